Background: an optimization exercise with open tools, aiming at small area, a short achievable clock period and few clock cycles. Do not read the settings as production practice. At most, simulation tests tie the RTL to the original design; equivalence was not proved. Order is by start time. A run may have started before the one above it ended, and the first run may already hold edits. Some runs may be left out. An edit can pass the tests and still lose a function that they never use. Function not checked in runs 10, 14, 17, 19, 24 and 26: the RTL went through the layout flow alone.

[config.mk]
export PLATFORM = sky130hd
export DESIGN_NAME = ieee754multiplier
export DESIGN_NICKNAME = ieee754multiplier
export VERILOG_FILES = /design/flow/design.v
export SDC_FILE = /design/flow/constraint.sdc
export NUM_CORES = 4
export LEC_CHECK = 0
export CAP_MARGIN = 20
export CORE_MARGIN = 2
export CORE_UTILIZATION = 50
export SLEW_MARGIN = 20
[constraint.sdc]
create_clock -name core_clock -period 9.0 [get_ports {clk}]
set_input_delay 1.8000 -clock core_clock [delete_from_list [all_inputs] [get_ports {clk}]]
set_output_delay 1.8000 -clock core_clock [all_outputs]
set_load 0.01 [all_outputs]
[design.v]
module ieee754multiplier (
    input logic clk, rst_n,
    input logic [31:0] a_i,
    input logic [31:0] b_i,
    input logic start_i,
    output logic done_o,
    output logic nan_o,
    output logic inifinit_o,
    output logic overflow_o,
    output logic underflow_o,
    output logic [31:0] product_o
);
typedef enum logic[1:0] {
    INITIAL_STATE = 2'b00,
    MULTIPLY_STEP = 2'b01,
    RESULT_VERIFICATION_STEP = 2'b10,
    DONE = 2'b11
} MULTIPLIER_FSM_STATE;
MULTIPLIER_FSM_STATE current_state;
logic [31:0] a_r, b_r;  
logic signal_a, signal_b;
logic [7:0] exponent_a, exponent_b;
logic [23:0] mantissa_a, mantissa_b;  
logic [47:0] mantissa_temp;
logic [9:0] exponent_temp;
logic [31:0] product_r;      
logic [1:0]  exponent_hi_r;  
always_comb begin : MULTIPLIER_COMB_BLOCK
    signal_a = a_r[31];  
    signal_b = b_r[31];  
    exponent_a = a_r[30:23];  
    exponent_b = b_r[30:23];  
    mantissa_a[23] = 1;
    mantissa_a[22:0] = a_r[22:0];   
    mantissa_b[23] = 1;
    mantissa_b[22:0] = b_r[22:0];   
    if (mantissa_a[22-:23] == 0 || mantissa_b[22-:23] == 0) begin  
        mantissa_temp = 0;  
        exponent_temp = 0;  
    end else begin
        mantissa_temp = mantissa_a * mantissa_b;  
        exponent_temp = exponent_a + exponent_b - 127;  
        if (mantissa_temp[47] == 1) begin  
            mantissa_temp = mantissa_temp >> 1;  
            exponent_temp = exponent_temp + 1;  
        end
    end
end
always_ff @(posedge clk, negedge rst_n) begin : MULTIPLIER_FF_BLOCK
    if(!rst_n) begin
        current_state <= INITIAL_STATE;
        a_r <= 32'b0;
        b_r <= 32'b0;
        product_r <= 32'b0;
        exponent_hi_r <= 2'b0;
        done_o <= 1'b0;
        nan_o <= 1'b0;
        inifinit_o <= 1'b0;
        overflow_o <= 1'b0;
        underflow_o <= 1'b0;
        product_o <= 32'b0;
    end else begin
        case (current_state)
            INITIAL_STATE, DONE: begin
                done_o <= 1'b0;
                if (start_i) begin
                    a_r <= a_i;
                    b_r <= b_i;
                    current_state <= MULTIPLY_STEP;
                end else begin
                    current_state <= INITIAL_STATE;
                end
            end
            MULTIPLY_STEP: begin
                product_r[31] <= signal_a ^ signal_b;  
                product_r[30:23] <= exponent_temp[7:0];  
                product_r[22:0] <= mantissa_temp[45:23];  
                exponent_hi_r <= exponent_temp[9:8];
                current_state <= RESULT_VERIFICATION_STEP;
            end
            RESULT_VERIFICATION_STEP: begin
                nan_o <= 1'b0;
                inifinit_o <= 1'b0;
                overflow_o <= 1'b0;
                underflow_o <= 1'b0;
                product_o <= product_r;
                if (product_r[30:23] == 8'hFF && product_r[22:0] != 23'b00) begin
                    nan_o <= 1'b1;
                    product_o <= 32'b00;
                end else if (product_r[30:23] == 8'b11111111 && product_r[22:0] == 23'b0) begin
                    inifinit_o <= 1'b1;
                end else if (exponent_hi_r[0] == 1'b1 || exponent_hi_r[1] == 1'b1) begin
                    overflow_o <= 1'b1;
                    product_o <= 32'h7FFFFFFF;
                end else if (product_r[30:23] == 8'b00000000) begin
                    underflow_o <= 1'b1;
                    product_o <= 32'b00;
                end
                done_o <= 1'b1;
                current_state <= DONE;
            end
        endcase
    end
end
endmodule
[run.sh]
#!/bin/bash
# synth_recipe.tcl (not shown) runs the flow's synth.tcl, then flattens the netlist and writes it again
# the make line also repeats each setting of config.mk as NAME=value (left out here)
make -C /OpenROAD-flow-scripts/flow DESIGN_CONFIG=/design/flow/config.mk WORK_HOME=/design/flow/orfs CLKGATE_MAP_FILE= SYNTH_SCRIPT=/design/flow/synth_recipe.tcl finish
==> results of run 1 <==
## cell usage after synthesis (all sizes together) (11+ instances only)
master,number
fa,482
and2,238
nor2,93
xor2,16
o2bb2ai,45
a21oi,60
nand4,14
o21ai,33
mux2,66
nor2b,11
xnor2,22
ha,187
a21o,11
mux2i,13
nor3,14
inv,610
nand2,307
clkbuf,117
nor4,20
dfrtp,137
## cells by family after synthesis
family	count (synthesis)	synth area share, %
buffers and inverters	739	11.3
and+or+nand+nor	731	14.6
adders and majority gates	669	48.5
DFF	137	13.9
muxes	79	3.54
AOI/OAI and AO/OA	228	6.66
xor gates and xnor gates	39	1.47
## layout make-up
type | count | area (um^2) | area share [%]
Sequential cell | 137 | 3430 | 12.6
Tap cell | 664 | 831 | 3.06
Inverter | 613 | 2300 | 8.49
Clock buffer | 17 | 425 | 1.57
Multi-Input combinational cell | 1746 | 18500 | 68.2
Timing Repair Buffer | 157 | 1440 | 5.32
Clock inverter | 15 | 181 | 0.669
## per-stage QoR
step	utilization [%]	worst slack [ns]
2_1_floorplan	-	1.75
3_3_place_gp	54.2	1.01
3_5_place_dp	54.2	0.867
4_1_cts	55.5	0.835
5_1_grt	55.5	0.376
6_report	55.5	0.781
## flip-flops by register name, indices dropped and copies added (netlist names)
signal and count:
a_r 32, b_r 32, product_o 32, product_r 32, current_state 2, exponent_hi_r 2, done_o 1, inifinit_o 1
nan_o 1, overflow_o 1, underflow_o 1
## critical path: cells and delay by family (launching register included)
family | cells | cell delay (ns)
adders and majority gates | 8 | 3.95
muxes | 1 | 0.25
DFF | 1 | 0.76
and+or+nand+nor | 4 | 0.95
AOI/OAI and AO/OA | 4 | 1.06
buffers and inverters | 7 | 1.11
## routing by layer
| layer | wire length (um) | vias to the layer above | GRT usage [%] |
|---|---|---|---|
| met5 | 0 | - | 0 |
| met4 | 2350 | 0 | 9.66 |
| met3 | 3520 | 132 | 3.60 |
| met2 | 34700 | 540 | 50.3 |
| met1 | 27600 | 9426 | 36.2 |
| li1 | - | 8036 | - |
## path summary, 6_finish.rpt
kind / slack [ns] / depth (start not counted) / endpoint
setup / recovery: 0.78 / 24 / product_r[6]$_DFFE_PN0N_
hold / removal: 0.49 / 1 / nan_o$_DFFE_PN0P_
setup reg to reg: 0.78 / 24 / product_r[6]$_DFFE_PN0N_
hold reg to reg: 0.49 / 1 / nan_o$_DFFE_PN0P_
max in group asynchronous: 6.49 / 2 / b_r[10]$_DFFE_PN0P_
min in group asynchronous: 1.32 / 1 / product_o[26]$_DFFE_PN0P_
==> results.yml, run 1 <==
finish:
  final_common_cell: "inv_1"
  fin_area_um2: 27100
  final_nets: 3408
  diodes: 0
  final_cell_mix: "610 x inv_1, 482 x fa_1, 306 x nand2_1, 238 x and2_1, 187 x ha_1"
  area_growth_pct: 9.72
  final_cells: 3349
  layout-drive-gt1-share_pct: 6.29
  fillCellCount: 4486
yosys:
  synth_cell_type_count: 75
  synth_area_leaders: "fa_1 39%, dfrtp_1 14%, ha_1 9.5%"
  synth_nets: 3358
  async_flop_share_pct: 100
  synth_area_um2: 24700
  synth_top_area_cell: "fa_1"
  synth_top_area_share_pct: 39.1
  yosysWarnings: 1
  synth_flop_cell: "dfrtp_1"
  ys_seq_area_share_pct: 13.9
  synth_cells: 2622
  ys_seq_elements: 137
  syn_area_per_cell_um2: 9.42
  synth_edf_count: 0
setup_path:
  worstSetupPathType: "flop to flop"
  crit_fanout: 19
  r2r-start: "b_r[0]$_DFFE_PN0P_"
  cp_common_cell: "fa_1"
  endpoint_kind: "flop"
  max_stage_delay_ns: 0.76
  critical_path_arrival_ns: 8.56
  critical_path.slowest_cell: "dfrtp_1"
  path_cells: "inv_1, nor2_1, fa_1, fa_1, inv_1, fa_1, fa_1, inv_1, fa_1, fa_1, inv_1, fa_1, inv_1, ha_1, a21oi_1, a21boi_0, nor3_1, nor3_2, buf_4, a211o_1, and2_1, buf_4, mux2i_1, o2bb2ai_1"
  cp.required_ns: 9.34
  startpoint_type: "flop"
  startpoint: "b_r[0]$_DFFE_PN0P_"
routing:
  routed_via_density: 5.41
  antenna_left: 0
  drc: 0
  vias: 18134
  first_iter_violations: 1021
  dr.pass1.iters: 6
  avgRoutedWirePerCell_um: 20.4
  wl_um: 68200
grt:
  track_usage_pct: 28.5
  grt_pass1_wl_um: 110000
  gr-total-overflow: 0
  grt_pass1_vias: 19974
  grt_max_degree: 82
  antenna_found_initial: 1
timing:
  period_share_pct: 91.3
  grt_setup_unrepaired: "false"
  hold_ws_ns: 0.489
  max-slew-margin-rel_pct: 27.6
  fmax_mhz: 122
  finalClockSkew_ns: 0.0262
  final-setup-viol-count: 0
  finalHoldViolCount: 0
  maxSlewViolCount: 0
  setup-tns-final_ns: 0
  worst_slew_pin_slew_ns: 1.09
  post-route-min-period_ns: 8.22
min_path:
  hold_class: "flop to flop"
  worstHoldStart: "nan_o$_DFFE_PN0P_"
clocking:
  root_buffer: "clkbuf_16"
  clock_path_buffers: 2
  clk_pin_slew_ns: 0.07
  postCtsHoldBufs: 0
  cts_resized: 0
  htreeDepth: 4
  insertion_delay_ns: 0.47
  clock-sinks: 137
  cts_buffers: 17
  postCtsSetupBuffers: 0
  cts_tree: "built"
floorplan:
  ioPinCount: 104
  die_x_um: 226
  rows: 81
  fp.coreArea_um2: 48800
  die_h_um: 226
  die_area_um2: 51200
  initial_core_util_pct: 50.6
run:
  max-cap-violations: 0
placed_design:
  placed_area_um2: 26500
  place_inst: 3317
  numPortBuffers: 103
  hpwl_um: 55700
  gp_congestion: 0.965
run_status:
  outcome: "timing/DRC/antenna clean"
Testbench counts, summed over its fixed seeds: cycles 9,608.
Power of run 1 is left out: the tool's default activity adds up to more than one toggle a clock period on the data nets, which glitch-free logic cannot reach.
==> run 2, diff against run 1 <==
==> design.v (replaced) <==
module ieee754multiplier (
    input logic clk, rst_n,
    input logic [31:0] a_i,
    input logic [31:0] b_i,
    input logic start_i,
    output logic done_o,
    output logic nan_o,
    output logic inifinit_o,
    output logic overflow_o,
    output logic underflow_o,
    output logic [31:0] product_o
);
logic        zero;
logic [47:0] m;
logic        norm;        
logic [22:0] frac;
logic        frac_nz;
logic [9:0]  e0, e1, e;
logic        sign;
logic        nan_d, inf_d, ovf_d, unf_d;
logic [31:0] prod_d;
always_comb begin
    sign    = a_i[31] ^ b_i[31];
    zero    = (a_i[22:0] == 23'd0) || (b_i[22:0] == 23'd0);
    m       = {1'b1, a_i[22:0]} * {1'b1, b_i[22:0]};
    norm    = m[47];
    frac    = norm ? m[46:24] : m[45:23];
    frac_nz = norm ? (m[46:24] != 23'd0) : (m[45:23] != 23'd0);
    e0      = {2'b00, a_i[30:23]} + {2'b00, b_i[30:23]} - 10'd127;
    e1      = {2'b00, a_i[30:23]} + {2'b00, b_i[30:23]} - 10'd126;
    e       = norm ? e1 : e0;
    nan_d  = 1'b0;
    inf_d  = 1'b0;
    ovf_d  = 1'b0;
    unf_d  = 1'b0;
    prod_d = {sign, e[7:0], frac};
    if (zero) begin
        unf_d  = 1'b1;
        prod_d = 32'd0;
    end else if (e[7:0] == 8'hFF && frac_nz) begin
        nan_d  = 1'b1;
        prod_d = 32'd0;
    end else if (e[7:0] == 8'hFF) begin
        inf_d  = 1'b1;
    end else if (e[9:8] != 2'b00) begin
        ovf_d  = 1'b1;
        prod_d = 32'h7FFFFFFF;
    end else if (e[7:0] == 8'h00) begin
        unf_d  = 1'b1;
        prod_d = 32'd0;
    end
end
always_ff @(posedge clk, negedge rst_n) begin
    if (!rst_n) done_o <= 1'b0;
    else        done_o <= start_i;
end
always_ff @(posedge clk) begin
    nan_o       <= nan_d;
    inifinit_o  <= inf_d;
    overflow_o  <= ovf_d;
    underflow_o <= unf_d;
    product_o   <= prod_d;
end
endmodule
==> run 2 against run 1 <==
Sequential share of layout area is 10 points lower. Synthesized cell count is 6.6% lower. Routed wire length is 1.9% higher. Global-route usage rose by 4.1 points. Hold slack improved by 1.2 ns. Final area increased by 6.0%. Core utilization is 13 points higher. Flip-flop and latch count down 100. Non-clock buffer count grew 466. Critical path depth is 5 higher. Die area down 14%. Now fails the layout checks on negative setup slack.
==> results.yml, run 2 <==
placed_design:
  numPortBuffers: 103
  place_inst: 3351
  gp_congestion: 0.909
  hpwl_um: 54800
clocking:
  cts_buffers: 5
  htreeDepth: 2
  clk_pin_slew_ns: 0.06
  cts_tree: "built"
  root_buffer: "clkbuf_16"
  clock_path_buffers: 2
  clock-sinks: 37
timing:
  max-slew-margin-rel_pct: 45.7
  finalHoldViolCount: 0
  fin_ws_ns: -0.205
  final-setup-viol-count: 34
  worst_slew_pin_slew_ns: 0.815
  maxSlewViolCount: 0
  fmax_mhz: 109
  post-route-min-period_ns: 9.21
  grt_setup_unrepaired: "true"
  period_share_pct: 102
routing:
  first_iter_violations: 1083
  routed_via_density: 5.31
  dr.pass1.iters: 5
  drc: 0
  avgRoutedWirePerCell_um: 19.8
  wl_um: 69500
  vias: 18626
  antenna_left: 0
floorplan:
  initial_core_util_pct: 50.6
  fp.coreArea_um2: 41900
  die_x_um: 210
  die_h_um: 210
  die_area_um2: 44000
  rows: 75
  ioPinCount: 104
yosys:
  synth_cell_type_count: 75
  synth.most_common_cell: "inv_1"
  ys_seq_area_share_pct: 3.52
  ys_seq_elements: 37
  synth_top_area_share_pct: 45.6
  synth_area_leaders: "fa_1 46%, inv_1 11%, ha_1 11%"
  muxShareOfSynthArea_pct: 1.13
  async_flop_share_pct: 2.70
  synth_cells: 2450
  syn_area_per_cell_um2: 8.64
  synth_top_area_cell: "fa_1"
  synth-simple-area-share_pct: 17.3
  synth-compound-area-share_pct: 7.17
  synth_fa_ha_area_share_pct: 56.1
  synthXorXnorAreaFrac_pct: 1.74
  synth_nets: 3178
  synth_area_um2: 21200
  synth_edf_count: 0
  yosysWarnings: 1
  synth_flop_cell: "dfxtp_1"
  netlist_top_cells_count: "602 x inv_1, 482 x fa_1, 328 x nand2_1"
  synth_top_family_by_area: "adder cells"
grt:
  gr-total-overflow: 0
  grt_max_degree: 36
  grt_pass1_wl_um: 110000
  antenna_found_initial: 0
  track_usage_pct: 32.6
  grt_pass1_vias: 20161
finish:
  final_common_cell: "inv_1"
  top_register: "product_o"
  layout-drive-gt1-share_pct: 30.4
  area_growth_pct: 35.6
  postLayoutCoreUtil_pct: 68.6
  diodes: 0
  final_cell_mix: "541 x inv_1, 430 x fa_1, 397 x buf_4, 306 x nand2_1, 210 x and2_1"
  final_nets: 3693
  largest_register_ffs: 32
  final_cells: 3505
setup_path:
  critical_path.slowest_cell: "fa_2"
  crit_fanout: 6
  worstSetupPathType: "primary input to flop"
  cp.required_ns: 9.17
  endpoint_kind: "flop"
  max_stage_delay_ns: 0.61
  startpoint_type: "primary input"
  critical_path_arrival_ns: 9.38
min_path:
  hold_class: "primary input to async pin"
run_status:
  violations: "negative setup slack"
  outcome: "complete, but fails checks"
run:
  max-cap-violations: 0
## run 2: timing repair
action / CTS / global route
hold buffers: 0 / 0
pin swaps: 155 / 150
setup endpoints to repair: 36 / 36
gates resized for setup: 414 / 248
gates cloned: 20 / 4
setup buffers: 101 / 34
## run 2: cell families (layout without fill, tap and decap cells)
| family | after synthesis | after routing |
|---|---|---|
| simple gates | 744 | 744 |
| mux | 23 | 23 |
| compound gates | 224 | 224 |
| buf+inv | 719 | 1235 |
| fa+ha+maj | 661 | 661 |
| xor+xnor | 42 | 42 |
| flops | 37 | 37 |
## run 2: worst max-delay path by stage
stage               startpoint                        to  slack (ns)  depth (start not counted)
floorplan              a_i[12]   product_o[4]$_SDFF_PP0_      0.0008                         30
global placement        a_i[7]   product_o[3]$_SDFF_PP0_       -1.07                         30
detailed placement      a_i[7]  product_o[25]$_SDFF_PP0_       -1.06                         30
CTS                     b_i[5]   product_o[1]$_SDFF_PP0_       -0.19                         32
global route            a_i[4]  product_o[31]$_SDFF_PP0_       -0.42                         28
finish                  a_i[4]   product_o[8]$_SDFF_PP0_       -0.21                         29
## run 2: through the flow
stage	setup WS [ns]	TNS [ns]	hold slack [ns]	area (um^2)
2_1_floorplan	0.000806	0	1.50	21200
3_3_place_gp	-1.07	-37.18	1.95	25600
3_5_place_dp	-1.06	-36.78	1.95	25600
4_1_cts	-0.194	-5.91	1.64	28000
5_1_grt	-0.416	-13.66	1.65	28700
6_report	-0.205	-6.01	1.65	28700
## run 2: layer usage
layer | wire length, um | share of wire (%) | GRT usage (%) | vias to the layer above
met5 | 0 | 0 | 0 | -
met4 | 3450 | 5.0 | 13.3 | 0
met3 | 5580 | 8.0 | 6.96 | 179
met2 | 33100 | 48 | 53.9 | 700
met1 | 27300 | 39 | 41.8 | 9394
li1 | - | - | - | 8353
## run 2: final cells by class
class	instances	area, um^2
Clock inverter	3	21.3
Multi-Input combinational cell	1694	18800
Timing Repair Buffer	623	6030
Sequential cell	37	746
Tap cell	539	674
Inverter	604	2300
Clock buffer	5	125
Fill cell	3292	13100
## run 2: critical path, delay by kind of cell
kind / cells / cell delay, ns
buffers and inverters: 11 / 1.36
adders and majority gates: 8 / 4.00
AOI/OAI and AO/OA: 6 / 1.28
and+or+nand+nor: 3 / 0.73
xor gates and xnor gates: 1 / 0.16
Testbench counts for the RTL of run 2, summed over its fixed seeds: cycles 3,208.
Power of run 2 is left out for the same reason.
==> run 3, diff against run 2 <==
==> design.v (replaced) <==
module ieee754multiplier (
    input logic clk, rst_n,
    input logic [31:0] a_i,
    input logic [31:0] b_i,
    input logic start_i,
    output logic done_o,
    output logic nan_o,
    output logic inifinit_o,
    output logic overflow_o,
    output logic underflow_o,
    output logic [31:0] product_o
);
logic [47:0] m;
logic        zero, norm, sign;
logic [9:0]  e0, e1;
logic        eff0, eff1, ehi0, ehi1, ez0, ez1;
logic        eff, ehi, ez;
logic [22:0] frac;
logic        frac_nz;
logic        nan_d, inf_d, ovf_d, unf_d, kill;
logic [7:0]  exp_d;
logic [22:0] frac_d;
logic        sign_d;
fpmul_sigmul u_sigmul (.ma(a_i[22:0]), .mb(b_i[22:0]), .m(m));
assign sign = a_i[31] ^ b_i[31];
assign zero = (a_i[22:0] == 23'd0) || (b_i[22:0] == 23'd0);
assign e0   = {2'b00, a_i[30:23]} + {2'b00, b_i[30:23]} - 10'd127;
assign e1   = {2'b00, a_i[30:23]} + {2'b00, b_i[30:23]} - 10'd126;
assign eff0 = (e0[7:0] == 8'hFF);
assign eff1 = (e1[7:0] == 8'hFF);
assign ehi0 = (e0[9:8] != 2'b00);
assign ehi1 = (e1[9:8] != 2'b00);
assign ez0  = (e0[7:0] == 8'h00);
assign ez1  = (e1[7:0] == 8'h00);
assign norm    = m[47];
assign eff     = norm ? eff1 : eff0;
assign ehi     = norm ? ehi1 : ehi0;
assign ez      = norm ? ez1  : ez0;
assign frac    = norm ? m[46:24] : m[45:23];
assign frac_nz = (m[45:24] != 22'd0) | (norm ? m[46] : m[23]);
assign nan_d = !zero &  eff &  frac_nz;
assign inf_d = !zero &  eff & !frac_nz;
assign ovf_d = !zero & !eff &  ehi;
assign unf_d =  zero | (!eff & !ehi & ez);
assign kill   = zero | eff | (!ehi & ez);
assign frac_d = ovf_d ? 23'h7FFFFF : (kill ? 23'd0 : frac);
assign exp_d  = (zero || nan_d || (!eff && !ehi && ez)) ? 8'h00 :
                ((eff || ehi) ? 8'hFF : (norm ? e1[7:0] : e0[7:0]));
assign sign_d = sign & !zero & ((eff & !frac_nz) | (!eff & !ehi & !ez));
always_ff @(posedge clk, negedge rst_n) begin
    if (!rst_n) done_o <= 1'b0;
    else        done_o <= start_i;
end
always_ff @(posedge clk) begin
    nan_o       <= nan_d;
    inifinit_o  <= inf_d;
    overflow_o  <= ovf_d;
    underflow_o <= unf_d;
    product_o   <= {sign_d, exp_d, frac_d};
end
endmodule
module fpmul_sigmul (
    input  logic [22:0] ma,
    input  logic [22:0] mb,
    output logic [47:0] m
);
logic neg0;
logic one0;
logic two0;
logic pp1;
logic pp2;
logic pp3;
logic pp4;
logic pp5;
logic pp6;
logic pp7;
logic pp8;
logic pp9;
logic pp10;
logic pp11;
logic pp12;
logic pp13;
logic pp14;
logic pp15;
logic pp16;
logic pp17;
logic pp18;
logic pp19;
logic pp20;
logic pp21;
logic pp22;
logic pp23;
logic pp24;
logic pp25;
logic ns26;
logic neg1;
logic one1;
logic two1;
logic pp27;
logic pp28;
logic pp29;
logic pp30;
logic pp31;
logic pp32;
logic pp33;
logic pp34;
logic pp35;
logic pp36;
logic pp37;
logic pp38;
logic pp39;
logic pp40;
logic pp41;
logic pp42;
logic pp43;
logic pp44;
logic pp45;
logic pp46;
logic pp47;
logic pp48;
logic pp49;
logic pp50;
logic pp51;
logic ns52;
logic neg2;
logic one2;
logic two2;
logic pp53;
logic pp54;
logic pp55;
logic pp56;
logic pp57;
logic pp58;
logic pp59;
logic pp60;
logic pp61;
logic pp62;
logic pp63;
logic pp64;
logic pp65;
logic pp66;
logic pp67;
logic pp68;
logic pp69;
logic pp70;
logic pp71;
logic pp72;
logic pp73;
logic pp74;
logic pp75;
logic pp76;
logic pp77;
logic ns78;
logic neg3;
logic one3;
logic two3;
logic pp79;
logic pp80;
logic pp81;
logic pp82;
logic pp83;
logic pp84;
logic pp85;
logic pp86;
logic pp87;
logic pp88;
logic pp89;
logic pp90;
logic pp91;
logic pp92;
logic pp93;
logic pp94;
logic pp95;
logic pp96;
logic pp97;
logic pp98;
logic pp99;
logic pp100;
logic pp101;
logic pp102;
logic pp103;
logic ns104;
logic neg4;
logic one4;
logic two4;
logic pp105;
logic pp106;
logic pp107;
logic pp108;
logic pp109;
logic pp110;
logic pp111;
logic pp112;
logic pp113;
logic pp114;
logic pp115;
logic pp116;
logic pp117;
logic pp118;
logic pp119;
logic pp120;
logic pp121;
logic pp122;
logic pp123;
logic pp124;
logic pp125;
logic pp126;
logic pp127;
logic pp128;
logic pp129;
logic ns130;
logic neg5;
logic one5;
logic two5;
logic pp131;
logic pp132;
logic pp133;
logic pp134;
logic pp135;
logic pp136;
logic pp137;
logic pp138;
logic pp139;
logic pp140;
logic pp141;
logic pp142;
logic pp143;
logic pp144;
logic pp145;
logic pp146;
logic pp147;
logic pp148;
logic pp149;
logic pp150;
logic pp151;
logic pp152;
logic pp153;
logic pp154;
logic pp155;
logic ns156;
logic neg6;
logic one6;
logic two6;
logic pp157;
logic pp158;
logic pp159;
logic pp160;
logic pp161;
logic pp162;
logic pp163;
logic pp164;
logic pp165;
logic pp166;
logic pp167;
logic pp168;
logic pp169;
logic pp170;
logic pp171;
logic pp172;
logic pp173;
logic pp174;
logic pp175;
logic pp176;
logic pp177;
logic pp178;
logic pp179;
logic pp180;
logic pp181;
logic ns182;
logic neg7;
logic one7;
logic two7;
logic pp183;
logic pp184;
logic pp185;
logic pp186;
logic pp187;
logic pp188;
logic pp189;
logic pp190;
logic pp191;
logic pp192;
logic pp193;
logic pp194;
logic pp195;
logic pp196;
logic pp197;
logic pp198;
logic pp199;
logic pp200;
logic pp201;
logic pp202;
logic pp203;
logic pp204;
logic pp205;
logic pp206;
logic pp207;
logic ns208;
logic neg8;
logic one8;
logic two8;
logic pp209;
logic pp210;
logic pp211;
logic pp212;
logic pp213;
logic pp214;
logic pp215;
logic pp216;
logic pp217;
logic pp218;
logic pp219;
logic pp220;
logic pp221;
logic pp222;
logic pp223;
logic pp224;
logic pp225;
logic pp226;
logic pp227;
logic pp228;
logic pp229;
logic pp230;
logic pp231;
logic pp232;
logic pp233;
logic ns234;
logic neg9;
logic one9;
logic two9;
logic pp235;
logic pp236;
logic pp237;
logic pp238;
logic pp239;
logic pp240;
logic pp241;
logic pp242;
logic pp243;
logic pp244;
logic pp245;
logic pp246;
logic pp247;
logic pp248;
logic pp249;
logic pp250;
logic pp251;
logic pp252;
logic pp253;
logic pp254;
logic pp255;
logic pp256;
logic pp257;
logic pp258;
logic pp259;
logic ns260;
logic neg10;
logic one10;
logic two10;
logic pp261;
logic pp262;
logic pp263;
logic pp264;
logic pp265;
logic pp266;
logic pp267;
logic pp268;
logic pp269;
logic pp270;
logic pp271;
logic pp272;
logic pp273;
logic pp274;
logic pp275;
logic pp276;
logic pp277;
logic pp278;
logic pp279;
logic pp280;
logic pp281;
logic pp282;
logic pp283;
logic pp284;
logic pp285;
logic ns286;
logic neg11;
logic one11;
logic two11;
logic pp287;
logic pp288;
logic pp289;
logic pp290;
logic pp291;
logic pp292;
logic pp293;
logic pp294;
logic pp295;
logic pp296;
logic pp297;
logic pp298;
logic pp299;
logic pp300;
logic pp301;
logic pp302;
logic pp303;
logic pp304;
logic pp305;
logic pp306;
logic pp307;
logic pp308;
logic pp309;
logic pp310;
logic pp311;
logic s312;
logic c313;
logic s314;
logic c315;
logic s316;
logic c317;
logic s318;
logic c319;
logic s320;
logic c321;
logic s322;
logic c323;
logic s324;
logic c325;
logic s326;
logic c327;
logic s328;
logic c329;
logic s330;
logic c331;
logic s332;
logic c333;
logic s334;
logic c335;
logic s336;
logic c337;
logic s338;
logic c339;
logic s340;
logic c341;
logic s342;
logic c343;
logic s344;
logic c345;
logic s346;
logic c347;
logic s348;
logic c349;
logic s350;
logic c351;
logic s352;
logic c353;
logic s354;
logic c355;
logic s356;
logic c357;
logic s358;
logic c359;
logic s360;
logic c361;
logic s362;
logic c363;
logic s364;
logic c365;
logic s366;
logic c367;
logic s368;
logic c369;
logic s370;
logic c371;
logic s372;
logic c373;
logic s374;
logic c375;
logic s376;
logic c377;
logic s378;
logic c379;
logic s380;
logic c381;
logic s382;
logic c383;
logic s384;
logic c385;
logic s386;
logic c387;
logic s388;
logic c389;
logic s390;
logic c391;
logic s392;
logic c393;
logic s394;
logic c395;
logic s396;
logic c397;
logic s398;
logic c399;
logic s400;
logic c401;
logic s402;
logic c403;
logic s404;
logic c405;
logic s406;
logic c407;
logic s408;
logic c409;
logic s410;
logic c411;
logic s412;
logic c413;
logic s414;
logic c415;
logic s416;
logic c417;
logic s418;
logic c419;
logic s420;
logic c421;
logic s422;
logic c423;
logic s424;
logic c425;
logic s426;
logic c427;
logic s428;
logic c429;
logic s430;
logic c431;
logic s432;
logic c433;
logic s434;
logic c435;
logic s436;
logic c437;
logic s438;
logic c439;
logic s440;
logic c441;
logic s442;
logic c443;
logic s444;
logic c445;
logic s446;
logic c447;
logic s448;
logic c449;
logic s450;
logic c451;
logic s452;
logic c453;
logic s454;
logic c455;
logic s456;
logic c457;
logic s458;
logic c459;
logic s460;
logic c461;
logic s462;
logic c463;
logic s464;
logic c465;
logic s466;
logic c467;
logic s468;
logic c469;
logic s470;
logic c471;
logic s472;
logic c473;
logic s474;
logic c475;
logic s476;
logic c477;
logic s478;
logic c479;
logic s480;
logic c481;
logic s482;
logic c483;
logic s484;
logic c485;
logic s486;
logic c487;
logic s488;
logic c489;
logic s490;
logic c491;
logic s492;
logic c493;
logic s494;
logic c495;
logic s496;
logic c497;
logic s498;
logic c499;
logic s500;
logic c501;
logic s502;
logic c503;
logic s504;
logic c505;
logic s506;
logic c507;
logic s508;
logic c509;
logic s510;
logic c511;
logic s512;
logic c513;
logic s514;
logic c515;
logic s516;
logic c517;
logic s518;
logic c519;
logic s520;
logic c521;
logic s522;
logic c523;
logic s524;
logic c525;
logic s526;
logic c527;
logic s528;
logic c529;
logic s530;
logic c531;
logic ci532;
logic s533;
logic c534;
logic s535;
logic c536;
logic s537;
logic c538;
logic s539;
logic c540;
logic s541;
logic c542;
logic s543;
logic c544;
logic s545;
logic c546;
logic s547;
logic c548;
logic s549;
logic c550;
logic s551;
logic c552;
logic s553;
logic c554;
logic s555;
logic c556;
logic s557;
logic c558;
logic s559;
logic c560;
logic s561;
logic c562;
logic s563;
logic c564;
logic s565;
logic c566;
logic s567;
logic c568;
logic s569;
logic c570;
logic s571;
logic c572;
logic s573;
logic c574;
logic s575;
logic c576;
logic s577;
logic c578;
logic s579;
logic c580;
logic s581;
logic c582;
logic s583;
logic c584;
logic s585;
logic c586;
logic s587;
logic c588;
logic s589;
logic c590;
logic s591;
logic c592;
logic s593;
logic c594;
logic s595;
logic c596;
logic ci597;
logic s598;
logic c599;
logic s600;
logic c601;
logic s602;
logic c603;
logic s604;
logic c605;
logic s606;
logic c607;
logic s608;
logic c609;
logic s610;
logic c611;
logic s612;
logic c613;
logic s614;
logic c615;
logic s616;
logic c617;
logic s618;
logic c619;
logic ci620;
logic s621;
logic c622;
logic s623;
logic c624;
logic s625;
logic c626;
logic s627;
logic c628;
logic s629;
logic c630;
logic s631;
logic c632;
logic s633;
logic c634;
logic s635;
logic c636;
logic s637;
logic c638;
logic s639;
logic c640;
logic s641;
logic c642;
logic s643;
logic c644;
logic s645;
logic c646;
logic s647;
logic c648;
logic s649;
logic c650;
logic s651;
logic c652;
logic s653;
logic c654;
logic s655;
logic c656;
logic s657;
logic c658;
logic s659;
logic c660;
logic s661;
logic c662;
logic s663;
logic c664;
logic ci665;
logic s666;
logic c667;
logic s668;
logic c669;
logic s670;
logic c671;
logic s672;
logic c673;
logic s674;
logic c675;
logic s676;
logic c677;
logic s678;
logic c679;
logic s680;
logic c681;
logic s682;
logic c683;
logic s684;
logic c685;
logic s686;
logic c687;
logic s688;
logic c689;
logic s690;
logic c691;
logic s692;
logic c693;
logic s694;
logic c695;
logic s696;
logic c697;
logic s698;
logic c699;
logic s700;
logic c701;
logic s702;
logic c703;
logic s704;
logic c705;
logic ci706;
logic s707;
logic c708;
logic s709;
logic c710;
logic s711;
logic c712;
logic s713;
logic c714;
logic s715;
logic c716;
logic s717;
logic c718;
logic s719;
logic c720;
logic s721;
logic c722;
logic s723;
logic c724;
logic s725;
logic c726;
logic s727;
logic c728;
logic s729;
logic c730;
logic s731;
logic c732;
logic s733;
logic c734;
logic s735;
logic c736;
logic s737;
logic c738;
logic s739;
logic c740;
logic s741;
logic c742;
logic ci743;
logic s744;
logic c745;
logic s746;
logic c747;
logic s748;
logic c749;
logic s750;
logic c751;
logic s752;
logic c753;
logic s754;
logic c755;
logic s756;
logic c757;
logic s758;
logic c759;
logic s760;
logic c761;
logic s762;
logic c763;
logic s764;
logic c765;
logic s766;
logic c767;
logic s768;
logic c769;
logic s770;
logic c771;
logic s772;
logic c773;
logic s774;
logic c775;
logic ci776;
logic s777;
logic c778;
logic s779;
logic c780;
logic s781;
logic c782;
logic s783;
logic c784;
logic s785;
logic c786;
logic s787;
logic c788;
logic s789;
logic c790;
logic s791;
logic c792;
logic s793;
logic c794;
logic s795;
logic c796;
logic s797;
logic c798;
logic s799;
logic c800;
logic s801;
logic c802;
logic s803;
logic c804;
logic ci805;
logic s806;
logic c807;
logic s808;
logic c809;
logic s810;
logic c811;
logic s812;
logic c813;
logic s814;
logic c815;
logic s816;
logic c817;
logic s818;
logic c819;
logic s820;
logic c821;
logic s822;
logic c823;
logic s824;
logic c825;
logic s826;
logic c827;
logic s828;
logic c829;
logic ci830;
logic s831;
logic c832;
logic s833;
logic c834;
logic s835;
logic c836;
logic s837;
logic c838;
logic s839;
logic c840;
logic s841;
logic c842;
logic s843;
logic c844;
logic s845;
logic c846;
logic s847;
logic c848;
logic s849;
logic c850;
logic ci851;
logic s852;
logic c853;
logic s854;
logic c855;
logic s856;
logic c857;
logic s858;
logic c859;
logic s860;
logic c861;
logic s862;
logic c863;
logic s864;
logic c865;
logic s866;
logic c867;
logic ci868;
logic s869;
logic c870;
logic s871;
logic c872;
logic s873;
logic c874;
logic s875;
logic c876;
logic s877;
logic c878;
logic s879;
logic c880;
logic ci881;
logic s882;
logic c883;
logic s884;
logic c885;
logic s886;
logic c887;
logic s888;
logic c889;
logic ci890;
logic s891;
logic c892;
logic ci893;
logic [47:0] rx, ry;
assign neg0 = mb[1];
assign one0 = mb[0] ^ 0;
assign two0 = (mb[1] & ~mb[0] & ~0) | (~mb[1] & mb[0] & 0);
assign pp1 = ((one0 & ma[0])) ^ neg0;
assign pp2 = ((one0 & ma[1]) | (two0 & ma[0])) ^ neg0;
assign pp3 = ((one0 & ma[2]) | (two0 & ma[1])) ^ neg0;
assign pp4 = ((one0 & ma[3]) | (two0 & ma[2])) ^ neg0;
assign pp5 = ((one0 & ma[4]) | (two0 & ma[3])) ^ neg0;
assign pp6 = ((one0 & ma[5]) | (two0 & ma[4])) ^ neg0;
assign pp7 = ((one0 & ma[6]) | (two0 & ma[5])) ^ neg0;
assign pp8 = ((one0 & ma[7]) | (two0 & ma[6])) ^ neg0;
assign pp9 = ((one0 & ma[8]) | (two0 & ma[7])) ^ neg0;
assign pp10 = ((one0 & ma[9]) | (two0 & ma[8])) ^ neg0;
assign pp11 = ((one0 & ma[10]) | (two0 & ma[9])) ^ neg0;
assign pp12 = ((one0 & ma[11]) | (two0 & ma[10])) ^ neg0;
assign pp13 = ((one0 & ma[12]) | (two0 & ma[11])) ^ neg0;
assign pp14 = ((one0 & ma[13]) | (two0 & ma[12])) ^ neg0;
assign pp15 = ((one0 & ma[14]) | (two0 & ma[13])) ^ neg0;
assign pp16 = ((one0 & ma[15]) | (two0 & ma[14])) ^ neg0;
assign pp17 = ((one0 & ma[16]) | (two0 & ma[15])) ^ neg0;
assign pp18 = ((one0 & ma[17]) | (two0 & ma[16])) ^ neg0;
assign pp19 = ((one0 & ma[18]) | (two0 & ma[17])) ^ neg0;
assign pp20 = ((one0 & ma[19]) | (two0 & ma[18])) ^ neg0;
assign pp21 = ((one0 & ma[20]) | (two0 & ma[19])) ^ neg0;
assign pp22 = ((one0 & ma[21]) | (two0 & ma[20])) ^ neg0;
assign pp23 = ((one0 & ma[22]) | (two0 & ma[21])) ^ neg0;
assign pp24 = (one0 | (two0 & ma[22])) ^ neg0;
assign pp25 = (two0) ^ neg0;
assign ns26 = ~neg0;
assign neg1 = mb[3];
assign one1 = mb[2] ^ mb[1];
assign two1 = (mb[3] & ~mb[2] & ~mb[1]) | (~mb[3] & mb[2] & mb[1]);
assign pp27 = ((one1 & ma[0])) ^ neg1;
assign pp28 = ((one1 & ma[1]) | (two1 & ma[0])) ^ neg1;
assign pp29 = ((one1 & ma[2]) | (two1 & ma[1])) ^ neg1;
assign pp30 = ((one1 & ma[3]) | (two1 & ma[2])) ^ neg1;
assign pp31 = ((one1 & ma[4]) | (two1 & ma[3])) ^ neg1;
assign pp32 = ((one1 & ma[5]) | (two1 & ma[4])) ^ neg1;
assign pp33 = ((one1 & ma[6]) | (two1 & ma[5])) ^ neg1;
assign pp34 = ((one1 & ma[7]) | (two1 & ma[6])) ^ neg1;
assign pp35 = ((one1 & ma[8]) | (two1 & ma[7])) ^ neg1;
assign pp36 = ((one1 & ma[9]) | (two1 & ma[8])) ^ neg1;
assign pp37 = ((one1 & ma[10]) | (two1 & ma[9])) ^ neg1;
assign pp38 = ((one1 & ma[11]) | (two1 & ma[10])) ^ neg1;
assign pp39 = ((one1 & ma[12]) | (two1 & ma[11])) ^ neg1;
assign pp40 = ((one1 & ma[13]) | (two1 & ma[12])) ^ neg1;
assign pp41 = ((one1 & ma[14]) | (two1 & ma[13])) ^ neg1;
assign pp42 = ((one1 & ma[15]) | (two1 & ma[14])) ^ neg1;
assign pp43 = ((one1 & ma[16]) | (two1 & ma[15])) ^ neg1;
assign pp44 = ((one1 & ma[17]) | (two1 & ma[16])) ^ neg1;
assign pp45 = ((one1 & ma[18]) | (two1 & ma[17])) ^ neg1;
assign pp46 = ((one1 & ma[19]) | (two1 & ma[18])) ^ neg1;
assign pp47 = ((one1 & ma[20]) | (two1 & ma[19])) ^ neg1;
assign pp48 = ((one1 & ma[21]) | (two1 & ma[20])) ^ neg1;
assign pp49 = ((one1 & ma[22]) | (two1 & ma[21])) ^ neg1;
assign pp50 = (one1 | (two1 & ma[22])) ^ neg1;
assign pp51 = (two1) ^ neg1;
assign ns52 = ~neg1;
assign neg2 = mb[5];
assign one2 = mb[4] ^ mb[3];
assign two2 = (mb[5] & ~mb[4] & ~mb[3]) | (~mb[5] & mb[4] & mb[3]);
assign pp53 = ((one2 & ma[0])) ^ neg2;
assign pp54 = ((one2 & ma[1]) | (two2 & ma[0])) ^ neg2;
assign pp55 = ((one2 & ma[2]) | (two2 & ma[1])) ^ neg2;
assign pp56 = ((one2 & ma[3]) | (two2 & ma[2])) ^ neg2;
assign pp57 = ((one2 & ma[4]) | (two2 & ma[3])) ^ neg2;
assign pp58 = ((one2 & ma[5]) | (two2 & ma[4])) ^ neg2;
assign pp59 = ((one2 & ma[6]) | (two2 & ma[5])) ^ neg2;
assign pp60 = ((one2 & ma[7]) | (two2 & ma[6])) ^ neg2;
assign pp61 = ((one2 & ma[8]) | (two2 & ma[7])) ^ neg2;
assign pp62 = ((one2 & ma[9]) | (two2 & ma[8])) ^ neg2;
assign pp63 = ((one2 & ma[10]) | (two2 & ma[9])) ^ neg2;
assign pp64 = ((one2 & ma[11]) | (two2 & ma[10])) ^ neg2;
assign pp65 = ((one2 & ma[12]) | (two2 & ma[11])) ^ neg2;
assign pp66 = ((one2 & ma[13]) | (two2 & ma[12])) ^ neg2;
assign pp67 = ((one2 & ma[14]) | (two2 & ma[13])) ^ neg2;
assign pp68 = ((one2 & ma[15]) | (two2 & ma[14])) ^ neg2;
assign pp69 = ((one2 & ma[16]) | (two2 & ma[15])) ^ neg2;
assign pp70 = ((one2 & ma[17]) | (two2 & ma[16])) ^ neg2;
assign pp71 = ((one2 & ma[18]) | (two2 & ma[17])) ^ neg2;
assign pp72 = ((one2 & ma[19]) | (two2 & ma[18])) ^ neg2;
assign pp73 = ((one2 & ma[20]) | (two2 & ma[19])) ^ neg2;
assign pp74 = ((one2 & ma[21]) | (two2 & ma[20])) ^ neg2;
assign pp75 = ((one2 & ma[22]) | (two2 & ma[21])) ^ neg2;
assign pp76 = (one2 | (two2 & ma[22])) ^ neg2;
assign pp77 = (two2) ^ neg2;
assign ns78 = ~neg2;
assign neg3 = mb[7];
assign one3 = mb[6] ^ mb[5];
assign two3 = (mb[7] & ~mb[6] & ~mb[5]) | (~mb[7] & mb[6] & mb[5]);
assign pp79 = ((one3 & ma[0])) ^ neg3;
assign pp80 = ((one3 & ma[1]) | (two3 & ma[0])) ^ neg3;
assign pp81 = ((one3 & ma[2]) | (two3 & ma[1])) ^ neg3;
assign pp82 = ((one3 & ma[3]) | (two3 & ma[2])) ^ neg3;
assign pp83 = ((one3 & ma[4]) | (two3 & ma[3])) ^ neg3;
assign pp84 = ((one3 & ma[5]) | (two3 & ma[4])) ^ neg3;
assign pp85 = ((one3 & ma[6]) | (two3 & ma[5])) ^ neg3;
assign pp86 = ((one3 & ma[7]) | (two3 & ma[6])) ^ neg3;
assign pp87 = ((one3 & ma[8]) | (two3 & ma[7])) ^ neg3;
assign pp88 = ((one3 & ma[9]) | (two3 & ma[8])) ^ neg3;
assign pp89 = ((one3 & ma[10]) | (two3 & ma[9])) ^ neg3;
assign pp90 = ((one3 & ma[11]) | (two3 & ma[10])) ^ neg3;
assign pp91 = ((one3 & ma[12]) | (two3 & ma[11])) ^ neg3;
assign pp92 = ((one3 & ma[13]) | (two3 & ma[12])) ^ neg3;
assign pp93 = ((one3 & ma[14]) | (two3 & ma[13])) ^ neg3;
assign pp94 = ((one3 & ma[15]) | (two3 & ma[14])) ^ neg3;
assign pp95 = ((one3 & ma[16]) | (two3 & ma[15])) ^ neg3;
assign pp96 = ((one3 & ma[17]) | (two3 & ma[16])) ^ neg3;
assign pp97 = ((one3 & ma[18]) | (two3 & ma[17])) ^ neg3;
assign pp98 = ((one3 & ma[19]) | (two3 & ma[18])) ^ neg3;
assign pp99 = ((one3 & ma[20]) | (two3 & ma[19])) ^ neg3;
assign pp100 = ((one3 & ma[21]) | (two3 & ma[20])) ^ neg3;
assign pp101 = ((one3 & ma[22]) | (two3 & ma[21])) ^ neg3;
assign pp102 = (one3 | (two3 & ma[22])) ^ neg3;
assign pp103 = (two3) ^ neg3;
assign ns104 = ~neg3;
assign neg4 = mb[9];
assign one4 = mb[8] ^ mb[7];
assign two4 = (mb[9] & ~mb[8] & ~mb[7]) | (~mb[9] & mb[8] & mb[7]);
assign pp105 = ((one4 & ma[0])) ^ neg4;
assign pp106 = ((one4 & ma[1]) | (two4 & ma[0])) ^ neg4;
assign pp107 = ((one4 & ma[2]) | (two4 & ma[1])) ^ neg4;
assign pp108 = ((one4 & ma[3]) | (two4 & ma[2])) ^ neg4;
assign pp109 = ((one4 & ma[4]) | (two4 & ma[3])) ^ neg4;
assign pp110 = ((one4 & ma[5]) | (two4 & ma[4])) ^ neg4;
assign pp111 = ((one4 & ma[6]) | (two4 & ma[5])) ^ neg4;
assign pp112 = ((one4 & ma[7]) | (two4 & ma[6])) ^ neg4;
assign pp113 = ((one4 & ma[8]) | (two4 & ma[7])) ^ neg4;
assign pp114 = ((one4 & ma[9]) | (two4 & ma[8])) ^ neg4;
assign pp115 = ((one4 & ma[10]) | (two4 & ma[9])) ^ neg4;
assign pp116 = ((one4 & ma[11]) | (two4 & ma[10])) ^ neg4;
assign pp117 = ((one4 & ma[12]) | (two4 & ma[11])) ^ neg4;
assign pp118 = ((one4 & ma[13]) | (two4 & ma[12])) ^ neg4;
assign pp119 = ((one4 & ma[14]) | (two4 & ma[13])) ^ neg4;
assign pp120 = ((one4 & ma[15]) | (two4 & ma[14])) ^ neg4;
assign pp121 = ((one4 & ma[16]) | (two4 & ma[15])) ^ neg4;
assign pp122 = ((one4 & ma[17]) | (two4 & ma[16])) ^ neg4;
assign pp123 = ((one4 & ma[18]) | (two4 & ma[17])) ^ neg4;
assign pp124 = ((one4 & ma[19]) | (two4 & ma[18])) ^ neg4;
assign pp125 = ((one4 & ma[20]) | (two4 & ma[19])) ^ neg4;
assign pp126 = ((one4 & ma[21]) | (two4 & ma[20])) ^ neg4;
assign pp127 = ((one4 & ma[22]) | (two4 & ma[21])) ^ neg4;
assign pp128 = (one4 | (two4 & ma[22])) ^ neg4;
assign pp129 = (two4) ^ neg4;
assign ns130 = ~neg4;
assign neg5 = mb[11];
assign one5 = mb[10] ^ mb[9];
assign two5 = (mb[11] & ~mb[10] & ~mb[9]) | (~mb[11] & mb[10] & mb[9]);
assign pp131 = ((one5 & ma[0])) ^ neg5;
assign pp132 = ((one5 & ma[1]) | (two5 & ma[0])) ^ neg5;
assign pp133 = ((one5 & ma[2]) | (two5 & ma[1])) ^ neg5;
assign pp134 = ((one5 & ma[3]) | (two5 & ma[2])) ^ neg5;
assign pp135 = ((one5 & ma[4]) | (two5 & ma[3])) ^ neg5;
assign pp136 = ((one5 & ma[5]) | (two5 & ma[4])) ^ neg5;
assign pp137 = ((one5 & ma[6]) | (two5 & ma[5])) ^ neg5;
assign pp138 = ((one5 & ma[7]) | (two5 & ma[6])) ^ neg5;
assign pp139 = ((one5 & ma[8]) | (two5 & ma[7])) ^ neg5;
assign pp140 = ((one5 & ma[9]) | (two5 & ma[8])) ^ neg5;
assign pp141 = ((one5 & ma[10]) | (two5 & ma[9])) ^ neg5;
assign pp142 = ((one5 & ma[11]) | (two5 & ma[10])) ^ neg5;
assign pp143 = ((one5 & ma[12]) | (two5 & ma[11])) ^ neg5;
assign pp144 = ((one5 & ma[13]) | (two5 & ma[12])) ^ neg5;
assign pp145 = ((one5 & ma[14]) | (two5 & ma[13])) ^ neg5;
assign pp146 = ((one5 & ma[15]) | (two5 & ma[14])) ^ neg5;
assign pp147 = ((one5 & ma[16]) | (two5 & ma[15])) ^ neg5;
assign pp148 = ((one5 & ma[17]) | (two5 & ma[16])) ^ neg5;
assign pp149 = ((one5 & ma[18]) | (two5 & ma[17])) ^ neg5;
assign pp150 = ((one5 & ma[19]) | (two5 & ma[18])) ^ neg5;
assign pp151 = ((one5 & ma[20]) | (two5 & ma[19])) ^ neg5;
assign pp152 = ((one5 & ma[21]) | (two5 & ma[20])) ^ neg5;
assign pp153 = ((one5 & ma[22]) | (two5 & ma[21])) ^ neg5;
assign pp154 = (one5 | (two5 & ma[22])) ^ neg5;
assign pp155 = (two5) ^ neg5;
assign ns156 = ~neg5;
assign neg6 = mb[13];
assign one6 = mb[12] ^ mb[11];
assign two6 = (mb[13] & ~mb[12] & ~mb[11]) | (~mb[13] & mb[12] & mb[11]);
assign pp157 = ((one6 & ma[0])) ^ neg6;
assign pp158 = ((one6 & ma[1]) | (two6 & ma[0])) ^ neg6;
assign pp159 = ((one6 & ma[2]) | (two6 & ma[1])) ^ neg6;
assign pp160 = ((one6 & ma[3]) | (two6 & ma[2])) ^ neg6;
assign pp161 = ((one6 & ma[4]) | (two6 & ma[3])) ^ neg6;
assign pp162 = ((one6 & ma[5]) | (two6 & ma[4])) ^ neg6;
assign pp163 = ((one6 & ma[6]) | (two6 & ma[5])) ^ neg6;
assign pp164 = ((one6 & ma[7]) | (two6 & ma[6])) ^ neg6;
assign pp165 = ((one6 & ma[8]) | (two6 & ma[7])) ^ neg6;
assign pp166 = ((one6 & ma[9]) | (two6 & ma[8])) ^ neg6;
assign pp167 = ((one6 & ma[10]) | (two6 & ma[9])) ^ neg6;
assign pp168 = ((one6 & ma[11]) | (two6 & ma[10])) ^ neg6;
assign pp169 = ((one6 & ma[12]) | (two6 & ma[11])) ^ neg6;
assign pp170 = ((one6 & ma[13]) | (two6 & ma[12])) ^ neg6;
assign pp171 = ((one6 & ma[14]) | (two6 & ma[13])) ^ neg6;
assign pp172 = ((one6 & ma[15]) | (two6 & ma[14])) ^ neg6;
assign pp173 = ((one6 & ma[16]) | (two6 & ma[15])) ^ neg6;
assign pp174 = ((one6 & ma[17]) | (two6 & ma[16])) ^ neg6;
assign pp175 = ((one6 & ma[18]) | (two6 & ma[17])) ^ neg6;
assign pp176 = ((one6 & ma[19]) | (two6 & ma[18])) ^ neg6;
assign pp177 = ((one6 & ma[20]) | (two6 & ma[19])) ^ neg6;
assign pp178 = ((one6 & ma[21]) | (two6 & ma[20])) ^ neg6;
assign pp179 = ((one6 & ma[22]) | (two6 & ma[21])) ^ neg6;
assign pp180 = (one6 | (two6 & ma[22])) ^ neg6;
assign pp181 = (two6) ^ neg6;
assign ns182 = ~neg6;
assign neg7 = mb[15];
assign one7 = mb[14] ^ mb[13];
assign two7 = (mb[15] & ~mb[14] & ~mb[13]) | (~mb[15] & mb[14] & mb[13]);
assign pp183 = ((one7 & ma[0])) ^ neg7;
assign pp184 = ((one7 & ma[1]) | (two7 & ma[0])) ^ neg7;
assign pp185 = ((one7 & ma[2]) | (two7 & ma[1])) ^ neg7;
assign pp186 = ((one7 & ma[3]) | (two7 & ma[2])) ^ neg7;
assign pp187 = ((one7 & ma[4]) | (two7 & ma[3])) ^ neg7;
assign pp188 = ((one7 & ma[5]) | (two7 & ma[4])) ^ neg7;
assign pp189 = ((one7 & ma[6]) | (two7 & ma[5])) ^ neg7;
assign pp190 = ((one7 & ma[7]) | (two7 & ma[6])) ^ neg7;
assign pp191 = ((one7 & ma[8]) | (two7 & ma[7])) ^ neg7;
assign pp192 = ((one7 & ma[9]) | (two7 & ma[8])) ^ neg7;
assign pp193 = ((one7 & ma[10]) | (two7 & ma[9])) ^ neg7;
assign pp194 = ((one7 & ma[11]) | (two7 & ma[10])) ^ neg7;
assign pp195 = ((one7 & ma[12]) | (two7 & ma[11])) ^ neg7;
assign pp196 = ((one7 & ma[13]) | (two7 & ma[12])) ^ neg7;
assign pp197 = ((one7 & ma[14]) | (two7 & ma[13])) ^ neg7;
assign pp198 = ((one7 & ma[15]) | (two7 & ma[14])) ^ neg7;
assign pp199 = ((one7 & ma[16]) | (two7 & ma[15])) ^ neg7;
assign pp200 = ((one7 & ma[17]) | (two7 & ma[16])) ^ neg7;
assign pp201 = ((one7 & ma[18]) | (two7 & ma[17])) ^ neg7;
assign pp202 = ((one7 & ma[19]) | (two7 & ma[18])) ^ neg7;
assign pp203 = ((one7 & ma[20]) | (two7 & ma[19])) ^ neg7;
assign pp204 = ((one7 & ma[21]) | (two7 & ma[20])) ^ neg7;
assign pp205 = ((one7 & ma[22]) | (two7 & ma[21])) ^ neg7;
assign pp206 = (one7 | (two7 & ma[22])) ^ neg7;
assign pp207 = (two7) ^ neg7;
assign ns208 = ~neg7;
assign neg8 = mb[17];
assign one8 = mb[16] ^ mb[15];
assign two8 = (mb[17] & ~mb[16] & ~mb[15]) | (~mb[17] & mb[16] & mb[15]);
assign pp209 = ((one8 & ma[0])) ^ neg8;
assign pp210 = ((one8 & ma[1]) | (two8 & ma[0])) ^ neg8;
assign pp211 = ((one8 & ma[2]) | (two8 & ma[1])) ^ neg8;
assign pp212 = ((one8 & ma[3]) | (two8 & ma[2])) ^ neg8;
assign pp213 = ((one8 & ma[4]) | (two8 & ma[3])) ^ neg8;
assign pp214 = ((one8 & ma[5]) | (two8 & ma[4])) ^ neg8;
assign pp215 = ((one8 & ma[6]) | (two8 & ma[5])) ^ neg8;
assign pp216 = ((one8 & ma[7]) | (two8 & ma[6])) ^ neg8;
assign pp217 = ((one8 & ma[8]) | (two8 & ma[7])) ^ neg8;
assign pp218 = ((one8 & ma[9]) | (two8 & ma[8])) ^ neg8;
assign pp219 = ((one8 & ma[10]) | (two8 & ma[9])) ^ neg8;
assign pp220 = ((one8 & ma[11]) | (two8 & ma[10])) ^ neg8;
assign pp221 = ((one8 & ma[12]) | (two8 & ma[11])) ^ neg8;
assign pp222 = ((one8 & ma[13]) | (two8 & ma[12])) ^ neg8;
assign pp223 = ((one8 & ma[14]) | (two8 & ma[13])) ^ neg8;
assign pp224 = ((one8 & ma[15]) | (two8 & ma[14])) ^ neg8;
assign pp225 = ((one8 & ma[16]) | (two8 & ma[15])) ^ neg8;
assign pp226 = ((one8 & ma[17]) | (two8 & ma[16])) ^ neg8;
assign pp227 = ((one8 & ma[18]) | (two8 & ma[17])) ^ neg8;
assign pp228 = ((one8 & ma[19]) | (two8 & ma[18])) ^ neg8;
assign pp229 = ((one8 & ma[20]) | (two8 & ma[19])) ^ neg8;
assign pp230 = ((one8 & ma[21]) | (two8 & ma[20])) ^ neg8;
assign pp231 = ((one8 & ma[22]) | (two8 & ma[21])) ^ neg8;
assign pp232 = (one8 | (two8 & ma[22])) ^ neg8;
assign pp233 = (two8) ^ neg8;
assign ns234 = ~neg8;
assign neg9 = mb[19];
assign one9 = mb[18] ^ mb[17];
assign two9 = (mb[19] & ~mb[18] & ~mb[17]) | (~mb[19] & mb[18] & mb[17]);
assign pp235 = ((one9 & ma[0])) ^ neg9;
assign pp236 = ((one9 & ma[1]) | (two9 & ma[0])) ^ neg9;
assign pp237 = ((one9 & ma[2]) | (two9 & ma[1])) ^ neg9;
assign pp238 = ((one9 & ma[3]) | (two9 & ma[2])) ^ neg9;
assign pp239 = ((one9 & ma[4]) | (two9 & ma[3])) ^ neg9;
assign pp240 = ((one9 & ma[5]) | (two9 & ma[4])) ^ neg9;
assign pp241 = ((one9 & ma[6]) | (two9 & ma[5])) ^ neg9;
assign pp242 = ((one9 & ma[7]) | (two9 & ma[6])) ^ neg9;
assign pp243 = ((one9 & ma[8]) | (two9 & ma[7])) ^ neg9;
assign pp244 = ((one9 & ma[9]) | (two9 & ma[8])) ^ neg9;
assign pp245 = ((one9 & ma[10]) | (two9 & ma[9])) ^ neg9;
assign pp246 = ((one9 & ma[11]) | (two9 & ma[10])) ^ neg9;
assign pp247 = ((one9 & ma[12]) | (two9 & ma[11])) ^ neg9;
assign pp248 = ((one9 & ma[13]) | (two9 & ma[12])) ^ neg9;
assign pp249 = ((one9 & ma[14]) | (two9 & ma[13])) ^ neg9;
assign pp250 = ((one9 & ma[15]) | (two9 & ma[14])) ^ neg9;
assign pp251 = ((one9 & ma[16]) | (two9 & ma[15])) ^ neg9;
assign pp252 = ((one9 & ma[17]) | (two9 & ma[16])) ^ neg9;
assign pp253 = ((one9 & ma[18]) | (two9 & ma[17])) ^ neg9;
assign pp254 = ((one9 & ma[19]) | (two9 & ma[18])) ^ neg9;
assign pp255 = ((one9 & ma[20]) | (two9 & ma[19])) ^ neg9;
assign pp256 = ((one9 & ma[21]) | (two9 & ma[20])) ^ neg9;
assign pp257 = ((one9 & ma[22]) | (two9 & ma[21])) ^ neg9;
assign pp258 = (one9 | (two9 & ma[22])) ^ neg9;
assign pp259 = (two9) ^ neg9;
assign ns260 = ~neg9;
assign neg10 = mb[21];
assign one10 = mb[20] ^ mb[19];
assign two10 = (mb[21] & ~mb[20] & ~mb[19]) | (~mb[21] & mb[20] & mb[19]);
assign pp261 = ((one10 & ma[0])) ^ neg10;
assign pp262 = ((one10 & ma[1]) | (two10 & ma[0])) ^ neg10;
assign pp263 = ((one10 & ma[2]) | (two10 & ma[1])) ^ neg10;
assign pp264 = ((one10 & ma[3]) | (two10 & ma[2])) ^ neg10;
assign pp265 = ((one10 & ma[4]) | (two10 & ma[3])) ^ neg10;
assign pp266 = ((one10 & ma[5]) | (two10 & ma[4])) ^ neg10;
assign pp267 = ((one10 & ma[6]) | (two10 & ma[5])) ^ neg10;
assign pp268 = ((one10 & ma[7]) | (two10 & ma[6])) ^ neg10;
assign pp269 = ((one10 & ma[8]) | (two10 & ma[7])) ^ neg10;
assign pp270 = ((one10 & ma[9]) | (two10 & ma[8])) ^ neg10;
assign pp271 = ((one10 & ma[10]) | (two10 & ma[9])) ^ neg10;
assign pp272 = ((one10 & ma[11]) | (two10 & ma[10])) ^ neg10;
assign pp273 = ((one10 & ma[12]) | (two10 & ma[11])) ^ neg10;
assign pp274 = ((one10 & ma[13]) | (two10 & ma[12])) ^ neg10;
assign pp275 = ((one10 & ma[14]) | (two10 & ma[13])) ^ neg10;
assign pp276 = ((one10 & ma[15]) | (two10 & ma[14])) ^ neg10;
assign pp277 = ((one10 & ma[16]) | (two10 & ma[15])) ^ neg10;
assign pp278 = ((one10 & ma[17]) | (two10 & ma[16])) ^ neg10;
assign pp279 = ((one10 & ma[18]) | (two10 & ma[17])) ^ neg10;
assign pp280 = ((one10 & ma[19]) | (two10 & ma[18])) ^ neg10;
assign pp281 = ((one10 & ma[20]) | (two10 & ma[19])) ^ neg10;
assign pp282 = ((one10 & ma[21]) | (two10 & ma[20])) ^ neg10;
assign pp283 = ((one10 & ma[22]) | (two10 & ma[21])) ^ neg10;
assign pp284 = (one10 | (two10 & ma[22])) ^ neg10;
assign pp285 = (two10) ^ neg10;
assign ns286 = ~neg10;
assign neg11 = 1;
assign one11 = mb[22] ^ mb[21];
assign two11 = (1 & ~mb[22] & ~mb[21]) | (~1 & mb[22] & mb[21]);
assign pp287 = ((one11 & ma[0])) ^ neg11;
assign pp288 = ((one11 & ma[1]) | (two11 & ma[0])) ^ neg11;
assign pp289 = ((one11 & ma[2]) | (two11 & ma[1])) ^ neg11;
assign pp290 = ((one11 & ma[3]) | (two11 & ma[2])) ^ neg11;
assign pp291 = ((one11 & ma[4]) | (two11 & ma[3])) ^ neg11;
assign pp292 = ((one11 & ma[5]) | (two11 & ma[4])) ^ neg11;
assign pp293 = ((one11 & ma[6]) | (two11 & ma[5])) ^ neg11;
assign pp294 = ((one11 & ma[7]) | (two11 & ma[6])) ^ neg11;
assign pp295 = ((one11 & ma[8]) | (two11 & ma[7])) ^ neg11;
assign pp296 = ((one11 & ma[9]) | (two11 & ma[8])) ^ neg11;
assign pp297 = ((one11 & ma[10]) | (two11 & ma[9])) ^ neg11;
assign pp298 = ((one11 & ma[11]) | (two11 & ma[10])) ^ neg11;
assign pp299 = ((one11 & ma[12]) | (two11 & ma[11])) ^ neg11;
assign pp300 = ((one11 & ma[13]) | (two11 & ma[12])) ^ neg11;
assign pp301 = ((one11 & ma[14]) | (two11 & ma[13])) ^ neg11;
assign pp302 = ((one11 & ma[15]) | (two11 & ma[14])) ^ neg11;
assign pp303 = ((one11 & ma[16]) | (two11 & ma[15])) ^ neg11;
assign pp304 = ((one11 & ma[17]) | (two11 & ma[16])) ^ neg11;
assign pp305 = ((one11 & ma[18]) | (two11 & ma[17])) ^ neg11;
assign pp306 = ((one11 & ma[19]) | (two11 & ma[18])) ^ neg11;
assign pp307 = ((one11 & ma[20]) | (two11 & ma[19])) ^ neg11;
assign pp308 = ((one11 & ma[21]) | (two11 & ma[20])) ^ neg11;
assign pp309 = ((one11 & ma[22]) | (two11 & ma[21])) ^ neg11;
assign pp310 = (one11 | (two11 & ma[22])) ^ neg11;
assign pp311 = (two11) ^ neg11;
assign s312 = neg1 ^ pp27;
assign c313 = neg1 & pp27;
assign s314 = pp28 ^ pp4;
assign c315 = pp28 & pp4;
assign s316 = neg2 ^ pp29 ^ pp5;
assign c317 = (neg2 & pp29) | (pp5 & (neg2 ^ pp29));
assign s318 = pp53 ^ c315;
assign c319 = pp53 & c315;
assign s320 = pp30 ^ pp54 ^ pp6;
assign c321 = (pp30 & pp54) | (pp6 & (pp30 ^ pp54));
assign s322 = c317 ^ c319;
assign c323 = c317 & c319;
assign s324 = neg3 ^ pp31 ^ pp55;
assign c325 = (neg3 & pp31) | (pp55 & (neg3 ^ pp31));
assign s326 = pp7 ^ pp79 ^ c321;
assign c327 = (pp7 & pp79) | (c321 & (pp7 ^ pp79));
assign s328 = s324 ^ c323;
assign c329 = s324 & c323;
assign s330 = pp32 ^ pp56 ^ pp8;
assign c331 = (pp32 & pp56) | (pp8 & (pp32 ^ pp56));
assign s332 = pp80 ^ c325 ^ s330;
assign c333 = (pp80 & c325) | (s330 & (pp80 ^ c325));
assign s334 = c327 ^ c329;
assign c335 = c327 & c329;
assign s336 = neg4 ^ pp105 ^ pp33;
assign c337 = (neg4 & pp105) | (pp33 & (neg4 ^ pp105));
assign s338 = pp57 ^ pp81 ^ pp9;
assign c339 = (pp57 & pp81) | (pp9 & (pp57 ^ pp81));
assign s340 = c331 ^ s336 ^ s338;
assign c341 = (c331 & s336) | (s338 & (c331 ^ s336));
assign s342 = c333 ^ s340;
assign c343 = c333 & s340;
assign s344 = pp10 ^ pp106 ^ pp34;
assign c345 = (pp10 & pp106) | (pp34 & (pp10 ^ pp106));
assign s346 = pp58 ^ pp82 ^ c337;
assign c347 = (pp58 & pp82) | (c337 & (pp58 ^ pp82));
assign s348 = c339 ^ s344 ^ c341;
assign c349 = (c339 & s344) | (c341 & (c339 ^ s344));
assign s350 = s346 ^ c343;
assign c351 = s346 & c343;
assign s352 = neg5 ^ pp107 ^ pp11;
assign c353 = (neg5 & pp107) | (pp11 & (neg5 ^ pp107));
assign s354 = pp131 ^ pp35 ^ pp59;
assign c355 = (pp131 & pp35) | (pp59 & (pp131 ^ pp35));
assign s356 = pp83 ^ c345 ^ s352;
assign c357 = (pp83 & c345) | (s352 & (pp83 ^ c345));
assign s358 = s354 ^ c347 ^ s356;
assign c359 = (s354 & c347) | (s356 & (s354 ^ c347));
assign s360 = c349 ^ c351;
assign c361 = c349 & c351;
assign s362 = pp108 ^ pp12 ^ pp132;
assign c363 = (pp108 & pp12) | (pp132 & (pp108 ^ pp12));
assign s364 = pp36 ^ pp60 ^ pp84;
assign c365 = (pp36 & pp60) | (pp84 & (pp36 ^ pp60));
assign s366 = c353 ^ c355 ^ s362;
assign c367 = (c353 & c355) | (s362 & (c353 ^ c355));
assign s368 = s364 ^ c357 ^ s366;
assign c369 = (s364 & c357) | (s366 & (s364 ^ c357));
assign s370 = c359 ^ s368;
assign c371 = c359 & s368;
assign s372 = neg6 ^ pp109 ^ pp13;
assign c373 = (neg6 & pp109) | (pp13 & (neg6 ^ pp109));
assign s374 = pp133 ^ pp157 ^ pp37;
assign c375 = (pp133 & pp157) | (pp37 & (pp133 ^ pp157));
assign s376 = pp61 ^ pp85 ^ c363;
assign c377 = (pp61 & pp85) | (c363 & (pp61 ^ pp85));
assign s378 = c365 ^ s372 ^ s374;
assign c379 = (c365 & s372) | (s374 & (c365 ^ s372));
assign s380 = c367 ^ s376 ^ s378;
assign c381 = (c367 & s376) | (s378 & (c367 ^ s376));
assign s382 = c369 ^ s380;
assign c383 = c369 & s380;
assign s384 = pp110 ^ pp134 ^ pp14;
assign c385 = (pp110 & pp134) | (pp14 & (pp110 ^ pp134));
assign s386 = pp158 ^ pp38 ^ pp62;
assign c387 = (pp158 & pp38) | (pp62 & (pp158 ^ pp38));
assign s388 = pp86 ^ c373 ^ c375;
assign c389 = (pp86 & c373) | (c375 & (pp86 ^ c373));
assign s390 = s384 ^ s386 ^ c377;
assign c391 = (s384 & s386) | (c377 & (s384 ^ s386));
assign s392 = c379 ^ s388 ^ s390;
assign c393 = (c379 & s388) | (s390 & (c379 ^ s388));
assign s394 = c381 ^ c383;
assign c395 = c381 & c383;
assign s396 = neg7 ^ pp111 ^ pp135;
assign c397 = (neg7 & pp111) | (pp135 & (neg7 ^ pp111));
assign s398 = pp15 ^ pp159 ^ pp183;
assign c399 = (pp15 & pp159) | (pp183 & (pp15 ^ pp159));
assign s400 = pp39 ^ pp63 ^ pp87;
assign c401 = (pp39 & pp63) | (pp87 & (pp39 ^ pp63));
assign s402 = c385 ^ c387 ^ s396;
assign c403 = (c385 & c387) | (s396 & (c385 ^ c387));
assign s404 = s398 ^ s400 ^ c389;
assign c405 = (s398 & s400) | (c389 & (s398 ^ s400));
assign s406 = s402 ^ c391 ^ s404;
assign c407 = (s402 & c391) | (s404 & (s402 ^ c391));
assign s408 = c393 ^ s406;
assign c409 = c393 & s406;
assign s410 = pp112 ^ pp136 ^ pp16;
assign c411 = (pp112 & pp136) | (pp16 & (pp112 ^ pp136));
assign s412 = pp160 ^ pp184 ^ pp40;
assign c413 = (pp160 & pp184) | (pp40 & (pp160 ^ pp184));
assign s414 = pp64 ^ pp88 ^ c397;
assign c415 = (pp64 & pp88) | (c397 & (pp64 ^ pp88));
assign s416 = c399 ^ c401 ^ s410;
assign c417 = (c399 & c401) | (s410 & (c399 ^ c401));
assign s418 = s412 ^ c403 ^ s414;
assign c419 = (s412 & c403) | (s414 & (s412 ^ c403));
assign s420 = s416 ^ c405 ^ s418;
assign c421 = (s416 & c405) | (s418 & (s416 ^ c405));
assign s422 = c407 ^ s420;
assign c423 = c407 & s420;
assign s424 = neg8 ^ pp113 ^ pp137;
assign c425 = (neg8 & pp113) | (pp137 & (neg8 ^ pp113));
assign s426 = pp161 ^ pp17 ^ pp185;
assign c427 = (pp161 & pp17) | (pp185 & (pp161 ^ pp17));
assign s428 = pp209 ^ pp41 ^ pp65;
assign c429 = (pp209 & pp41) | (pp65 & (pp209 ^ pp41));
assign s430 = pp89 ^ c411 ^ c413;
assign c431 = (pp89 & c411) | (c413 & (pp89 ^ c411));
assign s432 = s424 ^ s426 ^ s428;
assign c433 = (s424 & s426) | (s428 & (s424 ^ s426));
assign s434 = c415 ^ c417 ^ s430;
assign c435 = (c415 & c417) | (s430 & (c415 ^ c417));
assign s436 = s432 ^ c419 ^ s434;
assign c437 = (s432 & c419) | (s434 & (s432 ^ c419));
assign s438 = c421 ^ s436;
assign c439 = c421 & s436;
assign s440 = pp114 ^ pp138 ^ pp162;
assign c441 = (pp114 & pp138) | (pp162 & (pp114 ^ pp138));
assign s442 = pp18 ^ pp186 ^ pp210;
assign c443 = (pp18 & pp186) | (pp210 & (pp18 ^ pp186));
assign s444 = pp42 ^ pp66 ^ pp90;
assign c445 = (pp42 & pp66) | (pp90 & (pp42 ^ pp66));
assign s446 = c425 ^ c427 ^ c429;
assign c447 = (c425 & c427) | (c429 & (c425 ^ c427));
assign s448 = s440 ^ s442 ^ s444;
assign c449 = (s440 & s442) | (s444 & (s440 ^ s442));
assign s450 = c431 ^ c433 ^ s446;
assign c451 = (c431 & c433) | (s446 & (c431 ^ c433));
assign s452 = s448 ^ c435 ^ s450;
assign c453 = (s448 & c435) | (s450 & (s448 ^ c435));
assign s454 = c437 ^ s452;
assign c455 = c437 & s452;
assign s456 = neg9 ^ pp115 ^ pp139;
assign c457 = (neg9 & pp115) | (pp139 & (neg9 ^ pp115));
assign s458 = pp163 ^ pp187 ^ pp19;
assign c459 = (pp163 & pp187) | (pp19 & (pp163 ^ pp187));
assign s460 = pp211 ^ pp235 ^ pp43;
assign c461 = (pp211 & pp235) | (pp43 & (pp211 ^ pp235));
assign s462 = pp67 ^ pp91 ^ c441;
assign c463 = (pp67 & pp91) | (c441 & (pp67 ^ pp91));
assign s464 = c443 ^ c445 ^ s456;
assign c465 = (c443 & c445) | (s456 & (c443 ^ c445));
assign s466 = s458 ^ s460 ^ c447;
assign c467 = (s458 & s460) | (c447 & (s458 ^ s460));
assign s468 = c449 ^ s462 ^ s464;
assign c469 = (c449 & s462) | (s464 & (c449 ^ s462));
assign s470 = c451 ^ s466 ^ s468;
assign c471 = (c451 & s466) | (s468 & (c451 ^ s466));
assign s472 = c453 ^ s470;
assign c473 = c453 & s470;
assign s474 = pp116 ^ pp140 ^ pp164;
assign c475 = (pp116 & pp140) | (pp164 & (pp116 ^ pp140));
assign s476 = pp188 ^ pp20 ^ pp212;
assign c477 = (pp188 & pp20) | (pp212 & (pp188 ^ pp20));
assign s478 = pp236 ^ pp44 ^ pp68;
assign c479 = (pp236 & pp44) | (pp68 & (pp236 ^ pp44));
assign s480 = pp92 ^ c457 ^ c459;
assign c481 = (pp92 & c457) | (c459 & (pp92 ^ c457));
assign s482 = c461 ^ s474 ^ s476;
assign c483 = (c461 & s474) | (s476 & (c461 ^ s474));
assign s484 = s478 ^ c463 ^ c465;
assign c485 = (s478 & c463) | (c465 & (s478 ^ c463));
assign s486 = s480 ^ s482 ^ c467;
assign c487 = (s480 & s482) | (c467 & (s480 ^ s482));
assign s488 = c469 ^ s484 ^ s486;
assign c489 = (c469 & s484) | (s486 & (c469 ^ s484));
assign s490 = c471 ^ c473;
assign c491 = c471 & c473;
assign s492 = neg10 ^ pp117 ^ pp141;
assign c493 = (neg10 & pp117) | (pp141 & (neg10 ^ pp117));
assign s494 = pp165 ^ pp189 ^ pp21;
assign c495 = (pp165 & pp189) | (pp21 & (pp165 ^ pp189));
assign s496 = pp213 ^ pp237 ^ pp261;
assign c497 = (pp213 & pp237) | (pp261 & (pp213 ^ pp237));
assign s498 = pp45 ^ pp69 ^ pp93;
assign c499 = (pp45 & pp69) | (pp93 & (pp45 ^ pp69));
assign s500 = c475 ^ c477 ^ c479;
assign c501 = (c475 & c477) | (c479 & (c475 ^ c477));
assign s502 = s492 ^ s494 ^ s496;
assign c503 = (s492 & s494) | (s496 & (s492 ^ s494));
assign s504 = s498 ^ c481 ^ c483;
assign c505 = (s498 & c481) | (c483 & (s498 ^ c481));
assign s506 = s500 ^ s502 ^ c485;
assign c507 = (s500 & s502) | (c485 & (s500 ^ s502));
assign s508 = s504 ^ c487 ^ s506;
assign c509 = (s504 & c487) | (s506 & (s504 ^ c487));
assign s510 = c489 ^ s508;
assign c511 = c489 & s508;
assign s512 = pp118 ^ pp142 ^ pp166;
assign c513 = (pp118 & pp142) | (pp166 & (pp118 ^ pp142));
assign s514 = pp190 ^ pp214 ^ pp22;
assign c515 = (pp190 & pp214) | (pp22 & (pp190 ^ pp214));
assign s516 = pp238 ^ pp262 ^ pp46;
assign c517 = (pp238 & pp262) | (pp46 & (pp238 ^ pp262));
assign s518 = pp70 ^ pp94 ^ c493;
assign c519 = (pp70 & pp94) | (c493 & (pp70 ^ pp94));
assign s520 = c495 ^ c497 ^ c499;
assign c521 = (c495 & c497) | (c499 & (c495 ^ c497));
assign s522 = s512 ^ s514 ^ s516;
assign c523 = (s512 & s514) | (s516 & (s512 ^ s514));
assign s524 = c501 ^ c503 ^ s518;
assign c525 = (c501 & c503) | (s518 & (c501 ^ c503));
assign s526 = s520 ^ s522 ^ c505;
assign c527 = (s520 & s522) | (c505 & (s520 ^ s522));
assign s528 = s524 ^ c507 ^ s526;
assign c529 = (s524 & c507) | (s526 & (s524 ^ c507));
assign s530 = c509 ^ s528;
assign c531 = c509 & s528;
assign ci532 = ~pp119;
assign s533 = ci532 ^ pp143 ^ pp167;
assign c534 = (ci532 & pp143) | (pp167 & (ci532 ^ pp143));
assign s535 = pp191 ^ pp215 ^ pp23;
assign c536 = (pp191 & pp215) | (pp23 & (pp191 ^ pp215));
assign s537 = pp239 ^ pp263 ^ pp287;
assign c538 = (pp239 & pp263) | (pp287 & (pp239 ^ pp263));
assign s539 = pp47 ^ pp71 ^ pp95;
assign c540 = (pp47 & pp71) | (pp95 & (pp47 ^ pp71));
assign s541 = c513 ^ c515 ^ c517;
assign c542 = (c513 & c515) | (c517 & (c513 ^ c515));
assign s543 = s533 ^ s535 ^ s537;
assign c544 = (s533 & s535) | (s537 & (s533 ^ s535));
assign s545 = s539 ^ c519 ^ c521;
assign c546 = (s539 & c519) | (c521 & (s539 ^ c519));
assign s547 = c523 ^ s541 ^ s543;
assign c548 = (c523 & s541) | (s543 & (c523 ^ s541));
assign s549 = c525 ^ s545 ^ s547;
assign c550 = (c525 & s545) | (s547 & (c525 ^ s545));
assign s551 = c527 ^ s549 ^ c529;
assign c552 = (c527 & s549) | (c529 & (c527 ^ s549));
assign s553 = pp119 ^ pp120 ^ pp144;
assign c554 = (pp119 & pp120) | (pp144 & (pp119 ^ pp120));
assign s555 = pp168 ^ pp192 ^ pp216;
assign c556 = (pp168 & pp192) | (pp216 & (pp168 ^ pp192));
assign s557 = pp24 ^ pp240 ^ pp264;
assign c558 = (pp24 & pp240) | (pp264 & (pp24 ^ pp240));
assign s559 = pp288 ^ pp48 ^ pp72;
assign c560 = (pp288 & pp48) | (pp72 & (pp288 ^ pp48));
assign s561 = pp96 ^ c534 ^ c536;
assign c562 = (pp96 & c534) | (c536 & (pp96 ^ c534));
assign s563 = c538 ^ c540 ^ s553;
assign c564 = (c538 & c540) | (s553 & (c538 ^ c540));
assign s565 = s555 ^ s557 ^ s559;
assign c566 = (s555 & s557) | (s559 & (s555 ^ s557));
assign s567 = c542 ^ c544 ^ s561;
assign c568 = (c542 & c544) | (s561 & (c542 ^ c544));
assign s569 = s563 ^ s565 ^ c546;
assign c570 = (s563 & s565) | (c546 & (s563 ^ s565));
assign s571 = c548 ^ s567 ^ s569;
assign c572 = (c548 & s567) | (s569 & (c548 ^ s567));
assign s573 = c550 ^ s571;
assign c574 = c550 & s571;
assign s575 = ma[0] ^ pp121 ^ pp145;
assign c576 = (ma[0] & pp121) | (pp145 & (ma[0] ^ pp121));
assign s577 = pp169 ^ pp193 ^ pp217;
assign c578 = (pp169 & pp193) | (pp217 & (pp169 ^ pp193));
assign s579 = pp241 ^ pp25 ^ pp265;
assign c580 = (pp241 & pp25) | (pp265 & (pp241 ^ pp25));
assign s581 = pp289 ^ pp49 ^ pp73;
assign c582 = (pp289 & pp49) | (pp73 & (pp289 ^ pp49));
assign s583 = pp97 ^ c554 ^ c556;
assign c584 = (pp97 & c554) | (c556 & (pp97 ^ c554));
assign s585 = c558 ^ c560 ^ s575;
assign c586 = (c558 & c560) | (s575 & (c558 ^ c560));
assign s587 = s577 ^ s579 ^ s581;
assign c588 = (s577 & s579) | (s581 & (s577 ^ s579));
assign s589 = c562 ^ c564 ^ c566;
assign c590 = (c562 & c564) | (c566 & (c562 ^ c564));
assign s591 = s583 ^ s585 ^ s587;
assign c592 = (s583 & s585) | (s587 & (s583 ^ s585));
assign s593 = c568 ^ s589 ^ s591;
assign c594 = (c568 & s589) | (s591 & (c568 ^ s589));
assign s595 = c570 ^ s593 ^ c572;
assign c596 = (c570 & s593) | (c572 & (c570 ^ s593));
assign ci597 = ~ma[1];
assign s598 = ci597 ^ ns26 ^ pp122;
assign c599 = (ci597 & ns26) | (pp122 & (ci597 ^ ns26));
assign s600 = pp146 ^ pp170 ^ pp194;
assign c601 = (pp146 & pp170) | (pp194 & (pp146 ^ pp170));
assign s602 = pp218 ^ pp242 ^ pp266;
assign c603 = (pp218 & pp242) | (pp266 & (pp218 ^ pp242));
assign s604 = pp290 ^ pp50 ^ pp74;
assign c605 = (pp290 & pp50) | (pp74 & (pp290 ^ pp50));
assign s606 = pp98 ^ c576 ^ c578;
assign c607 = (pp98 & c576) | (c578 & (pp98 ^ c576));
assign s608 = c580 ^ c582 ^ s598;
assign c609 = (c580 & c582) | (s598 & (c580 ^ c582));
assign s610 = s600 ^ s602 ^ s604;
assign c611 = (s600 & s602) | (s604 & (s600 ^ s602));
assign s612 = c584 ^ c586 ^ c588;
assign c613 = (c584 & c586) | (c588 & (c584 ^ c586));
assign s614 = s606 ^ s608 ^ s610;
assign c615 = (s606 & s608) | (s610 & (s606 ^ s608));
assign s616 = c590 ^ c592 ^ s612;
assign c617 = (c590 & c592) | (s612 & (c590 ^ c592));
assign s618 = s614 ^ c594 ^ s616;
assign c619 = (s614 & c594) | (s616 & (s614 ^ c594));
assign ci620 = ~ma[1];
assign s621 = ci620 ^ ma[2] ^ pp123;
assign c622 = (ci620 & ma[2]) | (pp123 & (ci620 ^ ma[2]));
assign s623 = pp147 ^ pp171 ^ pp195;
assign c624 = (pp147 & pp171) | (pp195 & (pp147 ^ pp171));
assign s625 = pp219 ^ pp243 ^ pp267;
assign c626 = (pp219 & pp243) | (pp267 & (pp219 ^ pp243));
assign s627 = pp291 ^ pp51 ^ pp75;
assign c628 = (pp291 & pp51) | (pp75 & (pp291 ^ pp51));
assign s629 = pp99 ^ c599 ^ c601;
assign c630 = (pp99 & c599) | (c601 & (pp99 ^ c599));
assign s631 = c603 ^ c605 ^ s621;
assign c632 = (c603 & c605) | (s621 & (c603 ^ c605));
assign s633 = s623 ^ s625 ^ s627;
assign c634 = (s623 & s625) | (s627 & (s623 ^ s625));
assign s635 = c607 ^ c609 ^ c611;
assign c636 = (c607 & c609) | (c611 & (c607 ^ c609));
assign s637 = s629 ^ s631 ^ s633;
assign c638 = (s629 & s631) | (s633 & (s629 ^ s631));
assign s639 = c613 ^ c615 ^ s635;
assign c640 = (c613 & c615) | (s635 & (c613 ^ c615));
assign s641 = s637 ^ c617 ^ s639;
assign c642 = (s637 & c617) | (s639 & (s637 ^ c617));
assign s643 = ma[1] ^ ma[3] ^ ns52;
assign c644 = (ma[1] & ma[3]) | (ns52 & (ma[1] ^ ma[3]));
assign s645 = pp100 ^ pp124 ^ pp148;
assign c646 = (pp100 & pp124) | (pp148 & (pp100 ^ pp124));
assign s647 = pp172 ^ pp196 ^ pp220;
assign c648 = (pp172 & pp196) | (pp220 & (pp172 ^ pp196));
assign s649 = pp244 ^ pp268 ^ pp292;
assign c650 = (pp244 & pp268) | (pp292 & (pp244 ^ pp268));
assign s651 = pp76 ^ c622 ^ c624;
assign c652 = (pp76 & c622) | (c624 & (pp76 ^ c622));
assign s653 = c626 ^ c628 ^ s643;
assign c654 = (c626 & c628) | (s643 & (c626 ^ c628));
assign s655 = s645 ^ s647 ^ s649;
assign c656 = (s645 & s647) | (s649 & (s645 ^ s647));
assign s657 = c630 ^ c632 ^ c634;
assign c658 = (c630 & c632) | (c634 & (c630 ^ c632));
assign s659 = s651 ^ s653 ^ s655;
assign c660 = (s651 & s653) | (s655 & (s651 ^ s653));
assign s661 = c636 ^ c638 ^ s657;
assign c662 = (c636 & c638) | (s657 & (c636 ^ c638));
assign s663 = s659 ^ c640 ^ s661;
assign c664 = (s659 & c640) | (s661 & (s659 ^ c640));
assign ci665 = ~ma[4];
assign s666 = ci665 ^ pp101 ^ pp125;
assign c667 = (ci665 & pp101) | (pp125 & (ci665 ^ pp101));
assign s668 = pp149 ^ pp173 ^ pp197;
assign c669 = (pp149 & pp173) | (pp197 & (pp149 ^ pp173));
assign s670 = pp221 ^ pp245 ^ pp269;
assign c671 = (pp221 & pp245) | (pp269 & (pp221 ^ pp245));
assign s672 = pp293 ^ pp77 ^ c644;
assign c673 = (pp293 & pp77) | (c644 & (pp293 ^ pp77));
assign s674 = c646 ^ c648 ^ c650;
assign c675 = (c646 & c648) | (c650 & (c646 ^ c648));
assign s676 = s666 ^ s668 ^ s670;
assign c677 = (s666 & s668) | (s670 & (s666 ^ s668));
assign s678 = c652 ^ c654 ^ c656;
assign c679 = (c652 & c654) | (c656 & (c652 ^ c654));
assign s680 = s672 ^ s674 ^ s676;
assign c681 = (s672 & s674) | (s676 & (s672 ^ s674));
assign s682 = c658 ^ c660 ^ s678;
assign c683 = (c658 & c660) | (s678 & (c658 ^ c660));
assign s684 = s680 ^ c662 ^ s682;
assign c685 = (s680 & c662) | (s682 & (s680 ^ c662));
assign s686 = ma[4] ^ ma[5] ^ ns78;
assign c687 = (ma[4] & ma[5]) | (ns78 & (ma[4] ^ ma[5]));
assign s688 = pp102 ^ pp126 ^ pp150;
assign c689 = (pp102 & pp126) | (pp150 & (pp102 ^ pp126));
assign s690 = pp174 ^ pp198 ^ pp222;
assign c691 = (pp174 & pp198) | (pp222 & (pp174 ^ pp198));
assign s692 = pp246 ^ pp270 ^ pp294;
assign c693 = (pp246 & pp270) | (pp294 & (pp246 ^ pp270));
assign s694 = c667 ^ c669 ^ c671;
assign c695 = (c667 & c669) | (c671 & (c667 ^ c669));
assign s696 = s686 ^ s688 ^ s690;
assign c697 = (s686 & s688) | (s690 & (s686 ^ s688));
assign s698 = s692 ^ c673 ^ c675;
assign c699 = (s692 & c673) | (c675 & (s692 ^ c673));
assign s700 = c677 ^ s694 ^ s696;
assign c701 = (c677 & s694) | (s696 & (c677 ^ s694));
assign s702 = c679 ^ s698 ^ c681;
assign c703 = (c679 & s698) | (c681 & (c679 ^ s698));
assign s704 = s700 ^ c683 ^ s702;
assign c705 = (s700 & c683) | (s702 & (s700 ^ c683));
assign ci706 = ~ma[6];
assign s707 = ci706 ^ pp103 ^ pp127;
assign c708 = (ci706 & pp103) | (pp127 & (ci706 ^ pp103));
assign s709 = pp151 ^ pp175 ^ pp199;
assign c710 = (pp151 & pp175) | (pp199 & (pp151 ^ pp175));
assign s711 = pp223 ^ pp247 ^ pp271;
assign c712 = (pp223 & pp247) | (pp271 & (pp223 ^ pp247));
assign s713 = pp295 ^ c687 ^ c689;
assign c714 = (pp295 & c687) | (c689 & (pp295 ^ c687));
assign s715 = c691 ^ c693 ^ s707;
assign c716 = (c691 & c693) | (s707 & (c691 ^ c693));
assign s717 = s709 ^ s711 ^ c695;
assign c718 = (s709 & s711) | (c695 & (s709 ^ s711));
assign s719 = c697 ^ s713 ^ s715;
assign c720 = (c697 & s713) | (s715 & (c697 ^ s713));
assign s721 = c699 ^ s717 ^ c701;
assign c722 = (c699 & s717) | (c701 & (c699 ^ s717));
assign s723 = s719 ^ c703 ^ s721;
assign c724 = (s719 & c703) | (s721 & (s719 ^ c703));
assign s725 = ma[6] ^ ma[7] ^ ns104;
assign c726 = (ma[6] & ma[7]) | (ns104 & (ma[6] ^ ma[7]));
assign s727 = pp128 ^ pp152 ^ pp176;
assign c728 = (pp128 & pp152) | (pp176 & (pp128 ^ pp152));
assign s729 = pp200 ^ pp224 ^ pp248;
assign c730 = (pp200 & pp224) | (pp248 & (pp200 ^ pp224));
assign s731 = pp272 ^ pp296 ^ c708;
assign c732 = (pp272 & pp296) | (c708 & (pp272 ^ pp296));
assign s733 = c710 ^ c712 ^ s725;
assign c734 = (c710 & c712) | (s725 & (c710 ^ c712));
assign s735 = s727 ^ s729 ^ c714;
assign c736 = (s727 & s729) | (c714 & (s727 ^ s729));
assign s737 = c716 ^ s731 ^ s733;
assign c738 = (c716 & s731) | (s733 & (c716 ^ s731));
assign s739 = c718 ^ s735 ^ c720;
assign c740 = (c718 & s735) | (c720 & (c718 ^ s735));
assign s741 = s737 ^ c722 ^ s739;
assign c742 = (s737 & c722) | (s739 & (s737 ^ c722));
assign ci743 = ~ma[8];
assign s744 = ci743 ^ pp129 ^ pp153;
assign c745 = (ci743 & pp129) | (pp153 & (ci743 ^ pp129));
assign s746 = pp177 ^ pp201 ^ pp225;
assign c747 = (pp177 & pp201) | (pp225 & (pp177 ^ pp201));
assign s748 = pp249 ^ pp273 ^ pp297;
assign c749 = (pp249 & pp273) | (pp297 & (pp249 ^ pp273));
assign s750 = c726 ^ c728 ^ c730;
assign c751 = (c726 & c728) | (c730 & (c726 ^ c728));
assign s752 = s744 ^ s746 ^ s748;
assign c753 = (s744 & s746) | (s748 & (s744 ^ s746));
assign s754 = c732 ^ c734 ^ s750;
assign c755 = (c732 & c734) | (s750 & (c732 ^ c734));
assign s756 = s752 ^ c736 ^ c738;
assign c757 = (s752 & c736) | (c738 & (s752 ^ c736));
assign s758 = s754 ^ c740 ^ s756;
assign c759 = (s754 & c740) | (s756 & (s754 ^ c740));
assign s760 = ma[8] ^ ma[9] ^ ns130;
assign c761 = (ma[8] & ma[9]) | (ns130 & (ma[8] ^ ma[9]));
assign s762 = pp154 ^ pp178 ^ pp202;
assign c763 = (pp154 & pp178) | (pp202 & (pp154 ^ pp178));
assign s764 = pp226 ^ pp250 ^ pp274;
assign c765 = (pp226 & pp250) | (pp274 & (pp226 ^ pp250));
assign s766 = pp298 ^ c745 ^ c747;
assign c767 = (pp298 & c745) | (c747 & (pp298 ^ c745));
assign s768 = c749 ^ s760 ^ s762;
assign c769 = (c749 & s760) | (s762 & (c749 ^ s760));
assign s770 = s764 ^ c751 ^ c753;
assign c771 = (s764 & c751) | (c753 & (s764 ^ c751));
assign s772 = s766 ^ s768 ^ c755;
assign c773 = (s766 & s768) | (c755 & (s766 ^ s768));
assign s774 = s770 ^ s772 ^ c757;
assign c775 = (s770 & s772) | (c757 & (s770 ^ s772));
assign ci776 = ~ma[10];
assign s777 = ci776 ^ pp155 ^ pp179;
assign c778 = (ci776 & pp155) | (pp179 & (ci776 ^ pp155));
assign s779 = pp203 ^ pp227 ^ pp251;
assign c780 = (pp203 & pp227) | (pp251 & (pp203 ^ pp227));
assign s781 = pp275 ^ pp299 ^ c761;
assign c782 = (pp275 & pp299) | (c761 & (pp275 ^ pp299));
assign s783 = c763 ^ c765 ^ s777;
assign c784 = (c763 & c765) | (s777 & (c763 ^ c765));
assign s785 = s779 ^ c767 ^ c769;
assign c786 = (s779 & c767) | (c769 & (s779 ^ c767));
assign s787 = s781 ^ s783 ^ c771;
assign c788 = (s781 & s783) | (c771 & (s781 ^ s783));
assign s789 = s785 ^ c773 ^ s787;
assign c790 = (s785 & c773) | (s787 & (s785 ^ c773));
assign s791 = ma[10] ^ ma[11] ^ ns156;
assign c792 = (ma[10] & ma[11]) | (ns156 & (ma[10] ^ ma[11]));
assign s793 = pp180 ^ pp204 ^ pp228;
assign c794 = (pp180 & pp204) | (pp228 & (pp180 ^ pp204));
assign s795 = pp252 ^ pp276 ^ pp300;
assign c796 = (pp252 & pp276) | (pp300 & (pp252 ^ pp276));
assign s797 = c778 ^ c780 ^ s791;
assign c798 = (c778 & c780) | (s791 & (c778 ^ c780));
assign s799 = s793 ^ s795 ^ c782;
assign c800 = (s793 & s795) | (c782 & (s793 ^ s795));
assign s801 = c784 ^ s797 ^ c786;
assign c802 = (c784 & s797) | (c786 & (c784 ^ s797));
assign s803 = s799 ^ c788 ^ s801;
assign c804 = (s799 & c788) | (s801 & (s799 ^ c788));
assign ci805 = ~ma[12];
assign s806 = ci805 ^ pp181 ^ pp205;
assign c807 = (ci805 & pp181) | (pp205 & (ci805 ^ pp181));
assign s808 = pp229 ^ pp253 ^ pp277;
assign c809 = (pp229 & pp253) | (pp277 & (pp229 ^ pp253));
assign s810 = pp301 ^ c792 ^ c794;
assign c811 = (pp301 & c792) | (c794 & (pp301 ^ c792));
assign s812 = c796 ^ s806 ^ s808;
assign c813 = (c796 & s806) | (s808 & (c796 ^ s806));
assign s814 = c798 ^ s810 ^ s812;
assign c815 = (c798 & s810) | (s812 & (c798 ^ s810));
assign s816 = c800 ^ s814 ^ c802;
assign c817 = (c800 & s814) | (c802 & (c800 ^ s814));
assign s818 = ma[12] ^ ma[13] ^ ns182;
assign c819 = (ma[12] & ma[13]) | (ns182 & (ma[12] ^ ma[13]));
assign s820 = pp206 ^ pp230 ^ pp254;
assign c821 = (pp206 & pp230) | (pp254 & (pp206 ^ pp230));
assign s822 = pp278 ^ pp302 ^ c807;
assign c823 = (pp278 & pp302) | (c807 & (pp278 ^ pp302));
assign s824 = c809 ^ s818 ^ s820;
assign c825 = (c809 & s818) | (s820 & (c809 ^ s818));
assign s826 = c811 ^ c813 ^ s822;
assign c827 = (c811 & c813) | (s822 & (c811 ^ c813));
assign s828 = s824 ^ c815 ^ s826;
assign c829 = (s824 & c815) | (s826 & (s824 ^ c815));
assign ci830 = ~ma[14];
assign s831 = ci830 ^ pp207 ^ pp231;
assign c832 = (ci830 & pp207) | (pp231 & (ci830 ^ pp207));
assign s833 = pp255 ^ pp279 ^ pp303;
assign c834 = (pp255 & pp279) | (pp303 & (pp255 ^ pp279));
assign s835 = c819 ^ c821 ^ s831;
assign c836 = (c819 & c821) | (s831 & (c819 ^ c821));
assign s837 = s833 ^ c823 ^ c825;
assign c838 = (s833 & c823) | (c825 & (s833 ^ c823));
assign s839 = s835 ^ c827 ^ s837;
assign c840 = (s835 & c827) | (s837 & (s835 ^ c827));
assign s841 = ma[14] ^ ma[15] ^ ns208;
assign c842 = (ma[14] & ma[15]) | (ns208 & (ma[14] ^ ma[15]));
assign s843 = pp232 ^ pp256 ^ pp280;
assign c844 = (pp232 & pp256) | (pp280 & (pp232 ^ pp256));
assign s845 = pp304 ^ c832 ^ c834;
assign c846 = (pp304 & c832) | (c834 & (pp304 ^ c832));
assign s847 = s841 ^ s843 ^ c836;
assign c848 = (s841 & s843) | (c836 & (s841 ^ s843));
assign s849 = s845 ^ c838 ^ s847;
assign c850 = (s845 & c838) | (s847 & (s845 ^ c838));
assign ci851 = ~ma[16];
assign s852 = ci851 ^ pp233 ^ pp257;
assign c853 = (ci851 & pp233) | (pp257 & (ci851 ^ pp233));
assign s854 = pp281 ^ pp305 ^ c842;
assign c855 = (pp281 & pp305) | (c842 & (pp281 ^ pp305));
assign s856 = c844 ^ s852 ^ c846;
assign c857 = (c844 & s852) | (c846 & (c844 ^ s852));
assign s858 = s854 ^ c848 ^ s856;
assign c859 = (s854 & c848) | (s856 & (s854 ^ c848));
assign s860 = ma[16] ^ ma[17] ^ ns234;
assign c861 = (ma[16] & ma[17]) | (ns234 & (ma[16] ^ ma[17]));
assign s862 = pp258 ^ pp282 ^ pp306;
assign c863 = (pp258 & pp282) | (pp306 & (pp258 ^ pp282));
assign s864 = c853 ^ s860 ^ s862;
assign c865 = (c853 & s860) | (s862 & (c853 ^ s860));
assign s866 = c855 ^ s864 ^ c857;
assign c867 = (c855 & s864) | (c857 & (c855 ^ s864));
assign ci868 = ~ma[18];
assign s869 = ci868 ^ pp259 ^ pp283;
assign c870 = (ci868 & pp259) | (pp283 & (ci868 ^ pp259));
assign s871 = pp307 ^ c861 ^ c863;
assign c872 = (pp307 & c861) | (c863 & (pp307 ^ c861));
assign s873 = s869 ^ c865 ^ s871;
assign c874 = (s869 & c865) | (s871 & (s869 ^ c865));
assign s875 = ma[18] ^ ma[19] ^ ns260;
assign c876 = (ma[18] & ma[19]) | (ns260 & (ma[18] ^ ma[19]));
assign s877 = pp284 ^ pp308 ^ c870;
assign c878 = (pp284 & pp308) | (c870 & (pp284 ^ pp308));
assign s879 = s875 ^ c872 ^ s877;
assign c880 = (s875 & c872) | (s877 & (s875 ^ c872));
assign ci881 = ~ma[20];
assign s882 = ci881 ^ pp285 ^ pp309;
assign c883 = (ci881 & pp285) | (pp309 & (ci881 ^ pp285));
assign s884 = c876 ^ s882 ^ c878;
assign c885 = (c876 & s882) | (c878 & (c876 ^ s882));
assign s886 = ma[20] ^ ma[21] ^ ns286;
assign c887 = (ma[20] & ma[21]) | (ns286 & (ma[20] ^ ma[21]));
assign s888 = pp310 ^ c883 ^ s886;
assign c889 = (pp310 & c883) | (s886 & (pp310 ^ c883));
assign ci890 = ~ma[22];
assign s891 = ci890 ^ pp311 ^ c887;
assign c892 = (ci890 & pp311) | (c887 & (ci890 ^ pp311));
assign ci893 = ~ma[22];
assign rx = {ci893, c889, c885, c880, c874, c867, c859, c850, c840, c829, c817, c804, c790, c775, c759, c742, c724, c705, c685, c664, c642, c619, c596, c574, c552, c531, c511, c491, s488, c455, c439, c423, c409, c395, s392, c371, c361, s358, s348, c335, s332, s326, s320, s316, c313, pp3, pp2, neg0};
assign ry = {c892, s891, s888, s884, s879, s873, s866, s858, s849, s839, s828, s816, s803, s789, s774, s758, s741, s723, s704, s684, s663, s641, s618, s595, s573, s551, s530, s510, s490, s472, s454, s438, s422, s408, s394, s382, s370, s360, s350, s342, s334, s328, s322, s318, s314, s312, 1'b0, pp1};
assign m = rx + ry;
endmodule
--- a/config.mk
+++ b/config.mk
@@ -7,2 +7,3 @@
 export LEC_CHECK = 0
+export ABC_AREA = 1
 export CAP_MARGIN = 20
==> run 3 against run 2 <==
Now clean on timing, DRC and antenna. Routed wire length shrank 4.5%. Hold slack better by 0.0090 ns. Worst setup slack improved by 0.73 ns. Global-route usage up 3.9 points. Final area shrank 31%. Flip-flop and latch count stayed put. Highest routed layer is now met5. Largest cell class unchanged. Count of clock-buffer cells in the layout unchanged. Maximum frequency up 8.6%. Sequential share of layout area increased by 1.2 points.
==> results.yml, run 3 <==
setup_path:
  worstSetupPathType: "primary input to flop"
  critical_path.slowest_cell: "clkdlybuf4s50_1"
  cp_top_family: "simple AND/OR/NAND/NOR gates"
  endpoint_kind: "flop"
  cp.required_ns: 9.21
  critical_path_arrival_ns: 8.69
  crit_path_end: "product_o[25]$_SDFF_PP0_"
  max_stage_delay_ns: 0.53
  path_depth: 37
  startpoint_type: "primary input"
  critPathBufInv: 9
  cp_common_cell: "nand2_1"
  startpoint: "b_i[8]"
  crit_fanout: 26
grt:
  gr-total-overflow: 0
  antenna_found_initial: 1
  grt_pass1_vias: 17450
  grt_max_degree: 27
  track_usage_pct: 36.5
  grt_pass1_wl_um: 101000
yosys:
  synth_nets: 2974
  synth_flop_cell: "dfxtp_1"
  synth_area_leaders: "fa_1 29%, xor2_1 13%, nand2_1 12%"
  ys_seq_area_share_pct: 4.19
  synth-simple-area-share_pct: 20.0
  synth_cell_type_count: 41
  synth_area_um2: 17800
  synth_edf_count: 0
  netlist_top_cells_count: "564 x nand2_1, 495 x inv_1, 267 x xor2_1"
  syn_area_per_cell_um2: 6.97
  synth_top_family_by_area: "adder cells"
  async_flop_share_pct: 2.70
  synth_cells: 2555
  synthXorXnorAreaFrac_pct: 13.3
  synth-compound-area-share_pct: 12.8
  yosysWarnings: 1
  synth_top_area_share_pct: 29.3
  muxShareOfSynthArea_pct: 0
  ys_seq_elements: 37
  synth.most_common_cell: "nand2_1"
  synth_fa_ha_area_share_pct: 35.7
  synth_top_area_cell: "fa_1"
timing:
  max-slew-margin-rel_pct: 46.2
  final-setup-viol-count: 0
  maxSlewViolCount: 0
  fin_ws_ns: 0.523
  period_share_pct: 94.2
  worst_slew_pin_slew_ns: 0.801
  setup-tns-final_ns: 0
  finalHoldViolCount: 0
  hold_ws_ns: 1.66
  grt_setup_unrepaired: "false"
  fmax_mhz: 118
  post-route-min-period_ns: 8.48
routing:
  drc: 0
  dr.pass1.iters: 6
  first_iter_violations: 1834
  wl_um: 66400
  antenna_left: 0
  vias: 17523
  avgRoutedWirePerCell_um: 21.5
  routed_via_density: 5.68
finish:
  diodes: 0
  largest_register_ffs: 32
  top_register: "product_o"
  final_common_cell: "nand2_1"
  area_growth_pct: 11.3
  final_nets: 3043
  layout-drive-gt1-share_pct: 5.98
  fin_area_um2: 19800
  final_cell_mix: "564 x nand2_1, 495 x inv_1, 267 x xor2_1, 262 x o22ai_1, 261 x fa_1"
floorplan:
  ioPinCount: 104
  die_area_um2: 37100
  initial_core_util_pct: 50.4
  fp.coreArea_um2: 35300
  die_x_um: 193
  die_h_um: 193
  rows: 69
placed_design:
  hpwl_um: 55100
  numPortBuffers: 103
  gp_congestion: 1.01
  placed_area_um2: 19600
  dp_slack_ns: 0.226
run:
  max-cap-violations: 0
clocking:
  cts_buffers: 5
  clk_pin_slew_ns: 0.06
  clock-sinks: 37
  htreeDepth: 2
  clock_path_buffers: 2
  root_buffer: "clkbuf_16"
  cts_tree: "built"
min_path:
  hold_class: "primary input to async pin"
run_status:
  outcome: "timing/DRC/antenna clean"
[run 3: cell count changes in the layout (fill, tap and decap cells not counted), moves of 44 or more]
| cell | change |
|---|---|
| and2_1 | -209 |
| ha_1 | -63 |
| fa_1 | -169 |
| buf_6 | -69 |
| nand2_1 | +258 |
| nor2_1 | +94 |
| fa_2 | -52 |
| xor2_1 | +254 |
| inv_1 | -46 |
| a21oi_2 | -44 |
| clkdlybuf4s50_1 | +46 |
| o22ai_1 | +261 |
| buf_4 | -306 |
[run 3: metrics by stage]
stage	utilization, %	instances
after floorplan	-	2555
after global placement	55.5	3077
after detailed placement	55.5	3077
after CTS	56.0	3085
after global routing	56.1	3086
final	56.1	3086
[run 3: cell families after synthesis]
family / Yosys count
fa+ha+maj: 352
flops: 37
xor+xnor: 270
buf+inv: 655
simple gates: 860
compound gates: 381
[run 3: worst min path at each step]
stage          startpoint          endpoint  cells past startpoint
6_report            rst_n  done_o$_DFF_PN0_                      1
5_1_grt             rst_n  done_o$_DFF_PN0_                      1
4_1_cts             rst_n  done_o$_DFF_PN0_                      1
3_5_place_dp        rst_n  done_o$_DFF_PN0_                      1
3_3_place_gp        rst_n  done_o$_DFF_PN0_                      1
2_1_floorplan       rst_n  done_o$_DFF_PN0_                      0
[run 3: cell type report]
cell class / count / area [um^2]
inverters: 520 / 1960
multi-input cells: 1863 / 14600
clock buffers: 5 / 125
fillers: 3568 / 15500
repair buffers: 197 / 1770
flip-flops and latches: 37 / 746
well taps: 461 / 577
clock inverters: 3 / 68.8
[run 3: repair_timing]
item | CTS | global route
resized for setup | 0 | 4
hold buffers | 0 | 0
buffers inserted | 0 | 1
setup endpoints to repair | 0 | 31
[run 3: layer usage]
layer  part of all wire (%)  vias to the layer above  global-route usage [%]  routed length, um
li1                       -                     8074                       -                  -
met1                     42                     8380                    48.6              27900
met2                     43                      897                    56.5              28600
met3                     11                      170                    9.78               7070
met4                    4.3                        2                    13.4               2860
met5                  0.026                        -                   0.687                 17
Testbench counts for the RTL of run 3, summed over its fixed seeds: cycles 3,208.
Power of run 3 is left out for the same reason.
==> run 4, diff against run 3 <==
--- a/design.v
+++ b/design.v
@@ -13,12 +13,4 @@
 logic [47:0] m;
-logic        zero, norm, sign;
-logic [9:0]  e0, e1;
-logic        eff0, eff1, ehi0, ehi1, ez0, ez1;
-logic        eff, ehi, ez;
-logic [22:0] frac;
-logic        frac_nz;
-logic        nan_d, inf_d, ovf_d, unf_d, kill;
-logic [7:0]  exp_d;
-logic [22:0] frac_d;
-logic        sign_d;
+logic        zero, sign, norm;
+logic [9:0]  esum, e0, e1;
 fpmul_sigmul u_sigmul (.ma(a_i[22:0]), .mb(b_i[22:0]), .m(m));
@@ -26,25 +18,33 @@
 assign zero = (a_i[22:0] == 23'd0) || (b_i[22:0] == 23'd0);
-assign e0   = {2'b00, a_i[30:23]} + {2'b00, b_i[30:23]} - 10'd127;
-assign e1   = {2'b00, a_i[30:23]} + {2'b00, b_i[30:23]} - 10'd126;
-assign eff0 = (e0[7:0] == 8'hFF);
-assign eff1 = (e1[7:0] == 8'hFF);
-assign ehi0 = (e0[9:8] != 2'b00);
-assign ehi1 = (e1[9:8] != 2'b00);
-assign ez0  = (e0[7:0] == 8'h00);
-assign ez1  = (e1[7:0] == 8'h00);
-assign norm    = m[47];
-assign eff     = norm ? eff1 : eff0;
-assign ehi     = norm ? ehi1 : ehi0;
-assign ez      = norm ? ez1  : ez0;
-assign frac    = norm ? m[46:24] : m[45:23];
-assign frac_nz = (m[45:24] != 22'd0) | (norm ? m[46] : m[23]);
-assign nan_d = !zero &  eff &  frac_nz;
-assign inf_d = !zero &  eff & !frac_nz;
-assign ovf_d = !zero & !eff &  ehi;
-assign unf_d =  zero | (!eff & !ehi & ez);
-assign kill   = zero | eff | (!ehi & ez);
-assign frac_d = ovf_d ? 23'h7FFFFF : (kill ? 23'd0 : frac);
-assign exp_d  = (zero || nan_d || (!eff && !ehi && ez)) ? 8'h00 :
-                ((eff || ehi) ? 8'hFF : (norm ? e1[7:0] : e0[7:0]));
-assign sign_d = sign & !zero & ((eff & !frac_nz) | (!eff & !ehi & !ez));
+assign esum = {2'b00, a_i[30:23]} + {2'b00, b_i[30:23]};
+assign e0   = esum - 10'd127;
+assign e1   = esum - 10'd126;
+logic        nan0, ovf0, unf0, keep0, sgn0;
+logic [7:0]  exp0;
+assign nan0  = !zero && e0[7:0] == 8'hFF;
+assign ovf0  = !zero && e0[7:0] != 8'hFF && e0[9:8] != 2'b00;
+assign unf0  = zero || (e0[7:0] == 8'h00 && e0[9:8] == 2'b00);
+assign keep0 = !nan0 && !ovf0 && !unf0;             
+assign sgn0  = sign && keep0;
+assign exp0  = ovf0 ? 8'hFF : (keep0 ? e0[7:0] : 8'h00);
+logic        eff1, ovf1, unf1, keep1, nz1;
+logic [7:0]  exp1;
+assign eff1  = !zero && e1[7:0] == 8'hFF;
+assign ovf1  = !zero && e1[7:0] != 8'hFF && e1[9:8] != 2'b00;
+assign unf1  = zero || (e1[7:0] == 8'h00 && e1[9:8] == 2'b00);
+assign keep1 = !eff1 && !ovf1 && !unf1;
+assign exp1  = (ovf1 || eff1) ? 8'hFF : (keep1 ? e1[7:0] : 8'h00);
+assign nz1   = (m[46:24] != 23'd0);
+logic        nan_d, inf_d, ovf_d, unf_d, sign_d;
+logic [7:0]  exp_d;
+logic [22:0] frac_d;
+assign norm   = m[47];
+assign nan_d  = norm ? (eff1 && nz1) : nan0;
+assign inf_d  = norm && eff1 && !nz1;
+assign ovf_d  = norm ? ovf1 : ovf0;
+assign unf_d  = norm ? unf1 : unf0;
+assign frac_d = norm ? ((m[46:24] & {23{keep1}}) | {23{ovf1}})
+                     : ((m[45:23] & {23{keep0}}) | {23{ovf0}});
+assign exp_d  = norm ? (eff1 ? {8{!nz1}} : exp1) : exp0;
+assign sign_d = norm ? (sign && (keep1 || (eff1 && !nz1))) : sgn0;
 always_ff @(posedge clk, negedge rst_n) begin
@@ -1343,583 +1343,299 @@
 assign pp311 = (two11) ^ neg11;
-assign s312 = neg1 ^ pp27;
-assign c313 = neg1 & pp27;
-assign s314 = pp28 ^ pp4;
-assign c315 = pp28 & pp4;
-assign s316 = neg2 ^ pp29 ^ pp5;
-assign c317 = (neg2 & pp29) | (pp5 & (neg2 ^ pp29));
-assign s318 = pp53 ^ c315;
-assign c319 = pp53 & c315;
-assign s320 = pp30 ^ pp54 ^ pp6;
-assign c321 = (pp30 & pp54) | (pp6 & (pp30 ^ pp54));
-assign s322 = c317 ^ c319;
-assign c323 = c317 & c319;
-assign s324 = neg3 ^ pp31 ^ pp55;
-assign c325 = (neg3 & pp31) | (pp55 & (neg3 ^ pp31));
-assign s326 = pp7 ^ pp79 ^ c321;
-assign c327 = (pp7 & pp79) | (c321 & (pp7 ^ pp79));
-assign s328 = s324 ^ c323;
-assign c329 = s324 & c323;
-assign s330 = pp32 ^ pp56 ^ pp8;
-assign c331 = (pp32 & pp56) | (pp8 & (pp32 ^ pp56));
-assign s332 = pp80 ^ c325 ^ s330;
-assign c333 = (pp80 & c325) | (s330 & (pp80 ^ c325));
-assign s334 = c327 ^ c329;
-assign c335 = c327 & c329;
-assign s336 = neg4 ^ pp105 ^ pp33;
-assign c337 = (neg4 & pp105) | (pp33 & (neg4 ^ pp105));
-assign s338 = pp57 ^ pp81 ^ pp9;
-assign c339 = (pp57 & pp81) | (pp9 & (pp57 ^ pp81));
-assign s340 = c331 ^ s336 ^ s338;
-assign c341 = (c331 & s336) | (s338 & (c331 ^ s336));
-assign s342 = c333 ^ s340;
-assign c343 = c333 & s340;
-assign s344 = pp10 ^ pp106 ^ pp34;
-assign c345 = (pp10 & pp106) | (pp34 & (pp10 ^ pp106));
-assign s346 = pp58 ^ pp82 ^ c337;
-assign c347 = (pp58 & pp82) | (c337 & (pp58 ^ pp82));
-assign s348 = c339 ^ s344 ^ c341;
-assign c349 = (c339 & s344) | (c341 & (c339 ^ s344));
-assign s350 = s346 ^ c343;
-assign c351 = s346 & c343;
-assign s352 = neg5 ^ pp107 ^ pp11;
-assign c353 = (neg5 & pp107) | (pp11 & (neg5 ^ pp107));
-assign s354 = pp131 ^ pp35 ^ pp59;
-assign c355 = (pp131 & pp35) | (pp59 & (pp131 ^ pp35));
-assign s356 = pp83 ^ c345 ^ s352;
-assign c357 = (pp83 & c345) | (s352 & (pp83 ^ c345));
-assign s358 = s354 ^ c347 ^ s356;
-assign c359 = (s354 & c347) | (s356 & (s354 ^ c347));
-assign s360 = c349 ^ c351;
-assign c361 = c349 & c351;
-assign s362 = pp108 ^ pp12 ^ pp132;
-assign c363 = (pp108 & pp12) | (pp132 & (pp108 ^ pp12));
-assign s364 = pp36 ^ pp60 ^ pp84;
-assign c365 = (pp36 & pp60) | (pp84 & (pp36 ^ pp60));
-assign s366 = c353 ^ c355 ^ s362;
-assign c367 = (c353 & c355) | (s362 & (c353 ^ c355));
-assign s368 = s364 ^ c357 ^ s366;
-assign c369 = (s364 & c357) | (s366 & (s364 ^ c357));
-assign s370 = c359 ^ s368;
-assign c371 = c359 & s368;
-assign s372 = neg6 ^ pp109 ^ pp13;
-assign c373 = (neg6 & pp109) | (pp13 & (neg6 ^ pp109));
-assign s374 = pp133 ^ pp157 ^ pp37;
-assign c375 = (pp133 & pp157) | (pp37 & (pp133 ^ pp157));
-assign s376 = pp61 ^ pp85 ^ c363;
-assign c377 = (pp61 & pp85) | (c363 & (pp61 ^ pp85));
-assign s378 = c365 ^ s372 ^ s374;
-assign c379 = (c365 & s372) | (s374 & (c365 ^ s372));
-assign s380 = c367 ^ s376 ^ s378;
-assign c381 = (c367 & s376) | (s378 & (c367 ^ s376));
-assign s382 = c369 ^ s380;
-assign c383 = c369 & s380;
-assign s384 = pp110 ^ pp134 ^ pp14;
-assign c385 = (pp110 & pp134) | (pp14 & (pp110 ^ pp134));
-assign s386 = pp158 ^ pp38 ^ pp62;
-assign c387 = (pp158 & pp38) | (pp62 & (pp158 ^ pp38));
-assign s388 = pp86 ^ c373 ^ c375;
-assign c389 = (pp86 & c373) | (c375 & (pp86 ^ c373));
-assign s390 = s384 ^ s386 ^ c377;
-assign c391 = (s384 & s386) | (c377 & (s384 ^ s386));
-assign s392 = c379 ^ s388 ^ s390;
-assign c393 = (c379 & s388) | (s390 & (c379 ^ s388));
-assign s394 = c381 ^ c383;
-assign c395 = c381 & c383;
-assign s396 = neg7 ^ pp111 ^ pp135;
-assign c397 = (neg7 & pp111) | (pp135 & (neg7 ^ pp111));
-assign s398 = pp15 ^ pp159 ^ pp183;
-assign c399 = (pp15 & pp159) | (pp183 & (pp15 ^ pp159));
-assign s400 = pp39 ^ pp63 ^ pp87;
-assign c401 = (pp39 & pp63) | (pp87 & (pp39 ^ pp63));
-assign s402 = c385 ^ c387 ^ s396;
-assign c403 = (c385 & c387) | (s396 & (c385 ^ c387));
-assign s404 = s398 ^ s400 ^ c389;
-assign c405 = (s398 & s400) | (c389 & (s398 ^ s400));
-assign s406 = s402 ^ c391 ^ s404;
-assign c407 = (s402 & c391) | (s404 & (s402 ^ c391));
-assign s408 = c393 ^ s406;
-assign c409 = c393 & s406;
-assign s410 = pp112 ^ pp136 ^ pp16;
-assign c411 = (pp112 & pp136) | (pp16 & (pp112 ^ pp136));
-assign s412 = pp160 ^ pp184 ^ pp40;
-assign c413 = (pp160 & pp184) | (pp40 & (pp160 ^ pp184));
-assign s414 = pp64 ^ pp88 ^ c397;
-assign c415 = (pp64 & pp88) | (c397 & (pp64 ^ pp88));
-assign s416 = c399 ^ c401 ^ s410;
-assign c417 = (c399 & c401) | (s410 & (c399 ^ c401));
-assign s418 = s412 ^ c403 ^ s414;
-assign c419 = (s412 & c403) | (s414 & (s412 ^ c403));
-assign s420 = s416 ^ c405 ^ s418;
-assign c421 = (s416 & c405) | (s418 & (s416 ^ c405));
-assign s422 = c407 ^ s420;
-assign c423 = c407 & s420;
-assign s424 = neg8 ^ pp113 ^ pp137;
-assign c425 = (neg8 & pp113) | (pp137 & (neg8 ^ pp113));
-assign s426 = pp161 ^ pp17 ^ pp185;
-assign c427 = (pp161 & pp17) | (pp185 & (pp161 ^ pp17));
-assign s428 = pp209 ^ pp41 ^ pp65;
-assign c429 = (pp209 & pp41) | (pp65 & (pp209 ^ pp41));
-assign s430 = pp89 ^ c411 ^ c413;
-assign c431 = (pp89 & c411) | (c413 & (pp89 ^ c411));
-assign s432 = s424 ^ s426 ^ s428;
-assign c433 = (s424 & s426) | (s428 & (s424 ^ s426));
-assign s434 = c415 ^ c417 ^ s430;
-assign c435 = (c415 & c417) | (s430 & (c415 ^ c417));
-assign s436 = s432 ^ c419 ^ s434;
-assign c437 = (s432 & c419) | (s434 & (s432 ^ c419));
-assign s438 = c421 ^ s436;
-assign c439 = c421 & s436;
-assign s440 = pp114 ^ pp138 ^ pp162;
-assign c441 = (pp114 & pp138) | (pp162 & (pp114 ^ pp138));
-assign s442 = pp18 ^ pp186 ^ pp210;
-assign c443 = (pp18 & pp186) | (pp210 & (pp18 ^ pp186));
-assign s444 = pp42 ^ pp66 ^ pp90;
-assign c445 = (pp42 & pp66) | (pp90 & (pp42 ^ pp66));
-assign s446 = c425 ^ c427 ^ c429;
-assign c447 = (c425 & c427) | (c429 & (c425 ^ c427));
-assign s448 = s440 ^ s442 ^ s444;
-assign c449 = (s440 & s442) | (s444 & (s440 ^ s442));
-assign s450 = c431 ^ c433 ^ s446;
-assign c451 = (c431 & c433) | (s446 & (c431 ^ c433));
-assign s452 = s448 ^ c435 ^ s450;
-assign c453 = (s448 & c435) | (s450 & (s448 ^ c435));
-assign s454 = c437 ^ s452;
-assign c455 = c437 & s452;
-assign s456 = neg9 ^ pp115 ^ pp139;
-assign c457 = (neg9 & pp115) | (pp139 & (neg9 ^ pp115));
-assign s458 = pp163 ^ pp187 ^ pp19;
-assign c459 = (pp163 & pp187) | (pp19 & (pp163 ^ pp187));
-assign s460 = pp211 ^ pp235 ^ pp43;
-assign c461 = (pp211 & pp235) | (pp43 & (pp211 ^ pp235));
-assign s462 = pp67 ^ pp91 ^ c441;
-assign c463 = (pp67 & pp91) | (c441 & (pp67 ^ pp91));
-assign s464 = c443 ^ c445 ^ s456;
-assign c465 = (c443 & c445) | (s456 & (c443 ^ c445));
-assign s466 = s458 ^ s460 ^ c447;
-assign c467 = (s458 & s460) | (c447 & (s458 ^ s460));
-assign s468 = c449 ^ s462 ^ s464;
-assign c469 = (c449 & s462) | (s464 & (c449 ^ s462));
-assign s470 = c451 ^ s466 ^ s468;
-assign c471 = (c451 & s466) | (s468 & (c451 ^ s466));
-assign s472 = c453 ^ s470;
-assign c473 = c453 & s470;
-assign s474 = pp116 ^ pp140 ^ pp164;
-assign c475 = (pp116 & pp140) | (pp164 & (pp116 ^ pp140));
-assign s476 = pp188 ^ pp20 ^ pp212;
-assign c477 = (pp188 & pp20) | (pp212 & (pp188 ^ pp20));
-assign s478 = pp236 ^ pp44 ^ pp68;
-assign c479 = (pp236 & pp44) | (pp68 & (pp236 ^ pp44));
-assign s480 = pp92 ^ c457 ^ c459;
-assign c481 = (pp92 & c457) | (c459 & (pp92 ^ c457));
-assign s482 = c461 ^ s474 ^ s476;
-assign c483 = (c461 & s474) | (s476 & (c461 ^ s474));
-assign s484 = s478 ^ c463 ^ c465;
-assign c485 = (s478 & c463) | (c465 & (s478 ^ c463));
-assign s486 = s480 ^ s482 ^ c467;
-assign c487 = (s480 & s482) | (c467 & (s480 ^ s482));
-assign s488 = c469 ^ s484 ^ s486;
-assign c489 = (c469 & s484) | (s486 & (c469 ^ s484));
-assign s490 = c471 ^ c473;
-assign c491 = c471 & c473;
-assign s492 = neg10 ^ pp117 ^ pp141;
-assign c493 = (neg10 & pp117) | (pp141 & (neg10 ^ pp117));
-assign s494 = pp165 ^ pp189 ^ pp21;
-assign c495 = (pp165 & pp189) | (pp21 & (pp165 ^ pp189));
-assign s496 = pp213 ^ pp237 ^ pp261;
-assign c497 = (pp213 & pp237) | (pp261 & (pp213 ^ pp237));
-assign s498 = pp45 ^ pp69 ^ pp93;
-assign c499 = (pp45 & pp69) | (pp93 & (pp45 ^ pp69));
-assign s500 = c475 ^ c477 ^ c479;
-assign c501 = (c475 & c477) | (c479 & (c475 ^ c477));
-assign s502 = s492 ^ s494 ^ s496;
-assign c503 = (s492 & s494) | (s496 & (s492 ^ s494));
-assign s504 = s498 ^ c481 ^ c483;
-assign c505 = (s498 & c481) | (c483 & (s498 ^ c481));
-assign s506 = s500 ^ s502 ^ c485;
-assign c507 = (s500 & s502) | (c485 & (s500 ^ s502));
-assign s508 = s504 ^ c487 ^ s506;
-assign c509 = (s504 & c487) | (s506 & (s504 ^ c487));
-assign s510 = c489 ^ s508;
-assign c511 = c489 & s508;
-assign s512 = pp118 ^ pp142 ^ pp166;
-assign c513 = (pp118 & pp142) | (pp166 & (pp118 ^ pp142));
-assign s514 = pp190 ^ pp214 ^ pp22;
-assign c515 = (pp190 & pp214) | (pp22 & (pp190 ^ pp214));
-assign s516 = pp238 ^ pp262 ^ pp46;
-assign c517 = (pp238 & pp262) | (pp46 & (pp238 ^ pp262));
-assign s518 = pp70 ^ pp94 ^ c493;
-assign c519 = (pp70 & pp94) | (c493 & (pp70 ^ pp94));
-assign s520 = c495 ^ c497 ^ c499;
-assign c521 = (c495 & c497) | (c499 & (c495 ^ c497));
-assign s522 = s512 ^ s514 ^ s516;
-assign c523 = (s512 & s514) | (s516 & (s512 ^ s514));
-assign s524 = c501 ^ c503 ^ s518;
-assign c525 = (c501 & c503) | (s518 & (c501 ^ c503));
-assign s526 = s520 ^ s522 ^ c505;
-assign c527 = (s520 & s522) | (c505 & (s520 ^ s522));
-assign s528 = s524 ^ c507 ^ s526;
-assign c529 = (s524 & c507) | (s526 & (s524 ^ c507));
-assign s530 = c509 ^ s528;
-assign c531 = c509 & s528;
+fpmul_ha u_s312 (.a(neg1), .b(pp27), .s(s312), .co(c313));
+fpmul_ha u_s314 (.a(pp28), .b(pp4), .s(s314), .co(c315));
+fpmul_fa u_s316 (.a(neg2), .b(pp29), .c(pp5), .s(s316), .co(c317));
+fpmul_ha u_s318 (.a(pp53), .b(c315), .s(s318), .co(c319));
+fpmul_fa u_s320 (.a(pp30), .b(pp54), .c(pp6), .s(s320), .co(c321));
+fpmul_ha u_s322 (.a(c317), .b(c319), .s(s322), .co(c323));
+fpmul_fa u_s324 (.a(neg3), .b(pp31), .c(pp55), .s(s324), .co(c325));
+fpmul_fa u_s326 (.a(pp7), .b(pp79), .c(c321), .s(s326), .co(c327));
+fpmul_ha u_s328 (.a(s324), .b(c323), .s(s328), .co(c329));
+fpmul_fa u_s330 (.a(pp32), .b(pp56), .c(pp8), .s(s330), .co(c331));
+fpmul_fa u_s332 (.a(pp80), .b(c325), .c(s330), .s(s332), .co(c333));
+fpmul_ha u_s334 (.a(c327), .b(c329), .s(s334), .co(c335));
+fpmul_fa u_s336 (.a(neg4), .b(pp105), .c(pp33), .s(s336), .co(c337));
+fpmul_fa u_s338 (.a(pp57), .b(pp81), .c(pp9), .s(s338), .co(c339));
+fpmul_fa u_s340 (.a(c331), .b(s336), .c(s338), .s(s340), .co(c341));
+fpmul_ha u_s342 (.a(c333), .b(s340), .s(s342), .co(c343));
+fpmul_fa u_s344 (.a(pp10), .b(pp106), .c(pp34), .s(s344), .co(c345));
+fpmul_fa u_s346 (.a(pp58), .b(pp82), .c(c337), .s(s346), .co(c347));
+fpmul_fa u_s348 (.a(c339), .b(s344), .c(c341), .s(s348), .co(c349));
+fpmul_ha u_s350 (.a(s346), .b(c343), .s(s350), .co(c351));
+fpmul_fa u_s352 (.a(neg5), .b(pp107), .c(pp11), .s(s352), .co(c353));
+fpmul_fa u_s354 (.a(pp131), .b(pp35), .c(pp59), .s(s354), .co(c355));
+fpmul_fa u_s356 (.a(pp83), .b(c345), .c(s352), .s(s356), .co(c357));
+fpmul_fa u_s358 (.a(s354), .b(c347), .c(s356), .s(s358), .co(c359));
+fpmul_ha u_s360 (.a(c349), .b(c351), .s(s360), .co(c361));
+fpmul_fa u_s362 (.a(pp108), .b(pp12), .c(pp132), .s(s362), .co(c363));
+fpmul_fa u_s364 (.a(pp36), .b(pp60), .c(pp84), .s(s364), .co(c365));
+fpmul_fa u_s366 (.a(c353), .b(c355), .c(s362), .s(s366), .co(c367));
+fpmul_fa u_s368 (.a(s364), .b(c357), .c(s366), .s(s368), .co(c369));
+fpmul_ha u_s370 (.a(c359), .b(s368), .s(s370), .co(c371));
+fpmul_fa u_s372 (.a(neg6), .b(pp109), .c(pp13), .s(s372), .co(c373));
+fpmul_fa u_s374 (.a(pp133), .b(pp157), .c(pp37), .s(s374), .co(c375));
+fpmul_fa u_s376 (.a(pp61), .b(pp85), .c(c363), .s(s376), .co(c377));
+fpmul_fa u_s378 (.a(c365), .b(s372), .c(s374), .s(s378), .co(c379));
+fpmul_fa u_s380 (.a(c367), .b(s376), .c(s378), .s(s380), .co(c381));
+fpmul_ha u_s382 (.a(c369), .b(s380), .s(s382), .co(c383));
+fpmul_fa u_s384 (.a(pp110), .b(pp134), .c(pp14), .s(s384), .co(c385));
+fpmul_fa u_s386 (.a(pp158), .b(pp38), .c(pp62), .s(s386), .co(c387));
+fpmul_fa u_s388 (.a(pp86), .b(c373), .c(c375), .s(s388), .co(c389));
+fpmul_fa u_s390 (.a(s384), .b(s386), .c(c377), .s(s390), .co(c391));
+fpmul_fa u_s392 (.a(c379), .b(s388), .c(s390), .s(s392), .co(c393));
+fpmul_ha u_s394 (.a(c381), .b(c383), .s(s394), .co(c395));
+fpmul_fa u_s396 (.a(neg7), .b(pp111), .c(pp135), .s(s396), .co(c397));
+fpmul_fa u_s398 (.a(pp15), .b(pp159), .c(pp183), .s(s398), .co(c399));
+fpmul_fa u_s400 (.a(pp39), .b(pp63), .c(pp87), .s(s400), .co(c401));
+fpmul_fa u_s402 (.a(c385), .b(c387), .c(s396), .s(s402), .co(c403));
+fpmul_fa u_s404 (.a(s398), .b(s400), .c(c389), .s(s404), .co(c405));
+fpmul_fa u_s406 (.a(s402), .b(c391), .c(s404), .s(s406), .co(c407));
+fpmul_ha u_s408 (.a(c393), .b(s406), .s(s408), .co(c409));
+fpmul_fa u_s410 (.a(pp112), .b(pp136), .c(pp16), .s(s410), .co(c411));
+fpmul_fa u_s412 (.a(pp160), .b(pp184), .c(pp40), .s(s412), .co(c413));
+fpmul_fa u_s414 (.a(pp64), .b(pp88), .c(c397), .s(s414), .co(c415));
+fpmul_fa u_s416 (.a(c399), .b(c401), .c(s410), .s(s416), .co(c417));
+fpmul_fa u_s418 (.a(s412), .b(c403), .c(s414), .s(s418), .co(c419));
+fpmul_fa u_s420 (.a(s416), .b(c405), .c(s418), .s(s420), .co(c421));
+fpmul_ha u_s422 (.a(c407), .b(s420), .s(s422), .co(c423));
+fpmul_fa u_s424 (.a(neg8), .b(pp113), .c(pp137), .s(s424), .co(c425));
+fpmul_fa u_s426 (.a(pp161), .b(pp17), .c(pp185), .s(s426), .co(c427));
+fpmul_fa u_s428 (.a(pp209), .b(pp41), .c(pp65), .s(s428), .co(c429));
+fpmul_fa u_s430 (.a(pp89), .b(c411), .c(c413), .s(s430), .co(c431));
+fpmul_fa u_s432 (.a(s424), .b(s426), .c(s428), .s(s432), .co(c433));
+fpmul_fa u_s434 (.a(c415), .b(c417), .c(s430), .s(s434), .co(c435));
+fpmul_fa u_s436 (.a(s432), .b(c419), .c(s434), .s(s436), .co(c437));
+fpmul_ha u_s438 (.a(c421), .b(s436), .s(s438), .co(c439));
+fpmul_fa u_s440 (.a(pp114), .b(pp138), .c(pp162), .s(s440), .co(c441));
+fpmul_fa u_s442 (.a(pp18), .b(pp186), .c(pp210), .s(s442), .co(c443));
+fpmul_fa u_s444 (.a(pp42), .b(pp66), .c(pp90), .s(s444), .co(c445));
+fpmul_fa u_s446 (.a(c425), .b(c427), .c(c429), .s(s446), .co(c447));
+fpmul_fa u_s448 (.a(s440), .b(s442), .c(s444), .s(s448), .co(c449));
+fpmul_fa u_s450 (.a(c431), .b(c433), .c(s446), .s(s450), .co(c451));
+fpmul_fa u_s452 (.a(s448), .b(c435), .c(s450), .s(s452), .co(c453));
+fpmul_ha u_s454 (.a(c437), .b(s452), .s(s454), .co(c455));
+fpmul_fa u_s456 (.a(neg9), .b(pp115), .c(pp139), .s(s456), .co(c457));
+fpmul_fa u_s458 (.a(pp163), .b(pp187), .c(pp19), .s(s458), .co(c459));
+fpmul_fa u_s460 (.a(pp211), .b(pp235), .c(pp43), .s(s460), .co(c461));
+fpmul_fa u_s462 (.a(pp67), .b(pp91), .c(c441), .s(s462), .co(c463));
+fpmul_fa u_s464 (.a(c443), .b(c445), .c(s456), .s(s464), .co(c465));
+fpmul_fa u_s466 (.a(s458), .b(s460), .c(c447), .s(s466), .co(c467));
+fpmul_fa u_s468 (.a(c449), .b(s462), .c(s464), .s(s468), .co(c469));
+fpmul_fa u_s470 (.a(c451), .b(s466), .c(s468), .s(s470), .co(c471));
+fpmul_ha u_s472 (.a(c453), .b(s470), .s(s472), .co(c473));
+fpmul_fa u_s474 (.a(pp116), .b(pp140), .c(pp164), .s(s474), .co(c475));
+fpmul_fa u_s476 (.a(pp188), .b(pp20), .c(pp212), .s(s476), .co(c477));
+fpmul_fa u_s478 (.a(pp236), .b(pp44), .c(pp68), .s(s478), .co(c479));
+fpmul_fa u_s480 (.a(pp92), .b(c457), .c(c459), .s(s480), .co(c481));
+fpmul_fa u_s482 (.a(c461), .b(s474), .c(s476), .s(s482), .co(c483));
+fpmul_fa u_s484 (.a(s478), .b(c463), .c(c465), .s(s484), .co(c485));
+fpmul_fa u_s486 (.a(s480), .b(s482), .c(c467), .s(s486), .co(c487));
+fpmul_fa u_s488 (.a(c469), .b(s484), .c(s486), .s(s488), .co(c489));
+fpmul_ha u_s490 (.a(c471), .b(c473), .s(s490), .co(c491));
+fpmul_fa u_s492 (.a(neg10), .b(pp117), .c(pp141), .s(s492), .co(c493));
+fpmul_fa u_s494 (.a(pp165), .b(pp189), .c(pp21), .s(s494), .co(c495));
+fpmul_fa u_s496 (.a(pp213), .b(pp237), .c(pp261), .s(s496), .co(c497));
+fpmul_fa u_s498 (.a(pp45), .b(pp69), .c(pp93), .s(s498), .co(c499));
+fpmul_fa u_s500 (.a(c475), .b(c477), .c(c479), .s(s500), .co(c501));
+fpmul_fa u_s502 (.a(s492), .b(s494), .c(s496), .s(s502), .co(c503));
+fpmul_fa u_s504 (.a(s498), .b(c481), .c(c483), .s(s504), .co(c505));
+fpmul_fa u_s506 (.a(s500), .b(s502), .c(c485), .s(s506), .co(c507));
+fpmul_fa u_s508 (.a(s504), .b(c487), .c(s506), .s(s508), .co(c509));
+fpmul_ha u_s510 (.a(c489), .b(s508), .s(s510), .co(c511));
+fpmul_fa u_s512 (.a(pp118), .b(pp142), .c(pp166), .s(s512), .co(c513));
+fpmul_fa u_s514 (.a(pp190), .b(pp214), .c(pp22), .s(s514), .co(c515));
+fpmul_fa u_s516 (.a(pp238), .b(pp262), .c(pp46), .s(s516), .co(c517));
+fpmul_fa u_s518 (.a(pp70), .b(pp94), .c(c493), .s(s518), .co(c519));
+fpmul_fa u_s520 (.a(c495), .b(c497), .c(c499), .s(s520), .co(c521));
+fpmul_fa u_s522 (.a(s512), .b(s514), .c(s516), .s(s522), .co(c523));
+fpmul_fa u_s524 (.a(c501), .b(c503), .c(s518), .s(s524), .co(c525));
+fpmul_fa u_s526 (.a(s520), .b(s522), .c(c505), .s(s526), .co(c527));
+fpmul_fa u_s528 (.a(s524), .b(c507), .c(s526), .s(s528), .co(c529));
+fpmul_ha u_s530 (.a(c509), .b(s528), .s(s530), .co(c531));
 assign ci532 = ~pp119;
-assign s533 = ci532 ^ pp143 ^ pp167;
-assign c534 = (ci532 & pp143) | (pp167 & (ci532 ^ pp143));
-assign s535 = pp191 ^ pp215 ^ pp23;
-assign c536 = (pp191 & pp215) | (pp23 & (pp191 ^ pp215));
-assign s537 = pp239 ^ pp263 ^ pp287;
-assign c538 = (pp239 & pp263) | (pp287 & (pp239 ^ pp263));
-assign s539 = pp47 ^ pp71 ^ pp95;
-assign c540 = (pp47 & pp71) | (pp95 & (pp47 ^ pp71));
-assign s541 = c513 ^ c515 ^ c517;
-assign c542 = (c513 & c515) | (c517 & (c513 ^ c515));
-assign s543 = s533 ^ s535 ^ s537;
-assign c544 = (s533 & s535) | (s537 & (s533 ^ s535));
-assign s545 = s539 ^ c519 ^ c521;
-assign c546 = (s539 & c519) | (c521 & (s539 ^ c519));
-assign s547 = c523 ^ s541 ^ s543;
-assign c548 = (c523 & s541) | (s543 & (c523 ^ s541));
-assign s549 = c525 ^ s545 ^ s547;
-assign c550 = (c525 & s545) | (s547 & (c525 ^ s545));
-assign s551 = c527 ^ s549 ^ c529;
-assign c552 = (c527 & s549) | (c529 & (c527 ^ s549));
-assign s553 = pp119 ^ pp120 ^ pp144;
-assign c554 = (pp119 & pp120) | (pp144 & (pp119 ^ pp120));
-assign s555 = pp168 ^ pp192 ^ pp216;
-assign c556 = (pp168 & pp192) | (pp216 & (pp168 ^ pp192));
-assign s557 = pp24 ^ pp240 ^ pp264;
-assign c558 = (pp24 & pp240) | (pp264 & (pp24 ^ pp240));
-assign s559 = pp288 ^ pp48 ^ pp72;
-assign c560 = (pp288 & pp48) | (pp72 & (pp288 ^ pp48));
-assign s561 = pp96 ^ c534 ^ c536;
-assign c562 = (pp96 & c534) | (c536 & (pp96 ^ c534));
-assign s563 = c538 ^ c540 ^ s553;
-assign c564 = (c538 & c540) | (s553 & (c538 ^ c540));
-assign s565 = s555 ^ s557 ^ s559;
-assign c566 = (s555 & s557) | (s559 & (s555 ^ s557));
-assign s567 = c542 ^ c544 ^ s561;
-assign c568 = (c542 & c544) | (s561 & (c542 ^ c544));
-assign s569 = s563 ^ s565 ^ c546;
-assign c570 = (s563 & s565) | (c546 & (s563 ^ s565));
-assign s571 = c548 ^ s567 ^ s569;
-assign c572 = (c548 & s567) | (s569 & (c548 ^ s567));
-assign s573 = c550 ^ s571;
-assign c574 = c550 & s571;
-assign s575 = ma[0] ^ pp121 ^ pp145;
-assign c576 = (ma[0] & pp121) | (pp145 & (ma[0] ^ pp121));
-assign s577 = pp169 ^ pp193 ^ pp217;
-assign c578 = (pp169 & pp193) | (pp217 & (pp169 ^ pp193));
-assign s579 = pp241 ^ pp25 ^ pp265;
-assign c580 = (pp241 & pp25) | (pp265 & (pp241 ^ pp25));
-assign s581 = pp289 ^ pp49 ^ pp73;
-assign c582 = (pp289 & pp49) | (pp73 & (pp289 ^ pp49));
-assign s583 = pp97 ^ c554 ^ c556;
-assign c584 = (pp97 & c554) | (c556 & (pp97 ^ c554));
-assign s585 = c558 ^ c560 ^ s575;
-assign c586 = (c558 & c560) | (s575 & (c558 ^ c560));
-assign s587 = s577 ^ s579 ^ s581;
-assign c588 = (s577 & s579) | (s581 & (s577 ^ s579));
-assign s589 = c562 ^ c564 ^ c566;
-assign c590 = (c562 & c564) | (c566 & (c562 ^ c564));
-assign s591 = s583 ^ s585 ^ s587;
-assign c592 = (s583 & s585) | (s587 & (s583 ^ s585));
-assign s593 = c568 ^ s589 ^ s591;
-assign c594 = (c568 & s589) | (s591 & (c568 ^ s589));
-assign s595 = c570 ^ s593 ^ c572;
-assign c596 = (c570 & s593) | (c572 & (c570 ^ s593));
+fpmul_fa u_s533 (.a(ci532), .b(pp143), .c(pp167), .s(s533), .co(c534));
+fpmul_fa u_s535 (.a(pp191), .b(pp215), .c(pp23), .s(s535), .co(c536));
+fpmul_fa u_s537 (.a(pp239), .b(pp263), .c(pp287), .s(s537), .co(c538));
+fpmul_fa u_s539 (.a(pp47), .b(pp71), .c(pp95), .s(s539), .co(c540));
+fpmul_fa u_s541 (.a(c513), .b(c515), .c(c517), .s(s541), .co(c542));
+fpmul_fa u_s543 (.a(s533), .b(s535), .c(s537), .s(s543), .co(c544));
+fpmul_fa u_s545 (.a(s539), .b(c519), .c(c521), .s(s545), .co(c546));
+fpmul_fa u_s547 (.a(c523), .b(s541), .c(s543), .s(s547), .co(c548));
+fpmul_fa u_s549 (.a(c525), .b(s545), .c(s547), .s(s549), .co(c550));
+fpmul_fa u_s551 (.a(c527), .b(s549), .c(c529), .s(s551), .co(c552));
+fpmul_fa u_s553 (.a(pp119), .b(pp120), .c(pp144), .s(s553), .co(c554));
+fpmul_fa u_s555 (.a(pp168), .b(pp192), .c(pp216), .s(s555), .co(c556));
+fpmul_fa u_s557 (.a(pp24), .b(pp240), .c(pp264), .s(s557), .co(c558));
+fpmul_fa u_s559 (.a(pp288), .b(pp48), .c(pp72), .s(s559), .co(c560));
+fpmul_fa u_s561 (.a(pp96), .b(c534), .c(c536), .s(s561), .co(c562));
+fpmul_fa u_s563 (.a(c538), .b(c540), .c(s553), .s(s563), .co(c564));
+fpmul_fa u_s565 (.a(s555), .b(s557), .c(s559), .s(s565), .co(c566));
+fpmul_fa u_s567 (.a(c542), .b(c544), .c(s561), .s(s567), .co(c568));
+fpmul_fa u_s569 (.a(s563), .b(s565), .c(c546), .s(s569), .co(c570));
+fpmul_fa u_s571 (.a(c548), .b(s567), .c(s569), .s(s571), .co(c572));
+fpmul_ha u_s573 (.a(c550), .b(s571), .s(s573), .co(c574));
+fpmul_fa u_s575 (.a(ma[0]), .b(pp121), .c(pp145), .s(s575), .co(c576));
+fpmul_fa u_s577 (.a(pp169), .b(pp193), .c(pp217), .s(s577), .co(c578));
+fpmul_fa u_s579 (.a(pp241), .b(pp25), .c(pp265), .s(s579), .co(c580));
+fpmul_fa u_s581 (.a(pp289), .b(pp49), .c(pp73), .s(s581), .co(c582));
+fpmul_fa u_s583 (.a(pp97), .b(c554), .c(c556), .s(s583), .co(c584));
+fpmul_fa u_s585 (.a(c558), .b(c560), .c(s575), .s(s585), .co(c586));
+fpmul_fa u_s587 (.a(s577), .b(s579), .c(s581), .s(s587), .co(c588));
+fpmul_fa u_s589 (.a(c562), .b(c564), .c(c566), .s(s589), .co(c590));
+fpmul_fa u_s591 (.a(s583), .b(s585), .c(s587), .s(s591), .co(c592));
+fpmul_fa u_s593 (.a(c568), .b(s589), .c(s591), .s(s593), .co(c594));
+fpmul_fa u_s595 (.a(c570), .b(s593), .c(c572), .s(s595), .co(c596));
 assign ci597 = ~ma[1];
-assign s598 = ci597 ^ ns26 ^ pp122;
-assign c599 = (ci597 & ns26) | (pp122 & (ci597 ^ ns26));
-assign s600 = pp146 ^ pp170 ^ pp194;
-assign c601 = (pp146 & pp170) | (pp194 & (pp146 ^ pp170));
-assign s602 = pp218 ^ pp242 ^ pp266;
-assign c603 = (pp218 & pp242) | (pp266 & (pp218 ^ pp242));
-assign s604 = pp290 ^ pp50 ^ pp74;
-assign c605 = (pp290 & pp50) | (pp74 & (pp290 ^ pp50));
-assign s606 = pp98 ^ c576 ^ c578;
-assign c607 = (pp98 & c576) | (c578 & (pp98 ^ c576));
-assign s608 = c580 ^ c582 ^ s598;
-assign c609 = (c580 & c582) | (s598 & (c580 ^ c582));
-assign s610 = s600 ^ s602 ^ s604;
-assign c611 = (s600 & s602) | (s604 & (s600 ^ s602));
-assign s612 = c584 ^ c586 ^ c588;
-assign c613 = (c584 & c586) | (c588 & (c584 ^ c586));
-assign s614 = s606 ^ s608 ^ s610;
-assign c615 = (s606 & s608) | (s610 & (s606 ^ s608));
-assign s616 = c590 ^ c592 ^ s612;
-assign c617 = (c590 & c592) | (s612 & (c590 ^ c592));
-assign s618 = s614 ^ c594 ^ s616;
-assign c619 = (s614 & c594) | (s616 & (s614 ^ c594));
+fpmul_fa u_s598 (.a(ci597), .b(ns26), .c(pp122), .s(s598), .co(c599));
+fpmul_fa u_s600 (.a(pp146), .b(pp170), .c(pp194), .s(s600), .co(c601));
+fpmul_fa u_s602 (.a(pp218), .b(pp242), .c(pp266), .s(s602), .co(c603));
+fpmul_fa u_s604 (.a(pp290), .b(pp50), .c(pp74), .s(s604), .co(c605));
+fpmul_fa u_s606 (.a(pp98), .b(c576), .c(c578), .s(s606), .co(c607));
+fpmul_fa u_s608 (.a(c580), .b(c582), .c(s598), .s(s608), .co(c609));
+fpmul_fa u_s610 (.a(s600), .b(s602), .c(s604), .s(s610), .co(c611));
+fpmul_fa u_s612 (.a(c584), .b(c586), .c(c588), .s(s612), .co(c613));
+fpmul_fa u_s614 (.a(s606), .b(s608), .c(s610), .s(s614), .co(c615));
+fpmul_fa u_s616 (.a(c590), .b(c592), .c(s612), .s(s616), .co(c617));
+fpmul_fa u_s618 (.a(s614), .b(c594), .c(s616), .s(s618), .co(c619));
 assign ci620 = ~ma[1];
-assign s621 = ci620 ^ ma[2] ^ pp123;
-assign c622 = (ci620 & ma[2]) | (pp123 & (ci620 ^ ma[2]));
-assign s623 = pp147 ^ pp171 ^ pp195;
-assign c624 = (pp147 & pp171) | (pp195 & (pp147 ^ pp171));
-assign s625 = pp219 ^ pp243 ^ pp267;
-assign c626 = (pp219 & pp243) | (pp267 & (pp219 ^ pp243));
-assign s627 = pp291 ^ pp51 ^ pp75;
-assign c628 = (pp291 & pp51) | (pp75 & (pp291 ^ pp51));
-assign s629 = pp99 ^ c599 ^ c601;
-assign c630 = (pp99 & c599) | (c601 & (pp99 ^ c599));
-assign s631 = c603 ^ c605 ^ s621;
-assign c632 = (c603 & c605) | (s621 & (c603 ^ c605));
-assign s633 = s623 ^ s625 ^ s627;
-assign c634 = (s623 & s625) | (s627 & (s623 ^ s625));
-assign s635 = c607 ^ c609 ^ c611;
-assign c636 = (c607 & c609) | (c611 & (c607 ^ c609));
-assign s637 = s629 ^ s631 ^ s633;
-assign c638 = (s629 & s631) | (s633 & (s629 ^ s631));
-assign s639 = c613 ^ c615 ^ s635;
-assign c640 = (c613 & c615) | (s635 & (c613 ^ c615));
-assign s641 = s637 ^ c617 ^ s639;
-assign c642 = (s637 & c617) | (s639 & (s637 ^ c617));
-assign s643 = ma[1] ^ ma[3] ^ ns52;
-assign c644 = (ma[1] & ma[3]) | (ns52 & (ma[1] ^ ma[3]));
-assign s645 = pp100 ^ pp124 ^ pp148;
-assign c646 = (pp100 & pp124) | (pp148 & (pp100 ^ pp124));
-assign s647 = pp172 ^ pp196 ^ pp220;
-assign c648 = (pp172 & pp196) | (pp220 & (pp172 ^ pp196));
-assign s649 = pp244 ^ pp268 ^ pp292;
-assign c650 = (pp244 & pp268) | (pp292 & (pp244 ^ pp268));
-assign s651 = pp76 ^ c622 ^ c624;
-assign c652 = (pp76 & c622) | (c624 & (pp76 ^ c622));
-assign s653 = c626 ^ c628 ^ s643;
-assign c654 = (c626 & c628) | (s643 & (c626 ^ c628));
-assign s655 = s645 ^ s647 ^ s649;
-assign c656 = (s645 & s647) | (s649 & (s645 ^ s647));
-assign s657 = c630 ^ c632 ^ c634;
-assign c658 = (c630 & c632) | (c634 & (c630 ^ c632));
-assign s659 = s651 ^ s653 ^ s655;
-assign c660 = (s651 & s653) | (s655 & (s651 ^ s653));
-assign s661 = c636 ^ c638 ^ s657;
-assign c662 = (c636 & c638) | (s657 & (c636 ^ c638));
-assign s663 = s659 ^ c640 ^ s661;
-assign c664 = (s659 & c640) | (s661 & (s659 ^ c640));
+fpmul_fa u_s621 (.a(ci620), .b(ma[2]), .c(pp123), .s(s621), .co(c622));
+fpmul_fa u_s623 (.a(pp147), .b(pp171), .c(pp195), .s(s623), .co(c624));
+fpmul_fa u_s625 (.a(pp219), .b(pp243), .c(pp267), .s(s625), .co(c626));
+fpmul_fa u_s627 (.a(pp291), .b(pp51), .c(pp75), .s(s627), .co(c628));
+fpmul_fa u_s629 (.a(pp99), .b(c599), .c(c601), .s(s629), .co(c630));
+fpmul_fa u_s631 (.a(c603), .b(c605), .c(s621), .s(s631), .co(c632));
+fpmul_fa u_s633 (.a(s623), .b(s625), .c(s627), .s(s633), .co(c634));
+fpmul_fa u_s635 (.a(c607), .b(c609), .c(c611), .s(s635), .co(c636));
+fpmul_fa u_s637 (.a(s629), .b(s631), .c(s633), .s(s637), .co(c638));
+fpmul_fa u_s639 (.a(c613), .b(c615), .c(s635), .s(s639), .co(c640));
+fpmul_fa u_s641 (.a(s637), .b(c617), .c(s639), .s(s641), .co(c642));
+fpmul_fa u_s643 (.a(ma[1]), .b(ma[3]), .c(ns52), .s(s643), .co(c644));
+fpmul_fa u_s645 (.a(pp100), .b(pp124), .c(pp148), .s(s645), .co(c646));
+fpmul_fa u_s647 (.a(pp172), .b(pp196), .c(pp220), .s(s647), .co(c648));
+fpmul_fa u_s649 (.a(pp244), .b(pp268), .c(pp292), .s(s649), .co(c650));
+fpmul_fa u_s651 (.a(pp76), .b(c622), .c(c624), .s(s651), .co(c652));
+fpmul_fa u_s653 (.a(c626), .b(c628), .c(s643), .s(s653), .co(c654));
+fpmul_fa u_s655 (.a(s645), .b(s647), .c(s649), .s(s655), .co(c656));
+fpmul_fa u_s657 (.a(c630), .b(c632), .c(c634), .s(s657), .co(c658));
+fpmul_fa u_s659 (.a(s651), .b(s653), .c(s655), .s(s659), .co(c660));
+fpmul_fa u_s661 (.a(c636), .b(c638), .c(s657), .s(s661), .co(c662));
+fpmul_fa u_s663 (.a(s659), .b(c640), .c(s661), .s(s663), .co(c664));
 assign ci665 = ~ma[4];
-assign s666 = ci665 ^ pp101 ^ pp125;
-assign c667 = (ci665 & pp101) | (pp125 & (ci665 ^ pp101));
-assign s668 = pp149 ^ pp173 ^ pp197;
-assign c669 = (pp149 & pp173) | (pp197 & (pp149 ^ pp173));
-assign s670 = pp221 ^ pp245 ^ pp269;
-assign c671 = (pp221 & pp245) | (pp269 & (pp221 ^ pp245));
-assign s672 = pp293 ^ pp77 ^ c644;
-assign c673 = (pp293 & pp77) | (c644 & (pp293 ^ pp77));
-assign s674 = c646 ^ c648 ^ c650;
-assign c675 = (c646 & c648) | (c650 & (c646 ^ c648));
-assign s676 = s666 ^ s668 ^ s670;
-assign c677 = (s666 & s668) | (s670 & (s666 ^ s668));
-assign s678 = c652 ^ c654 ^ c656;
-assign c679 = (c652 & c654) | (c656 & (c652 ^ c654));
-assign s680 = s672 ^ s674 ^ s676;
-assign c681 = (s672 & s674) | (s676 & (s672 ^ s674));
-assign s682 = c658 ^ c660 ^ s678;
-assign c683 = (c658 & c660) | (s678 & (c658 ^ c660));
-assign s684 = s680 ^ c662 ^ s682;
-assign c685 = (s680 & c662) | (s682 & (s680 ^ c662));
-assign s686 = ma[4] ^ ma[5] ^ ns78;
-assign c687 = (ma[4] & ma[5]) | (ns78 & (ma[4] ^ ma[5]));
-assign s688 = pp102 ^ pp126 ^ pp150;
-assign c689 = (pp102 & pp126) | (pp150 & (pp102 ^ pp126));
-assign s690 = pp174 ^ pp198 ^ pp222;
-assign c691 = (pp174 & pp198) | (pp222 & (pp174 ^ pp198));
-assign s692 = pp246 ^ pp270 ^ pp294;
-assign c693 = (pp246 & pp270) | (pp294 & (pp246 ^ pp270));
-assign s694 = c667 ^ c669 ^ c671;
-assign c695 = (c667 & c669) | (c671 & (c667 ^ c669));
-assign s696 = s686 ^ s688 ^ s690;
-assign c697 = (s686 & s688) | (s690 & (s686 ^ s688));
-assign s698 = s692 ^ c673 ^ c675;
-assign c699 = (s692 & c673) | (c675 & (s692 ^ c673));
-assign s700 = c677 ^ s694 ^ s696;
-assign c701 = (c677 & s694) | (s696 & (c677 ^ s694));
-assign s702 = c679 ^ s698 ^ c681;
-assign c703 = (c679 & s698) | (c681 & (c679 ^ s698));
-assign s704 = s700 ^ c683 ^ s702;
-assign c705 = (s700 & c683) | (s702 & (s700 ^ c683));
+fpmul_fa u_s666 (.a(ci665), .b(pp101), .c(pp125), .s(s666), .co(c667));
+fpmul_fa u_s668 (.a(pp149), .b(pp173), .c(pp197), .s(s668), .co(c669));
+fpmul_fa u_s670 (.a(pp221), .b(pp245), .c(pp269), .s(s670), .co(c671));
+fpmul_fa u_s672 (.a(pp293), .b(pp77), .c(c644), .s(s672), .co(c673));
+fpmul_fa u_s674 (.a(c646), .b(c648), .c(c650), .s(s674), .co(c675));
+fpmul_fa u_s676 (.a(s666), .b(s668), .c(s670), .s(s676), .co(c677));
+fpmul_fa u_s678 (.a(c652), .b(c654), .c(c656), .s(s678), .co(c679));
+fpmul_fa u_s680 (.a(s672), .b(s674), .c(s676), .s(s680), .co(c681));
+fpmul_fa u_s682 (.a(c658), .b(c660), .c(s678), .s(s682), .co(c683));
+fpmul_fa u_s684 (.a(s680), .b(c662), .c(s682), .s(s684), .co(c685));
+fpmul_fa u_s686 (.a(ma[4]), .b(ma[5]), .c(ns78), .s(s686), .co(c687));
+fpmul_fa u_s688 (.a(pp102), .b(pp126), .c(pp150), .s(s688), .co(c689));
+fpmul_fa u_s690 (.a(pp174), .b(pp198), .c(pp222), .s(s690), .co(c691));
+fpmul_fa u_s692 (.a(pp246), .b(pp270), .c(pp294), .s(s692), .co(c693));
+fpmul_fa u_s694 (.a(c667), .b(c669), .c(c671), .s(s694), .co(c695));
+fpmul_fa u_s696 (.a(s686), .b(s688), .c(s690), .s(s696), .co(c697));
+fpmul_fa u_s698 (.a(s692), .b(c673), .c(c675), .s(s698), .co(c699));
+fpmul_fa u_s700 (.a(c677), .b(s694), .c(s696), .s(s700), .co(c701));
+fpmul_fa u_s702 (.a(c679), .b(s698), .c(c681), .s(s702), .co(c703));
+fpmul_fa u_s704 (.a(s700), .b(c683), .c(s702), .s(s704), .co(c705));
 assign ci706 = ~ma[6];
-assign s707 = ci706 ^ pp103 ^ pp127;
-assign c708 = (ci706 & pp103) | (pp127 & (ci706 ^ pp103));
-assign s709 = pp151 ^ pp175 ^ pp199;
-assign c710 = (pp151 & pp175) | (pp199 & (pp151 ^ pp175));
-assign s711 = pp223 ^ pp247 ^ pp271;
-assign c712 = (pp223 & pp247) | (pp271 & (pp223 ^ pp247));
-assign s713 = pp295 ^ c687 ^ c689;
-assign c714 = (pp295 & c687) | (c689 & (pp295 ^ c687));
-assign s715 = c691 ^ c693 ^ s707;
-assign c716 = (c691 & c693) | (s707 & (c691 ^ c693));
-assign s717 = s709 ^ s711 ^ c695;
-assign c718 = (s709 & s711) | (c695 & (s709 ^ s711));
-assign s719 = c697 ^ s713 ^ s715;
-assign c720 = (c697 & s713) | (s715 & (c697 ^ s713));
-assign s721 = c699 ^ s717 ^ c701;
-assign c722 = (c699 & s717) | (c701 & (c699 ^ s717));
-assign s723 = s719 ^ c703 ^ s721;
-assign c724 = (s719 & c703) | (s721 & (s719 ^ c703));
-assign s725 = ma[6] ^ ma[7] ^ ns104;
-assign c726 = (ma[6] & ma[7]) | (ns104 & (ma[6] ^ ma[7]));
-assign s727 = pp128 ^ pp152 ^ pp176;
-assign c728 = (pp128 & pp152) | (pp176 & (pp128 ^ pp152));
-assign s729 = pp200 ^ pp224 ^ pp248;
-assign c730 = (pp200 & pp224) | (pp248 & (pp200 ^ pp224));
-assign s731 = pp272 ^ pp296 ^ c708;
-assign c732 = (pp272 & pp296) | (c708 & (pp272 ^ pp296));
-assign s733 = c710 ^ c712 ^ s725;
-assign c734 = (c710 & c712) | (s725 & (c710 ^ c712));
-assign s735 = s727 ^ s729 ^ c714;
-assign c736 = (s727 & s729) | (c714 & (s727 ^ s729));
-assign s737 = c716 ^ s731 ^ s733;
-assign c738 = (c716 & s731) | (s733 & (c716 ^ s731));
-assign s739 = c718 ^ s735 ^ c720;
-assign c740 = (c718 & s735) | (c720 & (c718 ^ s735));
-assign s741 = s737 ^ c722 ^ s739;
-assign c742 = (s737 & c722) | (s739 & (s737 ^ c722));
+fpmul_fa u_s707 (.a(ci706), .b(pp103), .c(pp127), .s(s707), .co(c708));
+fpmul_fa u_s709 (.a(pp151), .b(pp175), .c(pp199), .s(s709), .co(c710));
+fpmul_fa u_s711 (.a(pp223), .b(pp247), .c(pp271), .s(s711), .co(c712));
+fpmul_fa u_s713 (.a(pp295), .b(c687), .c(c689), .s(s713), .co(c714));
+fpmul_fa u_s715 (.a(c691), .b(c693), .c(s707), .s(s715), .co(c716));
+fpmul_fa u_s717 (.a(s709), .b(s711), .c(c695), .s(s717), .co(c718));
+fpmul_fa u_s719 (.a(c697), .b(s713), .c(s715), .s(s719), .co(c720));
+fpmul_fa u_s721 (.a(c699), .b(s717), .c(c701), .s(s721), .co(c722));
+fpmul_fa u_s723 (.a(s719), .b(c703), .c(s721), .s(s723), .co(c724));
+fpmul_fa u_s725 (.a(ma[6]), .b(ma[7]), .c(ns104), .s(s725), .co(c726));
+fpmul_fa u_s727 (.a(pp128), .b(pp152), .c(pp176), .s(s727), .co(c728));
+fpmul_fa u_s729 (.a(pp200), .b(pp224), .c(pp248), .s(s729), .co(c730));
+fpmul_fa u_s731 (.a(pp272), .b(pp296), .c(c708), .s(s731), .co(c732));
+fpmul_fa u_s733 (.a(c710), .b(c712), .c(s725), .s(s733), .co(c734));
+fpmul_fa u_s735 (.a(s727), .b(s729), .c(c714), .s(s735), .co(c736));
+fpmul_fa u_s737 (.a(c716), .b(s731), .c(s733), .s(s737), .co(c738));
+fpmul_fa u_s739 (.a(c718), .b(s735), .c(c720), .s(s739), .co(c740));
+fpmul_fa u_s741 (.a(s737), .b(c722), .c(s739), .s(s741), .co(c742));
 assign ci743 = ~ma[8];
-assign s744 = ci743 ^ pp129 ^ pp153;
-assign c745 = (ci743 & pp129) | (pp153 & (ci743 ^ pp129));
-assign s746 = pp177 ^ pp201 ^ pp225;
-assign c747 = (pp177 & pp201) | (pp225 & (pp177 ^ pp201));
-assign s748 = pp249 ^ pp273 ^ pp297;
-assign c749 = (pp249 & pp273) | (pp297 & (pp249 ^ pp273));
-assign s750 = c726 ^ c728 ^ c730;
-assign c751 = (c726 & c728) | (c730 & (c726 ^ c728));
-assign s752 = s744 ^ s746 ^ s748;
-assign c753 = (s744 & s746) | (s748 & (s744 ^ s746));
-assign s754 = c732 ^ c734 ^ s750;
-assign c755 = (c732 & c734) | (s750 & (c732 ^ c734));
-assign s756 = s752 ^ c736 ^ c738;
-assign c757 = (s752 & c736) | (c738 & (s752 ^ c736));
-assign s758 = s754 ^ c740 ^ s756;
-assign c759 = (s754 & c740) | (s756 & (s754 ^ c740));
-assign s760 = ma[8] ^ ma[9] ^ ns130;
-assign c761 = (ma[8] & ma[9]) | (ns130 & (ma[8] ^ ma[9]));
-assign s762 = pp154 ^ pp178 ^ pp202;
-assign c763 = (pp154 & pp178) | (pp202 & (pp154 ^ pp178));
-assign s764 = pp226 ^ pp250 ^ pp274;
-assign c765 = (pp226 & pp250) | (pp274 & (pp226 ^ pp250));
-assign s766 = pp298 ^ c745 ^ c747;
-assign c767 = (pp298 & c745) | (c747 & (pp298 ^ c745));
-assign s768 = c749 ^ s760 ^ s762;
-assign c769 = (c749 & s760) | (s762 & (c749 ^ s760));
-assign s770 = s764 ^ c751 ^ c753;
-assign c771 = (s764 & c751) | (c753 & (s764 ^ c751));
-assign s772 = s766 ^ s768 ^ c755;
-assign c773 = (s766 & s768) | (c755 & (s766 ^ s768));
-assign s774 = s770 ^ s772 ^ c757;
-assign c775 = (s770 & s772) | (c757 & (s770 ^ s772));
+fpmul_fa u_s744 (.a(ci743), .b(pp129), .c(pp153), .s(s744), .co(c745));
+fpmul_fa u_s746 (.a(pp177), .b(pp201), .c(pp225), .s(s746), .co(c747));
+fpmul_fa u_s748 (.a(pp249), .b(pp273), .c(pp297), .s(s748), .co(c749));
+fpmul_fa u_s750 (.a(c726), .b(c728), .c(c730), .s(s750), .co(c751));
+fpmul_fa u_s752 (.a(s744), .b(s746), .c(s748), .s(s752), .co(c753));
+fpmul_fa u_s754 (.a(c732), .b(c734), .c(s750), .s(s754), .co(c755));
+fpmul_fa u_s756 (.a(s752), .b(c736), .c(c738), .s(s756), .co(c757));
+fpmul_fa u_s758 (.a(s754), .b(c740), .c(s756), .s(s758), .co(c759));
+fpmul_fa u_s760 (.a(ma[8]), .b(ma[9]), .c(ns130), .s(s760), .co(c761));
+fpmul_fa u_s762 (.a(pp154), .b(pp178), .c(pp202), .s(s762), .co(c763));
+fpmul_fa u_s764 (.a(pp226), .b(pp250), .c(pp274), .s(s764), .co(c765));
+fpmul_fa u_s766 (.a(pp298), .b(c745), .c(c747), .s(s766), .co(c767));
+fpmul_fa u_s768 (.a(c749), .b(s760), .c(s762), .s(s768), .co(c769));
+fpmul_fa u_s770 (.a(s764), .b(c751), .c(c753), .s(s770), .co(c771));
+fpmul_fa u_s772 (.a(s766), .b(s768), .c(c755), .s(s772), .co(c773));
+fpmul_fa u_s774 (.a(s770), .b(s772), .c(c757), .s(s774), .co(c775));
 assign ci776 = ~ma[10];
-assign s777 = ci776 ^ pp155 ^ pp179;
-assign c778 = (ci776 & pp155) | (pp179 & (ci776 ^ pp155));
-assign s779 = pp203 ^ pp227 ^ pp251;
-assign c780 = (pp203 & pp227) | (pp251 & (pp203 ^ pp227));
-assign s781 = pp275 ^ pp299 ^ c761;
-assign c782 = (pp275 & pp299) | (c761 & (pp275 ^ pp299));
-assign s783 = c763 ^ c765 ^ s777;
-assign c784 = (c763 & c765) | (s777 & (c763 ^ c765));
-assign s785 = s779 ^ c767 ^ c769;
-assign c786 = (s779 & c767) | (c769 & (s779 ^ c767));
-assign s787 = s781 ^ s783 ^ c771;
-assign c788 = (s781 & s783) | (c771 & (s781 ^ s783));
-assign s789 = s785 ^ c773 ^ s787;
-assign c790 = (s785 & c773) | (s787 & (s785 ^ c773));
-assign s791 = ma[10] ^ ma[11] ^ ns156;
-assign c792 = (ma[10] & ma[11]) | (ns156 & (ma[10] ^ ma[11]));
-assign s793 = pp180 ^ pp204 ^ pp228;
-assign c794 = (pp180 & pp204) | (pp228 & (pp180 ^ pp204));
-assign s795 = pp252 ^ pp276 ^ pp300;
-assign c796 = (pp252 & pp276) | (pp300 & (pp252 ^ pp276));
-assign s797 = c778 ^ c780 ^ s791;
-assign c798 = (c778 & c780) | (s791 & (c778 ^ c780));
-assign s799 = s793 ^ s795 ^ c782;
-assign c800 = (s793 & s795) | (c782 & (s793 ^ s795));
-assign s801 = c784 ^ s797 ^ c786;
-assign c802 = (c784 & s797) | (c786 & (c784 ^ s797));
-assign s803 = s799 ^ c788 ^ s801;
-assign c804 = (s799 & c788) | (s801 & (s799 ^ c788));
+fpmul_fa u_s777 (.a(ci776), .b(pp155), .c(pp179), .s(s777), .co(c778));
+fpmul_fa u_s779 (.a(pp203), .b(pp227), .c(pp251), .s(s779), .co(c780));
+fpmul_fa u_s781 (.a(pp275), .b(pp299), .c(c761), .s(s781), .co(c782));
+fpmul_fa u_s783 (.a(c763), .b(c765), .c(s777), .s(s783), .co(c784));
+fpmul_fa u_s785 (.a(s779), .b(c767), .c(c769), .s(s785), .co(c786));
+fpmul_fa u_s787 (.a(s781), .b(s783), .c(c771), .s(s787), .co(c788));
+fpmul_fa u_s789 (.a(s785), .b(c773), .c(s787), .s(s789), .co(c790));
+fpmul_fa u_s791 (.a(ma[10]), .b(ma[11]), .c(ns156), .s(s791), .co(c792));
+fpmul_fa u_s793 (.a(pp180), .b(pp204), .c(pp228), .s(s793), .co(c794));
+fpmul_fa u_s795 (.a(pp252), .b(pp276), .c(pp300), .s(s795), .co(c796));
+fpmul_fa u_s797 (.a(c778), .b(c780), .c(s791), .s(s797), .co(c798));
+fpmul_fa u_s799 (.a(s793), .b(s795), .c(c782), .s(s799), .co(c800));
+fpmul_fa u_s801 (.a(c784), .b(s797), .c(c786), .s(s801), .co(c802));
+fpmul_fa u_s803 (.a(s799), .b(c788), .c(s801), .s(s803), .co(c804));
 assign ci805 = ~ma[12];
-assign s806 = ci805 ^ pp181 ^ pp205;
-assign c807 = (ci805 & pp181) | (pp205 & (ci805 ^ pp181));
-assign s808 = pp229 ^ pp253 ^ pp277;
-assign c809 = (pp229 & pp253) | (pp277 & (pp229 ^ pp253));
-assign s810 = pp301 ^ c792 ^ c794;
-assign c811 = (pp301 & c792) | (c794 & (pp301 ^ c792));
-assign s812 = c796 ^ s806 ^ s808;
-assign c813 = (c796 & s806) | (s808 & (c796 ^ s806));
-assign s814 = c798 ^ s810 ^ s812;
-assign c815 = (c798 & s810) | (s812 & (c798 ^ s810));
-assign s816 = c800 ^ s814 ^ c802;
-assign c817 = (c800 & s814) | (c802 & (c800 ^ s814));
-assign s818 = ma[12] ^ ma[13] ^ ns182;
-assign c819 = (ma[12] & ma[13]) | (ns182 & (ma[12] ^ ma[13]));
-assign s820 = pp206 ^ pp230 ^ pp254;
-assign c821 = (pp206 & pp230) | (pp254 & (pp206 ^ pp230));
-assign s822 = pp278 ^ pp302 ^ c807;
-assign c823 = (pp278 & pp302) | (c807 & (pp278 ^ pp302));
-assign s824 = c809 ^ s818 ^ s820;
-assign c825 = (c809 & s818) | (s820 & (c809 ^ s818));
-assign s826 = c811 ^ c813 ^ s822;
-assign c827 = (c811 & c813) | (s822 & (c811 ^ c813));
-assign s828 = s824 ^ c815 ^ s826;
-assign c829 = (s824 & c815) | (s826 & (s824 ^ c815));
+fpmul_fa u_s806 (.a(ci805), .b(pp181), .c(pp205), .s(s806), .co(c807));
+fpmul_fa u_s808 (.a(pp229), .b(pp253), .c(pp277), .s(s808), .co(c809));
+fpmul_fa u_s810 (.a(pp301), .b(c792), .c(c794), .s(s810), .co(c811));
+fpmul_fa u_s812 (.a(c796), .b(s806), .c(s808), .s(s812), .co(c813));
+fpmul_fa u_s814 (.a(c798), .b(s810), .c(s812), .s(s814), .co(c815));
+fpmul_fa u_s816 (.a(c800), .b(s814), .c(c802), .s(s816), .co(c817));
+fpmul_fa u_s818 (.a(ma[12]), .b(ma[13]), .c(ns182), .s(s818), .co(c819));
+fpmul_fa u_s820 (.a(pp206), .b(pp230), .c(pp254), .s(s820), .co(c821));
+fpmul_fa u_s822 (.a(pp278), .b(pp302), .c(c807), .s(s822), .co(c823));
+fpmul_fa u_s824 (.a(c809), .b(s818), .c(s820), .s(s824), .co(c825));
+fpmul_fa u_s826 (.a(c811), .b(c813), .c(s822), .s(s826), .co(c827));
+fpmul_fa u_s828 (.a(s824), .b(c815), .c(s826), .s(s828), .co(c829));
 assign ci830 = ~ma[14];
-assign s831 = ci830 ^ pp207 ^ pp231;
-assign c832 = (ci830 & pp207) | (pp231 & (ci830 ^ pp207));
-assign s833 = pp255 ^ pp279 ^ pp303;
-assign c834 = (pp255 & pp279) | (pp303 & (pp255 ^ pp279));
-assign s835 = c819 ^ c821 ^ s831;
-assign c836 = (c819 & c821) | (s831 & (c819 ^ c821));
-assign s837 = s833 ^ c823 ^ c825;
-assign c838 = (s833 & c823) | (c825 & (s833 ^ c823));
-assign s839 = s835 ^ c827 ^ s837;
-assign c840 = (s835 & c827) | (s837 & (s835 ^ c827));
-assign s841 = ma[14] ^ ma[15] ^ ns208;
-assign c842 = (ma[14] & ma[15]) | (ns208 & (ma[14] ^ ma[15]));
-assign s843 = pp232 ^ pp256 ^ pp280;
-assign c844 = (pp232 & pp256) | (pp280 & (pp232 ^ pp256));
-assign s845 = pp304 ^ c832 ^ c834;
-assign c846 = (pp304 & c832) | (c834 & (pp304 ^ c832));
-assign s847 = s841 ^ s843 ^ c836;
-assign c848 = (s841 & s843) | (c836 & (s841 ^ s843));
-assign s849 = s845 ^ c838 ^ s847;
-assign c850 = (s845 & c838) | (s847 & (s845 ^ c838));
+fpmul_fa u_s831 (.a(ci830), .b(pp207), .c(pp231), .s(s831), .co(c832));
+fpmul_fa u_s833 (.a(pp255), .b(pp279), .c(pp303), .s(s833), .co(c834));
+fpmul_fa u_s835 (.a(c819), .b(c821), .c(s831), .s(s835), .co(c836));
+fpmul_fa u_s837 (.a(s833), .b(c823), .c(c825), .s(s837), .co(c838));
+fpmul_fa u_s839 (.a(s835), .b(c827), .c(s837), .s(s839), .co(c840));
+fpmul_fa u_s841 (.a(ma[14]), .b(ma[15]), .c(ns208), .s(s841), .co(c842));
+fpmul_fa u_s843 (.a(pp232), .b(pp256), .c(pp280), .s(s843), .co(c844));
+fpmul_fa u_s845 (.a(pp304), .b(c832), .c(c834), .s(s845), .co(c846));
+fpmul_fa u_s847 (.a(s841), .b(s843), .c(c836), .s(s847), .co(c848));
+fpmul_fa u_s849 (.a(s845), .b(c838), .c(s847), .s(s849), .co(c850));
 assign ci851 = ~ma[16];
-assign s852 = ci851 ^ pp233 ^ pp257;
-assign c853 = (ci851 & pp233) | (pp257 & (ci851 ^ pp233));
-assign s854 = pp281 ^ pp305 ^ c842;
-assign c855 = (pp281 & pp305) | (c842 & (pp281 ^ pp305));
-assign s856 = c844 ^ s852 ^ c846;
-assign c857 = (c844 & s852) | (c846 & (c844 ^ s852));
-assign s858 = s854 ^ c848 ^ s856;
-assign c859 = (s854 & c848) | (s856 & (s854 ^ c848));
-assign s860 = ma[16] ^ ma[17] ^ ns234;
-assign c861 = (ma[16] & ma[17]) | (ns234 & (ma[16] ^ ma[17]));
-assign s862 = pp258 ^ pp282 ^ pp306;
-assign c863 = (pp258 & pp282) | (pp306 & (pp258 ^ pp282));
-assign s864 = c853 ^ s860 ^ s862;
-assign c865 = (c853 & s860) | (s862 & (c853 ^ s860));
-assign s866 = c855 ^ s864 ^ c857;
-assign c867 = (c855 & s864) | (c857 & (c855 ^ s864));
+fpmul_fa u_s852 (.a(ci851), .b(pp233), .c(pp257), .s(s852), .co(c853));
+fpmul_fa u_s854 (.a(pp281), .b(pp305), .c(c842), .s(s854), .co(c855));
+fpmul_fa u_s856 (.a(c844), .b(s852), .c(c846), .s(s856), .co(c857));
+fpmul_fa u_s858 (.a(s854), .b(c848), .c(s856), .s(s858), .co(c859));
+fpmul_fa u_s860 (.a(ma[16]), .b(ma[17]), .c(ns234), .s(s860), .co(c861));
+fpmul_fa u_s862 (.a(pp258), .b(pp282), .c(pp306), .s(s862), .co(c863));
+fpmul_fa u_s864 (.a(c853), .b(s860), .c(s862), .s(s864), .co(c865));
+fpmul_fa u_s866 (.a(c855), .b(s864), .c(c857), .s(s866), .co(c867));
 assign ci868 = ~ma[18];
-assign s869 = ci868 ^ pp259 ^ pp283;
-assign c870 = (ci868 & pp259) | (pp283 & (ci868 ^ pp259));
-assign s871 = pp307 ^ c861 ^ c863;
-assign c872 = (pp307 & c861) | (c863 & (pp307 ^ c861));
-assign s873 = s869 ^ c865 ^ s871;
-assign c874 = (s869 & c865) | (s871 & (s869 ^ c865));
-assign s875 = ma[18] ^ ma[19] ^ ns260;
-assign c876 = (ma[18] & ma[19]) | (ns260 & (ma[18] ^ ma[19]));
-assign s877 = pp284 ^ pp308 ^ c870;
-assign c878 = (pp284 & pp308) | (c870 & (pp284 ^ pp308));
-assign s879 = s875 ^ c872 ^ s877;
-assign c880 = (s875 & c872) | (s877 & (s875 ^ c872));
+fpmul_fa u_s869 (.a(ci868), .b(pp259), .c(pp283), .s(s869), .co(c870));
+fpmul_fa u_s871 (.a(pp307), .b(c861), .c(c863), .s(s871), .co(c872));
+fpmul_fa u_s873 (.a(s869), .b(c865), .c(s871), .s(s873), .co(c874));
+fpmul_fa u_s875 (.a(ma[18]), .b(ma[19]), .c(ns260), .s(s875), .co(c876));
+fpmul_fa u_s877 (.a(pp284), .b(pp308), .c(c870), .s(s877), .co(c878));
+fpmul_fa u_s879 (.a(s875), .b(c872), .c(s877), .s(s879), .co(c880));
 assign ci881 = ~ma[20];
-assign s882 = ci881 ^ pp285 ^ pp309;
-assign c883 = (ci881 & pp285) | (pp309 & (ci881 ^ pp285));
-assign s884 = c876 ^ s882 ^ c878;
-assign c885 = (c876 & s882) | (c878 & (c876 ^ s882));
-assign s886 = ma[20] ^ ma[21] ^ ns286;
-assign c887 = (ma[20] & ma[21]) | (ns286 & (ma[20] ^ ma[21]));
-assign s888 = pp310 ^ c883 ^ s886;
-assign c889 = (pp310 & c883) | (s886 & (pp310 ^ c883));
+fpmul_fa u_s882 (.a(ci881), .b(pp285), .c(pp309), .s(s882), .co(c883));
+fpmul_fa u_s884 (.a(c876), .b(s882), .c(c878), .s(s884), .co(c885));
+fpmul_fa u_s886 (.a(ma[20]), .b(ma[21]), .c(ns286), .s(s886), .co(c887));
+fpmul_fa u_s888 (.a(pp310), .b(c883), .c(s886), .s(s888), .co(c889));
 assign ci890 = ~ma[22];
-assign s891 = ci890 ^ pp311 ^ c887;
-assign c892 = (ci890 & pp311) | (c887 & (ci890 ^ pp311));
+fpmul_fa u_s891 (.a(ci890), .b(pp311), .c(c887), .s(s891), .co(c892));
 assign ci893 = ~ma[22];
@@ -1929 +1645,9 @@
 endmodule
+module fpmul_fa (input logic a, b, c, output logic s, co);
+assign s  = a ^ b ^ c;
+assign co = (a & b) | (c & (a ^ b));
+endmodule
+module fpmul_ha (input logic a, b, output logic s, co);
+assign s  = a ^ b;
+assign co = a & b;
+endmodule
--- a/config.mk
+++ b/config.mk
@@ -12 +12,2 @@
 export SLEW_MARGIN = 20
+export SYNTH_HIERARCHICAL = 1
==> run 4 against run 3 <==
Still clean on timing, DRC and antenna. Synthesized cell count shrank 10%. Critical path depth shrank 9. Flip-flop and latch count is the same. Core utilization is essentially flat.
==> results.yml, run 4 <==
finish:
  final_common_cell: "nand2_1"
  final_cell_mix: "473 x nand2_1, 266 x xor2_1, 264 x fa_1, 263 x o22ai_1, 255 x inv_1"
  diodes: 0
  final_nets: 2793
  layout-drive-gt1-share_pct: 9.45
  area_growth_pct: 11.5
  top_register: "product_o"
  largest_register_ffs: 32
routing:
  met2_length_um: 27500
  drc: 0
  dr.max_layer_used: "met4"
  routed-wl-met3_um: 5850
  wl_met1_um: 25900
  first_iter_violations: 1470
  wl_um: 61300
  routed_via_density: 5.87
  antenna_left: 0
  dr.pass1.iters: 8
  vias: 16639
  avgRoutedWirePerCell_um: 21.6
floorplan:
  die_area_um2: 36000
  rows: 68
  initial_core_util_pct: 50.3
  ioPinCount: 104
  die_x_um: 190
  fp.coreArea_um2: 34300
  die_h_um: 190
yosys:
  synth_nets: 2708
  syn_area_per_cell_um2: 7.52
  synth_cells: 2294
  yosysWarnings: 7
  synth_area_um2: 17300
placed_design:
  dp_slack_ns: 0.369
  numPortBuffers: 103
  gp_congestion: 0.991
  hpwl_um: 50900
timing:
  finalHoldViolCount: 0
  fmax_mhz: 119
  grt_setup_unrepaired: "false"
  max-slew-margin-rel_pct: 53.5
  maxSlewViolCount: 0
  worst_slew_pin_slew_ns: 0.697
  final-setup-viol-count: 0
  fin_ws_ns: 0.564
  setup-tns-final_ns: 0
  period_share_pct: 93.7
  post-route-min-period_ns: 8.44
setup_path:
  cp.required_ns: 9.20
  crit_fanout: 10
  critical_path.slowest_cell: "fa_1"
  cp_top_family: "adder cells"
  endpoint_kind: "flop"
  critPathBufInv: 4
  max_stage_delay_ns: 0.58
  critical_path_arrival_ns: 8.64
  worstSetupPathType: "primary input to flop"
  path_depth: 28
  startpoint_type: "primary input"
  cp_common_cell: "nand2_1"
min_path:
  hold_class: "primary input to async pin"
grt:
  gr-total-overflow: 0
  antenna_found_initial: 0
  grt_pass1_vias: 16369
  grt_max_degree: 31
  track_usage_pct: 34.2
  grt_pass1_wl_um: 94600
run_status:
  outcome: "timing/DRC/antenna clean"
clocking:
  clock_path_buffers: 2
  postCtsHoldBufs: 0
  clock-sinks: 37
  cts_buffers: 5
  postCtsSetupBuffers: 0
  htreeDepth: 2
  clk_pin_slew_ns: 0.05
  cts_resized: 0
  root_buffer: "clkbuf_16"
  cts_tree: "built"
run:
  max-cap-violations: 0
-- run 4: worst max path at each step --
stage / startpoint / to / slack [ns]
after global routing: b_i[10] / product_o[31]$_DFF_P_ / 0.04
after CTS: b_i[16] / product_o[31]$_DFF_P_ / 0.63
final: b_i[12] / product_o[29]$_DFF_P_ / 0.56
after detailed placement: b_i[12] / product_o[31]$_DFF_P_ / 0.37
after floorplan: b_i[11] / product_o[31]$_DFF_P_ / 1.71
after global placement: b_i[12] / product_o[31]$_DFF_P_ / 0.34
-- run 4: per-layer routing --
layer	GRT usage, %	up-vias
li1	-	7659
met1	47.7	8014
met2	54.2	855
met3	5.07	111
met4	12.4	0
met5	0	-
-- run 4: area by class of cell --
type,instances,area (um^2)
sequential,37,746
fill,3302,15000
clock inverter,3,65.1
clock buffer,5,125
multi-input combinational,1844,14800
timing repair buffer,219,1900
tap,455,569
inverter,272,1020
-- run 4: stage by stage --
stage	instance area [um^2]	hold slack [ns]	instances	utilization, %
floorplan	17300	1.50	2294	-
global placement	19100	1.95	2827	55.6
detailed placement	19100	1.95	2827	55.6
CTS	19300	1.65	2835	56.1
global route	19300	1.66	2835	56.1
finish	19300	1.66	2835	56.1
Testbench counts for the RTL of run 4, summed over its fixed seeds: cycles 3,208.
Power of run 4 is left out for the same reason.
==> run 5, diff against run 4 <==
--- a/config.mk
+++ b/config.mk
@@ -11,2 +11,3 @@
 export CORE_UTILIZATION = 50
+export SETUP_SLACK_MARGIN = 2
 export SLEW_MARGIN = 20
==> run 5 against run 4 <==
Count of clock-buffer cells in the layout grew 1. Largest cell class unchanged. Worst setup slack better by 0.88 ns. Hold slack gained 0.0097 ns. First-iteration DRC count grew 37%. Area after synthesis did not move. Non-clock buffer count grew 98. Via count increased by 9.0%.
==> results.yml, run 5 <==
routing:
  wl_um: 71200
  vias: 18137
  met2_length_um: 31800
  drc: 0
  antenna_left: 0
  avgRoutedWirePerCell_um: 24.2
  routed-wl-met3_um: 8050
  first_iter_violations: 2019
  dr.pass1.iters: 6
  wl_met1_um: 26400
  dr.max_layer_used: "met4"
  routed_via_density: 6.15
setup_path:
  startpoint: "b_i[9]"
  cp.required_ns: 9.20
  cp_common_cell: "fa_2"
  critical_path_arrival_ns: 7.76
  crit_fanout: 12
  startpoint_type: "primary input"
  max_stage_delay_ns: 0.62
  worstSetupPathType: "primary input to flop"
  cp_top_family: "adder cells"
  endpoint_kind: "flop"
  critPathBufInv: 6
  critical_path.slowest_cell: "fa_2"
grt:
  grt_max_degree: 31
  track_usage_pct: 38.6
  gr-total-overflow: 0
  grt_pass1_wl_um: 106000
  grt_pass1_vias: 18309
  antenna_found_initial: 0
clocking:
  cts_tree: "built"
  clk_pin_slew_ns: 0.05
  root_buffer: "clkbuf_16"
  clock_path_buffers: 2
  clock-sinks: 37
  postCtsHoldBufs: 0
  htreeDepth: 2
  cts_buffers: 5
yosys:
  synth_area_um2: 17300
  synth_nets: 2708
  yosysWarnings: 7
  syn_area_per_cell_um2: 7.52
  synth_cells: 2294
floorplan:
  die_h_um: 190
  rows: 68
  initial_core_util_pct: 50.3
  ioPinCount: 104
  fp.coreArea_um2: 34300
  die_x_um: 190
  die_area_um2: 36000
timing:
  setup-tns-final_ns: 0
  max-slew-margin-rel_pct: 54.9
  final-setup-viol-count: 0
  post-route-min-period_ns: 7.56
  fmax_mhz: 132
  grt_setup_unrepaired: "true"
  worst_slew_pin_slew_ns: 0.671
  hold_ws_ns: 1.67
  fin_ws_ns: 1.44
  maxSlewViolCount: 0
  period_share_pct: 84.0
  finalHoldViolCount: 0
finish:
  final_common_cell: "nand2_1"
  area_growth_pct: 35.8
  top_register: "product_o"
  final_cell_mix: "363 x nand2_1, 240 x xor2_1, 221 x inv_1, 196 x fa_1, 195 x o22ai_1"
  seq_area_um2: 746
  fillCellCount: 2821
  layout-drive-gt1-share_pct: 32.3
  diodes: 0
  multi_input_area_um2: 17500
  fin_area_um2: 23400
  final_nets: 2905
  largest_register_ffs: 32
run:
  max-cap-violations: 0
run_status:
  outcome: "timing/DRC/antenna clean"
placed_design:
  dp_slack_ns: 0.0983
  hpwl_um: 49000
  numPortBuffers: 103
  gp_congestion: 0.961
  placed_area_um2: 19100
min_path:
  hold_class: "primary input to async pin"
-- run 5: stage by stage --
step	util (%)	cells
detailed placement	55.7	2787
floorplan	-	2294
CTS	64.8	2916
global placement	55.7	2787
finish	68.4	2947
global route	68.4	2947
-- run 5: routing by layer --
metal | global-route usage [%] | vias to the layer above
li1 | - | 7900
met1 | 48.8 | 8682
met2 | 62.2 | 1229
met3 | 7.58 | 326
met4 | 21.7 | 0
met5 | 0 | -
-- run 5: final cells by class --
type                       count  share of cell area [%]
clock buffer                   6                   0.550
clock inverter                 2                  0.0427
inverter                     272                    5.40
multi-input combinational   1856                    74.5
sequential                    37                    3.18
tap                          455                    2.43
timing repair buffer         317                    13.8
timing repair inverter         2                  0.0694
-- run 5: worst max-delay path by stage --
stage                             to  cells past startpoint
3_3_place_gp   product_o[31]$_DFF_P_                     29
4_1_cts        product_o[31]$_DFF_P_                     34
5_1_grt        product_o[31]$_DFF_P_                     30
3_5_place_dp   product_o[31]$_DFF_P_                     30
6_report       product_o[29]$_DFF_P_                     29
2_1_floorplan  product_o[31]$_DFF_P_                     31
-- run 5: what timing repair did --
| item | CTS | global route |
|---|---|---|
| setup endpoints to repair | 36 | 36 |
| gates resized for setup | 539 | 225 |
| cloned | 21 | 1 |
| pin swaps | 129 | 129 |
| setup buffers | 100 | 30 |
Power of run 5 is left out for the same reason.
==> run 6, diff against run 5 <==
--- a/config.mk
+++ b/config.mk
@@ -11,3 +11,3 @@
 export CORE_UTILIZATION = 50
-export SETUP_SLACK_MARGIN = 2
+export SETUP_SLACK_MARGIN = 1
 export SLEW_MARGIN = 20
==> run 6 against run 5 <==
Sequential share of layout area rose by 0.40 points. Hold slack got worse by 0.0095 ns. Count of clock-buffer cells in the layout fell by 1. Global-route usage fell by 4.2 points. Synthesized cell count did not move. Critical path type unchanged. Critical endpoint unchanged. Via count fell by 6.1%.
==> results.yml, run 6 <==
run_status:
  outcome: "timing/DRC/antenna clean"
timing:
  fmax_mhz: 130
  finalHoldViolCount: 0
  final-setup-viol-count: 0
  grt_setup_unrepaired: "false"
  max-slew-margin-rel_pct: 60.5
  post-route-min-period_ns: 7.70
  worst_slew_pin_slew_ns: 0.592
  period_share_pct: 85.5
  setup-tns-final_ns: 0
  hold_ws_ns: 1.66
  maxSlewViolCount: 0
grt:
  grt_max_degree: 31
  grt_pass1_vias: 16510
  busiest_layer: "met2"
  grt_util_met2_pct: 54.7
  antenna_found_initial: 0
  grt_pass1_wl_um: 95100
  track_usage_pct: 34.4
  gr-total-overflow: 0
  use_met3_pct: 5.29
  use_met1_pct: 47.6
finish:
  final_cell_mix: "417 x nand2_1, 258 x xor2_1, 248 x o22ai_1, 238 x inv_1, 234 x fa_1"
  multi_input_area_um2: 15700
  top_register: "product_o"
  final_nets: 2849
  area_growth_pct: 20.7
  seq_area_um2: 746
  final_cells: 2891
  diodes: 0
  layout-drive-gt1-share_pct: 19.6
  postLayoutCoreUtil_pct: 60.7
  fillCellCount: 3131
  largest_register_ffs: 32
  final_common_cell: "nand2_1"
run:
  max-cap-violations: 0
clocking:
  postCtsHoldBufs: 0
  htreeDepth: 2
  clock-sinks: 37
  root_buffer: "clkbuf_16"
  cts_buffers: 5
  clk_pin_slew_ns: 0.05
  clock_path_buffers: 2
  cts_tree: "built"
setup_path:
  critical_path.slowest_cell: "fa_1"
  max_stage_delay_ns: 0.51
  critPathBufInv: 7
  cp_top_family: "adder cells"
  worstSetupPathType: "primary input to flop"
  cp.required_ns: 9.21
  endpoint_kind: "flop"
  crit_fanout: 12
  startpoint_type: "primary input"
  critical_path_arrival_ns: 7.90
routing:
  drc: 0
  first_iter_violations: 1553
  vias: 17023
  avgRoutedWirePerCell_um: 22.0
  dr.pass1.iters: 5
  antenna_left: 0
  routed_via_density: 5.89
  wl_um: 63600
floorplan:
  die_area_um2: 36000
  ioPinCount: 104
  die_x_um: 190
  die_h_um: 190
  fp.coreArea_um2: 34300
  initial_core_util_pct: 50.3
  rows: 68
placed_design:
  place_inst: 2827
  gp_congestion: 0.991
  hpwl_um: 50900
  numPortBuffers: 103
min_path:
  hold_class: "primary input to async pin"
yosys:
  synth_area_um2: 17300
  yosysWarnings: 7
  synth_nets: 2708
  synth_cells: 2294
  syn_area_per_cell_um2: 7.52
==> run 6: final cells by class <==
cell class	count	area share [%]
Clock inverter	3	0.312
Tap cell	455	2.73
Sequential cell	37	3.58
Timing Repair inverter	2	0.0481
Inverter	272	5.30
Timing Repair Buffer	272	12.0
Clock buffer	5	0.601
Multi-Input combinational cell	1845	75.4
==> run 6: worst max path at each step <==
stage	slack, ns	end	from	cells after the start
floorplan	1.71	product_o[31]$_DFF_P_	b_i[11]	33
global placement	0.34	product_o[31]$_DFF_P_	b_i[12]	31
detailed placement	0.37	product_o[31]$_DFF_P_	b_i[12]	30
CTS	0.97	product_o[31]$_DFF_P_	b_i[12]	32
global route	0.94	product_o[31]$_DFF_P_	b_i[6]	32
finish	1.30	product_o[29]$_DFF_P_	b_i[7]	30
==> run 6: metal layers <==
metal	vias to the layer above	wire length [um]
met3	145	6060
met4	0	2690
met5	-	0
met1	8194	26100
li1	7769	-
met2	915	28800
==> run 6: through the flow <==
stage               setup slack (ns)  cell area (um^2)
floorplan                       1.71             17300
global placement               0.339             19100
detailed placement             0.369             19100
CTS                            0.969             19500
global route                   0.938             20800
finish                          1.30             20800
==> run 6: timing repair <==
| item | in CTS | in global routing |
|---|---|---|
| gates cloned | 1 | 4 |
| setup buffers | 10 | 41 |
| setup endpoints to repair | 35 | 36 |
| pin swaps | 2 | 67 |
| resized for setup | 36 | 271 |
Power of run 6 is left out for the same reason.
==> run 7, diff against run 6 <==
==> flow/run.sh (new file) <==
#!/bin/bash
# The standard layout (standard.sh: the standard synthesis and the
# ORFS steps to finish), except that the port buffers that global placement
# inserts are buf_2 cells instead of the tool's default pick.
set -euo pipefail
export BUFFER_PORTS_ARGS="-buffer_cell sky130_fd_sc_hd__buf_2"
bash standard.sh > standard.log 2>&1
==> standard.sh (new file) <==
#!/bin/bash
# synth_recipe.tcl (not shown) runs the flow's synth.tcl, then flattens the netlist and writes it again
# the make line also repeats each setting of config.mk as NAME=value (left out here)
make -C /OpenROAD-flow-scripts/flow DESIGN_CONFIG=/design/flow/config.mk WORK_HOME=/design/flow/orfs CLKGATE_MAP_FILE= SYNTH_SCRIPT=/design/flow/synth_recipe.tcl "${@:-finish}"
--- a/config.mk
+++ b/config.mk
@@ -11,3 +11,2 @@
 export CORE_UTILIZATION = 50
-export SETUP_SLACK_MARGIN = 1
 export SLEW_MARGIN = 20
removed: run.sh
==> run 7 against run 6 <==
Still clean on timing, DRC and antenna. Die area did not move. Worst setup slack got worse by 0.68 ns. Area after synthesis unchanged. Routed wire length decreased by 6.9%. Hold slack worse by 0.38 ns. Via count is 3.0% lower. Sequential share of layout area grew 0.47 points. Non-clock buffer count fell by 95. Maximum frequency decreased by 8.1%. Count of clock-buffer cells in the layout did not move. Synthesized cell count unchanged. Critical path type unchanged. Critical endpoint unchanged. Highest routed layer unchanged.
==> results.yml, run 7 <==
floorplan:
  fp.coreArea_um2: 34300
  die_x_um: 190
  rows: 68
  die_h_um: 190
  initial_core_util_pct: 50.3
  die_area_um2: 36000
  ioPinCount: 104
grt:
  gr-total-overflow: 0
  grt_max_degree: 31
  antenna_found_initial: 1
  grt_pass1_vias: 16188
  track_usage_pct: 33.1
  grt_pass1_wl_um: 91900
finish:
  largest_register_ffs: 32
  final_nets: 2751
  fillCellCount: 3380
  final_cell_mix: "473 x nand2_1, 266 x xor2_1, 264 x fa_1, 263 x o22ai_1, 255 x inv_1"
  top_register: "product_o"
  area_growth_pct: 6.63
  multi_input_area_um2: 14800
  seq_area_um2: 746
  final_cells: 2794
  layout-drive-gt1-share_pct: 11.9
  final_common_cell: "nand2_1"
timing:
  fmax_mhz: 119
  final-setup-viol-count: 0
  setup-tns-final_ns: 0
  finalHoldViolCount: 0
  maxSlewViolCount: 0
  hold_ws_ns: 1.28
  grt_setup_unrepaired: "false"
  period_share_pct: 93.1
  post-route-min-period_ns: 8.38
  max-slew-margin-rel_pct: 41.3
  worst_slew_pin_slew_ns: 0.880
clocking:
  root_buffer: "clkbuf_16"
  postCtsHoldBufs: 0
  clk_pin_slew_ns: 0.05
  htreeDepth: 2
  clock-sinks: 37
  postCtsSetupBuffers: 0
  cts_tree: "built"
  cts_resized: 0
  clock_path_buffers: 2
  cts_buffers: 5
setup_path:
  critical_path_arrival_ns: 8.58
  cp.required_ns: 9.21
  startpoint_type: "primary input"
  crit_fanout: 12
  cp_common_cell: "fa_1"
  endpoint_kind: "flop"
  max_stage_delay_ns: 0.54
  worstSetupPathType: "primary input to flop"
  critical_path.slowest_cell: "fa_1"
placed_design:
  place_inst: 2785
  hpwl_um: 49200
  gp_congestion: 1.01
  numPortBuffers: 103
routing:
  wl_um: 59200
  dr.pass1.iters: 7
  vias: 16519
  antenna_left: 0
  drc: 0
  routed_via_density: 5.91
  first_iter_violations: 1528
  avgRoutedWirePerCell_um: 21.2
run_status:
  outcome: "timing/DRC/antenna clean"
yosys:
  syn_area_per_cell_um2: 7.52
  synth_cells: 2294
  yosysWarnings: 7
  synth_area_um2: 17300
  synth_nets: 2708
min_path:
  hold_class: "primary input to async pin"
run:
  max-cap-violations: 0
[run 7: cell type report]
cell class / count / area share (%)
Antenna cell: 1 / 0.0136
Clock buffer: 5 / 0.680
Clock inverter: 3 / 0.252
Inverter: 272 / 5.55
Multi-Input combinational cell: 1844 / 80.5
Sequential cell: 37 / 4.05
Tap cell: 455 / 3.09
Timing Repair Buffer: 177 / 5.82
[run 7: metal layers]
| layer | part of all wire, % | global-route usage (%) | routed length [um] | vias to the layer above |
|---|---|---|---|---|
| met3 | 9.2 | 4.57 | 5480 | 109 |
| met1 | 42 | 45.3 | 24700 | 7935 |
| li1 | - | - | - | 7589 |
| met5 | 0 | 0 | 0 | - |
| met4 | 3.6 | 11.3 | 2140 | 0 |
| met2 | 45 | 53.9 | 26900 | 886 |
[run 7: critical path, delay by kind of cell]
family                   cells  cell delay, ns
adder cells (fa/ha/maj)      7            3.05
AND/OR/NAND/NOR             12            1.71
AO/OA/AOI/OAI                6            0.90
buffers and inverters        4            0.89
XOR/XNOR                     1            0.20
[run 7: worst paths after layout]
path,start,endpoint,slack [ns],cells after the start
worst min-delay path,rst_n,done_o$_DFF_PN0_,1.28,1
max in group asynchronous,rst_n,done_o$_DFF_PN0_,7.64,1
worst max-delay path,b_i[7],product_o[29]$_DFF_P_,0.62,30
min in group core_clock,start_i,done_o$_DFF_PN0_,1.62,1
[run 7: per-stage QoR]
step | utilization, % | setup WS (ns) | cell area [um^2]
detailed placement | 53.2 | 0.443 | 18200
global placement | 53.2 | 0.429 | 18200
CTS | 53.7 | 0.714 | 18400
global route | 53.7 | 0.147 | 18400
floorplan | - | 1.71 | 17300
finish | 53.7 | 0.624 | 18400
Power of run 7 is left out for the same reason.
## Run 8: large edit since run 7, in outline
design.v: 1653 -> 1646 lines; modules unchanged: 2
  ieee754multiplier: edited, 61 -> 1638 lines, shown in part
  removed: fpmul_sigmul
==> module ieee754multiplier, changes in run 8, first 132 of 1582 lines <==
@@ -15,3 +15,1580 @@
 logic [9:0]  esum, e0, e1;
-fpmul_sigmul u_sigmul (.ma(a_i[22:0]), .mb(b_i[22:0]), .m(m));
+logic neg0;
+logic one0;
+logic two0;
+logic pp1;
+logic pp2;
+logic pp3;
+logic pp4;
+logic pp5;
+logic pp6;
+logic pp7;
+logic pp8;
+logic pp9;
+logic pp10;
+logic pp11;
+logic pp12;
+logic pp13;
+logic pp14;
+logic pp15;
+logic pp16;
+logic pp17;
+logic pp18;
+logic pp19;
+logic pp20;
+logic pp21;
+logic pp22;
+logic pp23;
+logic pp24;
+logic pp25;
+logic ns26;
+logic neg1;
+logic one1;
+logic two1;
+logic pp27;
+logic pp28;
+logic pp29;
+logic pp30;
+logic pp31;
+logic pp32;
+logic pp33;
+logic pp34;
+logic pp35;
+logic pp36;
+logic pp37;
+logic pp38;
+logic pp39;
+logic pp40;
+logic pp41;
+logic pp42;
+logic pp43;
+logic pp44;
+logic pp45;
+logic pp46;
+logic pp47;
+logic pp48;
+logic pp49;
+logic pp50;
+logic pp51;
+logic ns52;
+logic neg2;
+logic one2;
+logic two2;
+logic pp53;
+logic pp54;
+logic pp55;
+logic pp56;
+logic pp57;
+logic pp58;
+logic pp59;
+logic pp60;
+logic pp61;
+logic pp62;
+logic pp63;
+logic pp64;
+logic pp65;
+logic pp66;
+logic pp67;
+logic pp68;
+logic pp69;
+logic pp70;
+logic pp71;
+logic pp72;
+logic pp73;
+logic pp74;
+logic pp75;
+logic pp76;
+logic pp77;
+logic ns78;
+logic neg3;
+logic one3;
+logic two3;
+logic pp79;
+logic pp80;
+logic pp81;
+logic pp82;
+logic pp83;
+logic pp84;
+logic pp85;
+logic pp86;
+logic pp87;
+logic pp88;
+logic pp89;
+logic pp90;
+logic pp91;
+logic pp92;
+logic pp93;
+logic pp94;
+logic pp95;
+logic pp96;
+logic pp97;
+logic pp98;
+logic pp99;
+logic pp100;
+logic pp101;
+logic pp102;
+logic pp103;
+logic ns104;
+logic neg4;
+logic one4;
+logic two4;
+logic pp105;
+logic pp106;
+logic pp107;
+logic pp108;
+logic pp109;
+logic pp110;
+logic pp111;
+logic pp112;
+logic pp113;
+logic pp114;
==> run 8 against run 7 <==
Maximum frequency decreased by 3.5%. Hold slack improved by 0.0019 ns. Largest cell class unchanged. Die area decreased by 1.8%. Count of clock-buffer cells in the layout increased by 1. Critical path type unchanged.
==> results.yml, run 8 <==
floorplan:
  die_x_um: 188
  ioPinCount: 104
  initial_core_util_pct: 50.7
  die_area_um2: 35400
  rows: 67
  fp.coreArea_um2: 33400
  die_h_um: 188
yosys:
  async_flop_share_pct: 2.70
  synth_top_area_share_pct: 31.2
  synth_edf_count: 0
  synth_top_area_cell: "fa_1"
  synth.most_common_cell: "nand2_1"
  synth_area_um2: 16900
  ys_seq_elements: 37
  syn_area_per_cell_um2: 7.39
  netlist_top_cells_count: "552 x nand2_1, 264 x fa_1, 263 x o22ai_1"
  synth_nets: 2706
  synth_area_leaders: "fa_1 31%, xor2_1 14%, nand2_1 12%"
  ys_seq_area_share_pct: 4.40
  synth_flop_cell: "dfxtp_1"
  synth_cell_type_count: 44
  synth_cells: 2294
  yosysWarnings: 7
clocking:
  cts_buffers: 5
  clock_path_buffers: 2
  cts_tree: "built"
  postCtsSetupBuffers: 0
  htreeDepth: 2
  root_buffer: "clkbuf_16"
  cts_resized: 0
  clk_pin_slew_ns: 0.05
  clock-sinks: 37
  postCtsHoldBufs: 0
finish:
  fillCellCount: 3368
  final_nets: 2739
  diodes: 0
  final_cell_mix: "551 x nand2_1, 264 x fa_1, 263 x o22ai_1, 262 x xor2_1, 259 x inv_1"
  layout-drive-gt1-share_pct: 10.3
  area_growth_pct: 6.62
  largest_register_ffs: 32
  top_register: "product_o"
  final_common_cell: "nand2_1"
  multi_input_area_um2: 14500
  seq_area_um2: 746
placed_design:
  gp_congestion: 1.01
  hpwl_um: 48000
  numPortBuffers: 103
  dp_slack_ns: 0.128
setup_path:
  critical_path_arrival_ns: 8.90
  worstSetupPathType: "primary input to flop"
  critical_path.slowest_cell: "nand2_1"
  cp_common_cell: "nand2_1"
  startpoint_type: "primary input"
  max_stage_delay_ns: 0.68
  cp.required_ns: 9.22
  endpoint_kind: "flop"
  crit_fanout: 31
timing:
  fmax_mhz: 115
  maxSlewViolCount: 0
  final-setup-viol-count: 0
  period_share_pct: 96.5
  finalHoldViolCount: 0
  setup-tns-final_ns: 0
  post-route-min-period_ns: 8.68
  grt_setup_unrepaired: "false"
  max-slew-margin-rel_pct: 28.8
  fin_ws_ns: 0.316
  worst_slew_pin_slew_ns: 1.07
run_status:
  outcome: "timing/DRC/antenna clean"
routing:
  antenna_left: 0
  wl_um: 61400
  routed_via_density: 5.91
  dr.pass1.iters: 5
  vias: 16394
  first_iter_violations: 1656
  avgRoutedWirePerCell_um: 22.1
  drc: 0
grt:
  grt_max_degree: 32
  grt_pass1_vias: 16415
  track_usage_pct: 34.5
  grt_pass1_wl_um: 93900
  antenna_found_initial: 0
  gr-total-overflow: 0
min_path:
  hold_class: "primary input to async pin"
run:
  max-cap-violations: 0
[run 8: logic make-up after synthesis]
kind of cell,count (synthesis),synth area share (%)
buffers and inverters,418,9.77
AOI/OAI and AO/OA,360,12.8
DFF,37,4.40
adders and majority gates,345,37.2
xor gates and xnor gates,269,14.0
and+or+nand+nor,865,21.9
[run 8: critical path: cells and delay by family]
kind,cells,cell delay (ns)
adder cells (fa/ha/maj),7,3.01
AND/OR/NAND/NOR,17,2.73
buffers and inverters,4,0.65
AO/OA/AOI/OAI,2,0.46
XOR/XNOR,1,0.21
[run 8: worst max-delay path by stage]
| stage | from | endpoint | cells after the start |
|---|---|---|---|
| floorplan | b_i[7] | product_o[12]$_DFF_P_ | 32 |
| global placement | b_i[13] | product_o[3]$_DFF_P_ | 30 |
| detailed placement | b_i[13] | product_o[11]$_DFF_P_ | 30 |
| CTS | b_i[13] | product_o[13]$_DFF_P_ | 30 |
| global route | b_i[13] | product_o[26]$_DFF_P_ | 31 |
| finish | b_i[13] | product_o[13]$_DFF_P_ | 31 |
[run 8: per-stage QoR]
step	cells	hold slack, ns	cell area, um^2	util (%)
floorplan	2294	1.50	16900	-
global placement	2768	1.57	17900	53.5
detailed placement	2768	1.58	17900	53.5
CTS	2776	1.28	18100	54.0
global route	2776	1.27	18100	54.0
finish	2776	1.28	18100	54.0
[run 8: final cells by class]
type	count	area share (%)
clock buffers	6	0.769
well taps	448	3.10
clock inverters	2	0.208
flip-flops and latches	37	4.13
multi-input cells	1839	80.5
repair buffers	162	5.37
inverters	282	5.90
[run 8: metal layers]
layer / part of all wire [%] / vias up / global-route usage [%]
li1: - / 7456 / -
met5: 0 / - / 0
met3: 10 / 185 / 5.35
met4: 4.6 / 0 / 15.3
met2: 44 / 975 / 54.7
met1: 41 / 7778 / 46.7
[run 8: per-module statistics from Yosys (local to each module, per instance)]
module / flops+latches / cells / copies in the design / area (um^2)
ieee754multiplier: 37 / 2010 / 1 / 11400
fpmul_fa: 0 / 1 / 263 / 20.0
fpmul_ha: 0 / 1 / 21 / 12.5
Testbench counts for the RTL of run 8, summed over its fixed seeds: cycles 3,208.
Power of run 8 is left out for the same reason.
==> run 9, diff against run 8 <==
--- a/config.mk
+++ b/config.mk
@@ -11,2 +11,3 @@
 export CORE_UTILIZATION = 50
+export SETUP_SLACK_MARGIN = 1.5
 export SLEW_MARGIN = 20
==> run 9 against run 8 <==
Still clean on timing, DRC and antenna. Maximum frequency rose by 17%. Flip-flop and latch count unchanged. Synthesized cell count stayed put. Via count is 4.4% higher. Sequential share of layout area shrank 0.43 points.
==> results.yml, run 9 <==
grt:
  grt_max_degree: 27
  grt_pass1_vias: 16734
  track_usage_pct: 35.6
  gr-total-overflow: 0
  antenna_found_initial: 0
  grt_pass1_wl_um: 96500
min_path:
  hold_class: "primary input to async pin"
setup_path:
  critical_path.slowest_cell: "fa_1"
  startpoint_type: "primary input"
  critPathBufInv: 5
  cp_top_family: "adder cells"
  cp_common_cell: "fa_1"
  max_stage_delay_ns: 0.61
  critical_path_arrival_ns: 7.64
  endpoint_kind: "flop"
  path_depth: 27
  cp.required_ns: 9.22
  crit_fanout: 25
  worstSetupPathType: "primary input to flop"
finish:
  top_register: "product_o"
  multi_input_area_um2: 15700
  largest_register_ffs: 32
  final_common_cell: "nand2_1"
  area_growth_pct: 18.9
  final_nets: 2831
  diodes: 0
  final_cell_mix: "491 x nand2_1, 256 x xor2_1, 245 x o22ai_1, 239 x inv_1, 235 x fa_1"
  seq_area_um2: 746
  fillCellCount: 3107
  layout-drive-gt1-share_pct: 22.0
floorplan:
  die_area_um2: 35400
  die_h_um: 188
  fp.coreArea_um2: 33400
  die_x_um: 188
  initial_core_util_pct: 50.7
  rows: 67
  ioPinCount: 104
yosys:
  synth_cells: 2294
  synth_area_um2: 16900
  ys_seq_area_share_pct: 4.40
  syn_area_per_cell_um2: 7.39
  async_flop_share_pct: 2.70
  netlist_top_cells_count: "552 x nand2_1, 264 x fa_1, 263 x o22ai_1"
  synth_edf_count: 0
  synth_nets: 2706
  synth_flop_cell: "dfxtp_1"
  synth.most_common_cell: "nand2_1"
  ys_seq_elements: 37
  synth_cell_type_count: 44
  yosysWarnings: 7
  synth_area_leaders: "fa_1 31%, xor2_1 14%, nand2_1 12%"
  synth_top_area_share_pct: 31.2
  synth_top_area_cell: "fa_1"
routing:
  avgRoutedWirePerCell_um: 22.6
  dr.pass1.iters: 5
  antenna_left: 0
  drc: 0
  vias: 17112
  routed_via_density: 5.97
  wl_um: 64800
  first_iter_violations: 1760
clocking:
  postCtsHoldBufs: 0
  htreeDepth: 2
  cts_buffers: 5
  clk_pin_slew_ns: 0.05
  root_buffer: "clkbuf_16"
  clock_path_buffers: 2
  clock-sinks: 37
  cts_tree: "built"
placed_design:
  hpwl_um: 48000
  numPortBuffers: 103
  gp_congestion: 1.01
timing:
  max-slew-margin-rel_pct: 57.3
  final-setup-viol-count: 0
  setup-tns-final_ns: 0
  grt_setup_unrepaired: "false"
  maxSlewViolCount: 0
  finalHoldViolCount: 0
  period_share_pct: 82.5
  worst_slew_pin_slew_ns: 0.639
  post-route-min-period_ns: 7.42
  fmax_mhz: 135
run:
  max-cap-violations: 0
run_status:
  outcome: "timing/DRC/antenna clean"
==> run 9: cell type report <==
cell class | instances | share of cell area [%]
multi-input cells | 1846 | 77.7
repair buffers | 245 | 9.17
inverters | 282 | 5.64
flip-flops and latches | 37 | 3.70
well taps | 448 | 2.78
clock buffers | 6 | 0.689
clock inverters | 2 | 0.186
repair inverters | 2 | 0.0993
==> run 9: worst paths after layout <==
check | slack, ns | to | start
min in group core_clock | 1.62 | done_o$_DFF_PN0_ | start_i
worst min-delay path | 1.28 | done_o$_DFF_PN0_ | rst_n
worst max-delay path | 1.58 | product_o[22]$_DFF_P_ | b_i[1]
max in group asynchronous | 7.64 | done_o$_DFF_PN0_ | rst_n
==> run 9: modules after synthesis, one instance, submodules excluded <==
module | flops+latches | copies in the design | area [um^2]
fpmul_fa | 0 | 263 | 20.0
ieee754multiplier | 37 | 1 | 11400
fpmul_ha | 0 | 21 | 12.5
==> run 9: layer usage <==
metal / wire, um / global-route usage (%) / vias up / share of wire [%]
met4: 3560 / 17.9 / 0 / 5.5
met2: 29100 / 56.5 / 1159 / 45
met3: 6600 / 6.27 / 223 / 10
met1: 25600 / 46.8 / 8079 / 40
met5: 0 / 0 / - / 0
li1: - / - / 7651 / -
==> run 9: per-stage QoR <==
step	hold WS [ns]	setup slack, ns	cells	util [%]	cell area (um^2)
2_1_floorplan	1.50	1.68	2294	-	16900
3_3_place_gp	1.57	0.262	2768	53.5	17900
3_5_place_dp	1.58	0.128	2768	53.5	17900
4_1_cts	1.28	1.50	2815	56.3	18800
5_1_grt	1.27	1.36	2868	60.3	20200
6_report	1.28	1.58	2868	60.3	20200
==> run 9: kinds of logic (layout without fill, tap and decap cells) <==
logic type | after synthesis | after routing | share of synthesized area [%]
buffers and inverters | 418 | 537 | 9.77
and+or+nand+nor | 865 | 872 | 21.9
adders and majority gates | 345 | 345 | 37.2
DFF | 37 | 37 | 4.40
xor gates and xnor gates | 269 | 269 | 14.0
AOI/OAI and AO/OA | 360 | 360 | 12.8
==> run 9: timing repair <==
| item | CTS | global route |
|---|---|---|
| setup endpoints to repair | 36 | 34 |
| gates cloned | 6 | 4 |
| resized for setup | 110 | 212 |
| buffers inserted | 33 | 49 |
| pin swaps | 10 | 71 |
Power of run 9 is left out for the same reason.
==> run 10, diff against run 9 <==
--- a/design.v
+++ b/design.v
@@ -13,2 +13,3 @@
 logic [47:0] m;
+logic        mhi_min;    
 logic        zero, sign, norm;
@@ -1593,2 +1594,3 @@
 assign m = rx + ry;
+assign mhi_min = ~m[24] & ~(((rx[25] ^ ry[25])) ^ (rx[24] | ry[24])) & ~(((rx[26] ^ ry[26])) ^ (rx[25] | ry[25])) & ~(((rx[27] ^ ry[27])) ^ (rx[26] | ry[26])) & ~(((rx[28] ^ ry[28])) ^ (rx[27] | ry[27])) & ~(((rx[29] ^ ry[29])) ^ (rx[28] | ry[28])) & ~(((rx[30] ^ ry[30])) ^ (rx[29] | ry[29])) & ~(((rx[31] ^ ry[31])) ^ (rx[30] | ry[30])) & ~(((rx[32] ^ ry[32])) ^ (rx[31] | ry[31])) & ~(((rx[33] ^ ry[33])) ^ (rx[32] | ry[32])) & ~(((rx[34] ^ ry[34])) ^ (rx[33] | ry[33])) & ~(((rx[35] ^ ry[35])) ^ (rx[34] | ry[34])) & ~(((rx[36] ^ ry[36])) ^ (rx[35] | ry[35])) & ~(((rx[37] ^ ry[37])) ^ (rx[36] | ry[36])) & ~(((rx[38] ^ ry[38])) ^ (rx[37] | ry[37])) & ~(((rx[39] ^ ry[39])) ^ (rx[38] | ry[38])) & ~(((rx[40] ^ ry[40])) ^ (rx[39] | ry[39])) & ~(((rx[41] ^ ry[41])) ^ (rx[40] | ry[40])) & ~(((rx[42] ^ ry[42])) ^ (rx[41] | ry[41])) & ~(((rx[43] ^ ry[43])) ^ (rx[42] | ry[42])) & ~(((rx[44] ^ ry[44])) ^ (rx[43] | ry[43])) & ~(((rx[45] ^ ry[45])) ^ (rx[44] | ry[44])) & ~(((rx[46] ^ ry[46])) ^ (rx[45] | ry[45])) & ~(((rx[47] ^ ry[47]) ^ 1'b1) ^ (rx[46] | ry[46]));
 assign sign = a_i[31] ^ b_i[31];
@@ -1613,3 +1615,3 @@
 assign exp1  = (ovf1 || eff1) ? 8'hFF : (keep1 ? e1[7:0] : 8'h00);
-assign nz1   = (m[46:24] != 23'd0);
+assign nz1   = !mhi_min;    
 logic        nan_d, inf_d, ovf_d, unf_d, sign_d;
--- a/config.mk
+++ b/config.mk
@@ -11,3 +11,3 @@
 export CORE_UTILIZATION = 50
-export SETUP_SLACK_MARGIN = 1.5
+export SETUP_SLACK_MARGIN = 1
 export SLEW_MARGIN = 20
==> run 10 against run 9 <==
Still clean. First-iteration DRC count down 10%. Non-clock buffer count down 82. Synthesized cell count down 3.0%. Critical endpoint is now product_o[9]$_DFF_P_. Largest cell class unchanged.
==> results.yml, run 10 <==
grt:
  busiest_layer: "met2"
  track_usage_pct: 34.3
  grt_pass1_wl_um: 94300
  gr-total-overflow: 0
  grt_pass1_vias: 16477
  grt_max_degree: 32
  use_met3_pct: 7.84
  use_met1_pct: 44.8
  grt_util_met2_pct: 54.1
  antenna_found_initial: 2
setup_path:
  startpoint_type: "primary input"
  crit_fanout: 18
  endpoint_kind: "flop"
  worstSetupPathType: "primary input to flop"
  max_stage_delay_ns: 0.63
  cp_common_cell: "fa_1"
  critical_path.slowest_cell: "clkinv_1"
  cp.required_ns: 9.23
  critical_path_arrival_ns: 8.06
finish:
  layout-drive-gt1-share_pct: 12.8
  largest_register_ffs: 32
  fillCellCount: 3343
  final_nets: 2692
  final_common_cell: "nand2_1"
  top_register: "product_o"
  diodes: 0
  final_cell_mix: "350 x nand2_1, 278 x xor2_1, 264 x fa_1, 263 x o22ai_1, 218 x inv_1"
  area_growth_pct: 7.07
yosys:
  synth_cells: 2226
  ys_seq_elements: 37
  synth_top_area_share_pct: 30.6
  synth_top_area_cell: "fa_1"
  async_flop_share_pct: 2.70
  synth.most_common_cell: "nand2_1"
  synth_nets: 2661
  netlist_top_cells_count: "365 x nand2_1, 279 x xor2_1, 264 x fa_1"
  synth_area_um2: 17300
  synth_cell_type_count: 53
  synth_flop_cell: "dfxtp_1"
  syn_area_per_cell_um2: 7.76
  ys_seq_area_share_pct: 4.32
  synth_edf_count: 0
  yosysWarnings: 7
  synth_area_leaders: "fa_1 31%, xor2_1 14%, o22ai_1 9.5%"
clocking:
  cts_buffers: 5
  clk_pin_slew_ns: 0.06
  root_buffer: "clkbuf_16"
  clock_path_buffers: 2
  clock-sinks: 37
  cts_tree: "built"
  htreeDepth: 2
floorplan:
  die_area_um2: 36000
  initial_core_util_pct: 50.4
  ioPinCount: 104
  die_h_um: 190
  rows: 68
  fp.coreArea_um2: 34300
  die_x_um: 190
placed_design:
  gp_congestion: 1.01
  numPortBuffers: 103
  hpwl_um: 49500
routing:
  drc: 0
  antenna_left: 0
  dr.pass1.iters: 6
  wl_um: 62600
  first_iter_violations: 1578
  vias: 16624
  routed_via_density: 6.13
  avgRoutedWirePerCell_um: 23.1
timing:
  fmax_mhz: 128
  period_share_pct: 87.0
  grt_setup_unrepaired: "false"
  max-slew-margin-rel_pct: 45.3
  post-route-min-period_ns: 7.83
  finalHoldViolCount: 0
  setup-tns-final_ns: 0
  worst_slew_pin_slew_ns: 0.816
  final-setup-viol-count: 0
  maxSlewViolCount: 0
run_status:
  outcome: "timing/DRC/antenna clean"
min_path:
  hold_class: "primary input to async pin"
run:
  max-cap-violations: 0
[run 10: layout make-up]
cell class              instances  area (um^2)  area share, %
multi-input cells            1803        15100           81.5
repair buffers                163          998           5.40
inverters                     246          955           5.16
flip-flops and latches         37          746           4.03
well taps                     455          569           3.08
clock buffers                   5          125          0.677
clock inverters                 3         21.3          0.115
repair inverters                1         6.26         0.0338
[run 10: what timing repair did]
item | 4_1_cts | 5_1_grt
pin swaps | 0 | 1
endpoints found under the setup margin | 31 | 35
hold buffers | 0 | 0
buffers inserted | 0 | 5
gates cloned | 0 | 1
resized for setup | 8 | 37
[run 10: kinds of logic (layout without fill, tap and decap cells)]
kind of cell             count (synthesis)  count (layout)  synth area share (%)
AND/OR/NAND/NOR                        715             715                  19.0
AO/OA/AOI/OAI                          426             426                  14.7
XOR/XNOR                               294             294                  14.9
adder cells (fa/ha/maj)                368             368                  38.1
buffers and inverters                  386             418                  8.90
flip-flops                              37              37                  4.32
[run 10: critical path, delay by kind of cell]
family / cells / cell delay, ns
AOI/OAI and AO/OA: 1 / 0.41
xor gates and xnor gates: 1 / 0.15
buffers and inverters: 5 / 1.20
adders and majority gates: 7 / 3.05
and+or+nand+nor: 12 / 1.41
[run 10: stage by stage]
step | area (um^2) | cells | hold WS, ns | setup slack, ns | util [%]
finish | 18500 | 2713 | 1.28 | 1.17 | 53.9
CTS | 18300 | 2706 | 1.27 | 0.999 | 53.4
floorplan | 17300 | 2226 | 1.50 | 1.61 | -
global route | 18500 | 2713 | 1.27 | 0.963 | 53.9
global placement | 18100 | 2698 | 1.57 | 0.415 | 52.9
detailed placement | 18100 | 2698 | 1.58 | 0.346 | 52.9
[run 10: Yosys stat by module, one instance, submodules excluded]
module	cells	flip-flops and latches	area, um^2
fpmul_ha	1	0	12.5
fpmul_fa	1	0	20.0
ieee754multiplier	1942	37	11700
[run 10: worst max path at each step]
stage / from / to / slack [ns] / cells after the start
finish: a_i[16] / product_o[9]$_DFF_P_ / 1.17 / 26
global route: a_i[10] / product_o[25]$_DFF_P_ / 0.96 / 26
CTS: b_i[7] / product_o[1]$_DFF_P_ / 1.0 / 29
floorplan: b_i[15] / product_o[10]$_DFF_P_ / 1.61 / 30
detailed placement: b_i[15] / product_o[1]$_DFF_P_ / 0.35 / 27
global placement: b_i[13] / product_o[1]$_DFF_P_ / 0.42 / 28
[run 10: routing by layer]
metal  vias to the layer above  part of all wire, %
li1                       7377                    -
met1                      8043                   40
met2                      1014                   45
met3                       190                   10
met4                         0                  4.9
met5                         -                    0
Power of run 10 is left out for the same reason.
==> run 11, diff against run 10 <==
--- a/design.v
+++ b/design.v
@@ -13,3 +13,2 @@
 logic [47:0] m;
-logic        mhi_min;    
 logic        zero, sign, norm;
@@ -1594,3 +1593,2 @@
 assign m = rx + ry;
-assign mhi_min = ~m[24] & ~(((rx[25] ^ ry[25])) ^ (rx[24] | ry[24])) & ~(((rx[26] ^ ry[26])) ^ (rx[25] | ry[25])) & ~(((rx[27] ^ ry[27])) ^ (rx[26] | ry[26])) & ~(((rx[28] ^ ry[28])) ^ (rx[27] | ry[27])) & ~(((rx[29] ^ ry[29])) ^ (rx[28] | ry[28])) & ~(((rx[30] ^ ry[30])) ^ (rx[29] | ry[29])) & ~(((rx[31] ^ ry[31])) ^ (rx[30] | ry[30])) & ~(((rx[32] ^ ry[32])) ^ (rx[31] | ry[31])) & ~(((rx[33] ^ ry[33])) ^ (rx[32] | ry[32])) & ~(((rx[34] ^ ry[34])) ^ (rx[33] | ry[33])) & ~(((rx[35] ^ ry[35])) ^ (rx[34] | ry[34])) & ~(((rx[36] ^ ry[36])) ^ (rx[35] | ry[35])) & ~(((rx[37] ^ ry[37])) ^ (rx[36] | ry[36])) & ~(((rx[38] ^ ry[38])) ^ (rx[37] | ry[37])) & ~(((rx[39] ^ ry[39])) ^ (rx[38] | ry[38])) & ~(((rx[40] ^ ry[40])) ^ (rx[39] | ry[39])) & ~(((rx[41] ^ ry[41])) ^ (rx[40] | ry[40])) & ~(((rx[42] ^ ry[42])) ^ (rx[41] | ry[41])) & ~(((rx[43] ^ ry[43])) ^ (rx[42] | ry[42])) & ~(((rx[44] ^ ry[44])) ^ (rx[43] | ry[43])) & ~(((rx[45] ^ ry[45])) ^ (rx[44] | ry[44])) & ~(((rx[46] ^ ry[46])) ^ (rx[45] | ry[45])) & ~(((rx[47] ^ ry[47]) ^ 1'b1) ^ (rx[46] | ry[46]));
 assign sign = a_i[31] ^ b_i[31];
@@ -1615,3 +1613,3 @@
 assign exp1  = (ovf1 || eff1) ? 8'hFF : (keep1 ? e1[7:0] : 8'h00);
-assign nz1   = !mhi_min;    
+assign nz1   = (m[46:24] != 23'd0);
 logic        nan_d, inf_d, ovf_d, unf_d, sign_d;
==> run 11 against run 10 <==
Still clean. Hold slack improved by 0.0046 ns. Sequential share of layout area is essentially flat. Non-clock buffer count up 20. Core utilization is 2.0 points higher. Critical path depth is 5 higher. Flip-flop and latch count unchanged. First-iteration DRC count shrank 5.8%. Routed wire length rose by 0.36%. Cell count is 3.2% higher. Maximum frequency grew 1.9%. Area after synthesis is 1.9% lower. Global-route usage grew 0.32 points. Critical endpoint is now product_o[27]$_DFF_P_.
==> results.yml, run 11 <==
run_status:
  outcome: "timing/DRC/antenna clean"
grt:
  gr-total-overflow: 0
  antenna_found_initial: 0
  grt_pass1_wl_um: 94100
  grt_pass1_vias: 16473
  track_usage_pct: 34.6
  grt_max_degree: 27
floorplan:
  die_x_um: 188
  die_h_um: 188
  die_area_um2: 35400
  fp.coreArea_um2: 33400
  ioPinCount: 104
  rows: 67
  initial_core_util_pct: 50.7
yosys:
  synth_top_area_cell: "fa_1"
  synth_top_area_share_pct: 31.2
  ys_seq_area_share_pct: 4.40
  ys_seq_elements: 37
  netlist_top_cells_count: "552 x nand2_1, 264 x fa_1, 263 x o22ai_1"
  synth_cell_type_count: 44
  async_flop_share_pct: 2.70
  synth_area_um2: 16900
  synth_flop_cell: "dfxtp_1"
  synth_nets: 2706
  syn_area_per_cell_um2: 7.39
  synth_cells: 2294
  synth_area_leaders: "fa_1 31%, xor2_1 14%, nand2_1 12%"
  synth.most_common_cell: "nand2_1"
  yosysWarnings: 7
  synth_edf_count: 0
setup_path:
  critical_path.slowest_cell: "fa_1"
  cp.required_ns: 9.17
  worstSetupPathType: "primary input to flop"
  critical_path_arrival_ns: 7.86
  endpoint_kind: "flop"
  startpoint_type: "primary input"
  crit_fanout: 15
  max_stage_delay_ns: 0.54
clocking:
  clk_pin_slew_ns: 0.05
  postCtsHoldBufs: 0
  clock-sinks: 37
  cts_buffers: 5
  clock_path_buffers: 2
  htreeDepth: 2
  root_buffer: "clkbuf_16"
  cts_tree: "built"
timing:
  setup-tns-final_ns: 0
  worst_slew_pin_slew_ns: 0.704
  finalHoldViolCount: 0
  period_share_pct: 85.4
  final-setup-viol-count: 0
  fmax_mhz: 130
  maxSlewViolCount: 0
  grt_setup_unrepaired: "false"
  post-route-min-period_ns: 7.68
  max-slew-margin-rel_pct: 53.0
  hold_ws_ns: 1.28
routing:
  vias: 16719
  drc: 0
  dr.pass1.iters: 6
  wl_um: 62900
  routed_via_density: 5.97
  avgRoutedWirePerCell_um: 22.4
  antenna_left: 0
  first_iter_violations: 1487
finish:
  top_register: "product_o"
  area_growth_pct: 10.4
  seq_area_um2: 746
  multi_input_area_um2: 14900
  fillCellCount: 3305
  final_cell_mix: "523 x nand2_1, 264 x fa_1, 262 x o22ai_1, 262 x xor2_1, 248 x inv_1"
  layout-drive-gt1-share_pct: 14.3
  fin_area_um2: 18700
  final_common_cell: "nand2_1"
  diodes: 0
  largest_register_ffs: 32
  final_nets: 2764
placed_design:
  gp_congestion: 1.01
  placed_area_um2: 17900
  numPortBuffers: 103
  hpwl_um: 48000
run:
  max-cap-violations: 0
min_path:
  hold_class: "primary input to async pin"
run 11: cell count changes in the layout (fill, tap and decap cells not counted), moves of 16 or more:
cell	before	now
nand2_1	350	523
nor2_1	150	134
inv_1	218	248
o21ai_0	56	25
xor2_1	278	262
ha_1	103	65
buf_4	54	73
a21oi_1	70	54
run 11: metal layers:
layer / track usage [%] / up-vias / share of wire, %
met2: 55.2 / 1006 / 45
li1: - / 7524 / -
met5: 0 / - / 0
met1: 46.4 / 8012 / 40
met4: 15.4 / 0 / 4.7
met3: 5.61 / 177 / 11
run 11: repair_timing:
item	4_1_cts	5_1_grt
pin swaps	1	8
gates cloned	1	3
setup buffers	0	21
endpoints found under the hold margin	0	0
endpoints found under the setup margin	35	34
gates resized for setup	16	95
run 11: worst paths after layout:
kind,start,endpoint
max,b_i[9],product_o[27]$_DFF_P_
min,rst_n,done_o$_DFF_PN0_
max in group asynchronous,rst_n,done_o$_DFF_PN0_
min in group core_clock,start_i,done_o$_DFF_PN0_
run 11: kinds of logic after synthesis:
group	synth area share (%)
simple gates	21.9
buf+inv	9.77
compound gates	12.8
fa+ha+maj	37.2
xor+xnor	14.0
flops	4.40
run 11: Yosys stat by module, one instance, submodules excluded:
module             flip-flops and latches  cells inside  cell area (um^2)  times used
ieee754multiplier                      37          2010             11400           1
fpmul_fa                                0             1              20.0         263
fpmul_ha                                0             1              12.5          21
run 11: worst max-delay path: cells and delay by family:
family,cells,cell delay (ns)
adders and majority gates,7,2.98
and+or+nand+nor,14,1.51
buffers and inverters,6,0.93
AOI/OAI and AO/OA,3,0.42
xor gates and xnor gates,1,0.20
run 11: cell type report:
type	count	area share [%]
Inverter	282	5.89
Clock buffer	6	0.742
Clock inverter	2	0.201
Sequential cell	37	3.99
Tap cell	448	3.00
Timing Repair Buffer	183	6.43
Multi-Input combinational cell	1843	79.8
run 11: metrics by stage:
step,setup WS (ns),instances,util (%)
after detailed placement,0.128,2768,53.5
after global placement,0.262,2768,53.5
after CTS,1.01,2777,54.2
after global routing,0.988,2801,55.9
final,1.32,2801,55.9
after floorplan,1.68,2294,-
Testbench counts for the RTL of run 11, summed over its fixed seeds: cycles 3,208.
Power of run 11 is left out for the same reason.
==> run 12, diff against run 11 <==
--- a/config.mk
+++ b/config.mk
@@ -10,3 +10,3 @@
 export CORE_MARGIN = 2
-export CORE_UTILIZATION = 50
+export CORE_UTILIZATION = 70
 export SETUP_SLACK_MARGIN = 1
==> run 12 against run 11 <==
Via count up 5.4%. Non-clock buffer count decreased by 6. Critical endpoint is now nan_o$_DFF_P_. Cell count decreased by 4.8%. Critical path depth down 3. Hold slack improved by 0.0018 ns. Highest routed layer unchanged. Maximum frequency fell by 2.2%. Core utilization increased by 22 points. Flip-flop and latch count stayed put. Worst setup slack worse by 0.17 ns. Area after synthesis unchanged. Count of clock-buffer cells in the layout decreased by 1. Sequential share of layout area up 0.089 points.
==> results.yml, run 12 <==
yosys:
  yosysWarnings: 7
  synth_cells: 2294
  synth_edf_count: 0
  netlist_top_cells_count: "552 x nand2_1, 264 x fa_1, 263 x o22ai_1"
  ys_seq_elements: 37
  synth_area_leaders: "fa_1 31%, xor2_1 14%, nand2_1 12%"
  synth_top_area_share_pct: 31.2
  synth_flop_cell: "dfxtp_1"
  synth_cell_type_count: 44
  async_flop_share_pct: 2.70
  synth_top_area_cell: "fa_1"
  synth_nets: 2706
  synth.most_common_cell: "nand2_1"
  syn_area_per_cell_um2: 7.39
  synth_area_um2: 16900
  ys_seq_area_share_pct: 4.40
clocking:
  cts_buffers: 5
  cts_tree: "built"
  clock-sinks: 37
  clk_pin_slew_ns: 0.05
  clock_path_buffers: 2
  htreeDepth: 2
  root_buffer: "clkbuf_16"
  postCtsHoldBufs: 0
floorplan:
  die_h_um: 160
  ioPinCount: 104
  die_x_um: 160
  fp.coreArea_um2: 23600
  rows: 56
  initial_core_util_pct: 71.8
  die_area_um2: 25500
timing:
  period_share_pct: 87.3
  worst_slew_pin_slew_ns: 0.702
  hold_ws_ns: 1.28
  post-route-min-period_ns: 7.86
  setup-tns-final_ns: 0
  max-slew-margin-rel_pct: 53.2
  fmax_mhz: 127
  finalHoldViolCount: 0
  maxSlewViolCount: 0
  grt_setup_unrepaired: "false"
  final-setup-viol-count: 0
run:
  max-cap-violations: 0
finish:
  final_common_cell: "nand2_1"
  postLayoutCoreUtil_pct: 77.5
  final_nets: 2757
  area_growth_pct: 8.03
  top_register: "product_o"
  final_cell_mix: "530 x nand2_1, 264 x fa_1, 263 x o22ai_1, 261 x xor2_1, 253 x inv_1"
  layout-drive-gt1-share_pct: 13.2
  largest_register_ffs: 32
setup_path:
  startpoint_type: "primary input"
  max_stage_delay_ns: 0.54
  endpoint_kind: "flop"
  cp.required_ns: 9.16
  critical_path_arrival_ns: 8.01
  cp_top_family: "adder cells"
  worstSetupPathType: "primary input to flop"
  critical_path.slowest_cell: "fa_1"
  cp_common_cell: "nand2_1"
  crit_fanout: 13
  critPathBufInv: 5
routing:
  vias: 17618
  wl_um: 61400
  avgRoutedWirePerCell_um: 23.0
  dr.pass1.iters: 10
  routed_via_density: 6.61
  drc: 0
  first_iter_violations: 2521
  antenna_left: 0
min_path:
  hold_class: "primary input to async pin"
placed_design:
  gp_congestion: 1.06
  numPortBuffers: 103
  hpwl_um: 46200
grt:
  gr-total-overflow: 0
  grt_pass1_vias: 17081
  antenna_found_initial: 1
  track_usage_pct: 46.7
  grt_pass1_wl_um: 92800
  grt_max_degree: 26
run_status:
  outcome: "timing/DRC/antenna clean"
[run 12: cell counts after synthesis]
No cell type changed its count.
[run 12: logic make-up (layout without fill, tap and decap cells)]
group	Yosys count	count (layout)	share of synthesized area (%)
buffers and inverters	418	468	9.77
other	0	1	0
AOI/OAI and AO/OA	360	360	12.8
DFF	37	37	4.40
xor gates and xnor gates	269	269	14.0
adders and majority gates	345	345	37.2
and+or+nand+nor	865	867	21.9
[run 12: cell type report]
cell class                 instances  area (um^2)
multi-input combinational       1841        14800
fill                            1833         5310
timing repair buffer             177         1130
inverter                         282         1100
sequential                        37          746
tap                              319          399
clock buffer                       5          125
clock inverter                     3         17.5
timing repair inverter             1         5.00
antenna                            1         2.50
[run 12: what timing repair did]
action,in CTS,in global routing
pin swaps,1,8
endpoints found under the hold margin,0,0
setup endpoints to repair,34,34
buffers inserted,0,22
gates resized for setup,11,69
gates cloned,1,2
[run 12: modules after synthesis (local to each module, per instance)]
module	times used	cells	flip-flops and latches	area, um^2
fpmul_fa	263	1	0	20.0
fpmul_ha	21	1	0	12.5
ieee754multiplier	1	2010	37	11400
[run 12: final timing paths]
path,cells after the start,endpoint,slack (ns),from
setup / recovery,28,nan_o$_DFF_P_,1.14,b_i[21]
hold / removal,1,done_o$_DFF_PN0_,1.28,rst_n
max in group asynchronous,1,done_o$_DFF_PN0_,7.63,rst_n
min in group core_clock,1,done_o$_DFF_PN0_,1.63,start_i
[run 12: metrics by stage]
stage	worst slack, ns	area, um^2	std cells
finish	1.14	18300	2666
detailed placement	0.378	17700	2632
floorplan	1.68	16900	2294
CTS	1.00	17800	2641
global placement	0.491	17700	2632
global route	0.904	18300	2666
[run 12: layer usage]
metal | share of wire (%) | up-vias | track usage, %
met5 | 0 | - | 0
met4 | 7.6 | 0 | 25.8
met3 | 15 | 414 | 14.7
met2 | 43 | 1627 | 72.7
met1 | 35 | 8076 | 58.0
li1 | - | 7501 | -
Power of run 12 is left out for the same reason.
==> run 13, diff against run 12 <==
--- a/design.v
+++ b/design.v
@@ -1592,3 +1592,5 @@
 assign ry = {c892, s891, s888, s884, s879, s873, s866, s858, s849, s839, s828, s816, s803, s789, s774, s758, s741, s723, s704, s684, s663, s641, s618, s595, s573, s551, s530, s510, s490, s472, s454, s438, s422, s408, s394, s382, s370, s360, s350, s342, s334, s328, s322, s318, s314, s312, 1'b0, pp1};
-assign m = rx + ry;
+logic [16:0] mlo;
+assign mlo = {1'b0, rx[15:0]} + {1'b0, ry[15:0]};
+assign m = {rx[47:16] + ry[47:16] + {31'd0, mlo[16]}, mlo[15:0]};
 assign sign = a_i[31] ^ b_i[31];
--- a/config.mk
+++ b/config.mk
@@ -10,3 +10,3 @@
 export CORE_MARGIN = 2
-export CORE_UTILIZATION = 70
+export CORE_UTILIZATION = 50
 export SETUP_SLACK_MARGIN = 1
==> run 13 against run 12 <==
Routed wire length decreased by 12%. Largest cell class unchanged. Cell count decreased by 11%. Core utilization decreased by 22 points. Area after synthesis is 8.1% lower. Hold slack better by 0.0013 ns. Via count fell by 17%.
==> results.yml, run 13 <==
run_status:
  outcome: "timing/DRC/antenna clean"
yosys:
  muxShareOfSynthArea_pct: 0
  synth_top_area_cell: "fa_1"
  synth.most_common_cell: "nand2_1"
  synth_area_um2: 15600
  synth_cells: 1935
  synth_nets: 2347
  syn_area_per_cell_um2: 8.05
  netlist_top_cells_count: "300 x nand2_1, 271 x xor2_1, 264 x fa_1"
  synthXorXnorAreaFrac_pct: 16.3
  synth-compound-area-share_pct: 16.8
  synth_edf_count: 0
  ys_seq_area_share_pct: 4.79
  ys_seq_elements: 37
  synth_fa_ha_area_share_pct: 40.5
  synth_flop_cell: "dfxtp_1"
  synth_cell_type_count: 47
  synth-simple-area-share_pct: 13.7
  synth_area_leaders: "fa_1 34%, xor2_1 15%, o22ai_1 11%"
  synth_top_area_share_pct: 33.9
  synth_top_family_by_area: "adder cells"
  yosysWarnings: 7
  async_flop_share_pct: 2.70
routing:
  drc: 0
  vias: 14596
  antenna_left: 0
  wl_um: 54100
  dr.pass1.iters: 6
  routed_via_density: 6.15
  first_iter_violations: 1593
  avgRoutedWirePerCell_um: 22.8
finish:
  final_cell_mix: "280 x nand2_1, 270 x xor2_1, 263 x o22ai_1, 263 x fa_1, 154 x inv_1"
  largest_register_ffs: 32
  final_nets: 2388
  final_common_cell: "nand2_1"
  layout-drive-gt1-share_pct: 14.7
  top_register: "product_o"
  area_growth_pct: 9.44
timing:
  fmax_mhz: 129
  maxSlewViolCount: 0
  grt_setup_unrepaired: "true"
  final-setup-viol-count: 0
  fin_ws_ns: 1.27
  max-slew-margin-rel_pct: 40.2
  setup-tns-final_ns: 0
  worst_slew_pin_slew_ns: 0.875
  finalHoldViolCount: 0
  period_share_pct: 85.9
  post-route-min-period_ns: 7.73
clocking:
  htreeDepth: 2
  clk_pin_slew_ns: 0.05
  cts_buffers: 5
  clock_path_buffers: 2
  clock-sinks: 37
  root_buffer: "clkbuf_16"
  cts_tree: "built"
  postCtsHoldBufs: 0
placed_design:
  numPortBuffers: 103
  hpwl_um: 41900
  gp_congestion: 0.996
  dp_slack_ns: 0.301
grt:
  grt_max_degree: 40
  antenna_found_initial: 2
  track_usage_pct: 33.0
  gr-total-overflow: 0
  grt_pass1_wl_um: 84100
  grt_pass1_vias: 14866
setup_path:
  worstSetupPathType: "primary input to flop"
  crit_fanout: 13
  cp.required_ns: 9.22
  endpoint_kind: "flop"
  critical_path_arrival_ns: 7.95
  startpoint_type: "primary input"
floorplan:
  die_h_um: 180
  initial_core_util_pct: 50.9
  fp.coreArea_um2: 30600
  ioPinCount: 104
  rows: 64
  die_area_um2: 32600
  die_x_um: 180
min_path:
  hold_class: "primary input to async pin"
run:
  max-cap-violations: 0
-- run 13: changes by cell type after synthesis, sizes merged, moves of 20 or more --
| cell | delta |
|---|---|
| o21ai | +52 |
| nand2 | -259 |
| clkbuf | +24 |
| buf | -20 |
| nor2 | -29 |
| inv | -100 |
| nand3 | -54 |
-- run 13: cell families after synthesis --
group                      count (synthesis)
and+or+nand+nor                          510
AOI/OAI and AO/OA                        437
adders and majority gates                345
buffers and inverters                    321
xor gates and xnor gates                 285
DFF                                       37
-- run 13: worst paths after layout --
| path | from | to | slack (ns) |
|---|---|---|---|
| max | b_i[9] | product_o[30]$_DFF_P_ | 1.27 |
| min | rst_n | done_o$_DFF_PN0_ | 1.28 |
| max in group asynchronous | rst_n | done_o$_DFF_PN0_ | 7.63 |
| min in group core_clock | start_i | done_o$_DFF_PN0_ | 1.63 |
-- run 13: per-layer routing --
metal	up-vias	GRT usage, %	routed length [um]
li1	6515	-	-
met1	7214	46.3	22900
met2	757	51.6	24500
met3	110	5.58	4680
met4	0	11.9	2000
met5	-	0	0
-- run 13: worst max-delay path, stage by stage --
cell and delay (ns):
buf_2 0.25, nand2_1 0.16, nand2_2 0.23, buf_4 0.25, o22ai_1 0.13, xor2_2 0.26
fa_1 0.47, fa_1 0.52, fa_1 0.58, fa_1 0.45, fa_1 0.48, ha_1 0.37
a21oi_2 0.20, o21a_1 0.20, o21ai_0 0.12, a21oi_2 0.22, o21bai_2 0.11, nand2_1 0.10
nand2_1 0.09, xnor2_2 0.20, nand3_1 0.17, nor2_4 0.18, nand3_2 0.13, nand2_4 0.12
nand2_1 0.07, nand2_1 0.06
-- run 13: metrics by stage --
stage	cells	hold slack [ns]	cell area [um^2]	util (%)
after floorplan	1935	1.50	15600	-
after global placement	2360	1.57	16500	54.0
after detailed placement	2360	1.57	16500	54.0
after CTS	2368	1.28	16700	54.6
after global routing	2373	1.27	17000	55.7
final	2374	1.28	17000	55.7
-- run 13: layout make-up --
class	instances	area (um^2)
repair inverters	1	7.51
well taps	396	495
inverters	181	699
clock inverters	2	10.0
flip-flops and latches	37	746
diodes	1	2.50
multi-input cells	1577	13800
repair buffers	173	1120
clock buffers	6	129
fillers	2923	13600
-- run 13: what timing repair did --
action / in CTS / in global routing
pin swaps: 1 / 8
gates cloned: 0 / 2
endpoints found under the setup margin: 14 / 36
buffers inserted: 0 / 3
gates resized for setup: 16 / 78
hold endpoints to repair: 0 / 0
-- run 13: modules after synthesis, one instance, submodules excluded --
module / cells / flip-flops and latches / area, um^2
fpmul_ha: 1 / 0 / 12.5
ieee754multiplier: 1651 / 37 / 10000
fpmul_fa: 1 / 0 / 20.0
Testbench counts for the RTL of run 13, summed over its fixed seeds: cycles 3,208.
Power of run 13 is left out for the same reason.
==> run 14, diff against run 13 <==
--- a/design.v
+++ b/design.v
@@ -1592,5 +1592,5 @@
 assign ry = {c892, s891, s888, s884, s879, s873, s866, s858, s849, s839, s828, s816, s803, s789, s774, s758, s741, s723, s704, s684, s663, s641, s618, s595, s573, s551, s530, s510, s490, s472, s454, s438, s422, s408, s394, s382, s370, s360, s350, s342, s334, s328, s322, s318, s314, s312, 1'b0, pp1};
-logic [16:0] mlo;
-assign mlo = {1'b0, rx[15:0]} + {1'b0, ry[15:0]};
-assign m = {rx[47:16] + ry[47:16] + {31'd0, mlo[16]}, mlo[15:0]};
+logic [20:0] mlo;
+assign mlo = {1'b0, rx[19:0]} + {1'b0, ry[19:0]};
+assign m = {rx[47:20] + ry[47:20] + {27'd0, mlo[20]}, mlo[19:0]};
 assign sign = a_i[31] ^ b_i[31];
==> run 14 against run 13 <==
Count of clock-buffer cells in the layout unchanged. Flip-flop and latch count did not move. First-iteration DRC count down 14%. Final area increased by 1.9%. Core utilization up 2.9 points. Critical path depth up 3. Non-clock buffer count rose by 46. Via count is 2.2% lower. Largest cell class unchanged.
==> results.yml, run 14 <==
floorplan:
  die_h_um: 178
  fp.coreArea_um2: 29600
  die_area_um2: 31500
  rows: 63
  initial_core_util_pct: 50.8
  die_x_um: 178
  ioPinCount: 104
routing:
  wl_um: 52600
  dr.pass1.iters: 7
  vias: 14272
  first_iter_violations: 1369
  antenna_left: 0
  routed_via_density: 6.15
  drc: 0
  avgRoutedWirePerCell_um: 22.6
placed_design:
  gp_congestion: 0.978
  hpwl_um: 40900
  numPortBuffers: 103
  placed_area_um2: 16100
yosys:
  synth_edf_count: 0
  synth.most_common_cell: "xor2_1"
  synth_top_area_share_pct: 35.1
  async_flop_share_pct: 2.70
  ys_seq_area_share_pct: 4.95
  synth_flop_cell: "dfxtp_1"
  yosysWarnings: 7
  synth_cells: 1833
  synth_top_area_cell: "fa_1"
  ys_seq_elements: 37
  netlist_top_cells_count: "274 x xor2_1, 264 x fa_1, 263 x o22ai_1"
  synth_nets: 2245
  synth_cell_type_count: 44
  syn_area_per_cell_um2: 8.22
  synth_area_um2: 15100
  synth_area_leaders: "fa_1 35%, xor2_1 16%, o22ai_1 11%"
setup_path:
  cp_common_cell: "fa_1"
  critical_path_arrival_ns: 7.97
  cp.required_ns: 9.22
  startpoint_type: "primary input"
  critical_path.slowest_cell: "fa_1"
  max_stage_delay_ns: 0.51
  crit_fanout: 16
  endpoint_kind: "flop"
  worstSetupPathType: "primary input to flop"
timing:
  setup-tns-final_ns: 0
  final-setup-viol-count: 0
  finalHoldViolCount: 0
  max-slew-margin-rel_pct: 53.4
  period_share_pct: 86.2
  post-route-min-period_ns: 7.76
  grt_setup_unrepaired: "true"
  maxSlewViolCount: 0
  fmax_mhz: 129
  worst_slew_pin_slew_ns: 0.693
grt:
  grt_pass1_wl_um: 78700
  grt_max_degree: 28
  gr-total-overflow: 0
  antenna_found_initial: 1
  busiest_layer: "met2"
  use_met3_pct: 4.93
  grt_pass1_vias: 13987
  grt_util_met2_pct: 52.0
  track_usage_pct: 32.5
  use_met1_pct: 44.5
clocking:
  clock-sinks: 37
  root_buffer: "clkbuf_16"
  clock_path_buffers: 2
  clk_pin_slew_ns: 0.06
  postCtsHoldBufs: 0
  cts_buffers: 5
  cts_tree: "built"
  htreeDepth: 2
finish:
  diodes: 0
  area_growth_pct: 15.3
  largest_register_ffs: 32
  fillCellCount: 2707
  layout-drive-gt1-share_pct: 19.5
  final_nets: 2343
  fin_area_um2: 17400
  final_common_cell: "xor2_1"
  top_register: "product_o"
  final_cell_mix: "265 x xor2_1, 255 x fa_1, 254 x o22ai_1, 219 x nand2_1, 149 x inv_1"
  postLayoutCoreUtil_pct: 58.6
run:
  max-cap-violations: 0
min_path:
  hold_class: "primary input to async pin"
run_status:
  outcome: "timing/DRC/antenna clean"
-- run 14: worst max-delay path: cells and delay by family --
family                     cells  cell delay [ns]
adders and majority gates      6             2.80
and+or+nand+nor               14             1.47
buffers and inverters          6             1.35
AOI/OAI and AO/OA              2             0.29
xor gates and xnor gates       1             0.23
-- run 14: path summary, 6_finish.rpt --
kind,startpoint,endpoint,slack (ns),cells past startpoint
max,a_i[18],product_o[9]$_DFF_P_,1.24,29
min,rst_n,done_o$_DFF_PN0_,1.27,1
min in group core_clock,start_i,done_o$_DFF_PN0_,1.62,1
max in group asynchronous,rst_n,done_o$_DFF_PN0_,7.64,1
-- run 14: final cells by class --
| cell class | count | area [um^2] | area share (%) |
|---|---|---|---|
| clock buffers | 6 | 139 | 0.800 |
| clock inverters | 2 | 37.5 | 0.216 |
| repair buffers | 219 | 1550 | 8.95 |
| well taps | 390 | 488 | 2.81 |
| inverters | 175 | 691 | 3.98 |
| multi-input cells | 1493 | 13700 | 78.9 |
| flip-flops and latches | 37 | 746 | 4.30 |
-- run 14: logic make-up after synthesis --
kind of cell | synth area share, %
xor gates and xnor gates | 16.6
buffers and inverters | 7.90
DFF | 4.95
and+or+nand+nor | 12.6
adders and majority gates | 41.8
AOI/OAI and AO/OA | 16.1
-- run 14: timing repair --
item                                    in CTS  in global routing
endpoints found under the setup margin      36                 36
buffers inserted                             0                 45
cloned                                       0                  6
resized for setup                           28                145
pin swaps                                    0                 39
-- run 14: stage by stage --
stage	worst slack (ns)	hold WS (ns)	std cells
3_3_place_gp	0.230	1.57	2263
3_5_place_dp	0.144	1.58	2263
2_1_floorplan	1.30	1.50	1833
6_report	1.24	1.27	2322
4_1_cts	1.02	1.27	2271
5_1_grt	0.966	1.27	2322
-- run 14: modules after synthesis, one instance, submodules excluded --
module / flops+latches / cells / cell area, um^2 / copies in the design
fpmul_fa: 0 / 1 / 20.0 / 263
ieee754multiplier: 37 / 1549 / 9530 / 1
fpmul_ha: 0 / 1 / 12.5 / 21
-- run 14: routing by layer --
| metal | vias to the layer above | routed length (um) |
|---|---|---|
| met5 | - | 12 |
| li1 | 6303 | - |
| met1 | 7013 | 21600 |
| met4 | 2 | 2460 |
| met2 | 801 | 24000 |
| met3 | 153 | 4450 |
Power of run 14 is left out for the same reason.
==> run 15, diff against run 14 <==
--- a/design.v
+++ b/design.v
@@ -1592,5 +1592,5 @@
 assign ry = {c892, s891, s888, s884, s879, s873, s866, s858, s849, s839, s828, s816, s803, s789, s774, s758, s741, s723, s704, s684, s663, s641, s618, s595, s573, s551, s530, s510, s490, s472, s454, s438, s422, s408, s394, s382, s370, s360, s350, s342, s334, s328, s322, s318, s314, s312, 1'b0, pp1};
-logic [20:0] mlo;
-assign mlo = {1'b0, rx[19:0]} + {1'b0, ry[19:0]};
-assign m = {rx[47:20] + ry[47:20] + {27'd0, mlo[20]}, mlo[19:0]};
+logic [16:0] mlo;
+assign mlo = {1'b0, rx[15:0]} + {1'b0, ry[15:0]};
+assign m = {rx[47:16] + ry[47:16] + {31'd0, mlo[16]}, mlo[15:0]};
 assign sign = a_i[31] ^ b_i[31];
--- a/config.mk
+++ b/config.mk
@@ -11,3 +11,3 @@
 export CORE_UTILIZATION = 50
-export SETUP_SLACK_MARGIN = 1
+export SETUP_SLACK_MARGIN = 0.75
 export SLEW_MARGIN = 20
==> run 15 against run 14 <==
Still clean on timing, DRC and antenna. First-iteration DRC count increased by 14%. Maximum frequency decreased by 2.9%. Area after synthesis increased by 3.4%. Sequential share of layout area increased by 0.14 points. Flip-flop and latch count unchanged. Non-clock buffer count decreased by 50. Via count increased by 1.8%. Count of clock-buffer cells in the layout unchanged. Cell count increased by 2.0%. Final area decreased by 3.1%. Critical path depth unchanged.
==> results.yml, run 15 <==
clocking:
  postCtsHoldBufs: 0
  cts_tree: "built"
  clock-sinks: 37
  cts_buffers: 5
  clk_pin_slew_ns: 0.05
  postCtsSetupBuffers: 0
  htreeDepth: 2
  root_buffer: "clkbuf_16"
  clock_path_buffers: 2
yosys:
  synth_top_family_by_area: "adder cells"
  synth_flop_cell: "dfxtp_1"
  yosysWarnings: 7
  synth_top_area_cell: "fa_1"
  ys_seq_elements: 37
  synth.most_common_cell: "nand2_1"
  synth-compound-area-share_pct: 16.8
  synth_top_area_share_pct: 33.9
  synth_nets: 2347
  synthXorXnorAreaFrac_pct: 16.3
  synth_cells: 1935
  muxShareOfSynthArea_pct: 0
  synth_edf_count: 0
  synth-simple-area-share_pct: 13.7
  async_flop_share_pct: 2.70
  synth_area_um2: 15600
  ys_seq_area_share_pct: 4.79
  synth_area_leaders: "fa_1 34%, xor2_1 15%, o22ai_1 11%"
  syn_area_per_cell_um2: 8.05
  synth_fa_ha_area_share_pct: 40.5
  synth_cell_type_count: 47
  netlist_top_cells_count: "300 x nand2_1, 271 x xor2_1, 264 x fa_1"
routing:
  avgRoutedWirePerCell_um: 22.6
  routed_via_density: 6.13
  first_iter_violations: 1556
  antenna_left: 0
  dr.pass1.iters: 5
  vias: 14533
  drc: 0
  wl_um: 53500
timing:
  setup-tns-final_ns: 0
  fmax_mhz: 125
  period_share_pct: 88.7
  final-setup-viol-count: 0
  maxSlewViolCount: 0
  max-slew-margin-rel_pct: 45.3
  grt_setup_unrepaired: "false"
  post-route-min-period_ns: 7.99
  worst_slew_pin_slew_ns: 0.800
  finalHoldViolCount: 0
floorplan:
  die_area_um2: 32600
  die_x_um: 180
  ioPinCount: 104
  die_h_um: 180
  initial_core_util_pct: 50.9
  rows: 64
  fp.coreArea_um2: 30600
placed_design:
  numPortBuffers: 103
  hpwl_um: 41900
  gp_congestion: 0.996
finish:
  top_register: "product_o"
  final_nets: 2383
  area_growth_pct: 8.08
  final_common_cell: "nand2_1"
  final_cell_mix: "284 x nand2_1, 271 x xor2_1, 264 x fa_1, 263 x o22ai_1, 156 x inv_1"
  layout-drive-gt1-share_pct: 13.2
  largest_register_ffs: 32
grt:
  track_usage_pct: 33.1
  grt_pass1_wl_um: 84100
  grt_max_degree: 40
  grt_pass1_vias: 14867
  antenna_found_initial: 2
  gr-total-overflow: 0
setup_path:
  max_stage_delay_ns: 0.55
  cp.required_ns: 9.22
  critical_path.slowest_cell: "fa_1"
  startpoint_type: "primary input"
  crit_fanout: 15
  path_depth: 29
  cp_top_family: "adder cells"
  cp_common_cell: "nand2_1"
  critical_path_arrival_ns: 8.21
  worstSetupPathType: "primary input to flop"
  critPathBufInv: 3
  endpoint_kind: "flop"
min_path:
  hold_class: "primary input to async pin"
run_status:
  outcome: "timing/DRC/antenna clean"
run:
  max-cap-violations: 0
## run 15: changes by cell type after synthesis, sizes merged, moves of 3 or more
cell | before | now
nand3 | 38 | 41
o21ai | 60 | 79
nand3b | 9 | 2
o21bai | 1 | 4
buf | 48 | 42
a31oi | 8 | 12
a21boi | 1 | 4
clkbuf | 84 | 98
nor2 | 106 | 123
inv | 170 | 176
nand2 | 273 | 311
## run 15: layout make-up
type / instances / area (um^2)
Tap cell: 396 / 495
Timing Repair Buffer: 169 / 1050
Clock buffer: 6 / 129
Fill cell: 2952 / 13800
Inverter: 181 / 693
Sequential cell: 37 / 746
Antenna cell: 1 / 2.50
Clock inverter: 2 / 10.0
Multi-Input combinational cell: 1577 / 13700
## run 15: routing by layer
layer | global-route usage [%] | routed length (um) | up-vias
li1 | - | - | 6509
met1 | 46.3 | 23000 | 7159
met2 | 51.7 | 23900 | 728
met3 | 5.62 | 4230 | 135
met4 | 11.7 | 2310 | 2
met5 | 0 | 13 | -
## run 15: worst paths after layout
path / endpoint / slack, ns / from
setup / recovery: product_o[30]$_DFF_P_ / 1.01 / b_i[1]
hold / removal: done_o$_DFF_PN0_ / 1.28 / rst_n
max in group asynchronous: done_o$_DFF_PN0_ / 7.63 / rst_n
min in group core_clock: done_o$_DFF_PN0_ / 1.62 / start_i
## run 15: per-module statistics from Yosys, one instance, submodules excluded
module | flip-flops and latches | area [um^2]
ieee754multiplier | 37 | 10000
fpmul_fa | 0 | 20.0
fpmul_ha | 0 | 12.5
## run 15: per-stage QoR
step	hold slack, ns	cells	cell area [um^2]	util, %	setup WS [ns]
5_1_grt	1.27	2368	16800	55.0	0.730
4_1_cts	1.28	2368	16700	54.5	0.836
3_3_place_gp	1.57	2360	16500	54.0	0.384
3_5_place_dp	1.57	2360	16500	54.0	0.301
2_1_floorplan	1.50	1935	15600	-	1.52
6_report	1.28	2369	16800	55.0	1.01
## run 15: repair_timing
action | CTS | global route
setup endpoints to repair | 11 | 22
pin swaps | 0 | 2
gates resized for setup | 8 | 43
gates cloned | 0 | 0
## run 15: kinds of logic after synthesis
logic type                 Yosys count
DFF                                 37
adders and majority gates          345
buffers and inverters              321
and+or+nand+nor                    510
xor gates and xnor gates           285
AOI/OAI and AO/OA                  437
Testbench counts for the RTL of run 15, summed over its fixed seeds: cycles 3,208.
Power of run 15 is left out for the same reason.
==> run 16, diff against run 15 <==
--- a/config.mk
+++ b/config.mk
@@ -11,3 +11,3 @@
 export CORE_UTILIZATION = 50
-export SETUP_SLACK_MARGIN = 0.75
+export SETUP_SLACK_MARGIN = 1.25
 export SLEW_MARGIN = 20
==> run 16 against run 15 <==
Worst setup slack better by 0.42 ns. Critical path depth decreased by 3. Maximum frequency up 5.5%. Flip-flop and latch count did not move. Cell count is 1.2% higher. Sequential share of layout area is 0.23 points lower. Hold slack barely moved. Synthesized cell count did not move. Routed wire length is 2.6% higher. Core utilization is 3.0 points higher. Via count grew 1.6%. Critical endpoint is now product_o[27]$_DFF_P_.
==> results.yml, run 16 <==
timing:
  post-route-min-period_ns: 7.57
  final-setup-viol-count: 0
  max-slew-margin-rel_pct: 40.9
  worst_slew_pin_slew_ns: 0.864
  grt_setup_unrepaired: "false"
  period_share_pct: 84.1
  setup-tns-final_ns: 0
  fmax_mhz: 132
  maxSlewViolCount: 0
  finalHoldViolCount: 0
clocking:
  cts_tree: "built"
  root_buffer: "clkbuf_16"
  cts_buffers: 5
  htreeDepth: 2
  clk_pin_slew_ns: 0.05
  clock_path_buffers: 2
  clock-sinks: 37
yosys:
  synth_top_area_share_pct: 33.9
  ys_seq_elements: 37
  synth-compound-area-share_pct: 16.8
  synth_flop_cell: "dfxtp_1"
  synth_top_family_by_area: "adder cells"
  synth_fa_ha_area_share_pct: 40.5
  async_flop_share_pct: 2.70
  synth_area_um2: 15600
  synth-simple-area-share_pct: 13.7
  synth_area_leaders: "fa_1 34%, xor2_1 15%, o22ai_1 11%"
  muxShareOfSynthArea_pct: 0
  synth_top_area_cell: "fa_1"
  syn_area_per_cell_um2: 8.05
  yosysWarnings: 7
  synth.most_common_cell: "nand2_1"
  synth_cell_type_count: 47
  synth_cells: 1935
  netlist_top_cells_count: "300 x nand2_1, 271 x xor2_1, 264 x fa_1"
  ys_seq_area_share_pct: 4.79
  synthXorXnorAreaFrac_pct: 16.3
  synth_edf_count: 0
  synth_nets: 2347
routing:
  routed_via_density: 6.16
  met2_length_um: 24700
  first_iter_violations: 1564
  routed-wl-met3_um: 4700
  dr.max_layer_used: "met5"
  vias: 14768
  avgRoutedWirePerCell_um: 22.9
  antenna_left: 0
  wl_met1_um: 23300
  dr.pass1.iters: 8
  wl_um: 54900
  drc: 0
setup_path:
  crit_fanout: 8
  critical_path.slowest_cell: "fa_1"
  max_stage_delay_ns: 0.64
  worstSetupPathType: "primary input to flop"
  endpoint_kind: "flop"
  critical_path_arrival_ns: 7.79
  cp_common_cell: "fa_1"
  startpoint_type: "primary input"
  cp.required_ns: 9.22
floorplan:
  die_x_um: 180
  fp.coreArea_um2: 30600
  rows: 64
  initial_core_util_pct: 50.9
  die_h_um: 180
  die_area_um2: 32600
  ioPinCount: 104
finish:
  largest_register_ffs: 32
  final_nets: 2412
  final_cells: 2398
  final_common_cell: "nand2_1"
  top_register: "product_o"
  final_cell_mix: "271 x nand2_1, 267 x xor2_1, 255 x o22ai_1, 251 x fa_1, 152 x inv_1"
  postLayoutCoreUtil_pct: 58.0
  layout-drive-gt1-share_pct: 19.0
  area_growth_pct: 14.0
placed_design:
  hpwl_um: 41900
  place_inst: 2360
  numPortBuffers: 103
  gp_congestion: 0.996
grt:
  grt_max_degree: 40
  track_usage_pct: 33.1
  grt_pass1_wl_um: 84400
  gr-total-overflow: 0
  grt_pass1_vias: 14900
  antenna_found_initial: 2
run:
  max-cap-violations: 0
min_path:
  hold_class: "primary input to async pin"
run_status:
  outcome: "timing/DRC/antenna clean"
## run 16: cell counts after synthesis
Identical to the previous run, type by type.
## run 16: modules after synthesis, one instance, submodules excluded
| module | cell area, um^2 | cells inside | copies in the design |
|---|---|---|---|
| fpmul_ha | 12.5 | 1 | 21 |
| ieee754multiplier | 10000 | 1651 | 1 |
| fpmul_fa | 20.0 | 1 | 263 |
## run 16: path summary, 6_finish.rpt
kind | to | slack, ns | cells after the start | startpoint
min in group core_clock | done_o$_DFF_PN0_ | 1.63 | 1 | start_i
max in group asynchronous | done_o$_DFF_PN0_ | 7.63 | 1 | rst_n
min | done_o$_DFF_PN0_ | 1.28 | 1 | rst_n
max | product_o[27]$_DFF_P_ | 1.43 | 26 | b_i[22]
## run 16: area by class of cell
| cell class | count | area [um^2] |
|---|---|---|
| timing repair buffer | 196 | 1380 |
| clock inverter | 2 | 10.0 |
| antenna | 1 | 2.50 |
| multi-input combinational | 1578 | 14200 |
| timing repair inverter | 1 | 7.51 |
| inverter | 181 | 723 |
| tap | 396 | 495 |
| fill | 2865 | 12800 |
| sequential | 37 | 746 |
| clock buffer | 6 | 129 |
## run 16: metrics by stage
step | hold slack, ns | cell area (um^2) | worst slack, ns
final | 1.28 | 17700 | 1.43
after detailed placement | 1.57 | 16500 | 0.301
after CTS | 1.28 | 16800 | 1.25
after global routing | 1.27 | 17700 | 1.21
after floorplan | 1.50 | 15600 | 1.52
after global placement | 1.57 | 16500 | 0.384
## run 16: metal layers
layer / GRT usage [%] / up-vias
met1: 46.2 / 7289
met2: 52.2 / 786
met3: 5.74 / 138
met5: 0 / -
li1: - / 6553
met4: 11.4 / 2
## run 16: repair_timing
item | in CTS | in global routing
buffers inserted | 2 | 23
pin swaps | 4 | 38
cloned | 1 | 3
setup endpoints to repair | 36 | 36
hold buffers | 0 | 0
resized for setup | 42 | 161
endpoints found under the hold margin | 0 | 0
## run 16: cell families (layout without fill, tap and decap cells)
kind of cell,after synthesis,count (layout)
AND/OR/NAND/NOR,510,511
adder cells (fa/ha/maj),345,345
XOR/XNOR,285,285
buffers and inverters,321,386
other,0,1
flip-flops,37,37
AO/OA/AOI/OAI,437,437
## run 16: worst max-delay path: cells and delay by family
kind | cells | cell delay [ns]
adders and majority gates | 7 | 3.34
AOI/OAI and AO/OA | 6 | 1.00
and+or+nand+nor | 8 | 0.89
buffers and inverters | 4 | 0.53
xor gates and xnor gates | 1 | 0.22
Power of run 16 is left out for the same reason.
==> run 17, diff against run 16 <==
--- a/design.v
+++ b/design.v
@@ -13,2 +13,3 @@
 logic [47:0] m;
+logic        mhi_min;    
 logic        zero, sign, norm;
@@ -1592,5 +1593,9 @@
 assign ry = {c892, s891, s888, s884, s879, s873, s866, s858, s849, s839, s828, s816, s803, s789, s774, s758, s741, s723, s704, s684, s663, s641, s618, s595, s573, s551, s530, s510, s490, s472, s454, s438, s422, s408, s394, s382, s370, s360, s350, s342, s334, s328, s322, s318, s314, s312, 1'b0, pp1};
-logic [16:0] mlo;
-assign mlo = {1'b0, rx[15:0]} + {1'b0, ry[15:0]};
-assign m = {rx[47:16] + ry[47:16] + {31'd0, mlo[16]}, mlo[15:0]};
+logic [16:0] mseg0;
+assign mseg0 = {1'b0, rx[15:0]} + {1'b0, ry[15:0]};
+assign m[15:0] = mseg0[15:0];
+logic [32:0] mseg1;
+assign mseg1 = {1'b0, rx[47:16]} + {1'b0, ry[47:16]} + {32'd0, mseg0[16]};
+assign m[47:16] = mseg1[31:0];
+assign mhi_min = ~m[24] & ~(((rx[25] ^ ry[25])) ^ (rx[24] | ry[24])) & ~(((rx[26] ^ ry[26])) ^ (rx[25] | ry[25])) & ~(((rx[27] ^ ry[27])) ^ (rx[26] | ry[26])) & ~(((rx[28] ^ ry[28])) ^ (rx[27] | ry[27])) & ~(((rx[29] ^ ry[29])) ^ (rx[28] | ry[28])) & ~(((rx[30] ^ ry[30])) ^ (rx[29] | ry[29])) & ~(((rx[31] ^ ry[31])) ^ (rx[30] | ry[30])) & ~(((rx[32] ^ ry[32])) ^ (rx[31] | ry[31])) & ~(((rx[33] ^ ry[33])) ^ (rx[32] | ry[32])) & ~(((rx[34] ^ ry[34])) ^ (rx[33] | ry[33])) & ~(((rx[35] ^ ry[35])) ^ (rx[34] | ry[34])) & ~(((rx[36] ^ ry[36])) ^ (rx[35] | ry[35])) & ~(((rx[37] ^ ry[37])) ^ (rx[36] | ry[36])) & ~(((rx[38] ^ ry[38])) ^ (rx[37] | ry[37])) & ~(((rx[39] ^ ry[39])) ^ (rx[38] | ry[38])) & ~(((rx[40] ^ ry[40])) ^ (rx[39] | ry[39])) & ~(((rx[41] ^ ry[41])) ^ (rx[40] | ry[40])) & ~(((rx[42] ^ ry[42])) ^ (rx[41] | ry[41])) & ~(((rx[43] ^ ry[43])) ^ (rx[42] | ry[42])) & ~(((rx[44] ^ ry[44])) ^ (rx[43] | ry[43])) & ~(((rx[45] ^ ry[45])) ^ (rx[44] | ry[44])) & ~(((rx[46] ^ ry[46])) ^ (rx[45] | ry[45])) & ~(((rx[47] ^ ry[47]) ^ 1'b1) ^ (rx[46] | ry[46]));
 assign sign = a_i[31] ^ b_i[31];
@@ -1615,3 +1620,3 @@
 assign exp1  = (ovf1 || eff1) ? 8'hFF : (keep1 ? e1[7:0] : 8'h00);
-assign nz1   = (m[46:24] != 23'd0);
+assign nz1   = !mhi_min;    
 logic        nan_d, inf_d, ovf_d, unf_d, sign_d;
--- a/config.mk
+++ b/config.mk
@@ -11,3 +11,3 @@
 export CORE_UTILIZATION = 50
-export SETUP_SLACK_MARGIN = 1.25
+export SETUP_SLACK_MARGIN = 1
 export SLEW_MARGIN = 20
==> run 17 against run 16 <==
Still clean on timing, DRC and antenna. Core utilization down 3.9 points. Die area increased by 5.9%. Routed wire length increased by 1.6%. Cell count grew 5.5%. Flip-flop and latch count stayed put. Synthesized cell count increased by 7.1%. Critical path depth is 1 lower. Sequential share of layout area barely moved.
==> results.yml, run 17 <==
placed_design:
  gp_congestion: 0.927
  hpwl_um: 43000
  numPortBuffers: 103
run:
  max-cap-violations: 0
clocking:
  htreeDepth: 2
  cts_tree: "built"
  root_buffer: "clkbuf_16"
  clock_path_buffers: 2
  clk_pin_slew_ns: 0.05
  clock-sinks: 37
  cts_buffers: 5
  postCtsHoldBufs: 0
timing:
  grt_setup_unrepaired: "false"
  hold_ws_ns: 1.29
  finalHoldViolCount: 0
  fmax_mhz: 130
  period_share_pct: 85.7
  maxSlewViolCount: 0
  post-route-min-period_ns: 7.71
  final-setup-viol-count: 0
  worst_slew_pin_slew_ns: 0.901
  setup-tns-final_ns: 0
  max-slew-margin-rel_pct: 39.9
floorplan:
  ioPinCount: 104
  rows: 66
  die_area_um2: 34500
  die_h_um: 186
  die_x_um: 186
  fp.coreArea_um2: 32500
  initial_core_util_pct: 50.7
grt:
  grt_pass1_vias: 15470
  gr-total-overflow: 0
  track_usage_pct: 32.8
  grt_pass1_wl_um: 87000
  antenna_found_initial: 1
  grt_max_degree: 28
setup_path:
  startpoint_type: "primary input"
  worstSetupPathType: "primary input to flop"
  critical_path_arrival_ns: 7.88
  cp.required_ns: 9.17
  endpoint_kind: "flop"
  crit_fanout: 17
routing:
  avgRoutedWirePerCell_um: 22.0
  dr.pass1.iters: 7
  vias: 15202
  drc: 0
  routed_via_density: 6.01
  antenna_left: 0
  first_iter_violations: 1323
  wl_um: 55800
yosys:
  ys_seq_elements: 37
  synth_flop_cell: "dfxtp_1"
  synth_top_family_by_area: "adder cells"
  synth_edf_count: 0
  syn_area_per_cell_um2: 7.96
  synth_cell_type_count: 49
  synthXorXnorAreaFrac_pct: 16.0
  synth.most_common_cell: "nand2_1"
  synth_top_area_share_pct: 32.0
  synth_fa_ha_area_share_pct: 39.9
  ys_seq_area_share_pct: 4.52
  yosysWarnings: 7
  synth-compound-area-share_pct: 15.0
  netlist_top_cells_count: "349 x nand2_1, 278 x xor2_1, 264 x fa_1"
  synth_top_area_cell: "fa_1"
  synth_nets: 2507
  synth_area_leaders: "fa_1 32%, xor2_1 15%, o22ai_1 10%"
  synth_area_um2: 16500
  synth-simple-area-share_pct: 15.8
  async_flop_share_pct: 2.70
  muxShareOfSynthArea_pct: 0
  synth_cells: 2072
finish:
  multi_input_area_um2: 14400
  final_common_cell: "nand2_1"
  final_nets: 2523
  area_growth_pct: 6.63
  final_cell_mix: "342 x nand2_1, 278 x xor2_1, 264 x fa_1, 263 x o22ai_1, 179 x inv_1"
  layout-drive-gt1-share_pct: 11.8
  fillCellCount: 3182
  largest_register_ffs: 32
  diodes: 0
  top_register: "product_o"
  seq_area_um2: 746
run_status:
  outcome: "timing/DRC/antenna clean"
min_path:
  hold_class: "primary input to async pin"
run 17: cell types whose count changed after synthesis, moves of 7 or more:
cell | before | now
o21ai_1 | 30 | 18
ha_1 | 81 | 104
nand3b_1 | 2 | 10
nand3_2 | 2 | 9
nand3_1 | 39 | 52
nor2_1 | 117 | 103
xor2_1 | 271 | 278
inv_1 | 157 | 182
nand2_1 | 300 | 349
run 17: timing repair:
| action | CTS | global route |
|---|---|---|
| endpoints found under the hold margin | 0 | 0 |
| setup buffers | 0 | 1 |
| gates resized for setup | 0 | 24 |
| setup endpoints to repair | 0 | 36 |
run 17: cells by family after synthesis:
kind of cell | Yosys count
AOI/OAI and AO/OA | 416
xor gates and xnor gates | 296
adders and majority gates | 368
buffers and inverters | 362
DFF | 37
and+or+nand+nor | 593
run 17: final cells by class:
class | instances | area share [%]
clock buffers | 7 | 0.811
clock inverters | 1 | 0.0427
inverters | 211 | 4.56
multi-input cells | 1673 | 81.6
flip-flops and latches | 37 | 4.24
well taps | 442 | 3.14
repair buffers | 160 | 5.59
run 17: routing by layer:
| metal | GRT usage [%] | vias to the layer above | part of all wire (%) |
|---|---|---|---|
| li1 | - | 6846 | - |
| met1 | 43.9 | 7356 | 41 |
| met2 | 53.5 | 863 | 45 |
| met3 | 5.18 | 135 | 9.3 |
| met4 | 12.8 | 2 | 4.1 |
| met5 | 0 | - | 0.023 |
run 17: worst paths after layout:
| kind | start | endpoint | slack [ns] | cells after the start |
|---|---|---|---|---|
| worst max-delay path | b_i[13] | product_o[6]$_DFF_P_ | 1.29 | 25 |
| worst min-delay path | rst_n | done_o$_DFF_PN0_ | 1.29 | 1 |
| max in group asynchronous | rst_n | done_o$_DFF_PN0_ | 7.63 | 1 |
| min in group core_clock | start_i | done_o$_DFF_PN0_ | 1.63 | 1 |
run 17: worst max-delay path, stage by stage:
cell and delay [ns]:
buf_2 0.19, nor2_1 0.25, inv_1 0.09, nand2_1 0.23, buf_4 0.34, o22ai_1 0.14, xor2_1 0.21, fa_1 0.44
fa_1 0.44, fa_1 0.39, fa_1 0.49, fa_1 0.41, fa_1 0.51, inv_1 0.05, ha_1 0.34, a21oi_1 0.26
o21ai_0 0.13, a21oi_1 0.13, nand2_1 0.11, nand2_1 0.12, nand2_1 0.15, xnor2_1 0.33, nor3_1 0.10, o21ai_0 0.15
nand2_1 0.06
run 17: stage by stage:
step,utilization [%],instances,area (um^2),setup WS [ns]
2_1_floorplan,-,2072,16500,1.91
3_3_place_gp,53.3,2522,17300,0.957
3_5_place_dp,53.3,2522,17300,0.887
4_1_cts,53.8,2530,17500,1.16
5_1_grt,54.1,2531,17600,1.01
6_report,54.1,2531,17600,1.29
run 17: modules after synthesis, one instance, submodules excluded:
module / times used / flip-flops and latches / cells / cell area [um^2]
ieee754multiplier: 1 / 37 / 1788 / 11000
fpmul_ha: 21 / 0 / 1 / 12.5
fpmul_fa: 263 / 0 / 1 / 20.0
Power of run 17 is left out for the same reason.
==> run 18, diff against run 17 <==
--- a/design.v
+++ b/design.v
@@ -13,3 +13,2 @@
 logic [47:0] m;
-logic        mhi_min;    
 logic        zero, sign, norm;
@@ -1593,9 +1592,5 @@
 assign ry = {c892, s891, s888, s884, s879, s873, s866, s858, s849, s839, s828, s816, s803, s789, s774, s758, s741, s723, s704, s684, s663, s641, s618, s595, s573, s551, s530, s510, s490, s472, s454, s438, s422, s408, s394, s382, s370, s360, s350, s342, s334, s328, s322, s318, s314, s312, 1'b0, pp1};
-logic [16:0] mseg0;
-assign mseg0 = {1'b0, rx[15:0]} + {1'b0, ry[15:0]};
-assign m[15:0] = mseg0[15:0];
-logic [32:0] mseg1;
-assign mseg1 = {1'b0, rx[47:16]} + {1'b0, ry[47:16]} + {32'd0, mseg0[16]};
-assign m[47:16] = mseg1[31:0];
-assign mhi_min = ~m[24] & ~(((rx[25] ^ ry[25])) ^ (rx[24] | ry[24])) & ~(((rx[26] ^ ry[26])) ^ (rx[25] | ry[25])) & ~(((rx[27] ^ ry[27])) ^ (rx[26] | ry[26])) & ~(((rx[28] ^ ry[28])) ^ (rx[27] | ry[27])) & ~(((rx[29] ^ ry[29])) ^ (rx[28] | ry[28])) & ~(((rx[30] ^ ry[30])) ^ (rx[29] | ry[29])) & ~(((rx[31] ^ ry[31])) ^ (rx[30] | ry[30])) & ~(((rx[32] ^ ry[32])) ^ (rx[31] | ry[31])) & ~(((rx[33] ^ ry[33])) ^ (rx[32] | ry[32])) & ~(((rx[34] ^ ry[34])) ^ (rx[33] | ry[33])) & ~(((rx[35] ^ ry[35])) ^ (rx[34] | ry[34])) & ~(((rx[36] ^ ry[36])) ^ (rx[35] | ry[35])) & ~(((rx[37] ^ ry[37])) ^ (rx[36] | ry[36])) & ~(((rx[38] ^ ry[38])) ^ (rx[37] | ry[37])) & ~(((rx[39] ^ ry[39])) ^ (rx[38] | ry[38])) & ~(((rx[40] ^ ry[40])) ^ (rx[39] | ry[39])) & ~(((rx[41] ^ ry[41])) ^ (rx[40] | ry[40])) & ~(((rx[42] ^ ry[42])) ^ (rx[41] | ry[41])) & ~(((rx[43] ^ ry[43])) ^ (rx[42] | ry[42])) & ~(((rx[44] ^ ry[44])) ^ (rx[43] | ry[43])) & ~(((rx[45] ^ ry[45])) ^ (rx[44] | ry[44])) & ~(((rx[46] ^ ry[46])) ^ (rx[45] | ry[45])) & ~(((rx[47] ^ ry[47]) ^ 1'b1) ^ (rx[46] | ry[46]));
+logic [16:0] mlo;
+assign mlo = {1'b0, rx[15:0]} + {1'b0, ry[15:0]};
+assign m = {rx[47:16] + ry[47:16] + {31'd0, mlo[16]}, mlo[15:0]};
 assign sign = a_i[31] ^ b_i[31];
@@ -1620,3 +1615,3 @@
 assign exp1  = (ovf1 || eff1) ? 8'hFF : (keep1 ? e1[7:0] : 8'h00);
-assign nz1   = !mhi_min;    
+assign nz1   = (m[46:24] != 23'd0);
 logic        nan_d, inf_d, ovf_d, unf_d, sign_d;
==> flow/run.sh (replaced) <==
#!/bin/bash
# The standard layout (standard.sh: the standard synthesis and the
# ORFS steps to finish), except that the port buffers that global placement
# inserts are buf_1 cells instead of the tool's default pick.
set -euo pipefail
export BUFFER_PORTS_ARGS="-buffer_cell sky130_fd_sc_hd__buf_1"
bash standard.sh > standard.log 2>&1
==> run 18 against run 17 <==
Still clean on timing, DRC and antenna. Via count down 3.9%. Area after synthesis is 5.7% lower. Global-route usage fell by 0.69 points. Synthesized cell count is 6.6% lower. Maximum frequency down 0.51%. Worst setup slack got worse by 0.040 ns. Final area fell by 4.2%. Largest cell class unchanged.
==> results.yml, run 18 <==
timing:
  post-route-min-period_ns: 7.75
  maxSlewViolCount: 0
  fmax_mhz: 129
  hold_ws_ns: 1.27
  grt_setup_unrepaired: "false"
  period_share_pct: 86.1
  worst_slew_pin_slew_ns: 0.809
  final-setup-viol-count: 0
  finalHoldViolCount: 0
  setup-tns-final_ns: 0
  max-slew-margin-rel_pct: 46.0
finish:
  seq_area_um2: 746
  diodes: 0
  final_nets: 2387
  fillCellCount: 2973
  final_cell_mix: "278 x nand2_1, 269 x xor2_1, 264 x fa_1, 261 x o22ai_1, 155 x inv_1"
  final_common_cell: "nand2_1"
  final_cells: 2372
  multi_input_area_um2: 13800
  fin_area_um2: 16900
  largest_register_ffs: 32
  layout-drive-gt1-share_pct: 9.72
  area_growth_pct: 8.30
  top_register: "product_o"
routing:
  first_iter_violations: 1633
  wl_um: 52700
  dr.pass1.iters: 6
  avgRoutedWirePerCell_um: 22.2
  antenna_left: 0
  drc: 0
  vias: 14607
  routed_via_density: 6.16
setup_path:
  cp_top_family: "adder cells"
  startpoint_type: "primary input"
  endpoint_kind: "flop"
  crit_fanout: 15
  startpoint: "b_i[11]"
  critical_path_arrival_ns: 7.98
  critical_path.slowest_cell: "fa_1"
  cp_common_cell: "nand2_1"
  cp.required_ns: 9.22
  max_stage_delay_ns: 0.57
  worstSetupPathType: "primary input to flop"
  critPathBufInv: 5
yosys:
  synth-simple-area-share_pct: 13.7
  syn_area_per_cell_um2: 8.05
  synth_nets: 2347
  ys_seq_elements: 37
  yosysWarnings: 7
  synth_cell_type_count: 47
  synth_fa_ha_area_share_pct: 40.5
  synth_area_um2: 15600
  synth_area_leaders: "fa_1 34%, xor2_1 15%, o22ai_1 11%"
  synth_top_area_cell: "fa_1"
  synth_flop_cell: "dfxtp_1"
  synth_edf_count: 0
  async_flop_share_pct: 2.70
  synthXorXnorAreaFrac_pct: 16.3
  synth_top_family_by_area: "adder cells"
  synth.most_common_cell: "nand2_1"
  synth_cells: 1935
  synth-compound-area-share_pct: 16.8
  muxShareOfSynthArea_pct: 0
  ys_seq_area_share_pct: 4.79
  netlist_top_cells_count: "300 x nand2_1, 271 x xor2_1, 264 x fa_1"
  synth_top_area_share_pct: 33.9
clocking:
  clock-sinks: 37
  clk_pin_slew_ns: 0.06
  root_buffer: "clkbuf_16"
  htreeDepth: 2
  cts_tree: "built"
  cts_buffers: 5
  clock_path_buffers: 2
placed_design:
  numPortBuffers: 103
  gp_congestion: 0.958
  place_inst: 2354
  hpwl_um: 40700
  placed_area_um2: 16400
grt:
  grt_pass1_vias: 14705
  grt_max_degree: 29
  track_usage_pct: 32.1
  antenna_found_initial: 1
  gr-total-overflow: 0
  grt_pass1_wl_um: 82700
floorplan:
  die_x_um: 180
  fp.coreArea_um2: 30600
  rows: 64
  die_area_um2: 32600
  initial_core_util_pct: 50.9
  ioPinCount: 104
  die_h_um: 180
run:
  max-cap-violations: 0
min_path:
  hold_class: "primary input to async pin"
run_status:
  outcome: "timing/DRC/antenna clean"
run 18: logic make-up after synthesis:
logic type / count (synthesis)
AO/OA/AOI/OAI: 437
XOR/XNOR: 285
adder cells (fa/ha/maj): 345
buffers and inverters: 321
flip-flops: 37
AND/OR/NAND/NOR: 510
run 18: per-module statistics from Yosys, one instance, submodules excluded:
module             copies in the design  area (um^2)  flip-flops and latches
ieee754multiplier                     1        10000                      37
fpmul_fa                            263         20.0                       0
fpmul_ha                             21         12.5                       0
run 18: routing by layer:
| metal | share of wire [%] | track usage [%] |
|---|---|---|
| met5 | 0.021 | 0 |
| met4 | 3.9 | 11.2 |
| met3 | 9.5 | 6.14 |
| met2 | 45 | 51.1 |
| met1 | 41 | 44.0 |
run 18: worst max-delay path by stage:
stage / endpoint / slack (ns) / cells after the start
floorplan: product_o[27]$_DFF_P_ / 1.52 / 29
global placement: product_o[27]$_DFF_P_ / 0.03 / 28
detailed placement: product_o[29]$_DFF_P_ / 0.07 / 28
CTS: product_o[29]$_DFF_P_ / 1.07 / 29
global route: product_o[23]$_DFF_P_ / 0.96 / 31
finish: product_o[23]$_DFF_P_ / 1.25 / 30
run 18: what timing repair did:
| item | CTS | global route |
|---|---|---|
| endpoints found under the setup margin | 18 | 33 |
| pin swaps | 0 | 4 |
| hold buffers | 0 | 0 |
| gates cloned | 0 | 2 |
| setup buffers | 0 | 8 |
| gates resized for setup | 21 | 66 |
run 18: area by class of cell:
class | instances | share of cell area, %
Clock buffer | 6 | 0.764
Inverter | 181 | 4.13
Sequential cell | 37 | 4.42
Clock inverter | 2 | 0.0594
Timing Repair inverter | 2 | 0.0891
Timing Repair Buffer | 171 | 5.65
Tap cell | 396 | 2.94
Multi-Input combinational cell | 1577 | 82.0
run 18: stage by stage:
stage | utilization [%] | worst slack [ns]
finish | 55.1 | 1.25
global route | 55.1 | 0.963
CTS | 54.1 | 1.07
detailed placement | 53.5 | 0.0662
global placement | 53.5 | 0.0320
floorplan | - | 1.52
Testbench counts for the RTL of run 18, summed over its fixed seeds: cycles 3,208.
Power of run 18 is left out for the same reason.
==> run 19, diff against run 18 <==
--- a/design.v
+++ b/design.v
@@ -1592,5 +1592,362 @@
 assign ry = {c892, s891, s888, s884, s879, s873, s866, s858, s849, s839, s828, s816, s803, s789, s774, s758, s741, s723, s704, s684, s663, s641, s618, s595, s573, s551, s530, s510, s490, s472, s454, s438, s422, s408, s394, s382, s370, s360, s350, s342, s334, s328, s322, s318, s314, s312, 1'b0, pp1};
-logic [16:0] mlo;
-assign mlo = {1'b0, rx[15:0]} + {1'b0, ry[15:0]};
-assign m = {rx[47:16] + ry[47:16] + {31'd0, mlo[16]}, mlo[15:0]};
+logic [47:0] pg, pp_, pt;
+assign pg = rx & ry;
+assign pp_ = rx ^ ry;
+assign pt = rx | ry;      
+logic gg1_0;
+assign gg1_0 = pg[1] | (pt[1] & pg[0]);
+logic gg3_2;
+assign gg3_2 = pg[3] | (pt[3] & pg[2]);
+logic gp3_2;
+assign gp3_2 = pt[3] & pt[2];
+logic gg5_4;
+assign gg5_4 = pg[5] | (pt[5] & pg[4]);
+logic gp5_4;
+assign gp5_4 = pt[5] & pt[4];
+logic gg7_6;
+assign gg7_6 = pg[7] | (pt[7] & pg[6]);
+logic gp7_6;
+assign gp7_6 = pt[7] & pt[6];
+logic gg9_8;
+assign gg9_8 = pg[9] | (pt[9] & pg[8]);
+logic gp9_8;
+assign gp9_8 = pt[9] & pt[8];
+logic gg11_10;
+assign gg11_10 = pg[11] | (pt[11] & pg[10]);
+logic gp11_10;
+assign gp11_10 = pt[11] & pt[10];
+logic gg13_12;
+assign gg13_12 = pg[13] | (pt[13] & pg[12]);
+logic gp13_12;
+assign gp13_12 = pt[13] & pt[12];
+logic gg15_14;
+assign gg15_14 = pg[15] | (pt[15] & pg[14]);
+logic gp15_14;
+assign gp15_14 = pt[15] & pt[14];
+logic gg17_16;
+assign gg17_16 = pg[17] | (pt[17] & pg[16]);
+logic gp17_16;
+assign gp17_16 = pt[17] & pt[16];
+logic gg19_18;
+assign gg19_18 = pg[19] | (pt[19] & pg[18]);
+logic gp19_18;
+assign gp19_18 = pt[19] & pt[18];
+logic gg21_20;
+assign gg21_20 = pg[21] | (pt[21] & pg[20]);
+logic gp21_20;
+assign gp21_20 = pt[21] & pt[20];
+logic gg23_22;
+assign gg23_22 = pg[23] | (pt[23] & pg[22]);
+logic gp23_22;
+assign gp23_22 = pt[23] & pt[22];
+logic gg25_24;
+assign gg25_24 = pg[25] | (pt[25] & pg[24]);
+logic gp25_24;
+assign gp25_24 = pt[25] & pt[24];
+logic gg27_26;
+assign gg27_26 = pg[27] | (pt[27] & pg[26]);
+logic gp27_26;
+assign gp27_26 = pt[27] & pt[26];
+logic gg29_28;
+assign gg29_28 = pg[29] | (pt[29] & pg[28]);
+logic gp29_28;
+assign gp29_28 = pt[29] & pt[28];
+logic gg31_30;
+assign gg31_30 = pg[31] | (pt[31] & pg[30]);
+logic gp31_30;
+assign gp31_30 = pt[31] & pt[30];
+logic gg33_32;
+assign gg33_32 = pg[33] | (pt[33] & pg[32]);
+logic gp33_32;
+assign gp33_32 = pt[33] & pt[32];
+logic gg35_34;
+assign gg35_34 = pg[35] | (pt[35] & pg[34]);
+logic gp35_34;
+assign gp35_34 = pt[35] & pt[34];
+logic gg37_36;
+assign gg37_36 = pg[37] | (pt[37] & pg[36]);
+logic gp37_36;
+assign gp37_36 = pt[37] & pt[36];
+logic gg39_38;
+assign gg39_38 = pg[39] | (pt[39] & pg[38]);
+logic gp39_38;
+assign gp39_38 = pt[39] & pt[38];
+logic gg41_40;
+assign gg41_40 = pg[41] | (pt[41] & pg[40]);
+logic gp41_40;
+assign gp41_40 = pt[41] & pt[40];
+logic gg43_42;
+assign gg43_42 = pg[43] | (pt[43] & pg[42]);
+logic gp43_42;
+assign gp43_42 = pt[43] & pt[42];
+logic gg45_44;
+assign gg45_44 = pg[45] | (pt[45] & pg[44]);
+logic gp45_44;
+assign gp45_44 = pt[45] & pt[44];
+logic gg3_0;
+assign gg3_0 = gg3_2 | (gp3_2 & gg1_0);
+logic gg7_4;
+assign gg7_4 = gg7_6 | (gp7_6 & gg5_4);
+logic gp7_4;
+assign gp7_4 = gp7_6 & gp5_4;
+logic gg11_8;
+assign gg11_8 = gg11_10 | (gp11_10 & gg9_8);
+logic gp11_8;
+assign gp11_8 = gp11_10 & gp9_8;
+logic gg15_12;
+assign gg15_12 = gg15_14 | (gp15_14 & gg13_12);
+logic gp15_12;
+assign gp15_12 = gp15_14 & gp13_12;
+logic gg19_16;
+assign gg19_16 = gg19_18 | (gp19_18 & gg17_16);
+logic gp19_16;
+assign gp19_16 = gp19_18 & gp17_16;
+logic gg22_20;
+assign gg22_20 = pg[22] | (pt[22] & gg21_20);
+logic gp22_20;
+assign gp22_20 = pt[22] & gp21_20;
+logic gg23_20;
+assign gg23_20 = gg23_22 | (gp23_22 & gg21_20);
+logic gp23_20;
+assign gp23_20 = gp23_22 & gp21_20;
+logic gg26_24;
+assign gg26_24 = pg[26] | (pt[26] & gg25_24);
+logic gp26_24;
+assign gp26_24 = pt[26] & gp25_24;
+logic gg27_24;
+assign gg27_24 = gg27_26 | (gp27_26 & gg25_24);
+logic gp27_24;
+assign gp27_24 = gp27_26 & gp25_24;
+logic gg30_28;
+assign gg30_28 = pg[30] | (pt[30] & gg29_28);
+logic gp30_28;
+assign gp30_28 = pt[30] & gp29_28;
+logic gg31_28;
+assign gg31_28 = gg31_30 | (gp31_30 & gg29_28);
+logic gp31_28;
+assign gp31_28 = gp31_30 & gp29_28;
+logic gg34_32;
+assign gg34_32 = pg[34] | (pt[34] & gg33_32);
+logic gp34_32;
+assign gp34_32 = pt[34] & gp33_32;
+logic gg35_32;
+assign gg35_32 = gg35_34 | (gp35_34 & gg33_32);
+logic gp35_32;
+assign gp35_32 = gp35_34 & gp33_32;
+logic gg38_36;
+assign gg38_36 = pg[38] | (pt[38] & gg37_36);
+logic gp38_36;
+assign gp38_36 = pt[38] & gp37_36;
+logic gg39_36;
+assign gg39_36 = gg39_38 | (gp39_38 & gg37_36);
+logic gp39_36;
+assign gp39_36 = gp39_38 & gp37_36;
+logic gg42_40;
+assign gg42_40 = pg[42] | (pt[42] & gg41_40);
+logic gp42_40;
+assign gp42_40 = pt[42] & gp41_40;
+logic gg43_40;
+assign gg43_40 = gg43_42 | (gp43_42 & gg41_40);
+logic gp43_40;
+assign gp43_40 = gp43_42 & gp41_40;
+logic gg46_44;
+assign gg46_44 = pg[46] | (pt[46] & gg45_44);
+logic gp46_44;
+assign gp46_44 = pt[46] & gp45_44;
+logic gg7_0;
+assign gg7_0 = gg7_4 | (gp7_4 & gg3_0);
+logic gg15_8;
+assign gg15_8 = gg15_12 | (gp15_12 & gg11_8);
+logic gp15_8;
+assign gp15_8 = gp15_12 & gp11_8;
+logic gg22_16;
+assign gg22_16 = gg22_20 | (gp22_20 & gg19_16);
+logic gp22_16;
+assign gp22_16 = gp22_20 & gp19_16;
+logic gg23_16;
+assign gg23_16 = gg23_20 | (gp23_20 & gg19_16);
+logic gp23_16;
+assign gp23_16 = gp23_20 & gp19_16;
+logic gg28_24;
+assign gg28_24 = pg[28] | (pt[28] & gg27_24);
+logic gp28_24;
+assign gp28_24 = pt[28] & gp27_24;
+logic gg29_24;
+assign gg29_24 = gg29_28 | (gp29_28 & gg27_24);
+logic gp29_24;
+assign gp29_24 = gp29_28 & gp27_24;
+logic gg30_24;
+assign gg30_24 = gg30_28 | (gp30_28 & gg27_24);
+logic gp30_24;
+assign gp30_24 = gp30_28 & gp27_24;
+logic gg31_24;
+assign gg31_24 = gg31_28 | (gp31_28 & gg27_24);
+logic gp31_24;
+assign gp31_24 = gp31_28 & gp27_24;
+logic gg36_32;
+assign gg36_32 = pg[36] | (pt[36] & gg35_32);
+logic gp36_32;
+assign gp36_32 = pt[36] & gp35_32;
+logic gg37_32;
+assign gg37_32 = gg37_36 | (gp37_36 & gg35_32);
+logic gp37_32;
+assign gp37_32 = gp37_36 & gp35_32;
+logic gg38_32;
+assign gg38_32 = gg38_36 | (gp38_36 & gg35_32);
+logic gp38_32;
+assign gp38_32 = gp38_36 & gp35_32;
+logic gg39_32;
+assign gg39_32 = gg39_36 | (gp39_36 & gg35_32);
+logic gp39_32;
+assign gp39_32 = gp39_36 & gp35_32;
+logic gg44_40;
+assign gg44_40 = pg[44] | (pt[44] & gg43_40);
+logic gp44_40;
+assign gp44_40 = pt[44] & gp43_40;
+logic gg45_40;
+assign gg45_40 = gg45_44 | (gp45_44 & gg43_40);
+logic gp45_40;
+assign gp45_40 = gp45_44 & gp43_40;
+logic gg46_40;
+assign gg46_40 = gg46_44 | (gp46_44 & gg43_40);
+logic gp46_40;
+assign gp46_40 = gp46_44 & gp43_40;
+logic gg15_0;
+assign gg15_0 = gg15_8 | (gp15_8 & gg7_0);
+logic gg24_16;
+assign gg24_16 = pg[24] | (pt[24] & gg23_16);
+logic gp24_16;
+assign gp24_16 = pt[24] & gp23_16;
+logic gg25_16;
+assign gg25_16 = gg25_24 | (gp25_24 & gg23_16);
+logic gp25_16;
+assign gp25_16 = gp25_24 & gp23_16;
+logic gg26_16;
+assign gg26_16 = gg26_24 | (gp26_24 & gg23_16);
+logic gp26_16;
+assign gp26_16 = gp26_24 & gp23_16;
+logic gg27_16;
+assign gg27_16 = gg27_24 | (gp27_24 & gg23_16);
+logic gp27_16;
+assign gp27_16 = gp27_24 & gp23_16;
+logic gg28_16;
+assign gg28_16 = gg28_24 | (gp28_24 & gg23_16);
+logic gp28_16;
+assign gp28_16 = gp28_24 & gp23_16;
+logic gg29_16;
+assign gg29_16 = gg29_24 | (gp29_24 & gg23_16);
+logic gp29_16;
+assign gp29_16 = gp29_24 & gp23_16;
+logic gg30_16;
+assign gg30_16 = gg30_24 | (gp30_24 & gg23_16);
+logic gp30_16;
+assign gp30_16 = gp30_24 & gp23_16;
+logic gg31_16;
+assign gg31_16 = gg31_24 | (gp31_24 & gg23_16);
+logic gp31_16;
+assign gp31_16 = gp31_24 & gp23_16;
+logic gg40_32;
+assign gg40_32 = pg[40] | (pt[40] & gg39_32);
+logic gp40_32;
+assign gp40_32 = pt[40] & gp39_32;
+logic gg41_32;
+assign gg41_32 = gg41_40 | (gp41_40 & gg39_32);
+logic gp41_32;
+assign gp41_32 = gp41_40 & gp39_32;
+logic gg42_32;
+assign gg42_32 = gg42_40 | (gp42_40 & gg39_32);
+logic gp42_32;
+assign gp42_32 = gp42_40 & gp39_32;
+logic gg43_32;
+assign gg43_32 = gg43_40 | (gp43_40 & gg39_32);
+logic gp43_32;
+assign gp43_32 = gp43_40 & gp39_32;
+logic gg44_32;
+assign gg44_32 = gg44_40 | (gp44_40 & gg39_32);
+logic gp44_32;
+assign gp44_32 = gp44_40 & gp39_32;
+logic gg45_32;
+assign gg45_32 = gg45_40 | (gp45_40 & gg39_32);
+logic gp45_32;
+assign gp45_32 = gp45_40 & gp39_32;
+logic gg46_32;
+assign gg46_32 = gg46_40 | (gp46_40 & gg39_32);
+logic gp46_32;
+assign gp46_32 = gp46_40 & gp39_32;
+logic gg22_0;
+assign gg22_0 = gg22_16 | (gp22_16 & gg15_0);
+logic gg23_0;
+assign gg23_0 = gg23_16 | (gp23_16 & gg15_0);
+logic gg24_0;
+assign gg24_0 = gg24_16 | (gp24_16 & gg15_0);
+logic gg25_0;
+assign gg25_0 = gg25_16 | (gp25_16 & gg15_0);
+logic gg26_0;
+assign gg26_0 = gg26_16 | (gp26_16 & gg15_0);
+logic gg27_0;
+assign gg27_0 = gg27_16 | (gp27_16 & gg15_0);
+logic gg28_0;
+assign gg28_0 = gg28_16 | (gp28_16 & gg15_0);
+logic gg29_0;
+assign gg29_0 = gg29_16 | (gp29_16 & gg15_0);
+logic gg30_0;
+assign gg30_0 = gg30_16 | (gp30_16 & gg15_0);
+logic gg31_0;
+assign gg31_0 = gg31_16 | (gp31_16 & gg15_0);
+logic gg32_0;
+assign gg32_0 = pg[32] | (pt[32] & gg31_0);
+logic gg33_0;
+assign gg33_0 = gg33_32 | (gp33_32 & gg31_0);
+logic gg34_0;
+assign gg34_0 = gg34_32 | (gp34_32 & gg31_0);
+logic gg35_0;
+assign gg35_0 = gg35_32 | (gp35_32 & gg31_0);
+logic gg36_0;
+assign gg36_0 = gg36_32 | (gp36_32 & gg31_0);
+logic gg37_0;
+assign gg37_0 = gg37_32 | (gp37_32 & gg31_0);
+logic gg38_0;
+assign gg38_0 = gg38_32 | (gp38_32 & gg31_0);
+logic gg39_0;
+assign gg39_0 = gg39_32 | (gp39_32 & gg31_0);
+logic gg40_0;
+assign gg40_0 = gg40_32 | (gp40_32 & gg31_0);
+logic gg41_0;
+assign gg41_0 = gg41_32 | (gp41_32 & gg31_0);
+logic gg42_0;
+assign gg42_0 = gg42_32 | (gp42_32 & gg31_0);
+logic gg43_0;
+assign gg43_0 = gg43_32 | (gp43_32 & gg31_0);
+logic gg44_0;
+assign gg44_0 = gg44_32 | (gp44_32 & gg31_0);
+logic gg45_0;
+assign gg45_0 = gg45_32 | (gp45_32 & gg31_0);
+logic gg46_0;
+assign gg46_0 = gg46_32 | (gp46_32 & gg31_0);
+assign m[22:0] = '0;    
+assign m[23] = pp_[23] ^ gg22_0;
+assign m[24] = pp_[24] ^ gg23_0;
+assign m[25] = pp_[25] ^ gg24_0;
+assign m[26] = pp_[26] ^ gg25_0;
+assign m[27] = pp_[27] ^ gg26_0;
+assign m[28] = pp_[28] ^ gg27_0;
+assign m[29] = pp_[29] ^ gg28_0;
+assign m[30] = pp_[30] ^ gg29_0;
+assign m[31] = pp_[31] ^ gg30_0;
+assign m[32] = pp_[32] ^ gg31_0;
+assign m[33] = pp_[33] ^ gg32_0;
+assign m[34] = pp_[34] ^ gg33_0;
+assign m[35] = pp_[35] ^ gg34_0;
+assign m[36] = pp_[36] ^ gg35_0;
+assign m[37] = pp_[37] ^ gg36_0;
+assign m[38] = pp_[38] ^ gg37_0;
+assign m[39] = pp_[39] ^ gg38_0;
+assign m[40] = pp_[40] ^ gg39_0;
+assign m[41] = pp_[41] ^ gg40_0;
+assign m[42] = pp_[42] ^ gg41_0;
+assign m[43] = pp_[43] ^ gg42_0;
+assign m[44] = pp_[44] ^ gg43_0;
+assign m[45] = pp_[45] ^ gg44_0;
+assign m[46] = pp_[46] ^ gg45_0;
+assign m[47] = pp_[47] ^ gg46_0;
 assign sign = a_i[31] ^ b_i[31];
==> flow/run.sh (replaced) <==
#!/bin/bash
# The standard layout (standard.sh: the standard synthesis and the
# ORFS steps to finish), except that the port buffers that global placement
# inserts are buf_2 cells instead of the tool's default pick.
set -euo pipefail
export BUFFER_PORTS_ARGS="-buffer_cell sky130_fd_sc_hd__buf_2"
bash standard.sh > standard.log 2>&1
==> run 19 against run 18 <==
Maximum frequency is 0.63% lower. First-iteration DRC count fell by 4.9%. Via count down 1.9%. Critical path depth is 3 higher. Critical endpoint is now product_o[31]$_DFF_P_. Critical path type unchanged. Cell count increased by 1.5%. Die area down 0.36%. Routed wire length up 1.4%.
==> results.yml, run 19 <==
run_status:
  outcome: "timing/DRC/antenna clean"
grt:
  antenna_found_initial: 0
  grt_max_degree: 28
  grt_pass1_vias: 14490
  grt_pass1_wl_um: 83300
  gr-total-overflow: 0
  track_usage_pct: 32.8
clocking:
  clock_path_buffers: 2
  cts_tree: "built"
  htreeDepth: 2
  root_buffer: "clkbuf_16"
  clk_pin_slew_ns: 0.06
  cts_buffers: 5
  clock-sinks: 37
yosys:
  synth.most_common_cell: "nand2_1"
  yosysWarnings: 7
  ys_seq_elements: 37
  synth_edf_count: 0
  synth_area_um2: 15500
  synth_cell_type_count: 47
  synth_area_leaders: "fa_1 34%, xor2_1 15%, o22ai_1 11%"
  synth_top_area_cell: "fa_1"
  netlist_top_cells_count: "278 x nand2_1, 266 x xor2_1, 265 x fa_1"
  ys_seq_area_share_pct: 4.81
  syn_area_per_cell_um2: 8.18
  synth_top_area_share_pct: 34.2
  synth_nets: 2313
  synth_flop_cell: "dfxtp_1"
  async_flop_share_pct: 2.70
  synth_cells: 1897
setup_path:
  startpoint_type: "primary input"
  critical_path_arrival_ns: 8.03
  worstSetupPathType: "primary input to flop"
  crit_fanout: 17
  max_stage_delay_ns: 0.61
  cp.required_ns: 9.22
  critical_path.slowest_cell: "fa_1"
  endpoint_kind: "flop"
timing:
  finalHoldViolCount: 0
  period_share_pct: 86.7
  grt_setup_unrepaired: "true"
  max-slew-margin-rel_pct: 51.1
  fmax_mhz: 128
  maxSlewViolCount: 0
  worst_slew_pin_slew_ns: 0.726
  setup-tns-final_ns: 0
  post-route-min-period_ns: 7.80
  final-setup-viol-count: 0
finish:
  area_growth_pct: 16.7
  diodes: 0
  largest_register_ffs: 32
  top_register: "product_o"
  fillCellCount: 2806
  final_common_cell: "xor2_1"
  layout-drive-gt1-share_pct: 22.5
  seq_area_um2: 746
  multi_input_area_um2: 14000
  final_nets: 2426
  final_cell_mix: "258 x xor2_1, 243 x o22ai_1, 242 x fa_1, 241 x nand2_1, 168 x inv_1"
floorplan:
  die_h_um: 180
  die_x_um: 180
  rows: 64
  fp.coreArea_um2: 30600
  die_area_um2: 32400
  ioPinCount: 104
  initial_core_util_pct: 50.7
placed_design:
  numPortBuffers: 103
  hpwl_um: 41200
  gp_congestion: 0.989
min_path:
  hold_class: "primary input to async pin"
routing:
  dr.pass1.iters: 7
  avgRoutedWirePerCell_um: 22.2
  wl_um: 53400
  first_iter_violations: 1553
  routed_via_density: 5.95
  vias: 14330
  drc: 0
  antenna_left: 0
run:
  max-cap-violations: 0
-- run 19: cell count changes after synthesis, moves of 9 or more --
| cell | before | now |
|---|---|---|
| a21oi_1 | 61 | 29 |
| inv_1 | 157 | 187 |
| o21ai_1 | 30 | 2 |
| nand2_1 | 300 | 278 |
| o21ai_0 | 48 | 27 |
| nand3_1 | 39 | 59 |
| clkbuf_1 | 98 | 82 |
| o211ai_1 | 0 | 14 |
| buf_1 | 31 | 44 |
| a31oi_1 | 12 | 2 |
| o211ai_2 | 1 | 10 |
-- run 19: per-layer routing --
metal  routed length (um)  GRT usage, %
met1                22300          45.6
met2                23900          51.4
met3                 5480          7.28
met4                 1700          9.42
met5                    0             0
-- run 19: cell families after synthesis --
family | after synthesis | synth area share [%]
adders and majority gates | 349 | 41.0
xor gates and xnor gates | 271 | 15.4
buffers and inverters | 341 | 8.58
AOI/OAI and AO/OA | 366 | 15.1
and+or+nand+nor | 533 | 15.2
DFF | 37 | 4.81
-- run 19: repair_timing --
| action | in CTS | in global routing |
|---|---|---|
| hold buffers | 0 | 0 |
| endpoints found under the hold margin | 0 | 0 |
| setup endpoints to repair | 34 | 34 |
| gates resized for setup | 45 | 172 |
| gates cloned | 1 | 2 |
| pin swaps | 11 | 45 |
| setup buffers | 8 | 45 |
-- run 19: layout make-up --
class | instances | area share (%)
well taps | 396 | 2.74
clock inverters | 3 | 0.380
repair buffers | 240 | 10.1
flip-flops and latches | 37 | 4.12
multi-input cells | 1520 | 77.5
clock buffers | 5 | 0.691
inverters | 206 | 4.46
-- run 19: critical path: cells and delay by family --
kind	cells	cell delay [ns]
simple gates	15	1.47
xor+xnor	1	0.17
fa+ha+maj	7	3.34
compound gates	2	0.25
buf+inv	8	0.96
-- run 19: final timing paths --
path                                          to    start  slack, ns
max in group asynchronous       done_o$_DFF_PN0_    rst_n       7.64
min                             done_o$_DFF_PN0_    rst_n       1.28
min in group core_clock         done_o$_DFF_PN0_  start_i       1.62
max                        product_o[31]$_DFF_P_   a_i[7]       1.20
-- run 19: metrics by stage --
| step | setup WS (ns) | cell area, um^2 | std cells | utilization, % | hold slack (ns) |
|---|---|---|---|---|---|
| global placement | 0.373 | 16600 | 2343 | 54.2 | 1.57 |
| detailed placement | 0.284 | 16600 | 2343 | 54.2 | 1.58 |
| CTS | 1.01 | 17000 | 2360 | 55.7 | 1.27 |
| floorplan | 1.00 | 15500 | 1897 | - | 1.50 |
| finish | 1.20 | 18100 | 2407 | 59.2 | 1.28 |
| global route | 0.907 | 18100 | 2407 | 59.2 | 1.27 |
-- run 19: Yosys stat by module, one instance, submodules excluded --
module	area (um^2)	times used	cells inside	flops+latches
ieee754multiplier	9980	1	1613	37
fpmul_fa	20.0	263	1	0
fpmul_ha	12.5	21	1	0
Power of run 19 is left out for the same reason.
==> run 20, diff against run 19 <==
==> design.v: back to that of run 13 <==
==> flow/run.sh (replaced) <==
#!/bin/bash
# The standard layout (standard.sh: the standard synthesis and the
# ORFS steps to finish), except that the port buffers that global placement
# inserts are buf_1 cells instead of the tool's default pick.
set -euo pipefail
export BUFFER_PORTS_ARGS="-buffer_cell sky130_fd_sc_hd__buf_1"
bash standard.sh > standard.log 2>&1
--- a/config.mk
+++ b/config.mk
@@ -11,2 +11,3 @@
 export CORE_UTILIZATION = 50
+export PLACE_DENSITY = 0.8
 export SETUP_SLACK_MARGIN = 1
==> run 20 against run 19 <==
Still clean. Routed wire length grew 0.63%. Critical path depth shrank 7. Hold slack gained 0.0041 ns. Die area grew 0.36%. Count of clock-buffer cells in the layout grew 1. Global-route usage shrank 0.84 points. Final area shrank 5.9%. Highest routed layer unchanged.
==> results.yml, run 20 <==
run_status:
  outcome: "timing/DRC/antenna clean"
setup_path:
  crit_path_end: "product_o[26]$_DFF_P_"
  worstSetupPathType: "primary input to flop"
  critical_path_arrival_ns: 8.00
  critical_path.slowest_cell: "inv_1"
  max_stage_delay_ns: 0.67
  startpoint: "a_i[9]"
  startpoint_type: "primary input"
  crit_fanout: 18
  cp.required_ns: 9.22
  endpoint_kind: "flop"
  cp_common_cell: "nand2_1"
clocking:
  clk_pin_slew_ns: 0.05
  htreeDepth: 2
  cts_buffers: 5
  clock_path_buffers: 2
  clock-sinks: 37
  cts_tree: "built"
  root_buffer: "clkbuf_16"
  postCtsHoldBufs: 0
routing:
  antenna_left: 0
  wl_met1_um: 20300
  routed-wl-met3_um: 6510
  drc: 0
  first_iter_violations: 2252
  wl_um: 53700
  met2_length_um: 23600
  avgRoutedWirePerCell_um: 22.5
  dr.pass1.iters: 6
  dr.max_layer_used: "met4"
  vias: 15177
  routed_via_density: 6.35
floorplan:
  initial_core_util_pct: 50.9
  rows: 64
  die_area_um2: 32600
  die_h_um: 180
  ioPinCount: 104
  die_x_um: 180
  fp.coreArea_um2: 30600
placed_design:
  gp_congestion: 1.00
  place_inst: 2358
  numPortBuffers: 103
  hpwl_um: 41000
yosys:
  synth_edf_count: 0
  synth_area_leaders: "fa_1 34%, xor2_1 15%, o22ai_1 11%"
  synth_area_um2: 15600
  synth_flop_cell: "dfxtp_1"
  netlist_top_cells_count: "300 x nand2_1, 271 x xor2_1, 264 x fa_1"
  synth.most_common_cell: "nand2_1"
  synth_nets: 2347
  ys_seq_elements: 37
  synth_cells: 1935
  synth_cell_type_count: 47
  synth_top_area_share_pct: 33.9
  async_flop_share_pct: 2.70
  syn_area_per_cell_um2: 8.05
  ys_seq_area_share_pct: 4.79
  synth_top_area_cell: "fa_1"
  yosysWarnings: 7
timing:
  finalHoldViolCount: 0
  max-slew-margin-rel_pct: 41.2
  final-setup-viol-count: 0
  fmax_mhz: 128
  post-route-min-period_ns: 7.78
  grt_setup_unrepaired: "false"
  maxSlewViolCount: 0
  worst_slew_pin_slew_ns: 0.881
  hold_ws_ns: 1.28
  period_share_pct: 86.5
  setup-tns-final_ns: 0
finish:
  final_nets: 2403
  largest_register_ffs: 32
  multi_input_area_um2: 13800
  final_common_cell: "nand2_1"
  layout-drive-gt1-share_pct: 10.6
  seq_area_um2: 746
  final_cell_mix: "280 x nand2_1, 270 x xor2_1, 264 x fa_1, 260 x o22ai_1, 152 x inv_1"
  final_cells: 2389
  area_growth_pct: 9.50
  top_register: "product_o"
  fillCellCount: 2832
grt:
  gr-total-overflow: 0
  antenna_found_initial: 1
  grt_max_degree: 45
  grt_pass1_vias: 15217
  track_usage_pct: 31.9
  grt_pass1_wl_um: 82700
min_path:
  hold_class: "primary input to async pin"
run:
  max-cap-violations: 0
run 20: metrics by stage:
stage          setup slack (ns)  instance area, um^2  utilization [%]
4_1_cts                    1.01                16600             54.2
6_report                   1.22                17000             55.7
3_3_place_gp              0.502                16400             53.6
2_1_floorplan              1.52                15600                -
3_5_place_dp              0.410                16400             53.6
5_1_grt                   0.970                17000             55.7
run 20: final cells by class:
cell class              count  area share (%)
diodes                      1          0.0147
clock buffers               6           0.756
clock inverters             2          0.0587
inverters                 181            4.20
multi-input cells        1577            81.1
flip-flops and latches     37            4.37
well taps                 396            2.91
repair buffers            186            6.50
repair inverters            3           0.132
run 20: critical path: cells and delay by family:
kind                       cells  cell delay, ns
adders and majority gates      6            2.86
and+or+nand+nor               12            1.24
buffers and inverters          3            1.13
AOI/OAI and AO/OA              4            0.75
xor gates and xnor gates       1            0.23
run 20: modules after synthesis, one instance, submodules excluded:
module | times used | cells
fpmul_ha | 21 | 1
ieee754multiplier | 1 | 1651
fpmul_fa | 263 | 1
run 20: worst min-delay path by stage:
stage                from          endpoint  slack [ns]  cells past startpoint
finish              rst_n  done_o$_DFF_PN0_        1.28                      1
global route        rst_n  done_o$_DFF_PN0_        1.28                      1
CTS                 rst_n  done_o$_DFF_PN0_        1.28                      1
detailed placement  rst_n  done_o$_DFF_PN0_        1.56                      1
global placement    rst_n  done_o$_DFF_PN0_        1.56                      1
floorplan           rst_n  done_o$_DFF_PN0_        1.50                      0
run 20: timing repair:
item / 4_1_cts / 5_1_grt
setup buffers: 0 / 18
gates resized for setup: 12 / 84
cloned: 0 / 4
endpoints found under the hold margin: 0 / 0
setup endpoints to repair: 28 / 36
pin swaps: 0 / 4
run 20: cells by family after synthesis:
logic type | count (synthesis) | share of synthesized area (%)
flops | 37 | 4.79
buf+inv | 321 | 7.98
fa+ha+maj | 345 | 40.5
xor+xnor | 285 | 16.3
simple gates | 510 | 13.7
compound gates | 437 | 16.8
run 20: routing by layer:
layer / vias to the layer above / track usage (%)
met5: - / 0
met4: 0 / 17.2
met3: 271 / 6.95
met2: 1253 / 50.1
met1: 7119 / 41.2
li1: 6534 / -
Testbench counts for the RTL of run 20, summed over its fixed seeds: cycles 3,208.
Power of run 20 is left out for the same reason.
==> run 21, diff against run 20 <==
--- a/design.v
+++ b/design.v
@@ -362,16 +362,16 @@
 logic pp311;
-logic s312;
-logic c313;
-logic s314;
-logic c315;
-logic s316;
-logic c317;
-logic s318;
-logic c319;
-logic s320;
-logic c321;
-logic s322;
-logic c323;
-logic s324;
-logic c325;
+logic ci312;
+logic ci313;
+logic ci314;
+logic ci315;
+logic ci316;
+logic ci317;
+logic ci318;
+logic ci319;
+logic ci320;
+logic ci321;
+logic ci322;
+logic ci323;
+logic ci324;
+logic ci325;
 logic s326;
@@ -582,68 +582,68 @@
 logic c531;
-logic ci532;
-logic s533;
-logic c534;
-logic s535;
-logic c536;
-logic s537;
-logic c538;
-logic s539;
-logic c540;
-logic s541;
-logic c542;
-logic s543;
-logic c544;
-logic s545;
-logic c546;
-logic s547;
-logic c548;
-logic s549;
-logic c550;
-logic s551;
-logic c552;
-logic s553;
-logic c554;
-logic s555;
-logic c556;
-logic s557;
-logic c558;
-logic s559;
-logic c560;
-logic s561;
-logic c562;
-logic s563;
-logic c564;
-logic s565;
-logic c566;
-logic s567;
-logic c568;
-logic s569;
-logic c570;
-logic s571;
-logic c572;
-logic s573;
-logic c574;
-logic s575;
-logic c576;
-logic s577;
-logic c578;
-logic s579;
-logic c580;
-logic s581;
-logic c582;
-logic s583;
-logic c584;
-logic s585;
-logic c586;
-logic s587;
-logic c588;
-logic s589;
-logic c590;
-logic s591;
-logic c592;
-logic s593;
-logic c594;
-logic s595;
-logic c596;
-logic ci597;
+logic s532;
+logic c533;
+logic s534;
+logic c535;
+logic s536;
+logic c537;
+logic s538;
+logic c539;
+logic s540;
+logic c541;
+logic s542;
+logic c543;
+logic s544;
+logic c545;
+logic s546;
+logic c547;
+logic s548;
+logic c549;
+logic s550;
+logic c551;
+logic s552;
+logic c553;
+logic s554;
+logic c555;
+logic s556;
+logic c557;
+logic s558;
+logic c559;
+logic s560;
+logic c561;
+logic s562;
+logic c563;
+logic s564;
+logic c565;
+logic s566;
+logic c567;
+logic s568;
+logic c569;
+logic s570;
+logic c571;
+logic s572;
+logic c573;
+logic s574;
+logic c575;
+logic s576;
+logic c577;
+logic s578;
+logic c579;
+logic s580;
+logic c581;
+logic s582;
+logic c583;
+logic s584;
+logic c585;
+logic s586;
+logic c587;
+logic s588;
+logic c589;
+logic s590;
+logic c591;
+logic s592;
+logic c593;
+logic s594;
+logic c595;
+logic s596;
+logic c597;
 logic s598;
@@ -670,48 +670,48 @@
 logic c619;
-logic ci620;
-logic s621;
-logic c622;
-logic s623;
-logic c624;
-logic s625;
-logic c626;
-logic s627;
-logic c628;
-logic s629;
-logic c630;
-logic s631;
-logic c632;
-logic s633;
-logic c634;
-logic s635;
-logic c636;
-logic s637;
-logic c638;
-logic s639;
-logic c640;
-logic s641;
-logic c642;
-logic s643;
-logic c644;
-logic s645;
-logic c646;
-logic s647;
-logic c648;
-logic s649;
-logic c650;
-logic s651;
-logic c652;
-logic s653;
-logic c654;
-logic s655;
-logic c656;
-logic s657;
-logic c658;
-logic s659;
-logic c660;
-logic s661;
-logic c662;
-logic s663;
-logic c664;
-logic ci665;
+logic s620;
+logic c621;
+logic s622;
+logic c623;
+logic s624;
+logic c625;
+logic s626;
+logic c627;
+logic s628;
+logic c629;
+logic s630;
+logic c631;
+logic s632;
+logic c633;
+logic s634;
+logic c635;
+logic s636;
+logic c637;
+logic s638;
+logic c639;
+logic s640;
+logic c641;
+logic s642;
+logic c643;
+logic s644;
+logic c645;
+logic s646;
+logic c647;
+logic s648;
+logic c649;
+logic s650;
+logic c651;
+logic s652;
+logic c653;
+logic s654;
+logic c655;
+logic s656;
+logic c657;
+logic s658;
+logic c659;
+logic s660;
+logic c661;
+logic s662;
+logic c663;
+logic s664;
+logic c665;
 logic s666;
@@ -756,40 +756,40 @@
 logic c705;
-logic ci706;
-logic s707;
-logic c708;
-logic s709;
-logic c710;
-logic s711;
-logic c712;
-logic s713;
-logic c714;
-logic s715;
-logic c716;
-logic s717;
-logic c718;
-logic s719;
-logic c720;
-logic s721;
-logic c722;
-logic s723;
-logic c724;
-logic s725;
-logic c726;
-logic s727;
-logic c728;
-logic s729;
-logic c730;
-logic s731;
-logic c732;
-logic s733;
-logic c734;
-logic s735;
-logic c736;
-logic s737;
-logic c738;
-logic s739;
-logic c740;
-logic s741;
-logic c742;
-logic ci743;
+logic s706;
+logic c707;
+logic s708;
+logic c709;
+logic s710;
+logic c711;
+logic s712;
+logic c713;
+logic s714;
+logic c715;
+logic s716;
+logic c717;
+logic s718;
+logic c719;
+logic s720;
+logic c721;
+logic s722;
+logic c723;
+logic s724;
+logic c725;
+logic s726;
+logic c727;
+logic s728;
+logic c729;
+logic s730;
+logic c731;
+logic s732;
+logic c733;
+logic s734;
+logic c735;
+logic s736;
+logic c737;
+logic s738;
+logic c739;
+logic s740;
+logic c741;
+logic s742;
+logic c743;
 logic s744;
@@ -826,32 +826,32 @@
 logic c775;
-logic ci776;
-logic s777;
-logic c778;
-logic s779;
-logic c780;
-logic s781;
-logic c782;
-logic s783;
-logic c784;
-logic s785;
-logic c786;
-logic s787;
-logic c788;
-logic s789;
-logic c790;
-logic s791;
-logic c792;
-logic s793;
-logic c794;
-logic s795;
-logic c796;
-logic s797;
-logic c798;
-logic s799;
-logic c800;
-logic s801;
-logic c802;
-logic s803;
-logic c804;
-logic ci805;
+logic s776;
+logic c777;
+logic s778;
+logic c779;
+logic s780;
+logic c781;
+logic s782;
+logic c783;
+logic s784;
+logic c785;
+logic s786;
+logic c787;
+logic s788;
+logic c789;
+logic s790;
+logic c791;
+logic s792;
+logic c793;
+logic s794;
+logic c795;
+logic s796;
+logic c797;
+logic s798;
+logic c799;
+logic s800;
+logic c801;
+logic s802;
+logic c803;
+logic s804;
+logic c805;
 logic s806;
@@ -880,24 +880,24 @@
 logic c829;
-logic ci830;
-logic s831;
-logic c832;
-logic s833;
-logic c834;
-logic s835;
-logic c836;
-logic s837;
-logic c838;
-logic s839;
-logic c840;
-logic s841;
-logic c842;
-logic s843;
-logic c844;
-logic s845;
-logic c846;
-logic s847;
-logic c848;
-logic s849;
-logic c850;
-logic ci851;
+logic s830;
+logic c831;
+logic s832;
+logic c833;
+logic s834;
+logic c835;
+logic s836;
+logic c837;
+logic s838;
+logic c839;
+logic s840;
+logic c841;
+logic s842;
+logic c843;
+logic s844;
+logic c845;
+logic s846;
+logic c847;
+logic s848;
+logic c849;
+logic s850;
+logic c851;
 logic s852;
@@ -918,16 +918,16 @@
 logic c867;
-logic ci868;
-logic s869;
-logic c870;
-logic s871;
-logic c872;
-logic s873;
-logic c874;
-logic s875;
-logic c876;
-logic s877;
-logic c878;
-logic s879;
-logic c880;
-logic ci881;
+logic s868;
+logic c869;
+logic s870;
+logic c871;
+logic s872;
+logic c873;
+logic s874;
+logic c875;
+logic s876;
+logic c877;
+logic s878;
+logic c879;
+logic s880;
+logic c881;
 logic s882;
@@ -940,6 +940,6 @@
 logic c889;
-logic ci890;
-logic s891;
-logic c892;
-logic ci893;
+logic s890;
+logic c891;
+logic s892;
+logic c893;
 logic [47:0] rx, ry;
@@ -1292,305 +1292,308 @@
 assign pp311 = (two11) ^ neg11;
-fpmul_ha u_s312 (.a(neg1), .b(pp27), .s(s312), .co(c313));
-fpmul_ha u_s314 (.a(pp28), .b(pp4), .s(s314), .co(c315));
-fpmul_fa u_s316 (.a(neg2), .b(pp29), .c(pp5), .s(s316), .co(c317));
-fpmul_ha u_s318 (.a(pp53), .b(c315), .s(s318), .co(c319));
-fpmul_fa u_s320 (.a(pp30), .b(pp54), .c(pp6), .s(s320), .co(c321));
-fpmul_ha u_s322 (.a(c317), .b(c319), .s(s322), .co(c323));
-fpmul_fa u_s324 (.a(neg3), .b(pp31), .c(pp55), .s(s324), .co(c325));
-fpmul_fa u_s326 (.a(pp7), .b(pp79), .c(c321), .s(s326), .co(c327));
-fpmul_ha u_s328 (.a(s324), .b(c323), .s(s328), .co(c329));
-fpmul_fa u_s330 (.a(pp32), .b(pp56), .c(pp8), .s(s330), .co(c331));
-fpmul_fa u_s332 (.a(pp80), .b(c325), .c(s330), .s(s332), .co(c333));
-fpmul_ha u_s334 (.a(c327), .b(c329), .s(s334), .co(c335));
-fpmul_fa u_s336 (.a(neg4), .b(pp105), .c(pp33), .s(s336), .co(c337));
-fpmul_fa u_s338 (.a(pp57), .b(pp81), .c(pp9), .s(s338), .co(c339));
-fpmul_fa u_s340 (.a(c331), .b(s336), .c(s338), .s(s340), .co(c341));
-fpmul_ha u_s342 (.a(c333), .b(s340), .s(s342), .co(c343));
-fpmul_fa u_s344 (.a(pp10), .b(pp106), .c(pp34), .s(s344), .co(c345));
-fpmul_fa u_s346 (.a(pp58), .b(pp82), .c(c337), .s(s346), .co(c347));
-fpmul_fa u_s348 (.a(c339), .b(s344), .c(c341), .s(s348), .co(c349));
-fpmul_ha u_s350 (.a(s346), .b(c343), .s(s350), .co(c351));
-fpmul_fa u_s352 (.a(neg5), .b(pp107), .c(pp11), .s(s352), .co(c353));
-fpmul_fa u_s354 (.a(pp131), .b(pp35), .c(pp59), .s(s354), .co(c355));
-fpmul_fa u_s356 (.a(pp83), .b(c345), .c(s352), .s(s356), .co(c357));
-fpmul_fa u_s358 (.a(s354), .b(c347), .c(s356), .s(s358), .co(c359));
-fpmul_ha u_s360 (.a(c349), .b(c351), .s(s360), .co(c361));
-fpmul_fa u_s362 (.a(pp108), .b(pp12), .c(pp132), .s(s362), .co(c363));
-fpmul_fa u_s364 (.a(pp36), .b(pp60), .c(pp84), .s(s364), .co(c365));
-fpmul_fa u_s366 (.a(c353), .b(c355), .c(s362), .s(s366), .co(c367));
-fpmul_fa u_s368 (.a(s364), .b(c357), .c(s366), .s(s368), .co(c369));
-fpmul_ha u_s370 (.a(c359), .b(s368), .s(s370), .co(c371));
-fpmul_fa u_s372 (.a(neg6), .b(pp109), .c(pp13), .s(s372), .co(c373));
-fpmul_fa u_s374 (.a(pp133), .b(pp157), .c(pp37), .s(s374), .co(c375));
-fpmul_fa u_s376 (.a(pp61), .b(pp85), .c(c363), .s(s376), .co(c377));
-fpmul_fa u_s378 (.a(c365), .b(s372), .c(s374), .s(s378), .co(c379));
-fpmul_fa u_s380 (.a(c367), .b(s376), .c(s378), .s(s380), .co(c381));
-fpmul_ha u_s382 (.a(c369), .b(s380), .s(s382), .co(c383));
-fpmul_fa u_s384 (.a(pp110), .b(pp134), .c(pp14), .s(s384), .co(c385));
-fpmul_fa u_s386 (.a(pp158), .b(pp38), .c(pp62), .s(s386), .co(c387));
-fpmul_fa u_s388 (.a(pp86), .b(c373), .c(c375), .s(s388), .co(c389));
-fpmul_fa u_s390 (.a(s384), .b(s386), .c(c377), .s(s390), .co(c391));
-fpmul_fa u_s392 (.a(c379), .b(s388), .c(s390), .s(s392), .co(c393));
-fpmul_ha u_s394 (.a(c381), .b(c383), .s(s394), .co(c395));
-fpmul_fa u_s396 (.a(neg7), .b(pp111), .c(pp135), .s(s396), .co(c397));
-fpmul_fa u_s398 (.a(pp15), .b(pp159), .c(pp183), .s(s398), .co(c399));
-fpmul_fa u_s400 (.a(pp39), .b(pp63), .c(pp87), .s(s400), .co(c401));
-fpmul_fa u_s402 (.a(c385), .b(c387), .c(s396), .s(s402), .co(c403));
-fpmul_fa u_s404 (.a(s398), .b(s400), .c(c389), .s(s404), .co(c405));
-fpmul_fa u_s406 (.a(s402), .b(c391), .c(s404), .s(s406), .co(c407));
-fpmul_ha u_s408 (.a(c393), .b(s406), .s(s408), .co(c409));
-fpmul_fa u_s410 (.a(pp112), .b(pp136), .c(pp16), .s(s410), .co(c411));
-fpmul_fa u_s412 (.a(pp160), .b(pp184), .c(pp40), .s(s412), .co(c413));
-fpmul_fa u_s414 (.a(pp64), .b(pp88), .c(c397), .s(s414), .co(c415));
-fpmul_fa u_s416 (.a(c399), .b(c401), .c(s410), .s(s416), .co(c417));
-fpmul_fa u_s418 (.a(s412), .b(c403), .c(s414), .s(s418), .co(c419));
-fpmul_fa u_s420 (.a(s416), .b(c405), .c(s418), .s(s420), .co(c421));
-fpmul_ha u_s422 (.a(c407), .b(s420), .s(s422), .co(c423));
-fpmul_fa u_s424 (.a(neg8), .b(pp113), .c(pp137), .s(s424), .co(c425));
-fpmul_fa u_s426 (.a(pp161), .b(pp17), .c(pp185), .s(s426), .co(c427));
-fpmul_fa u_s428 (.a(pp209), .b(pp41), .c(pp65), .s(s428), .co(c429));
-fpmul_fa u_s430 (.a(pp89), .b(c411), .c(c413), .s(s430), .co(c431));
-fpmul_fa u_s432 (.a(s424), .b(s426), .c(s428), .s(s432), .co(c433));
-fpmul_fa u_s434 (.a(c415), .b(c417), .c(s430), .s(s434), .co(c435));
-fpmul_fa u_s436 (.a(s432), .b(c419), .c(s434), .s(s436), .co(c437));
-fpmul_ha u_s438 (.a(c421), .b(s436), .s(s438), .co(c439));
-fpmul_fa u_s440 (.a(pp114), .b(pp138), .c(pp162), .s(s440), .co(c441));
-fpmul_fa u_s442 (.a(pp18), .b(pp186), .c(pp210), .s(s442), .co(c443));
-fpmul_fa u_s444 (.a(pp42), .b(pp66), .c(pp90), .s(s444), .co(c445));
-fpmul_fa u_s446 (.a(c425), .b(c427), .c(c429), .s(s446), .co(c447));
-fpmul_fa u_s448 (.a(s440), .b(s442), .c(s444), .s(s448), .co(c449));
-fpmul_fa u_s450 (.a(c431), .b(c433), .c(s446), .s(s450), .co(c451));
-fpmul_fa u_s452 (.a(s448), .b(c435), .c(s450), .s(s452), .co(c453));
-fpmul_ha u_s454 (.a(c437), .b(s452), .s(s454), .co(c455));
-fpmul_fa u_s456 (.a(neg9), .b(pp115), .c(pp139), .s(s456), .co(c457));
-fpmul_fa u_s458 (.a(pp163), .b(pp187), .c(pp19), .s(s458), .co(c459));
-fpmul_fa u_s460 (.a(pp211), .b(pp235), .c(pp43), .s(s460), .co(c461));
-fpmul_fa u_s462 (.a(pp67), .b(pp91), .c(c441), .s(s462), .co(c463));
-fpmul_fa u_s464 (.a(c443), .b(c445), .c(s456), .s(s464), .co(c465));
-fpmul_fa u_s466 (.a(s458), .b(s460), .c(c447), .s(s466), .co(c467));
-fpmul_fa u_s468 (.a(c449), .b(s462), .c(s464), .s(s468), .co(c469));
-fpmul_fa u_s470 (.a(c451), .b(s466), .c(s468), .s(s470), .co(c471));
-fpmul_ha u_s472 (.a(c453), .b(s470), .s(s472), .co(c473));
-fpmul_fa u_s474 (.a(pp116), .b(pp140), .c(pp164), .s(s474), .co(c475));
-fpmul_fa u_s476 (.a(pp188), .b(pp20), .c(pp212), .s(s476), .co(c477));
-fpmul_fa u_s478 (.a(pp236), .b(pp44), .c(pp68), .s(s478), .co(c479));
-fpmul_fa u_s480 (.a(pp92), .b(c457), .c(c459), .s(s480), .co(c481));
-fpmul_fa u_s482 (.a(c461), .b(s474), .c(s476), .s(s482), .co(c483));
-fpmul_fa u_s484 (.a(s478), .b(c463), .c(c465), .s(s484), .co(c485));
-fpmul_fa u_s486 (.a(s480), .b(s482), .c(c467), .s(s486), .co(c487));
-fpmul_fa u_s488 (.a(c469), .b(s484), .c(s486), .s(s488), .co(c489));
-fpmul_ha u_s490 (.a(c471), .b(c473), .s(s490), .co(c491));
-fpmul_fa u_s492 (.a(neg10), .b(pp117), .c(pp141), .s(s492), .co(c493));
-fpmul_fa u_s494 (.a(pp165), .b(pp189), .c(pp21), .s(s494), .co(c495));
-fpmul_fa u_s496 (.a(pp213), .b(pp237), .c(pp261), .s(s496), .co(c497));
-fpmul_fa u_s498 (.a(pp45), .b(pp69), .c(pp93), .s(s498), .co(c499));
-fpmul_fa u_s500 (.a(c475), .b(c477), .c(c479), .s(s500), .co(c501));
-fpmul_fa u_s502 (.a(s492), .b(s494), .c(s496), .s(s502), .co(c503));
-fpmul_fa u_s504 (.a(s498), .b(c481), .c(c483), .s(s504), .co(c505));
-fpmul_fa u_s506 (.a(s500), .b(s502), .c(c485), .s(s506), .co(c507));
-fpmul_fa u_s508 (.a(s504), .b(c487), .c(s506), .s(s508), .co(c509));
-fpmul_ha u_s510 (.a(c489), .b(s508), .s(s510), .co(c511));
-fpmul_fa u_s512 (.a(pp118), .b(pp142), .c(pp166), .s(s512), .co(c513));
-fpmul_fa u_s514 (.a(pp190), .b(pp214), .c(pp22), .s(s514), .co(c515));
-fpmul_fa u_s516 (.a(pp238), .b(pp262), .c(pp46), .s(s516), .co(c517));
-fpmul_fa u_s518 (.a(pp70), .b(pp94), .c(c493), .s(s518), .co(c519));
-fpmul_fa u_s520 (.a(c495), .b(c497), .c(c499), .s(s520), .co(c521));
-fpmul_fa u_s522 (.a(s512), .b(s514), .c(s516), .s(s522), .co(c523));
-fpmul_fa u_s524 (.a(c501), .b(c503), .c(s518), .s(s524), .co(c525));
-fpmul_fa u_s526 (.a(s520), .b(s522), .c(c505), .s(s526), .co(c527));
-fpmul_fa u_s528 (.a(s524), .b(c507), .c(s526), .s(s528), .co(c529));
-fpmul_ha u_s530 (.a(c509), .b(s528), .s(s530), .co(c531));
-assign ci532 = ~pp119;
-fpmul_fa u_s533 (.a(ci532), .b(pp143), .c(pp167), .s(s533), .co(c534));
-fpmul_fa u_s535 (.a(pp191), .b(pp215), .c(pp23), .s(s535), .co(c536));
-fpmul_fa u_s537 (.a(pp239), .b(pp263), .c(pp287), .s(s537), .co(c538));
-fpmul_fa u_s539 (.a(pp47), .b(pp71), .c(pp95), .s(s539), .co(c540));
-fpmul_fa u_s541 (.a(c513), .b(c515), .c(c517), .s(s541), .co(c542));
-fpmul_fa u_s543 (.a(s533), .b(s535), .c(s537), .s(s543), .co(c544));
-fpmul_fa u_s545 (.a(s539), .b(c519), .c(c521), .s(s545), .co(c546));
-fpmul_fa u_s547 (.a(c523), .b(s541), .c(s543), .s(s547), .co(c548));
-fpmul_fa u_s549 (.a(c525), .b(s545), .c(s547), .s(s549), .co(c550));
-fpmul_fa u_s551 (.a(c527), .b(s549), .c(c529), .s(s551), .co(c552));
-fpmul_fa u_s553 (.a(pp119), .b(pp120), .c(pp144), .s(s553), .co(c554));
-fpmul_fa u_s555 (.a(pp168), .b(pp192), .c(pp216), .s(s555), .co(c556));
-fpmul_fa u_s557 (.a(pp24), .b(pp240), .c(pp264), .s(s557), .co(c558));
-fpmul_fa u_s559 (.a(pp288), .b(pp48), .c(pp72), .s(s559), .co(c560));
-fpmul_fa u_s561 (.a(pp96), .b(c534), .c(c536), .s(s561), .co(c562));
-fpmul_fa u_s563 (.a(c538), .b(c540), .c(s553), .s(s563), .co(c564));
-fpmul_fa u_s565 (.a(s555), .b(s557), .c(s559), .s(s565), .co(c566));
-fpmul_fa u_s567 (.a(c542), .b(c544), .c(s561), .s(s567), .co(c568));
-fpmul_fa u_s569 (.a(s563), .b(s565), .c(c546), .s(s569), .co(c570));
-fpmul_fa u_s571 (.a(c548), .b(s567), .c(s569), .s(s571), .co(c572));
-fpmul_ha u_s573 (.a(c550), .b(s571), .s(s573), .co(c574));
-fpmul_fa u_s575 (.a(a_i[0]), .b(pp121), .c(pp145), .s(s575), .co(c576));
-fpmul_fa u_s577 (.a(pp169), .b(pp193), .c(pp217), .s(s577), .co(c578));
-fpmul_fa u_s579 (.a(pp241), .b(pp25), .c(pp265), .s(s579), .co(c580));
-fpmul_fa u_s581 (.a(pp289), .b(pp49), .c(pp73), .s(s581), .co(c582));
-fpmul_fa u_s583 (.a(pp97), .b(c554), .c(c556), .s(s583), .co(c584));
-fpmul_fa u_s585 (.a(c558), .b(c560), .c(s575), .s(s585), .co(c586));
-fpmul_fa u_s587 (.a(s577), .b(s579), .c(s581), .s(s587), .co(c588));
-fpmul_fa u_s589 (.a(c562), .b(c564), .c(c566), .s(s589), .co(c590));
-fpmul_fa u_s591 (.a(s583), .b(s585), .c(s587), .s(s591), .co(c592));
-fpmul_fa u_s593 (.a(c568), .b(s589), .c(s591), .s(s593), .co(c594));
-fpmul_fa u_s595 (.a(c570), .b(s593), .c(c572), .s(s595), .co(c596));
-assign ci597 = ~a_i[1];
-fpmul_fa u_s598 (.a(ci597), .b(ns26), .c(pp122), .s(s598), .co(c599));
-fpmul_fa u_s600 (.a(pp146), .b(pp170), .c(pp194), .s(s600), .co(c601));
-fpmul_fa u_s602 (.a(pp218), .b(pp242), .c(pp266), .s(s602), .co(c603));
-fpmul_fa u_s604 (.a(pp290), .b(pp50), .c(pp74), .s(s604), .co(c605));
-fpmul_fa u_s606 (.a(pp98), .b(c576), .c(c578), .s(s606), .co(c607));
-fpmul_fa u_s608 (.a(c580), .b(c582), .c(s598), .s(s608), .co(c609));
-fpmul_fa u_s610 (.a(s600), .b(s602), .c(s604), .s(s610), .co(c611));
-fpmul_fa u_s612 (.a(c584), .b(c586), .c(c588), .s(s612), .co(c613));
-fpmul_fa u_s614 (.a(s606), .b(s608), .c(s610), .s(s614), .co(c615));
-fpmul_fa u_s616 (.a(c590), .b(c592), .c(s612), .s(s616), .co(c617));
-fpmul_fa u_s618 (.a(s614), .b(c594), .c(s616), .s(s618), .co(c619));
-assign ci620 = ~a_i[1];
-fpmul_fa u_s621 (.a(ci620), .b(a_i[2]), .c(pp123), .s(s621), .co(c622));
-fpmul_fa u_s623 (.a(pp147), .b(pp171), .c(pp195), .s(s623), .co(c624));
-fpmul_fa u_s625 (.a(pp219), .b(pp243), .c(pp267), .s(s625), .co(c626));
-fpmul_fa u_s627 (.a(pp291), .b(pp51), .c(pp75), .s(s627), .co(c628));
-fpmul_fa u_s629 (.a(pp99), .b(c599), .c(c601), .s(s629), .co(c630));
-fpmul_fa u_s631 (.a(c603), .b(c605), .c(s621), .s(s631), .co(c632));
-fpmul_fa u_s633 (.a(s623), .b(s625), .c(s627), .s(s633), .co(c634));
-fpmul_fa u_s635 (.a(c607), .b(c609), .c(c611), .s(s635), .co(c636));
-fpmul_fa u_s637 (.a(s629), .b(s631), .c(s633), .s(s637), .co(c638));
-fpmul_fa u_s639 (.a(c613), .b(c615), .c(s635), .s(s639), .co(c640));
-fpmul_fa u_s641 (.a(s637), .b(c617), .c(s639), .s(s641), .co(c642));
-fpmul_fa u_s643 (.a(a_i[1]), .b(a_i[3]), .c(ns52), .s(s643), .co(c644));
-fpmul_fa u_s645 (.a(pp100), .b(pp124), .c(pp148), .s(s645), .co(c646));
-fpmul_fa u_s647 (.a(pp172), .b(pp196), .c(pp220), .s(s647), .co(c648));
-fpmul_fa u_s649 (.a(pp244), .b(pp268), .c(pp292), .s(s649), .co(c650));
-fpmul_fa u_s651 (.a(pp76), .b(c622), .c(c624), .s(s651), .co(c652));
-fpmul_fa u_s653 (.a(c626), .b(c628), .c(s643), .s(s653), .co(c654));
-fpmul_fa u_s655 (.a(s645), .b(s647), .c(s649), .s(s655), .co(c656));
-fpmul_fa u_s657 (.a(c630), .b(c632), .c(c634), .s(s657), .co(c658));
-fpmul_fa u_s659 (.a(s651), .b(s653), .c(s655), .s(s659), .co(c660));
-fpmul_fa u_s661 (.a(c636), .b(c638), .c(s657), .s(s661), .co(c662));
-fpmul_fa u_s663 (.a(s659), .b(c640), .c(s661), .s(s663), .co(c664));
-assign ci665 = ~a_i[4];
-fpmul_fa u_s666 (.a(ci665), .b(pp101), .c(pp125), .s(s666), .co(c667));
-fpmul_fa u_s668 (.a(pp149), .b(pp173), .c(pp197), .s(s668), .co(c669));
-fpmul_fa u_s670 (.a(pp221), .b(pp245), .c(pp269), .s(s670), .co(c671));
-fpmul_fa u_s672 (.a(pp293), .b(pp77), .c(c644), .s(s672), .co(c673));
-fpmul_fa u_s674 (.a(c646), .b(c648), .c(c650), .s(s674), .co(c675));
-fpmul_fa u_s676 (.a(s666), .b(s668), .c(s670), .s(s676), .co(c677));
-fpmul_fa u_s678 (.a(c652), .b(c654), .c(c656), .s(s678), .co(c679));
-fpmul_fa u_s680 (.a(s672), .b(s674), .c(s676), .s(s680), .co(c681));
-fpmul_fa u_s682 (.a(c658), .b(c660), .c(s678), .s(s682), .co(c683));
-fpmul_fa u_s684 (.a(s680), .b(c662), .c(s682), .s(s684), .co(c685));
-fpmul_fa u_s686 (.a(a_i[4]), .b(a_i[5]), .c(ns78), .s(s686), .co(c687));
-fpmul_fa u_s688 (.a(pp102), .b(pp126), .c(pp150), .s(s688), .co(c689));
-fpmul_fa u_s690 (.a(pp174), .b(pp198), .c(pp222), .s(s690), .co(c691));
-fpmul_fa u_s692 (.a(pp246), .b(pp270), .c(pp294), .s(s692), .co(c693));
-fpmul_fa u_s694 (.a(c667), .b(c669), .c(c671), .s(s694), .co(c695));
-fpmul_fa u_s696 (.a(s686), .b(s688), .c(s690), .s(s696), .co(c697));
-fpmul_fa u_s698 (.a(s692), .b(c673), .c(c675), .s(s698), .co(c699));
-fpmul_fa u_s700 (.a(c677), .b(s694), .c(s696), .s(s700), .co(c701));
-fpmul_fa u_s702 (.a(c679), .b(s698), .c(c681), .s(s702), .co(c703));
-fpmul_fa u_s704 (.a(s700), .b(c683), .c(s702), .s(s704), .co(c705));
-assign ci706 = ~a_i[6];
-fpmul_fa u_s707 (.a(ci706), .b(pp103), .c(pp127), .s(s707), .co(c708));
-fpmul_fa u_s709 (.a(pp151), .b(pp175), .c(pp199), .s(s709), .co(c710));
-fpmul_fa u_s711 (.a(pp223), .b(pp247), .c(pp271), .s(s711), .co(c712));
-fpmul_fa u_s713 (.a(pp295), .b(c687), .c(c689), .s(s713), .co(c714));
-fpmul_fa u_s715 (.a(c691), .b(c693), .c(s707), .s(s715), .co(c716));
-fpmul_fa u_s717 (.a(s709), .b(s711), .c(c695), .s(s717), .co(c718));
-fpmul_fa u_s719 (.a(c697), .b(s713), .c(s715), .s(s719), .co(c720));
-fpmul_fa u_s721 (.a(c699), .b(s717), .c(c701), .s(s721), .co(c722));
-fpmul_fa u_s723 (.a(s719), .b(c703), .c(s721), .s(s723), .co(c724));
-fpmul_fa u_s725 (.a(a_i[6]), .b(a_i[7]), .c(ns104), .s(s725), .co(c726));
-fpmul_fa u_s727 (.a(pp128), .b(pp152), .c(pp176), .s(s727), .co(c728));
-fpmul_fa u_s729 (.a(pp200), .b(pp224), .c(pp248), .s(s729), .co(c730));
-fpmul_fa u_s731 (.a(pp272), .b(pp296), .c(c708), .s(s731), .co(c732));
-fpmul_fa u_s733 (.a(c710), .b(c712), .c(s725), .s(s733), .co(c734));
-fpmul_fa u_s735 (.a(s727), .b(s729), .c(c714), .s(s735), .co(c736));
-fpmul_fa u_s737 (.a(c716), .b(s731), .c(s733), .s(s737), .co(c738));
-fpmul_fa u_s739 (.a(c718), .b(s735), .c(c720), .s(s739), .co(c740));
-fpmul_fa u_s741 (.a(s737), .b(c722), .c(s739), .s(s741), .co(c742));
-assign ci743 = ~a_i[8];
-fpmul_fa u_s744 (.a(ci743), .b(pp129), .c(pp153), .s(s744), .co(c745));
-fpmul_fa u_s746 (.a(pp177), .b(pp201), .c(pp225), .s(s746), .co(c747));
-fpmul_fa u_s748 (.a(pp249), .b(pp273), .c(pp297), .s(s748), .co(c749));
-fpmul_fa u_s750 (.a(c726), .b(c728), .c(c730), .s(s750), .co(c751));
-fpmul_fa u_s752 (.a(s744), .b(s746), .c(s748), .s(s752), .co(c753));
-fpmul_fa u_s754 (.a(c732), .b(c734), .c(s750), .s(s754), .co(c755));
-fpmul_fa u_s756 (.a(s752), .b(c736), .c(c738), .s(s756), .co(c757));
-fpmul_fa u_s758 (.a(s754), .b(c740), .c(s756), .s(s758), .co(c759));
-fpmul_fa u_s760 (.a(a_i[8]), .b(a_i[9]), .c(ns130), .s(s760), .co(c761));
-fpmul_fa u_s762 (.a(pp154), .b(pp178), .c(pp202), .s(s762), .co(c763));
-fpmul_fa u_s764 (.a(pp226), .b(pp250), .c(pp274), .s(s764), .co(c765));
-fpmul_fa u_s766 (.a(pp298), .b(c745), .c(c747), .s(s766), .co(c767));
-fpmul_fa u_s768 (.a(c749), .b(s760), .c(s762), .s(s768), .co(c769));
-fpmul_fa u_s770 (.a(s764), .b(c751), .c(c753), .s(s770), .co(c771));
-fpmul_fa u_s772 (.a(s766), .b(s768), .c(c755), .s(s772), .co(c773));
-fpmul_fa u_s774 (.a(s770), .b(s772), .c(c757), .s(s774), .co(c775));
-assign ci776 = ~a_i[10];
-fpmul_fa u_s777 (.a(ci776), .b(pp155), .c(pp179), .s(s777), .co(c778));
-fpmul_fa u_s779 (.a(pp203), .b(pp227), .c(pp251), .s(s779), .co(c780));
-fpmul_fa u_s781 (.a(pp275), .b(pp299), .c(c761), .s(s781), .co(c782));
-fpmul_fa u_s783 (.a(c763), .b(c765), .c(s777), .s(s783), .co(c784));
-fpmul_fa u_s785 (.a(s779), .b(c767), .c(c769), .s(s785), .co(c786));
-fpmul_fa u_s787 (.a(s781), .b(s783), .c(c771), .s(s787), .co(c788));
-fpmul_fa u_s789 (.a(s785), .b(c773), .c(s787), .s(s789), .co(c790));
-fpmul_fa u_s791 (.a(a_i[10]), .b(a_i[11]), .c(ns156), .s(s791), .co(c792));
-fpmul_fa u_s793 (.a(pp180), .b(pp204), .c(pp228), .s(s793), .co(c794));
-fpmul_fa u_s795 (.a(pp252), .b(pp276), .c(pp300), .s(s795), .co(c796));
-fpmul_fa u_s797 (.a(c778), .b(c780), .c(s791), .s(s797), .co(c798));
-fpmul_fa u_s799 (.a(s793), .b(s795), .c(c782), .s(s799), .co(c800));
-fpmul_fa u_s801 (.a(c784), .b(s797), .c(c786), .s(s801), .co(c802));
-fpmul_fa u_s803 (.a(s799), .b(c788), .c(s801), .s(s803), .co(c804));
-assign ci805 = ~a_i[12];
-fpmul_fa u_s806 (.a(ci805), .b(pp181), .c(pp205), .s(s806), .co(c807));
-fpmul_fa u_s808 (.a(pp229), .b(pp253), .c(pp277), .s(s808), .co(c809));
-fpmul_fa u_s810 (.a(pp301), .b(c792), .c(c794), .s(s810), .co(c811));
-fpmul_fa u_s812 (.a(c796), .b(s806), .c(s808), .s(s812), .co(c813));
-fpmul_fa u_s814 (.a(c798), .b(s810), .c(s812), .s(s814), .co(c815));
-fpmul_fa u_s816 (.a(c800), .b(s814), .c(c802), .s(s816), .co(c817));
-fpmul_fa u_s818 (.a(a_i[12]), .b(a_i[13]), .c(ns182), .s(s818), .co(c819));
-fpmul_fa u_s820 (.a(pp206), .b(pp230), .c(pp254), .s(s820), .co(c821));
-fpmul_fa u_s822 (.a(pp278), .b(pp302), .c(c807), .s(s822), .co(c823));
-fpmul_fa u_s824 (.a(c809), .b(s818), .c(s820), .s(s824), .co(c825));
-fpmul_fa u_s826 (.a(c811), .b(c813), .c(s822), .s(s826), .co(c827));
-fpmul_fa u_s828 (.a(s824), .b(c815), .c(s826), .s(s828), .co(c829));
-assign ci830 = ~a_i[14];
-fpmul_fa u_s831 (.a(ci830), .b(pp207), .c(pp231), .s(s831), .co(c832));
-fpmul_fa u_s833 (.a(pp255), .b(pp279), .c(pp303), .s(s833), .co(c834));
-fpmul_fa u_s835 (.a(c819), .b(c821), .c(s831), .s(s835), .co(c836));
-fpmul_fa u_s837 (.a(s833), .b(c823), .c(c825), .s(s837), .co(c838));
-fpmul_fa u_s839 (.a(s835), .b(c827), .c(s837), .s(s839), .co(c840));
-fpmul_fa u_s841 (.a(a_i[14]), .b(a_i[15]), .c(ns208), .s(s841), .co(c842));
-fpmul_fa u_s843 (.a(pp232), .b(pp256), .c(pp280), .s(s843), .co(c844));
-fpmul_fa u_s845 (.a(pp304), .b(c832), .c(c834), .s(s845), .co(c846));
-fpmul_fa u_s847 (.a(s841), .b(s843), .c(c836), .s(s847), .co(c848));
-fpmul_fa u_s849 (.a(s845), .b(c838), .c(s847), .s(s849), .co(c850));
-assign ci851 = ~a_i[16];
-fpmul_fa u_s852 (.a(ci851), .b(pp233), .c(pp257), .s(s852), .co(c853));
-fpmul_fa u_s854 (.a(pp281), .b(pp305), .c(c842), .s(s854), .co(c855));
-fpmul_fa u_s856 (.a(c844), .b(s852), .c(c846), .s(s856), .co(c857));
-fpmul_fa u_s858 (.a(s854), .b(c848), .c(s856), .s(s858), .co(c859));
-fpmul_fa u_s860 (.a(a_i[16]), .b(a_i[17]), .c(ns234), .s(s860), .co(c861));
-fpmul_fa u_s862 (.a(pp258), .b(pp282), .c(pp306), .s(s862), .co(c863));
-fpmul_fa u_s864 (.a(c853), .b(s860), .c(s862), .s(s864), .co(c865));
-fpmul_fa u_s866 (.a(c855), .b(s864), .c(c857), .s(s866), .co(c867));
-assign ci868 = ~a_i[18];
-fpmul_fa u_s869 (.a(ci868), .b(pp259), .c(pp283), .s(s869), .co(c870));
-fpmul_fa u_s871 (.a(pp307), .b(c861), .c(c863), .s(s871), .co(c872));
-fpmul_fa u_s873 (.a(s869), .b(c865), .c(s871), .s(s873), .co(c874));
-fpmul_fa u_s875 (.a(a_i[18]), .b(a_i[19]), .c(ns260), .s(s875), .co(c876));
-fpmul_fa u_s877 (.a(pp284), .b(pp308), .c(c870), .s(s877), .co(c878));
-fpmul_fa u_s879 (.a(s875), .b(c872), .c(s877), .s(s879), .co(c880));
-assign ci881 = ~a_i[20];
-fpmul_fa u_s882 (.a(ci881), .b(pp285), .c(pp309), .s(s882), .co(c883));
-fpmul_fa u_s884 (.a(c876), .b(s882), .c(c878), .s(s884), .co(c885));
-fpmul_fa u_s886 (.a(a_i[20]), .b(a_i[21]), .c(ns286), .s(s886), .co(c887));
-fpmul_fa u_s888 (.a(pp310), .b(c883), .c(s886), .s(s888), .co(c889));
-assign ci890 = ~a_i[22];
-fpmul_fa u_s891 (.a(ci890), .b(pp311), .c(c887), .s(s891), .co(c892));
-assign ci893 = ~a_i[22];
-assign rx = {ci893, c889, c885, c880, c874, c867, c859, c850, c840, c829, c817, c804, c790, c775, c759, c742, c724, c705, c685, c664, c642, c619, c596, c574, c552, c531, c511, c491, s488, c455, c439, c423, c409, c395, s392, c371, c361, s358, s348, c335, s332, s326, s320, s316, c313, pp3, pp2, neg0};
-assign ry = {c892, s891, s888, s884, s879, s873, s866, s858, s849, s839, s828, s816, s803, s789, s774, s758, s741, s723, s704, s684, s663, s641, s618, s595, s573, s551, s530, s510, s490, s472, s454, s438, s422, s408, s394, s382, s370, s360, s350, s342, s334, s328, s322, s318, s314, s312, 1'b0, pp1};
-logic [16:0] mlo;
-assign mlo = {1'b0, rx[15:0]} + {1'b0, ry[15:0]};
-assign m = {rx[47:16] + ry[47:16] + {31'd0, mlo[16]}, mlo[15:0]};
+assign ci312 = ~pp119;
+assign ci313 = ~a_i[1];
+assign ci314 = ~a_i[1];
+assign ci315 = ~a_i[4];
+assign ci316 = ~a_i[6];
+assign ci317 = ~a_i[8];
+assign ci318 = ~a_i[10];
+assign ci319 = ~a_i[12];
+assign ci320 = ~a_i[14];
+assign ci321 = ~a_i[16];
+assign ci322 = ~a_i[18];
+assign ci323 = ~a_i[20];
+assign ci324 = ~a_i[22];
+assign ci325 = ~a_i[22];
+fpmul_ha u_s326 (.a(neg8), .b(pp113), .s(s326), .co(c327));
+fpmul_ha u_s328 (.a(pp114), .b(pp138), .s(s328), .co(c329));
+fpmul_fa u_s330 (.a(neg9), .b(pp115), .c(pp139), .s(s330), .co(c331));
+fpmul_ha u_s332 (.a(pp163), .b(pp187), .s(s332), .co(c333));
+fpmul_fa u_s334 (.a(pp116), .b(pp140), .c(pp164), .s(s334), .co(c335));
+fpmul_ha u_s336 (.a(pp188), .b(pp20), .s(s336), .co(c337));
+fpmul_fa u_s338 (.a(neg10), .b(pp117), .c(pp141), .s(s338), .co(c339));
+fpmul_fa u_s340 (.a(pp165), .b(pp189), .c(pp21), .s(s340), .co(c341));
+fpmul_ha u_s342 (.a(pp213), .b(pp237), .s(s342), .co(c343));
+fpmul_fa u_s344 (.a(pp118), .b(pp142), .c(pp166), .s(s344), .co(c345));
+fpmul_fa u_s346 (.a(pp190), .b(pp214), .c(pp22), .s(s346), .co(c347));
+fpmul_ha u_s348 (.a(pp238), .b(pp262), .s(s348), .co(c349));
+fpmul_fa u_s350 (.a(ci312), .b(pp143), .c(pp167), .s(s350), .co(c351));
+fpmul_fa u_s352 (.a(pp191), .b(pp215), .c(pp23), .s(s352), .co(c353));
+fpmul_fa u_s354 (.a(pp239), .b(pp263), .c(pp287), .s(s354), .co(c355));
+fpmul_fa u_s356 (.a(pp119), .b(pp120), .c(pp144), .s(s356), .co(c357));
+fpmul_fa u_s358 (.a(pp168), .b(pp192), .c(pp216), .s(s358), .co(c359));
+fpmul_fa u_s360 (.a(pp24), .b(pp240), .c(pp264), .s(s360), .co(c361));
+fpmul_ha u_s362 (.a(pp288), .b(pp48), .s(s362), .co(c363));
+fpmul_fa u_s364 (.a(a_i[0]), .b(pp121), .c(pp145), .s(s364), .co(c365));
+fpmul_fa u_s366 (.a(pp169), .b(pp193), .c(pp217), .s(s366), .co(c367));
+fpmul_fa u_s368 (.a(pp241), .b(pp25), .c(pp265), .s(s368), .co(c369));
+fpmul_fa u_s370 (.a(pp289), .b(pp49), .c(pp73), .s(s370), .co(c371));
+fpmul_fa u_s372 (.a(ci313), .b(ns26), .c(pp122), .s(s372), .co(c373));
+fpmul_fa u_s374 (.a(pp146), .b(pp170), .c(pp194), .s(s374), .co(c375));
+fpmul_fa u_s376 (.a(pp218), .b(pp242), .c(pp266), .s(s376), .co(c377));
+fpmul_fa u_s378 (.a(pp290), .b(pp50), .c(pp74), .s(s378), .co(c379));
+fpmul_fa u_s380 (.a(ci314), .b(a_i[2]), .c(pp123), .s(s380), .co(c381));
+fpmul_fa u_s382 (.a(pp147), .b(pp171), .c(pp195), .s(s382), .co(c383));
+fpmul_fa u_s384 (.a(pp219), .b(pp243), .c(pp267), .s(s384), .co(c385));
+fpmul_fa u_s386 (.a(pp291), .b(pp51), .c(pp75), .s(s386), .co(c387));
+fpmul_fa u_s388 (.a(a_i[1]), .b(a_i[3]), .c(ns52), .s(s388), .co(c389));
+fpmul_fa u_s390 (.a(pp100), .b(pp124), .c(pp148), .s(s390), .co(c391));
+fpmul_fa u_s392 (.a(pp172), .b(pp196), .c(pp220), .s(s392), .co(c393));
+fpmul_fa u_s394 (.a(pp244), .b(pp268), .c(pp292), .s(s394), .co(c395));
+fpmul_fa u_s396 (.a(ci315), .b(pp101), .c(pp125), .s(s396), .co(c397));
+fpmul_fa u_s398 (.a(pp149), .b(pp173), .c(pp197), .s(s398), .co(c399));
+fpmul_fa u_s400 (.a(pp221), .b(pp245), .c(pp269), .s(s400), .co(c401));
+fpmul_fa u_s402 (.a(a_i[4]), .b(a_i[5]), .c(ns78), .s(s402), .co(c403));
+fpmul_fa u_s404 (.a(pp102), .b(pp126), .c(pp150), .s(s404), .co(c405));
+fpmul_fa u_s406 (.a(pp174), .b(pp198), .c(pp222), .s(s406), .co(c407));
+fpmul_fa u_s408 (.a(ci316), .b(pp103), .c(pp127), .s(s408), .co(c409));
+fpmul_fa u_s410 (.a(pp151), .b(pp175), .c(pp199), .s(s410), .co(c411));
+fpmul_fa u_s412 (.a(a_i[6]), .b(a_i[7]), .c(ns104), .s(s412), .co(c413));
+fpmul_fa u_s414 (.a(pp128), .b(pp152), .c(pp176), .s(s414), .co(c415));
+fpmul_fa u_s416 (.a(ci317), .b(pp129), .c(pp153), .s(s416), .co(c417));
+fpmul_fa u_s418 (.a(a_i[8]), .b(a_i[9]), .c(ns130), .s(s418), .co(c419));
+fpmul_ha u_s420 (.a(neg5), .b(pp107), .s(s420), .co(c421));
+fpmul_ha u_s422 (.a(pp108), .b(pp12), .s(s422), .co(c423));
+fpmul_fa u_s424 (.a(neg6), .b(pp109), .c(pp13), .s(s424), .co(c425));
+fpmul_ha u_s426 (.a(pp133), .b(pp157), .s(s426), .co(c427));
+fpmul_fa u_s428 (.a(pp110), .b(pp134), .c(pp14), .s(s428), .co(c429));
+fpmul_ha u_s430 (.a(pp158), .b(pp38), .s(s430), .co(c431));
+fpmul_fa u_s432 (.a(neg7), .b(pp111), .c(pp135), .s(s432), .co(c433));
+fpmul_fa u_s434 (.a(pp15), .b(pp159), .c(pp183), .s(s434), .co(c435));
+fpmul_ha u_s436 (.a(pp39), .b(pp63), .s(s436), .co(c437));
+fpmul_fa u_s438 (.a(pp112), .b(pp136), .c(pp16), .s(s438), .co(c439));
+fpmul_fa u_s440 (.a(pp160), .b(pp184), .c(pp40), .s(s440), .co(c441));
+fpmul_ha u_s442 (.a(pp64), .b(pp88), .s(s442), .co(c443));
+fpmul_fa u_s444 (.a(pp137), .b(pp161), .c(pp17), .s(s444), .co(c445));
+fpmul_fa u_s446 (.a(pp185), .b(pp209), .c(pp41), .s(s446), .co(c447));
+fpmul_fa u_s448 (.a(pp65), .b(pp89), .c(s326), .s(s448), .co(c449));
+fpmul_fa u_s450 (.a(pp162), .b(pp18), .c(pp186), .s(s450), .co(c451));
+fpmul_fa u_s452 (.a(pp210), .b(pp42), .c(pp66), .s(s452), .co(c453));
+fpmul_fa u_s454 (.a(pp90), .b(c327), .c(s328), .s(s454), .co(c455));
+fpmul_fa u_s456 (.a(pp19), .b(pp211), .c(pp235), .s(s456), .co(c457));
+fpmul_fa u_s458 (.a(pp43), .b(pp67), .c(pp91), .s(s458), .co(c459));
+fpmul_fa u_s460 (.a(c329), .b(s332), .c(s330), .s(s460), .co(c461));
+fpmul_fa u_s462 (.a(pp212), .b(pp236), .c(pp44), .s(s462), .co(c463));
+fpmul_fa u_s464 (.a(pp68), .b(pp92), .c(c333), .s(s464), .co(c465));
+fpmul_fa u_s466 (.a(s336), .b(c331), .c(s334), .s(s466), .co(c467));
+fpmul_fa u_s468 (.a(pp261), .b(pp45), .c(pp69), .s(s468), .co(c469));
+fpmul_fa u_s470 (.a(pp93), .b(c337), .c(s342), .s(s470), .co(c471));
+fpmul_fa u_s472 (.a(c335), .b(s338), .c(s340), .s(s472), .co(c473));
+fpmul_fa u_s474 (.a(pp46), .b(pp70), .c(pp94), .s(s474), .co(c475));
+fpmul_fa u_s476 (.a(c343), .b(s348), .c(c339), .s(s476), .co(c477));
+fpmul_fa u_s478 (.a(c341), .b(s344), .c(s346), .s(s478), .co(c479));
+fpmul_fa u_s480 (.a(pp47), .b(pp71), .c(pp95), .s(s480), .co(c481));
+fpmul_fa u_s482 (.a(c349), .b(c345), .c(c347), .s(s482), .co(c483));
+fpmul_fa u_s484 (.a(s350), .b(s352), .c(s354), .s(s484), .co(c485));
+fpmul_fa u_s486 (.a(pp72), .b(pp96), .c(s362), .s(s486), .co(c487));
+fpmul_fa u_s488 (.a(c351), .b(c353), .c(c355), .s(s488), .co(c489));
+fpmul_fa u_s490 (.a(s356), .b(s358), .c(s360), .s(s490), .co(c491));
+fpmul_fa u_s492 (.a(pp97), .b(c363), .c(c357), .s(s492), .co(c493));
+fpmul_fa u_s494 (.a(c359), .b(c361), .c(s364), .s(s494), .co(c495));
+fpmul_fa u_s496 (.a(s366), .b(s368), .c(s370), .s(s496), .co(c497));
+fpmul_fa u_s498 (.a(pp98), .b(c365), .c(c367), .s(s498), .co(c499));
+fpmul_fa u_s500 (.a(c369), .b(c371), .c(s372), .s(s500), .co(c501));
+fpmul_fa u_s502 (.a(s374), .b(s376), .c(s378), .s(s502), .co(c503));
+fpmul_fa u_s504 (.a(pp99), .b(c373), .c(c375), .s(s504), .co(c505));
+fpmul_fa u_s506 (.a(c377), .b(c379), .c(s380), .s(s506), .co(c507));
+fpmul_fa u_s508 (.a(s382), .b(s384), .c(s386), .s(s508), .co(c509));
+fpmul_fa u_s510 (.a(pp76), .b(c381), .c(c383), .s(s510), .co(c511));
+fpmul_fa u_s512 (.a(c385), .b(c387), .c(s388), .s(s512), .co(c513));
+fpmul_fa u_s514 (.a(s390), .b(s392), .c(s394), .s(s514), .co(c515));
+fpmul_fa u_s516 (.a(pp293), .b(pp77), .c(c389), .s(s516), .co(c517));
+fpmul_fa u_s518 (.a(c391), .b(c393), .c(c395), .s(s518), .co(c519));
+fpmul_fa u_s520 (.a(s396), .b(s398), .c(s400), .s(s520), .co(c521));
+fpmul_fa u_s522 (.a(pp246), .b(pp270), .c(pp294), .s(s522), .co(c523));
+fpmul_fa u_s524 (.a(c397), .b(c399), .c(c401), .s(s524), .co(c525));
+fpmul_fa u_s526 (.a(s402), .b(s404), .c(s406), .s(s526), .co(c527));
+fpmul_fa u_s528 (.a(pp223), .b(pp247), .c(pp271), .s(s528), .co(c529));
+fpmul_fa u_s530 (.a(pp295), .b(c403), .c(c405), .s(s530), .co(c531));
+fpmul_fa u_s532 (.a(c407), .b(s408), .c(s410), .s(s532), .co(c533));
+fpmul_fa u_s534 (.a(pp200), .b(pp224), .c(pp248), .s(s534), .co(c535));
+fpmul_fa u_s536 (.a(pp272), .b(pp296), .c(c409), .s(s536), .co(c537));
+fpmul_fa u_s538 (.a(c411), .b(s412), .c(s414), .s(s538), .co(c539));
+fpmul_fa u_s540 (.a(pp177), .b(pp201), .c(pp225), .s(s540), .co(c541));
+fpmul_fa u_s542 (.a(pp249), .b(pp273), .c(pp297), .s(s542), .co(c543));
+fpmul_fa u_s544 (.a(c413), .b(c415), .c(s416), .s(s544), .co(c545));
+fpmul_fa u_s546 (.a(pp154), .b(pp178), .c(pp202), .s(s546), .co(c547));
+fpmul_fa u_s548 (.a(pp226), .b(pp250), .c(pp274), .s(s548), .co(c549));
+fpmul_fa u_s550 (.a(pp298), .b(c417), .c(s418), .s(s550), .co(c551));
+fpmul_fa u_s552 (.a(ci318), .b(pp155), .c(pp179), .s(s552), .co(c553));
+fpmul_fa u_s554 (.a(pp203), .b(pp227), .c(pp251), .s(s554), .co(c555));
+fpmul_fa u_s556 (.a(pp275), .b(pp299), .c(c419), .s(s556), .co(c557));
+fpmul_fa u_s558 (.a(a_i[10]), .b(a_i[11]), .c(ns156), .s(s558), .co(c559));
+fpmul_fa u_s560 (.a(pp180), .b(pp204), .c(pp228), .s(s560), .co(c561));
+fpmul_fa u_s562 (.a(pp252), .b(pp276), .c(pp300), .s(s562), .co(c563));
+fpmul_fa u_s564 (.a(ci319), .b(pp181), .c(pp205), .s(s564), .co(c565));
+fpmul_fa u_s566 (.a(pp229), .b(pp253), .c(pp277), .s(s566), .co(c567));
+fpmul_fa u_s568 (.a(a_i[12]), .b(a_i[13]), .c(ns182), .s(s568), .co(c569));
+fpmul_fa u_s570 (.a(pp206), .b(pp230), .c(pp254), .s(s570), .co(c571));
+fpmul_fa u_s572 (.a(ci320), .b(pp207), .c(pp231), .s(s572), .co(c573));
+fpmul_fa u_s574 (.a(a_i[14]), .b(a_i[15]), .c(ns208), .s(s574), .co(c575));
+fpmul_ha u_s576 (.a(neg3), .b(pp31), .s(s576), .co(c577));
+fpmul_ha u_s578 (.a(pp32), .b(pp56), .s(s578), .co(c579));
+fpmul_fa u_s580 (.a(neg4), .b(pp105), .c(pp33), .s(s580), .co(c581));
+fpmul_ha u_s582 (.a(pp57), .b(pp81), .s(s582), .co(c583));
+fpmul_fa u_s584 (.a(pp10), .b(pp106), .c(pp34), .s(s584), .co(c585));
+fpmul_ha u_s586 (.a(pp58), .b(pp82), .s(s586), .co(c587));
+fpmul_fa u_s588 (.a(pp11), .b(pp131), .c(pp35), .s(s588), .co(c589));
+fpmul_fa u_s590 (.a(pp59), .b(pp83), .c(s420), .s(s590), .co(c591));
+fpmul_fa u_s592 (.a(pp132), .b(pp36), .c(pp60), .s(s592), .co(c593));
+fpmul_fa u_s594 (.a(pp84), .b(c421), .c(s422), .s(s594), .co(c595));
+fpmul_fa u_s596 (.a(pp37), .b(pp61), .c(pp85), .s(s596), .co(c597));
+fpmul_fa u_s598 (.a(c423), .b(s426), .c(s424), .s(s598), .co(c599));
+fpmul_fa u_s600 (.a(pp62), .b(pp86), .c(c427), .s(s600), .co(c601));
+fpmul_fa u_s602 (.a(s430), .b(c425), .c(s428), .s(s602), .co(c603));
+fpmul_fa u_s604 (.a(pp87), .b(c431), .c(s436), .s(s604), .co(c605));
+fpmul_fa u_s606 (.a(c429), .b(s432), .c(s434), .s(s606), .co(c607));
+fpmul_fa u_s608 (.a(c437), .b(s442), .c(c433), .s(s608), .co(c609));
+fpmul_fa u_s610 (.a(c435), .b(s438), .c(s440), .s(s610), .co(c611));
+fpmul_fa u_s612 (.a(c443), .b(c439), .c(c441), .s(s612), .co(c613));
+fpmul_fa u_s614 (.a(s444), .b(s446), .c(s448), .s(s614), .co(c615));
+fpmul_fa u_s616 (.a(c445), .b(c447), .c(s450), .s(s616), .co(c617));
+fpmul_fa u_s618 (.a(s452), .b(c449), .c(s454), .s(s618), .co(c619));
+fpmul_fa u_s620 (.a(c451), .b(c453), .c(s456), .s(s620), .co(c621));
+fpmul_fa u_s622 (.a(s458), .b(c455), .c(s460), .s(s622), .co(c623));
+fpmul_fa u_s624 (.a(c457), .b(c459), .c(s462), .s(s624), .co(c625));
+fpmul_fa u_s626 (.a(s464), .b(c461), .c(s466), .s(s626), .co(c627));
+fpmul_fa u_s628 (.a(c463), .b(s468), .c(c465), .s(s628), .co(c629));
+fpmul_fa u_s630 (.a(s470), .b(c467), .c(s472), .s(s630), .co(c631));
+fpmul_fa u_s632 (.a(c469), .b(s474), .c(c471), .s(s632), .co(c633));
+fpmul_fa u_s634 (.a(c473), .b(s476), .c(s478), .s(s634), .co(c635));
+fpmul_fa u_s636 (.a(c475), .b(s480), .c(c477), .s(s636), .co(c637));
+fpmul_fa u_s638 (.a(c479), .b(s482), .c(s484), .s(s638), .co(c639));
+fpmul_fa u_s640 (.a(c481), .b(s486), .c(c483), .s(s640), .co(c641));
+fpmul_fa u_s642 (.a(c485), .b(s488), .c(s490), .s(s642), .co(c643));
+fpmul_fa u_s644 (.a(c487), .b(c489), .c(c491), .s(s644), .co(c645));
+fpmul_fa u_s646 (.a(s492), .b(s494), .c(s496), .s(s646), .co(c647));
+fpmul_fa u_s648 (.a(c493), .b(c495), .c(c497), .s(s648), .co(c649));
+fpmul_fa u_s650 (.a(s498), .b(s500), .c(s502), .s(s650), .co(c651));
+fpmul_fa u_s652 (.a(c499), .b(c501), .c(c503), .s(s652), .co(c653));
+fpmul_fa u_s654 (.a(s504), .b(s506), .c(s508), .s(s654), .co(c655));
+fpmul_fa u_s656 (.a(c505), .b(c507), .c(c509), .s(s656), .co(c657));
+fpmul_fa u_s658 (.a(s510), .b(s512), .c(s514), .s(s658), .co(c659));
+fpmul_fa u_s660 (.a(c511), .b(c513), .c(c515), .s(s660), .co(c661));
+fpmul_fa u_s662 (.a(s516), .b(s518), .c(s520), .s(s662), .co(c663));
+fpmul_fa u_s664 (.a(s522), .b(c517), .c(c519), .s(s664), .co(c665));
+fpmul_fa u_s666 (.a(c521), .b(s524), .c(s526), .s(s666), .co(c667));
+fpmul_fa u_s668 (.a(c523), .b(s528), .c(c525), .s(s668), .co(c669));
+fpmul_fa u_s670 (.a(c527), .b(s530), .c(s532), .s(s670), .co(c671));
+fpmul_fa u_s672 (.a(c529), .b(s534), .c(c531), .s(s672), .co(c673));
+fpmul_fa u_s674 (.a(c533), .b(s536), .c(s538), .s(s674), .co(c675));
+fpmul_fa u_s676 (.a(c535), .b(s540), .c(s542), .s(s676), .co(c677));
+fpmul_fa u_s678 (.a(c537), .b(c539), .c(s544), .s(s678), .co(c679));
+fpmul_fa u_s680 (.a(c541), .b(c543), .c(s546), .s(s680), .co(c681));
+fpmul_fa u_s682 (.a(s548), .b(c545), .c(s550), .s(s682), .co(c683));
+fpmul_fa u_s684 (.a(c547), .b(c549), .c(s552), .s(s684), .co(c685));
+fpmul_fa u_s686 (.a(s554), .b(c551), .c(s556), .s(s686), .co(c687));
+fpmul_fa u_s688 (.a(c553), .b(c555), .c(s558), .s(s688), .co(c689));
+fpmul_fa u_s690 (.a(s560), .b(s562), .c(c557), .s(s690), .co(c691));
+fpmul_fa u_s692 (.a(pp301), .b(c559), .c(c561), .s(s692), .co(c693));
+fpmul_fa u_s694 (.a(c563), .b(s564), .c(s566), .s(s694), .co(c695));
+fpmul_fa u_s696 (.a(pp278), .b(pp302), .c(c565), .s(s696), .co(c697));
+fpmul_fa u_s698 (.a(c567), .b(s568), .c(s570), .s(s698), .co(c699));
+fpmul_fa u_s700 (.a(pp255), .b(pp279), .c(pp303), .s(s700), .co(c701));
+fpmul_fa u_s702 (.a(c569), .b(c571), .c(s572), .s(s702), .co(c703));
+fpmul_fa u_s704 (.a(pp232), .b(pp256), .c(pp280), .s(s704), .co(c705));
+fpmul_fa u_s706 (.a(pp304), .b(c573), .c(s574), .s(s706), .co(c707));
+fpmul_fa u_s708 (.a(ci321), .b(pp233), .c(pp257), .s(s708), .co(c709));
+fpmul_fa u_s710 (.a(pp281), .b(pp305), .c(c575), .s(s710), .co(c711));
+fpmul_fa u_s712 (.a(a_i[16]), .b(a_i[17]), .c(ns234), .s(s712), .co(c713));
+fpmul_fa u_s714 (.a(pp258), .b(pp282), .c(pp306), .s(s714), .co(c715));
+fpmul_fa u_s716 (.a(ci322), .b(pp259), .c(pp283), .s(s716), .co(c717));
+fpmul_fa u_s718 (.a(a_i[18]), .b(a_i[19]), .c(ns260), .s(s718), .co(c719));
+fpmul_ha u_s720 (.a(neg2), .b(pp29), .s(s720), .co(c721));
+fpmul_ha u_s722 (.a(pp30), .b(pp54), .s(s722), .co(c723));
+fpmul_fa u_s724 (.a(pp55), .b(pp7), .c(pp79), .s(s724), .co(c725));
+fpmul_fa u_s726 (.a(pp8), .b(pp80), .c(c577), .s(s726), .co(c727));
+fpmul_fa u_s728 (.a(pp9), .b(c579), .c(s582), .s(s728), .co(c729));
+fpmul_fa u_s730 (.a(c583), .b(s586), .c(c581), .s(s730), .co(c731));
+fpmul_fa u_s732 (.a(c587), .b(c585), .c(s588), .s(s732), .co(c733));
+fpmul_fa u_s734 (.a(c589), .b(s592), .c(c591), .s(s734), .co(c735));
+fpmul_fa u_s736 (.a(c593), .b(s596), .c(c595), .s(s736), .co(c737));
+fpmul_fa u_s738 (.a(c597), .b(s600), .c(c599), .s(s738), .co(c739));
+fpmul_fa u_s740 (.a(c601), .b(s604), .c(c603), .s(s740), .co(c741));
+fpmul_fa u_s742 (.a(c605), .b(c607), .c(s608), .s(s742), .co(c743));
+fpmul_fa u_s744 (.a(c609), .b(c611), .c(s612), .s(s744), .co(c745));
+fpmul_fa u_s746 (.a(c613), .b(s616), .c(c615), .s(s746), .co(c747));
+fpmul_fa u_s748 (.a(c617), .b(s620), .c(c619), .s(s748), .co(c749));
+fpmul_fa u_s750 (.a(c621), .b(s624), .c(c623), .s(s750), .co(c751));
+fpmul_fa u_s752 (.a(c625), .b(s628), .c(c627), .s(s752), .co(c753));
+fpmul_fa u_s754 (.a(c629), .b(s632), .c(c631), .s(s754), .co(c755));
+fpmul_fa u_s756 (.a(c633), .b(s636), .c(c635), .s(s756), .co(c757));
+fpmul_fa u_s758 (.a(c637), .b(s640), .c(c639), .s(s758), .co(c759));
+fpmul_fa u_s760 (.a(c641), .b(c643), .c(s644), .s(s760), .co(c761));
+fpmul_fa u_s762 (.a(c645), .b(c647), .c(s648), .s(s762), .co(c763));
+fpmul_fa u_s764 (.a(c649), .b(c651), .c(s652), .s(s764), .co(c765));
+fpmul_fa u_s766 (.a(c653), .b(c655), .c(s656), .s(s766), .co(c767));
+fpmul_fa u_s768 (.a(c657), .b(c659), .c(s660), .s(s768), .co(c769));
+fpmul_fa u_s770 (.a(c661), .b(s664), .c(c663), .s(s770), .co(c771));
+fpmul_fa u_s772 (.a(c665), .b(s668), .c(c667), .s(s772), .co(c773));
+fpmul_fa u_s774 (.a(c669), .b(s672), .c(c671), .s(s774), .co(c775));
+fpmul_fa u_s776 (.a(s676), .b(c673), .c(c675), .s(s776), .co(c777));
+fpmul_fa u_s778 (.a(c677), .b(s680), .c(c679), .s(s778), .co(c779));
+fpmul_fa u_s780 (.a(c681), .b(s684), .c(c683), .s(s780), .co(c781));
+fpmul_fa u_s782 (.a(c685), .b(s688), .c(c687), .s(s782), .co(c783));
+fpmul_fa u_s784 (.a(c689), .b(s692), .c(s694), .s(s784), .co(c785));
+fpmul_fa u_s786 (.a(c693), .b(c695), .c(s696), .s(s786), .co(c787));
+fpmul_fa u_s788 (.a(s700), .b(c697), .c(c699), .s(s788), .co(c789));
+fpmul_fa u_s790 (.a(c701), .b(s704), .c(c703), .s(s790), .co(c791));
+fpmul_fa u_s792 (.a(c705), .b(s708), .c(c707), .s(s792), .co(c793));
+fpmul_fa u_s794 (.a(c709), .b(s712), .c(s714), .s(s794), .co(c795));
+fpmul_fa u_s796 (.a(pp307), .b(c713), .c(c715), .s(s796), .co(c797));
+fpmul_fa u_s798 (.a(pp284), .b(pp308), .c(c717), .s(s798), .co(c799));
+fpmul_fa u_s800 (.a(ci323), .b(pp285), .c(pp309), .s(s800), .co(c801));
+fpmul_fa u_s802 (.a(a_i[20]), .b(a_i[21]), .c(ns286), .s(s802), .co(c803));
+fpmul_ha u_s804 (.a(neg1), .b(pp27), .s(s804), .co(c805));
+fpmul_ha u_s806 (.a(pp28), .b(pp4), .s(s806), .co(c807));
+fpmul_fa u_s808 (.a(pp5), .b(pp53), .c(s720), .s(s808), .co(c809));
+fpmul_fa u_s810 (.a(pp6), .b(c721), .c(s722), .s(s810), .co(c811));
+fpmul_fa u_s812 (.a(c723), .b(s576), .c(s724), .s(s812), .co(c813));
+fpmul_fa u_s814 (.a(s578), .b(c725), .c(s726), .s(s814), .co(c815));
+fpmul_fa u_s816 (.a(s580), .b(c727), .c(s728), .s(s816), .co(c817));
+fpmul_fa u_s818 (.a(s584), .b(c729), .c(s730), .s(s818), .co(c819));
+fpmul_fa u_s820 (.a(s590), .b(c731), .c(s732), .s(s820), .co(c821));
+fpmul_fa u_s822 (.a(s594), .b(c733), .c(s734), .s(s822), .co(c823));
+fpmul_fa u_s824 (.a(s598), .b(c735), .c(s736), .s(s824), .co(c825));
+fpmul_fa u_s826 (.a(s602), .b(c737), .c(s738), .s(s826), .co(c827));
+fpmul_fa u_s828 (.a(s606), .b(c739), .c(s740), .s(s828), .co(c829));
+fpmul_fa u_s830 (.a(s610), .b(c741), .c(s742), .s(s830), .co(c831));
+fpmul_fa u_s832 (.a(s614), .b(c743), .c(s744), .s(s832), .co(c833));
+fpmul_fa u_s834 (.a(s618), .b(c745), .c(s746), .s(s834), .co(c835));
+fpmul_fa u_s836 (.a(s622), .b(c747), .c(s748), .s(s836), .co(c837));
+fpmul_fa u_s838 (.a(s626), .b(c749), .c(s750), .s(s838), .co(c839));
+fpmul_fa u_s840 (.a(s630), .b(c751), .c(s752), .s(s840), .co(c841));
+fpmul_fa u_s842 (.a(s634), .b(c753), .c(s754), .s(s842), .co(c843));
+fpmul_fa u_s844 (.a(s638), .b(c755), .c(s756), .s(s844), .co(c845));
+fpmul_fa u_s846 (.a(s642), .b(c757), .c(s758), .s(s846), .co(c847));
+fpmul_fa u_s848 (.a(s646), .b(c759), .c(s760), .s(s848), .co(c849));
+fpmul_fa u_s850 (.a(s650), .b(c761), .c(s762), .s(s850), .co(c851));
+fpmul_fa u_s852 (.a(s654), .b(c763), .c(s764), .s(s852), .co(c853));
+fpmul_fa u_s854 (.a(s658), .b(c765), .c(s766), .s(s854), .co(c855));
+fpmul_fa u_s856 (.a(s662), .b(c767), .c(s768), .s(s856), .co(c857));
+fpmul_fa u_s858 (.a(s666), .b(c769), .c(s770), .s(s858), .co(c859));
+fpmul_fa u_s860 (.a(s670), .b(c771), .c(s772), .s(s860), .co(c861));
+fpmul_fa u_s862 (.a(s674), .b(c773), .c(s774), .s(s862), .co(c863));
+fpmul_fa u_s864 (.a(s678), .b(c775), .c(s776), .s(s864), .co(c865));
+fpmul_fa u_s866 (.a(s682), .b(c777), .c(s778), .s(s866), .co(c867));
+fpmul_fa u_s868 (.a(s686), .b(c779), .c(s780), .s(s868), .co(c869));
+fpmul_fa u_s870 (.a(s690), .b(s782), .c(c781), .s(s870), .co(c871));
+fpmul_fa u_s872 (.a(c691), .b(s784), .c(c783), .s(s872), .co(c873));
+fpmul_fa u_s874 (.a(s698), .b(c785), .c(s786), .s(s874), .co(c875));
+fpmul_fa u_s876 (.a(s702), .b(c787), .c(s788), .s(s876), .co(c877));
+fpmul_fa u_s878 (.a(s706), .b(c789), .c(s790), .s(s878), .co(c879));
+fpmul_fa u_s880 (.a(s710), .b(c791), .c(s792), .s(s880), .co(c881));
+fpmul_fa u_s882 (.a(c711), .b(s794), .c(c793), .s(s882), .co(c883));
+fpmul_fa u_s884 (.a(s716), .b(c795), .c(s796), .s(s884), .co(c885));
+fpmul_fa u_s886 (.a(s718), .b(c797), .c(s798), .s(s886), .co(c887));
+fpmul_fa u_s888 (.a(c719), .b(s800), .c(c799), .s(s888), .co(c889));
+fpmul_fa u_s890 (.a(pp310), .b(c801), .c(s802), .s(s890), .co(c891));
+fpmul_fa u_s892 (.a(ci324), .b(pp311), .c(c803), .s(s892), .co(c893));
+assign rx = {ci325, c891, s890, c887, c885, s884, s882, c879, c877, c875, s874, c871, c869, c867, c865, c863, c861, c859, c857, c855, c853, c851, c849, c847, c845, c843, c841, c839, c837, c835, c833, c831, c829, c827, c825, c823, c821, c819, c817, c815, c813, c811, c809, c807, c805, pp3, pp2, neg0};
+assign ry = {c893, s892, c889, s888, s886, c883, c881, s880, s878, s876, c873, s872, s870, s868, s866, s864, s862, s860, s858, s856, s854, s852, s850, s848, s846, s844, s842, s840, s838, s836, s834, s832, s830, s828, s826, s824, s822, s820, s818, s816, s814, s812, s810, s808, s806, s804, 1'b0, pp1};
+logic [16:0] mseg0;
+assign mseg0 = {1'b0, rx[15:0]} + {1'b0, ry[15:0]};
+assign m[15:0] = mseg0[15:0];
+logic [32:0] mseg1;
+assign mseg1 = {1'b0, rx[47:16]} + {1'b0, ry[47:16]} + {32'd0, mseg0[16]};
+assign m[47:16] = mseg1[31:0];
 assign sign = a_i[31] ^ b_i[31];
--- a/config.mk
+++ b/config.mk
@@ -11,4 +11,3 @@
 export CORE_UTILIZATION = 50
-export PLACE_DENSITY = 0.8
-export SETUP_SLACK_MARGIN = 1
+export SETUP_SLACK_MARGIN = 0.75
 export SLEW_MARGIN = 20
==> run 21 against run 20 <==
Hold slack lost 0.0049 ns. Routed wire length down 2.9%. Maximum frequency shrank 0.98%. Critical endpoint unchanged. Flip-flop and latch count unchanged. Core utilization fell by 1.7 points. Non-clock buffer count shrank 32. Worst setup slack worse by 0.077 ns. Count of clock-buffer cells in the layout up 1.
==> results.yml, run 21 <==
finish:
  final_cell_mix: "289 x nand2_1, 270 x xor2_1, 264 x fa_1, 263 x o22ai_1, 157 x inv_1"
  diodes: 0
  area_growth_pct: 6.23
  final_common_cell: "nand2_1"
  seq_area_um2: 746
  final_cells: 2353
  fillCellCount: 3012
  final_nets: 2368
  largest_register_ffs: 32
  top_register: "product_o"
  layout-drive-gt1-share_pct: 7.26
  multi_input_area_um2: 13700
timing:
  max-slew-margin-rel_pct: 27.8
  period_share_pct: 87.4
  hold_ws_ns: 1.27
  grt_setup_unrepaired: "false"
  post-route-min-period_ns: 7.86
  worst_slew_pin_slew_ns: 1.06
  final-setup-viol-count: 0
  finalHoldViolCount: 0
  maxSlewViolCount: 0
  setup-tns-final_ns: 0
  fmax_mhz: 127
min_path:
  hold_class: "primary input to async pin"
placed_design:
  place_inst: 2345
  numPortBuffers: 103
  hpwl_um: 40400
  gp_congestion: 0.960
routing:
  wl_um: 52100
  avgRoutedWirePerCell_um: 22.2
  vias: 14403
  dr.pass1.iters: 5
  routed_via_density: 6.12
  antenna_left: 0
  first_iter_violations: 1519
  drc: 0
grt:
  busiest_layer: "met2"
  track_usage_pct: 32.5
  antenna_found_initial: 1
  use_met1_pct: 44.9
  gr-total-overflow: 0
  grt_pass1_wl_um: 83600
  use_met3_pct: 4.32
  grt_util_met2_pct: 51.8
  grt_pass1_vias: 14966
  grt_max_degree: 28
floorplan:
  die_x_um: 180
  ioPinCount: 104
  die_area_um2: 32600
  rows: 64
  fp.coreArea_um2: 30600
  die_h_um: 180
  initial_core_util_pct: 50.9
setup_path:
  startpoint_type: "primary input"
  worstSetupPathType: "primary input to flop"
  critical_path_arrival_ns: 8.08
  cp.required_ns: 9.22
  crit_fanout: 13
  endpoint_kind: "flop"
yosys:
  synth_flop_cell: "dfxtp_1"
  yosysWarnings: 7
  synth_edf_count: 0
  synth_top_area_share_pct: 33.9
  synth_cells: 1935
  synth_cell_type_count: 47
  synth_area_leaders: "fa_1 34%, xor2_1 15%, o22ai_1 11%"
  async_flop_share_pct: 2.70
  synth_top_area_cell: "fa_1"
  synth.most_common_cell: "nand2_1"
  synth_nets: 2347
  netlist_top_cells_count: "300 x nand2_1, 271 x xor2_1, 264 x fa_1"
  ys_seq_area_share_pct: 4.79
  syn_area_per_cell_um2: 8.05
  synth_area_um2: 15600
  ys_seq_elements: 37
clocking:
  clock_path_buffers: 2
  clk_pin_slew_ns: 0.05
  htreeDepth: 2
  clock-sinks: 37
  cts_tree: "built"
  root_buffer: "clkbuf_16"
  postCtsHoldBufs: 0
  cts_buffers: 5
run_status:
  outcome: "timing/DRC/antenna clean"
run:
  max-cap-violations: 0
[run 21: cell counts after synthesis]
No cell type changed its count.
[run 21: logic make-up after synthesis]
group / Yosys count / synth area share [%]
AND/OR/NAND/NOR: 510 / 13.7
XOR/XNOR: 285 / 16.3
buffers and inverters: 321 / 7.98
flip-flops: 37 / 4.79
adder cells (fa/ha/maj): 345 / 40.5
AO/OA/AOI/OAI: 437 / 16.8
[run 21: per-stage QoR]
| step | utilization (%) | worst slack, ns | instance area [um^2] |
|---|---|---|---|
| CTS | 53.8 | 0.779 | 16400 |
| global placement | 53.2 | 0.433 | 16300 |
| detailed placement | 53.2 | 0.353 | 16300 |
| global route | 54.1 | 0.758 | 16500 |
| finish | 54.1 | 1.14 | 16500 |
| floorplan | - | 1.70 | 15600 |
[run 21: layer usage]
layer,wire length [um],part of all wire (%),vias to the layer above
li1,-,-,6461
met1,22300,43,7093
met2,23800,46,708
met3,3700,7.1,139
met4,2290,4.4,2
met5,18,0.035,-
[run 21: final timing paths]
| path | start | to | cells after the start |
|---|---|---|---|
| max | b_i[11] | product_o[26]$_DFF_P_ | 28 |
| min in group core_clock | start_i | done_o$_DFF_PN0_ | 1 |
| max in group asynchronous | rst_n | done_o$_DFF_PN0_ | 1 |
| min | rst_n | done_o$_DFF_PN0_ | 1 |
[run 21: area by class of cell]
type	count	share of cell area (%)
timing repair buffer	154	4.79
tap	396	3.00
clock buffer	7	0.923
inverter	181	4.11
sequential	37	4.51
clock inverter	1	0.0303
multi-input combinational	1577	82.6
[run 21: timing repair]
item | 4_1_cts | 5_1_grt
endpoints found under the setup margin | 9 | 36
buffers inserted | 0 | 0
gates resized for setup | 3 | 28
[run 21: critical path, stage by stage]
cell and delay, ns:
clkbuf_2 0.24, nor2_1 0.22, inv_1 0.08, nand2_2 0.26
buf_4 0.27, o22ai_1 0.12, xor2_1 0.32, fa_1 0.50
fa_1 0.51, fa_1 0.41, fa_1 0.53, fa_1 0.41
ha_1 0.36, nand2_1 0.11, nor2_1 0.18, inv_1 0.07
o21ai_0 0.30, a21oi_1 0.11, nand2_1 0.14, nand2_1 0.07
nand2_1 0.07, xor2_1 0.21, nand3_1 0.13, nor2_2 0.18
nand3_1 0.15, nand2_2 0.17, nand2_1 0.08, nand2_1 0.06
[run 21: modules after synthesis (local to each module, per instance)]
module,cells,flops+latches,copies in the design,area [um^2]
fpmul_ha,1,0,21,12.5
fpmul_fa,1,0,263,20.0
ieee754multiplier,1651,37,1,10000
Testbench counts for the RTL of run 21, summed over its fixed seeds: cycles 3,208.
Power of run 21 is left out for the same reason.
==> run 22, diff against run 21 <==
--- a/config.mk
+++ b/config.mk
@@ -11,3 +11,3 @@
 export CORE_UTILIZATION = 50
-export SETUP_SLACK_MARGIN = 0.75
+export SETUP_SLACK_MARGIN = 1
 export SLEW_MARGIN = 20
==> run 22 against run 21 <==
Synthesized cell count stayed put. Sequential share of layout area is essentially flat. Maximum frequency grew 1.1%. Die area unchanged. Global-route usage hardly changed. Final area increased by 0.78%. Critical endpoint unchanged.
==> results.yml, run 22 <==
yosys:
  synth_top_area_share_pct: 33.9
  ys_seq_area_share_pct: 4.79
  synth_flop_cell: "dfxtp_1"
  synth_edf_count: 0
  synth_nets: 2347
  syn_area_per_cell_um2: 8.05
  yosysWarnings: 7
  synth-compound-area-share_pct: 16.8
  synth_fa_ha_area_share_pct: 40.5
  synth.most_common_cell: "nand2_1"
  synth_area_um2: 15600
  synth_top_area_cell: "fa_1"
  synth_cells: 1935
  synth-simple-area-share_pct: 13.7
  netlist_top_cells_count: "300 x nand2_1, 271 x xor2_1, 264 x fa_1"
  synth_area_leaders: "fa_1 34%, xor2_1 15%, o22ai_1 11%"
  muxShareOfSynthArea_pct: 0
  synthXorXnorAreaFrac_pct: 16.3
  async_flop_share_pct: 2.70
  ys_seq_elements: 37
  synth_top_family_by_area: "adder cells"
  synth_cell_type_count: 47
grt:
  gr-total-overflow: 0
  track_usage_pct: 32.5
  grt_pass1_wl_um: 83600
  grt_max_degree: 28
  grt_pass1_vias: 14986
  antenna_found_initial: 1
placed_design:
  gp_congestion: 0.960
  numPortBuffers: 103
  dp_slack_ns: 0.353
  hpwl_um: 40400
timing:
  period_share_pct: 86.4
  final-setup-viol-count: 0
  fmax_mhz: 129
  max-slew-margin-rel_pct: 47.6
  hold_ws_ns: 1.27
  setup-tns-final_ns: 0
  worst_slew_pin_slew_ns: 0.784
  finalHoldViolCount: 0
  maxSlewViolCount: 0
  grt_setup_unrepaired: "false"
  fin_ws_ns: 1.23
  post-route-min-period_ns: 7.77
floorplan:
  die_h_um: 180
  fp.coreArea_um2: 30600
  die_x_um: 180
  die_area_um2: 32600
  initial_core_util_pct: 50.9
  rows: 64
  ioPinCount: 104
routing:
  antenna_left: 0
  vias: 14488
  first_iter_violations: 1401
  drc: 0
  wl_um: 52400
  avgRoutedWirePerCell_um: 22.2
  routed_via_density: 6.15
  dr.pass1.iters: 5
finish:
  fillCellCount: 3015
  final_nets: 2370
  layout-drive-gt1-share_pct: 8.17
  diodes: 0
  area_growth_pct: 7.06
  largest_register_ffs: 32
  final_common_cell: "nand2_1"
  top_register: "product_o"
  final_cell_mix: "287 x nand2_1, 270 x xor2_1, 263 x fa_1, 262 x o22ai_1, 156 x inv_1"
setup_path:
  cp.required_ns: 9.22
  cp_top_family: "adder cells"
  startpoint_type: "primary input"
  max_stage_delay_ns: 0.52
  endpoint_kind: "flop"
  critical_path_arrival_ns: 8.00
  crit_fanout: 17
  critical_path.slowest_cell: "fa_1"
  startpoint: "b_i[13]"
  cp_common_cell: "nand2_1"
  critPathBufInv: 3
  worstSetupPathType: "primary input to flop"
clocking:
  clock_path_buffers: 2
  clk_pin_slew_ns: 0.05
  cts_tree: "built"
  cts_buffers: 5
  clock-sinks: 37
  root_buffer: "clkbuf_16"
  htreeDepth: 2
run_status:
  outcome: "timing/DRC/antenna clean"
min_path:
  hold_class: "primary input to async pin"
run:
  max-cap-violations: 0
==> run 22: cell types whose count changed in the layout (fill, tap and decap cells not counted), sizes merged <==
cell and delta:
buf +3, clkinvlp +1, clkbuf -1, inv -1
==> run 22: per-module statistics from Yosys, one instance, submodules excluded <==
module / flops+latches / cells inside
fpmul_fa: 0 / 1
fpmul_ha: 0 / 1
ieee754multiplier: 37 / 1651
==> run 22: metrics by stage <==
stage,area [um^2],instances,utilization (%)
after floorplan,15600,1935,-
after global placement,16300,2345,53.2
after detailed placement,16300,2345,53.2
after CTS,16500,2353,53.9
after global routing,16700,2355,54.5
final,16700,2355,54.5
==> run 22: area by class of cell <==
class | count | area, um^2 | area share, %
repair buffers | 156 | 816 | 4.89
clock inverters | 1 | 5.00 | 0.0300
flip-flops and latches | 37 | 746 | 4.47
inverters | 181 | 683 | 4.10
well taps | 396 | 495 | 2.97
clock buffers | 7 | 153 | 0.916
multi-input cells | 1577 | 13800 | 82.6
==> run 22: what timing repair did <==
item / CTS / global route
endpoints found under the setup margin: 12 / 36
pin swaps: 0 / 2
gates resized for setup: 16 / 48
hold buffers: 0 / 0
buffers inserted: 0 / 2
==> run 22: worst paths after layout <==
kind                                          to  slack, ns  cells past startpoint
min in group core_clock         done_o$_DFF_PN0_       1.62                      1
setup / recovery           product_o[26]$_DFF_P_       1.23                     30
max in group asynchronous       done_o$_DFF_PN0_       7.63                      1
hold / removal                  done_o$_DFF_PN0_       1.27                      1
==> run 22: per-layer routing <==
| metal | track usage (%) | up-vias | wire length (um) |
|---|---|---|---|
| li1 | - | 6465 | - |
| met1 | 45.0 | 7162 | 22000 |
| met5 | 0 | - | 13 |
| met2 | 51.5 | 711 | 23800 |
| met3 | 4.14 | 148 | 4090 |
| met4 | 13.6 | 2 | 2450 |
==> run 22: kinds of logic (layout without fill, tap and decap cells) <==
family / after synthesis / after routing
AND/OR/NAND/NOR: 510 / 510
AO/OA/AOI/OAI: 437 / 437
adder cells (fa/ha/maj): 345 / 345
buffers and inverters: 321 / 345
XOR/XNOR: 285 / 285
flip-flops: 37 / 37
Power of run 22 is left out for the same reason.
==> run 23, diff against run 22 <==
--- a/config.mk
+++ b/config.mk
@@ -11,3 +11,3 @@
 export CORE_UTILIZATION = 50
-export SETUP_SLACK_MARGIN = 1
+export SETUP_SLACK_MARGIN = 1.5
 export SLEW_MARGIN = 20
==> run 23 against run 22 <==
Final area increased by 5.9%. Via count increased by 1.7%. Area after synthesis unchanged. Global-route usage increased by 0.34 points. Maximum frequency increased by 6.5%. Hold slack about the same. Core utilization increased by 3.2 points. Flip-flop and latch count unchanged. Synthesized cell count unchanged. Routed wire length increased by 2.6%. Die area unchanged. Count of clock-buffer cells in the layout unchanged. Critical path type unchanged. Highest routed layer unchanged.
==> results.yml, run 23 <==
yosys:
  netlist_top_cells_count: "300 x nand2_1, 271 x xor2_1, 264 x fa_1"
  syn_area_per_cell_um2: 8.05
  synth_nets: 2347
  synthXorXnorAreaFrac_pct: 16.3
  async_flop_share_pct: 2.70
  ys_seq_elements: 37
  synth-compound-area-share_pct: 16.8
  synth_cell_type_count: 47
  muxShareOfSynthArea_pct: 0
  synth.most_common_cell: "nand2_1"
  synth_edf_count: 0
  synth_top_area_cell: "fa_1"
  synth_cells: 1935
  synth_area_leaders: "fa_1 34%, xor2_1 15%, o22ai_1 11%"
  synth_flop_cell: "dfxtp_1"
  synth_top_family_by_area: "adder cells"
  ys_seq_area_share_pct: 4.79
  yosysWarnings: 7
  synth-simple-area-share_pct: 13.7
  synth_top_area_share_pct: 33.9
  synth_area_um2: 15600
  synth_fa_ha_area_share_pct: 40.5
timing:
  maxSlewViolCount: 0
  final-setup-viol-count: 0
  setup-tns-final_ns: 0
  post-route-min-period_ns: 7.30
  max-slew-margin-rel_pct: 54.0
  worst_slew_pin_slew_ns: 0.673
  grt_setup_unrepaired: "false"
  finalHoldViolCount: 0
  period_share_pct: 81.1
  fmax_mhz: 137
finish:
  final_nets: 2407
  final_cell_mix: "269 x nand2_1, 265 x xor2_1, 258 x fa_1, 249 x o22ai_1, 146 x inv_1"
  final_cells: 2392
  layout-drive-gt1-share_pct: 14.8
  diodes: 0
  area_growth_pct: 13.4
  fillCellCount: 2908
  final_common_cell: "nand2_1"
  fin_area_um2: 17600
  largest_register_ffs: 32
  multi_input_area_um2: 14300
  seq_area_um2: 746
  top_register: "product_o"
placed_design:
  hpwl_um: 40400
  gp_congestion: 0.960
  place_inst: 2345
  placed_area_um2: 16300
  numPortBuffers: 103
clocking:
  postCtsHoldBufs: 0
  root_buffer: "clkbuf_16"
  clock_path_buffers: 2
  cts_tree: "built"
  cts_buffers: 5
  clock-sinks: 37
  clk_pin_slew_ns: 0.05
  htreeDepth: 2
setup_path:
  worstSetupPathType: "primary input to flop"
  cp.required_ns: 9.22
  crit_fanout: 17
  endpoint_kind: "flop"
  startpoint_type: "primary input"
  critical_path_arrival_ns: 7.52
routing:
  dr.pass1.iters: 6
  first_iter_violations: 1467
  vias: 14737
  wl_um: 53800
  routed_via_density: 6.16
  avgRoutedWirePerCell_um: 22.5
  drc: 0
  antenna_left: 0
grt:
  gr-total-overflow: 0
  antenna_found_initial: 1
  grt_pass1_vias: 15093
  grt_max_degree: 28
  track_usage_pct: 32.8
  grt_pass1_wl_um: 84400
floorplan:
  die_h_um: 180
  initial_core_util_pct: 50.9
  fp.coreArea_um2: 30600
  die_x_um: 180
  ioPinCount: 104
  die_area_um2: 32600
  rows: 64
run:
  max-cap-violations: 0
run_status:
  outcome: "timing/DRC/antenna clean"
min_path:
  hold_class: "primary input to async pin"
-- run 23: cell counts after synthesis --
Identical to the previous run, type by type.
-- run 23: per-stage QoR --
stage / setup slack, ns / hold slack (ns) / utilization [%]
after floorplan: 1.70 / 1.50 / -
after global placement: 0.433 / 1.56 / 53.2
after detailed placement: 0.353 / 1.56 / 53.2
after CTS: 1.49 / 1.27 / 54.8
after global routing: 1.46 / 1.27 / 57.7
final: 1.70 / 1.27 / 57.7
-- run 23: path summary, 6_finish.rpt --
kind	from	end	slack (ns)	depth (start not counted)
setup / recovery	b_i[13]	product_o[27]$_DFF_P_	1.70	28
max in group asynchronous	rst_n	done_o$_DFF_PN0_	7.63	1
hold / removal	rst_n	done_o$_DFF_PN0_	1.27	1
min in group core_clock	start_i	done_o$_DFF_PN0_	1.62	1
-- run 23: kinds of logic (layout without fill, tap and decap cells) --
family	Yosys count	count (layout)
DFF	37	37
AOI/OAI and AO/OA	437	437
adders and majority gates	345	345
xor gates and xnor gates	285	285
buffers and inverters	321	380
and+or+nand+nor	510	512
-- run 23: critical path, cell delays in order --
cell,delay [ns]
buf_8,0.15
nor2_2,0.16
inv_1,0.10
nand2_2,0.10
nand2_4,0.10
buf_6,0.16
o22ai_1,0.14
xor2_1,0.25
fa_1,0.48
fa_1,0.47
fa_1,0.52
fa_1,0.42
fa_1,0.53
ha_4,0.22
a21oi_2,0.18
o21a_1,0.23
o21ai_1,0.10
a21oi_2,0.24
o21bai_2,0.14
nand2_1,0.07
nand2_1,0.07
xnor2_2,0.19
nand3_1,0.15
nor2_4,0.16
nand3_2,0.12
nand2_4,0.12
nand2_1,0.06
nand2_1,0.06
-- run 23: final cells by class --
cell class              instances  share of cell area [%]
multi-input cells            1579                    81.3
repair buffers                191                    6.67
flip-flops and latches         37                    4.23
inverters                     181                    4.09
well taps                     396                    2.81
clock buffers                   7                   0.865
clock inverters                 1                  0.0284
-- run 23: repair_timing --
action | CTS | global route
setup endpoints to repair | 36 | 36
pin swaps | 9 | 31
cloned | 1 | 1
buffers inserted | 4 | 33
gates resized for setup | 75 | 155
-- run 23: routing by layer --
layer	up-vias	GRT usage (%)	wire length [um]	part of all wire (%)
met5	-	0	13	0.024
met4	2	14.1	2650	4.9
met3	163	4.89	4480	8.3
met2	803	52.0	24300	45
met1	7222	44.9	22300	41
li1	6547	-	-	-
-- run 23: Yosys stat by module, one instance, submodules excluded --
module | cells inside | times used | flops+latches | cell area, um^2
ieee754multiplier | 1651 | 1 | 37 | 10000
fpmul_fa | 1 | 263 | 0 | 20.0
fpmul_ha | 1 | 21 | 0 | 12.5
Power of run 23 is left out for the same reason.
==> run 24, diff against run 23 <==
--- a/design.v
+++ b/design.v
@@ -1592,8 +1592,8 @@
 assign ry = {c893, s892, c889, s888, s886, c883, c881, s880, s878, s876, c873, s872, s870, s868, s866, s864, s862, s860, s858, s856, s854, s852, s850, s848, s846, s844, s842, s840, s838, s836, s834, s832, s830, s828, s826, s824, s822, s820, s818, s816, s814, s812, s810, s808, s806, s804, 1'b0, pp1};
-logic [16:0] mseg0;
-assign mseg0 = {1'b0, rx[15:0]} + {1'b0, ry[15:0]};
-assign m[15:0] = mseg0[15:0];
-logic [32:0] mseg1;
-assign mseg1 = {1'b0, rx[47:16]} + {1'b0, ry[47:16]} + {32'd0, mseg0[16]};
-assign m[47:16] = mseg1[31:0];
+logic [20:0] mseg0;
+assign mseg0 = {1'b0, rx[19:0]} + {1'b0, ry[19:0]};
+assign m[19:0] = mseg0[19:0];
+logic [28:0] mseg1;
+assign mseg1 = {1'b0, rx[47:20]} + {1'b0, ry[47:20]} + {28'd0, mseg0[20]};
+assign m[47:20] = mseg1[27:0];
 assign sign = a_i[31] ^ b_i[31];
--- a/config.mk
+++ b/config.mk
@@ -11,3 +11,3 @@
 export CORE_UTILIZATION = 50
-export SETUP_SLACK_MARGIN = 1.5
+export SETUP_SLACK_MARGIN = 1.25
 export SLEW_MARGIN = 20
==> run 24 against run 23 <==
Via count fell by 3.0%. Critical path type unchanged. Core utilization rose by 1.4 points. Cell count fell by 2.3%.
==> results.yml, run 24 <==
run_status:
  outcome: "timing/DRC/antenna clean"
timing:
  setup-tns-final_ns: 0
  finalHoldViolCount: 0
  period_share_pct: 83.9
  max-slew-margin-rel_pct: 32.5
  post-route-min-period_ns: 7.55
  final-setup-viol-count: 0
  maxSlewViolCount: 0
  worst_slew_pin_slew_ns: 1.00
  fmax_mhz: 132
  grt_setup_unrepaired: "false"
floorplan:
  ioPinCount: 104
  die_h_um: 178
  rows: 63
  fp.coreArea_um2: 29600
  die_x_um: 178
  initial_core_util_pct: 50.8
  die_area_um2: 31500
min_path:
  hold_class: "primary input to async pin"
setup_path:
  cp.required_ns: 9.21
  worstSetupPathType: "primary input to flop"
  max_stage_delay_ns: 0.64
  cp_common_cell: "nand2_2"
  critical_path_arrival_ns: 7.77
  critical_path.slowest_cell: "fa_1"
  startpoint_type: "primary input"
  endpoint_kind: "flop"
  crit_fanout: 9
grt:
  gr-total-overflow: 0
  grt_pass1_wl_um: 80200
  antenna_found_initial: 0
  track_usage_pct: 33.2
  grt_max_degree: 27
  grt_pass1_vias: 14327
placed_design:
  numPortBuffers: 103
  gp_congestion: 0.950
  hpwl_um: 39400
routing:
  first_iter_violations: 1419
  avgRoutedWirePerCell_um: 22.8
  vias: 14299
  wl_um: 53300
  antenna_left: 0
  dr.pass1.iters: 7
  drc: 0
  routed_via_density: 6.12
yosys:
  synth_area_leaders: "fa_1 35%, xor2_1 16%, o22ai_1 11%"
  synth_edf_count: 0
  synth.most_common_cell: "xor2_1"
  ys_seq_elements: 37
  yosysWarnings: 7
  netlist_top_cells_count: "274 x xor2_1, 264 x fa_1, 263 x o22ai_1"
  synth_flop_cell: "dfxtp_1"
  ys_seq_area_share_pct: 4.95
  async_flop_share_pct: 2.70
  synth_top_area_cell: "fa_1"
  synth_cell_type_count: 44
  syn_area_per_cell_um2: 8.22
  synth_area_um2: 15100
  synth_nets: 2245
  synth_top_area_share_pct: 35.1
  synth_cells: 1833
finish:
  fillCellCount: 2766
  final_cell_mix: "268 x xor2_1, 262 x fa_1, 260 x o22ai_1, 207 x nand2_1, 140 x inv_1"
  final_common_cell: "xor2_1"
  top_register: "product_o"
  area_growth_pct: 16.3
  layout-drive-gt1-share_pct: 16.5
  largest_register_ffs: 32
  final_nets: 2358
  diodes: 0
clocking:
  root_buffer: "clkbuf_16"
  clock_path_buffers: 2
  clk_pin_slew_ns: 0.06
  cts_tree: "built"
  cts_buffers: 5
  clock-sinks: 37
  htreeDepth: 2
run:
  max-cap-violations: 0
==> run 24: cell types whose count changed after synthesis, sizes merged, moves of 3 or more <==
cell and delta:
buf +6, nand2 -38, a31oi -4, nand3b +7, o21bai -3, clkbuf -14, inv -6, nor2 -17
nand3 -3, o21ai -19, a21boi -3
==> run 24: cell families (layout without fill, tap and decap cells) <==
| kind of cell | after synthesis | in the layout | share of synthesized area (%) |
|---|---|---|---|
| adders and majority gates | 345 | 345 | 41.8 |
| AOI/OAI and AO/OA | 408 | 411 | 16.1 |
| DFF | 37 | 37 | 4.95 |
| and+or+nand+nor | 453 | 453 | 12.6 |
| xor gates and xnor gates | 283 | 283 | 16.6 |
| buffers and inverters | 307 | 418 | 7.90 |
==> run 24: what timing repair did <==
item | 4_1_cts | 5_1_grt
resized for setup | 46 | 178
hold buffers | 0 | 0
cloned | 1 | 7
setup endpoints to repair | 36 | 36
pin swaps | 3 | 46
setup buffers | 6 | 56
==> run 24: worst paths after layout <==
check / from / end / slack, ns / cells after the start
max: b_i[13] / product_o[8]$_DFF_P_ / 1.45 / 34
min: rst_n / done_o$_DFF_PN0_ / 1.26 / 1
max in group asynchronous: rst_n / done_o$_DFF_PN0_ / 7.64 / 1
min in group core_clock: start_i / done_o$_DFF_PN0_ / 1.61 / 1
==> run 24: metrics by stage <==
stage | hold slack (ns) | instances | utilization, % | instance area [um^2] | setup WS [ns]
2_1_floorplan | 1.50 | 1833 | - | 15100 | 1.51
3_3_place_gp | 1.56 | 2259 | 53.7 | 15900 | 0.219
3_5_place_dp | 1.56 | 2259 | 53.7 | 15900 | 0.151
4_1_cts | 1.26 | 2274 | 55.0 | 16300 | 1.25
5_1_grt | 1.26 | 2337 | 59.1 | 17500 | 1.21
6_report | 1.26 | 2337 | 59.1 | 17500 | 1.45
==> run 24: critical path, delay by kind of cell <==
| family | cells | cell delay, ns |
|---|---|---|
| adder cells (fa/ha/maj) | 6 | 2.52 |
| AND/OR/NAND/NOR | 17 | 1.64 |
| AO/OA/AOI/OAI | 5 | 0.80 |
| buffers and inverters | 5 | 0.77 |
| XOR/XNOR | 1 | 0.25 |
==> run 24: routing by layer <==
layer  up-vias  global-route usage [%]  share of wire, %
li1       6315                       -                 -
met1      7036                    44.9                41
met2       795                    52.8                45
met3       153                    5.98               9.4
met4         0                    12.8               4.7
met5         -                       0                 0
==> run 24: Yosys stat by module, one instance, submodules excluded <==
module             flops+latches  cells  copies in the design
fpmul_fa                       0      1                   263
fpmul_ha                       0      1                    21
ieee754multiplier             37   1549                     1
==> run 24: final cells by class <==
class / instances / area, um^2 / area share, %
repair inverters: 1 / 7.51 / 0.0429
inverters: 175 / 704 / 4.02
well taps: 390 / 488 / 2.79
multi-input cells: 1492 / 13700 / 78.5
flip-flops and latches: 37 / 746 / 4.26
repair buffers: 234 / 1650 / 9.44
clock inverters: 3 / 46.3 / 0.264
clock buffers: 5 / 125 / 0.714
Power of run 24 is left out for the same reason.
==> run 25, diff against run 24 <==
--- a/design.v
+++ b/design.v
@@ -1592,8 +1592,8 @@
 assign ry = {c893, s892, c889, s888, s886, c883, c881, s880, s878, s876, c873, s872, s870, s868, s866, s864, s862, s860, s858, s856, s854, s852, s850, s848, s846, s844, s842, s840, s838, s836, s834, s832, s830, s828, s826, s824, s822, s820, s818, s816, s814, s812, s810, s808, s806, s804, 1'b0, pp1};
-logic [20:0] mseg0;
-assign mseg0 = {1'b0, rx[19:0]} + {1'b0, ry[19:0]};
-assign m[19:0] = mseg0[19:0];
-logic [28:0] mseg1;
-assign mseg1 = {1'b0, rx[47:20]} + {1'b0, ry[47:20]} + {28'd0, mseg0[20]};
-assign m[47:20] = mseg1[27:0];
+logic [16:0] mseg0;
+assign mseg0 = {1'b0, rx[15:0]} + {1'b0, ry[15:0]};
+assign m[15:0] = mseg0[15:0];
+logic [32:0] mseg1;
+assign mseg1 = {1'b0, rx[47:16]} + {1'b0, ry[47:16]} + {32'd0, mseg0[16]};
+assign m[47:16] = mseg1[31:0];
 assign sign = a_i[31] ^ b_i[31];
--- a/config.mk
+++ b/config.mk
@@ -8,3 +8,3 @@
 export ABC_AREA = 1
-export CAP_MARGIN = 20
+export CAP_MARGIN = 5
 export CORE_MARGIN = 2
@@ -12,3 +12,3 @@
 export SETUP_SLACK_MARGIN = 1.25
-export SLEW_MARGIN = 20
+export SLEW_MARGIN = 5
 export SYNTH_HIERARCHICAL = 1
==> run 25 against run 24 <==
Sequential share of layout area up 0.15 points. Routed wire length down 1.5%. Worst setup slack worse by 0.044 ns. Cell count up 1.0%. Count of clock-buffer cells in the layout up 2. Critical path depth down 7. Synthesized cell count up 5.6%. Global-route usage down 0.65 points. Via count up 1.6%. Core utilization down 3.8 points.
==> results.yml, run 25 <==
yosys:
  yosysWarnings: 7
  synth_cell_type_count: 47
  ys_seq_area_share_pct: 4.79
  netlist_top_cells_count: "300 x nand2_1, 271 x xor2_1, 264 x fa_1"
  async_flop_share_pct: 2.70
  synth_top_area_share_pct: 33.9
  synth_area_leaders: "fa_1 34%, xor2_1 15%, o22ai_1 11%"
  synth_nets: 2347
  synth_cells: 1935
  synth_top_area_cell: "fa_1"
  synth_area_um2: 15600
  ys_seq_elements: 37
  synth_edf_count: 0
  synth.most_common_cell: "nand2_1"
  syn_area_per_cell_um2: 8.05
  synth_flop_cell: "dfxtp_1"
setup_path:
  worstSetupPathType: "primary input to flop"
  startpoint_type: "primary input"
  max_stage_delay_ns: 0.52
  crit_fanout: 11
  endpoint_kind: "flop"
  startpoint: "a_i[20]"
  critical_path_arrival_ns: 7.82
  cp_common_cell: "nand2_1"
  cp.required_ns: 9.22
  critical_path.slowest_cell: "fa_1"
finish:
  largest_register_ffs: 32
  top_register: "product_o"
  layout-drive-gt1-share_pct: 9.72
  diodes: 0
  final_common_cell: "nand2_1"
  final_nets: 2376
  final_cell_mix: "279 x nand2_1, 270 x xor2_1, 263 x fa_1, 261 x o22ai_1, 156 x inv_1"
  area_growth_pct: 8.74
grt:
  grt_pass1_wl_um: 83800
  gr-total-overflow: 0
  antenna_found_initial: 1
  grt_max_degree: 28
  track_usage_pct: 32.5
  grt_pass1_vias: 15021
floorplan:
  rows: 64
  die_area_um2: 32600
  fp.coreArea_um2: 30600
  ioPinCount: 104
  initial_core_util_pct: 50.9
  die_h_um: 180
  die_x_um: 180
routing:
  dr.pass1.iters: 6
  first_iter_violations: 1539
  vias: 14529
  avgRoutedWirePerCell_um: 22.2
  antenna_left: 0
  drc: 0
  wl_um: 52500
  routed_via_density: 6.15
timing:
  fmax_mhz: 132
  grt_setup_unrepaired: "true"
  setup-tns-final_ns: 0
  maxSlewViolCount: 0
  max-slew-margin-rel_pct: 47.6
  finalHoldViolCount: 0
  post-route-min-period_ns: 7.60
  fin_ws_ns: 1.40
  period_share_pct: 84.4
  worst_slew_pin_slew_ns: 0.784
  final-setup-viol-count: 0
placed_design:
  numPortBuffers: 103
  hpwl_um: 40400
  dp_slack_ns: 0.353
  gp_congestion: 0.960
clocking:
  postCtsHoldBufs: 0
  clk_pin_slew_ns: 0.05
  htreeDepth: 2
  cts_buffers: 5
  clock_path_buffers: 2
  cts_tree: "built"
  clock-sinks: 37
  root_buffer: "clkbuf_16"
min_path:
  hold_class: "primary input to async pin"
run:
  max-cap-violations: 0
run_status:
  outcome: "timing/DRC/antenna clean"
-- run 25: kinds of logic (layout without fill, tap and decap cells) --
| kind of cell | Yosys count | in the layout | synth area share [%] |
|---|---|---|---|
| simple gates | 510 | 511 | 13.7 |
| fa+ha+maj | 345 | 345 | 40.5 |
| buf+inv | 321 | 350 | 7.98 |
| compound gates | 437 | 437 | 16.8 |
| flops | 37 | 37 | 4.79 |
| xor+xnor | 285 | 285 | 16.3 |
-- run 25: final cells by class --
type | instances | area, um^2
Clock buffer | 7 | 153
Clock inverter | 1 | 5.00
Fill cell | 2988 | 13700
Inverter | 181 | 686
Multi-Input combinational cell | 1578 | 14000
Sequential cell | 37 | 746
Tap cell | 396 | 495
Timing Repair Buffer | 161 | 881
-- run 25: worst paths after layout --
path                                    endpoint  slack [ns]  cells past startpoint
min in group core_clock         done_o$_DFF_PN0_        1.62                      1
min                             done_o$_DFF_PN0_        1.27                      1
max                        product_o[26]$_DFF_P_        1.40                     27
max in group asynchronous       done_o$_DFF_PN0_        7.63                      1
-- run 25: per-stage QoR --
stage	std cells	utilization (%)	instance area (um^2)	hold slack, ns
after floorplan	1935	-	15600	1.50
after global placement	2345	53.2	16300	1.56
after detailed placement	2345	53.2	16300	1.56
after CTS	2353	54.0	16500	1.27
after global routing	2361	55.3	16900	1.27
final	2361	55.3	16900	1.27
-- run 25: repair_timing --
| item | CTS | global route |
|---|---|---|
| buffers inserted | 0 | 7 |
| cloned | 0 | 1 |
| pin swaps | 0 | 10 |
| resized for setup | 29 | 83 |
| setup endpoints to repair | 36 | 36 |
-- run 25: modules after synthesis (local to each module, per instance) --
| module | flops+latches | area [um^2] | copies in the design | cells |
|---|---|---|---|---|
| fpmul_ha | 0 | 12.5 | 21 | 1 |
| fpmul_fa | 0 | 20.0 | 263 | 1 |
| ieee754multiplier | 37 | 10000 | 1 | 1651 |
-- run 25: critical path, delay by kind of cell --
family	cells	cell delay, ns
AOI/OAI and AO/OA	5	1.11
and+or+nand+nor	12	1.10
buffers and inverters	3	0.92
xor gates and xnor gates	1	0.20
adders and majority gates	6	2.65
-- run 25: layer usage --
layer / track usage, % / part of all wire, % / vias up
li1: - / - / 6486
met1: 44.9 / 41 / 7098
met2: 51.6 / 46 / 784
met3: 4.30 / 8.1 / 159
met4: 13.8 / 4.6 / 2
met5: 0 / 0.025 / -
Testbench counts for the RTL of run 25, summed over its fixed seeds: cycles 3,208.
Power of run 25 is left out for the same reason.
==> run 26, diff against run 25 <==
--- a/design.v
+++ b/design.v
@@ -13,2 +13,3 @@
 logic [47:0] m;
+logic        mhi_min;    
 logic        zero, sign, norm;
@@ -1598,2 +1599,3 @@
 assign m[47:16] = mseg1[31:0];
+assign mhi_min = ~m[24] & ~(((rx[25] ^ ry[25])) ^ (rx[24] | ry[24])) & ~(((rx[26] ^ ry[26])) ^ (rx[25] | ry[25])) & ~(((rx[27] ^ ry[27])) ^ (rx[26] | ry[26])) & ~(((rx[28] ^ ry[28])) ^ (rx[27] | ry[27])) & ~(((rx[29] ^ ry[29])) ^ (rx[28] | ry[28])) & ~(((rx[30] ^ ry[30])) ^ (rx[29] | ry[29])) & ~(((rx[31] ^ ry[31])) ^ (rx[30] | ry[30])) & ~(((rx[32] ^ ry[32])) ^ (rx[31] | ry[31])) & ~(((rx[33] ^ ry[33])) ^ (rx[32] | ry[32])) & ~(((rx[34] ^ ry[34])) ^ (rx[33] | ry[33])) & ~(((rx[35] ^ ry[35])) ^ (rx[34] | ry[34])) & ~(((rx[36] ^ ry[36])) ^ (rx[35] | ry[35])) & ~(((rx[37] ^ ry[37])) ^ (rx[36] | ry[36])) & ~(((rx[38] ^ ry[38])) ^ (rx[37] | ry[37])) & ~(((rx[39] ^ ry[39])) ^ (rx[38] | ry[38])) & ~(((rx[40] ^ ry[40])) ^ (rx[39] | ry[39])) & ~(((rx[41] ^ ry[41])) ^ (rx[40] | ry[40])) & ~(((rx[42] ^ ry[42])) ^ (rx[41] | ry[41])) & ~(((rx[43] ^ ry[43])) ^ (rx[42] | ry[42])) & ~(((rx[44] ^ ry[44])) ^ (rx[43] | ry[43])) & ~(((rx[45] ^ ry[45])) ^ (rx[44] | ry[44])) & ~(((rx[46] ^ ry[46])) ^ (rx[45] | ry[45])) & ~(((rx[47] ^ ry[47]) ^ 1'b1) ^ (rx[46] | ry[46]));
 assign sign = a_i[31] ^ b_i[31];
@@ -1618,3 +1620,3 @@
 assign exp1  = (ovf1 || eff1) ? 8'hFF : (keep1 ? e1[7:0] : 8'h00);
-assign nz1   = (m[46:24] != 23'd0);
+assign nz1   = !mhi_min;    
 logic        nan_d, inf_d, ovf_d, unf_d, sign_d;
--- a/config.mk
+++ b/config.mk
@@ -8,3 +8,3 @@
 export ABC_AREA = 1
-export CAP_MARGIN = 5
+export CAP_MARGIN = 20
 export CORE_MARGIN = 2
@@ -12,3 +12,3 @@
 export SETUP_SLACK_MARGIN = 1.25
-export SLEW_MARGIN = 5
+export SLEW_MARGIN = 20
 export SYNTH_HIERARCHICAL = 1
==> run 26 against run 25 <==
Flip-flop and latch count is the same. Count of clock-buffer cells in the layout is the same. Die area grew 5.9%. Hold slack gained 0.0049 ns. Sequential share of layout area shrank 0.17 points. Critical path type unchanged. Critical endpoint is now product_o[28]$_DFF_P_. Largest cell class unchanged.
==> results.yml, run 26 <==
setup_path:
  critical_path_arrival_ns: 7.69
  startpoint: "b_i[21]"
  cp.required_ns: 9.16
  crit_fanout: 31
  endpoint_kind: "flop"
  crit_path_end: "product_o[28]$_DFF_P_"
  startpoint_type: "primary input"
  worstSetupPathType: "primary input to flop"
timing:
  final-setup-viol-count: 0
  period_share_pct: 83.7
  maxSlewViolCount: 0
  grt_setup_unrepaired: "false"
  setup-tns-final_ns: 0
  max-slew-margin-rel_pct: 43.0
  finalHoldViolCount: 0
  fmax_mhz: 133
  worst_slew_pin_slew_ns: 0.854
  post-route-min-period_ns: 7.53
floorplan:
  die_h_um: 186
  die_x_um: 186
  die_area_um2: 34500
  initial_core_util_pct: 50.7
  rows: 66
  fp.coreArea_um2: 32500
  ioPinCount: 104
placed_design:
  hpwl_um: 42100
  numPortBuffers: 103
  placed_area_um2: 17100
  gp_congestion: 0.994
routing:
  routed_via_density: 6.05
  avgRoutedWirePerCell_um: 22.0
  vias: 15278
  antenna_left: 0
  wl_um: 55500
  first_iter_violations: 1464
  drc: 0
  dr.pass1.iters: 6
yosys:
  synth_top_area_cell: "fa_1"
  async_flop_share_pct: 2.70
  synth_cell_type_count: 49
  synth_nets: 2507
  syn_area_per_cell_um2: 7.96
  netlist_top_cells_count: "349 x nand2_1, 278 x xor2_1, 264 x fa_1"
  synth_area_um2: 16500
  synth_edf_count: 0
  synth_top_area_share_pct: 32.0
  synth.most_common_cell: "nand2_1"
  yosysWarnings: 7
  ys_seq_area_share_pct: 4.52
  ys_seq_elements: 37
  synth_cells: 2072
  synth_area_leaders: "fa_1 32%, xor2_1 15%, o22ai_1 10%"
  synth_flop_cell: "dfxtp_1"
min_path:
  hold_class: "primary input to async pin"
grt:
  track_usage_pct: 32.3
  grt_pass1_vias: 15364
  gr-total-overflow: 0
  antenna_found_initial: 1
  grt_max_degree: 32
  grt_pass1_wl_um: 85800
clocking:
  root_buffer: "clkbuf_16"
  postCtsHoldBufs: 0
  htreeDepth: 2
  clk_pin_slew_ns: 0.05
  clock-sinks: 37
  cts_buffers: 5
  clock_path_buffers: 2
  cts_tree: "built"
finish:
  fin_area_um2: 17600
  seq_area_um2: 746
  final_cell_mix: "335 x nand2_1, 277 x xor2_1, 263 x o22ai_1, 263 x fa_1, 181 x inv_1"
  final_nets: 2517
  largest_register_ffs: 32
  multi_input_area_um2: 14500
  final_common_cell: "nand2_1"
  area_growth_pct: 6.75
  fillCellCount: 3215
  postLayoutCoreUtil_pct: 54.1
  top_register: "product_o"
  layout-drive-gt1-share_pct: 8.02
run_status:
  outcome: "timing/DRC/antenna clean"
run:
  max-cap-violations: 0
[run 26: layout make-up]
cell class              instances  share of cell area (%)
clock buffers                   7                   0.866
clock inverters                 1                  0.0284
well taps                     442                    3.14
flip-flops and latches         37                    4.23
inverters                     211                    4.56
multi-input cells            1673                    82.2
diodes                          1                  0.0142
repair buffers                153                    4.94
repair inverters                1                  0.0284
[run 26: what timing repair did]
item | in CTS | in global routing
gates cloned | 0 | 3
setup buffers | 0 | 5
pin swaps | 0 | 4
hold endpoints to repair | 0 | 0
setup endpoints to repair | 36 | 36
resized for setup | 18 | 46
[run 26: worst max-delay path, stage by stage]
cell and delay, ns:
clkbuf_2 0.18, buf_4 0.34, nand2_1 0.14, nand2_2 0.31, buf_4 0.28, o22ai_1 0.10
xor2_1 0.19, fa_1 0.45, fa_1 0.59, fa_1 0.46, fa_1 0.66, inv_1 0.08
ha_1 0.40, a21oi_1 0.24, o21a_1 0.19, o21ai_0 0.13, a31oi_1 0.33, nand3_1 0.29
nand2_8 0.27, nor2_4 0.07, nor2_1 0.11, nand2_1 0.06
[run 26: how the worst min path moves through the flow]
| stage | depth (start not counted) | slack (ns) | endpoint |
|---|---|---|---|
| floorplan | 0 | 1.50 | done_o$_DFF_PN0_ |
| global route | 1 | 1.28 | done_o$_DFF_PN0_ |
| finish | 1 | 1.28 | done_o$_DFF_PN0_ |
| global placement | 1 | 1.56 | done_o$_DFF_PN0_ |
| detailed placement | 1 | 1.57 | done_o$_DFF_PN0_ |
| CTS | 1 | 1.27 | done_o$_DFF_PN0_ |
[run 26: per-module statistics from Yosys (local to each module, per instance)]
module             copies in the design  cells inside
ieee754multiplier                     1          1788
fpmul_fa                            263             1
fpmul_ha                             21             1
[run 26: per-layer routing]
layer,track usage [%],part of all wire (%),up-vias
met4,12.1,4.2,0
met3,5.42,9.2,166
li1,-,-,6843
met5,0,0,-
met2,53.6,46,853
met1,42.4,41,7416
[run 26: cells by family after synthesis]
kind of cell    synth area share, %
compound gates                 15.0
xor+xnor                       16.0
buf+inv                        8.73
fa+ha+maj                      39.9
simple gates                   15.8
flops                          4.52
[run 26: metrics by stage]
stage	worst slack [ns]	hold WS, ns	std cells
floorplan	1.93	1.50	2072
global placement	0.568	1.56	2509
detailed placement	0.527	1.57	2509
CTS	1.27	1.27	2517
global route	1.26	1.28	2526
finish	1.47	1.28	2526
Power of run 26 is left out for the same reason.
==> run 27, diff against run 26 <==
--- a/design.v
+++ b/design.v
@@ -13,3 +13,2 @@
 logic [47:0] m;
-logic        mhi_min;    
 logic        zero, sign, norm;
@@ -1599,3 +1598,2 @@
 assign m[47:16] = mseg1[31:0];
-assign mhi_min = ~m[24] & ~(((rx[25] ^ ry[25])) ^ (rx[24] | ry[24])) & ~(((rx[26] ^ ry[26])) ^ (rx[25] | ry[25])) & ~(((rx[27] ^ ry[27])) ^ (rx[26] | ry[26])) & ~(((rx[28] ^ ry[28])) ^ (rx[27] | ry[27])) & ~(((rx[29] ^ ry[29])) ^ (rx[28] | ry[28])) & ~(((rx[30] ^ ry[30])) ^ (rx[29] | ry[29])) & ~(((rx[31] ^ ry[31])) ^ (rx[30] | ry[30])) & ~(((rx[32] ^ ry[32])) ^ (rx[31] | ry[31])) & ~(((rx[33] ^ ry[33])) ^ (rx[32] | ry[32])) & ~(((rx[34] ^ ry[34])) ^ (rx[33] | ry[33])) & ~(((rx[35] ^ ry[35])) ^ (rx[34] | ry[34])) & ~(((rx[36] ^ ry[36])) ^ (rx[35] | ry[35])) & ~(((rx[37] ^ ry[37])) ^ (rx[36] | ry[36])) & ~(((rx[38] ^ ry[38])) ^ (rx[37] | ry[37])) & ~(((rx[39] ^ ry[39])) ^ (rx[38] | ry[38])) & ~(((rx[40] ^ ry[40])) ^ (rx[39] | ry[39])) & ~(((rx[41] ^ ry[41])) ^ (rx[40] | ry[40])) & ~(((rx[42] ^ ry[42])) ^ (rx[41] | ry[41])) & ~(((rx[43] ^ ry[43])) ^ (rx[42] | ry[42])) & ~(((rx[44] ^ ry[44])) ^ (rx[43] | ry[43])) & ~(((rx[45] ^ ry[45])) ^ (rx[44] | ry[44])) & ~(((rx[46] ^ ry[46])) ^ (rx[45] | ry[45])) & ~(((rx[47] ^ ry[47]) ^ 1'b1) ^ (rx[46] | ry[46]));
 assign sign = a_i[31] ^ b_i[31];
@@ -1620,3 +1618,3 @@
 assign exp1  = (ovf1 || eff1) ? 8'hFF : (keep1 ? e1[7:0] : 8'h00);
-assign nz1   = !mhi_min;    
+assign nz1   = (m[46:24] != 23'd0);
 logic        nan_d, inf_d, ovf_d, unf_d, sign_d;
==> run 27 against run 26 <==
Still clean on timing, DRC and antenna. Non-clock buffer count up 8. Flip-flop and latch count unchanged. Routed wire length down 5.5%. Highest routed layer is now met5.
==> results.yml, run 27 <==
run_status:
  outcome: "timing/DRC/antenna clean"
yosys:
  synth.most_common_cell: "nand2_1"
  synth_edf_count: 0
  synth_flop_cell: "dfxtp_1"
  synth_cell_type_count: 47
  ys_seq_elements: 37
  ys_seq_area_share_pct: 4.79
  async_flop_share_pct: 2.70
  synth_top_area_cell: "fa_1"
  synth_area_um2: 15600
  synth_cells: 1935
  yosysWarnings: 7
  synth_nets: 2347
  synth_area_leaders: "fa_1 34%, xor2_1 15%, o22ai_1 11%"
  netlist_top_cells_count: "300 x nand2_1, 271 x xor2_1, 264 x fa_1"
  syn_area_per_cell_um2: 8.05
  synth_top_area_share_pct: 33.9
routing:
  drc: 0
  routed_via_density: 6.15
  antenna_left: 0
  avgRoutedWirePerCell_um: 22.2
  vias: 14529
  first_iter_violations: 1539
  wl_um: 52500
  dr.pass1.iters: 6
setup_path:
  endpoint_kind: "flop"
  startpoint_type: "primary input"
  worstSetupPathType: "primary input to flop"
  crit_fanout: 11
  critical_path_arrival_ns: 7.82
  cp.required_ns: 9.22
timing:
  max-slew-margin-rel_pct: 47.6
  grt_setup_unrepaired: "true"
  worst_slew_pin_slew_ns: 0.784
  finalHoldViolCount: 0
  fmax_mhz: 132
  maxSlewViolCount: 0
  setup-tns-final_ns: 0
  final-setup-viol-count: 0
  period_share_pct: 84.4
  post-route-min-period_ns: 7.60
floorplan:
  rows: 64
  ioPinCount: 104
  fp.coreArea_um2: 30600
  die_h_um: 180
  die_area_um2: 32600
  initial_core_util_pct: 50.9
  die_x_um: 180
clocking:
  cts_tree: "built"
  root_buffer: "clkbuf_16"
  clock-sinks: 37
  clock_path_buffers: 2
  clk_pin_slew_ns: 0.05
  postCtsHoldBufs: 0
  cts_buffers: 5
  htreeDepth: 2
finish:
  top_register: "product_o"
  area_growth_pct: 8.74
  largest_register_ffs: 32
  final_cell_mix: "279 x nand2_1, 270 x xor2_1, 263 x fa_1, 261 x o22ai_1, 156 x inv_1"
  final_nets: 2376
  layout-drive-gt1-share_pct: 9.72
  diodes: 0
  final_common_cell: "nand2_1"
  fillCellCount: 2988
grt:
  antenna_found_initial: 1
  grt_max_degree: 28
  grt_pass1_vias: 15021
  track_usage_pct: 32.5
  gr-total-overflow: 0
  grt_pass1_wl_um: 83800
min_path:
  hold_class: "primary input to async pin"
run:
  max-cap-violations: 0
placed_design:
  hpwl_um: 40400
  numPortBuffers: 103
  gp_congestion: 0.960
-- run 27: cell families (layout without fill, tap and decap cells) --
family | after synthesis | count (layout) | share of synthesized area, %
AOI/OAI and AO/OA | 437 | 437 | 16.8
adders and majority gates | 345 | 345 | 40.5
DFF | 37 | 37 | 4.79
buffers and inverters | 321 | 350 | 7.98
xor gates and xnor gates | 285 | 285 | 16.3
and+or+nand+nor | 510 | 511 | 13.7
-- run 27: modules after synthesis, one instance, submodules excluded --
module	times used	cells	flip-flops and latches
ieee754multiplier	1	1651	37
fpmul_fa	263	1	0
fpmul_ha	21	1	0
-- run 27: repair_timing --
item / CTS / global route
resized for setup: 29 / 83
pin swaps: 0 / 10
endpoints found under the hold margin: 0 / 0
setup endpoints to repair: 36 / 36
setup buffers: 0 / 7
gates cloned: 0 / 1
-- run 27: path summary, 6_finish.rpt --
kind	cells past startpoint	slack [ns]	start	to
setup / recovery	27	1.40	a_i[20]	product_o[26]$_DFF_P_
hold / removal	1	1.27	rst_n	done_o$_DFF_PN0_
max in group asynchronous	1	7.63	rst_n	done_o$_DFF_PN0_
min in group core_clock	1	1.62	start_i	done_o$_DFF_PN0_
-- run 27: final cells by class --
| type | instances | area [um^2] | area share [%] |
|---|---|---|---|
| inverter | 181 | 686 | 4.05 |
| clock inverter | 1 | 5.00 | 0.0296 |
| multi-input combinational | 1578 | 14000 | 82.5 |
| tap | 396 | 495 | 2.93 |
| timing repair buffer | 161 | 881 | 5.20 |
| clock buffer | 7 | 153 | 0.902 |
| sequential | 37 | 746 | 4.41 |
-- run 27: critical path: stages --
cell      delay, ns
buf_1          0.13
clkinv_1       0.41
buf_4          0.38
o22ai_1        0.22
xor2_1         0.20
fa_1           0.45
fa_1           0.52
fa_1           0.40
fa_1           0.52
fa_1           0.42
ha_1           0.34
a21oi_1        0.27
o21ai_0        0.23
a21oi_2        0.23
o211a_1        0.16
nand2_1        0.08
nand2_1        0.09
nand2_1        0.05
nand2_1        0.07
nand2_1        0.06
nor2_1         0.08
nand3_1        0.13
nor2_4         0.18
nand3_2        0.12
nand2_4        0.12
nand2_1        0.07
nand2_1        0.05
-- run 27: per-stage QoR --
stage | instance area (um^2) | setup WS, ns | hold slack, ns | std cells | util, %
6_report | 16900 | 1.40 | 1.27 | 2361 | 55.3
5_1_grt | 16900 | 1.18 | 1.27 | 2361 | 55.3
4_1_cts | 16500 | 1.25 | 1.27 | 2353 | 54.0
3_5_place_dp | 16300 | 0.353 | 1.56 | 2345 | 53.2
3_3_place_gp | 16300 | 0.433 | 1.56 | 2345 | 53.2
2_1_floorplan | 15600 | 1.70 | 1.50 | 1935 | -
-- run 27: metal layers --
layer	GRT usage (%)	vias to the layer above	wire, um
met5	0	-	13
met4	13.8	2	2440
met3	4.30	159	4260
met2	51.6	784	24000
met1	44.9	7098	21800
li1	-	6486	-
Testbench counts for the RTL of run 27, summed over its fixed seeds: cycles 3,208.
Power of run 27 is left out for the same reason.
==> run 28, diff against run 27 <==
--- a/config.mk
+++ b/config.mk
@@ -11,2 +11,3 @@
 export CORE_UTILIZATION = 50
+export GPL_ROUTABILITY_DRIVEN = 0
 export SETUP_SLACK_MARGIN = 1.25
==> run 28 against run 27 <==
Still clean. Synthesized cell count unchanged. Maximum frequency is 1.3% higher. Core utilization increased by 0.41 points. Final area rose by 0.75%. Via count about the same. Area after synthesis stayed put. Die area did not move. Cell count shrank 0.17%. Critical path depth grew 1. Count of clock-buffer cells in the layout fell by 1. Sequential share of layout area about the same. Critical endpoint is now product_o[27]$_DFF_P_. Largest cell class unchanged. Highest routed layer unchanged.
==> results.yml, run 28 <==
placed_design:
  numPortBuffers: 103
  placed_area_um2: 16300
  hpwl_um: 40100
run_status:
  outcome: "timing/DRC/antenna clean"
floorplan:
  rows: 64
  initial_core_util_pct: 50.9
  fp.coreArea_um2: 30600
  die_x_um: 180
  die_area_um2: 32600
  ioPinCount: 104
  die_h_um: 180
routing:
  vias: 14535
  drc: 0
  wl_um: 51700
  routed_via_density: 6.17
  avgRoutedWirePerCell_um: 21.9
  dr.pass1.iters: 5
  first_iter_violations: 1396
  antenna_left: 0
timing:
  finalHoldViolCount: 0
  setup-tns-final_ns: 0
  period_share_pct: 83.4
  fmax_mhz: 133
  maxSlewViolCount: 0
  max-slew-margin-rel_pct: 49.8
  worst_slew_pin_slew_ns: 0.734
  post-route-min-period_ns: 7.50
  grt_setup_unrepaired: "true"
  final-setup-viol-count: 0
clocking:
  cts_buffers: 5
  clock_path_buffers: 2
  root_buffer: "clkbuf_16"
  clk_pin_slew_ns: 0.05
  clock-sinks: 37
  htreeDepth: 2
  postCtsHoldBufs: 0
  cts_tree: "built"
finish:
  final_nets: 2372
  area_growth_pct: 9.55
  final_cell_mix: "273 x nand2_1, 267 x xor2_1, 261 x fa_1, 257 x o22ai_1, 154 x inv_1"
  diodes: 0
  final_common_cell: "nand2_1"
  layout-drive-gt1-share_pct: 10.9
  top_register: "product_o"
  postLayoutCoreUtil_pct: 55.8
  fin_area_um2: 17100
  largest_register_ffs: 32
  fillCellCount: 2935
setup_path:
  critical_path_arrival_ns: 7.73
  worstSetupPathType: "primary input to flop"
  startpoint_type: "primary input"
  startpoint: "b_i[17]"
  cp.required_ns: 9.23
  crit_path_end: "product_o[27]$_DFF_P_"
  endpoint_kind: "flop"
  crit_fanout: 14
yosys:
  ys_seq_area_share_pct: 4.79
  synth_cells: 1935
  yosysWarnings: 7
  synth_edf_count: 0
  synth_flop_cell: "dfxtp_1"
  syn_area_per_cell_um2: 8.05
  synth.most_common_cell: "nand2_1"
  ys_seq_elements: 37
  async_flop_share_pct: 2.70
  synth_area_leaders: "fa_1 34%, xor2_1 15%, o22ai_1 11%"
  netlist_top_cells_count: "300 x nand2_1, 271 x xor2_1, 264 x fa_1"
  synth_nets: 2347
  synth_top_area_cell: "fa_1"
  synth_cell_type_count: 47
  synth_top_area_share_pct: 33.9
  synth_area_um2: 15600
grt:
  grt_pass1_wl_um: 82700
  gr-total-overflow: 0
  grt_max_degree: 27
  grt_pass1_vias: 14770
  track_usage_pct: 32.0
  antenna_found_initial: 1
min_path:
  hold_class: "primary input to async pin"
run:
  max-cap-violations: 0
run 28: cell types whose count changed in the layout (fill, tap and decap cells not counted), moves of 3 or more:
cell	before	now
buf_4	53	46
nand2_1	279	273
nor2_1	107	101
nor2_2	8	14
o22ai_1	261	257
o22ai_2	2	6
buf_12	0	3
xor2_1	270	267
xor2_2	7	10
run 28: how the worst min path moves through the flow:
stage | start | to | slack, ns
2_1_floorplan | rst_n | done_o$_DFF_PN0_ | 1.50
3_3_place_gp | rst_n | done_o$_DFF_PN0_ | 1.56
3_5_place_dp | rst_n | done_o$_DFF_PN0_ | 1.56
4_1_cts | rst_n | done_o$_DFF_PN0_ | 1.26
5_1_grt | rst_n | done_o$_DFF_PN0_ | 1.26
6_report | rst_n | done_o$_DFF_PN0_ | 1.27
run 28: worst max-delay path, cell delays in order:
cell and delay (ns):
clkbuf_2 0.22, buf_8 0.22, inv_1 0.11, nand2_1 0.13, nand2_4 0.14, o22ai_1 0.19, xor2_1 0.14, fa_1 0.52
fa_1 0.48, fa_1 0.58, fa_1 0.46, fa_1 0.54, ha_4 0.23, a21oi_1 0.18, o21ai_0 0.13, a21oi_1 0.24
nor2_1 0.10, nor3_1 0.20, nand2_1 0.13, nand2_1 0.09, nand3_1 0.07, nand2_1 0.12, nand3_1 0.12, nor2_4 0.17
nand3_2 0.12, nand2_4 0.13, nand2_1 0.07, nand2_1 0.06
run 28: layout make-up:
| type | instances | area [um^2] | area share [%] |
|---|---|---|---|
| multi-input combinational | 1577 | 14100 | 82.6 |
| tap | 396 | 495 | 2.91 |
| timing repair buffer | 158 | 892 | 5.23 |
| clock buffer | 6 | 129 | 0.756 |
| clock inverter | 2 | 10.0 | 0.0587 |
| inverter | 181 | 691 | 4.05 |
| sequential | 37 | 746 | 4.37 |
run 28: per-stage QoR:
| stage | worst slack (ns) | hold WS [ns] | instances |
|---|---|---|---|
| floorplan | 1.70 | 1.50 | 1935 |
| global placement | 0.350 | 1.56 | 2345 |
| detailed placement | 0.331 | 1.56 | 2345 |
| CTS | 1.25 | 1.26 | 2354 |
| global route | 1.22 | 1.26 | 2357 |
| finish | 1.50 | 1.27 | 2357 |
run 28: metal layers:
layer	part of all wire [%]	wire, um	track usage [%]	vias up
met5	0.023	12	0	-
met4	3.9	2040	12.3	2
met3	8.1	4200	4.32	139
met2	46	23600	50.4	799
met1	42	21900	44.8	7132
li1	-	-	-	6463
run 28: kinds of logic (layout without fill, tap and decap cells):
group           after synthesis  in the layout  synth area share (%)
compound gates              437            437                  16.8
xor+xnor                    285            285                  16.3
fa+ha+maj                   345            345                  40.5
buf+inv                     321            347                  7.98
flops                        37             37                  4.79
simple gates                510            510                  13.7
run 28: what timing repair did:
| action | 4_1_cts | 5_1_grt |
|---|---|---|
| resized for setup | 31 | 116 |
| setup endpoints to repair | 33 | 35 |
| pin swaps | 1 | 11 |
| buffers inserted | 1 | 3 |
run 28: per-module statistics from Yosys (local to each module, per instance):
module,cell area (um^2),times used,cells inside
fpmul_fa,20.0,263,1
fpmul_ha,12.5,21,1
ieee754multiplier,10000,1,1651
Power of run 28 is left out for the same reason.

[port drivers added, routing unchanged]
How much do the figures lean on ideal ports? The routed layouts below were timed once more, with nothing changed but the port constraints. Step 1 (the two cells are an assumption about what drives the block):
set clk [get_ports {clk}]
set_driving_cell -lib_cell sky130_fd_sc_hd__clkbuf_16 $clk
set_driving_cell -lib_cell sky130_fd_sc_hd__buf_2 [delete_from_list [all_inputs] $clk]
Step 2 also shifts input and output timing later by t, the mid clock arrival at the registers, as if the neighbouring blocks saw the same clock. Slacks: ideal / step 1 / step 2; pairs: ideal / step 1.
| run | t (ns) | setup slack, ns | hold WS [ns] |
|---|---|---|---|
| run 1 | 0.502 | 0.781 / 0.781 / 0.781 | 0.489 / 0.489 / 0.489 |
| run 2 | 0.314 | -0.205 / -0.216 / -0.529 | 1.649 / 1.643 / 1.956 |
| run 3 | 0.308 | 0.523 / 0.536 / 0.227 | 1.658 / 1.646 / 1.954 |
| run 4 | 0.316 | 0.564 / 0.572 / 0.257 | 1.657 / 1.647 / 1.962 |
| run 5 | 0.308 | 1.442 / 1.449 / 1.141 | 1.667 / 1.660 / 1.969 |
| run 6 | 0.316 | 1.301 / 1.300 / 0.985 | 1.657 / 1.646 / 1.962 |
| run 7 | 0.314 | 0.624 / 0.624 / 0.310 | 1.280 / 1.267 / 1.581 |
| run 8 | 0.316 | 0.316 / 0.266 / -0.050 | 1.282 / 1.269 / 1.585 |
| run 9 | 0.319 | 1.576 / 1.505 / 1.186 | 1.282 / 1.266 / 1.585 |
| run 10 | 0.327 | 1.168 / 1.160 / 0.833 | 1.277 / 1.255 / 1.581 |
| run 11 | 0.317 | 1.316 / 1.253 / 0.936 | 1.281 / 1.268 / 1.585 |
| run 12 | 0.315 | 1.142 / 1.089 / 0.774 | 1.283 / 1.273 / 1.588 |
| run 13 | 0.313 | 1.267 / 1.208 / 0.895 | 1.284 / 1.273 / 1.586 |
| run 14 | 0.321 | 1.244 / 1.217 / 0.896 | 1.275 / 1.265 / 1.586 |
| run 15 | 0.315 | 1.013 / 1.001 / 0.686 | 1.283 / 1.272 / 1.587 |
| run 16 | 0.315 | 1.430 / 1.377 / 1.063 | 1.283 / 1.272 / 1.586 |
| run 17 | 0.305 | 1.286 / 1.293 / 0.988 | 1.286 / 1.280 / 1.585 |
| run 18 | 0.309 | 1.247 / 1.186 / 0.877 | 1.269 / 1.261 / 1.570 |
| run 19 | 0.318 | 1.197 / 1.184 / 0.867 | 1.276 / 1.260 / 1.577 |
| run 20 | 0.302 | 1.215 / 1.165 / 0.863 | 1.280 / 1.271 / 1.574 |
| run 21 | 0.310 | 1.138 / 1.093 / 0.783 | 1.275 / 1.265 / 1.575 |
| run 22 | 0.311 | 1.226 / 1.238 / 0.927 | 1.274 / 1.264 / 1.575 |
| run 23 | 0.310 | 1.699 / 1.660 / 1.350 | 1.274 / 1.265 / 1.575 |
| run 24 | 0.320 | 1.447 / 1.451 / 1.131 | 1.263 / 1.253 / 1.572 |
| run 25 | 0.310 | 1.403 / 1.416 / 1.105 | 1.274 / 1.264 / 1.575 |
| run 26 | 0.303 | 1.470 / 1.468 / 1.165 | 1.279 / 1.271 / 1.574 |
| run 27 | 0.310 | 1.403 / 1.416 / 1.105 | 1.274 / 1.264 / 1.575 |
| run 28 | 0.315 | 1.497 / 1.458 / 1.144 | 1.267 / 1.259 / 1.574 |
With both steps, setup timing fails in run 8, where it was met with ideal ports. For run 9, which loses most, drivers alone change the setup slack by -0.071 ns; drivers and shift together by -0.390 ns.
